This is an optimization exercise on Yosys and OpenROAD, whose aim is small area and a short achievable clock period, not a production implementation.
Where RTL was checked, it was by simulation tests only, not by an equivalence proof against the original.
Runs are listed by start time; runs that overlapped did not see each other's results, and the first one shown may already differ from the original design.
Not every run is shown, and edits may drop behaviour that the tests do not exercise.
No functional check of the RTL was part of runs 2 to 5, 8 to 11, 19, 20, 25, 26, 28 and 29.
Power figures rest on the tool's default switching activity, not on a simulated workload.

==> flow/run.sh <==
#!/bin/bash
# synth_recipe.tcl (not shown) runs the flow's synth.tcl, then flattens the netlist and writes it again
# the make line also repeats each setting of config.mk as NAME=value (left out here)
make -C /OpenROAD-flow-scripts/flow DESIGN_CONFIG=/design/flow/config.mk WORK_HOME=/design/flow/orfs CLKGATE_MAP_FILE= SYNTH_SCRIPT=/design/flow/synth_recipe.tcl finish
==> flow/config.mk <==
export PLATFORM = sky130hd
export DESIGN_NAME = fpmul_pipe
export DESIGN_NICKNAME = fpmul_pipe
export VERILOG_FILES = /design/flow/design.v
export SDC_FILE = /design/flow/constraint.sdc
export NUM_CORES = 4
export LEC_CHECK = 0
export CAP_MARGIN = 20
export CORE_MARGIN = 2
export CORE_UTILIZATION = 40
export SLEW_MARGIN = 20
==> flow/constraint.sdc <==
create_clock -name core_clock -period 9.5 [get_ports {clk}]
set_input_delay 1.9000 -clock core_clock [delete_from_list [all_inputs] [get_ports {clk}]]
set_output_delay 1.9000 -clock core_clock [all_outputs]
set_load 0.01 [all_outputs]
==> flow/design.v <==
module fpmul (oprA, oprB, Result);
    input [31:0] oprA, oprB;
    output [31:0] Result;
    wire s_a, s_b;
    wire [7:0] exp_a, exp_b;
    wire [22:0] frac_a, frac_b;
    reg s_z; 
    reg [7:0] exp_z;
    reg [22:0] frac_z;
    assign {s_a, exp_a, frac_a} = oprA;
    assign {s_b, exp_b, frac_b} = oprB;
    assign Result = {s_z, exp_z, frac_z};
    always @(*)
        if(s_a == s_b) s_z = 1'b0;
        else s_z = 1'b1;
    reg [47:0] frac_z_i;
    reg inc_1;  
    always @(*)
    begin
        frac_z_i = {1'b1, frac_a} * {1'b1, frac_b};
        if(frac_z_i[47])
        begin
            inc_1 = 1'b1;
            frac_z = frac_z_i[46-:23];
        end
        else
        begin
            inc_1 = 1'b0;
            frac_z = frac_z_i[45-:23];
        end
    end
    reg [7:0] exp_z_2i;
    always @(*)
    begin
        exp_z_2i = (exp_a + exp_b) - 127;
        if(inc_1) exp_z = exp_z_2i + 1;
        else exp_z = exp_z_2i;
    end
endmodule
module fpmul_pipe (clk, oprA, oprB, Result);
    input clk;
    input [31:0] oprA, oprB;
    output [31:0] Result;
    reg [31:0] a_q, b_q;
    reg [31:0] r_q;
    wire [31:0] r_d;
    fpmul u_fpmul (.oprA(a_q), .oprB(b_q), .Result(r_d));
    always @(posedge clk)
    begin
        a_q <= oprA;
        b_q <= oprB;
        r_q <= r_d;
    end
    assign Result = r_q;
endmodule
==> results.json, run 1 <==
{
  "outcome": "timing/DRC/antenna clean",
  "yosysSeqAreaShare": 0.0919,
  "synth_edf_count": 0,
  "drtIter0Drc": 744,
  "numCtsBuffers": 9,
  "critPathCaptureType": "flip-flop",
  "gr-total-overflow": 0,
  "synth-seq-cells": 96,
  "hold_end": "r_q[31]",
  "design.core.area_um2": 51500,
  "synth-async-reset-ratio": 0,
  "rr_startpoint": "a_q[9]",
  "reg2regPathDepth": 25,
  "cpMostUsedCell": "fa_1",
  "final_util": 0.446,
  "num_rows": 83,
  "crit_required_ps": 9790,
  "synth.area.top_cells": "fa_1, ha_1, inv_1",
  "worst_slew_pin_slew_ps": 1110,
  "die_area_um2": 54100,
  "portBuffers": 96,
  "hold_buffers": 0,
  "drtPass1Iterations": 5,
  "dpl_worst_slack_ps": 1050,
  "syn_to_final_growth_pct": 9.83,
  "cp_top_family": "adder cells",
  "reg2reg_slack_ps": 930,
  "max_cap_violations": 0,
  "avgSynthCellArea_um2": 9.21,
  "dp_hpwl_um": 46600,
  "fin_setup_tns_ps": 0,
  "start_kind": "flip-flop",
  "post-route-period-util": 0.902,
  "yosysTopAreaCell": "fa_1",
  "antenna_found_initial": 0,
  "arrival_ps": 8860,
  "grt.total_usage": 0.225,
  "fin_skew_ps": 25.5,
  "ys_top_cells_by_count": "inv_1, fa_1, nand2_1",
  "root_buffer": "clkbuf_16",
  "grt_pass1_wl_um": 92100,
  "crit_buf_inv": 6,
  "synth_area_um2": 20900,
  "ys_types": 62,
  "die_width_um": 233,
  "avgRoutedWirePerCell_um": 18.8,
  "clockBufferDepth": 2,
  "period_needed_ps": 8570,
  "nFillCells": 5066,
  "drv_slew": 0,
  "critPathMaxStageDelay_ps": 1050,
  "htree_levels": 3,
  "synth_most_common_cell": "inv_1",
  "hold_start": "a_q[31]",
  "grt_setup_unrepaired": "false",
  "clk_pin_slew_worst_paths_ps": 100,
  "criticalPathCategory": "reg -> reg",
  "nets": 3050,
  "num_vias": 14800,
  "hold_viol_final": 0,
  "setup_ws_ps": 934,
  "cts_setup_buffers": 0,
  "syn_inst": 2269,
  "crit_slowest_cell": "dfxtp_1",
  "yosys.area.top_type_share": 0.462,
  "die_height_um": 233,
  "place_area_um2": 22700,
  "final_area_um2": 23000,
  "antenna_cells": 0,
  "gp_congestion": 0.949,
  "io_pins": 97,
  "vias_per_cell": 4.94,
  "crit_fanout": 24,
  "max_slew_margin": 0.259,
  "synth_top_flop_cell": "dfxtp_1",
  "ctsResizeCount": 0,
  "grt_pass1_vias": 16600,
  "grt_max_degree": 26,
  "fmax_mhz": 117,
  "hold_path.class": "reg -> reg",
  "yosys_warnings": 2,
  "drive_above_1_share": 0.0323,
  "ant_nets": 0,
  "setup_violations": 0,
  "cts_sinks": 96,
  "initial_core_util": 0.406,
  "wl_um": 56400,
  "r2r_end": "r_q[22]",
  "cts_tree": "built",
  "drc_errors": 0,
  "whs_path_depth": 1,
  "clock_latency_ps": 410
}
==> worst max path at each step <==
stage	to	slack, ps	from	cells past startpoint
global placement	r_q[22]	990	b_q[10]	25
detailed placement	r_q[0]	1050	a_q[10]	25
CTS	r_q[22]	1010	a_q[10]	25
global route	r_q[22]	410	a_q[10]	25
floorplan	r_q[27]	2240	a_q[13]	29
finish	r_q[22]	930	a_q[9]	25
==> per-layer routing <==
metal	vias to the layer above	part of all wire	GRT usage
li1	6641	-	-
met1	7671	0.43	0.301
met2	459	0.47	0.365
met3	67	0.071	0.0455
met4	0	0.029	0.0754
met5	-	0	0
==> layout by cell type (no fill, tap or decap), drive strengths merged, types with 13 or more instances in the layout <==
cell type	instances
nand2	298
a21oi	41
fa	482
ha	183
xor2	13
nor2	50
buf	43
a21o	15
dfxtp	96
and2	239
inv	608
clkdlybuf4s50	96
o21ai	25
xnor2	27
==> area by class of cell <==
class                           count  area (um2)  share of cell area
Multi-Input combinational cell   1468       16300               0.711
Tap cell                          680         851              0.0371
Timing Repair Buffer              139        1300              0.0565
Sequential cell                    96        1920              0.0838
Clock buffer                       10         229             0.00997
Clock inverter                      6        57.6             0.00251
Inverter                          606        2270              0.0991
==> worst reg2reg max path, cell delays in order (launching register included) <==
cell and delay (ps):
dfxtp_1 1050, nand2_1 210, fa_1 550, fa_1 550, inv_1 50, fa_1 490, inv_1 50, fa_1 530
inv_1 50, fa_1 380, fa_1 510, inv_1 50, fa_1 480, inv_1 50, ha_1 340, nand3_1 150
nor4_1 720, a22oi_1 310, a21oi_2 270, or3_1 260, a31o_4 220, a31oi_4 120, xor2_2 450, buf_4 280
nor3_1 60, a222oi_1 250
==> registers in the layout, summed over array words and instances (netlist names) <==
register,count
r_q,32
b_q,32
a_q,32
==> logic make-up after synthesis <==
group,Yosys count,synth area share
buffers and inverters,705,0.127
xor gates and xnor gates,40,0.0171
muxes,11,0.00551
adders and majority gates,665,0.571
AOI/OAI and AO/OA,119,0.0397
DFF,96,0.0919
and+or+nand+nor,633,0.147
==> through the flow <==
step | instances | hold slack [ps]
after floorplan | 2269 | 406
after global placement | 2989 | 415
after detailed placement | 2989 | 415
after CTS | 3005 | 429
after global routing | 3005 | 452
final | 3005 | 428
Power of run 1 is not shown: default switching activity piles up to over one toggle a cycle in this logic, so the estimate is an artifact.
==> run 2: too many edits to list; what changed since run 1 <==
flow/design.v: 55 -> 1958 lines; modules unchanged: 0
  fpmul_sa: new, 1380 lines, shown in part
  fpmul_sb: new, 542 lines, not shown
  fpmul_sc: new, 9 lines
  fpmul_pipe: edited, 16 -> 27 lines
  removed: fpmul
==> module fpmul_sa as of run 2, first 56 of 1380 lines <==
module fpmul_sa (oprA, oprB, r1, e1, s1);
    input [31:0] oprA, oprB;
    output [174:0] r1;
    output [7:0] e1;
    output s1;
    wire [23:0] ma = {1'b1, oprA[22:0]};
    wire [23:0] mb = {1'b1, oprB[22:0]};
    assign e1 = oprA[30:23] + oprB[30:23] + 8'd129;
    assign s1 = oprA[31] ^ oprB[31];
    wire a_0 = ma[0] & mb[0];
    wire a_1 = ma[0] & mb[1];
    wire a_2 = ma[0] & mb[2];
    wire a_3 = ma[0] & mb[3];
    wire a_4 = ma[0] & mb[4];
    wire a_5 = ma[0] & mb[5];
    wire a_6 = ma[0] & mb[6];
    wire a_7 = ma[0] & mb[7];
    wire a_8 = ma[0] & mb[8];
    wire a_9 = ma[0] & mb[9];
    wire a_10 = ma[0] & mb[10];
    wire a_11 = ma[0] & mb[11];
    wire a_12 = ma[0] & mb[12];
    wire a_13 = ma[0] & mb[13];
    wire a_14 = ma[0] & mb[14];
    wire a_15 = ma[0] & mb[15];
    wire a_16 = ma[0] & mb[16];
    wire a_17 = ma[0] & mb[17];
    wire a_18 = ma[0] & mb[18];
    wire a_19 = ma[0] & mb[19];
    wire a_20 = ma[0] & mb[20];
    wire a_21 = ma[0] & mb[21];
    wire a_22 = ma[0] & mb[22];
    wire a_23 = ma[1] & mb[0];
    wire a_24 = ma[1] & mb[1];
    wire a_25 = ma[1] & mb[2];
    wire a_26 = ma[1] & mb[3];
    wire a_27 = ma[1] & mb[4];
    wire a_28 = ma[1] & mb[5];
    wire a_29 = ma[1] & mb[6];
    wire a_30 = ma[1] & mb[7];
    wire a_31 = ma[1] & mb[8];
    wire a_32 = ma[1] & mb[9];
    wire a_33 = ma[1] & mb[10];
    wire a_34 = ma[1] & mb[11];
    wire a_35 = ma[1] & mb[12];
    wire a_36 = ma[1] & mb[13];
    wire a_37 = ma[1] & mb[14];
    wire a_38 = ma[1] & mb[15];
    wire a_39 = ma[1] & mb[16];
    wire a_40 = ma[1] & mb[17];
    wire a_41 = ma[1] & mb[18];
    wire a_42 = ma[1] & mb[19];
    wire a_43 = ma[1] & mb[20];
    wire a_44 = ma[1] & mb[21];
    wire a_45 = ma[1] & mb[22];
    wire a_46 = ma[2] & mb[0];
==> module fpmul_sc as of run 2 <==
module fpmul_sc (p2, e2, s2, Result);
    input [24:0] p2;
    input [7:0] e2;
    input s2;
    output [31:0] Result;
    wire [22:0] frac = p2[24] ? p2[23:1] : p2[22:0];
    wire [7:0] expo = e2 + {7'd0, p2[24]};
    assign Result = {s2, expo, frac};
endmodule
==> module fpmul_pipe as of run 2 <==
module fpmul_pipe (clk, oprA, oprB, Result);
    input clk;
    input [31:0] oprA, oprB;
    output [31:0] Result;
    wire [174:0] r1_d;
    wire [7:0] e1_d;
    wire s1_d;
    reg [174:0] r1_q;
    reg [7:0] e1_q;
    reg s1_q;
    wire [24:0] p2_d;
    reg [24:0] p2_q;
    reg [7:0] e2_q;
    reg s2_q;
    fpmul_sa u_sa (.oprA(oprA), .oprB(oprB), .r1(r1_d), .e1(e1_d), .s1(s1_d));
    fpmul_sb u_sb (.r1(r1_q), .p2(p2_d));
    fpmul_sc u_sc (.p2(p2_q), .e2(e2_q), .s2(s2_q), .Result(Result));
    always @(posedge clk)
    begin
        r1_q <= r1_d;
        e1_q <= e1_d;
        s1_q <= s1_d;
        p2_q <= p2_d;
        e2_q <= e1_q;
        s2_q <= s1_q;
    end
endmodule
==> run 2 against run 1 <==
Net effect:
- setup slack gained 3300 ps
- final area grew 8.3%
- first-iteration DRC count grew 14%
- largest cell class unchanged
- register-to-register slack gained 3700 ps
==> results.json, run 2 <==
{
  "outcome": "timing/DRC/antenna clean",
  "yosysTopAreaCell": "fa_1",
  "synth-compound-area-share": 0.0231,
  "powerDensity_nw_per_um2": 313,
  "start_kind": "input pin",
  "die_width_um": 239,
  "die_height_um": 239,
  "portBuffers": 96,
  "initial_core_util": 0.403,
  "drv_slew": 0,
  "final_util": 0.453,
  "ys_types": 54,
  "synth_top_family_by_area": "adder cells",
  "grt_pass1_wl_um": 94600,
  "setup_violations": 0,
  "vias_per_cell": 4.76,
  "synth.area.top_cells": "fa_1, dfxtp_1, inv_1",
  "io_pins": 97,
  "crit_required_ps": 9940,
  "layout_commonest_cell": "inv_1",
  "drtIter0Drc": 851,
  "htree_levels": 1,
  "antenna_found_initial": 4,
  "wl_um": 59200,
  "synth-async-reset-ratio": 0,
  "criticalPathCategory": "in -> reg",
  "synth_fa_ha_area_frac": 0.497,
  "hold_viol_final": 0,
  "critPathCaptureType": "flip-flop",
  "die_area_um2": 57200,
  "nets": 2939,
  "ctsResizeCount": 0,
  "gp_congestion": 0.939,
  "grt_pass1_vias": 16500,
  "hold_path.class": "reg -> reg",
  "fin_skew_ps": 14.2,
  "worst_slew_pin_slew_ps": 849,
  "grt.total_usage": 0.222,
  "top_register": "r1_q",
  "drtPass1Iterations": 5,
  "max_slew_margin": 0.432,
  "arrival_ps": 5730,
  "max_cap_violations": 0,
  "synth_most_common_cell": "inv_1",
  "leakagePower_uw": 0.0121,
  "clockBufferDepth": 3,
  "power_uw": 7790,
  "synthSimpleGateAreaFrac": 0.140,
  "avgSynthCellArea_um2": 10.0,
  "nFillCells": 5191,
  "root_buffer": "clkbuf_16",
  "ys_top_cells_by_count": "inv_1, fa_1, and2_1",
  "grt_setup_unrepaired": "false",
  "synth_top_flop_cell": "dfxtp_1",
  "hold_buffers": 0,
  "fin_setup_tns_ps": 0,
  "num_vias": 14400,
  "drc_errors": 0,
  "cts_tree": "built",
  "yosys.area.top_type_share": 0.439,
  "multiInputGateArea_um2": 15100,
  "num_rows": 86,
  "avgRoutedWirePerCell_um": 19.6,
  "yosys_warnings": 1,
  "numCtsBuffers": 27,
  "post-route-period-util": 0.557,
  "largest_reg_flops": 175,
  "syn_inst": 2210,
  "synth_edf_count": 0,
  "ir_drop_mv": 0.325,
  "final-instance-count-excl-fill": 3016,
  "gr-total-overflow": 0,
  "synthMuxAreaShare": 0.0122,
  "period_needed_ps": 5290,
  "syn_to_final_growth_pct": 12.4,
  "clk_pin_slew_worst_paths_ps": 60,
  "yosysSeqAreaShare": 0.197,
  "synth-seq-cells": 218,
  "design.core.area_um2": 54900,
  "crit_fanout": 20,
  "top_regs": "r1_q: 175 flops, p2_q: 25 flops",
  "regArea_um2": 4360,
  "dp_hpwl_um": 41900,
  "grt_max_degree": 25,
  "ant_nets": 0,
  "fmax_mhz": 189,
  "drive_above_1_share": 0.0529,
  "cts_sinks": 218,
  "cts_setup_buffers": 0,
  "clock_latency_ps": 570,
  "dp.cells": 2962,
  "layout_common_cells": "inv_1, fa_1, and2_1",
  "synth_xor_area_frac": 0.0119,
  "synth_area_um2": 22100
}
==> run 2: cell types whose count changed in the layout (fill, tap and decap cells not counted), moves of 5 or more <==
cell and delta:
mux2_2 +21, a21oi_1 -16, nor2_1 -7, o21ai_0 -15, a21o_1 -8, dfxtp_1 +123, clkbuf_16 +18, mux2i_1 -6
and2_1 +93, nand2_1 -133, ha_1 -81, clkinvlp_4 +6, xnor2_1 -6, diode_2 +5
==> run 2: cell type report <==
cell class              instances  share of cell area
multi-input cells            1296               0.609
clock inverters                16             0.00780
repair buffers                140              0.0517
inverters                     604              0.0912
well taps                     704              0.0354
diodes                          5            0.000503
flip-flops and latches        218               0.176
clock buffers                  33              0.0293
==> run 2: routing by layer <==
| layer | vias to the layer above | track usage | routed length [um] |
|---|---|---|---|
| met5 | - | 0 | 0 |
| met4 | 0 | 0.0824 | 2070 |
| met3 | 125 | 0.0566 | 4910 |
| met2 | 447 | 0.351 | 27100 |
| met1 | 7395 | 0.294 | 25100 |
| li1 | 6399 | - | - |
==> run 2: critical path: stages <==
cell and delay, ps:
clkdlybuf4s50_1 1020, inv_1 300, fa_1 610, inv_1 50, fa_1 370, inv_1 80, fa_1 430, fa_1 500
inv_1 50, fa_1 420
==> run 2: cell families after synthesis <==
logic type,after synthesis
compound gates,73
fa+ha+maj,587
flops,218
simple gates,582
xor+xnor,30
mux,24
buf+inv,696
==> run 2: path summary, 6_finish.rpt <==
path / startpoint / endpoint / slack, ps / cells past startpoint
worst min register to register: e1_q[6] / e2_q[6] / 320 / 0
worst max register to register: r1_q[77] / p2_q[17] / 4670 / 13
worst min-delay path: e1_q[6] / e2_q[6] / 320 / 0
worst max-delay path: oprA[3] / r1_q[104] / 4210 / 10
==> run 2: where the power goes <==
part	internal, uW	leakage, uW	total [uW]	switching [uW]
combinational	2270	0.00987	5260	3000
sequential	1330	0.00183	1450	125
clock	633	0.000434	1080	443
total	4230	0.0121	7790	3570
==> run 2: per-stage QoR <==
step / hold slack (ps) / setup slack, ps / cell area, um2
6_report: 323 / 4210 / 24900
5_1_grt: 330 / 4090 / 24900
4_1_cts: 324 / 4260 / 24900
3_5_place_dp: 312 / 3650 / 23900
3_3_place_gp: 311 / 3670 / 23900
2_1_floorplan: 310 / 4550 / 22100
==> run 3: too many edits to list; what changed since run 2 <==
flow/design.v: 1958 -> 1958 lines; modules unchanged: 1
  fpmul_sa: edited, 1380 -> 1552 lines, not shown
  fpmul_sb: edited, 542 -> 370 lines, shown in part
  fpmul_pipe: edited, 27 -> 27 lines
==> module fpmul_sb as of run 3, first 56 of 370 lines <==
module fpmul_sb (r1, p2);
    input [90:0] r1;
    output [24:0] p2;
    wire b_0 = r1[0] & r1[1];
    wire b_1 = r1[2] & r1[3];
    wire b_2 = r1[4] & r1[5];
    wire b_3 = r1[6] & r1[7];
    wire b_4 = r1[8] & r1[9];
    wire b_5 = r1[10] & r1[11];
    wire b_6 = r1[12] & r1[13];
    wire b_7 = r1[14] & r1[15];
    wire b_8 = r1[16] & r1[17];
    wire b_9 = r1[18] & r1[19];
    wire b_10 = r1[20] & r1[21];
    wire b_11 = r1[22] & r1[23];
    wire b_12 = r1[24] & r1[25];
    wire b_13 = r1[26] & r1[27];
    wire b_14 = r1[28] & r1[29];
    wire b_15 = r1[30] & r1[31];
    wire b_16 = r1[32] & r1[33];
    wire b_17 = r1[34] & r1[35];
    wire b_18 = r1[36] & r1[37];
    wire b_19 = r1[38] & r1[39];
    wire b_20 = r1[40] & r1[41];
    wire b_21 = r1[42] & r1[43];
    wire b_22 = r1[44] & r1[45];
    wire b_23 = r1[46] & r1[47];
    wire b_24 = r1[48] & r1[49];
    wire b_25 = r1[50] & r1[51];
    wire b_26 = r1[52] & r1[53];
    wire b_27 = r1[54] & r1[55];
    wire b_28 = r1[56] & r1[57];
    wire b_29 = r1[58] & r1[59];
    wire b_30 = r1[60] & r1[61];
    wire b_31 = r1[62] & r1[63];
    wire b_32 = r1[64] & r1[65];
    wire b_33 = r1[66] & r1[67];
    wire b_34 = r1[68] & r1[69];
    wire b_35 = r1[70] & r1[71];
    wire b_36 = r1[72] & r1[73];
    wire b_37 = r1[74] & r1[75];
    wire b_38 = r1[76] & r1[77];
    wire b_39 = r1[78] & r1[79];
    wire b_40 = r1[80] & r1[81];
    wire b_41 = r1[82] & r1[83];
    wire b_42 = r1[84] & r1[85];
    wire b_43 = r1[86] & r1[87];
    wire b_44 = r1[88] & r1[89];
    wire b_45 = r1[90] & 1'b1;
    wire b_46 = 1'b0 & 1'b0;
    wire b_47 = r1[0] ^ r1[1];
    wire b_48 = r1[2] ^ r1[3];
    wire b_49 = r1[4] ^ r1[5];
    wire b_50 = r1[6] ^ r1[7];
    wire b_51 = r1[8] ^ r1[9];
    wire b_52 = r1[10] ^ r1[11];
==> module fpmul_pipe, changes in run 3 <==
@@ -4,6 +4,6 @@
     output [31:0] Result;
-    wire [174:0] r1_d;
+    wire [90:0] r1_d;
     wire [7:0] e1_d;
     wire s1_d;
-    reg [174:0] r1_q;
+    reg [90:0] r1_q;
     reg [7:0] e1_q;
==> run 3 against run 2 <==
Net effect:
- power down 30%
- critical path depth grew 4
- utilization grew 0.24 points
- first-iteration DRC count is 3.6% higher
- register-to-register slack improved by 1500 ps
- cell count down 6.1%
- routed wire length is 2.8% lower
- clock power decreased by 39%
- count of clock-buffer cells in the layout down 16
- critical path type unchanged
- largest power group unchanged
==> results.json, run 3 <==
{
  "reg2reg_slack_ps": 6200,
  "initial_core_util": 0.407,
  "grt_setup_unrepaired": "false",
  "critPathCaptureType": "flip-flop",
  "final_area_um2": 22400,
  "dp_hpwl_um": 41800,
  "layout_common_cells": "inv_1, fa_1, nand2_1",
  "outcome": "timing/DRC/antenna clean",
  "antenna_cells": 0,
  "max_slew_margin": 0.322,
  "cts_sinks": 134,
  "cts_tree": "built",
  "synth_edf_count": 0,
  "dp.cells": 2800,
  "hold_ws_ps": 328,
  "rr_startpoint": "r1_q[18]",
  "clk_pin_slew_worst_paths_ps": 60,
  "nets": 2809,
  "clockBufferDepth": 2,
  "final-instance-count-excl-fill": 2832,
  "grt_pass1_vias": 16100,
  "cpMostUsedCell": "fa_1",
  "synth.area.top_cells": "fa_1, dfxtp_1, inv_1",
  "numCtsBuffers": 17,
  "r2r_end": "p2_q[10]",
  "synth_area_um2": 20000,
  "drtPass1Iterations": 5,
  "fmax_mhz": 152,
  "num_rows": 81,
  "synth_top_family_by_area": "adder cells",
  "antenna_found_initial": 2,
  "synth_xor_area_frac": 0.0149,
  "top_regs": "r1_q: 91 flops, p2_q: 25 flops",
  "leakagePower_uw": 0.0110,
  "synth-compound-area-share": 0.0243,
  "reg2regPathDepth": 10,
  "grt_max_degree": 25,
  "setup_violations": 0,
  "max_cap_violations": 0,
  "yosysSeqAreaShare": 0.134,
  "synth_fa_ha_area_frac": 0.550,
  "crit_slowest_cell": "clkdlybuf4s50_1",
  "yosys_warnings": 1,
  "layout_commonest_cell": "inv_1",
  "largest_reg_flops": 91,
  "met3_wirelength_um": 4950,
  "hold_viol_final": 0,
  "synth-seq-cells": 134,
  "gp_congestion": 0.869,
  "drv_slew": 0,
  "gr-total-overflow": 0,
  "fin_setup_tns_ps": 0,
  "avgSynthCellArea_um2": 9.63,
  "drc_errors": 0,
  "place_area_um2": 21800,
  "worst_slew_pin_slew_ps": 1010,
  "num_vias": 14000,
  "fin_skew_ps": 17.9,
  "grt.total_usage": 0.243,
  "setup.worst_path.end": "r1_q[47]",
  "portBuffers": 96,
  "clock_latency_ps": 480,
  "critPathMaxStageDelay_ps": 1140,
  "io_pins": 97,
  "synthSimpleGateAreaFrac": 0.139,
  "hold_buffers": 0,
  "ant_nets": 0,
  "path_cells": "clkdlybuf4s50_1 > inv_1 > nor2_1 > fa_1 > inv_1 > fa_1 > fa_1 > inv_1 > fa_1 > inv_1 > fa_1 > fa_1 > inv_1 > fa_1",
  "wl_met2_um": 27400,
  "top_layer_used": "met4",
  "power_uw": 5470,
  "synth-async-reset-ratio": 0,
  "root_buffer": "clkbuf_16",
  "syn_inst": 2078,
  "post-route-period-util": 0.691,
  "crit_fanout": 20,
  "drtIter0Drc": 882,
  "met1Wirelength_um": 22600,
  "synth_top_flop_cell": "dfxtp_1",
  "arrival_ps": 6910,
  "ir_drop_mv": 0.185,
  "start_kind": "input pin",
  "die_width_um": 228,
  "die_area_um2": 51800,
  "crit_start": "oprB[22]",
  "powerDensity_nw_per_um2": 244,
  "hold_path.class": "reg -> reg",
  "yosysTopAreaCell": "fa_1",
  "wl_um": 57500,
  "design.core.area_um2": 49200,
  "grt_pass1_wl_um": 90900,
  "yosys.area.top_type_share": 0.485,
  "htree_levels": 4,
  "ys_top_cells_by_count": "inv_1, fa_1, nand2_1",
  "top_register": "r1_q",
  "die_height_um": 228,
  "period_needed_ps": 6560,
  "crit_required_ps": 9850,
  "ctsResizeCount": 0,
  "drive_above_1_share": 0.0549,
  "vias_per_cell": 4.95,
  "syn_to_final_growth_pct": 11.9,
  "synthMuxAreaShare": 0.0146,
  "criticalPathCategory": "in -> reg",
  "synth_most_common_cell": "inv_1",
  "nFillCells": 4666,
  "avgRoutedWirePerCell_um": 20.3,
  "cts_setup_buffers": 0,
  "ys_types": 47
}
==> run 3: worst min-delay path by stage <==
stage                     startpoint      end  slack [ps]  depth (start not counted)
after floorplan              e1_q[0]  e2_q[0]         310                          0
after global placement       e1_q[7]  e2_q[7]         310                          0
after detailed placement     e1_q[4]  e2_q[4]         310                          0
after CTS                    e1_q[5]  e2_q[5]         330                          0
after global routing         e1_q[2]  e2_q[2]         330                          0
final                        e1_q[5]  e2_q[5]         330                          0
==> run 3: final cells by class <==
class	count	area, um2	share of cell area
multi-input combinational	1291	14900	0.664
sequential	134	2680	0.120
inverter	569	2140	0.0954
timing repair buffer	142	1310	0.0583
tap	664	831	0.0371
clock buffer	17	425	0.0190
clock inverter	15	139	0.00620
==> run 3: kinds of logic after synthesis <==
| kind of cell | count (synthesis) |
|---|---|
| buffers and inverters | 653 |
| adders and majority gates | 589 |
| and+or+nand+nor | 572 |
| DFF | 134 |
| AOI/OAI and AO/OA | 70 |
| xor gates and xnor gates | 34 |
| muxes | 26 |
==> run 3: metal layers <==
layer  global-route usage  up-vias
met5                    0        -
met4                0.109        0
met3               0.0626      172
met2                0.403      630
met1                0.298     7212
li1                     -     6014
==> run 3: worst max-delay path: cells and delay by family <==
family,cells,cell delay [ps]
fa+ha+maj,7,2980
buf+inv,6,1730
simple gates,1,300
==> run 3: report_power, final <==
| part | internal (uW) | switching (uW) | leakage [uW] |
|---|---|---|---|
| Clock | 345 | 309 | 0.000275 |
| Sequential | 903 | 104 | 0.00113 |
| Combinational | 1660 | 2160 | 0.00963 |
| Total | 2900 | 2570 | 0.0110 |
==> run 3: metrics by stage <==
stage | utilization | worst slack [ps]
5_1_grt | 0.456 | 2840
3_5_place_dp | 0.444 | 2550
3_3_place_gp | 0.444 | 2630
4_1_cts | 0.456 | 3080
6_report | 0.456 | 2940
2_1_floorplan | - | 3620
## Run 4: large edit since run 3, in outline
flow/design.v: 1958 -> 2011 lines; modules unchanged: 1
  fpmul_sa: edited, 1552 -> 1426 lines, shown in part
  fpmul_sb: edited, 370 -> 543 lines, not shown
  fpmul_fa: new, 6 lines
  fpmul_pipe: edited, 27 -> 27 lines
==> module fpmul_sa as of run 4, first 52 of 1426 lines <==
module fpmul_sa (oprA, oprB, r1, e1, s1);
    input [31:0] oprA, oprB;
    output [174:0] r1;
    output [7:0] e1;
    output s1;
    wire [23:0] ma = {1'b1, oprA[22:0]};
    wire [23:0] mb = {1'b1, oprB[22:0]};
    assign e1 = oprA[30:23] + oprB[30:23] + 8'd129;
    assign s1 = oprA[31] ^ oprB[31];
    wire a_0 = ~(ma[0] & mb[0]);
    wire a_1 = ~(ma[0] & mb[1]);
    wire a_2 = ~(ma[0] & mb[2]);
    wire a_3 = ~(ma[0] & mb[3]);
    wire a_4 = ~(ma[0] & mb[4]);
    wire a_5 = ~(ma[0] & mb[5]);
    wire a_6 = ~(ma[0] & mb[6]);
    wire a_7 = ~(ma[0] & mb[7]);
    wire a_8 = ~(ma[0] & mb[8]);
    wire a_9 = ~(ma[0] & mb[9]);
    wire a_10 = ~(ma[0] & mb[10]);
    wire a_11 = ~(ma[0] & mb[11]);
    wire a_12 = ~(ma[0] & mb[12]);
    wire a_13 = ~(ma[0] & mb[13]);
    wire a_14 = ~(ma[0] & mb[14]);
    wire a_15 = ~(ma[0] & mb[15]);
    wire a_16 = ~(ma[0] & mb[16]);
    wire a_17 = ~(ma[0] & mb[17]);
    wire a_18 = ~(ma[0] & mb[18]);
    wire a_19 = ~(ma[0] & mb[19]);
    wire a_20 = ~(ma[0] & mb[20]);
    wire a_21 = ~(ma[0] & mb[21]);
    wire a_22 = ~(ma[0] & mb[22]);
    wire a_23 = ~ma[0];
    wire a_24 = ~(ma[1] & mb[0]);
    wire a_25 = ~(ma[1] & mb[1]);
    wire a_26 = ~(ma[1] & mb[2]);
    wire a_27 = ~(ma[1] & mb[3]);
    wire a_28 = ~(ma[1] & mb[4]);
    wire a_29 = ~(ma[1] & mb[5]);
    wire a_30 = ~(ma[1] & mb[6]);
    wire a_31 = ~(ma[1] & mb[7]);
    wire a_32 = ~(ma[1] & mb[8]);
    wire a_33 = ~(ma[1] & mb[9]);
    wire a_34 = ~(ma[1] & mb[10]);
    wire a_35 = ~(ma[1] & mb[11]);
    wire a_36 = ~(ma[1] & mb[12]);
    wire a_37 = ~(ma[1] & mb[13]);
    wire a_38 = ~(ma[1] & mb[14]);
    wire a_39 = ~(ma[1] & mb[15]);
    wire a_40 = ~(ma[1] & mb[16]);
    wire a_41 = ~(ma[1] & mb[17]);
    wire a_42 = ~(ma[1] & mb[18]);
==> module fpmul_fa as of run 4 <==
module fpmul_fa (A, B, CIN, COUT, SUM);
    input A, B, CIN;
    output COUT, SUM;
    assign SUM = A ^ B ^ CIN;
    assign COUT = (A & B) | (A & CIN) | (B & CIN);
endmodule
==> module fpmul_pipe, changes in run 4 <==
@@ -4,6 +4,6 @@
     output [31:0] Result;
-    wire [90:0] r1_d;
+    wire [174:0] r1_d;
     wire [7:0] e1_d;
     wire s1_d;
-    reg [90:0] r1_q;
+    reg [174:0] r1_q;
     reg [7:0] e1_q;
--- a/flow/config.mk
+++ b/flow/config.mk
@@ -11 +11,3 @@
 export SLEW_MARGIN = 20
+export SYNTH_HIERARCHICAL = 1
+export SYNTH_MINIMUM_KEEP_SIZE = 0
==> run 4 against run 3 <==
Net effect:
- still clean on timing, DRC and antenna
- register-to-register slack worse by 1100 ps
- combinational power is 38% higher
- sequential cell count is 84 higher
- critical endpoint is now r1_q[96]
==> results.json, run 4 <==
{
  "outcome": "timing/DRC/antenna clean",
  "p_int_uw": 4390,
  "numCtsBuffers": 26,
  "clkPwrFrac": 0.139,
  "worst_slew_pin_slew_ps": 1150,
  "grt_pass1_wl_um": 90800,
  "crit_fanout": 19,
  "synth_most_common_cell": "nand2_1",
  "grt_max_degree": 25,
  "wl_um": 58700,
  "crit_buf_inv": 2,
  "r2r_end": "p2_q[24]",
  "io_pins": 97,
  "powerDensity_nw_per_um2": 358,
  "avgSynthCellArea_um2": 10.8,
  "die_width_um": 232,
  "fin_setup_tns_ps": 0,
  "ctsResizeCount": 0,
  "setup_violations": 0,
  "rr_startpoint": "r1_q[77]",
  "path_cells": "clkdlybuf4s50_1 > inv_2 > fa_1 > fa_1 > fa_1 > fa_1 > fa_1",
  "p_seq_frac": 0.193,
  "design.core.area_um2": 51400,
  "synth-seq-cells": 218,
  "fin_skew_ps": 29.2,
  "top_register": "r1_q",
  "drive_above_1_share": 0.0762,
  "synth_area_um2": 20900,
  "grt.total_usage": 0.226,
  "period_needed_ps": 5370,
  "comb_power_share": 0.667,
  "layout_commonest_cell": "nand2_1",
  "hold_end": "e2_q[6]",
  "final_area_um2": 22100,
  "top_regs": "r1_q: 175 flops, p2_q: 25 flops",
  "die_area_um2": 54000,
  "antenna_cells": 0,
  "syn_to_final_growth_pct": 5.77,
  "whs_path_depth": 0,
  "synth.area.top_cells": "fa_1, dfxtp_1, nand2_1",
  "grt_pass1_vias": 15400,
  "synth-async-reset-ratio": 0,
  "drtIter0Drc": 1064,
  "post-route-period-util": 0.566,
  "leakagePower_uw": 0.00841,
  "avgRoutedWirePerCell_um": 23.4,
  "largest_reg_flops": 175,
  "yosys.area.top_type_share": 0.465,
  "drv_slew": 0,
  "layout_common_cells": "nand2_1, fa_1, dfxtp_1",
  "reg2regPathDepth": 11,
  "gr-total-overflow": 0,
  "fmax_mhz": 186,
  "num_vias": 13300,
  "crit_slowest_cell": "clkdlybuf4s50_1",
  "clk_pin_slew_worst_paths_ps": 60,
  "criticalPathCategory": "in -> reg",
  "hold_path.class": "reg -> reg",
  "critPathMaxStageDelay_ps": 1230,
  "clockBufferDepth": 3,
  "reg2reg_slack_ps": 5110,
  "ant_nets": 0,
  "hold_buffers": 0,
  "synth_top_flop_cell": "dfxtp_1",
  "yosysTopAreaCell": "fa_1",
  "ir_drop_mv": 0.286,
  "cts_setup_buffers": 0,
  "place_area_um2": 21100,
  "cp_top_family": "adder cells",
  "hold_viol_final": 0,
  "hold_start": "e1_q[6]",
  "portBuffers": 96,
  "crit_required_ps": 9920,
  "arrival_ps": 5800,
  "htree_levels": 1,
  "critPathCaptureType": "flip-flop",
  "cts_sinks": 218,
  "syn_inst": 1933,
  "max_cap_violations": 0,
  "num_rows": 83,
  "gp_congestion": 0.939,
  "die_height_um": 232,
  "grt_setup_unrepaired": "false",
  "nets": 2439,
  "root_buffer": "clkbuf_16",
  "drtPass1Iterations": 5,
  "ys_top_cells_by_count": "nand2_1, fa_1, dfxtp_1",
  "drc_errors": 0,
  "start_kind": "input pin",
  "yosysSeqAreaShare": 0.209,
  "cpMostUsedCell": "fa_1",
  "power_switching_uw": 3510,
  "clock_latency_ps": 570,
  "p_sw_frac": 0.445,
  "ys_types": 55,
  "dp_hpwl_um": 41700,
  "cts_tree": "built",
  "nFillCells": 4771,
  "antenna_found_initial": 0,
  "yosys_warnings": 7,
  "vias_per_cell": 5.31,
  "synth_edf_count": 0,
  "max_slew_margin": 0.234,
  "final_util": 0.429,
  "initial_core_util": 0.406
}
[run 4: changes by cell type after synthesis, sizes merged, moves of 7 or more]
cell | before | now
a21oi | 34 | 27
and2 | 212 | 0
buf | 2 | 210
dfxtp | 134 | 218
ha | 104 | 82
inv | 564 | 113
nand2 | 258 | 509
nor2 | 66 | 58
[run 4: worst max-delay path by stage]
stage                 start       end  cells after the start
floorplan           oprA[3]  r1_q[96]                      9
global placement    oprA[0]  r1_q[92]                      7
detailed placement  oprA[0]  r1_q[92]                      7
CTS                 oprA[0]  r1_q[92]                      7
global route        oprA[1]  r1_q[96]                      7
finish              oprA[1]  r1_q[96]                      7
[run 4: per-stage QoR]
step	hold slack (ps)	setup slack (ps)	power [uW]	cells
floorplan	310	4480	6630	1933
global placement	311	3690	6650	2459
detailed placement	312	3640	6780	2459
CTS	326	4220	7940	2505
global route	334	4040	8670	2505
finish	326	4130	7900	2505
[run 4: area by class of cell]
| cell class | count | area (um2) | area share |
|---|---|---|---|
| inverters | 113 | 424 | 0.0192 |
| clock buffers | 36 | 749 | 0.0340 |
| clock inverters | 10 | 188 | 0.00850 |
| well taps | 680 | 851 | 0.0385 |
| repair buffers | 141 | 1300 | 0.0588 |
| multi-input cells | 1307 | 14200 | 0.643 |
| flip-flops and latches | 218 | 4360 | 0.198 |
[run 4: worst reg2reg max path, stage by stage, from the launching register on]
cell	delay, ps
dfxtp_1	370
fa_1	550
fa_1	750
ha_1	340
nand4_1	160
o21ai_1	280
o31ai_2	390
nand3_1	360
o211ai_1	440
a21oi_2	120
nor3_1	300
a2bb2oi_1	270
[run 4: routing by layer]
| metal | part of all wire | wire length [um] | vias up | global-route usage |
|---|---|---|---|---|
| li1 | - | - | 5420 | - |
| met1 | 0.41 | 23800 | 7049 | 0.299 |
| met4 | 0.033 | 1950 | 0 | 0.0745 |
| met2 | 0.47 | 27800 | 668 | 0.369 |
| met3 | 0.088 | 5190 | 153 | 0.0491 |
| met5 | 0 | 0 | - | 0 |
[run 4: power by group through the flow]
| stage | Combinational [uW] | Clock (uW) | Sequential, uW |
|---|---|---|---|
| after floorplan | 5130 | 0 | 1500 |
| after global placement | 5100 | 0 | 1550 |
| after detailed placement | 5220 | 0 | 1550 |
| after CTS | 5280 | 1120 | 1530 |
| after global routing | 5940 | 1160 | 1570 |
| final | 5270 | 1100 | 1530 |
[run 4: cells by family after synthesis]
kind of cell | share of synthesized area
buffers and inverters | 0.110
xor gates and xnor gates | 0.0122
and+or+nand+nor | 0.115
DFF | 0.209
AOI/OAI and AO/OA | 0.0260
adders and majority gates | 0.514
muxes | 0.0129
[run 4: Yosys stat by module (local to each module, per instance)]
module | copies in the design | area, um2 | cells inside
fpmul_sa | 1 | 4610 | 949
fpmul_pipe | 1 | 4360 | 218
fpmul_sb | 1 | 1810 | 241
fpmul_sc | 1 | 414 | 42
fpmul_fa | 483 | 20.0 | 1
==> inputs of run 5 (changes only) <==
--- a/flow/config.mk
+++ b/flow/config.mk
@@ -10,2 +10,3 @@
 export CORE_UTILIZATION = 40
+export SETUP_SLACK_MARGIN = 4.5
 export SLEW_MARGIN = 20
==> run 5 against run 4 <==
Net effect:
- maximum frequency up 8.9%
- power down 1.4%
- setup slack better by 440 ps
- final area down 0.60%
- global-route usage down 0.099 points
- area after synthesis unchanged
- first-iteration DRC count down 14%
==> results.json, run 5 <==
{
  "powerDensity_nw_per_um2": 355,
  "gp_congestion": 0.938,
  "arrival_ps": 5360,
  "nets": 2438,
  "die_width_um": 232,
  "yosysTopAreaCell": "fa_1",
  "fin_skew_ps": 22.4,
  "max_slew_margin": 0.467,
  "setup_violations": 0,
  "vias_per_cell": 5.19,
  "drtIter0Drc": 916,
  "synth.area.top_cells": "fa_1, dfxtp_1, nand2_1",
  "clockBufferDepth": 3,
  "crit_required_ps": 9930,
  "post-route-period-util": 0.520,
  "whs_path_depth": 0,
  "r2r_end": "p2_q[24]",
  "synth_area_um2": 20900,
  "worst_slew_pin_slew_ps": 798,
  "ys_types": 55,
  "cts_tree": "built",
  "hold_path.class": "reg -> reg",
  "clock_latency_ps": 560,
  "grt_max_degree": 25,
  "wl_um": 58200,
  "initial_core_util": 0.406,
  "root_buffer": "clkbuf_16",
  "avgRoutedWirePerCell_um": 23.3,
  "largest_reg_flops": 175,
  "layout_common_cells": "nand2_1, fa_1, dfxtp_1",
  "ys_top_cells_by_count": "nand2_1, fa_1, dfxtp_1",
  "drv_slew": 0,
  "max_cap_violations": 0,
  "yosys_warnings": 7,
  "dp.cells": 2459,
  "hold_viol_final": 0,
  "hold_end": "e2_q[7]",
  "drc_errors": 0,
  "place_area_um2": 21100,
  "die_area_um2": 54000,
  "ant_nets": 0,
  "portBuffers": 96,
  "synth-seq-cells": 218,
  "drive_above_1_share": 0.0753,
  "yosysSeqAreaShare": 0.209,
  "syn_to_final_growth_pct": 5.14,
  "fmax_mhz": 203,
  "criticalPathCategory": "in -> reg",
  "layout_commonest_cell": "nand2_1",
  "grt.total_usage": 0.225,
  "fin_setup_tns_ps": 0,
  "numCtsBuffers": 25,
  "syn_inst": 1933,
  "htree_levels": 1,
  "top_regs": "r1_q: 175 flops, p2_q: 25 flops",
  "reg2regPathDepth": 11,
  "dp_hpwl_um": 41200,
  "crit_fanout": 24,
  "hold_start": "e1_q[7]",
  "antenna_found_initial": 2,
  "synth_most_common_cell": "nand2_1",
  "synth_edf_count": 0,
  "avgSynthCellArea_um2": 10.8,
  "grt_pass1_wl_um": 89800,
  "cts_setup_buffers": 0,
  "ctsResizeCount": 2,
  "clk_pin_slew_worst_paths_ps": 60,
  "rr_startpoint": "r1_q[77]",
  "gr-total-overflow": 0,
  "grt_pass1_vias": 15100,
  "start_kind": "input pin",
  "num_vias": 13000,
  "reg2reg_slack_ps": 5100,
  "synth_top_flop_cell": "dfxtp_1",
  "num_rows": 83,
  "synth-async-reset-ratio": 0,
  "period_needed_ps": 4940,
  "grt_setup_unrepaired": "false",
  "critPathCaptureType": "flip-flop",
  "drtPass1Iterations": 5,
  "ir_drop_mv": 0.266,
  "final_area_um2": 21900,
  "yosys.area.top_type_share": 0.465,
  "final-instance-count-excl-fill": 2500,
  "hold_buffers": 0,
  "die_height_um": 232,
  "io_pins": 97,
  "top_register": "r1_q",
  "outcome": "timing/DRC/antenna clean",
  "design.core.area_um2": 51400,
  "leakagePower_uw": 0.00836,
  "cts_sinks": 218,
  "antenna_cells": 0
}
==> run 5: cell counts after synthesis <==
Identical to the previous run, type by type.
==> run 5: layer usage <==
layer | vias to the layer above | share of wire | global-route usage
met1 | 6798 | 0.40 | 0.289
li1 | 5416 | - | -
met5 | - | 0.00045 | 0
met2 | 629 | 0.47 | 0.362
met4 | 4 | 0.034 | 0.0749
met3 | 131 | 0.10 | 0.0697
==> run 5: cells by family (layout without fill, tap and decap cells) <==
logic type	after synthesis	in the layout	share of synthesized area
AOI/OAI and AO/OA	78	78	0.0260
xor gates and xnor gates	29	29	0.0122
adders and majority gates	567	567	0.514
buffers and inverters	408	295	0.110
DFF	218	218	0.209
muxes	24	24	0.0129
and+or+nand+nor	609	609	0.115
==> run 5: modules after synthesis, one instance, submodules excluded <==
module      cells  flops+latches  times used  cell area, um2
fpmul_sa      949              0           1            4610
fpmul_sb      241              0           1            1810
fpmul_sc       42              0           1             414
fpmul_fa        1              0         483            20.0
fpmul_pipe    218            218           1            4360
==> run 5: worst max-delay path by stage <==
stage,from,end,slack (ps),cells after the start
4_1_cts,oprA[1],r1_q[96],4530,7
3_3_place_gp,oprA[1],r1_q[96],3720,7
6_report,oprA[5],r1_q[108],4560,8
3_5_place_dp,oprA[1],r1_q[96],3650,7
2_1_floorplan,oprA[3],r1_q[96],4600,9
5_1_grt,oprB[11],r1_q[88],4500,10
==> run 5: critical path, cell delays in order <==
cell	delay, ps
clkdlybuf4s50_1	460
buf_4	420
nand2_1	160
fa_1	480
fa_1	460
fa_1	470
fa_1	560
fa_1	440
==> run 5: metrics by stage <==
step / setup slack (ps) / hold slack, ps / utilization / power [uW]
after floorplan: 4600 / 310 / - / 6630
after global placement: 3720 / 311 / 0.411 / 6660
after detailed placement: 3650 / 312 / 0.411 / 6780
after CTS: 4530 / 327 / 0.427 / 7820
after global routing: 4500 / 333 / 0.427 / 8610
final: 4560 / 325 / 0.427 / 7790
==> run 5: layout make-up <==
cell class              count  area, um2
clock inverters             6       87.6
well taps                 680        851
flip-flops and latches    218       4360
clock buffers              35        723
multi-input cells        1307      14200
fillers                  4794      29500
inverters                 113        424
repair buffers            141       1290
==> run 5: power breakdown <==
group          internal (uW)  switching, uW
Sequential              1340            198
Clock                    580            398
Combinational           2380           2900
Total                   4290           3500
==> run 6: too many edits to list; what changed since run 5 <==
flow/design.v: 2011 -> 2044 lines; modules unchanged: 3
  fpmul_sa: edited, 1426 -> 1447 lines, not shown
  fpmul_sb: edited, 543 -> 545 lines, shown in part
  fpmul_xnor: new, 5 lines
  fpmul_or: new, 5 lines
==> module fpmul_sb, changes in run 6, first 46 of 599 lines <==
@@ -3,4 +3,5 @@
     output [24:0] p2;
-    wire b_0 = ~(r1[5] ^ r1[6]);
-    wire b_1 = r1[5] | r1[6];
+    wire b_HS0, b_HC0;
+    fpmul_xnor b_hx0 (.A(r1[5]), .B(r1[6]), .Y(b_HS0));
+    fpmul_or b_ho0 (.A(r1[5]), .B(r1[6]), .Y(b_HC0));
     wire b_S0, b_C0;
@@ -87,8 +88,9 @@
     fpmul_fa b_fa40 (.A(r1[169]), .B(r1[170]), .CIN(r1[171]), .COUT(b_C40), .SUM(b_S40));
-    wire b_2 = ~(r1[2] ^ r1[3]);
-    wire b_3 = r1[2] | r1[3];
+    wire b_HS1, b_HC1;
+    fpmul_xnor b_hx1 (.A(r1[2]), .B(r1[3]), .Y(b_HS1));
+    fpmul_or b_ho1 (.A(r1[2]), .B(r1[3]), .Y(b_HC1));
     wire b_S41, b_C41;
-    fpmul_fa b_fa41 (.A(r1[7]), .B(r1[8]), .CIN(b_0), .COUT(b_C41), .SUM(b_S41));
+    fpmul_fa b_fa41 (.A(r1[7]), .B(r1[8]), .CIN(b_HS0), .COUT(b_C41), .SUM(b_S41));
     wire b_S42, b_C42;
-    fpmul_fa b_fa42 (.A(r1[12]), .B(b_1), .CIN(b_S0), .COUT(b_C42), .SUM(b_S42));
+    fpmul_fa b_fa42 (.A(r1[12]), .B(b_HC0), .CIN(b_S0), .COUT(b_C42), .SUM(b_S42));
     wire b_S43, b_C43;
@@ -175,98 +177,102 @@
     fpmul_fa b_fa83 (.A(r1[173]), .B(r1[174]), .CIN(b_C40), .COUT(b_C83), .SUM(b_S83));
-    wire b_4 = r1[0] & r1[1];
-    wire b_5 = b_2 & r1[4];
-    wire b_6 = b_3 & b_S41;
-    wire b_7 = b_C41 & b_S42;
-    wire b_8 = b_C42 & b_S43;
-    wire b_9 = b_C43 & b_S44;
-    wire b_10 = b_C44 & b_S45;
-    wire b_11 = b_C45 & b_S46;
-    wire b_12 = b_C46 & b_S47;
-    wire b_13 = b_C47 & b_S48;
-    wire b_14 = b_C48 & b_S49;
-    wire b_15 = b_C49 & b_S50;
-    wire b_16 = b_C50 & b_S51;
-    wire b_17 = b_C51 & b_S52;
-    wire b_18 = b_C52 & b_S53;
-    wire b_19 = b_C53 & b_S54;
-    wire b_20 = b_C54 & b_S55;
-    wire b_21 = b_C55 & b_S56;
-    wire b_22 = b_C56 & b_S57;
-    wire b_23 = b_C57 & b_S58;
-    wire b_24 = b_C58 & b_S59;
-    wire b_25 = b_C59 & b_S60;
==> module fpmul_xnor as of run 6 <==
module fpmul_xnor (A, B, Y);
    input A, B;
    output Y;
    assign Y = ~(A ^ B);
endmodule
==> module fpmul_or as of run 6 <==
module fpmul_or (A, B, Y);
    input A, B;
    output Y;
    assign Y = A | B;
endmodule
--- a/flow/config.mk
+++ b/flow/config.mk
@@ -10,3 +10,3 @@
 export CORE_UTILIZATION = 40
-export SETUP_SLACK_MARGIN = 4.5
+export SETUP_SLACK_MARGIN = 5
 export SLEW_MARGIN = 20
==> run 6 against run 5 <==
Net effect:
- clock power fell by 2%
- cell count barely moved
- maximum frequency up 10%
- setup slack better by 460 ps
- critical endpoint is now r1_q[76]
==> results.json, run 6 <==
{
  "arrival_ps": 4920,
  "wl_um": 58700,
  "post-route-period-util": 0.471,
  "root_buffer": "clkbuf_16",
  "yosys_warnings": 7,
  "yosys.area.top_type_share": 0.469,
  "outcome": "timing/DRC/antenna clean",
  "synth.area.top_cells": "fa_1, dfxtp_1, nand2_1",
  "hold_buffers": 0,
  "place_area_um2": 21100,
  "ant_nets": 0,
  "max_slew_margin": 0.467,
  "leakagePower_uw": 0.00894,
  "grt_pass1_vias": 14900,
  "synth_top_flop_cell": "dfxtp_1",
  "synth_area_um2": 20700,
  "synth-seq-cells": 218,
  "final-instance-count-excl-fill": 2499,
  "ys_types": 55,
  "synth_edf_count": 0,
  "hold_path.class": "reg -> reg",
  "vias_per_cell": 5.28,
  "period_needed_ps": 4480,
  "hold_end": "s2_q",
  "rr_startpoint": "r1_q[41]",
  "max_cap_violations": 0,
  "nets": 2411,
  "cts_sinks": 218,
  "final_area_um2": 23400,
  "hold_viol_final": 0,
  "grt_max_degree": 25,
  "gp_congestion": 0.849,
  "numCtsBuffers": 27,
  "grt_setup_unrepaired": "true",
  "drv_slew": 0,
  "die_area_um2": 53600,
  "dp.cells": 2422,
  "setup_violations": 0,
  "top_register": "r1_q",
  "die_height_um": 232,
  "reg2regPathDepth": 12,
  "drive_above_1_share": 0.109,
  "htree_levels": 1,
  "grt_pass1_wl_um": 89900,
  "drc_errors": 0,
  "clk_pin_slew_worst_paths_ps": 60,
  "layout_commonest_cell": "nand2_1",
  "multiInputGateArea_um2": 14400,
  "dp_hpwl_um": 36300,
  "io_pins": 97,
  "yosysTopAreaCell": "fa_1",
  "fmax_mhz": 223,
  "crit_required_ps": 9940,
  "ir_drop_mv": 0.329,
  "worst_slew_pin_slew_ps": 800,
  "layout_common_cells": "nand2_1, fa_1, dfxtp_1",
  "antenna_found_initial": 0,
  "powerDensity_nw_per_um2": 332,
  "hold_start": "s1_q",
  "portBuffers": 96,
  "design.core.area_um2": 51300,
  "fin_skew_ps": 11.2,
  "initial_core_util": 0.404,
  "yosysSeqAreaShare": 0.211,
  "critPathCaptureType": "flip-flop",
  "nFillCells": 4639,
  "fin_setup_tns_ps": 0,
  "antenna_cells": 0,
  "num_vias": 13200,
  "avgRoutedWirePerCell_um": 23.5,
  "syn_to_final_growth_pct": 12.7,
  "synth_most_common_cell": "nand2_1",
  "grt.total_usage": 0.225,
  "reg2reg_slack_ps": 5240,
  "synth-async-reset-ratio": 0,
  "criticalPathCategory": "in -> reg",
  "largest_reg_flops": 175,
  "cts_tree": "built",
  "regArea_um2": 4360,
  "avgSynthCellArea_um2": 10.9,
  "drtIter0Drc": 1063,
  "die_width_um": 232,
  "setup_ws_ps": 5020,
  "clock_latency_ps": 560,
  "crit_fanout": 24,
  "clockBufferDepth": 3,
  "start_kind": "input pin",
  "ys_top_cells_by_count": "nand2_1, fa_1, dfxtp_1",
  "r2r_end": "p2_q[11]",
  "dpl_worst_slack_ps": 4040,
  "syn_inst": 1895,
  "top_regs": "r1_q: 175 flops, p2_q: 25 flops",
  "gr-total-overflow": 0,
  "drtPass1Iterations": 5,
  "num_rows": 83,
  "whs_path_depth": 0
}
run 6: changes by cell type in the layout (fill, tap and decap cells not counted), moves of 29 or more:
cell,change
buf_12,+32
inv_1,-40
bufbuf_16,+29
clkdlybuf4s50_1,-30
nor2_1,-46
buf_4,-44
nand2_1,+30
fa_1,-29
fa_2,+29
run 6: how the worst max path moves through the flow:
stage              from       end  depth (start not counted)
2_1_floorplan   oprA[3]  r1_q[92]                          8
3_3_place_gp   oprB[22]  r1_q[92]                          8
3_5_place_dp   oprB[22]  r1_q[92]                          8
4_1_cts         oprA[8]  r1_q[92]                          8
5_1_grt         oprA[3]  r1_q[92]                          8
6_report        oprB[7]  r1_q[76]                          7
run 6: layout make-up:
| type | count | share of cell area |
|---|---|---|
| Timing Repair Buffer | 173 | 0.117 |
| Clock buffer | 38 | 0.0328 |
| Tap cell | 680 | 0.0364 |
| Sequential cell | 218 | 0.187 |
| Clock inverter | 8 | 0.00230 |
| Inverter | 63 | 0.0101 |
| Multi-Input combinational cell | 1319 | 0.615 |
run 6: logic make-up (layout without fill, tap and decap cells):
| family | count (synthesis) | in the layout | share of synthesized area |
|---|---|---|---|
| simple gates | 621 | 621 | 0.121 |
| flops | 218 | 218 | 0.211 |
| mux | 23 | 23 | 0.0125 |
| buf+inv | 358 | 282 | 0.102 |
| xor+xnor | 54 | 54 | 0.0228 |
| fa+ha+maj | 544 | 544 | 0.504 |
| compound gates | 77 | 77 | 0.0270 |
run 6: metrics by stage:
stage / total power, uW / utilization / hold slack (ps)
6_report: 7750 / 0.455 / 324
5_1_grt: 8460 / 0.455 / 328
4_1_cts: 7720 / 0.454 / 324
3_5_place_dp: 6640 / 0.411 / 312
3_3_place_gp: 6530 / 0.411 / 311
2_1_floorplan: 6590 / - / 310
run 6: critical path, cell delays in order:
cell,delay [ps]
clkdlybuf4s50_1,470
buf_6,290
nand2_1,130
fa_1,450
fa_1,580
fa_1,640
fa_1,440
run 6: per-module statistics from Yosys, one instance, submodules excluded:
module	times used	flip-flops and latches	cells inside	cell area, um2
fpmul_xnor	23	0	1	8.76
fpmul_fa	483	0	1	20.0
fpmul_sb	1	0	220	1730
fpmul_pipe	1	218	218	4360
fpmul_sa	1	0	886	4190
fpmul_or	23	0	1	6.26
fpmul_sc	1	0	42	414
run 6: repair_timing:
action	CTS	global route
setup endpoints to repair	26	19
gates resized for setup	134	44
gates cloned	29	2
setup buffers	0	0
run 6: power breakdown:
group	switching, uW	internal [uW]
registers	185	1340
clock network	401	558
logic	2850	2420
run 6: per-layer routing:
metal / GRT usage / vias to the layer above / wire length [um]
met5: 0 / - / 0
met2: 0.382 / 706 / 28700
met3: 0.0438 / 134 / 5080
met4: 0.0743 / 0 / 2110
li1: - / 5432 / -
met1: 0.289 / 6923 / 22800
==> inputs of run 7 (changes only) <==
==> flow/flow/run.sh (new file) <==
#!/bin/bash
# The standard layout, except that the port buffers are buf_4 cells rather than the
# clkdlybuf4s50_1 delay cells buffer_ports picks by default.
set -euo pipefail
export BUFFER_PORTS_ARGS="-buffer_cell sky130_fd_sc_hd__buf_4"
bash standard.sh finish > orfs_flow.log 2>&1
==> flow/standard.sh (new file) <==
#!/bin/bash
# synth_recipe.tcl (not shown) runs the flow's synth.tcl, then flattens the netlist and writes it again
# the make line also repeats each setting of config.mk as NAME=value (left out here)
make -C /OpenROAD-flow-scripts/flow DESIGN_CONFIG=/design/flow/config.mk WORK_HOME=/design/flow/orfs CLKGATE_MAP_FILE= SYNTH_SCRIPT=/design/flow/synth_recipe.tcl "${@:-finish}"
removed: flow/run.sh
==> run 7 against run 6 <==
Net effect:
- non-clock buffer count fell by 76
- synthesized cell count did not move
- maximum frequency rose by 2.3%
- die area did not move
- area after synthesis did not move
- setup slack improved by 100 ps
- combinational power fell by 3%
- still clean
- sequential cell count did not move
- cell count fell by 3.0%
==> results.json, run 7 <==
{
  "crit_start": "oprB[21]",
  "setup_violations": 0,
  "avgSynthCellArea_um2": 10.9,
  "crit_required_ps": 9940,
  "num_vias": 12600,
  "grt_pass1_vias": 14800,
  "grt.total_usage": 0.205,
  "nets": 2334,
  "vias_per_cell": 5.18,
  "io_pins": 97,
  "hold_start": "e1_q[7]",
  "start_kind": "input pin",
  "arrival_ps": 4820,
  "ys_top_cells_by_count": "nand2_1, fa_1, dfxtp_1",
  "synth_top_flop_cell": "dfxtp_1",
  "htree_levels": 1,
  "fmax_mhz": 228,
  "top_register": "r1_q",
  "initial_core_util": 0.404,
  "outcome": "timing/DRC/antenna clean",
  "layout_commonest_cell": "nand2_1",
  "criticalPathCategory": "in -> reg",
  "syn_to_final_growth_pct": 3.43,
  "synth_top_family_by_area": "adder cells",
  "drv_slew": 0,
  "drive_above_1_share": 0.123,
  "cts_tree": "built",
  "numCtsBuffers": 26,
  "ir_drop_mv": 0.311,
  "clock_latency_ps": 570,
  "syn_inst": 1895,
  "largest_reg_flops": 175,
  "die_width_um": 232,
  "top_regs": "r1_q: 175 flops, p2_q: 25 flops",
  "clockBufferDepth": 3,
  "hold_viol_final": 0,
  "drtIter0Drc": 995,
  "synth_most_common_cell": "nand2_1",
  "cts_sinks": 218,
  "die_height_um": 232,
  "antenna_cells": 0,
  "clk_pin_slew_worst_paths_ps": 60,
  "hold_buffers": 0,
  "drtPass1Iterations": 7,
  "gp_congestion": 0.811,
  "synth-seq-cells": 218,
  "final_util": 0.418,
  "synthSimpleGateAreaFrac": 0.121,
  "avgRoutedWirePerCell_um": 21.7,
  "root_buffer": "clkbuf_16",
  "yosys_warnings": 7,
  "grt_setup_unrepaired": "false",
  "design.core.area_um2": 51300,
  "die_area_um2": 53600,
  "worst_slew_pin_slew_ps": 471,
  "period_needed_ps": 4380,
  "ant_nets": 0,
  "max_slew_margin": 0.686,
  "crit_fanout": 24,
  "yosysSeqAreaShare": 0.211,
  "synth_fa_ha_area_frac": 0.504,
  "rr_startpoint": "r1_q[81]",
  "synth_edf_count": 0,
  "critPathCaptureType": "flip-flop",
  "post-route-period-util": 0.461,
  "dp_hpwl_um": 36700,
  "max_cap_violations": 0,
  "yosys.area.top_type_share": 0.469,
  "leakagePower_uw": 0.00802,
  "num_rows": 83,
  "cts_setup_buffers": 0,
  "ctsResizeCount": 0,
  "hold_ws_ps": 325,
  "hold_path.class": "reg -> reg",
  "wl_um": 52600,
  "layout_common_cells": "nand2_1, fa_1, dfxtp_1",
  "powerDensity_nw_per_um2": 359,
  "fin_skew_ps": 22.8,
  "synth-compound-area-share": 0.0270,
  "yosysTopAreaCell": "fa_1",
  "drc_errors": 0,
  "antenna_found_initial": 0,
  "ys_types": 55,
  "synth_xor_area_frac": 0.0228,
  "synth.area.top_cells": "fa_1, dfxtp_1, nand2_1",
  "synthMuxAreaShare": 0.0125,
  "synth-async-reset-ratio": 0,
  "gr-total-overflow": 0,
  "grt_max_degree": 25,
  "portBuffers": 96,
  "synth_area_um2": 20700,
  "grt_pass1_wl_um": 83400,
  "fin_setup_tns_ps": 0
}
run 7: area by class of cell:
class	instances	area, um2
Sequential cell	218	4360
Inverter	63	236
Timing Repair Buffer	97	728
Clock inverter	14	134
Tap cell	680	851
Fill cell	4858	29900
Clock buffer	34	762
Multi-Input combinational cell	1319	14300
run 7: routing by layer:
metal	share of wire	track usage	up-vias
met5	0	0	-
met4	0.033	0.0733	0
met3	0.074	0.0461	124
met2	0.50	0.353	546
met1	0.39	0.252	6627
li1	-	-	5263
run 7: cell families (layout without fill, tap and decap cells):
| kind of cell | Yosys count | count (layout) |
|---|---|---|
| flops | 218 | 218 |
| buf+inv | 358 | 208 |
| compound gates | 77 | 77 |
| fa+ha+maj | 544 | 544 |
| simple gates | 621 | 621 |
| mux | 23 | 23 |
| xor+xnor | 54 | 54 |
run 7: critical path: stages:
cell	delay, ps
buf_4	330
nand2_1	150
fa_2	420
fa_1	570
fa_1	440
fa_1	540
fa_2	430
run 7: worst paths after layout:
path                            slack [ps]  depth (start not counted)       end
worst max-delay path                  5120                          7  r1_q[92]
worst min-delay path                   330                          0   e2_q[7]
worst max register to register        5160                         12  p2_q[11]
worst min register to register         330                          0   e2_q[7]
run 7: report_power, final:
part | total [uW] | switching, uW | internal, uW
Sequential | 1520 | 182 | 1340
Combinational | 5130 | 2820 | 2310
Clock | 1040 | 419 | 618
run 7: metrics by stage:
stage	instances	setup slack, ps	total power, uW	cell area (um2)
6_report	2425	5120	7680	21400
5_1_grt	2425	5030	8460	21400
4_1_cts	2425	5120	7740	21400
3_5_place_dp	2377	4550	6670	20500
3_3_place_gp	2377	4550	6540	20500
2_1_floorplan	1895	4870	6590	21100
run 7: Yosys stat by module (local to each module, per instance), excerpt:
module | flops+latches | copies in the design | cells | area, um2
fpmul_or | 0 | 23 | 1 | 6.26
fpmul_pipe | 218 | 1 | 218 | 4360
fpmul_xnor | 0 | 23 | 1 | 8.76
fpmul_sa | 0 | 1 | 886 | 4190
fpmul_sc | 0 | 1 | 42 | 414
fpmul_sb | 0 | 1 | 220 | 1730
==> run 8: too many edits to list; what changed since run 7 <==
flow/design.v: 2044 -> 2099 lines; modules unchanged: 4
  fpmul_sa: edited, 1447 -> 1583 lines, not shown
  fpmul_sb: edited, 545 -> 464 lines, shown in part
  fpmul_pipe: edited, 27 -> 27 lines
==> module fpmul_sb, changes in run 8, first 41 of 969 lines <==
@@ -1,545 +1,464 @@
 module fpmul_sb (r1, p2);
-    input [174:0] r1;
+    input [116:0] r1;
     output [24:0] p2;
     wire b_HS0, b_HC0;
-    fpmul_xnor b_hx0 (.A(r1[5]), .B(r1[6]), .Y(b_HS0));
-    fpmul_or b_ho0 (.A(r1[5]), .B(r1[6]), .Y(b_HC0));
+    fpmul_xnor b_hx0 (.A(r1[33]), .B(r1[34]), .Y(b_HS0));
+    fpmul_or b_ho0 (.A(r1[33]), .B(r1[34]), .Y(b_HC0));
+    wire b_HS1, b_HC1;
+    fpmul_xnor b_hx1 (.A(r1[41]), .B(r1[42]), .Y(b_HS1));
+    fpmul_or b_ho1 (.A(r1[41]), .B(r1[42]), .Y(b_HC1));
+    wire b_HS2, b_HC2;
+    fpmul_xnor b_hx2 (.A(r1[49]), .B(r1[50]), .Y(b_HS2));
+    fpmul_or b_ho2 (.A(r1[49]), .B(r1[50]), .Y(b_HC2));
+    wire b_HS3, b_HC3;
+    fpmul_xnor b_hx3 (.A(r1[57]), .B(r1[58]), .Y(b_HS3));
+    fpmul_or b_ho3 (.A(r1[57]), .B(r1[58]), .Y(b_HC3));
+    wire b_HS4, b_HC4;
+    fpmul_xnor b_hx4 (.A(r1[65]), .B(r1[66]), .Y(b_HS4));
+    fpmul_or b_ho4 (.A(r1[65]), .B(r1[66]), .Y(b_HC4));
+    wire b_HS5, b_HC5;
+    fpmul_xnor b_hx5 (.A(r1[73]), .B(r1[74]), .Y(b_HS5));
+    fpmul_or b_ho5 (.A(r1[73]), .B(r1[74]), .Y(b_HC5));
+    wire b_HS6, b_HC6;
+    fpmul_xnor b_hx6 (.A(r1[14]), .B(r1[15]), .Y(b_HS6));
+    fpmul_or b_ho6 (.A(r1[14]), .B(r1[15]), .Y(b_HC6));
+    wire b_HS7, b_HC7;
+    fpmul_xnor b_hx7 (.A(r1[20]), .B(r1[21]), .Y(b_HS7));
+    fpmul_or b_ho7 (.A(r1[20]), .B(r1[21]), .Y(b_HC7));
+    wire b_HS8, b_HC8;
+    fpmul_xnor b_hx8 (.A(r1[24]), .B(r1[25]), .Y(b_HS8));
+    fpmul_or b_ho8 (.A(r1[24]), .B(r1[25]), .Y(b_HC8));
+    wire b_HS9, b_HC9;
+    fpmul_xnor b_hx9 (.A(r1[27]), .B(r1[28]), .Y(b_HS9));
+    fpmul_or b_ho9 (.A(r1[27]), .B(r1[28]), .Y(b_HC9));
+    wire b_HS10, b_HC10;
+    fpmul_xnor b_hx10 (.A(r1[30]), .B(r1[31]), .Y(b_HS10));
+    fpmul_or b_ho10 (.A(r1[30]), .B(r1[31]), .Y(b_HC10));
     wire b_S0, b_C0;
==> module fpmul_pipe, changes in run 8 <==
@@ -4,6 +4,6 @@
     output [31:0] Result;
-    wire [174:0] r1_d;
+    wire [116:0] r1_d;
     wire [7:0] e1_d;
     wire s1_d;
-    reg [174:0] r1_q;
+    reg [116:0] r1_q;
     reg [7:0] e1_q;
==> run 8 against run 7 <==
Net effect:
- utilization grew 0.50 points
- maximum frequency shrank 2.2%
- final area shrank 4.0%
- synthesized cell count shrank 2.3%
- die area shrank 5.2%
- clock power shrank 36%
- via count shrank 0.23%
- worst hold slack gained 2.4 ps
- global-route usage grew 1.3 points
- first-iteration DRC count shrank 16%
- area after synthesis shrank 5.2%
- critical path type unchanged
==> results.json, run 8 <==
{
  "period_needed_ps": 4480,
  "largest_reg_flops": 117,
  "grt_pass1_vias": 14400,
  "drtPass1Iterations": 7,
  "vias_per_cell": 5.30,
  "outcome": "timing/DRC/antenna clean",
  "setup_violations": 0,
  "syn_inst": 1851,
  "top_register": "r1_q",
  "regArea_um2": 3200,
  "avgRoutedWirePerCell_um": 22.0,
  "numCtsBuffers": 17,
  "yosysSeqAreaShare": 0.163,
  "hold_path.class": "reg -> reg",
  "worst_slew_pin_slew_ps": 725,
  "io_pins": 97,
  "arrival_ps": 4820,
  "ir_drop_mv": 0.328,
  "fin_setup_tns_ps": 0,
  "drv_slew": 0,
  "hold_ws_ps": 327,
  "yosys.area.top_type_share": 0.495,
  "die_height_um": 226,
  "synth.area.top_cells": "fa_1, dfxtp_1, nand2_1",
  "powerDensity_nw_per_um2": 339,
  "gp_congestion": 0.864,
  "antenna_cells": 0,
  "top_regs": "r1_q: 117 flops, p2_q: 25 flops",
  "clock_latency_ps": 460,
  "syn_to_final_growth_pct": 4.74,
  "yosys_warnings": 7,
  "portBuffers": 96,
  "max_slew_margin": 0.511,
  "nFillCells": 4599,
  "grt_max_degree": 26,
  "num_vias": 12500,
  "cts_sinks": 160,
  "avgSynthCellArea_um2": 10.6,
  "yosysTopAreaCell": "fa_1",
  "grt_setup_unrepaired": "false",
  "gr-total-overflow": 0,
  "htree_levels": 4,
  "initial_core_util": 0.403,
  "fmax_mhz": 223,
  "setup_ws_ps": 5020,
  "drc_errors": 0,
  "layout_common_cells": "nand2_1, fa_1, dfxtp_1",
  "dpl_worst_slack_ps": 4540,
  "clockBufferDepth": 2,
  "antenna_found_initial": 1,
  "grt_pass1_wl_um": 81800,
  "drive_above_1_share": 0.163,
  "ys_top_cells_by_count": "nand2_1, fa_1, dfxtp_1",
  "die_area_um2": 50900,
  "hold_viol_final": 0,
  "num_rows": 81,
  "synth-async-reset-ratio": 0,
  "cts_tree": "built",
  "hold_buffers": 0,
  "drtIter0Drc": 834,
  "grt.total_usage": 0.218,
  "multiInputGateArea_um2": 15000,
  "dp_hpwl_um": 36800,
  "wl_um": 52000,
  "nets": 2333,
  "layout_commonest_cell": "nand2_1",
  "synth_top_flop_cell": "dfxtp_1",
  "ant_nets": 0,
  "synth_edf_count": 0,
  "post-route-period-util": 0.471,
  "critPathCaptureType": "flip-flop",
  "criticalPathCategory": "in -> reg",
  "ys_types": 58,
  "fin_skew_ps": 13.3,
  "synth_most_common_cell": "nand2_1",
  "root_buffer": "clkbuf_16",
  "die_width_um": 226,
  "leakagePower_uw": 0.00739,
  "design.core.area_um2": 48600,
  "crit_required_ps": 9840,
  "start_kind": "input pin",
  "synth_area_um2": 19600,
  "max_cap_violations": 0,
  "synth-seq-cells": 160,
  "crit_fanout": 24,
  "clk_pin_slew_worst_paths_ps": 70
}
[run 8: critical path, stage by stage]
cell     delay, ps
buf_4          320
nand2_1        150
fa_2           420
fa_1           580
fa_1           450
fa_1           540
fa_2           430
[run 8: worst paths after layout]
| check | startpoint | end | slack, ps | depth (start not counted) |
|---|---|---|---|---|
| worst min-delay path | e1_q[0] | e2_q[0] | 330 | 0 |
| worst min register to register | e1_q[0] | e2_q[0] | 330 | 0 |
| worst max register to register | r1_q[38] | p2_q[13] | 5200 | 11 |
| worst max-delay path | oprB[21] | r1_q[53] | 5020 | 7 |
[run 8: layout make-up]
cell class | count | share of cell area
Clock buffer | 18 | 0.0209
Clock inverter | 14 | 0.00615
Sequential cell | 160 | 0.156
Tap cell | 622 | 0.0379
Timing Repair Buffer | 96 | 0.0362
Multi-Input combinational cell | 1392 | 0.732
Inverter | 62 | 0.0113
[run 8: logic make-up after synthesis]
kind of cell	Yosys count	synth area share
simple gates	662	0.140
fa+ha+maj	540	0.530
buf+inv	300	0.0857
flops	160	0.163
xor+xnor	91	0.0406
compound gates	74	0.0279
mux	23	0.0132
other cells	1	0.000191
[run 8: where the power goes]
part           leakage (uW)  internal [uW]  total (uW)  switching, uW
combinational       0.00577           2320        5020           2710
sequential          0.00135           1090        1290            196
clock              0.000273            344         667            323
total               0.00739           3750        6980           3230
[run 8: per-stage QoR]
stage / total power, uW / area (um2) / util / std cells
finish: 6980 / 20600 / 0.423 / 2364
CTS: 7040 / 20500 / 0.422 / 2364
detailed placement: 6330 / 20000 / 0.411 / 2332
floorplan: 6560 / 20400 / - / 1852
global route: 7720 / 20600 / 0.423 / 2364
global placement: 6200 / 20000 / 0.411 / 2332
[run 8: timing repair]
item                                    CTS  global route
endpoints found under the setup margin    0             6
gates resized for setup                   0             6
buffers inserted                          0             0
[run 8: modules after synthesis, one instance, submodules excluded, excerpt]
| module | times used | flops+latches | cells |
|---|---|---|---|
| fpmul_sc | 1 | 0 | 42 |
| fpmul_or | 58 | 0 | 1 |
| fpmul_pipe | 1 | 160 | 160 |
| fpmul_fa | 482 | 0 | 1 |
| fpmul_sa | 1 | 0 | 835 |
| fpmul_xnor | 58 | 0 | 1 |
[run 8: per-layer routing]
| metal | GRT usage | routed length (um) | vias up |
|---|---|---|---|
| li1 | - | - | 5278 |
| met1 | 0.281 | 21300 | 6558 |
| met2 | 0.349 | 24600 | 589 |
| met3 | 0.0572 | 4480 | 106 |
| met4 | 0.0884 | 1670 | 0 |
| met5 | 0 | 0 | - |
==> inputs of run 9 (changes only) <==
--- a/flow/config.mk
+++ b/flow/config.mk
@@ -10,2 +10,3 @@
 export CORE_UTILIZATION = 40
+export CTS_BUF_LIST = sky130_fd_sc_hd__clkbuf_4 sky130_fd_sc_hd__clkbuf_8
 export SETUP_SLACK_MARGIN = 5
==> run 9 against run 8 <==
Net effect:
- still clean on timing, DRC and antenna
- clock power is 26% lower
- utilization decreased by 0.43 points
- cell count hardly changed
- clock skew increased by 5.8 ps
==> results.json, run 9 <==
{
  "ant_nets": 0,
  "cts_tree": "built",
  "largest_reg_flops": 117,
  "clockBufferDepth": 2,
  "top_regs": "r1_q: 117 flops, p2_q: 25 flops",
  "hold_viol_final": 0,
  "htree_levels": 4,
  "synth-async-reset-ratio": 0,
  "drv_slew": 0,
  "die_width_um": 226,
  "synth_most_common_cell": "nand2_1",
  "nFillCells": 4638,
  "fin_setup_tns_ps": 0,
  "arrival_ps": 4840,
  "layout_commonest_cell": "nand2_1",
  "max_slew_margin": 0.474,
  "gr-total-overflow": 0,
  "clock_latency_ps": 530,
  "p_seq_frac": 0.189,
  "dp_hpwl_um": 36800,
  "die_area_um2": 50900,
  "die_height_um": 226,
  "io_pins": 97,
  "root_buffer": "clkbuf_8",
  "syn_inst": 1851,
  "avgRoutedWirePerCell_um": 22.0,
  "synth_area_um2": 19600,
  "yosysSeqAreaShare": 0.163,
  "hold_path.class": "reg -> reg",
  "period_needed_ps": 4430,
  "initial_core_util": 0.403,
  "path_cells": "buf_4 > nand2_1 > fa_2 > fa_2 > fa_1 > fa_2 > fa_1 > or2_1",
  "hold_buffers": 0,
  "crit_required_ps": 9910,
  "reg2regPathDepth": 11,
  "place_area_um2": 20000,
  "clk_pin_slew_worst_paths_ps": 90,
  "ir_drop_mv": 0.328,
  "worst_slew_pin_slew_ps": 781,
  "ys_top_cells_by_count": "nand2_1, fa_1, dfxtp_1",
  "power_switching_uw": 3200,
  "comb_power_share": 0.739,
  "vias_per_cell": 5.27,
  "avgSynthCellArea_um2": 10.6,
  "layout_common_cells": "nand2_1, fa_1, dfxtp_1",
  "cp.depth": 8,
  "nets": 2333,
  "numCtsBuffers": 17,
  "grt_pass1_vias": 14400,
  "outcome": "timing/DRC/antenna clean",
  "ys_types": 58,
  "synth_edf_count": 0,
  "synth_top_flop_cell": "dfxtp_1",
  "powerDensity_nw_per_um2": 334,
  "num_rows": 81,
  "yosys.area.top_type_share": 0.495,
  "top_register": "r1_q",
  "cp_top_family": "adder cells",
  "criticalPathCategory": "in -> reg",
  "portBuffers": 96,
  "clkPwrFrac": 0.073,
  "grt.total_usage": 0.217,
  "max_cap_violations": 0,
  "grt_max_degree": 26,
  "grt_setup_unrepaired": "false",
  "post-route-period-util": 0.467,
  "drtPass1Iterations": 5,
  "fmax_mhz": 225,
  "critPathMaxStageDelay_ps": 510,
  "wl_um": 51900,
  "whs_path_depth": 0,
  "design.core.area_um2": 48600,
  "crit_buf_inv": 1,
  "setup_violations": 0,
  "crit_slowest_cell": "fa_1",
  "synth.area.top_cells": "fa_1, dfxtp_1, nand2_1",
  "yosysTopAreaCell": "fa_1",
  "drive_above_1_share": 0.164,
  "fin_skew_ps": 19.1,
  "synth-seq-cells": 160,
  "crit_fanout": 25,
  "antenna_found_initial": 2,
  "critPathCaptureType": "flip-flop",
  "yosys_warnings": 7,
  "final_area_um2": 20400,
  "cts_sinks": 160,
  "start_kind": "input pin",
  "num_vias": 12500,
  "p_sw_frac": 0.471,
  "drtIter0Drc": 894,
  "p_int_uw": 3600,
  "drc_errors": 0,
  "leakagePower_uw": 0.00730,
  "grt_pass1_wl_um": 81700,
  "gp_congestion": 0.864,
  "cpMostUsedCell": "fa_2",
  "syn_to_final_growth_pct": 3.68
}
run 9: cells by family after synthesis:
family	synth area share
compound gates	0.0279
xor+xnor	0.0406
fa+ha+maj	0.530
buf+inv	0.0857
flops	0.163
mux	0.0132
other cells	0.000191
simple gates	0.140
run 9: timing repair:
item,in CTS,in global routing
resized for setup,1,0
endpoints found under the hold margin,0,0
setup buffers,0,0
endpoints found under the setup margin,3,0
run 9: layer usage:
layer  GRT usage  vias to the layer above  share of wire
met1       0.281                     6544           0.42
met5           0                        -              0
li1            -                     5272              -
met2       0.349                      551           0.47
met4      0.0814                        0          0.029
met3      0.0597                      102          0.083
run 9: per-module statistics from Yosys, one instance, submodules excluded:
module / cell area (um2) / cells inside / flip-flops and latches / times used
fpmul_sb: 1680 / 216 / 0 / 1
fpmul_or: 6.26 / 1 / 0 / 58
fpmul_pipe: 3200 / 160 / 160 / 1
fpmul_sc: 414 / 42 / 0 / 1
fpmul_fa: 20.0 / 1 / 0 / 482
fpmul_xnor: 8.76 / 1 / 0 / 58
fpmul_sa: 3810 / 835 / 0 / 1
run 9: path summary, 6_finish.rpt:
check                 from        to  slack, ps
setup / recovery   oprA[2]  r1_q[68]       5070
hold / removal     e1_q[0]   e2_q[0]        330
setup reg to reg  r1_q[38]  p2_q[13]       5150
hold reg to reg    e1_q[0]   e2_q[0]        330
run 9: cell type report:
type | instances | area, um2 | share of cell area
Multi-Input combinational cell | 1392 | 15000 | 0.739
Tap cell | 622 | 778 | 0.0382
Clock buffer | 18 | 241 | 0.0119
Inverter | 62 | 233 | 0.0114
Antenna cell | 1 | 2.50 | 0.000123
Timing Repair Buffer | 96 | 721 | 0.0354
Clock inverter | 14 | 126 | 0.00621
Sequential cell | 160 | 3200 | 0.157
run 9: power groups by stage:
| stage | Sequential (uW) | Clock, uW | Combinational [uW] |
|---|---|---|---|
| after floorplan | 1240 | 0 | 5320 |
| after global placement | 1300 | 0 | 4900 |
| after detailed placement | 1310 | 0 | 5020 |
| after CTS | 1290 | 518 | 5050 |
| after global routing | 1330 | 543 | 5670 |
| final | 1280 | 494 | 5020 |
run 9: per-stage QoR:
step | total power (uW) | hold WS, ps | util | cells | worst slack, ps
final | 6800 | 334 | 0.418 | 2365 | 5070
after detailed placement | 6330 | 312 | 0.411 | 2332 | 4540
after global placement | 6200 | 310 | 0.411 | 2332 | 4580
after CTS | 6860 | 336 | 0.418 | 2364 | 5120
after global routing | 7540 | 345 | 0.418 | 2365 | 5040
after floorplan | 6560 | 310 | - | 1852 | 4820
--- run 10: outline of the changes from run 9 ---
flow/design.v: 2099 -> 1538 lines; modules unchanged: 4
  fpmul_sa: edited, 1583 -> 956 lines, shown in part
  fpmul_sb: edited, 464 -> 530 lines, not shown
  fpmul_pipe: edited, 27 -> 27 lines
==> module fpmul_sa as of run 10, first 35 of 956 lines <==
module fpmul_sa (oprA, oprB, r1, e1, s1);
    input [31:0] oprA, oprB;
    output [139:0] r1;
    output [7:0] e1;
    output s1;
    wire [23:0] ma = {1'b1, oprA[22:0]};
    wire [23:0] mb = {1'b1, oprB[22:0]};
    assign e1 = oprA[30:23] + oprB[30:23] + 8'd129;
    assign s1 = oprA[31] ^ oprB[31];
    wire a_0 = mb[0] ^ 1'b0;
    wire a_1 = (mb[1] & ~mb[0] & ~1'b0) | (~mb[1] & mb[0] & 1'b0);
    wire a_2 = mb[1] & ~(mb[0] & 1'b0);
    wire a_3 = ~(((ma[0] & a_0) | (1'b0 & a_1)) ^ a_2);
    wire a_4 = ~(((ma[1] & a_0) | (ma[0] & a_1)) ^ a_2);
    wire a_5 = ~(((ma[2] & a_0) | (ma[1] & a_1)) ^ a_2);
    wire a_6 = ~(((ma[3] & a_0) | (ma[2] & a_1)) ^ a_2);
    wire a_7 = ~(((ma[4] & a_0) | (ma[3] & a_1)) ^ a_2);
    wire a_8 = ~(((ma[5] & a_0) | (ma[4] & a_1)) ^ a_2);
    wire a_9 = ~(((ma[6] & a_0) | (ma[5] & a_1)) ^ a_2);
    wire a_10 = ~(((ma[7] & a_0) | (ma[6] & a_1)) ^ a_2);
    wire a_11 = ~(((ma[8] & a_0) | (ma[7] & a_1)) ^ a_2);
    wire a_12 = ~(((ma[9] & a_0) | (ma[8] & a_1)) ^ a_2);
    wire a_13 = ~(((ma[10] & a_0) | (ma[9] & a_1)) ^ a_2);
    wire a_14 = ~(((ma[11] & a_0) | (ma[10] & a_1)) ^ a_2);
    wire a_15 = ~(((ma[12] & a_0) | (ma[11] & a_1)) ^ a_2);
    wire a_16 = ~(((ma[13] & a_0) | (ma[12] & a_1)) ^ a_2);
    wire a_17 = ~(((ma[14] & a_0) | (ma[13] & a_1)) ^ a_2);
    wire a_18 = ~(((ma[15] & a_0) | (ma[14] & a_1)) ^ a_2);
    wire a_19 = ~(((ma[16] & a_0) | (ma[15] & a_1)) ^ a_2);
    wire a_20 = ~(((ma[17] & a_0) | (ma[16] & a_1)) ^ a_2);
    wire a_21 = ~(((ma[18] & a_0) | (ma[17] & a_1)) ^ a_2);
    wire a_22 = ~(((ma[19] & a_0) | (ma[18] & a_1)) ^ a_2);
    wire a_23 = ~(((ma[20] & a_0) | (ma[19] & a_1)) ^ a_2);
    wire a_24 = ~(((ma[21] & a_0) | (ma[20] & a_1)) ^ a_2);
    wire a_25 = ~(((ma[22] & a_0) | (ma[21] & a_1)) ^ a_2);
==> module fpmul_pipe, changes in run 10 <==
@@ -4,6 +4,6 @@
     output [31:0] Result;
-    wire [116:0] r1_d;
+    wire [139:0] r1_d;
     wire [7:0] e1_d;
     wire s1_d;
-    reg [116:0] r1_q;
+    reg [139:0] r1_q;
     reg [7:0] e1_q;
==> run 10 against run 9 <==
Net effect:
- via count up 3.7%
- worst hold slack about the same
- cell count up 1.2%
- sequential cell count up 23
- maximum frequency down 1.2%
- register-to-register slack better by 400 ps
- critical path depth up 1
- routed wire length up 0.27%
- global-route usage down 0.64 points
- critical endpoint is now r1_q[97]
- largest cell class unchanged
- highest routed layer unchanged
==> results.json, run 10 <==
{
  "outcome": "timing/DRC/antenna clean",
  "crit_buf_inv": 2,
  "setup_violations": 0,
  "start_kind": "input pin",
  "grt_max_degree": 30,
  "ys_top_cells_by_count": "xnor2_1, fa_1, a22oi_1",
  "dp_hpwl_um": 36200,
  "critPathCaptureType": "flip-flop",
  "fin_skew_ps": 20.4,
  "clock_latency_ps": 580,
  "top_regs": "r1_q: 140 flops, p2_q: 25 flops",
  "synth_fa_ha_area_frac": 0.311,
  "drtIter0Drc": 1056,
  "grt_pass1_wl_um": 80500,
  "hold_ws_ps": 333,
  "yosysSeqAreaShare": 0.186,
  "post-route-period-util": 0.472,
  "fin_setup_tns_ps": 0,
  "cpMostUsedCell": "fa_1",
  "yosysTopAreaCell": "fa_1",
  "initial_core_util": 0.403,
  "dpl_worst_slack_ps": 4100,
  "yosys.area.top_type_share": 0.263,
  "path_cells": "buf_4 > ha_1 > nor2b_1 > inv_4 > xnor2_1 > fa_1 > fa_1 > fa_1 > or2_1",
  "vias_per_cell": 5.40,
  "synth_xor_area_frac": 0.180,
  "layout_commonest_cell": "xnor2_1",
  "synthSimpleGateAreaFrac": 0.0565,
  "reg2reg_slack_ps": 5550,
  "arrival_ps": 4970,
  "syn_to_final_growth_pct": 1.30,
  "synth.area.top_cells": "fa_1, dfxtp_1, xnor2_1",
  "synthMuxAreaShare": 0.0143,
  "synth_area_um2": 19700,
  "wl_um": 52100,
  "avgSynthCellArea_um2": 10.4,
  "antenna_cells": 0,
  "hold_path.class": "reg -> reg",
  "gp_congestion": 0.884,
  "top_register": "r1_q",
  "criticalPathCategory": "in -> reg",
  "crit_fanout": 25,
  "period_needed_ps": 4490,
  "die_height_um": 226,
  "grt_pass1_vias": 14000,
  "setup.worst_path.end": "r1_q[97]",
  "drtPass1Iterations": 6,
  "critPathMaxStageDelay_ps": 500,
  "antenna_found_initial": 1,
  "root_buffer": "clkbuf_8",
  "htree_levels": 4,
  "grt.total_usage": 0.211,
  "avgRoutedWirePerCell_um": 21.7,
  "reg2regPathDepth": 11,
  "drc_errors": 0,
  "ant_nets": 0,
  "clockBufferDepth": 2,
  "final-instance-count-excl-fill": 2394,
  "cts_tree": "built",
  "setup_ws_ps": 5010,
  "cp_top_family": "adder cells",
  "cp.depth": 9,
  "r2r_end": "p2_q[18]",
  "die_width_um": 226,
  "numCtsBuffers": 17,
  "layout_common_cells": "xnor2_1, fa_1, a22oi_1",
  "synth_top_flop_cell": "dfxtp_1",
  "synth-compound-area-share": 0.139,
  "drv_slew": 0,
  "nets": 2115,
  "num_rows": 81,
  "syn_inst": 1893,
  "synth_edf_count": 0,
  "ys_types": 66,
  "rr_startpoint": "r1_q[38]",
  "cts_sinks": 183,
  "num_vias": 12900,
  "gr-total-overflow": 0,
  "synth_top_family_by_area": "adder cells",
  "largest_reg_flops": 140,
  "synth-async-reset-ratio": 0,
  "die_area_um2": 50900,
  "max_slew_margin": 0.229,
  "crit_required_ps": 9980,
  "portBuffers": 96,
  "synth-seq-cells": 183,
  "dp.cells": 2358,
  "fmax_mhz": 223,
  "worst_slew_pin_slew_ps": 1160,
  "max_cap_violations": 0,
  "hold_viol_final": 0,
  "crit_start": "oprB[5]",
  "synth_most_common_cell": "xnor2_1",
  "crit_slowest_cell": "nor2b_1",
  "grt_setup_unrepaired": "false",
  "yosys_warnings": 7,
  "design.core.area_um2": 48700,
  "drive_above_1_share": 0.136,
  "clk_pin_slew_worst_paths_ps": 110,
  "io_pins": 97
}
run 10: cell type report:
| type | count | area (um2) |
|---|---|---|
| fill | 4702 | 28800 |
| multi-input combinational | 1345 | 13900 |
| sequential | 183 | 3660 |
| timing repair buffer | 116 | 883 |
| tap | 664 | 831 |
| clock buffer | 17 | 234 |
| inverter | 54 | 220 |
| clock inverter | 15 | 176 |
run 10: metrics by stage:
step	cell area (um2)	util
2_1_floorplan	19700	-
3_3_place_gp	19400	0.398
3_5_place_dp	19400	0.398
4_1_cts	19800	0.407
5_1_grt	19900	0.408
6_report	19900	0.408
run 10: per-layer routing:
metal / GRT usage / part of all wire
met1: 0.272 / 0.43
met2: 0.337 / 0.46
met3: 0.0493 / 0.082
met4: 0.0946 / 0.031
met5: 0 / 0
run 10: repair_timing:
| action | in CTS | in global routing |
|---|---|---|
| cloned | 1 | 0 |
| buffers inserted | 0 | 3 |
| endpoints found under the setup margin | 40 | 44 |
| resized for setup | 6 | 21 |
| pin swaps | 1 | 1 |
| endpoints found under the hold margin | 0 | 0 |
| hold buffers | 0 | 0 |
run 10: cell families after synthesis:
group	Yosys count
adders and majority gates	334
xor gates and xnor gates	404
other	1
buffers and inverters	377
AOI/OAI and AO/OA	365
muxes	25
and+or+nand+nor	204
DFF	183
run 10: Yosys stat by module (local to each module, per instance):
| module | flops+latches | times used | cells inside | area [um2] |
|---|---|---|---|---|
| fpmul_fa | 0 | 256 | 1 | 20.0 |
| fpmul_sc | 0 | 1 | 42 | 414 |
| fpmul_or | 0 | 72 | 1 | 6.26 |
| fpmul_pipe | 183 | 1 | 183 | 3660 |
| fpmul_xnor | 0 | 73 | 1 | 8.76 |
| fpmul_sa | 0 | 1 | 1042 | 7620 |
| fpmul_sb | 0 | 1 | 225 | 1740 |
run 10: worst min path at each step:
stage / to / startpoint / cells after the start / slack [ps]
floorplan: e2_q[0] / e1_q[0] / 0 / 310
finish: e2_q[7] / e1_q[7] / 0 / 330
CTS: e2_q[7] / e1_q[7] / 0 / 330
global placement: s2_q / s1_q / 0 / 310
global route: e2_q[4] / e1_q[4] / 0 / 340
detailed placement: e2_q[3] / e1_q[3] / 0 / 310
Power of run 10 is not shown: the default activity estimate is doubtful for this run.
==> run 11: too many edits to list; what changed since run 10 <==
flow/design.v: 1538 -> 1545 lines; modules unchanged: 4
  fpmul_sa: edited, 956 -> 936 lines, not shown
  fpmul_sb: edited, 530 -> 557 lines, shown in part
  fpmul_pipe: edited, 27 -> 27 lines
==> module fpmul_sb, changes in run 11, first 38 of 1005 lines <==
@@ -1,191 +1,210 @@
 module fpmul_sb (r1, p2);
-    input [139:0] r1;
+    input [146:0] r1;
     output [24:0] p2;
     wire b_HS0, b_HC0;
-    fpmul_xnor b_hx0 (.A(r1[33]), .B(r1[34]), .Y(b_HS0));
-    fpmul_or b_ho0 (.A(r1[33]), .B(r1[34]), .Y(b_HC0));
+    fpmul_xnor b_hx0 (.A(r1[30]), .B(r1[31]), .Y(b_HS0));
+    fpmul_or b_ho0 (.A(r1[30]), .B(r1[31]), .Y(b_HC0));
     wire b_HS1, b_HC1;
-    fpmul_xnor b_hx1 (.A(r1[41]), .B(r1[42]), .Y(b_HS1));
-    fpmul_or b_ho1 (.A(r1[41]), .B(r1[42]), .Y(b_HC1));
+    fpmul_xnor b_hx1 (.A(r1[38]), .B(r1[39]), .Y(b_HS1));
+    fpmul_or b_ho1 (.A(r1[38]), .B(r1[39]), .Y(b_HC1));
     wire b_HS2, b_HC2;
-    fpmul_xnor b_hx2 (.A(r1[49]), .B(r1[50]), .Y(b_HS2));
-    fpmul_or b_ho2 (.A(r1[49]), .B(r1[50]), .Y(b_HC2));
+    fpmul_xnor b_hx2 (.A(r1[46]), .B(r1[47]), .Y(b_HS2));
+    fpmul_or b_ho2 (.A(r1[46]), .B(r1[47]), .Y(b_HC2));
     wire b_HS3, b_HC3;
-    fpmul_xnor b_hx3 (.A(r1[57]), .B(r1[58]), .Y(b_HS3));
-    fpmul_or b_ho3 (.A(r1[57]), .B(r1[58]), .Y(b_HC3));
+    fpmul_xnor b_hx3 (.A(r1[51]), .B(r1[52]), .Y(b_HS3));
+    fpmul_or b_ho3 (.A(r1[51]), .B(r1[52]), .Y(b_HC3));
     wire b_HS4, b_HC4;
-    fpmul_xnor b_hx4 (.A(r1[62]), .B(r1[63]), .Y(b_HS4));
-    fpmul_or b_ho4 (.A(r1[62]), .B(r1[63]), .Y(b_HC4));
+    fpmul_xnor b_hx4 (.A(r1[55]), .B(r1[56]), .Y(b_HS4));
+    fpmul_or b_ho4 (.A(r1[55]), .B(r1[56]), .Y(b_HC4));
     wire b_HS5, b_HC5;
-    fpmul_xnor b_hx5 (.A(r1[66]), .B(r1[67]), .Y(b_HS5));
-    fpmul_or b_ho5 (.A(r1[66]), .B(r1[67]), .Y(b_HC5));
+    fpmul_xnor b_hx5 (.A(r1[59]), .B(r1[60]), .Y(b_HS5));
+    fpmul_or b_ho5 (.A(r1[59]), .B(r1[60]), .Y(b_HC5));
     wire b_HS6, b_HC6;
-    fpmul_xnor b_hx6 (.A(r1[70]), .B(r1[71]), .Y(b_HS6));
-    fpmul_or b_ho6 (.A(r1[70]), .B(r1[71]), .Y(b_HC6));
==> module fpmul_pipe, changes in run 11 <==
@@ -4,6 +4,6 @@
     output [31:0] Result;
-    wire [139:0] r1_d;
+    wire [146:0] r1_d;
     wire [7:0] e1_d;
     wire s1_d;
-    reg [139:0] r1_q;
+    reg [146:0] r1_q;
     reg [7:0] e1_q;
==> run 11 against run 10 <==
Net effect:
- still clean
- area after synthesis is 2.1% higher
- via count grew 0.56%
- count of clock-buffer cells in the layout did not move
- cell count rose by 0.58%
- highest routed layer unchanged
==> results.json, run 11 <==
{
  "die_area_um2": 52000,
  "hold_buffers": 0,
  "grt.total_usage": 0.209,
  "yosysSeqAreaShare": 0.190,
  "synth_area_um2": 20100,
  "critPathCaptureType": "flip-flop",
  "largest_reg_flops": 147,
  "num_vias": 13000,
  "numCtsBuffers": 17,
  "synth-async-reset-ratio": 0,
  "rr_startpoint": "r1_q[79]",
  "period_needed_ps": 4460,
  "portBuffers": 96,
  "top_register": "r1_q",
  "final-instance-count-excl-fill": 2408,
  "worst_slew_pin_slew_ps": 1080,
  "cpMostUsedCell": "fa_1",
  "post-route-period-util": 0.470,
  "nets": 2122,
  "crit_start": "oprB[17]",
  "ys_top_cells_by_count": "xnor2_1, fa_1, a22oi_1",
  "outcome": "timing/DRC/antenna clean",
  "crit_fanout": 24,
  "cp.depth": 8,
  "io_pins": 97,
  "critPathMaxStageDelay_ps": 530,
  "drc_errors": 0,
  "fin_setup_tns_ps": 0,
  "dpl_worst_slack_ps": 4060,
  "gr-total-overflow": 0,
  "dp.cells": 2376,
  "setup_violations": 0,
  "nFillCells": 4856,
  "cts_tree": "built",
  "crit_buf_inv": 2,
  "cts_sinks": 190,
  "reg2reg_slack_ps": 5370,
  "ys_types": 62,
  "grt_max_degree": 29,
  "drtIter0Drc": 1167,
  "r2r_end": "p2_q[17]",
  "setup_ws_ps": 5040,
  "max_slew_margin": 0.281,
  "yosys_warnings": 7,
  "final_area_um2": 20200,
  "crit_required_ps": 9910,
  "design.core.area_um2": 49900,
  "setup.worst_path.end": "r1_q[70]",
  "layout_commonest_cell": "xnor2_1",
  "antenna_cells": 0,
  "synth_most_common_cell": "xnor2_1",
  "wl_um": 53500,
  "clk_pin_slew_worst_paths_ps": 100,
  "grt_pass1_wl_um": 83200,
  "gp_congestion": 0.847,
  "layout_common_cells": "xnor2_1, fa_1, a22oi_1",
  "dp_hpwl_um": 36500,
  "top_regs": "r1_q: 147 flops, p2_q: 25 flops",
  "grt_pass1_vias": 13900,
  "grt_setup_unrepaired": "false",
  "synth_top_flop_cell": "dfxtp_1",
  "max_cap_violations": 0,
  "die_width_um": 228,
  "htree_levels": 4,
  "criticalPathCategory": "in -> reg",
  "crit_slowest_cell": "fa_1",
  "place_area_um2": 19700,
  "hold_path.class": "reg -> reg",
  "initial_core_util": 0.402,
  "antenna_found_initial": 0,
  "syn_to_final_growth_pct": 0.779,
  "fin_skew_ps": 14.2,
  "vias_per_cell": 5.40,
  "synth-seq-cells": 190,
  "synth_edf_count": 0,
  "path_cells": "buf_4 > ha_1 > nor2b_1 > inv_4 > xnor2_1 > fa_1 > fa_1 > fa_1",
  "num_rows": 82,
  "synth.area.top_cells": "fa_1, dfxtp_1, xnor2_1",
  "drv_slew": 0,
  "yosys.area.top_type_share": 0.257,
  "start_kind": "input pin",
  "hold_start": "e1_q[1]",
  "yosysTopAreaCell": "fa_1",
  "die_height_um": 228,
  "root_buffer": "clkbuf_8",
  "clock_latency_ps": 520,
  "hold_viol_final": 0,
  "ant_nets": 0,
  "clockBufferDepth": 2,
  "avgRoutedWirePerCell_um": 22.2,
  "fmax_mhz": 224,
  "cts_setup_buffers": 0,
  "avgSynthCellArea_um2": 10.5,
  "syn_inst": 1904,
  "cp_top_family": "adder cells",
  "arrival_ps": 4870,
  "drive_above_1_share": 0.151,
  "drtPass1Iterations": 5,
  "reg2regPathDepth": 12
}
## run 11: cell types whose count changed after synthesis, sizes merged, moves of 4 or more
cell,before,now
buf,242,268
clkbuf,81,61
dfxtp,183,190
nand2,32,26
nor2,39,43
o22ai,3,7
## run 11: worst min-delay path by stage
| stage | to | cells after the start |
|---|---|---|
| 6_report | e2_q[1] | 0 |
| 5_1_grt | e2_q[1] | 0 |
| 4_1_cts | e2_q[4] | 0 |
| 3_5_place_dp | e2_q[4] | 0 |
| 3_3_place_gp | e2_q[7] | 0 |
| 2_1_floorplan | e2_q[0] | 0 |
## run 11: per-layer routing
| layer | GRT usage | part of all wire | vias up |
|---|---|---|---|
| met5 | 0 | 0 | - |
| met4 | 0.0837 | 0.031 | 0 |
| met3 | 0.0465 | 0.080 | 106 |
| met2 | 0.334 | 0.46 | 580 |
| met1 | 0.276 | 0.43 | 6546 |
| li1 | - | - | 5768 |
## run 11: through the flow
stage                      util  hold slack, ps
after floorplan               -             310
after global placement    0.396             310
after detailed placement  0.396             312
after CTS                 0.405             338
after global routing      0.406             344
final                     0.406             335
## run 11: layout make-up
| type | instances | area (um2) | area share |
|---|---|---|---|
| Multi-Input combinational cell | 1340 | 14000 | 0.693 |
| Sequential cell | 190 | 3800 | 0.188 |
| Timing Repair Buffer | 118 | 897 | 0.0444 |
| Tap cell | 672 | 841 | 0.0416 |
| Clock buffer | 17 | 234 | 0.0116 |
| Inverter | 56 | 230 | 0.0114 |
| Clock inverter | 15 | 198 | 0.00978 |
## run 11: per-module statistics from Yosys, one instance, submodules excluded
module	cell area, um2	cells
fpmul_or	6.26	1
fpmul_sa	7910	1052
fpmul_sc	414	42
fpmul_xnor	8.76	1
fpmul_fa	20.0	1
fpmul_sb	1720	219
fpmul_pipe	3800	190
## run 11: logic make-up (layout without fill, tap and decap cells)
kind of cell	Yosys count	after routing	synth area share
AO/OA/AOI/OAI	353	353	0.138
XOR/XNOR	405	405	0.181
adder cells (fa/ha/maj)	336	336	0.306
buffers and inverters	385	206	0.115
flip-flops	190	190	0.190
multiplexers	24	24	0.0134
other	1	12	0.000187
AND/OR/NAND/NOR	210	210	0.0569
## run 11: what timing repair did
action,4_1_cts,5_1_grt
endpoints found under the setup margin,41,28
resized for setup,7,16
gates cloned,0,0
Power of run 11 is not shown: the default activity estimate is doubtful for this run.
--- run 12: outline of the changes from run 11 ---
flow/design.v: 1545 -> 1532 lines; modules unchanged: 4
  fpmul_sa: edited, 936 -> 988 lines, not shown
  fpmul_sb: edited, 557 -> 492 lines, shown in part
  fpmul_pipe: edited, 27 -> 27 lines
==> module fpmul_sb, changes in run 12, first 38 of 986 lines <==
@@ -1,210 +1,153 @@
 module fpmul_sb (r1, p2);
-    input [146:0] r1;
+    input [129:0] r1;
     output [24:0] p2;
     wire b_HS0, b_HC0;
-    fpmul_xnor b_hx0 (.A(r1[30]), .B(r1[31]), .Y(b_HS0));
-    fpmul_or b_ho0 (.A(r1[30]), .B(r1[31]), .Y(b_HC0));
+    fpmul_xnor b_hx0 (.A(r1[37]), .B(r1[38]), .Y(b_HS0));
+    fpmul_or b_ho0 (.A(r1[37]), .B(r1[38]), .Y(b_HC0));
     wire b_HS1, b_HC1;
-    fpmul_xnor b_hx1 (.A(r1[38]), .B(r1[39]), .Y(b_HS1));
-    fpmul_or b_ho1 (.A(r1[38]), .B(r1[39]), .Y(b_HC1));
+    fpmul_xnor b_hx1 (.A(r1[52]), .B(r1[53]), .Y(b_HS1));
+    fpmul_or b_ho1 (.A(r1[52]), .B(r1[53]), .Y(b_HC1));
     wire b_HS2, b_HC2;
-    fpmul_xnor b_hx2 (.A(r1[46]), .B(r1[47]), .Y(b_HS2));
-    fpmul_or b_ho2 (.A(r1[46]), .B(r1[47]), .Y(b_HC2));
+    fpmul_xnor b_hx2 (.A(r1[60]), .B(r1[61]), .Y(b_HS2));
+    fpmul_or b_ho2 (.A(r1[60]), .B(r1[61]), .Y(b_HC2));
     wire b_HS3, b_HC3;
-    fpmul_xnor b_hx3 (.A(r1[51]), .B(r1[52]), .Y(b_HS3));
-    fpmul_or b_ho3 (.A(r1[51]), .B(r1[52]), .Y(b_HC3));
+    fpmul_xnor b_hx3 (.A(r1[68]), .B(r1[69]), .Y(b_HS3));
+    fpmul_or b_ho3 (.A(r1[68]), .B(r1[69]), .Y(b_HC3));
     wire b_HS4, b_HC4;
-    fpmul_xnor b_hx4 (.A(r1[55]), .B(r1[56]), .Y(b_HS4));
-    fpmul_or b_ho4 (.A(r1[55]), .B(r1[56]), .Y(b_HC4));
+    fpmul_xnor b_hx4 (.A(r1[76]), .B(r1[77]), .Y(b_HS4));
+    fpmul_or b_ho4 (.A(r1[76]), .B(r1[77]), .Y(b_HC4));
     wire b_HS5, b_HC5;
-    fpmul_xnor b_hx5 (.A(r1[59]), .B(r1[60]), .Y(b_HS5));
-    fpmul_or b_ho5 (.A(r1[59]), .B(r1[60]), .Y(b_HC5));
+    fpmul_xnor b_hx5 (.A(r1[84]), .B(r1[85]), .Y(b_HS5));
+    fpmul_or b_ho5 (.A(r1[84]), .B(r1[85]), .Y(b_HC5));
     wire b_HS6, b_HC6;
-    fpmul_xnor b_hx6 (.A(r1[63]), .B(r1[64]), .Y(b_HS6));
-    fpmul_or b_ho6 (.A(r1[63]), .B(r1[64]), .Y(b_HC6));
==> module fpmul_pipe, changes in run 12 <==
@@ -4,6 +4,6 @@
     output [31:0] Result;
-    wire [146:0] r1_d;
+    wire [129:0] r1_d;
     wire [7:0] e1_d;
     wire s1_d;
-    reg [146:0] r1_q;
+    reg [129:0] r1_q;
     reg [7:0] e1_q;
==> flow/flow/run.sh (replaced) <==
#!/bin/bash
# The standard layout, except that the port buffers are buf_4 cells rather than the
# clkdlybuf4s50_1 delay cells buffer_ports picks by default, and that timing repair aims
# for a setup slack of 5.5 ns at the 9.5 ns clock.
set -euo pipefail
export BUFFER_PORTS_ARGS="-buffer_cell sky130_fd_sc_hd__buf_4"
export SETUP_SLACK_MARGIN=5.5
bash standard.sh finish > orfs_flow.log 2>&1
--- a/flow/config.mk
+++ b/flow/config.mk
@@ -10,4 +10,2 @@
 export CORE_UTILIZATION = 40
-export CTS_BUF_LIST = sky130_fd_sc_hd__clkbuf_4 sky130_fd_sc_hd__clkbuf_8
-export SETUP_SLACK_MARGIN = 5
 export SLEW_MARGIN = 20
==> run 12 against run 11 <==
Net effect:
- still clean on timing, DRC and antenna
- sequential cell count shrank 17
- maximum frequency grew 5.7%
- sequential share of layout area shrank 4.5 points
- first-iteration DRC count grew 40%
- critical path depth grew 3
- register-to-register slack gained 260 ps
- count of clock-buffer cells in the layout grew 1
- routed wire length grew 20%
- clock skew shrank 0.85 ps
- largest cell class unchanged
- highest routed layer unchanged
==> results.json, run 12 <==
{
  "hold_buffers": 0,
  "ys_top_cells_by_count": "xnor2_1, fa_1, a22oi_1",
  "nets": 2291,
  "nFillCells": 4005,
  "die_area_um2": 50100,
  "hold_path.class": "reg -> reg",
  "reg2regPathDepth": 11,
  "top_register": "r1_q",
  "final_area_um2": 24300,
  "clk_pin_slew_worst_paths_ps": 70,
  "design.core.area_um2": 47700,
  "clock_latency_ps": 490,
  "gr-total-overflow": 0,
  "wl_um": 64300,
  "ant_nets": 0,
  "synth_top_flop_cell": "dfxtp_1",
  "ir_drop_mv": 0.297,
  "drv_slew": 0,
  "setup_violations": 0,
  "crit_fanout": 6,
  "yosysSeqAreaShare": 0.179,
  "criticalPathCategory": "in -> reg",
  "critPathCaptureType": "flip-flop",
  "dpl_worst_slack_ps": 3960,
  "layout_common_cells": "xnor2_1, dfxtp_1, buf_4",
  "die_width_um": 224,
  "start_kind": "input pin",
  "clockBufferDepth": 2,
  "grt_pass1_wl_um": 95000,
  "ys_types": 66,
  "yosys_warnings": 7,
  "largest_reg_flops": 130,
  "io_pins": 97,
  "leakagePower_uw": 0.00905,
  "synth.area.top_cells": "fa_1, dfxtp_1, xnor2_1",
  "dp.cells": 2287,
  "max_cap_violations": 0,
  "grt_pass1_vias": 15200,
  "yosys.area.top_type_share": 0.267,
  "powerDensity_nw_per_um2": 352,
  "grt_max_degree": 28,
  "gp_congestion": 0.813,
  "fin_setup_tns_ps": 0,
  "cts_sinks": 173,
  "synth_edf_count": 0,
  "portBuffers": 96,
  "max_slew_margin": 0.570,
  "grt.total_usage": 0.257,
  "synth-async-reset-ratio": 0,
  "dp_hpwl_um": 36600,
  "yosysTopAreaCell": "fa_1",
  "grt_setup_unrepaired": "true",
  "hold_viol_final": 0,
  "arrival_ps": 4650,
  "worst_slew_pin_slew_ps": 638,
  "antenna_found_initial": 1,
  "num_vias": 14700,
  "top_regs": "r1_q: 130 flops, p2_q: 25 flops",
  "avgSynthCellArea_um2": 10.4,
  "setup_ws_ps": 5280,
  "drc_errors": 0,
  "crit_required_ps": 9930,
  "drive_above_1_share": 0.393,
  "synth-seq-cells": 173,
  "die_height_um": 224,
  "synth_most_common_cell": "xnor2_1",
  "fin_skew_ps": 13.4,
  "htree_levels": 4,
  "initial_core_util": 0.405,
  "hold_ws_ps": 327,
  "root_buffer": "clkbuf_16",
  "outcome": "timing/DRC/antenna clean",
  "post-route-period-util": 0.444,
  "whs_path_depth": 0,
  "cts_tree": "built",
  "syn_inst": 1869,
  "fmax_mhz": 237,
  "drtIter0Drc": 1636,
  "layout_commonest_cell": "xnor2_1",
  "synth_area_um2": 19300,
  "final-instance-count-excl-fill": 2521,
  "num_rows": 80,
  "drtPass1Iterations": 6,
  "reg2reg_slack_ps": 5630,
  "avgRoutedWirePerCell_um": 25.5,
  "syn_to_final_growth_pct": 25.5,
  "period_needed_ps": 4220,
  "numCtsBuffers": 17,
  "vias_per_cell": 5.83,
  "place_area_um2": 20000
}
==> run 12: cell types whose count changed after synthesis, sizes merged, moves of 4 or more <==
cell,change
dfxtp,-17
clkbuf,+20
nor2,-4
o22ai,-4
buf,-36
nand2,+6
==> run 12: critical path: stages <==
cell,delay (ps)
buf_12,120
nand3b_1,210
o21ai_4,130
buf_12,160
a22oi_1,80
xnor2_1,180
or2_1,260
fa_2,350
fa_1,480
or2_1,260
fa_2,520
==> run 12: cell families after synthesis <==
| logic type | count (synthesis) | synth area share |
|---|---|---|
| xor gates and xnor gates | 402 | 0.182 |
| and+or+nand+nor | 202 | 0.0568 |
| adders and majority gates | 334 | 0.316 |
| muxes | 25 | 0.0145 |
| DFF | 173 | 0.179 |
| other | 1 | 0.000194 |
| AOI/OAI and AO/OA | 365 | 0.142 |
| buffers and inverters | 367 | 0.110 |
==> run 12: worst paths after layout <==
path | startpoint | to
worst max register to register | r1_q[39] | p2_q[11]
worst max-delay path | oprB[5] | r1_q[45]
worst min-delay path | e1_q[7] | e2_q[7]
worst min register to register | e1_q[7] | e2_q[7]
==> run 12: cell type report <==
cell class | instances | area [um2] | area share
well taps | 615 | 769 | 0.0317
flip-flops and latches | 173 | 3460 | 0.143
clock inverters | 13 | 154 | 0.00634
multi-input cells | 1350 | 15700 | 0.648
clock buffers | 18 | 429 | 0.0177
repair inverters | 1 | 8.76 | 0.000361
inverters | 54 | 290 | 0.0120
diodes | 1 | 2.50 | 0.000103
repair buffers | 296 | 3430 | 0.141
==> run 12: metal layers <==
metal,part of all wire,track usage,up-vias
met5,0,0,-
met2,0.45,0.399,917
met1,0.38,0.316,7405
li1,-,-,6158
met4,0.050,0.134,0
met3,0.11,0.0908,221
==> run 12: through the flow <==
step	util	total power (uW)
final	0.508	8530
after global placement	0.420	7340
after detailed placement	0.420	7460
after CTS	0.486	8440
after global routing	0.508	9350
after floorplan	-	7840
==> run 12: what timing repair did <==
action | in CTS | in global routing
endpoints found under the setup margin | 113 | 77
resized for setup | 182 | 114
pin swaps | 171 | 111
setup buffers | 136 | 46
cloned | 19 | 1
==> run 12: modules after synthesis (local to each module, per instance) <==
| module | cells | times used |
|---|---|---|
| fpmul_xnor | 1 | 71 |
| fpmul_sc | 42 | 1 |
| fpmul_pipe | 173 | 1 |
| fpmul_fa | 1 | 256 |
| fpmul_sa | 1032 | 1 |
| fpmul_sb | 225 | 1 |
| fpmul_or | 1 | 70 |
==> run 12: report_power, final <==
group	leakage (uW)	internal, uW	switching (uW)	total (uW)
clock	0.000272	390	329	719
combinational	0.00732	3030	3400	6430
sequential	0.00146	1200	190	1390
total	0.00905	4620	3920	8530
==> inputs of run 13 (changes only) <==
==> flow/flow/run.sh (replaced) <==
#!/bin/bash
# The standard layout, except that the port buffers are buf_4 cells rather than the
# clkdlybuf4s50_1 delay cells buffer_ports picks by default, and that timing repair aims
# for a setup slack of 6.5 ns at the 9.5 ns clock.
set -euo pipefail
export BUFFER_PORTS_ARGS="-buffer_cell sky130_fd_sc_hd__buf_4"
export SETUP_SLACK_MARGIN=6.5
bash standard.sh finish > orfs_flow.log 2>&1
==> run 13 against run 12 <==
Net effect:
- cell count rose by 2.7%
- synthesized cell count did not move
- first-iteration DRC count rose by 1.3%
- critical path depth fell by 2
- worst hold slack improved by 2.2 ps
- setup slack got worse by 9.4 ps
- sequential cell count did not move
- die area did not move
- maximum frequency fell by 0.22%
- largest cell class unchanged
==> results.json, run 13 <==
{
  "io_pins": 97,
  "period_needed_ps": 4230,
  "hold_path.class": "reg -> reg",
  "num_vias": 15200,
  "synth_top_flop_cell": "dfxtp_1",
  "portBuffers": 96,
  "initial_core_util": 0.405,
  "vias_per_cell": 5.86,
  "largest_reg_flops": 130,
  "gp_congestion": 0.844,
  "synth_area_um2": 19300,
  "rr_startpoint": "r1_q[78]",
  "layout_commonest_cell": "xnor2_1",
  "critPathCaptureType": "flip-flop",
  "fmax_mhz": 236,
  "clock_latency_ps": 500,
  "die_height_um": 224,
  "start_kind": "input pin",
  "synth.area.top_cells": "fa_1, dfxtp_1, xnor2_1",
  "worst_slew_pin_slew_ps": 794,
  "reg2reg_slack_ps": 6040,
  "drc_errors": 0,
  "layout_common_cells": "xnor2_1, dfxtp_1, fa_2",
  "die_area_um2": 50100,
  "synth_edf_count": 0,
  "hold_start": "e1_q[3]",
  "clockBufferDepth": 2,
  "drive_above_1_share": 0.492,
  "avgSynthCellArea_um2": 10.4,
  "fin_setup_tns_ps": 0,
  "cts_sinks": 173,
  "crit_required_ps": 9870,
  "root_buffer": "clkbuf_16",
  "ys_types": 66,
  "cts_tree": "built",
  "gr-total-overflow": 0,
  "arrival_ps": 4600,
  "design.core.area_um2": 47700,
  "grt_pass1_wl_um": 102000,
  "drtIter0Drc": 1657,
  "post-route-period-util": 0.445,
  "hold_buffers": 0,
  "top_regs": "r1_q: 130 flops, p2_q: 25 flops",
  "max_cap_violations": 0,
  "syn_to_final_growth_pct": 36.7,
  "synth-async-reset-ratio": 0,
  "dp_hpwl_um": 37400,
  "grt_pass1_vias": 16200,
  "crit_fanout": 4,
  "hold_viol_final": 0,
  "yosys_warnings": 7,
  "drv_slew": 0,
  "drtPass1Iterations": 5,
  "yosysSeqAreaShare": 0.179,
  "syn_inst": 1869,
  "criticalPathCategory": "in -> reg",
  "crit_start": "oprB[6]",
  "nets": 2359,
  "antenna_found_initial": 0,
  "ys_top_cells_by_count": "xnor2_1, fa_1, a22oi_1",
  "yosys.area.top_type_share": 0.267,
  "grt.total_usage": 0.277,
  "fin_skew_ps": 12.9,
  "setup_violations": 0,
  "avgRoutedWirePerCell_um": 27.2,
  "numCtsBuffers": 17,
  "ant_nets": 0,
  "synth-seq-cells": 173,
  "clk_pin_slew_worst_paths_ps": 70,
  "yosysTopAreaCell": "fa_1",
  "die_width_um": 224,
  "wl_um": 70500,
  "htree_levels": 4,
  "grt_setup_unrepaired": "true",
  "num_rows": 80,
  "antenna_cells": 0,
  "grt_max_degree": 27,
  "synth_most_common_cell": "xnor2_1",
  "top_register": "r1_q",
  "outcome": "timing/DRC/antenna clean",
  "max_slew_margin": 0.469
}
## run 13: cell count changes in the layout (fill, tap and decap cells not counted), sizes merged
cell      previous run  this run
clkinvlp             4         0
bufinv               2         1
clkbuf              19        20
buf                294       357
bufbuf               1         4
clkinv               1         6
diode                1         0
inv                 61        63
## run 13: final timing paths
kind	endpoint	cells past startpoint
min	e2_q[3]	0
max reg2reg	p2_q[14]	12
max	r1_q[74]	9
min reg2reg	e2_q[3]	0
## run 13: final cells by class
cell class,count,area (um2)
timing repair inverter,1,20.0
fill,3800,21300
clock buffer,17,425
tap,615,769
multi-input combinational,1350,16900
clock inverter,15,153
sequential,173,3470
inverter,54,300
timing repair buffer,364,4400
## run 13: per-stage QoR
step	setup WS, ps	cell area (um2)	std cells	util	hold WS [ps]
after global placement	4010	20300	2283	0.426	310
after global routing	5260	26400	2589	0.554	336
after detailed placement	3980	20400	2284	0.427	312
after CTS	5350	25400	2551	0.533	330
final	5270	26400	2589	0.554	330
after floorplan	4930	21400	1880	-	310
## run 13: Yosys stat by module (local to each module, per instance)
module      cells  copies in the design  area (um2)  flip-flops and latches
fpmul_fa        1                   256        20.0                       0
fpmul_pipe    173                     1        3460                     173
fpmul_sa     1032                     1        7550                       0
fpmul_xnor      1                    71        8.76                       0
fpmul_sb      225                     1        1740                       0
fpmul_or        1                    70        6.26                       0
fpmul_sc       42                     1         414                       0
## run 13: cells by family (layout without fill, tap and decap cells)
kind of cell | count (synthesis) | count (layout) | share of synthesized area
xor+xnor | 402 | 402 | 0.182
buf+inv | 367 | 451 | 0.110
compound gates | 365 | 374 | 0.142
fa+ha+maj | 334 | 334 | 0.316
simple gates | 202 | 203 | 0.0568
flops | 173 | 173 | 0.179
mux | 25 | 25 | 0.0145
other cells | 1 | 12 | 0.000194
## run 13: critical path: stages
cell and delay (ps):
buf_8 130, ha_4 260, buf_6 140, buf_4 150, a22oi_2 230, xnor2_2 190, fa_2 560, fa_2 590
fa_2 450
## run 13: timing repair
action / 4_1_cts / 5_1_grt
gates resized for setup: 411 / 123
pin swaps: 253 / 153
endpoints found under the setup margin: 184 / 185
cloned: 23 / 3
setup buffers: 212 / 35
## run 13: routing by layer
layer | share of wire | vias to the layer above | global-route usage
met5 | 0 | - | 0
met3 | 0.10 | 300 | 0.0843
met4 | 0.074 | 0 | 0.191
met2 | 0.45 | 932 | 0.427
met1 | 0.37 | 7662 | 0.333
li1 | - | 6283 | -
Power of run 13 is not shown: the default activity estimate is doubtful for this run.
==> inputs of run 14 (changes only) <==
==> flow/flow/run.sh (replaced) <==
#!/bin/bash
# The standard layout, except that the port buffers are buf_4 cells rather than the
# clkdlybuf4s50_1 delay cells buffer_ports picks by default.
set -euo pipefail
export BUFFER_PORTS_ARGS="-buffer_cell sky130_fd_sc_hd__buf_4"
bash standard.sh finish > orfs_flow.log 2>&1
--- a/flow/config.mk
+++ b/flow/config.mk
@@ -10,2 +10,4 @@
 export CORE_UTILIZATION = 40
+export CTS_BUF_LIST = sky130_fd_sc_hd__clkbuf_4 sky130_fd_sc_hd__clkbuf_8
+export SETUP_SLACK_MARGIN = 5
 export SLEW_MARGIN = 20
==> run 14 against run 13 <==
Net effect:
- setup slack worse by 250 ps
- critical endpoint is now r1_q[97]
- worst hold slack worse by 4.5 ps
- cell count shrank 10%
- sequential share of layout area up 4.3 points
- sequential cell count unchanged
- largest cell class unchanged
- global-route usage shrank 5.8 points
- register-to-register slack lost 720 ps
- utilization fell by 14 points
- clock skew rose by 1.5 ps
==> results.json, run 14 <==
{
  "dp_hpwl_um": 36000,
  "drtIter0Drc": 980,
  "rr_startpoint": "r1_q[48]",
  "cts_tree": "built",
  "num_vias": 13100,
  "arrival_ps": 4890,
  "met1Wirelength_um": 22500,
  "yosysTopAreaCell": "fa_1",
  "numCtsBuffers": 17,
  "ys_top_cells_by_count": "xnor2_1, fa_1, a22oi_1",
  "hold_end": "e2_q[1]",
  "die_width_um": 224,
  "syn_inst": 1869,
  "yosys_warnings": 7,
  "reg2reg_slack_ps": 5320,
  "fin_skew_ps": 14.4,
  "final-instance-count-excl-fill": 2331,
  "cts_sinks": 173,
  "drtPass1Iterations": 6,
  "drc_errors": 0,
  "clock_latency_ps": 530,
  "fmax_mhz": 223,
  "top_regs": "r1_q: 130 flops, p2_q: 25 flops",
  "avgRoutedWirePerCell_um": 23.0,
  "grt.total_usage": 0.219,
  "r2r_end": "p2_q[18]",
  "fin_setup_tns_ps": 0,
  "max_cap_violations": 0,
  "grt_pass1_vias": 14100,
  "yosysSeqAreaShare": 0.179,
  "ant_nets": 0,
  "max_slew_margin": 0.265,
  "drv_slew": 0,
  "synth.area.top_cells": "fa_1, dfxtp_1, xnor2_1",
  "reg2regPathDepth": 10,
  "crit_fanout": 25,
  "avgSynthCellArea_um2": 10.4,
  "synth_area_um2": 19300,
  "gp_congestion": 0.810,
  "die_area_um2": 50100,
  "synth_most_common_cell": "xnor2_1",
  "post-route-period-util": 0.472,
  "clk_pin_slew_worst_paths_ps": 90,
  "worst_slew_pin_slew_ps": 1100,
  "grt_max_degree": 30,
  "outcome": "timing/DRC/antenna clean",
  "die_height_um": 224,
  "antenna_found_initial": 2,
  "synth-async-reset-ratio": 0,
  "num_rows": 80,
  "root_buffer": "clkbuf_8",
  "criticalPathCategory": "in -> reg",
  "yosys.area.top_type_share": 0.267,
  "synth-seq-cells": 173,
  "setup_ws_ps": 5020,
  "met3_wirelength_um": 3950,
  "critPathCaptureType": "flip-flop",
  "period_needed_ps": 4480,
  "dp.cells": 2294,
  "ys_types": 66,
  "start_kind": "input pin",
  "synth_top_flop_cell": "dfxtp_1",
  "setup_violations": 0,
  "grt_pass1_wl_um": 83300,
  "hold_path.class": "reg -> reg",
  "io_pins": 97,
  "htree_levels": 4,
  "largest_reg_flops": 130,
  "drive_above_1_share": 0.159,
  "final_util": 0.416,
  "initial_core_util": 0.405,
  "crit_required_ps": 9900,
  "nets": 2103,
  "layout_commonest_cell": "xnor2_1",
  "clockBufferDepth": 2,
  "synth_edf_count": 0,
  "hold_viol_final": 0,
  "syn_to_final_growth_pct": 2.65,
  "grt_setup_unrepaired": "true",
  "design.core.area_um2": 47700,
  "dpl_worst_slack_ps": 4020,
  "whs_path_depth": 0,
  "top_register": "r1_q",
  "top_layer_used": "met5",
  "vias_per_cell": 5.63,
  "wl_um": 53600,
  "hold_start": "e1_q[1]",
  "hold_buffers": 0,
  "wl_met2_um": 25600,
  "portBuffers": 96,
  "layout_common_cells": "xnor2_1, fa_1, a22oi_1",
  "gr-total-overflow": 0
}
-- run 14: what timing repair did --
| action | in CTS | in global routing |
|---|---|---|
| cloned | 1 | 0 |
| resized for setup | 17 | 6 |
| setup endpoints to repair | 81 | 11 |
| setup buffers | 4 | 2 |
| pin swaps | 2 | 1 |
-- run 14: cell type report --
cell class                      count  area (um2)
Clock buffer                       23         292
Multi-Input combinational cell   1341       14100
Timing Repair Buffer              118         935
Tap cell                          615         769
Sequential cell                   173        3460
Clock inverter                      6        88.8
Antenna cell                        1        2.50
Fill cell                        4520       27900
Inverter                           54         228
-- run 14: cells by family (layout without fill, tap and decap cells) --
logic type,count (synthesis),after routing,share of synthesized area
XOR/XNOR,402,402,0.182
adder cells (fa/ha/maj),334,334,0.316
AND/OR/NAND/NOR,202,202,0.0568
other,1,13,0.000194
multiplexers,25,25,0.0145
buffers and inverters,367,201,0.110
flip-flops,173,173,0.179
AO/OA/AOI/OAI,365,366,0.142
-- run 14: modules after synthesis, one instance, submodules excluded --
| module | times used | area, um2 | cells | flip-flops and latches |
|---|---|---|---|---|
| fpmul_fa | 256 | 20.0 | 1 | 0 |
| fpmul_or | 70 | 6.26 | 1 | 0 |
| fpmul_pipe | 1 | 3460 | 173 | 173 |
| fpmul_sa | 1 | 7550 | 1032 | 0 |
| fpmul_sb | 1 | 1740 | 225 | 0 |
| fpmul_sc | 1 | 414 | 42 | 0 |
| fpmul_xnor | 71 | 8.76 | 1 | 0 |
-- run 14: layer usage --
metal / track usage / vias up
met5: 0 / -
met4: 0.0871 / 2
met3: 0.0468 / 109
met2: 0.360 / 570
met1: 0.282 / 6702
li1: - / 5734
-- run 14: critical path, cell delays in order --
cell and delay, ps:
buf_4 140, ha_4 150, nor2b_2 340, inv_4 290, xnor2_1 280, fa_1 470, fa_1 510, fa_2 360
fa_1 430
-- run 14: stage by stage --
stage | hold slack, ps | area [um2]
after detailed placement | 312 | 19300
after global placement | 311 | 19300
after CTS | 326 | 19800
final | 325 | 19900
after global routing | 332 | 19900
after floorplan | 310 | 19800
-- run 14: worst max-delay path by stage --
stage / start / end / slack, ps / cells after the start
after global routing: oprB[11] / r1_q[103] / 4970 / 9
after detailed placement: oprB[1] / r1_q[64] / 4020 / 9
final: oprB[9] / r1_q[97] / 5020 / 9
after floorplan: oprB[3] / r1_q[45] / 4930 / 12
after global placement: oprB[1] / r1_q[64] / 4070 / 9
after CTS: oprB[1] / r1_q[36] / 5040 / 9
Power of run 14 is not shown: the default activity estimate is doubtful for this run.
==> inputs of run 15 (changes only) <==
==> flow/flow/run.sh (replaced) <==
#!/bin/bash
# The standard layout, except that the port buffers are buf_4 cells rather than the
# clkdlybuf4s50_1 delay cells buffer_ports picks by default, and that timing repair aims
# for a setup slack of 5.2 ns at the 9.5 ns clock.
set -euo pipefail
export BUFFER_PORTS_ARGS="-buffer_cell sky130_fd_sc_hd__buf_4"
export SETUP_SLACK_MARGIN=5.2
bash standard.sh finish > orfs_flow.log 2>&1
--- a/flow/config.mk
+++ b/flow/config.mk
@@ -11,3 +11,2 @@
 export CTS_BUF_LIST = sky130_fd_sc_hd__clkbuf_4 sky130_fd_sc_hd__clkbuf_8
-export SETUP_SLACK_MARGIN = 5
 export SLEW_MARGIN = 20
==> run 15 against run 14 <==
Net effect:
- still clean
- clock skew up 15 ps
- cell count up 0.82%
- count of clock-buffer cells in the layout down 3
- sequential cell count unchanged
- register-to-register slack better by 160 ps
- synthesized cell count unchanged
- final area up 4.2%
- routed wire length up 5.0%
- maximum frequency up 2.9%
- largest cell class unchanged
- highest routed layer is now met4
==> results.json, run 15 <==
{
  "initial_core_util": 0.405,
  "criticalPathCategory": "in -> reg",
  "grt-busiest-layer": "met2",
  "grt_max_degree": 30,
  "grt_util_met1": 0.319,
  "rr_startpoint": "r1_q[39]",
  "cts_sinks": 173,
  "clk_pin_slew_worst_paths_ps": 120,
  "period_needed_ps": 4350,
  "die_width_um": 224,
  "crit_fanout": 24,
  "gp_congestion": 0.859,
  "ys_top_cells_by_count": "xnor2_1, fa_1, a22oi_1",
  "dp.cells": 2286,
  "final_area_um2": 20700,
  "numCtsBuffers": 17,
  "outcome": "timing/DRC/antenna clean",
  "root_buffer": "clkbuf_8",
  "synth.area.top_cells": "fa_1, dfxtp_1, xnor2_1",
  "met2_usage": 0.341,
  "grt.total_usage": 0.226,
  "cts_tree": "built",
  "drv_slew": 0,
  "reg2regPathDepth": 11,
  "clock_latency_ps": 530,
  "synth-seq-cells": 173,
  "worst_slew_pin_slew_ps": 843,
  "drive_above_1_share": 0.223,
  "max_cap_violations": 0,
  "place_area_um2": 19700,
  "yosys.area.top_type_share": 0.267,
  "hold_path.class": "reg -> reg",
  "dp_hpwl_um": 37000,
  "avgRoutedWirePerCell_um": 24.0,
  "multiInputGateArea_um2": 14700,
  "use_met3": 0.0519,
  "synth_most_common_cell": "xnor2_1",
  "hold_ws_ps": 333,
  "post-route-period-util": 0.458,
  "hold_viol_final": 0,
  "synth_area_um2": 19300,
  "top_regs": "r1_q: 130 flops, p2_q: 25 flops",
  "final-instance-count-excl-fill": 2350,
  "avgSynthCellArea_um2": 10.4,
  "nets": 2119,
  "hold_start": "e1_q[6]",
  "start_kind": "input pin",
  "synth_top_flop_cell": "dfxtp_1",
  "design.core.area_um2": 47700,
  "yosys_warnings": 7,
  "antenna_found_initial": 1,
  "layout_common_cells": "xnor2_1, a22oi_1, fa_1",
  "arrival_ps": 4770,
  "syn_to_final_growth_pct": 6.91,
  "wl_um": 56300,
  "whs_path_depth": 0,
  "grt_pass1_vias": 13900,
  "regArea_um2": 3460,
  "critPathCaptureType": "flip-flop",
  "ant_nets": 0,
  "num_vias": 13300,
  "crit_required_ps": 9920,
  "max_slew_margin": 0.437,
  "reg2reg_slack_ps": 5480,
  "die_area_um2": 50100,
  "largest_reg_flops": 130,
  "setup_violations": 0,
  "io_pins": 97,
  "drc_errors": 0,
  "drtPass1Iterations": 5,
  "die_height_um": 224,
  "yosysTopAreaCell": "fa_1",
  "grt_pass1_wl_um": 85900,
  "hold_buffers": 0,
  "clockBufferDepth": 2,
  "grt_setup_unrepaired": "true",
  "syn_inst": 1869,
  "layout_commonest_cell": "xnor2_1",
  "nFillCells": 4479,
  "synth-async-reset-ratio": 0,
  "vias_per_cell": 5.68,
  "portBuffers": 96,
  "synth_edf_count": 0,
  "fin_skew_ps": 29.2,
  "fmax_mhz": 230,
  "yosysSeqAreaShare": 0.179,
  "drtIter0Drc": 1242,
  "htree_levels": 4,
  "gr-total-overflow": 0,
  "fin_setup_tns_ps": 0,
  "r2r_end": "p2_q[14]",
  "top_register": "r1_q",
  "num_rows": 80,
  "ys_types": 66,
  "hold_end": "e2_q[6]"
}
## run 15: cell counts after synthesis
Identical to the previous run, type by type.
## run 15: stage by stage
stage / setup slack [ps] / util
after floorplan: 4930 / -
after global placement: 4270 / 0.414
after detailed placement: 4160 / 0.414
after CTS: 5130 / 0.428
after global routing: 5110 / 0.433
final: 5150 / 0.433
## run 15: final cells by class
cell class,count,share of cell area
sequential,173,0.167
inverter,54,0.0117
timing repair buffer,125,0.0491
multi-input combinational,1350,0.712
tap,615,0.0372
clock inverter,12,0.00998
clock buffer,20,0.0130
antenna,1,0.000121
## run 15: cell families (layout without fill, tap and decap cells)
| logic type | after synthesis | after routing | synth area share |
|---|---|---|---|
| DFF | 173 | 173 | 0.179 |
| and+or+nand+nor | 202 | 202 | 0.0568 |
| adders and majority gates | 334 | 334 | 0.316 |
| xor gates and xnor gates | 402 | 402 | 0.182 |
| other | 1 | 13 | 0.000194 |
| AOI/OAI and AO/OA | 365 | 375 | 0.142 |
| muxes | 25 | 25 | 0.0145 |
| buffers and inverters | 367 | 211 | 0.110 |
## run 15: how the worst max path moves through the flow
stage	cells past startpoint	slack, ps	start	to
after floorplan	12	4930	oprB[3]	r1_q[45]
after detailed placement	10	4160	oprB[3]	r1_q[45]
after global routing	9	5110	oprB[3]	r1_q[45]
after global placement	10	4270	oprB[3]	r1_q[45]
final	9	5150	oprB[6]	r1_q[45]
after CTS	10	5130	oprB[6]	r1_q[45]
## run 15: worst max-delay path, cell delays in order
cell,delay [ps]
buf_4,160
ha_4,500
a22oi_1,170
xnor2_1,190
or2_1,290
fa_2,360
fa_1,500
or2_1,250
fa_1,430
## run 15: per-layer routing
metal	up-vias	wire length (um)
li1	5794	-
met1	6713	24800
met2	706	24600
met3	130	5040
met4	0	1850
met5	-	0
## run 15: per-module statistics from Yosys, one instance, submodules excluded
module / cell area, um2 / cells inside / times used / flip-flops and latches
fpmul_or: 6.26 / 1 / 70 / 0
fpmul_fa: 20.0 / 1 / 256 / 0
fpmul_sa: 7550 / 1032 / 1 / 0
fpmul_sb: 1740 / 225 / 1 / 0
fpmul_sc: 414 / 42 / 1 / 0
fpmul_xnor: 8.76 / 1 / 71 / 0
fpmul_pipe: 3460 / 173 / 1 / 173
## run 15: what timing repair did
item | in CTS | in global routing
buffers inserted | 8 | 13
gates cloned | 7 | 3
setup endpoints to repair | 80 | 46
pin swaps | 6 | 5
resized for setup | 24 | 15
Power of run 15 is not shown: the default activity estimate is doubtful for this run.
==> inputs of run 16 (changes only) <==
==> flow/flow/run.sh (replaced) <==
#!/bin/bash
# The standard layout, except that the port buffers are buf_4 cells rather than the
# clkdlybuf4s50_1 delay cells buffer_ports picks by default.
set -euo pipefail
export BUFFER_PORTS_ARGS="-buffer_cell sky130_fd_sc_hd__buf_4"
bash standard.sh finish > orfs_flow.log 2>&1
--- a/flow/config.mk
+++ b/flow/config.mk
@@ -9,4 +9,4 @@
 export CORE_MARGIN = 2
-export CORE_UTILIZATION = 40
-export CTS_BUF_LIST = sky130_fd_sc_hd__clkbuf_4 sky130_fd_sc_hd__clkbuf_8
+export CORE_UTILIZATION = 60
+export SETUP_SLACK_MARGIN = 5
 export SLEW_MARGIN = 20
==> run 16 against run 15 <==
Net effect:
- final area shrank 3.8%
- clock skew shrank 17 ps
- die area shrank 33%
- still clean
- largest cell class unchanged
- utilization grew 20 points
- sequential share of layout area grew 0.66 points
- critical path type unchanged
- sequential cell count is the same
- via count shrank 2.1%
==> results.json, run 16 <==
{
  "layout_common_cells": "xnor2_1, fa_1, a22oi_1",
  "synth_top_flop_cell": "dfxtp_1",
  "synth_edf_count": 0,
  "fmax_mhz": 225,
  "wl_um": 50900,
  "synth_top_family_by_area": "adder cells",
  "dp.cells": 2080,
  "max_slew_margin": 0.438,
  "cts_sinks": 173,
  "grt_pass1_vias": 13700,
  "cts_tree": "built",
  "clock_latency_ps": 460,
  "dp_hpwl_um": 34200,
  "grt_pass1_wl_um": 79500,
  "initial_core_util": 0.612,
  "top_regs": "r1_q: 130 flops, p2_q: 25 flops",
  "avgRoutedWirePerCell_um": 24.0,
  "portBuffers": 96,
  "drv_slew": 0,
  "arrival_ps": 4770,
  "final_area_um2": 19900,
  "max_cap_violations": 0,
  "hold_ws_ps": 325,
  "fin_skew_ps": 12.1,
  "die_width_um": 184,
  "hold_path.class": "reg -> reg",
  "avgSynthCellArea_um2": 10.4,
  "synth.area.top_cells": "fa_1, dfxtp_1, xnor2_1",
  "grt.total_usage": 0.315,
  "yosysTopAreaCell": "fa_1",
  "period_needed_ps": 4440,
  "criticalPathCategory": "in -> reg",
  "ys_types": 66,
  "hold_viol_final": 0,
  "grt_max_degree": 30,
  "layout_commonest_cell": "xnor2_1",
  "start_kind": "input pin",
  "syn_to_final_growth_pct": 2.86,
  "clk_pin_slew_worst_paths_ps": 60,
  "htree_levels": 4,
  "yosys.area.top_type_share": 0.267,
  "num_rows": 65,
  "drive_above_1_share": 0.160,
  "vias_per_cell": 6.16,
  "synth_fa_ha_area_frac": 0.316,
  "outcome": "timing/DRC/antenna clean",
  "yosys_warnings": 7,
  "numCtsBuffers": 17,
  "gp_congestion": 0.858,
  "die_area_um2": 33700,
  "final-instance-count-excl-fill": 2122,
  "setup_violations": 0,
  "drtPass1Iterations": 5,
  "whs_path_depth": 0,
  "synth-seq-cells": 173,
  "worst_slew_pin_slew_ps": 836,
  "synth-compound-area-share": 0.142,
  "nets": 2104,
  "synth-async-reset-ratio": 0,
  "synth_xor_area_frac": 0.182,
  "synthSimpleGateAreaFrac": 0.0568,
  "yosysSeqAreaShare": 0.179,
  "crit_fanout": 24,
  "crit_required_ps": 9830,
  "ys_top_cells_by_count": "xnor2_1, fa_1, a22oi_1",
  "num_vias": 13100,
  "fin_setup_tns_ps": 0,
  "grt_setup_unrepaired": "false",
  "synth_area_um2": 19300,
  "gr-total-overflow": 0,
  "antenna_found_initial": 0,
  "post-route-period-util": 0.467,
  "reg2regPathDepth": 10,
  "largest_reg_flops": 130,
  "critPathCaptureType": "flip-flop",
  "hold_buffers": 0,
  "io_pins": 97,
  "die_height_um": 184,
  "synth_most_common_cell": "xnor2_1",
  "drc_errors": 0,
  "synthMuxAreaShare": 0.0145,
  "drtIter0Drc": 1033,
  "design.core.area_um2": 31600,
  "root_buffer": "clkbuf_16",
  "place_area_um2": 19000,
  "syn_inst": 1869,
  "ant_nets": 0,
  "top_register": "r1_q",
  "clockBufferDepth": 2
}
[run 16: cell counts after synthesis]
Identical to the previous run, type by type.
[run 16: path summary, 6_finish.rpt]
check | start | endpoint | slack [ps]
worst max-delay path | oprB[7] | r1_q[93] | 5060
worst min-delay path | s1_q | s2_q | 320
worst max register to register | r1_q[73] | p2_q[14] | 5340
worst min register to register | s1_q | s2_q | 320
[run 16: repair_timing]
item,in CTS,in global routing
cloned,1,0
gates resized for setup,22,16
pin swaps,2,1
buffers inserted,5,3
setup endpoints to repair,89,27
[run 16: layout make-up]
type	count	area, um2
Sequential cell	173	3460
Timing Repair Buffer	119	941
Fill cell	2659	11700
Tap cell	402	503
Clock buffer	19	443
Inverter	54	233
Antenna cell	1	2.50
Clock inverter	13	186
Multi-Input combinational cell	1341	14100
[run 16: per-module statistics from Yosys, one instance, submodules excluded]
| module | cells inside | area (um2) | flops+latches | times used |
|---|---|---|---|---|
| fpmul_xnor | 1 | 8.76 | 0 | 71 |
| fpmul_or | 1 | 6.26 | 0 | 70 |
| fpmul_sc | 42 | 414 | 0 | 1 |
| fpmul_fa | 1 | 20.0 | 0 | 256 |
| fpmul_pipe | 173 | 3460 | 173 | 1 |
| fpmul_sa | 1032 | 7550 | 0 | 1 |
| fpmul_sb | 225 | 1740 | 0 | 1 |
[run 16: worst max-delay path, cell delays in order]
cell and delay, ps:
buf_4 140, ha_4 160, nor2b_2 340, inv_4 300
xnor2_1 230, fa_2 410, fa_1 470, fa_2 390
fa_1 420
[run 16: metrics by stage]
stage	utilization	setup slack (ps)
floorplan	-	4930
global placement	0.602	4060
detailed placement	0.602	3970
CTS	0.626	4990
global route	0.629	5000
finish	0.629	5060
[run 16: routing by layer]
layer	part of all wire	vias up	global-route usage	wire length (um)
met5	0	-	0	0
met2	0.47	548	0.501	23900
met3	0.076	94	0.0681	3880
met4	0.030	0	0.123	1540
li1	-	5744	-	-
met1	0.42	6675	0.423	21600
[run 16: kinds of logic after synthesis]
logic type,count (synthesis)
xor+xnor,402
mux,25
fa+ha+maj,334
flops,173
other cells,1
simple gates,202
buf+inv,367
compound gates,365
Power of run 16 is not shown: the default activity estimate is doubtful for this run.
==> inputs of run 17 (changes only) <==
--- a/flow/config.mk
+++ b/flow/config.mk
@@ -9,3 +9,3 @@
 export CORE_MARGIN = 2
-export CORE_UTILIZATION = 60
+export CORE_UTILIZATION = 40
 export SETUP_SLACK_MARGIN = 5
==> run 17 against run 16 <==
Net effect:
- clock skew hardly changed
- worst hold slack got worse by 1.4 ps
- setup slack got worse by 4.5 ps
- non-clock buffer count down 1
- via count up 0.26%
- critical path depth unchanged
- global-route usage is 9.6 points lower
- cell count increased by 9.8%
- sequential cell count did not move
- utilization down 21 points
- synthesized cell count unchanged
- register-to-register slack lost 50 ps
- critical path type unchanged
- critical endpoint is now r1_q[103]
==> results.json, run 17 <==
{
  "clk_pin_slew_worst_paths_ps": 70,
  "grt_pass1_vias": 14100,
  "cts_sinks": 173,
  "period_needed_ps": 4440,
  "nFillCells": 4490,
  "synth_edf_count": 0,
  "num_vias": 13100,
  "yosys.area.top_type_share": 0.267,
  "synth_top_flop_cell": "dfxtp_1",
  "reg2reg_slack_ps": 5290,
  "gr-total-overflow": 0,
  "crit_required_ps": 9870,
  "grt_max_degree": 30,
  "top_regs": "r1_q: 130 flops, p2_q: 25 flops",
  "crit_fanout": 25,
  "synth.area.top_cells": "fa_1, dfxtp_1, xnor2_1",
  "antenna_cells": 0,
  "ys_top_cells_by_count": "xnor2_1, fa_1, a22oi_1",
  "syn_inst": 1869,
  "grt_pass1_wl_um": 83200,
  "critPathMaxStageDelay_ps": 510,
  "synth-seq-cells": 173,
  "nets": 2103,
  "initial_core_util": 0.405,
  "setup_violations": 0,
  "outcome": "timing/DRC/antenna clean",
  "synth_most_common_cell": "xnor2_1",
  "cpMostUsedCell": "fa_1",
  "criticalPathCategory": "in -> reg",
  "top_register": "r1_q",
  "yosysSeqAreaShare": 0.179,
  "layout_common_cells": "xnor2_1, fa_1, a22oi_1",
  "yosysTopAreaCell": "fa_1",
  "clockBufferDepth": 2,
  "io_pins": 97,
  "gp_congestion": 0.810,
  "grt_setup_unrepaired": "true",
  "regArea_um2": 3460,
  "htree_levels": 4,
  "synth-async-reset-ratio": 0,
  "drtPass1Iterations": 6,
  "die_height_um": 224,
  "die_width_um": 224,
  "drtIter0Drc": 1048,
  "fin_setup_tns_ps": 0,
  "die_area_um2": 50100,
  "clock_latency_ps": 470,
  "critPathCaptureType": "flip-flop",
  "ys_types": 66,
  "path_cells": "buf_4 > ha_4 > nor2b_2 > inv_6 > xnor2_1 > fa_1 > fa_1 > fa_1 > or2_1",
  "crit_slowest_cell": "fa_1",
  "largest_reg_flops": 130,
  "max_cap_violations": 0,
  "layout_commonest_cell": "xnor2_1",
  "hold_buffers": 0,
  "post-route-period-util": 0.468,
  "numCtsBuffers": 17,
  "antenna_found_initial": 1,
  "crit_buf_inv": 2,
  "root_buffer": "clkbuf_16",
  "avgSynthCellArea_um2": 10.4,
  "cp_top_family": "adder cells",
  "worst_slew_pin_slew_ps": 1100,
  "max_slew_margin": 0.266,
  "hold_viol_final": 0,
  "multiInputGateArea_um2": 14100,
  "ant_nets": 0,
  "arrival_ps": 4810,
  "fin_skew_ps": 12.4,
  "drive_above_1_share": 0.156,
  "syn_to_final_growth_pct": 3.89,
  "dp_hpwl_um": 36000,
  "design.core.area_um2": 47700,
  "final_util": 0.421,
  "fmax_mhz": 225,
  "drv_slew": 0,
  "portBuffers": 96,
  "cts_tree": "built",
  "avgRoutedWirePerCell_um": 23.0,
  "synth_area_um2": 19300,
  "start_kind": "input pin",
  "hold_path.class": "reg -> reg",
  "yosys_warnings": 7,
  "drc_errors": 0,
  "num_rows": 80,
  "vias_per_cell": 5.62,
  "wl_um": 53600,
  "grt.total_usage": 0.219
}
-- run 17: logic make-up after synthesis --
| kind of cell | after synthesis | synth area share |
|---|---|---|
| compound gates | 365 | 0.142 |
| flops | 173 | 0.179 |
| simple gates | 202 | 0.0568 |
| buf+inv | 367 | 0.110 |
| mux | 25 | 0.0145 |
| xor+xnor | 402 | 0.182 |
| other cells | 1 | 0.000194 |
| fa+ha+maj | 334 | 0.316 |
-- run 17: worst reg2reg max path, stage by stage (launching register included) --
cell	delay [ps]
dfxtp_1	320
fa_1	570
fa_1	430
ha_1	310
a21o_1	110
a21oi_1	190
o2111a_1	380
o31ai_1	690
o2bb2ai_1	360
o21ai_1	200
and4b_1	250
a311oi_1	300
-- run 17: worst paths after layout --
| kind | start | to | depth (start not counted) |
|---|---|---|---|
| max reg2reg | r1_q[44] | p2_q[18] | 11 |
| min | e1_q[1] | e2_q[1] | 0 |
| min reg2reg | e1_q[1] | e2_q[1] | 0 |
| max | oprB[15] | r1_q[103] | 9 |
-- run 17: modules after synthesis, one instance, submodules excluded --
module,copies in the design,cells inside
fpmul_fa,256,1
fpmul_or,70,1
fpmul_pipe,1,173
fpmul_sa,1,1032
fpmul_sb,1,225
fpmul_sc,1,42
fpmul_xnor,71,1
-- run 17: timing repair --
item,CTS,global route
gates resized for setup,20,15
pin swaps,2,1
buffers inserted,4,2
cloned,1,0
endpoints found under the setup margin,90,12
-- run 17: area by class of cell --
cell class / instances / share of cell area
clock buffer: 23 / 0.0233
tap: 615 / 0.0383
multi-input combinational: 1341 / 0.702
clock inverter: 6 / 0.00442
timing repair buffer: 118 / 0.0478
inverter: 54 / 0.0118
sequential: 173 / 0.172
-- run 17: metrics by stage --
stage	instances	setup slack, ps	hold WS (ps)	cell area [um2]
global placement	2294	4070	311	19300
global route	2330	4990	327	20100
CTS	2328	5000	323	20000
detailed placement	2294	4020	312	19300
floorplan	1880	4930	310	19800
finish	2330	5060	324	20100
-- run 17: routing by layer --
layer,GRT usage,wire (um)
met5,0,13
met4,0.0832,1460
met3,0.0464,4190
met2,0.360,25600
met1,0.283,22300
Power of run 17 is not shown: the default activity estimate is doubtful for this run.
==> inputs of run 18 (changes only) <==
--- a/flow/config.mk
+++ b/flow/config.mk
@@ -14 +14,2 @@
 export SYNTH_MINIMUM_KEEP_SIZE = 0
+export TNS_END_PERCENT = 0
==> run 18 against run 17 <==
Net effect:
- final area fell by 0.87%
- critical path depth is the same
- largest cell class unchanged
- sequential share of layout area rose by 0.15 points
- via count rose by 0.38%
- critical path type unchanged
- first-iteration DRC count grew 8.0%
- highest routed layer is now met4
==> results.json, run 18 <==
{
  "outcome": "timing/DRC/antenna clean",
  "die_height_um": 224,
  "hold_viol_final": 0,
  "drc_errors": 0,
  "crit_buf_inv": 2,
  "max_cap_violations": 0,
  "yosysTopAreaCell": "fa_1",
  "crit_required_ps": 9870,
  "design.core.area_um2": 47700,
  "crit_slowest_cell": "fa_1",
  "nFillCells": 4582,
  "cts_tree": "built",
  "numCtsBuffers": 17,
  "top_regs": "r1_q: 130 flops, p2_q: 25 flops",
  "antenna_found_initial": 1,
  "cpMostUsedCell": "fa_1",
  "yosys.area.top_type_share": 0.267,
  "period_needed_ps": 4490,
  "gr-total-overflow": 0,
  "antenna_cells": 0,
  "die_area_um2": 50100,
  "num_vias": 13100,
  "wl_um": 52900,
  "drv_slew": 0,
  "synth-seq-cells": 173,
  "ant_nets": 0,
  "synth-async-reset-ratio": 0,
  "max_slew_margin": 0.385,
  "grt_setup_unrepaired": "true",
  "synth_edf_count": 0,
  "hold_buffers": 0,
  "clockBufferDepth": 2,
  "yosysSeqAreaShare": 0.179,
  "die_width_um": 224,
  "syn_inst": 1869,
  "syn_to_final_growth_pct": 2.99,
  "clk_pin_slew_worst_paths_ps": 70,
  "setup_violations": 0,
  "fmax_mhz": 223,
  "avgRoutedWirePerCell_um": 22.7,
  "nets": 2099,
  "cts_sinks": 173,
  "reg2reg_slack_ps": 5430,
  "drtPass1Iterations": 6,
  "fin_skew_ps": 15.5,
  "synth_most_common_cell": "xnor2_1",
  "arrival_ps": 4860,
  "vias_per_cell": 5.64,
  "initial_core_util": 0.405,
  "drtIter0Drc": 1132,
  "synth.area.top_cells": "fa_1, dfxtp_1, xnor2_1",
  "top_register": "r1_q",
  "cp_top_family": "adder cells",
  "worst_slew_pin_slew_ps": 915,
  "hold_path.class": "reg -> reg",
  "post-route-period-util": 0.472,
  "root_buffer": "clkbuf_16",
  "fin_setup_tns_ps": 0,
  "io_pins": 97,
  "num_rows": 80,
  "crit_fanout": 25,
  "grt_max_degree": 30,
  "drive_above_1_share": 0.148,
  "critPathCaptureType": "flip-flop",
  "layout_common_cells": "xnor2_1, fa_1, a22oi_1",
  "path_cells": "buf_4 > ha_4 > nor2b_2 > inv_4 > xnor2_1 > fa_1 > fa_1 > fa_1 > fa_1",
  "avgSynthCellArea_um2": 10.4,
  "dp_hpwl_um": 36500,
  "yosys_warnings": 7,
  "synth_top_flop_cell": "dfxtp_1",
  "largest_reg_flops": 130,
  "grt_pass1_vias": 14000,
  "cts_setup_buffers": 0,
  "htree_levels": 4,
  "gp_congestion": 0.837,
  "start_kind": "input pin",
  "grt.total_usage": 0.216,
  "critPathMaxStageDelay_ps": 470,
  "layout_commonest_cell": "xnor2_1",
  "synth_area_um2": 19300,
  "portBuffers": 96,
  "ys_top_cells_by_count": "xnor2_1, fa_1, a22oi_1",
  "criticalPathCategory": "in -> reg",
  "clock_latency_ps": 490,
  "grt_pass1_wl_um": 81800,
  "ys_types": 66
}
## run 18: cell counts after synthesis
Identical to the previous run, type by type.
## run 18: cell type report
type	count	area, um2	share of cell area
clock buffer	17	425	0.0213
clock inverter	15	149	0.00747
inverter	54	225	0.0113
multi-input combinational	1340	14000	0.703
sequential	173	3460	0.174
tap	615	769	0.0386
timing repair buffer	115	896	0.0450
## run 18: kinds of logic after synthesis
kind of cell | count (synthesis) | share of synthesized area
XOR/XNOR | 402 | 0.182
buffers and inverters | 367 | 0.110
AO/OA/AOI/OAI | 365 | 0.142
adder cells (fa/ha/maj) | 334 | 0.316
AND/OR/NAND/NOR | 202 | 0.0568
flip-flops | 173 | 0.179
multiplexers | 25 | 0.0145
other | 1 | 0.000194
## run 18: timing repair
item,4_1_cts,5_1_grt
gates cloned,0,0
endpoints found under the setup margin,65,36
gates resized for setup,16,15
## run 18: routing by layer
layer / wire (um) / global-route usage
met5: 0 / 0
met4: 1330 / 0.0692
met3: 4780 / 0.0518
met2: 23900 / 0.338
met1: 22900 / 0.296
## run 18: per-module statistics from Yosys, one instance, submodules excluded
module / cells inside / copies in the design / flip-flops and latches
fpmul_sa: 1032 / 1 / 0
fpmul_pipe: 173 / 1 / 173
fpmul_sb: 225 / 1 / 0
fpmul_sc: 42 / 1 / 0
fpmul_fa: 1 / 256 / 0
fpmul_xnor: 1 / 71 / 0
fpmul_or: 1 / 70 / 0
## run 18: final timing paths
check / start / to / depth (start not counted)
setup / recovery: oprB[9] / r1_q[97] / 9
hold / removal: s1_q / s2_q / 0
setup reg to reg: r1_q[62] / p2_q[14] / 10
hold reg to reg: s1_q / s2_q / 0
## run 18: metrics by stage
stage | hold slack, ps | instances | instance area [um2] | util | setup WS (ps)
after detailed placement | 313 | 2297 | 19300 | 0.403 | 4100
after CTS | 331 | 2329 | 19900 | 0.416 | 4880
after global routing | 343 | 2329 | 19900 | 0.417 | 4960
after global placement | 311 | 2297 | 19300 | 0.403 | 4140
final | 329 | 2329 | 19900 | 0.417 | 5010
after floorplan | 310 | 1880 | 19700 | - | 4900
Power of run 18 is not shown: the default activity estimate is doubtful for this run.
==> inputs of run 19 (changes only) <==
--- a/flow/design.v
+++ b/flow/design.v
@@ -2,3 +2,3 @@
     input [31:0] oprA, oprB;
-    output [129:0] r1;
+    output [116:0] r1;
     output [7:0] e1;
@@ -871,271 +871,268 @@
     fpmul_fa a_fa186 (.A(a_C123), .B(a_S125), .CIN(a_C124), .COUT(a_C186), .SUM(a_S186));
-    wire a_HS37, a_HC37;
-    fpmul_xnor a_hx37 (.A(a_C127), .B(a_S129), .Y(a_HS37));
-    fpmul_or a_ho37 (.A(a_C127), .B(a_S129), .Y(a_HC37));
-    wire a_HS38, a_HC38;
-    fpmul_xnor a_hx38 (.A(a_C131), .B(a_S133), .Y(a_HS38));
-    fpmul_or a_ho38 (.A(a_C131), .B(a_S133), .Y(a_HC38));
-    wire a_HS39, a_HC39;
-    fpmul_xnor a_hx39 (.A(a_C135), .B(a_S137), .Y(a_HS39));
-    fpmul_or a_ho39 (.A(a_C135), .B(a_S137), .Y(a_HC39));
-    wire a_HS40, a_HC40;
-    fpmul_xnor a_hx40 (.A(a_C139), .B(a_S141), .Y(a_HS40));
-    fpmul_or a_ho40 (.A(a_C139), .B(a_S141), .Y(a_HC40));
-    wire a_HS41, a_HC41;
-    fpmul_xnor a_hx41 (.A(a_C143), .B(a_S145), .Y(a_HS41));
-    fpmul_or a_ho41 (.A(a_C143), .B(a_S145), .Y(a_HC41));
-    wire a_HS42, a_HC42;
-    fpmul_xnor a_hx42 (.A(a_C147), .B(a_S149), .Y(a_HS42));
-    fpmul_or a_ho42 (.A(a_C147), .B(a_S149), .Y(a_HC42));
-    wire a_HS43, a_HC43;
-    fpmul_xnor a_hx43 (.A(a_S153), .B(a_C151), .Y(a_HS43));
-    fpmul_or a_ho43 (.A(a_S153), .B(a_C151), .Y(a_HC43));
     wire a_S187, a_C187;
-    fpmul_fa a_fa187 (.A(a_C153), .B(a_S155), .CIN(a_C154), .COUT(a_C187), .SUM(a_S187));
+    fpmul_fa a_fa187 (.A(a_C125), .B(a_S127), .CIN(a_C126), .COUT(a_C187), .SUM(a_S187));
     wire a_S188, a_C188;
-    fpmul_fa a_fa188 (.A(a_C155), .B(a_S157), .CIN(a_C156), .COUT(a_C188), .SUM(a_S188));
+    fpmul_fa a_fa188 (.A(a_C127), .B(a_S129), .CIN(a_C128), .COUT(a_C188), .SUM(a_S188));
     wire a_S189, a_C189;
-    fpmul_fa a_fa189 (.A(a_C157), .B(a_S159), .CIN(a_S160), .COUT(a_C189), .SUM(a_S189));
+    fpmul_fa a_fa189 (.A(a_C129), .B(a_S131), .CIN(a_C130), .COUT(a_C189), .SUM(a_S189));
     wire a_S190, a_C190;
-    fpmul_fa a_fa190 (.A(a_C159), .B(a_S161), .CIN(a_S162), .COUT(a_C190), .SUM(a_S190));
+    fpmul_fa a_fa190 (.A(a_C131), .B(a_S133), .CIN(a_C132), .COUT(a_C190), .SUM(a_S190));
     wire a_S191, a_C191;
-    fpmul_fa a_fa191 (.A(a_C161), .B(a_S163), .CIN(a_C162), .COUT(a_C191), .SUM(a_S191));
+    fpmul_fa a_fa191 (.A(a_C133), .B(a_S135), .CIN(a_C134), .COUT(a_C191), .SUM(a_S191));
     wire a_S192, a_C192;
-    fpmul_fa a_fa192 (.A(a_C163), .B(a_S165), .CIN(a_C164), .COUT(a_C192), .SUM(a_S192));
+    fpmul_fa a_fa192 (.A(a_C135), .B(a_S137), .CIN(a_C136), .COUT(a_C192), .SUM(a_S192));
     wire a_S193, a_C193;
-    fpmul_fa a_fa193 (.A(a_S167), .B(a_C165), .CIN(a_C166), .COUT(a_C193), .SUM(a_S193));
+    fpmul_fa a_fa193 (.A(a_C137), .B(a_C138), .CIN(a_S139), .COUT(a_C193), .SUM(a_S193));
     wire a_S194, a_C194;
-    fpmul_fa a_fa194 (.A(a_C167), .B(a_S169), .CIN(a_C168), .COUT(a_C194), .SUM(a_S194));
+    fpmul_fa a_fa194 (.A(a_C139), .B(a_S141), .CIN(a_C140), .COUT(a_C194), .SUM(a_S194));
     wire a_S195, a_C195;
-    fpmul_fa a_fa195 (.A(a_S171), .B(a_C169), .CIN(a_S172), .COUT(a_C195), .SUM(a_S195));
+    fpmul_fa a_fa195 (.A(a_C141), .B(a_S143), .CIN(a_C142), .COUT(a_C195), .SUM(a_S195));
     wire a_S196, a_C196;
-    fpmul_fa a_fa196 (.A(a_C171), .B(a_393), .CIN(a_HS33), .COUT(a_C196), .SUM(a_S196));
+    fpmul_fa a_fa196 (.A(a_C143), .B(a_S145), .CIN(a_C144), .COUT(a_C196), .SUM(a_S196));
     wire a_S197, a_C197;
-    fpmul_fa a_fa197 (.A(a_354), .B(a_394), .CIN(a_HC33), .COUT(a_C197), .SUM(a_S197));
+    fpmul_fa a_fa197 (.A(a_C145), .B(a_S147), .CIN(a_C146), .COUT(a_C197), .SUM(a_S197));
     wire a_S198, a_C198;
-    fpmul_fa a_fa198 (.A(a_HS34), .B(a_327), .CIN(a_355), .COUT(a_C198), .SUM(a_S198));
+    fpmul_fa a_fa198 (.A(a_C147), .B(a_S149), .CIN(a_C148), .COUT(a_C198), .SUM(a_S198));
     wire a_S199, a_C199;
-    fpmul_fa a_fa199 (.A(a_381), .B(a_HC34), .CIN(a_329), .COUT(a_C199), .SUM(a_S199));
-    wire a_HS44, a_HC44;
-    fpmul_xnor a_hx44 (.A(1'b0), .B(a_382), .Y(a_HS44));
-    fpmul_or a_ho44 (.A(1'b0), .B(a_382), .Y(a_HC44));
-    wire a_HS45, a_HC45;
-    fpmul_xnor a_hx45 (.A(a_58), .B(a_5), .Y(a_HS45));
-    fpmul_or a_ho45 (.A(a_58), .B(a_5), .Y(a_HC45));
-    wire a_HS46, a_HC46;
-    fpmul_xnor a_hx46 (.A(a_6), .B(a_34), .Y(a_HS46));
-    fpmul_or a_ho46 (.A(a_6), .B(a_34), .Y(a_HC46));
+    fpmul_fa a_fa199 (.A(a_C149), .B(a_S151), .CIN(a_C150), .COUT(a_C199), .SUM(a_S199));
     wire a_S200, a_C200;
-    fpmul_fa a_fa200 (.A(a_35), .B(a_63), .CIN(a_HS35), .COUT(a_C200), .SUM(a_S200));
+    fpmul_fa a_fa200 (.A(a_S153), .B(a_C151), .CIN(a_C152), .COUT(a_C200), .SUM(a_S200));
     wire a_S201, a_C201;
-    fpmul_fa a_fa201 (.A(a_64), .B(a_HC35), .CIN(a_HS36), .COUT(a_C201), .SUM(a_S201));
+    fpmul_fa a_fa201 (.A(a_C153), .B(a_S155), .CIN(a_C154), .COUT(a_C201), .SUM(a_S201));
     wire a_S202, a_C202;
-    fpmul_fa a_fa202 (.A(a_HC36), .B(a_HS28), .CIN(a_S174), .COUT(a_C202), .SUM(a_S202));
+    fpmul_fa a_fa202 (.A(a_C155), .B(a_S157), .CIN(a_C156), .COUT(a_C202), .SUM(a_S202));
     wire a_S203, a_C203;
-    fpmul_fa a_fa203 (.A(a_HS29), .B(a_C174), .CIN(a_S175), .COUT(a_C203), .SUM(a_S203));
+    fpmul_fa a_fa203 (.A(a_C157), .B(a_S159), .CIN(a_S160), .COUT(a_C203), .SUM(a_S203));
     wire a_S204, a_C204;
-    fpmul_fa a_fa204 (.A(a_S107), .B(a_C175), .CIN(a_S176), .COUT(a_C204), .SUM(a_S204));
+    fpmul_fa a_fa204 (.A(a_C159), .B(a_S161), .CIN(a_S162), .COUT(a_C204), .SUM(a_S204));
     wire a_S205, a_C205;
-    fpmul_fa a_fa205 (.A(a_S108), .B(a_C176), .CIN(a_S177), .COUT(a_C205), .SUM(a_S205));
+    fpmul_fa a_fa205 (.A(a_C161), .B(a_S163), .CIN(a_C162), .COUT(a_C205), .SUM(a_S205));
     wire a_S206, a_C206;
-    fpmul_fa a_fa206 (.A(a_C177), .B(a_S110), .CIN(a_S178), .COUT(a_C206), .SUM(a_S206));
+    fpmul_fa a_fa206 (.A(a_C163), .B(a_S165), .CIN(a_C164), .COUT(a_C206), .SUM(a_S206));
     wire a_S207, a_C207;
-    fpmul_fa a_fa207 (.A(a_S112), .B(a_C178), .CIN(a_S179), .COUT(a_C207), .SUM(a_S207));
+    fpmul_fa a_fa207 (.A(a_S167), .B(a_C165), .CIN(a_C166), .COUT(a_C207), .SUM(a_S207));
     wire a_S208, a_C208;
-    fpmul_fa a_fa208 (.A(a_S114), .B(a_C179), .CIN(a_S180), .COUT(a_C208), .SUM(a_S208));
-    wire a_HS47, a_HC47;
-    fpmul_xnor a_hx47 (.A(a_S118), .B(a_C181), .Y(a_HS47));
-    fpmul_or a_ho47 (.A(a_S118), .B(a_C181), .Y(a_HC47));
-    wire a_HS48, a_HC48;
-    fpmul_xnor a_hx48 (.A(a_S122), .B(a_C183), .Y(a_HS48));
-    fpmul_or a_ho48 (.A(a_S122), .B(a_C183), .Y(a_HC48));
-    wire a_HS49, a_HC49;
-    fpmul_xnor a_hx49 (.A(a_C128), .B(a_HS37), .Y(a_HS49));
-    fpmul_or a_ho49 (.A(a_C128), .B(a_HS37), .Y(a_HC49));
+    fpmul_fa a_fa208 (.A(a_C167), .B(a_S169), .CIN(a_C168), .COUT(a_C208), .SUM(a_S208));
     wire a_S209, a_C209;
-    fpmul_fa a_fa209 (.A(a_C129), .B(a_S131), .CIN(a_HC37), .COUT(a_C209), .SUM(a_S209));
-    wire a_HS50, a_HC50;
-    fpmul_xnor a_hx50 (.A(a_S156), .B(a_HC43), .Y(a_HS50));
-    fpmul_or a_ho50 (.A(a_S156), .B(a_HC43), .Y(a_HC50));
-    wire a_HS51, a_HC51;
-    fpmul_xnor a_hx51 (.A(a_C160), .B(a_S190), .Y(a_HS51));
-    fpmul_or a_ho51 (.A(a_C160), .B(a_S190), .Y(a_HC51));
-    wire a_HS52, a_HC52;
-    fpmul_xnor a_hx52 (.A(a_S166), .B(a_C191), .Y(a_HS52));
-    fpmul_or a_ho52 (.A(a_S166), .B(a_C191), .Y(a_HC52));
-    wire a_HS53, a_HC53;
-    fpmul_xnor a_hx53 (.A(a_S170), .B(a_C193), .Y(a_HS53));
-    fpmul_or a_ho53 (.A(a_S170), .B(a_C193), .Y(a_HC53));
+    fpmul_fa a_fa209 (.A(a_S171), .B(a_C169), .CIN(a_S172), .COUT(a_C209), .SUM(a_S209));
     wire a_S210, a_C210;
-    fpmul_fa a_fa210 (.A(a_C170), .B(a_S195), .CIN(a_C194), .COUT(a_C210), .SUM(a_S210));
+    fpmul_fa a_fa210 (.A(a_C171), .B(a_393), .CIN(a_HS33), .COUT(a_C210), .SUM(a_S210));
     wire a_S211, a_C211;
-    fpmul_fa a_fa211 (.A(a_C172), .B(a_S196), .CIN(a_C195), .COUT(a_C211), .SUM(a_S211));
+    fpmul_fa a_fa211 (.A(a_354), .B(a_394), .CIN(a_HC33), .COUT(a_C211), .SUM(a_S211));
     wire a_S212, a_C212;
-    fpmul_fa a_fa212 (.A(a_S173), .B(a_C196), .CIN(a_S197), .COUT(a_C212), .SUM(a_S212));
+    fpmul_fa a_fa212 (.A(a_HS34), .B(a_327), .CIN(a_355), .COUT(a_C212), .SUM(a_S212));
     wire a_S213, a_C213;
-    fpmul_fa a_fa213 (.A(a_C173), .B(a_S198), .CIN(a_C197), .COUT(a_C213), .SUM(a_S213));
+    fpmul_fa a_fa213 (.A(a_381), .B(a_HC34), .CIN(a_329), .COUT(a_C213), .SUM(a_S213));
+    wire a_HS37, a_HC37;
+    fpmul_xnor a_hx37 (.A(1'b0), .B(a_382), .Y(a_HS37));
+    fpmul_or a_ho37 (.A(1'b0), .B(a_382), .Y(a_HC37));
+    wire a_HS38, a_HC38;
+    fpmul_xnor a_hx38 (.A(a_58), .B(a_5), .Y(a_HS38));
+    fpmul_or a_ho38 (.A(a_58), .B(a_5), .Y(a_HC38));
+    wire a_HS39, a_HC39;
+    fpmul_xnor a_hx39 (.A(a_6), .B(a_34), .Y(a_HS39));
+    fpmul_or a_ho39 (.A(a_6), .B(a_34), .Y(a_HC39));
     wire a_S214, a_C214;
-    fpmul_fa a_fa214 (.A(a_356), .B(a_S199), .CIN(a_C198), .COUT(a_C214), .SUM(a_S214));
+    fpmul_fa a_fa214 (.A(a_35), .B(a_63), .CIN(a_HS35), .COUT(a_C214), .SUM(a_S214));
     wire a_S215, a_C215;
-    fpmul_fa a_fa215 (.A(a_HS44), .B(a_C199), .CIN(a_357), .COUT(a_C215), .SUM(a_S215));
-    wire a_395 = a_HC44 ^ a_359;
-    wire a_396 = a_HC44 & a_359;
+    fpmul_fa a_fa215 (.A(a_64), .B(a_HC35), .CIN(a_HS36), .COUT(a_C215), .SUM(a_S215));
+    wire a_S216, a_C216;
+    fpmul_fa a_fa216 (.A(a_HC36), .B(a_HS28), .CIN(a_S174), .COUT(a_C216), .SUM(a_S216));
+    wire a_S217, a_C217;
+    fpmul_fa a_fa217 (.A(a_HS29), .B(a_C174), .CIN(a_S175), .COUT(a_C217), .SUM(a_S217));
+    wire a_S218, a_C218;
+    fpmul_fa a_fa218 (.A(a_S107), .B(a_C175), .CIN(a_S176), .COUT(a_C218), .SUM(a_S218));
+    wire a_S219, a_C219;
+    fpmul_fa a_fa219 (.A(a_S108), .B(a_C176), .CIN(a_S177), .COUT(a_C219), .SUM(a_S219));
+    wire a_S220, a_C220;
+    fpmul_fa a_fa220 (.A(a_C177), .B(a_S110), .CIN(a_S178), .COUT(a_C220), .SUM(a_S220));
+    wire a_S221, a_C221;
+    fpmul_fa a_fa221 (.A(a_S112), .B(a_C178), .CIN(a_S179), .COUT(a_C221), .SUM(a_S221));
+    wire a_S222, a_C222;
+    fpmul_fa a_fa222 (.A(a_S114), .B(a_C179), .CIN(a_S180), .COUT(a_C222), .SUM(a_S222));
+    wire a_HS40, a_HC40;
+    fpmul_xnor a_hx40 (.A(a_S118), .B(a_C181), .Y(a_HS40));
+    fpmul_or a_ho40 (.A(a_S118), .B(a_C181), .Y(a_HC40));
+    wire a_HS41, a_HC41;
+    fpmul_xnor a_hx41 (.A(a_S122), .B(a_C183), .Y(a_HS41));
+    fpmul_or a_ho41 (.A(a_S122), .B(a_C183), .Y(a_HC41));
+    wire a_HS42, a_HC42;
+    fpmul_xnor a_hx42 (.A(a_C160), .B(a_S204), .Y(a_HS42));
+    fpmul_or a_ho42 (.A(a_C160), .B(a_S204), .Y(a_HC42));
+    wire a_HS43, a_HC43;
+    fpmul_xnor a_hx43 (.A(a_S166), .B(a_C205), .Y(a_HS43));
+    fpmul_or a_ho43 (.A(a_S166), .B(a_C205), .Y(a_HC43));
+    wire a_HS44, a_HC44;
+    fpmul_xnor a_hx44 (.A(a_S170), .B(a_C207), .Y(a_HS44));
+    fpmul_or a_ho44 (.A(a_S170), .B(a_C207), .Y(a_HC44));
+    wire a_S223, a_C223;
+    fpmul_fa a_fa223 (.A(a_C170), .B(a_S209), .CIN(a_C208), .COUT(a_C223), .SUM(a_S223));
+    wire a_S224, a_C224;
+    fpmul_fa a_fa224 (.A(a_C172), .B(a_S210), .CIN(a_C209), .COUT(a_C224), .SUM(a_S224));
+    wire a_S225, a_C225;
+    fpmul_fa a_fa225 (.A(a_S173), .B(a_C210), .CIN(a_S211), .COUT(a_C225), .SUM(a_S225));
+    wire a_S226, a_C226;
+    fpmul_fa a_fa226 (.A(a_C173), .B(a_S212), .CIN(a_C211), .COUT(a_C226), .SUM(a_S226));
+    wire a_S227, a_C227;
+    fpmul_fa a_fa227 (.A(a_356), .B(a_S213), .CIN(a_C212), .COUT(a_C227), .SUM(a_S227));
+    wire a_S228, a_C228;
+    fpmul_fa a_fa228 (.A(a_HS37), .B(a_C213), .CIN(a_357), .COUT(a_C228), .SUM(a_S228));
+    wire a_395 = a_HC37 ^ a_359;
+    wire a_396 = a_HC37 & a_359;
     wire a_397 = a_28 | a_3;
     wire a_398 = a_4 | a_397;
-    wire a_399 = (a_33 & a_HS45) | (a_33 & a_398) | (a_HS45 & a_398);
-    wire a_400 = (a_HC45 & a_HS46) | (a_HC45 & a_399) | (a_HS46 & a_399);
-    assign r1 = {a_400, a_395, a_C215, a_S215, a_C214, a_S214, a_C213, a_S213, a_C212, a_S212, a_C211, a_S211, a_C210, a_S210, a_HC53, a_S194, a_HS53, a_C192, a_S193, a_S168, a_HC52, a_S192, a_HS52, a_S191, a_C190, a_S164, a_HC51, a_C189, a_HS51, a_S189, a_C188, a_C158, a_S188, a_C187, a_S158, a_HC50, a_S187, a_HS50, a_HS43, a_S154, a_C152, a_HC42, a_S152, a_C150, a_S151, a_C149, a_HS42, a_S150, a_C148, a_HC41, a_S148, a_C146, a_S147, a_C145, a_HS41, a_S146, a_C144, a_HC40, a_S144, a_C142, a_S143, a_C141, a_HS40, a_S142, a_C140, a_HC39, a_S140, a_S139, a_C138, a_C137, a_HS39, a_S138, a_C136, a_S136, a_HC38, a_C134, a_S135, a_C133, a_HS38, a_S134, a_C132, a_C209, a_S132, a_C130, a_S209, a_HC49, a_S130, a_HS49, a_C186, a_S128, a_C126, a_S127, a_C125, a_S186, a_C185, a_S126, a_S185, a_C184, a_S124, a_HC48, a_S184, a_HS48, a_S183, a_C182, a_S120, a_HC47, a_S182, a_HS47, a_S181, a_C180, a_S116, a_C208, a_S208, a_C207, a_S207, a_C206, a_S206, a_C205, a_S205, a_C204, a_S204, a_C203, a_S203, a_C202, a_S202, a_C201, a_S201, a_C200, a_S200, a_HC46};
+    wire a_399 = (a_33 & a_HS38) | (a_33 & a_398) | (a_HS38 & a_398);
+    wire a_400 = (a_HC38 & a_HS39) | (a_HC38 & a_399) | (a_HS39 & a_399);
+    assign r1 = {a_400, a_395, a_C228, a_S228, a_C227, a_S227, a_C226, a_S226, a_C225, a_S225, a_C224, a_S224, a_C223, a_S223, a_HC44, a_S208, a_HS44, a_C206, a_S207, a_S168, a_HC43, a_S206, a_HS43, a_S205, a_C204, a_S164, a_HC42, a_C203, a_HS42, a_S203, a_C202, a_C158, a_S202, a_C201, a_S158, a_S201, a_C200, a_S156, a_S200, a_C199, a_S154, a_S199, a_C198, a_S152, a_S198, a_C197, a_S150, a_S197, a_C196, a_S148, a_S196, a_C195, a_S146, a_S195, a_C194, a_S144, a_S194, a_C193, a_S142, a_S193, a_C192, a_S140, a_S192, a_C191, a_S138, a_S191, a_C190, a_S136, a_S190, a_C189, a_S134, a_S189, a_C188, a_S132, a_S188, a_C187, a_S130, a_S187, a_C186, a_S128, a_S186, a_C185, a_S126, a_S185, a_C184, a_S124, a_HC41, a_S184, a_HS41, a_S183, a_C182, a_S120, a_HC40, a_S182, a_HS40, a_S181, a_C180, a_S116, a_C222, a_S222, a_C221, a_S221, a_C220, a_S220, a_C219, a_S219, a_C218, a_S218, a_C217, a_S217, a_C216, a_S216, a_C215, a_S215, a_C214, a_S214, a_HC39};
 endmodule
 module fpmul_sb (r1, p2);
-    input [129:0] r1;
+    input [116:0] r1;
     output [24:0] p2;
     wire b_HS0, b_HC0;
-    fpmul_xnor b_hx0 (.A(r1[37]), .B(r1[38]), .Y(b_HS0));
-    fpmul_or b_ho0 (.A(r1[37]), .B(r1[38]), .Y(b_HC0));
+    fpmul_xnor b_hx0 (.A(r1[18]), .B(r1[19]), .Y(b_HS0));
+    fpmul_or b_ho0 (.A(r1[18]), .B(r1[19]), .Y(b_HC0));
     wire b_HS1, b_HC1;
-    fpmul_xnor b_hx1 (.A(r1[52]), .B(r1[53]), .Y(b_HS1));
-    fpmul_or b_ho1 (.A(r1[52]), .B(r1[53]), .Y(b_HC1));
+    fpmul_xnor b_hx1 (.A(r1[24]), .B(r1[25]), .Y(b_HS1));
+    fpmul_or b_ho1 (.A(r1[24]), .B(r1[25]), .Y(b_HC1));
     wire b_HS2, b_HC2;
-    fpmul_xnor b_hx2 (.A(r1[60]), .B(r1[61]), .Y(b_HS2));
-    fpmul_or b_ho2 (.A(r1[60]), .B(r1[61]), .Y(b_HC2));
+    fpmul_xnor b_hx2 (.A(r1[30]), .B(r1[31]), .Y(b_HS2));
+    fpmul_or b_ho2 (.A(r1[30]), .B(r1[31]), .Y(b_HC2));
     wire b_HS3, b_HC3;
-    fpmul_xnor b_hx3 (.A(r1[68]), .B(r1[69]), .Y(b_HS3));
-    fpmul_or b_ho3 (.A(r1[68]), .B(r1[69]), .Y(b_HC3));
+    fpmul_xnor b_hx3 (.A(r1[34]), .B(r1[35]), .Y(b_HS3));
+    fpmul_or b_ho3 (.A(r1[34]), .B(r1[35]), .Y(b_HC3));
     wire b_HS4, b_HC4;
-    fpmul_xnor b_hx4 (.A(r1[76]), .B(r1[77]), .Y(b_HS4));
-    fpmul_or b_ho4 (.A(r1[76]), .B(r1[77]), .Y(b_HC4));
+    fpmul_xnor b_hx4 (.A(r1[37]), .B(r1[38]), .Y(b_HS4));
+    fpmul_or b_ho4 (.A(r1[37]), .B(r1[38]), .Y(b_HC4));
     wire b_HS5, b_HC5;
-    fpmul_xnor b_hx5 (.A(r1[84]), .B(r1[85]), .Y(b_HS5));
-    fpmul_or b_ho5 (.A(r1[84]), .B(r1[85]), .Y(b_HC5));
+    fpmul_xnor b_hx5 (.A(r1[40]), .B(r1[41]), .Y(b_HS5));
+    fpmul_or b_ho5 (.A(r1[40]), .B(r1[41]), .Y(b_HC5));
     wire b_HS6, b_HC6;
-    fpmul_xnor b_hx6 (.A(r1[18]), .B(r1[19]), .Y(b_HS6));
-    fpmul_or b_ho6 (.A(r1[18]), .B(r1[19]), .Y(b_HC6));
+    fpmul_xnor b_hx6 (.A(r1[43]), .B(r1[44]), .Y(b_HS6));
+    fpmul_or b_ho6 (.A(r1[43]), .B(r1[44]), .Y(b_HC6));
     wire b_HS7, b_HC7;
-    fpmul_xnor b_hx7 (.A(r1[24]), .B(r1[25]), .Y(b_HS7));
-    fpmul_or b_ho7 (.A(r1[24]), .B(r1[25]), .Y(b_HC7));
+    fpmul_xnor b_hx7 (.A(r1[46]), .B(r1[47]), .Y(b_HS7));
+    fpmul_or b_ho7 (.A(r1[46]), .B(r1[47]), .Y(b_HC7));
     wire b_HS8, b_HC8;
-    fpmul_xnor b_hx8 (.A(r1[30]), .B(r1[31]), .Y(b_HS8));
-    fpmul_or b_ho8 (.A(r1[30]), .B(r1[31]), .Y(b_HC8));
+    fpmul_xnor b_hx8 (.A(r1[49]), .B(r1[50]), .Y(b_HS8));
+    fpmul_or b_ho8 (.A(r1[49]), .B(r1[50]), .Y(b_HC8));
     wire b_HS9, b_HC9;
-    fpmul_xnor b_hx9 (.A(r1[34]), .B(r1[35]), .Y(b_HS9));
-    fpmul_or b_ho9 (.A(r1[34]), .B(r1[35]), .Y(b_HC9));
-    wire b_S0, b_C0;
-    fpmul_fa b_fa0 (.A(r1[39]), .B(r1[40]), .CIN(r1[41]), .COUT(b_C0), .SUM(b_S0));
+    fpmul_xnor b_hx9 (.A(r1[52]), .B(r1[53]), .Y(b_HS9));
+    fpmul_or b_ho9 (.A(r1[52]), .B(r1[53]), .Y(b_HC9));
     wire b_HS10, b_HC10;
-    fpmul_xnor b_hx10 (.A(r1[42]), .B(r1[43]), .Y(b_HS10));
-    fpmul_or b_ho10 (.A(r1[42]), .B(r1[43]), .Y(b_HC10));
+    fpmul_xnor b_hx10 (.A(r1[55]), .B(r1[56]), .Y(b_HS10));
+    fpmul_or b_ho10 (.A(r1[55]), .B(r1[56]), .Y(b_HC10));
+    wire b_HS11, b_HC11;
+    fpmul_xnor b_hx11 (.A(r1[58]), .B(r1[59]), .Y(b_HS11));
+    fpmul_or b_ho11 (.A(r1[58]), .B(r1[59]), .Y(b_HC11));
+    wire b_HS12, b_HC12;
+    fpmul_xnor b_hx12 (.A(r1[61]), .B(r1[62]), .Y(b_HS12));
+    fpmul_or b_ho12 (.A(r1[61]), .B(r1[62]), .Y(b_HC12));
+    wire b_HS13, b_HC13;
+    fpmul_xnor b_hx13 (.A(r1[64]), .B(r1[65]), .Y(b_HS13));
+    fpmul_or b_ho13 (.A(r1[64]), .B(r1[65]), .Y(b_HC13));
+    wire b_HS14, b_HC14;
+    fpmul_xnor b_hx14 (.A(r1[67]), .B(r1[68]), .Y(b_HS14));
+    fpmul_or b_ho14 (.A(r1[67]), .B(r1[68]), .Y(b_HC14));
+    wire b_HS15, b_HC15;
+    fpmul_xnor b_hx15 (.A(r1[70]), .B(r1[71]), .Y(b_HS15));
+    fpmul_or b_ho15 (.A(r1[70]), .B(r1[71]), .Y(b_HC15));
+    wire b_HS16, b_HC16;
+    fpmul_xnor b_hx16 (.A(r1[73]), .B(r1[74]), .Y(b_HS16));
+    fpmul_or b_ho16 (.A(r1[73]), .B(r1[74]), .Y(b_HC16));
+    wire b_HS17, b_HC17;
+    fpmul_xnor b_hx17 (.A(r1[76]), .B(r1[77]), .Y(b_HS17));
+    fpmul_or b_ho17 (.A(r1[76]), .B(r1[77]), .Y(b_HC17));
+    wire b_HS18, b_HC18;
+    fpmul_xnor b_hx18 (.A(r1[79]), .B(r1[80]), .Y(b_HS18));
+    fpmul_or b_ho18 (.A(r1[79]), .B(r1[80]), .Y(b_HC18));
+    wire b_HS19, b_HC19;
+    fpmul_xnor b_hx19 (.A(r1[82]), .B(r1[83]), .Y(b_HS19));
+    fpmul_or b_ho19 (.A(r1[82]), .B(r1[83]), .Y(b_HC19));
+    wire b_HS20, b_HC20;
+    fpmul_xnor b_hx20 (.A(r1[85]), .B(r1[86]), .Y(b_HS20));
+    fpmul_or b_ho20 (.A(r1[85]), .B(r1[86]), .Y(b_HC20));
+    wire b_HS21, b_HC21;
+    fpmul_xnor b_hx21 (.A(r1[90]), .B(r1[91]), .Y(b_HS21));
+    fpmul_or b_ho21 (.A(r1[90]), .B(r1[91]), .Y(b_HC21));
+    wire b_HS22, b_HC22;
+    fpmul_xnor b_hx22 (.A(r1[96]), .B(r1[97]), .Y(b_HS22));
+    fpmul_or b_ho22 (.A(r1[96]), .B(r1[97]), .Y(b_HC22));
+    wire b_HS23, b_HC23;
+    fpmul_xnor b_hx23 (.A(r1[20]), .B(r1[21]), .Y(b_HS23));
+    fpmul_or b_ho23 (.A(r1[20]), .B(r1[21]), .Y(b_HC23));
+    wire b_S0, b_C0;
+    fpmul_fa b_fa0 (.A(r1[22]), .B(r1[23]), .CIN(b_HC0), .COUT(b_C0), .SUM(b_S0));
     wire b_S1, b_C1;
-    fpmul_fa b_fa1 (.A(r1[44]), .B(r1[45]), .CIN(r1[46]), .COUT(b_C1), .SUM(b_S1));
+    fpmul_fa b_fa1 (.A(r1[26]), .B(r1[27]), .CIN(b_HS1), .COUT(b_C1), .SUM(b_S1));
     wire b_S2, b_C2;
-    fpmul_fa b_fa2 (.A(r1[48]), .B(r1[49]), .CIN(r1[50]), .COUT(b_C2), .SUM(b_S2));
+    fpmul_fa b_fa2 (.A(r1[28]), .B(r1[29]), .CIN(b_HC1), .COUT(b_C2), .SUM(b_S2));
     wire b_S3, b_C3;
-    fpmul_fa b_fa3 (.A(r1[54]), .B(r1[55]), .CIN(r1[56]), .COUT(b_C3), .SUM(b_S3));
+    fpmul_fa b_fa3 (.A(r1[32]), .B(r1[33]), .CIN(b_HS2), .COUT(b_C3), .SUM(b_S3));
     wire b_S4, b_C4;
-    fpmul_fa b_fa4 (.A(r1[57]), .B(r1[58]), .CIN(r1[59]), .COUT(b_C4), .SUM(b_S4));
+    fpmul_fa b_fa4 (.A(r1[36]), .B(b_HC2), .CIN(b_HS3), .COUT(b_C4), .SUM(b_S4));
     wire b_S5, b_C5;
-    fpmul_fa b_fa5 (.A(r1[62]), .B(r1[63]), .CIN(r1[64]), .COUT(b_C5), .SUM(b_S5));
+    fpmul_fa b_fa5 (.A(r1[39]), .B(b_HC3), .CIN(b_HS4), .COUT(b_C5), .SUM(b_S5));
     wire b_S6, b_C6;
-    fpmul_fa b_fa6 (.A(r1[65]), .B(r1[66]), .CIN(r1[67]), .COUT(b_C6), .SUM(b_S6));
+    fpmul_fa b_fa6 (.A(r1[42]), .B(b_HC4), .CIN(b_HS5), .COUT(b_C6), .SUM(b_S6));
     wire b_S7, b_C7;
-    fpmul_fa b_fa7 (.A(r1[70]), .B(r1[71]), .CIN(r1[72]), .COUT(b_C7), .SUM(b_S7));
+    fpmul_fa b_fa7 (.A(r1[45]), .B(b_HC5), .CIN(b_HS6), .COUT(b_C7), .SUM(b_S7));
     wire b_S8, b_C8;
-    fpmul_fa b_fa8 (.A(r1[73]), .B(r1[74]), .CIN(r1[75]), .COUT(b_C8), .SUM(b_S8));
+    fpmul_fa b_fa8 (.A(r1[48]), .B(b_HC6), .CIN(b_HS7), .COUT(b_C8), .SUM(b_S8));
     wire b_S9, b_C9;
-    fpmul_fa b_fa9 (.A(r1[78]), .B(r1[79]), .CIN(r1[80]), .COUT(b_C9), .SUM(b_S9));
+    fpmul_fa b_fa9 (.A(r1[51]), .B(b_HC7), .CIN(b_HS8), .COUT(b_C9), .SUM(b_S9));
     wire b_S10, b_C10;
-    fpmul_fa b_fa10 (.A(r1[81]), .B(r1[82]), .CIN(r1[83]), .COUT(b_C10), .SUM(b_S10));
+    fpmul_fa b_fa10 (.A(r1[54]), .B(b_HC8), .CIN(b_HS9), .COUT(b_C10), .SUM(b_S10));
     wire b_S11, b_C11;
-    fpmul_fa b_fa11 (.A(r1[86]), .B(r1[87]), .CIN(r1[88]), .COUT(b_C11), .SUM(b_S11));
+    fpmul_fa b_fa11 (.A(r1[57]), .B(b_HC9), .CIN(b_HS10), .COUT(b_C11), .SUM(b_S11));
     wire b_S12, b_C12;
-    fpmul_fa b_fa12 (.A(r1[89]), .B(r1[90]), .CIN(r1[91]), .COUT(b_C12), .SUM(b_S12));
-    wire b_HS11, b_HC11;
-    fpmul_xnor b_hx11 (.A(r1[94]), .B(r1[95]), .Y(b_HS11));
-    fpmul_or b_ho11 (.A(r1[94]), .B(r1[95]), .Y(b_HC11));
-    wire b_HS12, b_HC12;
-    fpmul_xnor b_hx12 (.A(r1[98]), .B(r1[99]), .Y(b_HS12));
-    fpmul_or b_ho12 (.A(r1[98]), .B(r1[99]), .Y(b_HC12));
-    wire b_HS13, b_HC13;
-    fpmul_xnor b_hx13 (.A(r1[103]), .B(r1[104]), .Y(b_HS13));
-    fpmul_or b_ho13 (.A(r1[103]), .B(r1[104]), .Y(b_HC13));
-    wire b_HS14, b_HC14;
-    fpmul_xnor b_hx14 (.A(r1[109]), .B(r1[110]), .Y(b_HS14));
-    fpmul_or b_ho14 (.A(r1[109]), .B(r1[110]), .Y(b_HC14));
-    wire b_HS15, b_HC15;
-    fpmul_xnor b_hx15 (.A(r1[20]), .B(r1[21]), .Y(b_HS15));
-    fpmul_or b_ho15 (.A(r1[20]), .B(r1[21]), .Y(b_HC15));
+    fpmul_fa b_fa12 (.A(r1[60]), .B(b_HC10), .CIN(b_HS11), .COUT(b_C12), .SUM(b_S12));
     wire b_S13, b_C13;
-    fpmul_fa b_fa13 (.A(r1[22]), .B(r1[23]), .CIN(b_HC6), .COUT(b_C13), .SUM(b_S13));
+    fpmul_fa b_fa13 (.A(r1[63]), .B(b_HC11), .CIN(b_HS12), .COUT(b_C13), .SUM(b_S13));
     wire b_S14, b_C14;
-    fpmul_fa b_fa14 (.A(r1[26]), .B(r1[27]), .CIN(b_HS7), .COUT(b_C14), .SUM(b_S14));
+    fpmul_fa b_fa14 (.A(r1[66]), .B(b_HC12), .CIN(b_HS13), .COUT(b_C14), .SUM(b_S14));
     wire b_S15, b_C15;
-    fpmul_fa b_fa15 (.A(r1[28]), .B(r1[29]), .CIN(b_HC7), .COUT(b_C15), .SUM(b_S15));
+    fpmul_fa b_fa15 (.A(r1[69]), .B(b_HC13), .CIN(b_HS14), .COUT(b_C15), .SUM(b_S15));
     wire b_S16, b_C16;
-    fpmul_fa b_fa16 (.A(r1[32]), .B(r1[33]), .CIN(b_HS8), .COUT(b_C16), .SUM(b_S16));
+    fpmul_fa b_fa16 (.A(r1[72]), .B(b_HC14), .CIN(b_HS15), .COUT(b_C16), .SUM(b_S16));
     wire b_S17, b_C17;
-    fpmul_fa b_fa17 (.A(r1[36]), .B(b_HC8), .CIN(b_HS9), .COUT(b_C17), .SUM(b_S17));
+    fpmul_fa b_fa17 (.A(r1[75]), .B(b_HC15), .CIN(b_HS16), .COUT(b_C17), .SUM(b_S17));
     wire b_S18, b_C18;
-    fpmul_fa b_fa18 (.A(b_HC9), .B(b_HS0), .CIN(b_S0), .COUT(b_C18), .SUM(b_S18));
+    fpmul_fa b_fa18 (.A(r1[78]), .B(b_HC16), .CIN(b_HS17), .COUT(b_C18), .SUM(b_S18));
     wire b_S19, b_C19;
-    fpmul_fa b_fa19 (.A(b_HC0), .B(b_HS10), .CIN(b_C0), .COUT(b_C19), .SUM(b_S19));
+    fpmul_fa b_fa19 (.A(r1[81]), .B(b_HC17), .CIN(b_HS18), .COUT(b_C19), .SUM(b_S19));
     wire b_S20, b_C20;
-    fpmul_fa b_fa20 (.A(r1[47]), .B(b_HC10), .CIN(b_S1), .COUT(b_C20), .SUM(b_S20));
+    fpmul_fa b_fa20 (.A(r1[84]), .B(b_HC18), .CIN(b_HS19), .COUT(b_C20), .SUM(b_S20));
     wire b_S21, b_C21;
-    fpmul_fa b_fa21 (.A(r1[51]), .B(b_C1), .CIN(b_S2), .COUT(b_C21), .SUM(b_S21));
+    fpmul_fa b_fa21 (.A(r1[87]), .B(b_HC19), .CIN(b_HS20), .COUT(b_C21), .SUM(b_S21));
     wire b_S22, b_C22;
-    fpmul_fa b_fa22 (.A(b_HS1), .B(b_C2), .CIN(b_S3), .COUT(b_C22), .SUM(b_S22));
+    fpmul_fa b_fa22 (.A(r1[88]), .B(r1[89]), .CIN(b_HC20), .COUT(b_C22), .SUM(b_S22));
     wire b_S23, b_C23;
-    fpmul_fa b_fa23 (.A(b_HC1), .B(b_C3), .CIN(b_S4), .COUT(b_C23), .SUM(b_S23));
+    fpmul_fa b_fa23 (.A(r1[92]), .B(r1[93]), .CIN(b_HS21), .COUT(b_C23), .SUM(b_S23));
     wire b_S24, b_C24;
-    fpmul_fa b_fa24 (.A(b_HS2), .B(b_C4), .CIN(b_S5), .COUT(b_C24), .SUM(b_S24));
+    fpmul_fa b_fa24 (.A(r1[94]), .B(r1[95]), .CIN(b_HC21), .COUT(b_C24), .SUM(b_S24));
     wire b_S25, b_C25;
-    fpmul_fa b_fa25 (.A(b_HC2), .B(b_C5), .CIN(b_S6), .COUT(b_C25), .SUM(b_S25));
+    fpmul_fa b_fa25 (.A(r1[98]), .B(r1[99]), .CIN(b_HS22), .COUT(b_C25), .SUM(b_S25));
     wire b_S26, b_C26;
-    fpmul_fa b_fa26 (.A(b_HS3), .B(b_C6), .CIN(b_S7), .COUT(b_C26), .SUM(b_S26));
-    wire b_S27, b_C27;
-    fpmul_fa b_fa27 (.A(b_HC3), .B(b_C7), .CIN(b_S8), .COUT(b_C27), .SUM(b_S27));
-    wire b_S28, b_C28;
-    fpmul_fa b_fa28 (.A(b_HS4), .B(b_C8), .CIN(b_S9), .COUT(b_C28), .SUM(b_S28));
-    wire b_S29, b_C29;
-    fpmul_fa b_fa29 (.A(b_HC4), .B(b_C9), .CIN(b_S10), .COUT(b_C29), .SUM(b_S29));
-    wire b_S30, b_C30;
-    fpmul_fa b_fa30 (.A(b_HS5), .B(b_C10), .CIN(b_S11), .COUT(b_C30), .SUM(b_S30));
-    wire b_S31, b_C31;
-    fpmul_fa b_fa31 (.A(b_HC5), .B(b_C11), .CIN(b_S12), .COUT(b_C31), .SUM(b_S31));
-    wire b_S32, b_C32;
-    fpmul_fa b_fa32 (.A(r1[92]), .B(r1[93]), .CIN(b_C12), .COUT(b_C32), .SUM(b_S32));
-    wire b_S33, b_C33;
-    fpmul_fa b_fa33 (.A(r1[96]), .B(r1[97]), .CIN(b_HS11), .COUT(b_C33), .SUM(b_S33));
-    wire b_S34, b_C34;
-    fpmul_fa b_fa34 (.A(r1[100]), .B(b_HC11), .CIN(b_HS12), .COUT(b_C34), .SUM(b_S34));
-    wire b_S35, b_C35;
-    fpmul_fa b_fa35 (.A(r1[101]), .B(r1[102]), .CIN(b_HC12), .COUT(b_C35), .SUM(b_S35));
-    wire b_S36, b_C36;
-    fpmul_fa b_fa36 (.A(r1[105]), .B(r1[106]), .CIN(b_HS13), .COUT(b_C36), .SUM(b_S36));
-    wire b_S37, b_C37;
-    fpmul_fa b_fa37 (.A(r1[107]), .B(r1[108]), .CIN(b_HC13), .COUT(b_C37), .SUM(b_S37));
-    wire b_S38, b_C38;
-    fpmul_fa b_fa38 (.A(r1[111]), .B(r1[112]), .CIN(b_HS14), .COUT(b_C38), .SUM(b_S38));
-    wire b_S39, b_C39;
-    fpmul_fa b_fa39 (.A(r1[113]), .B(r1[114]), .CIN(b_HC14), .COUT(b_C39), .SUM(b_S39));
-    wire b_HS16, b_HC16;
-    fpmul_xnor b_hx16 (.A(r1[115]), .B(r1[116]), .Y(b_HS16));
-    fpmul_or b_ho16 (.A(r1[115]), .B(r1[116]), .Y(b_HC16));
-    wire b_HS17, b_HC17;
-    fpmul_xnor b_hx17 (.A(r1[117]), .B(r1[118]), .Y(b_HS17));
-    fpmul_or b_ho17 (.A(r1[117]), .B(r1[118]), .Y(b_HC17));
-    wire b_HS18, b_HC18;
-    fpmul_xnor b_hx18 (.A(r1[119]), .B(r1[120]), .Y(b_HS18));
-    fpmul_or b_ho18 (.A(r1[119]), .B(r1[120]), .Y(b_HC18));
-    wire b_HS19, b_HC19;
-    fpmul_xnor b_hx19 (.A(r1[121]), .B(r1[122]), .Y(b_HS19));
-    fpmul_or b_ho19 (.A(r1[121]), .B(r1[122]), .Y(b_HC19));
-    wire b_HS20, b_HC20;
-    fpmul_xnor b_hx20 (.A(r1[123]), .B(r1[124]), .Y(b_HS20));
-    fpmul_or b_ho20 (.A(r1[123]), .B(r1[124]), .Y(b_HC20));
-    wire b_HS21, b_HC21;
-    fpmul_xnor b_hx21 (.A(r1[125]), .B(r1[126]), .Y(b_HS21));
-    fpmul_or b_ho21 (.A(r1[125]), .B(r1[126]), .Y(b_HC21));
-    wire b_HS22, b_HC22;
-    fpmul_xnor b_hx22 (.A(r1[127]), .B(r1[128]), .Y(b_HS22));
-    fpmul_or b_ho22 (.A(r1[127]), .B(r1[128]), .Y(b_HC22));
+    fpmul_fa b_fa26 (.A(r1[100]), .B(r1[101]), .CIN(b_HC22), .COUT(b_C26), .SUM(b_S26));
+    wire b_HS24, b_HC24;
+    fpmul_xnor b_hx24 (.A(r1[102]), .B(r1[103]), .Y(b_HS24));
+    fpmul_or b_ho24 (.A(r1[102]), .B(r1[103]), .Y(b_HC24));
+    wire b_HS25, b_HC25;
+    fpmul_xnor b_hx25 (.A(r1[104]), .B(r1[105]), .Y(b_HS25));
+    fpmul_or b_ho25 (.A(r1[104]), .B(r1[105]), .Y(b_HC25));
+    wire b_HS26, b_HC26;
+    fpmul_xnor b_hx26 (.A(r1[106]), .B(r1[107]), .Y(b_HS26));
+    fpmul_or b_ho26 (.A(r1[106]), .B(r1[107]), .Y(b_HC26));
+    wire b_HS27, b_HC27;
+    fpmul_xnor b_hx27 (.A(r1[108]), .B(r1[109]), .Y(b_HS27));
+    fpmul_or b_ho27 (.A(r1[108]), .B(r1[109]), .Y(b_HC27));
+    wire b_HS28, b_HC28;
+    fpmul_xnor b_hx28 (.A(r1[110]), .B(r1[111]), .Y(b_HS28));
+    fpmul_or b_ho28 (.A(r1[110]), .B(r1[111]), .Y(b_HC28));
+    wire b_HS29, b_HC29;
+    fpmul_xnor b_hx29 (.A(r1[112]), .B(r1[113]), .Y(b_HS29));
+    fpmul_or b_ho29 (.A(r1[112]), .B(r1[113]), .Y(b_HC29));
+    wire b_HS30, b_HC30;
+    fpmul_xnor b_hx30 (.A(r1[114]), .B(r1[115]), .Y(b_HS30));
+    fpmul_or b_ho30 (.A(r1[114]), .B(r1[115]), .Y(b_HC30));
     wire b_0 = r1[0] & r1[1];
@@ -1149,38 +1146,38 @@
     wire b_8 = r1[16] & r1[17];
-    wire b_9 = b_HS15 & b_HS6;
-    wire b_10 = b_HC15 & b_S13;
-    wire b_11 = b_C13 & b_S14;
-    wire b_12 = b_C14 & b_S15;
-    wire b_13 = b_C15 & b_S16;
-    wire b_14 = b_C16 & b_S17;
-    wire b_15 = b_C17 & b_S18;
-    wire b_16 = b_C18 & b_S19;
-    wire b_17 = b_C19 & b_S20;
-    wire b_18 = b_C20 & b_S21;
-    wire b_19 = b_C21 & b_S22;
-    wire b_20 = b_C22 & b_S23;
-    wire b_21 = b_C23 & b_S24;
-    wire b_22 = b_C24 & b_S25;
-    wire b_23 = b_C25 & b_S26;
-    wire b_24 = b_C26 & b_S27;
-    wire b_25 = b_C27 & b_S28;
-    wire b_26 = b_C28 & b_S29;
-    wire b_27 = b_C29 & b_S30;
-    wire b_28 = b_C30 & b_S31;
-    wire b_29 = b_C31 & b_S32;
-    wire b_30 = b_C32 & b_S33;
-    wire b_31 = b_C33 & b_S34;
-    wire b_32 = b_C34 & b_S35;
-    wire b_33 = b_C35 & b_S36;
-    wire b_34 = b_C36 & b_S37;
-    wire b_35 = b_C37 & b_S38;
-    wire b_36 = b_C38 & b_S39;
-    wire b_37 = b_C39 & b_HS16;
-    wire b_38 = b_HC16 & b_HS17;
-    wire b_39 = b_HC17 & b_HS18;
-    wire b_40 = b_HC18 & b_HS19;
-    wire b_41 = b_HC19 & b_HS20;
-    wire b_42 = b_HC20 & b_HS21;
-    wire b_43 = b_HC21 & b_HS22;
-    wire b_44 = (r1[0] & r1[1]) | (r1[0] & r1[129]) | (r1[1] & r1[129]);
+    wire b_9 = b_HS23 & b_HS0;
+    wire b_10 = b_HC23 & b_S0;
+    wire b_11 = b_C0 & b_S1;
+    wire b_12 = b_C1 & b_S2;
+    wire b_13 = b_C2 & b_S3;
+    wire b_14 = b_C3 & b_S4;
+    wire b_15 = b_C4 & b_S5;
+    wire b_16 = b_C5 & b_S6;
+    wire b_17 = b_C6 & b_S7;
+    wire b_18 = b_C7 & b_S8;
+    wire b_19 = b_C8 & b_S9;
+    wire b_20 = b_C9 & b_S10;
+    wire b_21 = b_C10 & b_S11;
+    wire b_22 = b_C11 & b_S12;
+    wire b_23 = b_C12 & b_S13;
+    wire b_24 = b_C13 & b_S14;
+    wire b_25 = b_C14 & b_S15;
+    wire b_26 = b_C15 & b_S16;
+    wire b_27 = b_C16 & b_S17;
+    wire b_28 = b_C17 & b_S18;
+    wire b_29 = b_C18 & b_S19;
+    wire b_30 = b_C19 & b_S20;
+    wire b_31 = b_C20 & b_S21;
+    wire b_32 = b_C21 & b_S22;
+    wire b_33 = b_C22 & b_S23;
+    wire b_34 = b_C23 & b_S24;
+    wire b_35 = b_C24 & b_S25;
+    wire b_36 = b_C25 & b_S26;
+    wire b_37 = b_C26 & b_HS24;
+    wire b_38 = b_HC24 & b_HS25;
+    wire b_39 = b_HC25 & b_HS26;
+    wire b_40 = b_HC26 & b_HS27;
+    wire b_41 = b_HC27 & b_HS28;
+    wire b_42 = b_HC28 & b_HS29;
+    wire b_43 = b_HC29 & b_HS30;
+    wire b_44 = (r1[0] & r1[1]) | (r1[0] & r1[116]) | (r1[1] & r1[116]);
     wire b_45 = r1[0] ^ r1[1];
@@ -1194,37 +1191,37 @@
     wire b_53 = r1[16] ^ r1[17];
-    wire b_54 = b_HS15 ^ b_HS6;
-    wire b_55 = b_HC15 ^ b_S13;
-    wire b_56 = b_C13 ^ b_S14;
-    wire b_57 = b_C14 ^ b_S15;
-    wire b_58 = b_C15 ^ b_S16;
-    wire b_59 = b_C16 ^ b_S17;
-    wire b_60 = b_C17 ^ b_S18;
-    wire b_61 = b_C18 ^ b_S19;
-    wire b_62 = b_C19 ^ b_S20;
-    wire b_63 = b_C20 ^ b_S21;
-    wire b_64 = b_C21 ^ b_S22;
-    wire b_65 = b_C22 ^ b_S23;
-    wire b_66 = b_C23 ^ b_S24;
-    wire b_67 = b_C24 ^ b_S25;
-    wire b_68 = b_C25 ^ b_S26;
-    wire b_69 = b_C26 ^ b_S27;
-    wire b_70 = b_C27 ^ b_S28;
-    wire b_71 = b_C28 ^ b_S29;
-    wire b_72 = b_C29 ^ b_S30;
-    wire b_73 = b_C30 ^ b_S31;
-    wire b_74 = b_C31 ^ b_S32;
-    wire b_75 = b_C32 ^ b_S33;
-    wire b_76 = b_C33 ^ b_S34;
-    wire b_77 = b_C34 ^ b_S35;
-    wire b_78 = b_C35 ^ b_S36;
-    wire b_79 = b_C36 ^ b_S37;
-    wire b_80 = b_C37 ^ b_S38;
-    wire b_81 = b_C38 ^ b_S39;
-    wire b_82 = b_C39 ^ b_HS16;
-    wire b_83 = b_HC16 ^ b_HS17;
-    wire b_84 = b_HC17 ^ b_HS18;
-    wire b_85 = b_HC18 ^ b_HS19;
-    wire b_86 = b_HC19 ^ b_HS20;
-    wire b_87 = b_HC20 ^ b_HS21;
-    wire b_88 = b_HC21 ^ b_HS22;
+    wire b_54 = b_HS23 ^ b_HS0;
+    wire b_55 = b_HC23 ^ b_S0;
+    wire b_56 = b_C0 ^ b_S1;
+    wire b_57 = b_C1 ^ b_S2;
+    wire b_58 = b_C2 ^ b_S3;
+    wire b_59 = b_C3 ^ b_S4;
+    wire b_60 = b_C4 ^ b_S5;
+    wire b_61 = b_C5 ^ b_S6;
+    wire b_62 = b_C6 ^ b_S7;
+    wire b_63 = b_C7 ^ b_S8;
+    wire b_64 = b_C8 ^ b_S9;
+    wire b_65 = b_C9 ^ b_S10;
+    wire b_66 = b_C10 ^ b_S11;
+    wire b_67 = b_C11 ^ b_S12;
+    wire b_68 = b_C12 ^ b_S13;
+    wire b_69 = b_C13 ^ b_S14;
+    wire b_70 = b_C14 ^ b_S15;
+    wire b_71 = b_C15 ^ b_S16;
+    wire b_72 = b_C16 ^ b_S17;
+    wire b_73 = b_C17 ^ b_S18;
+    wire b_74 = b_C18 ^ b_S19;
+    wire b_75 = b_C19 ^ b_S20;
+    wire b_76 = b_C20 ^ b_S21;
+    wire b_77 = b_C21 ^ b_S22;
+    wire b_78 = b_C22 ^ b_S23;
+    wire b_79 = b_C23 ^ b_S24;
+    wire b_80 = b_C24 ^ b_S25;
+    wire b_81 = b_C25 ^ b_S26;
+    wire b_82 = b_C26 ^ b_HS24;
+    wire b_83 = b_HC24 ^ b_HS25;
+    wire b_84 = b_HC25 ^ b_HS26;
+    wire b_85 = b_HC26 ^ b_HS27;
+    wire b_86 = b_HC27 ^ b_HS28;
+    wire b_87 = b_HC28 ^ b_HS29;
+    wire b_88 = b_HC29 ^ b_HS30;
     wire b_89 = b_1 | (b_46 & b_44);
@@ -1509,6 +1506,6 @@
     output [31:0] Result;
-    wire [129:0] r1_d;
+    wire [116:0] r1_d;
     wire [7:0] e1_d;
     wire s1_d;
-    reg [129:0] r1_q;
+    reg [116:0] r1_q;
     reg [7:0] e1_q;
--- a/flow/config.mk
+++ b/flow/config.mk
@@ -14,2 +14 @@
 export SYNTH_MINIMUM_KEEP_SIZE = 0
-export TNS_END_PERCENT = 0
==> run 19 against run 18 <==
Net effect:
- critical path depth grew 2
- first-iteration DRC count shrank 3.5%
- area after synthesis shrank 1.9%
- sequential cell count shrank 13
- utilization grew 2.4 points
- critical endpoint is now r1_q[66]
- still clean
- via count grew 0.72%
==> results.json, run 19 <==
{
  "ir_drop_mv": 0.200,
  "layout_common_cells": "xnor2_1, fa_1, a22oi_1",
  "drv_slew": 0,
  "avgSynthCellArea_um2": 10.3,
  "die_area_um2": 49200,
  "syn_to_final_growth_pct": 8.51,
  "post-route-period-util": 0.475,
  "antenna_cells": 0,
  "setup_ws_ps": 4980,
  "dpl_worst_slack_ps": 3790,
  "worst_slew_pin_slew_ps": 805,
  "fin_setup_tns_ps": 0,
  "drive_above_1_share": 0.204,
  "portBuffers": 96,
  "synth_edf_count": 0,
  "arrival_ps": 4860,
  "yosys.area.top_type_share": 0.272,
  "design.core.area_um2": 46700,
  "gr-total-overflow": 0,
  "yosys_warnings": 7,
  "criticalPathCategory": "in -> reg",
  "ys_types": 66,
  "synth.area.top_cells": "fa_1, dfxtp_1, xnor2_1",
  "period_needed_ps": 4520,
  "wl_um": 55700,
  "drc_errors": 0,
  "yosysTopAreaCell": "fa_1",
  "io_pins": 97,
  "top_register": "r1_q",
  "regArea_um2": 3200,
  "clockBufferDepth": 2,
  "vias_per_cell": 5.67,
  "setup_violations": 0,
  "max_slew_margin": 0.459,
  "grt_pass1_wl_um": 83000,
  "layout_commonest_cell": "xnor2_1",
  "grt_max_degree": 30,
  "antenna_found_initial": 0,
  "numCtsBuffers": 17,
  "crit_fanout": 6,
  "drtPass1Iterations": 17,
  "leakagePower_uw": 0.00753,
  "synth_most_common_cell": "xnor2_1",
  "outcome": "timing/DRC/antenna clean",
  "avgRoutedWirePerCell_um": 23.8,
  "final_util": 0.441,
  "num_rows": 79,
  "critPathCaptureType": "flip-flop",
  "fmax_mhz": 221,
  "max_cap_violations": 0,
  "htree_levels": 4,
  "ant_nets": 0,
  "fin_skew_ps": 8.63,
  "cts_sinks": 160,
  "top_regs": "r1_q: 117 flops, p2_q: 25 flops",
  "nets": 2114,
  "ys_top_cells_by_count": "xnor2_1, fa_1, a22oi_1",
  "cts_tree": "built",
  "grt_setup_unrepaired": "true",
  "synth_area_um2": 19000,
  "synth_top_flop_cell": "dfxtp_1",
  "die_height_um": 222,
  "die_width_um": 222,
  "initial_core_util": 0.407,
  "grt_pass1_vias": 13900,
  "synth-seq-cells": 160,
  "power_uw": 7600,
  "nFillCells": 4453,
  "dp_hpwl_um": 35600,
  "largest_reg_flops": 117,
  "hold_path.class": "reg -> reg",
  "root_buffer": "clkbuf_16",
  "syn_inst": 1841,
  "clk_pin_slew_worst_paths_ps": 70,
  "grt.total_usage": 0.223,
  "gp_congestion": 0.905,
  "yosysSeqAreaShare": 0.169,
  "hold_viol_final": 0,
  "crit_required_ps": 9840,
  "num_vias": 13200,
  "synth-async-reset-ratio": 0,
  "powerDensity_nw_per_um2": 369,
  "drtIter0Drc": 1092,
  "start_kind": "input pin",
  "multiInputGateArea_um2": 14400,
  "clock_latency_ps": 460
}
## run 19: worst paths after layout
path	from	endpoint	slack, ps	depth (start not counted)
max reg2reg	r1_q[35]	p2_q[18]	5630	11
min	e1_q[7]	e2_q[7]	330	0
min reg2reg	e1_q[7]	e2_q[7]	330	0
max	oprB[5]	r1_q[66]	4980	11
## run 19: per-stage QoR
stage          instance area, um2  std cells  hold WS, ps
4_1_cts                     20200       2312          327
5_1_grt                     20600       2336          332
3_5_place_dp                19200       2270          312
2_1_floorplan               19800       1852          310
3_3_place_gp                19200       2270          310
6_report                    20600       2336          326
## run 19: repair_timing
item / CTS / global route
hold buffers: 0 / 0
resized for setup: 43 / 32
pin swaps: 4 / 24
setup endpoints to repair: 76 / 27
buffers inserted: 8 / 21
cloned: 2 / 3
## run 19: per-module statistics from Yosys, one instance, submodules excluded
module      cell area, um2  flops+latches  cells inside
fpmul_sb              1740              0           225
fpmul_xnor            8.76              0             1
fpmul_fa              20.0              0             1
fpmul_or              6.26              0             1
fpmul_sa              7450              0          1019
fpmul_pipe            3200            160           160
fpmul_sc               414              0            42
## run 19: where the power goes
part	total, uW	switching (uW)	internal, uW
logic	5520	2960	2560
clock network	769	309	460
registers	1310	191	1120
## run 19: final cells by class
cell class | count | share of cell area
timing repair buffer | 143 | 0.0650
tap | 607 | 0.0369
clock buffer | 19 | 0.0220
inverter | 54 | 0.0120
sequential | 160 | 0.156
clock inverter | 13 | 0.00960
multi-input combinational | 1340 | 0.699
## run 19: cells by family (layout without fill, tap and decap cells)
group                    Yosys count  after routing  synth area share
adder cells (fa/ha/maj)          334            334             0.322
XOR/XNOR                         401            401             0.185
other                              1             12          0.000198
multiplexers                      25             25            0.0148
buffers and inverters            354            229             0.107
AND/OR/NAND/NOR                  201            201            0.0576
flip-flops                       160            160             0.169
AO/OA/AOI/OAI                    365            367             0.144
## run 19: metal layers
| layer | routed length [um] | up-vias | part of all wire | GRT usage |
|---|---|---|---|---|
| met5 | 0 | - | 0 | 0 |
| met4 | 1780 | 0 | 0.032 | 0.0902 |
| met3 | 5170 | 99 | 0.093 | 0.0470 |
| met2 | 25200 | 719 | 0.45 | 0.350 |
| met1 | 23500 | 6675 | 0.42 | 0.298 |
| li1 | - | 5747 | - | - |
## run 19: critical path, stage by stage
cell	delay (ps)
buf_4	140
nand2b_4	150
o22ai_4	200
buf_12	170
buf_4	110
a22oi_1	60
xnor2_1	180
fa_1	470
fa_1	480
fa_2	560
fa_1	420
## Run 20: large edit since run 19, in outline
flow/design.v: 1529 -> 1511 lines; modules unchanged: 4
  fpmul_sa: edited, 987 -> 998 lines, not shown
  fpmul_sb: edited, 490 -> 461 lines, shown in part
  fpmul_pipe: edited, 27 -> 27 lines
==> module fpmul_sb, changes in run 20, first 38 of 806 lines <==
@@ -1,7 +1,7 @@
 module fpmul_sb (r1, p2);
-    input [116:0] r1;
+    input [109:0] r1;
     output [24:0] p2;
     wire b_HS0, b_HC0;
-    fpmul_xnor b_hx0 (.A(r1[18]), .B(r1[19]), .Y(b_HS0));
-    fpmul_or b_ho0 (.A(r1[18]), .B(r1[19]), .Y(b_HC0));
+    fpmul_xnor b_hx0 (.A(r1[49]), .B(r1[50]), .Y(b_HS0));
+    fpmul_or b_ho0 (.A(r1[49]), .B(r1[50]), .Y(b_HC0));
     wire b_HS1, b_HC1;
@@ -27,54 +27,36 @@
     fpmul_or b_ho7 (.A(r1[46]), .B(r1[47]), .Y(b_HC7));
+    wire b_S0, b_C0;
+    fpmul_fa b_fa0 (.A(r1[51]), .B(r1[52]), .CIN(r1[53]), .COUT(b_C0), .SUM(b_S0));
     wire b_HS8, b_HC8;
-    fpmul_xnor b_hx8 (.A(r1[49]), .B(r1[50]), .Y(b_HS8));
-    fpmul_or b_ho8 (.A(r1[49]), .B(r1[50]), .Y(b_HC8));
+    fpmul_xnor b_hx8 (.A(r1[54]), .B(r1[55]), .Y(b_HS8));
+    fpmul_or b_ho8 (.A(r1[54]), .B(r1[55]), .Y(b_HC8));
+    wire b_S1, b_C1;
+    fpmul_fa b_fa1 (.A(r1[56]), .B(r1[57]), .CIN(r1[58]), .COUT(b_C1), .SUM(b_S1));
     wire b_HS9, b_HC9;
-    fpmul_xnor b_hx9 (.A(r1[52]), .B(r1[53]), .Y(b_HS9));
-    fpmul_or b_ho9 (.A(r1[52]), .B(r1[53]), .Y(b_HC9));
+    fpmul_xnor b_hx9 (.A(r1[60]), .B(r1[61]), .Y(b_HS9));
+    fpmul_or b_ho9 (.A(r1[60]), .B(r1[61]), .Y(b_HC9));
     wire b_HS10, b_HC10;
-    fpmul_xnor b_hx10 (.A(r1[55]), .B(r1[56]), .Y(b_HS10));
-    fpmul_or b_ho10 (.A(r1[55]), .B(r1[56]), .Y(b_HC10));
+    fpmul_xnor b_hx10 (.A(r1[63]), .B(r1[64]), .Y(b_HS10));
+    fpmul_or b_ho10 (.A(r1[63]), .B(r1[64]), .Y(b_HC10));
     wire b_HS11, b_HC11;
-    fpmul_xnor b_hx11 (.A(r1[58]), .B(r1[59]), .Y(b_HS11));
-    fpmul_or b_ho11 (.A(r1[58]), .B(r1[59]), .Y(b_HC11));
+    fpmul_xnor b_hx11 (.A(r1[66]), .B(r1[67]), .Y(b_HS11));
+    fpmul_or b_ho11 (.A(r1[66]), .B(r1[67]), .Y(b_HC11));
     wire b_HS12, b_HC12;
==> module fpmul_pipe, changes in run 20 <==
@@ -4,6 +4,6 @@
     output [31:0] Result;
-    wire [116:0] r1_d;
+    wire [109:0] r1_d;
     wire [7:0] e1_d;
     wire s1_d;
-    reg [116:0] r1_q;
+    reg [109:0] r1_q;
     reg [7:0] e1_q;
==> run 20 against run 19 <==
Net effect:
- maximum frequency grew 0.86%
- critical endpoint is now r1_q[45]
- highest routed layer unchanged
- largest cell class unchanged
- combinational power is 3% lower
- sequential cell count down 7
- routed wire length is 0.78% lower
- largest power group unchanged
==> results.json, run 20 <==
{
  "outcome": "timing/DRC/antenna clean",
  "grt_pass1_vias": 13300,
  "antenna_found_initial": 0,
  "top_regs": "r1_q: 110 flops, p2_q: 25 flops",
  "crit_start": "oprB[1]",
  "dp_hpwl_um": 35700,
  "cts_tree": "built",
  "leakagePower_uw": 0.00744,
  "grt_max_degree": 29,
  "die_height_um": 219,
  "vias_per_cell": 5.70,
  "layout_commonest_cell": "xnor2_1",
  "hold_buffers": 0,
  "yosys.area.top_type_share": 0.280,
  "gr-total-overflow": 0,
  "numCtsBuffers": 17,
  "drtIter0Drc": 1430,
  "die_area_um2": 47900,
  "drive_above_1_share": 0.238,
  "nets": 2091,
  "fmax_mhz": 223,
  "num_vias": 13100,
  "ys_top_cells_by_count": "xnor2_1, fa_1, a22oi_1",
  "yosys_warnings": 7,
  "max_slew_margin": 0.482,
  "rr_startpoint": "r1_q[56]",
  "yosysTopAreaCell": "fa_1",
  "syn_inst": 1802,
  "hold_start": "e1_q[6]",
  "cts_sinks": 153,
  "arrival_ps": 4880,
  "gp_congestion": 0.900,
  "die_width_um": 219,
  "initial_core_util": 0.406,
  "root_buffer": "clkbuf_16",
  "yosysSeqAreaShare": 0.166,
  "io_pins": 97,
  "portBuffers": 96,
  "syn_to_final_growth_pct": 11.0,
  "powerDensity_nw_per_um2": 355,
  "design.core.area_um2": 45500,
  "clk_pin_slew_worst_paths_ps": 60,
  "fin_skew_ps": 21.7,
  "grt.total_usage": 0.233,
  "antenna_cells": 0,
  "hold_path.class": "reg -> reg",
  "avgSynthCellArea_um2": 10.2,
  "max_cap_violations": 0,
  "synth_edf_count": 0,
  "post-route-period-util": 0.471,
  "grt_setup_unrepaired": "false",
  "ys_types": 59,
  "clock_latency_ps": 470,
  "setup_violations": 0,
  "criticalPathCategory": "in -> reg",
  "worst_slew_pin_slew_ps": 774,
  "fin_setup_tns_ps": 0,
  "synth_most_common_cell": "xnor2_1",
  "top_register": "r1_q",
  "htree_levels": 4,
  "clockBufferDepth": 2,
  "crit_required_ps": 9900,
  "avgRoutedWirePerCell_um": 23.9,
  "synth_top_flop_cell": "dfxtp_1",
  "synth-async-reset-ratio": 0,
  "largest_reg_flops": 110,
  "hold_ws_ps": 326,
  "drtPass1Iterations": 5,
  "wl_um": 55200,
  "drc_errors": 0,
  "ir_drop_mv": 0.208,
  "crit_fanout": 28,
  "period_needed_ps": 4480,
  "critPathCaptureType": "flip-flop",
  "synth.area.top_cells": "fa_1, xnor2_1, dfxtp_1",
  "grt_pass1_wl_um": 82600,
  "num_rows": 78,
  "ant_nets": 0,
  "layout_common_cells": "xnor2_1, a22oi_1, fa_1",
  "drv_slew": 0,
  "synth_area_um2": 18400,
  "hold_viol_final": 0,
  "synth-seq-cells": 153,
  "start_kind": "input pin"
}
[run 20: changes by cell type after synthesis, sizes merged, moves of 5 or more]
cell / change
or2: -5
inv: -6
xnor2: -9
clkbuf: +8
xor2: +7
dfxtp: -7
buf: -17
[run 20: logic make-up (layout without fill, tap and decap cells)]
logic type | count (synthesis) | count (layout) | share of synthesized area
flip-flops | 153 | 153 | 0.166
multiplexers | 24 | 24 | 0.0147
XOR/XNOR | 399 | 399 | 0.189
other | 1 | 12 | 0.000203
AO/OA/AOI/OAI | 359 | 363 | 0.138
adder cells (fa/ha/maj) | 333 | 333 | 0.331
AND/OR/NAND/NOR | 194 | 194 | 0.0579
buffers and inverters | 339 | 229 | 0.103
[run 20: modules after synthesis (local to each module, per instance)]
module      copies in the design  area, um2  flops+latches  cells
fpmul_sb                       1       1620              0    206
fpmul_xnor                    67       8.76              0      1
fpmul_sa                       1       7230              0   1012
fpmul_or                      66       6.26              0      1
fpmul_sc                       1        414              0     42
fpmul_fa                     256       20.0              0      1
fpmul_pipe                     1       3060            153    153
[run 20: per-stage QoR]
step | power (uW) | std cells | worst slack, ps | utilization | instance area, um2
2_1_floorplan | 6930 | 1813 | 4720 | - | 19800
3_3_place_gp | 6450 | 2231 | 3960 | 0.421 | 19200
3_5_place_dp | 6550 | 2231 | 3910 | 0.421 | 19200
4_1_cts | 7310 | 2285 | 5000 | 0.444 | 20200
5_1_grt | 8050 | 2307 | 5000 | 0.450 | 20500
6_report | 7280 | 2307 | 5020 | 0.450 | 20500
[run 20: where the power goes]
| group | total [uW] | internal, uW | switching [uW] |
|---|---|---|---|
| Clock | 704 | 411 | 293 |
| Combinational | 5330 | 2510 | 2820 |
| Sequential | 1240 | 1080 | 168 |
[run 20: worst paths after layout]
| path | to | slack, ps | cells past startpoint |
|---|---|---|---|
| setup reg to reg | p2_q[24] | 6000 | 11 |
| hold / removal | e2_q[6] | 330 | 0 |
| setup / recovery | r1_q[45] | 5020 | 8 |
| hold reg to reg | e2_q[6] | 330 | 0 |
[run 20: final cells by class]
type	count	area [um2]
repair buffers	149	1310
clock inverters	11	136
multi-input cells	1325	14500
fillers	4296	25000
flip-flops and latches	153	3060
inverters	48	235
clock buffers	21	470
well taps	600	751
[run 20: what timing repair did]
action	in CTS	in global routing
cloned	4	0
pin swaps	7	5
hold endpoints to repair	0	0
endpoints found under the setup margin	85	22
buffers inserted	18	22
gates resized for setup	38	23
[run 20: worst max-delay path, cell delays in order]
cell     delay, ps
buf_12         170
ha_4           510
a22oi_2        150
xnor2_1        190
fa_2           600
fa_2           450
fa_2           370
fa_2           520
[run 20: layer usage]
layer | routed length [um] | vias to the layer above | GRT usage
met3 | 5880 | 130 | 0.0661
li1 | - | 5678 | -
met4 | 2050 | 0 | 0.0860
met2 | 24300 | 777 | 0.358
met5 | 0 | - | 0
met1 | 23000 | 6560 | 0.312
==> inputs of run 21 (changes only) <==
==> flow/design.v: back to that of run 12 <==
==> flow/flow/run.sh (replaced) <==
#!/bin/bash
# The standard layout, except that the port buffers are buf_8 cells rather than the
# clkdlybuf4s50_1 delay cells buffer_ports picks by default.
set -euo pipefail
export BUFFER_PORTS_ARGS="-buffer_cell sky130_fd_sc_hd__buf_8"
bash standard.sh finish > orfs_flow.log 2>&1
==> run 21 against run 20 <==
Net effect:
- register-to-register slack worse by 560 ps
- worst hold slack worse by 2.3 ps
- synthesized cell count up 3.7%
- non-clock buffer count down 35
- routed wire length down 2.5%
- maximum frequency up 0.81%
- utilization down 1.6 points
- area after synthesis up 4.9%
- clock skew down 5.3 ps
- via count down 0.56%
- final area up 1.2%
- cell count up 0.95%
==> results.json, run 21 <==
{
  "outcome": "timing/DRC/antenna clean",
  "fin_skew_ps": 16.5,
  "synth.area.top_cells": "fa_1, dfxtp_1, xnor2_1",
  "clockBufferDepth": 2,
  "synth_xor_area_frac": 0.182,
  "grt.total_usage": 0.221,
  "synth_top_flop_cell": "dfxtp_1",
  "yosys.area.top_type_share": 0.267,
  "gr-total-overflow": 0,
  "drtIter0Drc": 1138,
  "avgSynthCellArea_um2": 10.4,
  "htree_levels": 4,
  "arrival_ps": 4800,
  "drtPass1Iterations": 5,
  "start_kind": "input pin",
  "hold_end": "e2_q[3]",
  "synth-seq-cells": 173,
  "critPathMaxStageDelay_ps": 580,
  "cts_tree": "built",
  "drive_above_1_share": 0.157,
  "yosys_warnings": 7,
  "top_regs": "r1_q: 130 flops, p2_q: 25 flops",
  "synth_most_common_cell": "xnor2_1",
  "fmax_mhz": 225,
  "rr_startpoint": "r1_q[48]",
  "synthMuxAreaShare": 0.0145,
  "grt_pass1_wl_um": 83800,
  "initial_core_util": 0.405,
  "syn_to_final_growth_pct": 7.07,
  "die_height_um": 224,
  "wl_um": 53900,
  "crit_slowest_cell": "fa_1",
  "synth_top_family_by_area": "adder cells",
  "critPathCaptureType": "flip-flop",
  "largest_reg_flops": 130,
  "synthSimpleGateAreaFrac": 0.0568,
  "layout_common_cells": "xnor2_1, fa_1, a22oi_1",
  "reg2reg_slack_ps": 5440,
  "die_width_um": 224,
  "num_vias": 13100,
  "nets": 2099,
  "numCtsBuffers": 17,
  "whs_path_depth": 0,
  "setup_violations": 0,
  "yosysSeqAreaShare": 0.179,
  "ys_top_cells_by_count": "xnor2_1, fa_1, a22oi_1",
  "cp_top_family": "adder cells",
  "design.core.area_um2": 47700,
  "cpMostUsedCell": "fa_1",
  "period_needed_ps": 4440,
  "cts_sinks": 173,
  "io_pins": 97,
  "drc_errors": 0,
  "hold_viol_final": 0,
  "yosysTopAreaCell": "fa_1",
  "ant_nets": 0,
  "grt_max_degree": 30,
  "crit_fanout": 24,
  "synth_fa_ha_area_frac": 0.316,
  "worst_slew_pin_slew_ps": 1110,
  "dpl_worst_slack_ps": 4020,
  "syn_inst": 1869,
  "vias_per_cell": 5.61,
  "clock_latency_ps": 480,
  "clk_pin_slew_worst_paths_ps": 70,
  "antenna_cells": 0,
  "crit_buf_inv": 2,
  "synth_edf_count": 0,
  "portBuffers": 96,
  "grt_setup_unrepaired": "false",
  "r2r_end": "p2_q[18]",
  "crit_required_ps": 9860,
  "final_util": 0.434,
  "root_buffer": "clkbuf_16",
  "die_area_um2": 50100,
  "synth_area_um2": 19300,
  "fin_setup_tns_ps": 0,
  "max_slew_margin": 0.259,
  "avgRoutedWirePerCell_um": 23.1,
  "reg2regPathDepth": 10,
  "hold_path.class": "reg -> reg",
  "criticalPathCategory": "in -> reg",
  "layout_commonest_cell": "xnor2_1",
  "dp_hpwl_um": 36200,
  "antenna_found_initial": 0,
  "grt_pass1_vias": 14100,
  "ys_types": 66,
  "hold_start": "e1_q[3]",
  "max_cap_violations": 0,
  "hold_buffers": 0,
  "gp_congestion": 0.826,
  "top_register": "r1_q",
  "path_cells": "buf_8 > ha_4 > nor2b_2 > inv_4 > xnor2_1 > fa_1 > fa_1 > fa_1 > or2_1",
  "post-route-period-util": 0.468,
  "synth-async-reset-ratio": 0,
  "setup_ws_ps": 5060,
  "num_rows": 80,
  "drv_slew": 0,
  "synth-compound-area-share": 0.142
}
run 21: cell count changes in the layout (fill, tap and decap cells not counted), moves of 10 or more:
| cell | change |
|---|---|
| a22oi_2 | -11 |
| xnor2_2 | -24 |
| buf_12 | -10 |
| buf_8 | +93 |
| buf_4 | -112 |
| fa_2 | -51 |
| dfxtp_1 | +19 |
| xnor2_1 | +35 |
| fa_1 | +51 |
| a22oi_1 | +12 |
run 21: layer usage:
layer  routed length (um)  global-route usage  vias up  part of all wire
li1                     -                   -     5734                 -
met1                22400               0.287     6616              0.41
met2                25700               0.361      610              0.48
met3                 4380              0.0472      112             0.081
met4                 1430              0.0834        0             0.027
met5                    0                   0        -                 0
run 21: worst max path at each step:
| stage | endpoint | slack, ps | cells past startpoint | from |
|---|---|---|---|---|
| 2_1_floorplan | r1_q[45] | 4930 | 12 | oprB[3] |
| 3_3_place_gp | r1_q[93] | 4130 | 9 | oprB[7] |
| 3_5_place_dp | r1_q[93] | 4020 | 9 | oprB[7] |
| 4_1_cts | r1_q[93] | 5030 | 9 | oprB[7] |
| 5_1_grt | r1_q[94] | 5020 | 11 | oprB[5] |
| 6_report | r1_q[103] | 5060 | 9 | oprB[11] |
run 21: metrics by stage:
stage	area [um2]	cells	hold slack, ps
global route	20700	2329	331
global placement	20000	2294	310
finish	20700	2329	324
detailed placement	20000	2294	312
CTS	20700	2329	325
floorplan	19800	1880	310
run 21: final cells by class:
type	instances	area (um2)
Multi-Input combinational cell	1341	14100
Inverter	54	225
Clock buffer	19	433
Clock inverter	13	139
Fill cell	4446	27000
Sequential cell	173	3460
Timing Repair Buffer	114	1600
Tap cell	615	769
run 21: modules after synthesis (local to each module, per instance):
| module | cell area [um2] | copies in the design |
|---|---|---|
| fpmul_xnor | 8.76 | 71 |
| fpmul_fa | 20.0 | 256 |
| fpmul_pipe | 3460 | 1 |
| fpmul_or | 6.26 | 70 |
| fpmul_sc | 414 | 1 |
| fpmul_sa | 7550 | 1 |
| fpmul_sb | 1740 | 1 |
run 21: repair_timing:
action / 4_1_cts / 5_1_grt
gates cloned: 1 / 0
buffers inserted: 2 / 0
setup endpoints to repair: 86 / 10
resized for setup: 17 / 5
pin swaps: 1 / 0
run 21: kinds of logic after synthesis:
group | count (synthesis)
adders and majority gates | 334
AOI/OAI and AO/OA | 365
DFF | 173
muxes | 25
xor gates and xnor gates | 402
other | 1
buffers and inverters | 367
and+or+nand+nor | 202
Power of run 21 is not shown: the default activity estimate is doubtful for this run.
==> inputs of run 22 (changes only) <==
==> flow/flow/run.sh (replaced) <==
#!/bin/bash
# The standard layout, except that the port buffers are buf_1 cells rather than the
# clkdlybuf4s50_1 delay cells buffer_ports picks by default.
set -euo pipefail
export BUFFER_PORTS_ARGS="-buffer_cell sky130_fd_sc_hd__buf_1"
bash standard.sh finish > orfs_flow.log 2>&1
==> run 22 against run 21 <==
Net effect:
- still clean on timing, DRC and antenna
- first-iteration DRC count is 10% lower
- synthesized cell count unchanged
- sequential cell count stayed put
- maximum frequency is 0.24% higher
- area after synthesis is the same
- register-to-register slack lost 110 ps
- via count is 0.99% higher
- cell count is 1.2% higher
- routed wire length fell by 1.7%
- non-clock buffer count is 29 higher
- die area did not move
- sequential share of layout area increased by 0.60 points
- critical path type unchanged
- largest cell class unchanged
==> results.json, run 22 <==
{
  "cts_tree": "built",
  "fin_setup_tns_ps": 0,
  "ys_types": 66,
  "period_needed_ps": 4430,
  "synth_edf_count": 0,
  "outcome": "timing/DRC/antenna clean",
  "hold_viol_final": 0,
  "final_area_um2": 20000,
  "die_width_um": 224,
  "clock_latency_ps": 480,
  "clockBufferDepth": 2,
  "avgRoutedWirePerCell_um": 22.5,
  "final-instance-count-excl-fill": 2358,
  "synth_top_family_by_area": "adder cells",
  "design.core.area_um2": 47700,
  "ant_nets": 0,
  "synth_xor_area_frac": 0.182,
  "layout_commonest_cell": "xnor2_1",
  "synth_area_um2": 19300,
  "gp_congestion": 0.834,
  "post-route-period-util": 0.467,
  "syn_inst": 1869,
  "num_vias": 13200,
  "cts_sinks": 173,
  "root_buffer": "clkbuf_16",
  "place_area_um2": 19100,
  "critPathCaptureType": "flip-flop",
  "synth-async-reset-ratio": 0,
  "drv_slew": 0,
  "drive_above_1_share": 0.124,
  "criticalPathCategory": "in -> reg",
  "synthMuxAreaShare": 0.0145,
  "portBuffers": 96,
  "top_regs": "r1_q: 130 flops, p2_q: 25 flops",
  "numCtsBuffers": 17,
  "dp_hpwl_um": 35700,
  "synth_fa_ha_area_frac": 0.316,
  "synth-compound-area-share": 0.142,
  "initial_core_util": 0.405,
  "htree_levels": 4,
  "max_cap_violations": 0,
  "grt_pass1_vias": 14200,
  "worst_slew_pin_slew_ps": 863,
  "syn_to_final_growth_pct": 3.38,
  "yosysSeqAreaShare": 0.179,
  "synth.area.top_cells": "fa_1, dfxtp_1, xnor2_1",
  "antenna_cells": 0,
  "drtIter0Drc": 1024,
  "nets": 2128,
  "drtPass1Iterations": 5,
  "synth-seq-cells": 173,
  "avgSynthCellArea_um2": 10.4,
  "max_slew_margin": 0.425,
  "ys_top_cells_by_count": "xnor2_1, fa_1, a22oi_1",
  "clk_pin_slew_worst_paths_ps": 70,
  "hold_path.class": "reg -> reg",
  "antenna_found_initial": 1,
  "drc_errors": 0,
  "grt.total_usage": 0.218,
  "yosys_warnings": 7,
  "vias_per_cell": 5.60,
  "die_height_um": 224,
  "yosys.area.top_type_share": 0.267,
  "layout_common_cells": "xnor2_1, fa_1, a22oi_1",
  "fmax_mhz": 226,
  "dp.cells": 2315,
  "wl_um": 53000,
  "synth_top_flop_cell": "dfxtp_1",
  "grt_setup_unrepaired": "true",
  "fin_skew_ps": 11.9,
  "grt_max_degree": 30,
  "gr-total-overflow": 0,
  "yosysTopAreaCell": "fa_1",
  "top_register": "r1_q",
  "synthSimpleGateAreaFrac": 0.0568,
  "largest_reg_flops": 130,
  "die_area_um2": 50100,
  "io_pins": 97,
  "grt_pass1_wl_um": 83200,
  "num_rows": 80,
  "arrival_ps": 4790,
  "start_kind": "input pin",
  "crit_required_ps": 9860,
  "crit_fanout": 25,
  "setup_violations": 0,
  "synth_most_common_cell": "xnor2_1"
}
run 22: timing repair:
| item | CTS | global route |
|---|---|---|
| hold buffers | 0 | 0 |
| hold endpoints to repair | 0 | 0 |
| pin swaps | 4 | 0 |
| gates cloned | 1 | 0 |
| gates resized for setup | 37 | 14 |
| setup endpoints to repair | 108 | 13 |
| buffers inserted | 10 | 0 |
run 22: layout make-up:
cell class	instances	area, um2
timing repair buffer	143	797
inverter	54	235
clock buffer	23	468
sequential	173	3460
multi-input combinational	1341	14100
fill	4546	27700
clock inverter	9	135
tap	615	769
run 22: cell families after synthesis:
logic type	after synthesis
multiplexers	25
flip-flops	173
XOR/XNOR	402
AO/OA/AOI/OAI	365
other	1
AND/OR/NAND/NOR	202
buffers and inverters	367
adder cells (fa/ha/maj)	334
run 22: path summary, 6_finish.rpt:
kind,from,end,slack (ps),cells after the start
max reg2reg,r1_q[48],p2_q[18],5330,10
min,e1_q[0],e2_q[0],320,0
min reg2reg,e1_q[0],e2_q[0],320,0
max,oprB[11],r1_q[97],5070,8
run 22: Yosys stat by module (local to each module, per instance):
module,area (um2),cells
fpmul_or,6.26,1
fpmul_pipe,3460,173
fpmul_sc,414,42
fpmul_fa,20.0,1
fpmul_sa,7550,1032
fpmul_sb,1740,225
fpmul_xnor,8.76,1
run 22: worst max-delay path: stages:
cell     delay, ps
buf_2          250
nor2b_4        350
inv_4          240
xnor2_1        280
fa_1           470
fa_1           500
fa_2           360
fa_1           440
run 22: metrics by stage:
step,hold slack [ps],util,worst slack (ps)
6_report,323,0.419,5070
5_1_grt,333,0.419,4980
4_1_cts,325,0.418,5000
3_5_place_dp,312,0.400,3620
3_3_place_gp,310,0.400,3700
2_1_floorplan,310,-,4930
run 22: routing by layer:
metal,GRT usage,vias up,share of wire
li1,-,5791,-
met1,0.285,6785,0.42
met3,0.0338,92,0.067
met4,0.0959,2,0.032
met2,0.358,532,0.48
met5,0,-,0.00021
Power of run 22 is not shown: the default activity estimate is doubtful for this run.
==> inputs of run 23 (changes only) <==
==> flow/flow/run.sh (replaced) <==
#!/bin/bash
# The standard layout, except that the port buffers are buf_2 cells rather than the
# clkdlybuf4s50_1 delay cells buffer_ports picks by default.
set -euo pipefail
export BUFFER_PORTS_ARGS="-buffer_cell sky130_fd_sc_hd__buf_2"
bash standard.sh finish > orfs_flow.log 2>&1
--- a/flow/config.mk
+++ b/flow/config.mk
@@ -14 +14,2 @@
 export SYNTH_MINIMUM_KEEP_SIZE = 0
+export TNS_END_PERCENT = 0
==> run 23 against run 22 <==
Net effect:
- register-to-register slack gained 230 ps
- area after synthesis is the same
- sequential cell count is the same
- still clean
- sequential share of layout area grew 0.13 points
- routed wire length shrank 1.1%
- utilization shrank 0.34 points
- count of clock-buffer cells in the layout shrank 4
==> results.json, run 23 <==
{
  "yosys_warnings": 7,
  "layout_common_cells": "xnor2_1, fa_1, a22oi_1",
  "hold_buffers": 0,
  "num_rows": 80,
  "io_pins": 97,
  "nets": 2106,
  "htree_levels": 4,
  "grt_pass1_vias": 13600,
  "met2_usage": 0.323,
  "hold_path.class": "reg -> reg",
  "yosys.area.top_type_share": 0.267,
  "largest_reg_flops": 130,
  "criticalPathCategory": "in -> reg",
  "reg2reg_slack_ps": 5560,
  "r2r_end": "p2_q[18]",
  "hold_viol_final": 0,
  "reg2regPathDepth": 10,
  "synth_top_flop_cell": "dfxtp_1",
  "antenna_cells": 0,
  "avgSynthCellArea_um2": 10.4,
  "gp_congestion": 0.879,
  "ys_top_cells_by_count": "xnor2_1, fa_1, a22oi_1",
  "use_met3": 0.0518,
  "critPathCaptureType": "flip-flop",
  "die_area_um2": 50100,
  "grt_setup_unrepaired": "true",
  "die_height_um": 224,
  "antenna_found_initial": 0,
  "ys_types": 66,
  "drtIter0Drc": 1308,
  "dp_hpwl_um": 36000,
  "grt_util_met1": 0.303,
  "synth_most_common_cell": "xnor2_1",
  "top_register": "r1_q",
  "fin_skew_ps": 12.8,
  "fmax_mhz": 220,
  "drc_errors": 0,
  "clock_latency_ps": 480,
  "layout_commonest_cell": "xnor2_1",
  "cts_sinks": 173,
  "numCtsBuffers": 17,
  "hold_start": "e1_q[5]",
  "die_width_um": 224,
  "crit_start": "oprB[0]",
  "max_cap_violations": 0,
  "worst_slew_pin_slew_ps": 796,
  "avgRoutedWirePerCell_um": 22.4,
  "synth-seq-cells": 173,
  "portBuffers": 96,
  "fin_setup_tns_ps": 0,
  "rr_startpoint": "r1_q[48]",
  "arrival_ps": 4920,
  "initial_core_util": 0.405,
  "start_kind": "input pin",
  "drive_above_1_share": 0.151,
  "outcome": "timing/DRC/antenna clean",
  "syn_to_final_growth_pct": 2.55,
  "max_slew_margin": 0.470,
  "clockBufferDepth": 2,
  "crit_fanout": 25,
  "synth_area_um2": 19300,
  "ant_nets": 0,
  "setup_violations": 0,
  "post-route-period-util": 0.479,
  "synth_edf_count": 0,
  "synth-async-reset-ratio": 0,
  "synth.area.top_cells": "fa_1, dfxtp_1, xnor2_1",
  "period_needed_ps": 4550,
  "drtPass1Iterations": 6,
  "vias_per_cell": 5.62,
  "drv_slew": 0,
  "top_regs": "r1_q: 130 flops, p2_q: 25 flops",
  "whs_path_depth": 0,
  "root_buffer": "clkbuf_16",
  "design.core.area_um2": 47700,
  "grt-busiest-layer": "met2",
  "grt_max_degree": 30,
  "crit_required_ps": 9870,
  "hold_end": "e2_q[5]",
  "wl_um": 52400,
  "grt_pass1_wl_um": 80800,
  "syn_inst": 1869,
  "clk_pin_slew_worst_paths_ps": 70,
  "grt.total_usage": 0.214,
  "yosysTopAreaCell": "fa_1",
  "yosysSeqAreaShare": 0.179,
  "gr-total-overflow": 0,
  "num_vias": 13100,
  "cts_tree": "built"
}
==> run 23: timing repair <==
item                       CTS  global route
pin swaps                    2             0
cloned                       1             0
resized for setup           19            16
setup endpoints to repair   90            33
setup buffers                6             0
==> run 23: cell type report <==
| class | count | area [um2] |
|---|---|---|
| flip-flops and latches | 173 | 3460 |
| multi-input cells | 1341 | 14000 |
| repair buffers | 121 | 727 |
| inverters | 54 | 228 |
| well taps | 615 | 769 |
| clock inverters | 13 | 201 |
| clock buffers | 19 | 443 |
| fillers | 4517 | 27900 |
==> run 23: modules after synthesis, one instance, submodules excluded <==
module      flops+latches  times used
fpmul_fa                0         256
fpmul_or                0          70
fpmul_pipe            173           1
fpmul_sa                0           1
fpmul_sb                0           1
fpmul_sc                0           1
fpmul_xnor              0          71
==> run 23: cells by family after synthesis <==
logic type | synth area share
multiplexers | 0.0145
AO/OA/AOI/OAI | 0.142
XOR/XNOR | 0.182
flip-flops | 0.179
buffers and inverters | 0.110
adder cells (fa/ha/maj) | 0.316
other | 0.000194
AND/OR/NAND/NOR | 0.0568
==> run 23: critical path: stages <==
cell	delay [ps]
buf_2	480
nand2b_2	620
nor2_1	80
a21oi_1	230
fa_1	480
fa_1	410
fa_1	450
or2_1	260
==> run 23: worst max-delay path by stage <==
stage	endpoint	slack [ps]	cells past startpoint
finish	r1_q[24]	4950	8
global route	r1_q[72]	4910	11
CTS	r1_q[45]	4960	9
detailed placement	r1_q[72]	3870	10
global placement	r1_q[72]	3890	10
floorplan	r1_q[97]	4900	10
==> run 23: per-layer routing <==
metal | vias to the layer above | wire length (um)
met5 | - | 0
met4 | 0 | 1010
met3 | 64 | 4970
met2 | 684 | 23000
met1 | 6633 | 23400
li1 | 5749 | -
==> run 23: per-stage QoR <==
step	util	worst slack (ps)	cell area, um2	instances	hold WS [ps]
finish	0.416	4950	19800	2336	327
floorplan	-	4900	19700	1880	310
detailed placement	0.398	3870	19000	2297	312
global placement	0.398	3890	19000	2297	310
global route	0.416	4910	19800	2336	333
CTS	0.415	4960	19800	2336	328
Power of run 23 is not shown: the default activity estimate is doubtful for this run.
==> inputs of run 24 (changes only) <==
--- a/flow/config.mk
+++ b/flow/config.mk
@@ -14,2 +14 @@
 export SYNTH_MINIMUM_KEEP_SIZE = 0
-export TNS_END_PERCENT = 0
==> run 24 against run 23 <==
Net effect:
- non-clock buffer count grew 7
- global-route usage grew 0.40 points
- area after synthesis is the same
- final area grew 0.59%
- register-to-register slack lost 260 ps
- utilization grew 0.25 points
- clock skew is essentially flat
- sequential share of layout area shrank 0.097 points
- die area is the same
- worst hold slack is essentially flat
- largest cell class unchanged
==> results.json, run 24 <==
{
  "cts_sinks": 173,
  "crit_fanout": 24,
  "criticalPathCategory": "in -> reg",
  "ys_top_cells_by_count": "xnor2_1, fa_1, a22oi_1",
  "final_area_um2": 20000,
  "yosys_warnings": 7,
  "cp.depth": 9,
  "grt_pass1_vias": 13900,
  "cpMostUsedCell": "fa_1",
  "syn_inst": 1869,
  "yosysSeqAreaShare": 0.179,
  "fin_setup_tns_ps": 0,
  "final_util": 0.418,
  "cp_top_family": "adder cells",
  "post-route-period-util": 0.468,
  "max_cap_violations": 0,
  "io_pins": 97,
  "layout_commonest_cell": "xnor2_1",
  "hold_buffers": 0,
  "num_vias": 13100,
  "period_needed_ps": 4450,
  "root_buffer": "clkbuf_16",
  "synth_top_flop_cell": "dfxtp_1",
  "clk_pin_slew_worst_paths_ps": 70,
  "ant_nets": 0,
  "layout_common_cells": "xnor2_1, fa_1, a22oi_1",
  "reg2reg_slack_ps": 5300,
  "numCtsBuffers": 17,
  "antenna_found_initial": 1,
  "largest_reg_flops": 130,
  "portBuffers": 96,
  "hold_viol_final": 0,
  "place_area_um2": 19100,
  "die_width_um": 224,
  "start_kind": "input pin",
  "initial_core_util": 0.405,
  "htree_levels": 4,
  "arrival_ps": 4830,
  "yosysTopAreaCell": "fa_1",
  "grt.total_usage": 0.218,
  "gp_congestion": 0.834,
  "die_height_um": 224,
  "clock_latency_ps": 500,
  "design.core.area_um2": 47700,
  "clockBufferDepth": 2,
  "outcome": "timing/DRC/antenna clean",
  "synth_edf_count": 0,
  "crit_start": "oprB[13]",
  "die_area_um2": 50100,
  "r2r_end": "p2_q[18]",
  "critPathMaxStageDelay_ps": 590,
  "dp_hpwl_um": 36000,
  "grt_pass1_wl_um": 82500,
  "drtIter0Drc": 989,
  "top_register": "r1_q",
  "grt_max_degree": 30,
  "drv_slew": 0,
  "gr-total-overflow": 0,
  "crit_slowest_cell": "fa_1",
  "path_cells": "buf_2 > ha_4 > nor2b_2 > inv_4 > xnor2_1 > fa_1 > fa_1 > fa_1 > or2_1",
  "fmax_mhz": 225,
  "num_rows": 80,
  "synth.area.top_cells": "fa_1, dfxtp_1, xnor2_1",
  "synth_area_um2": 19300,
  "vias_per_cell": 5.59,
  "worst_slew_pin_slew_ps": 870,
  "critPathCaptureType": "flip-flop",
  "drive_above_1_share": 0.162,
  "fin_skew_ps": 12.6,
  "synth-async-reset-ratio": 0,
  "setup_ws_ps": 5050,
  "setup.worst_path.end": "r1_q[103]",
  "hold_path.class": "reg -> reg",
  "rr_startpoint": "r1_q[44]",
  "nets": 2113,
  "syn_to_final_growth_pct": 3.16,
  "setup_violations": 0,
  "yosys.area.top_type_share": 0.267,
  "dpl_worst_slack_ps": 3740,
  "avgSynthCellArea_um2": 10.4,
  "grt_setup_unrepaired": "false",
  "drtPass1Iterations": 5,
  "ys_types": 66,
  "antenna_cells": 0,
  "avgRoutedWirePerCell_um": 22.5,
  "max_slew_margin": 0.420,
  "synth-seq-cells": 173,
  "reg2regPathDepth": 11,
  "cts_tree": "built",
  "top_regs": "r1_q: 130 flops, p2_q: 25 flops",
  "crit_required_ps": 9880,
  "wl_um": 52800,
  "synth_most_common_cell": "xnor2_1",
  "drc_errors": 0,
  "crit_buf_inv": 2
}
-- run 24: final cells by class --
cell class	count	area (um2)
Inverter	54	230
Multi-Input combinational cell	1341	14100
Timing Repair Buffer	128	783
Tap cell	615	769
Sequential cell	173	3460
Clock buffer	21	460
Fill cell	4491	27800
Clock inverter	10	139
-- run 24: how the worst min path moves through the flow --
stage               startpoint       to  cells past startpoint
global placement          s1_q     s2_q                      0
global route           e1_q[1]  e2_q[1]                      0
finish                 e1_q[6]  e2_q[6]                      0
CTS                    e1_q[2]  e2_q[2]                      0
detailed placement     e1_q[2]  e2_q[2]                      0
floorplan              e1_q[0]  e2_q[0]                      0
-- run 24: modules after synthesis (local to each module, per instance) --
module | area [um2] | flip-flops and latches | times used
fpmul_fa | 20.0 | 0 | 256
fpmul_or | 6.26 | 0 | 70
fpmul_pipe | 3460 | 173 | 1
fpmul_sa | 7550 | 0 | 1
fpmul_sb | 1740 | 0 | 1
fpmul_sc | 414 | 0 | 1
fpmul_xnor | 8.76 | 0 | 71
-- run 24: metrics by stage --
step,std cells,hold WS (ps)
CTS,2333,328
floorplan,1880,310
global placement,2297,310
global route,2342,328
detailed placement,2297,313
finish,2342,327
-- run 24: kinds of logic after synthesis --
group | synth area share
buf+inv | 0.110
simple gates | 0.0568
other cells | 0.000194
fa+ha+maj | 0.316
mux | 0.0145
compound gates | 0.142
xor+xnor | 0.182
flops | 0.179
-- run 24: routing by layer --
metal  GRT usage  up-vias  part of all wire
met4      0.0880        2             0.031
met1       0.281     6678              0.42
met5           0        -           0.00030
met3      0.0472      110             0.068
met2       0.358      546              0.48
li1            -     5761                 -
-- run 24: worst reg2reg max path: stages, from the launching register on --
cell and delay [ps]:
dfxtp_1 320, fa_1 550, fa_1 420, ha_1 310, a21o_1 120, a21oi_1 190
o2111a_1 370, o31ai_1 710, o2bb2ai_1 350, o21ai_1 190, and4b_1 240, a311oi_1 320
-- run 24: what timing repair did --
action | CTS | global route
setup endpoints to repair | 91 | 26
buffers inserted | 4 | 9
hold endpoints to repair | 0 | 0
pin swaps | 2 | 4
gates resized for setup | 23 | 9
gates cloned | 1 | 0
Power of run 24 is not shown: the default activity estimate is doubtful for this run.
==> inputs of run 25 (changes only) <==
--- a/flow/design.v
+++ b/flow/design.v
@@ -1273,208 +1273,142 @@
     wire b_132 = b_88 & b_87;
-    wire b_133 = b_2 | (b_47 & b_89);
-    wire b_134 = b_47 & b_90;
-    wire b_135 = b_91 | (b_92 & b_89);
-    wire b_136 = b_92 & b_90;
-    wire b_137 = b_6 | (b_51 & b_93);
-    wire b_138 = b_51 & b_94;
-    wire b_139 = b_95 | (b_96 & b_93);
-    wire b_140 = b_96 & b_94;
-    wire b_141 = b_10 | (b_55 & b_97);
-    wire b_142 = b_55 & b_98;
-    wire b_143 = b_99 | (b_100 & b_97);
-    wire b_144 = b_100 & b_98;
-    wire b_145 = b_14 | (b_59 & b_101);
-    wire b_146 = b_59 & b_102;
-    wire b_147 = b_103 | (b_104 & b_101);
-    wire b_148 = b_104 & b_102;
-    wire b_149 = b_18 | (b_63 & b_105);
-    wire b_150 = b_63 & b_106;
-    wire b_151 = b_107 | (b_108 & b_105);
-    wire b_152 = b_108 & b_106;
-    wire b_153 = b_22 | (b_67 & b_109);
-    wire b_154 = b_67 & b_110;
-    wire b_155 = b_111 | (b_112 & b_109);
-    wire b_156 = b_112 & b_110;
-    wire b_157 = b_26 | (b_71 & b_113);
-    wire b_158 = b_71 & b_114;
-    wire b_159 = b_115 | (b_116 & b_113);
-    wire b_160 = b_116 & b_114;
-    wire b_161 = b_30 | (b_75 & b_117);
-    wire b_162 = b_75 & b_118;
-    wire b_163 = b_119 | (b_120 & b_117);
-    wire b_164 = b_120 & b_118;
-    wire b_165 = b_34 | (b_79 & b_121);
-    wire b_166 = b_79 & b_122;
-    wire b_167 = b_123 | (b_124 & b_121);
-    wire b_168 = b_124 & b_122;
-    wire b_169 = b_38 | (b_83 & b_125);
-    wire b_170 = b_83 & b_126;
-    wire b_171 = b_127 | (b_128 & b_125);
-    wire b_172 = b_128 & b_126;
-    wire b_173 = b_42 | (b_87 & b_129);
-    wire b_174 = b_87 & b_130;
-    wire b_175 = b_131 | (b_132 & b_129);
-    wire b_176 = b_132 & b_130;
-    wire b_177 = b_4 | (b_49 & b_135);
-    wire b_178 = b_49 & b_136;
-    wire b_179 = b_93 | (b_94 & b_135);
-    wire b_180 = b_94 & b_136;
-    wire b_181 = b_137 | (b_138 & b_135);
-    wire b_182 = b_138 & b_136;
-    wire b_183 = b_139 | (b_140 & b_135);
-    wire b_184 = b_140 & b_136;
-    wire b_185 = b_12 | (b_57 & b_143);
-    wire b_186 = b_57 & b_144;
-    wire b_187 = b_101 | (b_102 & b_143);
-    wire b_188 = b_102 & b_144;
-    wire b_189 = b_145 | (b_146 & b_143);
-    wire b_190 = b_146 & b_144;
-    wire b_191 = b_147 | (b_148 & b_143);
-    wire b_192 = b_148 & b_144;
-    wire b_193 = b_20 | (b_65 & b_151);
-    wire b_194 = b_65 & b_152;
-    wire b_195 = b_109 | (b_110 & b_151);
-    wire b_196 = b_110 & b_152;
-    wire b_197 = b_153 | (b_154 & b_151);
-    wire b_198 = b_154 & b_152;
-    wire b_199 = b_155 | (b_156 & b_151);
-    wire b_200 = b_156 & b_152;
-    wire b_201 = b_28 | (b_73 & b_159);
-    wire b_202 = b_73 & b_160;
-    wire b_203 = b_117 | (b_118 & b_159);
-    wire b_204 = b_118 & b_160;
-    wire b_205 = b_161 | (b_162 & b_159);
-    wire b_206 = b_162 & b_160;
-    wire b_207 = b_163 | (b_164 & b_159);
-    wire b_208 = b_164 & b_160;
-    wire b_209 = b_36 | (b_81 & b_167);
-    wire b_210 = b_81 & b_168;
-    wire b_211 = b_125 | (b_126 & b_167);
-    wire b_212 = b_126 & b_168;
-    wire b_213 = b_169 | (b_170 & b_167);
-    wire b_214 = b_170 & b_168;
-    wire b_215 = b_171 | (b_172 & b_167);
-    wire b_216 = b_172 & b_168;
-    wire b_217 = b_8 | (b_53 & b_183);
-    wire b_218 = b_53 & b_184;
-    wire b_219 = b_97 | (b_98 & b_183);
-    wire b_220 = b_98 & b_184;
-    wire b_221 = b_141 | (b_142 & b_183);
-    wire b_222 = b_142 & b_184;
-    wire b_223 = b_143 | (b_144 & b_183);
-    wire b_224 = b_144 & b_184;
-    wire b_225 = b_185 | (b_186 & b_183);
-    wire b_226 = b_186 & b_184;
-    wire b_227 = b_187 | (b_188 & b_183);
-    wire b_228 = b_188 & b_184;
-    wire b_229 = b_189 | (b_190 & b_183);
-    wire b_230 = b_190 & b_184;
-    wire b_231 = b_191 | (b_192 & b_183);
-    wire b_232 = b_192 & b_184;
-    wire b_233 = b_24 | (b_69 & b_199);
-    wire b_234 = b_69 & b_200;
-    wire b_235 = b_113 | (b_114 & b_199);
-    wire b_236 = b_114 & b_200;
-    wire b_237 = b_157 | (b_158 & b_199);
-    wire b_238 = b_158 & b_200;
-    wire b_239 = b_159 | (b_160 & b_199);
-    wire b_240 = b_160 & b_200;
-    wire b_241 = b_201 | (b_202 & b_199);
-    wire b_242 = b_202 & b_200;
-    wire b_243 = b_203 | (b_204 & b_199);
-    wire b_244 = b_204 & b_200;
-    wire b_245 = b_205 | (b_206 & b_199);
-    wire b_246 = b_206 & b_200;
-    wire b_247 = b_207 | (b_208 & b_199);
-    wire b_248 = b_208 & b_200;
-    wire b_249 = b_40 | (b_85 & b_215);
-    wire b_250 = b_85 & b_216;
-    wire b_251 = b_129 | (b_130 & b_215);
-    wire b_252 = b_130 & b_216;
-    wire b_253 = b_173 | (b_174 & b_215);
-    wire b_254 = b_174 & b_216;
-    wire b_255 = b_175 | (b_176 & b_215);
-    wire b_256 = b_176 & b_216;
-    wire b_257 = b_16 | (b_61 & b_231);
-    wire b_258 = b_61 & b_232;
-    wire b_259 = b_105 | (b_106 & b_231);
-    wire b_260 = b_106 & b_232;
-    wire b_261 = b_149 | (b_150 & b_231);
-    wire b_262 = b_150 & b_232;
-    wire b_263 = b_151 | (b_152 & b_231);
-    wire b_264 = b_152 & b_232;
-    wire b_265 = b_193 | (b_194 & b_231);
-    wire b_266 = b_194 & b_232;
-    wire b_267 = b_195 | (b_196 & b_231);
-    wire b_268 = b_196 & b_232;
-    wire b_269 = b_197 | (b_198 & b_231);
-    wire b_270 = b_198 & b_232;
-    wire b_271 = b_199 | (b_200 & b_231);
-    wire b_272 = b_200 & b_232;
-    wire b_273 = b_233 | (b_234 & b_231);
-    wire b_274 = b_234 & b_232;
-    wire b_275 = b_235 | (b_236 & b_231);
-    wire b_276 = b_236 & b_232;
-    wire b_277 = b_237 | (b_238 & b_231);
-    wire b_278 = b_238 & b_232;
-    wire b_279 = b_239 | (b_240 & b_231);
-    wire b_280 = b_240 & b_232;
-    wire b_281 = b_241 | (b_242 & b_231);
-    wire b_282 = b_242 & b_232;
-    wire b_283 = b_243 | (b_244 & b_231);
-    wire b_284 = b_244 & b_232;
-    wire b_285 = b_245 | (b_246 & b_231);
-    wire b_286 = b_246 & b_232;
-    wire b_287 = b_247 | (b_248 & b_231);
-    wire b_288 = b_248 & b_232;
-    wire b_289 = b_32 | (b_77 & b_287);
-    wire b_290 = b_77 & b_288;
-    wire b_291 = b_121 | (b_122 & b_287);
-    wire b_292 = b_122 & b_288;
-    wire b_293 = b_165 | (b_166 & b_287);
-    wire b_294 = b_166 & b_288;
-    wire b_295 = b_167 | (b_168 & b_287);
-    wire b_296 = b_168 & b_288;
-    wire b_297 = b_209 | (b_210 & b_287);
-    wire b_298 = b_210 & b_288;
-    wire b_299 = b_211 | (b_212 & b_287);
-    wire b_300 = b_212 & b_288;
-    wire b_301 = b_213 | (b_214 & b_287);
-    wire b_302 = b_214 & b_288;
-    wire b_303 = b_215 | (b_216 & b_287);
-    wire b_304 = b_216 & b_288;
-    wire b_305 = b_249 | (b_250 & b_287);
-    wire b_306 = b_250 & b_288;
-    wire b_307 = b_251 | (b_252 & b_287);
-    wire b_308 = b_252 & b_288;
-    wire b_309 = b_253 | (b_254 & b_287);
-    wire b_310 = b_254 & b_288;
-    wire b_311 = b_255 | (b_256 & b_287);
-    wire b_312 = b_256 & b_288;
-    wire b_313 = ~(b_64 ^ b_261);
-    wire b_314 = ~(b_65 ^ b_263);
-    wire b_315 = ~(b_66 ^ b_265);
-    wire b_316 = ~(b_67 ^ b_267);
-    wire b_317 = ~(b_68 ^ b_269);
-    wire b_318 = ~(b_69 ^ b_271);
-    wire b_319 = ~(b_70 ^ b_273);
-    wire b_320 = ~(b_71 ^ b_275);
-    wire b_321 = ~(b_72 ^ b_277);
-    wire b_322 = ~(b_73 ^ b_279);
-    wire b_323 = ~(b_74 ^ b_281);
-    wire b_324 = ~(b_75 ^ b_283);
-    wire b_325 = ~(b_76 ^ b_285);
-    wire b_326 = ~(b_77 ^ b_287);
-    wire b_327 = ~(b_78 ^ b_289);
-    wire b_328 = ~(b_79 ^ b_291);
-    wire b_329 = ~(b_80 ^ b_293);
-    wire b_330 = ~(b_81 ^ b_295);
-    wire b_331 = ~(b_82 ^ b_297);
-    wire b_332 = ~(b_83 ^ b_299);
-    wire b_333 = ~(b_84 ^ b_301);
-    wire b_334 = ~(b_85 ^ b_303);
-    wire b_335 = ~(b_86 ^ b_305);
-    wire b_336 = ~(b_87 ^ b_307);
-    wire b_337 = ~(b_88 ^ b_309);
-    assign p2 = {b_337, b_336, b_335, b_334, b_333, b_332, b_331, b_330, b_329, b_328, b_327, b_326, b_325, b_324, b_323, b_322, b_321, b_320, b_319, b_318, b_317, b_316, b_315, b_314, b_313};
+    wire b_133 = b_91 | (b_92 & b_89);
+    wire b_134 = b_92 & b_90;
+    wire b_135 = b_95 | (b_96 & b_93);
+    wire b_136 = b_96 & b_94;
+    wire b_137 = b_99 | (b_100 & b_97);
+    wire b_138 = b_100 & b_98;
+    wire b_139 = b_103 | (b_104 & b_101);
+    wire b_140 = b_104 & b_102;
+    wire b_141 = b_107 | (b_108 & b_105);
+    wire b_142 = b_108 & b_106;
+    wire b_143 = b_111 | (b_112 & b_109);
+    wire b_144 = b_112 & b_110;
+    wire b_145 = b_115 | (b_116 & b_113);
+    wire b_146 = b_116 & b_114;
+    wire b_147 = b_119 | (b_120 & b_117);
+    wire b_148 = b_120 & b_118;
+    wire b_149 = b_123 | (b_124 & b_121);
+    wire b_150 = b_124 & b_122;
+    wire b_151 = b_127 | (b_128 & b_125);
+    wire b_152 = b_128 & b_126;
+    wire b_153 = b_131 | (b_132 & b_129);
+    wire b_154 = b_132 & b_130;
+    wire b_155 = b_135 | (b_136 & b_133);
+    wire b_156 = b_136 & b_134;
+    wire b_157 = b_139 | (b_140 & b_137);
+    wire b_158 = b_140 & b_138;
+    wire b_159 = b_143 | (b_144 & b_141);
+    wire b_160 = b_144 & b_142;
+    wire b_161 = b_147 | (b_148 & b_145);
+    wire b_162 = b_148 & b_146;
+    wire b_163 = b_151 | (b_152 & b_149);
+    wire b_164 = b_152 & b_150;
+    wire b_165 = b_157 | (b_158 & b_155);
+    wire b_166 = b_158 & b_156;
+    wire b_167 = b_161 | (b_162 & b_159);
+    wire b_168 = b_162 & b_160;
+    wire b_169 = b_167 | (b_168 & b_165);
+    wire b_170 = b_168 & b_166;
+    wire b_171 = b_159 | (b_160 & b_165);
+    wire b_172 = b_160 & b_166;
+    wire b_173 = b_163 | (b_164 & b_169);
+    wire b_174 = b_164 & b_170;
+    wire b_175 = b_137 | (b_138 & b_155);
+    wire b_176 = b_138 & b_156;
+    wire b_177 = b_141 | (b_142 & b_165);
+    wire b_178 = b_142 & b_166;
+    wire b_179 = b_145 | (b_146 & b_171);
+    wire b_180 = b_146 & b_172;
+    wire b_181 = b_149 | (b_150 & b_169);
+    wire b_182 = b_150 & b_170;
+    wire b_183 = b_153 | (b_154 & b_173);
+    wire b_184 = b_154 & b_174;
+    wire b_185 = b_93 | (b_94 & b_133);
+    wire b_186 = b_94 & b_134;
+    wire b_187 = b_97 | (b_98 & b_155);
+    wire b_188 = b_98 & b_156;
+    wire b_189 = b_101 | (b_102 & b_175);
+    wire b_190 = b_102 & b_176;
+    wire b_191 = b_105 | (b_106 & b_165);
+    wire b_192 = b_106 & b_166;
+    wire b_193 = b_109 | (b_110 & b_177);
+    wire b_194 = b_110 & b_178;
+    wire b_195 = b_113 | (b_114 & b_171);
+    wire b_196 = b_114 & b_172;
+    wire b_197 = b_117 | (b_118 & b_179);
+    wire b_198 = b_118 & b_180;
+    wire b_199 = b_121 | (b_122 & b_169);
+    wire b_200 = b_122 & b_170;
+    wire b_201 = b_125 | (b_126 & b_181);
+    wire b_202 = b_126 & b_182;
+    wire b_203 = b_129 | (b_130 & b_173);
+    wire b_204 = b_130 & b_174;
+    wire b_205 = b_2 | (b_47 & b_89);
+    wire b_206 = b_47 & b_90;
+    wire b_207 = b_4 | (b_49 & b_133);
+    wire b_208 = b_49 & b_134;
+    wire b_209 = b_6 | (b_51 & b_185);
+    wire b_210 = b_51 & b_186;
+    wire b_211 = b_8 | (b_53 & b_155);
+    wire b_212 = b_53 & b_156;
+    wire b_213 = b_10 | (b_55 & b_187);
+    wire b_214 = b_55 & b_188;
+    wire b_215 = b_12 | (b_57 & b_175);
+    wire b_216 = b_57 & b_176;
+    wire b_217 = b_14 | (b_59 & b_189);
+    wire b_218 = b_59 & b_190;
+    wire b_219 = b_16 | (b_61 & b_165);
+    wire b_220 = b_61 & b_166;
+    wire b_221 = b_18 | (b_63 & b_191);
+    wire b_222 = b_63 & b_192;
+    wire b_223 = b_20 | (b_65 & b_177);
+    wire b_224 = b_65 & b_178;
+    wire b_225 = b_22 | (b_67 & b_193);
+    wire b_226 = b_67 & b_194;
+    wire b_227 = b_24 | (b_69 & b_171);
+    wire b_228 = b_69 & b_172;
+    wire b_229 = b_26 | (b_71 & b_195);
+    wire b_230 = b_71 & b_196;
+    wire b_231 = b_28 | (b_73 & b_179);
+    wire b_232 = b_73 & b_180;
+    wire b_233 = b_30 | (b_75 & b_197);
+    wire b_234 = b_75 & b_198;
+    wire b_235 = b_32 | (b_77 & b_169);
+    wire b_236 = b_77 & b_170;
+    wire b_237 = b_34 | (b_79 & b_199);
+    wire b_238 = b_79 & b_200;
+    wire b_239 = b_36 | (b_81 & b_181);
+    wire b_240 = b_81 & b_182;
+    wire b_241 = b_38 | (b_83 & b_201);
+    wire b_242 = b_83 & b_202;
+    wire b_243 = b_40 | (b_85 & b_173);
+    wire b_244 = b_85 & b_174;
+    wire b_245 = b_42 | (b_87 & b_203);
+    wire b_246 = b_87 & b_204;
+    wire b_247 = ~(b_64 ^ b_221);
+    wire b_248 = ~(b_65 ^ b_177);
+    wire b_249 = ~(b_66 ^ b_223);
+    wire b_250 = ~(b_67 ^ b_193);
+    wire b_251 = ~(b_68 ^ b_225);
+    wire b_252 = ~(b_69 ^ b_171);
+    wire b_253 = ~(b_70 ^ b_227);
+    wire b_254 = ~(b_71 ^ b_195);
+    wire b_255 = ~(b_72 ^ b_229);
+    wire b_256 = ~(b_73 ^ b_179);
+    wire b_257 = ~(b_74 ^ b_231);
+    wire b_258 = ~(b_75 ^ b_197);
+    wire b_259 = ~(b_76 ^ b_233);
+    wire b_260 = ~(b_77 ^ b_169);
+    wire b_261 = ~(b_78 ^ b_235);
+    wire b_262 = ~(b_79 ^ b_199);
+    wire b_263 = ~(b_80 ^ b_237);
+    wire b_264 = ~(b_81 ^ b_181);
+    wire b_265 = ~(b_82 ^ b_239);
+    wire b_266 = ~(b_83 ^ b_201);
+    wire b_267 = ~(b_84 ^ b_241);
+    wire b_268 = ~(b_85 ^ b_173);
+    wire b_269 = ~(b_86 ^ b_243);
+    wire b_270 = ~(b_87 ^ b_203);
+    wire b_271 = ~(b_88 ^ b_245);
+    assign p2 = {b_271, b_270, b_269, b_268, b_267, b_266, b_265, b_264, b_263, b_262, b_261, b_260, b_259, b_258, b_257, b_256, b_255, b_254, b_253, b_252, b_251, b_250, b_249, b_248, b_247};
 endmodule
==> run 25 against run 24 <==
Net effect:
- global-route usage is 0.60 points lower
- sequential cell count stayed put
- via count is 2.5% lower
- sequential share of layout area is 0.21 points higher
- synthesized cell count is 1.4% lower
- register-to-register slack worse by 80 ps
- utilization is 0.42 points lower
- setup slack better by 15 ps
- die area is 0.24% lower
- first-iteration DRC count is 22% higher
- worst hold slack worse by 0.65 ps
- non-clock buffer count is 16 lower
- critical endpoint unchanged
==> results.json, run 25 <==
{
  "die_height_um": 224,
  "htree_levels": 4,
  "top_register": "r1_q",
  "num_vias": 12800,
  "root_buffer": "clkbuf_16",
  "start_kind": "input pin",
  "synth-async-reset-ratio": 0,
  "fmax_mhz": 226,
  "worst_slew_pin_slew_ps": 771,
  "top_regs": "r1_q: 130 flops, p2_q: 25 flops",
  "crit_slowest_cell": "ha_2",
  "ant_nets": 0,
  "critPathCaptureType": "flip-flop",
  "synth_most_common_cell": "xnor2_1",
  "yosysSeqAreaShare": 0.179,
  "io_pins": 97,
  "drtIter0Drc": 1208,
  "setup_violations": 0,
  "powerDensity_nw_per_um2": 382,
  "p_sw_frac": 0.456,
  "layout_common_cells": "xnor2_1, fa_1, a22oi_1",
  "p_int_uw": 4100,
  "drv_slew": 0,
  "largest_reg_flops": 130,
  "hold_path.class": "reg -> reg",
  "ys_top_cells_by_count": "xnor2_1, fa_1, a22oi_1",
  "crit_buf_inv": 1,
  "yosys.area.top_type_share": 0.279,
  "grt_max_degree": 30,
  "wl_um": 51900,
  "arrival_ps": 4800,
  "period_needed_ps": 4430,
  "synth_area_um2": 19300,
  "grt_pass1_wl_um": 80500,
  "gp_congestion": 0.930,
  "ir_drop_mv": 0.166,
  "cp_top_family": "adder cells",
  "vias_per_cell": 5.55,
  "p_seq_frac": 0.185,
  "yosysTopAreaCell": "fa_1",
  "path_cells": "buf_2 > ha_2 > a22oi_1 > xnor2_1 > fa_2 > fa_1 > fa_1 > or2_1",
  "antenna_found_initial": 2,
  "hold_buffers": 0,
  "comb_power_share": 0.725,
  "drtPass1Iterations": 5,
  "drive_above_1_share": 0.160,
  "power_switching_uw": 3430,
  "numCtsBuffers": 17,
  "hold_viol_final": 0,
  "hold_ws_ps": 326,
  "crit_required_ps": 9870,
  "grt.total_usage": 0.212,
  "grt_setup_unrepaired": "true",
  "gr-total-overflow": 0,
  "outcome": "timing/DRC/antenna clean",
  "syn_to_final_growth_pct": 2.15,
  "leakagePower_uw": 0.00721,
  "avgSynthCellArea_um2": 10.5,
  "setup_ws_ps": 5070,
  "final_util": 0.414,
  "synth_edf_count": 0,
  "layout_commonest_cell": "xnor2_1",
  "cpMostUsedCell": "fa_1",
  "max_cap_violations": 0,
  "post-route-period-util": 0.466,
  "clockBufferDepth": 2,
  "clkPwrFrac": 0.090,
  "design.core.area_um2": 47600,
  "fin_setup_tns_ps": 0,
  "cts_sinks": 173,
  "yosys_warnings": 7,
  "die_width_um": 224,
  "critPathMaxStageDelay_ps": 740,
  "nets": 2081,
  "synth_top_flop_cell": "dfxtp_1",
  "reg2reg_slack_ps": 5220,
  "dp_hpwl_um": 36000,
  "clk_pin_slew_worst_paths_ps": 60,
  "final_area_um2": 19700,
  "max_slew_margin": 0.486,
  "crit_fanout": 24,
  "initial_core_util": 0.405,
  "syn_inst": 1843,
  "fin_skew_ps": 12.7,
  "cts_tree": "built",
  "cts_setup_buffers": 0,
  "place_area_um2": 19000,
  "dpl_worst_slack_ps": 4000,
  "drc_errors": 0,
  "grt_pass1_vias": 13400,
  "criticalPathCategory": "in -> reg",
  "synth-seq-cells": 173,
  "ys_types": 58,
  "synth.area.top_cells": "fa_1, dfxtp_1, xnor2_1",
  "clock_latency_ps": 490,
  "num_rows": 80,
  "portBuffers": 96,
  "die_area_um2": 50000,
  "avgRoutedWirePerCell_um": 22.5
}
==> run 25: cell count changes in the layout (fill, tap and decap cells not counted), sizes merged, moves of 4 or more <==
cell / change
buf: -16
fa: +11
inv: +14
nand2: -6
nor2: -7
nor3: -4
o21ai: -6
xnor2: -5
==> run 25: logic make-up (layout without fill, tap and decap cells) <==
| kind of cell | count (synthesis) | count (layout) | synth area share |
|---|---|---|---|
| AO/OA/AOI/OAI | 345 | 345 | 0.134 |
| flip-flops | 173 | 173 | 0.179 |
| multiplexers | 24 | 24 | 0.0139 |
| adder cells (fa/ha/maj) | 344 | 344 | 0.328 |
| XOR/XNOR | 394 | 394 | 0.179 |
| buffers and inverters | 378 | 210 | 0.112 |
| other | 1 | 13 | 0.000194 |
| AND/OR/NAND/NOR | 184 | 184 | 0.0537 |
==> run 25: routing by layer <==
layer  GRT usage  vias up  share of wire
met2       0.326      614           0.45
met5           0        -              0
li1            -     5581              -
met1       0.285     6459           0.43
met4      0.0976        0          0.038
met3      0.0487      116          0.087
==> run 25: per-module statistics from Yosys, one instance, submodules excluded <==
module / flip-flops and latches / copies in the design / cell area (um2) / cells
fpmul_sa: 0 / 1 / 7550 / 1032
fpmul_xnor: 0 / 71 / 8.76 / 1
fpmul_or: 0 / 70 / 6.26 / 1
fpmul_fa: 0 / 256 / 20.0 / 1
fpmul_pipe: 173 / 1 / 3460 / 173
fpmul_sc: 0 / 1 / 414 / 42
fpmul_sb: 0 / 1 / 1690 / 199
==> run 25: layout make-up <==
cell class / instances / area, um2
Fill cell: 4589 / 27900
Multi-Input combinational cell: 1303 / 14000
Sequential cell: 173 / 3460
Tap cell: 615 / 769
Timing Repair Buffer: 112 / 633
Clock buffer: 22 / 474
Inverter: 66 / 278
Clock inverter: 10 / 80.1
Antenna cell: 1 / 2.50
==> run 25: stage by stage <==
stage | power, uW | std cells
3_3_place_gp | 6800 | 2269
5_1_grt | 8410 | 2302
2_1_floorplan | 7330 | 1854
6_report | 7530 | 2302
4_1_cts | 7620 | 2301
3_5_place_dp | 6900 | 2269
==> run 25: path summary, 6_finish.rpt <==
path | from | end | cells past startpoint
setup / recovery | oprB[19] | r1_q[103] | 8
hold / removal | e1_q[2] | e2_q[2] | 0
setup reg to reg | r1_q[48] | p2_q[24] | 14
hold reg to reg | e1_q[2] | e2_q[2] | 0
==> run 25: timing repair <==
action                     in CTS  in global routing
gates resized for setup        22                 19
pin swaps                       0                  1
setup endpoints to repair      94                 24
==> run 25: power by group through the flow <==
stage | logic, uW | registers (uW) | clock network (uW)
floorplan | 5960 | 1360 | 0
global placement | 5390 | 1410 | 0
CTS | 5520 | 1400 | 701
detailed placement | 5480 | 1420 | 0
global route | 6240 | 1440 | 727
finish | 5460 | 1400 | 675
==> inputs of run 26 (changes only) <==
--- a/flow/design.v
+++ b/flow/design.v
@@ -2,3 +2,3 @@
     input [31:0] oprA, oprB;
-    output [129:0] r1;
+    output [138:0] r1;
     output [7:0] e1;
@@ -867,2 +867,205 @@
     fpmul_fa a_fa184 (.A(a_C119), .B(a_C120), .CIN(a_S121), .COUT(a_C184), .SUM(a_S184));
+    wire a_S204, a_C204;
+    fpmul_fa a_fa204 (.A(a_C159), .B(a_S161), .CIN(a_S162), .COUT(a_C204), .SUM(a_S204));
+    wire a_S205, a_C205;
+    fpmul_fa a_fa205 (.A(a_C161), .B(a_S163), .CIN(a_C162), .COUT(a_C205), .SUM(a_S205));
+    wire a_S206, a_C206;
+    fpmul_fa a_fa206 (.A(a_C163), .B(a_S165), .CIN(a_C164), .COUT(a_C206), .SUM(a_S206));
+    wire a_S207, a_C207;
+    fpmul_fa a_fa207 (.A(a_S167), .B(a_C165), .CIN(a_C166), .COUT(a_C207), .SUM(a_S207));
+    wire a_S208, a_C208;
+    fpmul_fa a_fa208 (.A(a_C167), .B(a_S169), .CIN(a_C168), .COUT(a_C208), .SUM(a_S208));
+    wire a_S209, a_C209;
+    fpmul_fa a_fa209 (.A(a_S171), .B(a_C169), .CIN(a_S172), .COUT(a_C209), .SUM(a_S209));
+    wire a_S210, a_C210;
+    fpmul_fa a_fa210 (.A(a_C171), .B(a_393), .CIN(a_HS33), .COUT(a_C210), .SUM(a_S210));
+    wire a_S211, a_C211;
+    fpmul_fa a_fa211 (.A(a_354), .B(a_394), .CIN(a_HC33), .COUT(a_C211), .SUM(a_S211));
+    wire a_S212, a_C212;
+    fpmul_fa a_fa212 (.A(a_HS34), .B(a_327), .CIN(a_355), .COUT(a_C212), .SUM(a_S212));
+    wire a_S213, a_C213;
+    fpmul_fa a_fa213 (.A(a_381), .B(a_HC34), .CIN(a_329), .COUT(a_C213), .SUM(a_S213));
+    wire a_HS37, a_HC37;
+    fpmul_xnor a_hx37 (.A(1'b0), .B(a_382), .Y(a_HS37));
+    fpmul_or a_ho37 (.A(1'b0), .B(a_382), .Y(a_HC37));
+    wire a_HS38, a_HC38;
+    fpmul_xnor a_hx38 (.A(a_58), .B(a_5), .Y(a_HS38));
+    fpmul_or a_ho38 (.A(a_58), .B(a_5), .Y(a_HC38));
+    wire a_HS39, a_HC39;
+    fpmul_xnor a_hx39 (.A(a_6), .B(a_34), .Y(a_HS39));
+    fpmul_or a_ho39 (.A(a_6), .B(a_34), .Y(a_HC39));
+    wire a_S214, a_C214;
+    fpmul_fa a_fa214 (.A(a_35), .B(a_63), .CIN(a_HS35), .COUT(a_C214), .SUM(a_S214));
+    wire a_S215, a_C215;
+    fpmul_fa a_fa215 (.A(a_64), .B(a_HC35), .CIN(a_HS36), .COUT(a_C215), .SUM(a_S215));
+    wire a_S216, a_C216;
+    fpmul_fa a_fa216 (.A(a_HC36), .B(a_HS28), .CIN(a_S174), .COUT(a_C216), .SUM(a_S216));
+    wire a_S217, a_C217;
+    fpmul_fa a_fa217 (.A(a_HS29), .B(a_C174), .CIN(a_S175), .COUT(a_C217), .SUM(a_S217));
+    wire a_S218, a_C218;
+    fpmul_fa a_fa218 (.A(a_S107), .B(a_C175), .CIN(a_S176), .COUT(a_C218), .SUM(a_S218));
+    wire a_S219, a_C219;
+    fpmul_fa a_fa219 (.A(a_S108), .B(a_C176), .CIN(a_S177), .COUT(a_C219), .SUM(a_S219));
+    wire a_S220, a_C220;
+    fpmul_fa a_fa220 (.A(a_C177), .B(a_S110), .CIN(a_S178), .COUT(a_C220), .SUM(a_S220));
+    wire a_S252, a_C252;
+    fpmul_fa a_fa252 (.A(a_C172), .B(a_S210), .CIN(a_C209), .COUT(a_C252), .SUM(a_S252));
+    wire a_S253, a_C253;
+    fpmul_fa a_fa253 (.A(a_S173), .B(a_C210), .CIN(a_S211), .COUT(a_C253), .SUM(a_S253));
+    wire a_S254, a_C254;
+    fpmul_fa a_fa254 (.A(a_C173), .B(a_S212), .CIN(a_C211), .COUT(a_C254), .SUM(a_S254));
+    wire a_S255, a_C255;
+    fpmul_fa a_fa255 (.A(a_356), .B(a_S213), .CIN(a_C212), .COUT(a_C255), .SUM(a_S255));
+    wire a_S256, a_C256;
+    fpmul_fa a_fa256 (.A(a_HS37), .B(a_C213), .CIN(a_357), .COUT(a_C256), .SUM(a_S256));
+    wire a_395 = a_HC37 ^ a_359;
+    wire a_396 = a_HC37 & a_359;
+    wire a_397 = a_28 | a_3;
+    wire a_398 = a_4 | a_397;
+    wire a_399 = (a_33 & a_HS38) | (a_33 & a_398) | (a_HS38 & a_398);
+    wire a_400 = (a_HC38 & a_HS39) | (a_HC38 & a_399) | (a_HS39 & a_399);
+    assign r1 = {a_400, a_395, a_C256, a_S256, a_C255, a_S255, a_C254, a_S254, a_C253, a_S253, a_C252, a_S252, a_C220, a_S220, a_C219, a_S219, a_C218, a_S218, a_C217, a_S217, a_C216, a_S216, a_C215, a_S215, a_C214, a_S214, a_HC39, a_C208, a_S209, a_C170, a_S208, a_C207, a_S170, a_C206, a_S207, a_S168, a_S206, a_C205, a_S166, a_S205, a_C204, a_S164, a_S204, a_C160, a_C158, a_S158, a_S156, a_S154, a_S152, a_S150, a_S148, a_S146, a_S144, a_S142, a_S140, a_S138, a_S136, a_S134, a_S132, a_S130, a_S128, a_S126, a_C184, a_S124, a_S184, a_C183, a_S122, a_S183, a_C182, a_S120, a_S182, a_C181, a_S118, a_S181, a_C180, a_S116, a_S180, a_C179, a_S114, a_S179, a_C178, a_S112, a_S160, a_S159, a_C157, a_C156, a_S157, a_C155, a_C154, a_S155, a_C153, a_C152, a_C151, a_S153, a_C150, a_S151, a_C149, a_C148, a_S149, a_C147, a_C146, a_S147, a_C145, a_C144, a_S145, a_C143, a_C142, a_S143, a_C141, a_C140, a_S141, a_C139, a_S139, a_C138, a_C137, a_C136, a_S137, a_C135, a_C134, a_S135, a_C133, a_C132, a_S133, a_C131, a_C130, a_S131, a_C129, a_C128, a_S129, a_C127, a_C126, a_S127, a_C125, a_C124, a_S125, a_C123, a_C122, a_S123, a_C121};
+endmodule
+module fpmul_sb (r1, p2);
+    input [138:0] r1;
+    output [24:0] p2;
+    wire a_C121 = r1[0];
+    wire a_S123 = r1[1];
+    wire a_C122 = r1[2];
+    wire a_C123 = r1[3];
+    wire a_S125 = r1[4];
+    wire a_C124 = r1[5];
+    wire a_C125 = r1[6];
+    wire a_S127 = r1[7];
+    wire a_C126 = r1[8];
+    wire a_C127 = r1[9];
+    wire a_S129 = r1[10];
+    wire a_C128 = r1[11];
+    wire a_C129 = r1[12];
+    wire a_S131 = r1[13];
+    wire a_C130 = r1[14];
+    wire a_C131 = r1[15];
+    wire a_S133 = r1[16];
+    wire a_C132 = r1[17];
+    wire a_C133 = r1[18];
+    wire a_S135 = r1[19];
+    wire a_C134 = r1[20];
+    wire a_C135 = r1[21];
+    wire a_S137 = r1[22];
+    wire a_C136 = r1[23];
+    wire a_C137 = r1[24];
+    wire a_C138 = r1[25];
+    wire a_S139 = r1[26];
+    wire a_C139 = r1[27];
+    wire a_S141 = r1[28];
+    wire a_C140 = r1[29];
+    wire a_C141 = r1[30];
+    wire a_S143 = r1[31];
+    wire a_C142 = r1[32];
+    wire a_C143 = r1[33];
+    wire a_S145 = r1[34];
+    wire a_C144 = r1[35];
+    wire a_C145 = r1[36];
+    wire a_S147 = r1[37];
+    wire a_C146 = r1[38];
+    wire a_C147 = r1[39];
+    wire a_S149 = r1[40];
+    wire a_C148 = r1[41];
+    wire a_C149 = r1[42];
+    wire a_S151 = r1[43];
+    wire a_C150 = r1[44];
+    wire a_S153 = r1[45];
+    wire a_C151 = r1[46];
+    wire a_C152 = r1[47];
+    wire a_C153 = r1[48];
+    wire a_S155 = r1[49];
+    wire a_C154 = r1[50];
+    wire a_C155 = r1[51];
+    wire a_S157 = r1[52];
+    wire a_C156 = r1[53];
+    wire a_C157 = r1[54];
+    wire a_S159 = r1[55];
+    wire a_S160 = r1[56];
+    wire a_S112 = r1[57];
+    wire a_C178 = r1[58];
+    wire a_S179 = r1[59];
+    wire a_S114 = r1[60];
+    wire a_C179 = r1[61];
+    wire a_S180 = r1[62];
+    wire a_S116 = r1[63];
+    wire a_C180 = r1[64];
+    wire a_S181 = r1[65];
+    wire a_S118 = r1[66];
+    wire a_C181 = r1[67];
+    wire a_S182 = r1[68];
+    wire a_S120 = r1[69];
+    wire a_C182 = r1[70];
+    wire a_S183 = r1[71];
+    wire a_S122 = r1[72];
+    wire a_C183 = r1[73];
+    wire a_S184 = r1[74];
+    wire a_S124 = r1[75];
+    wire a_C184 = r1[76];
+    wire a_S126 = r1[77];
+    wire a_S128 = r1[78];
+    wire a_S130 = r1[79];
+    wire a_S132 = r1[80];
+    wire a_S134 = r1[81];
+    wire a_S136 = r1[82];
+    wire a_S138 = r1[83];
+    wire a_S140 = r1[84];
+    wire a_S142 = r1[85];
+    wire a_S144 = r1[86];
+    wire a_S146 = r1[87];
+    wire a_S148 = r1[88];
+    wire a_S150 = r1[89];
+    wire a_S152 = r1[90];
+    wire a_S154 = r1[91];
+    wire a_S156 = r1[92];
+    wire a_S158 = r1[93];
+    wire a_C158 = r1[94];
+    wire a_C160 = r1[95];
+    wire a_S204 = r1[96];
+    wire a_S164 = r1[97];
+    wire a_C204 = r1[98];
+    wire a_S205 = r1[99];
+    wire a_S166 = r1[100];
+    wire a_C205 = r1[101];
+    wire a_S206 = r1[102];
+    wire a_S168 = r1[103];
+    wire a_S207 = r1[104];
+    wire a_C206 = r1[105];
+    wire a_S170 = r1[106];
+    wire a_C207 = r1[107];
+    wire a_S208 = r1[108];
+    wire a_C170 = r1[109];
+    wire a_S209 = r1[110];
+    wire a_C208 = r1[111];
+    wire a_HC39 = r1[112];
+    wire a_S214 = r1[113];
+    wire a_C214 = r1[114];
+    wire a_S215 = r1[115];
+    wire a_C215 = r1[116];
+    wire a_S216 = r1[117];
+    wire a_C216 = r1[118];
+    wire a_S217 = r1[119];
+    wire a_C217 = r1[120];
+    wire a_S218 = r1[121];
+    wire a_C218 = r1[122];
+    wire a_S219 = r1[123];
+    wire a_C219 = r1[124];
+    wire a_S220 = r1[125];
+    wire a_C220 = r1[126];
+    wire a_S252 = r1[127];
+    wire a_C252 = r1[128];
+    wire a_S253 = r1[129];
+    wire a_C253 = r1[130];
+    wire a_S254 = r1[131];
+    wire a_C254 = r1[132];
+    wire a_S255 = r1[133];
+    wire a_C255 = r1[134];
+    wire a_S256 = r1[135];
+    wire a_C256 = r1[136];
+    wire a_395 = r1[137];
+    wire a_400 = r1[138];
     wire a_S185, a_C185;
@@ -871,360 +1074,187 @@
     fpmul_fa a_fa186 (.A(a_C123), .B(a_S125), .CIN(a_C124), .COUT(a_C186), .SUM(a_S186));
-    wire a_HS37, a_HC37;
-    fpmul_xnor a_hx37 (.A(a_C127), .B(a_S129), .Y(a_HS37));
-    fpmul_or a_ho37 (.A(a_C127), .B(a_S129), .Y(a_HC37));
-    wire a_HS38, a_HC38;
-    fpmul_xnor a_hx38 (.A(a_C131), .B(a_S133), .Y(a_HS38));
-    fpmul_or a_ho38 (.A(a_C131), .B(a_S133), .Y(a_HC38));
-    wire a_HS39, a_HC39;
-    fpmul_xnor a_hx39 (.A(a_C135), .B(a_S137), .Y(a_HS39));
-    fpmul_or a_ho39 (.A(a_C135), .B(a_S137), .Y(a_HC39));
-    wire a_HS40, a_HC40;
-    fpmul_xnor a_hx40 (.A(a_C139), .B(a_S141), .Y(a_HS40));
-    fpmul_or a_ho40 (.A(a_C139), .B(a_S141), .Y(a_HC40));
-    wire a_HS41, a_HC41;
-    fpmul_xnor a_hx41 (.A(a_C143), .B(a_S145), .Y(a_HS41));
-    fpmul_or a_ho41 (.A(a_C143), .B(a_S145), .Y(a_HC41));
-    wire a_HS42, a_HC42;
-    fpmul_xnor a_hx42 (.A(a_C147), .B(a_S149), .Y(a_HS42));
-    fpmul_or a_ho42 (.A(a_C147), .B(a_S149), .Y(a_HC42));
-    wire a_HS43, a_HC43;
-    fpmul_xnor a_hx43 (.A(a_S153), .B(a_C151), .Y(a_HS43));
-    fpmul_or a_ho43 (.A(a_S153), .B(a_C151), .Y(a_HC43));
     wire a_S187, a_C187;
-    fpmul_fa a_fa187 (.A(a_C153), .B(a_S155), .CIN(a_C154), .COUT(a_C187), .SUM(a_S187));
+    fpmul_fa a_fa187 (.A(a_C125), .B(a_S127), .CIN(a_C126), .COUT(a_C187), .SUM(a_S187));
     wire a_S188, a_C188;
-    fpmul_fa a_fa188 (.A(a_C155), .B(a_S157), .CIN(a_C156), .COUT(a_C188), .SUM(a_S188));
+    fpmul_fa a_fa188 (.A(a_C127), .B(a_S129), .CIN(a_C128), .COUT(a_C188), .SUM(a_S188));
     wire a_S189, a_C189;
-    fpmul_fa a_fa189 (.A(a_C157), .B(a_S159), .CIN(a_S160), .COUT(a_C189), .SUM(a_S189));
+    fpmul_fa a_fa189 (.A(a_C129), .B(a_S131), .CIN(a_C130), .COUT(a_C189), .SUM(a_S189));
     wire a_S190, a_C190;
-    fpmul_fa a_fa190 (.A(a_C159), .B(a_S161), .CIN(a_S162), .COUT(a_C190), .SUM(a_S190));
+    fpmul_fa a_fa190 (.A(a_C131), .B(a_S133), .CIN(a_C132), .COUT(a_C190), .SUM(a_S190));
     wire a_S191, a_C191;
-    fpmul_fa a_fa191 (.A(a_C161), .B(a_S163), .CIN(a_C162), .COUT(a_C191), .SUM(a_S191));
+    fpmul_fa a_fa191 (.A(a_C133), .B(a_S135), .CIN(a_C134), .COUT(a_C191), .SUM(a_S191));
     wire a_S192, a_C192;
-    fpmul_fa a_fa192 (.A(a_C163), .B(a_S165), .CIN(a_C164), .COUT(a_C192), .SUM(a_S192));
+    fpmul_fa a_fa192 (.A(a_C135), .B(a_S137), .CIN(a_C136), .COUT(a_C192), .SUM(a_S192));
     wire a_S193, a_C193;
-    fpmul_fa a_fa193 (.A(a_S167), .B(a_C165), .CIN(a_C166), .COUT(a_C193), .SUM(a_S193));
+    fpmul_fa a_fa193 (.A(a_C137), .B(a_C138), .CIN(a_S139), .COUT(a_C193), .SUM(a_S193));
     wire a_S194, a_C194;
-    fpmul_fa a_fa194 (.A(a_C167), .B(a_S169), .CIN(a_C168), .COUT(a_C194), .SUM(a_S194));
+    fpmul_fa a_fa194 (.A(a_C139), .B(a_S141), .CIN(a_C140), .COUT(a_C194), .SUM(a_S194));
     wire a_S195, a_C195;
-    fpmul_fa a_fa195 (.A(a_S171), .B(a_C169), .CIN(a_S172), .COUT(a_C195), .SUM(a_S195));
+    fpmul_fa a_fa195 (.A(a_C141), .B(a_S143), .CIN(a_C142), .COUT(a_C195), .SUM(a_S195));
     wire a_S196, a_C196;
-    fpmul_fa a_fa196 (.A(a_C171), .B(a_393), .CIN(a_HS33), .COUT(a_C196), .SUM(a_S196));
+    fpmul_fa a_fa196 (.A(a_C143), .B(a_S145), .CIN(a_C144), .COUT(a_C196), .SUM(a_S196));
     wire a_S197, a_C197;
-    fpmul_fa a_fa197 (.A(a_354), .B(a_394), .CIN(a_HC33), .COUT(a_C197), .SUM(a_S197));
+    fpmul_fa a_fa197 (.A(a_C145), .B(a_S147), .CIN(a_C146), .COUT(a_C197), .SUM(a_S197));
     wire a_S198, a_C198;
-    fpmul_fa a_fa198 (.A(a_HS34), .B(a_327), .CIN(a_355), .COUT(a_C198), .SUM(a_S198));
+    fpmul_fa a_fa198 (.A(a_C147), .B(a_S149), .CIN(a_C148), .COUT(a_C198), .SUM(a_S198));
     wire a_S199, a_C199;
-    fpmul_fa a_fa199 (.A(a_381), .B(a_HC34), .CIN(a_329), .COUT(a_C199), .SUM(a_S199));
-    wire a_HS44, a_HC44;
-    fpmul_xnor a_hx44 (.A(1'b0), .B(a_382), .Y(a_HS44));
-    fpmul_or a_ho44 (.A(1'b0), .B(a_382), .Y(a_HC44));
-    wire a_HS45, a_HC45;
-    fpmul_xnor a_hx45 (.A(a_58), .B(a_5), .Y(a_HS45));
-    fpmul_or a_ho45 (.A(a_58), .B(a_5), .Y(a_HC45));
-    wire a_HS46, a_HC46;
-    fpmul_xnor a_hx46 (.A(a_6), .B(a_34), .Y(a_HS46));
-    fpmul_or a_ho46 (.A(a_6), .B(a_34), .Y(a_HC46));
+    fpmul_fa a_fa199 (.A(a_C149), .B(a_S151), .CIN(a_C150), .COUT(a_C199), .SUM(a_S199));
     wire a_S200, a_C200;
-    fpmul_fa a_fa200 (.A(a_35), .B(a_63), .CIN(a_HS35), .COUT(a_C200), .SUM(a_S200));
+    fpmul_fa a_fa200 (.A(a_S153), .B(a_C151), .CIN(a_C152), .COUT(a_C200), .SUM(a_S200));
     wire a_S201, a_C201;
-    fpmul_fa a_fa201 (.A(a_64), .B(a_HC35), .CIN(a_HS36), .COUT(a_C201), .SUM(a_S201));
+    fpmul_fa a_fa201 (.A(a_C153), .B(a_S155), .CIN(a_C154), .COUT(a_C201), .SUM(a_S201));
     wire a_S202, a_C202;
-    fpmul_fa a_fa202 (.A(a_HC36), .B(a_HS28), .CIN(a_S174), .COUT(a_C202), .SUM(a_S202));
+    fpmul_fa a_fa202 (.A(a_C155), .B(a_S157), .CIN(a_C156), .COUT(a_C202), .SUM(a_S202));
     wire a_S203, a_C203;
-    fpmul_fa a_fa203 (.A(a_HS29), .B(a_C174), .CIN(a_S175), .COUT(a_C203), .SUM(a_S203));
-    wire a_S204, a_C204;
-    fpmul_fa a_fa204 (.A(a_S107), .B(a_C175), .CIN(a_S176), .COUT(a_C204), .SUM(a_S204));
-    wire a_S205, a_C205;
-    fpmul_fa a_fa205 (.A(a_S108), .B(a_C176), .CIN(a_S177), .COUT(a_C205), .SUM(a_S205));
-    wire a_S206, a_C206;
-    fpmul_fa a_fa206 (.A(a_C177), .B(a_S110), .CIN(a_S178), .COUT(a_C206), .SUM(a_S206));
-    wire a_S207, a_C207;
-    fpmul_fa a_fa207 (.A(a_S112), .B(a_C178), .CIN(a_S179), .COUT(a_C207), .SUM(a_S207));
-    wire a_S208, a_C208;
-    fpmul_fa a_fa208 (.A(a_S114), .B(a_C179), .CIN(a_S180), .COUT(a_C208), .SUM(a_S208));
-    wire a_HS47, a_HC47;
-    fpmul_xnor a_hx47 (.A(a_S118), .B(a_C181), .Y(a_HS47));
-    fpmul_or a_ho47 (.A(a_S118), .B(a_C181), .Y(a_HC47));
-    wire a_HS48, a_HC48;
-    fpmul_xnor a_hx48 (.A(a_S122), .B(a_C183), .Y(a_HS48));
-    fpmul_or a_ho48 (.A(a_S122), .B(a_C183), .Y(a_HC48));
-    wire a_HS49, a_HC49;
-    fpmul_xnor a_hx49 (.A(a_C128), .B(a_HS37), .Y(a_HS49));
-    fpmul_or a_ho49 (.A(a_C128), .B(a_HS37), .Y(a_HC49));
-    wire a_S209, a_C209;
-    fpmul_fa a_fa209 (.A(a_C129), .B(a_S131), .CIN(a_HC37), .COUT(a_C209), .SUM(a_S209));
-    wire a_HS50, a_HC50;
-    fpmul_xnor a_hx50 (.A(a_S156), .B(a_HC43), .Y(a_HS50));
-    fpmul_or a_ho50 (.A(a_S156), .B(a_HC43), .Y(a_HC50));
-    wire a_HS51, a_HC51;
-    fpmul_xnor a_hx51 (.A(a_C160), .B(a_S190), .Y(a_HS51));
-    fpmul_or a_ho51 (.A(a_C160), .B(a_S190), .Y(a_HC51));
-    wire a_HS52, a_HC52;
-    fpmul_xnor a_hx52 (.A(a_S166), .B(a_C191), .Y(a_HS52));
-    fpmul_or a_ho52 (.A(a_S166), .B(a_C191), .Y(a_HC52));
-    wire a_HS53, a_HC53;
-    fpmul_xnor a_hx53 (.A(a_S170), .B(a_C193), .Y(a_HS53));
-    fpmul_or a_ho53 (.A(a_S170), .B(a_C193), .Y(a_HC53));
-    wire a_S210, a_C210;
-    fpmul_fa a_fa210 (.A(a_C170), .B(a_S195), .CIN(a_C194), .COUT(a_C210), .SUM(a_S210));
-    wire a_S211, a_C211;
-    fpmul_fa a_fa211 (.A(a_C172), .B(a_S196), .CIN(a_C195), .COUT(a_C211), .SUM(a_S211));
-    wire a_S212, a_C212;
-    fpmul_fa a_fa212 (.A(a_S173), .B(a_C196), .CIN(a_S197), .COUT(a_C212), .SUM(a_S212));
-    wire a_S213, a_C213;
-    fpmul_fa a_fa213 (.A(a_C173), .B(a_S198), .CIN(a_C197), .COUT(a_C213), .SUM(a_S213));
-    wire a_S214, a_C214;
-    fpmul_fa a_fa214 (.A(a_356), .B(a_S199), .CIN(a_C198), .COUT(a_C214), .SUM(a_S214));
-    wire a_S215, a_C215;
-    fpmul_fa a_fa215 (.A(a_HS44), .B(a_C199), .CIN(a_357), .COUT(a_C215), .SUM(a_S215));
-    wire a_395 = a_HC44 ^ a_359;
-    wire a_396 = a_HC44 & a_359;
-    wire a_397 = a_28 | a_3;
-    wire a_398 = a_4 | a_397;
-    wire a_399 = (a_33 & a_HS45) | (a_33 & a_398) | (a_HS45 & a_398);
-    wire a_400 = (a_HC45 & a_HS46) | (a_HC45 & a_399) | (a_HS46 & a_399);
-    assign r1 = {a_400, a_395, a_C215, a_S215, a_C214, a_S214, a_C213, a_S213, a_C212, a_S212, a_C211, a_S211, a_C210, a_S210, a_HC53, a_S194, a_HS53, a_C192, a_S193, a_S168, a_HC52, a_S192, a_HS52, a_S191, a_C190, a_S164, a_HC51, a_C189, a_HS51, a_S189, a_C188, a_C158, a_S188, a_C187, a_S158, a_HC50, a_S187, a_HS50, a_HS43, a_S154, a_C152, a_HC42, a_S152, a_C150, a_S151, a_C149, a_HS42, a_S150, a_C148, a_HC41, a_S148, a_C146, a_S147, a_C145, a_HS41, a_S146, a_C144, a_HC40, a_S144, a_C142, a_S143, a_C141, a_HS40, a_S142, a_C140, a_HC39, a_S140, a_S139, a_C138, a_C137, a_HS39, a_S138, a_C136, a_S136, a_HC38, a_C134, a_S135, a_C133, a_HS38, a_S134, a_C132, a_C209, a_S132, a_C130, a_S209, a_HC49, a_S130, a_HS49, a_C186, a_S128, a_C126, a_S127, a_C125, a_S186, a_C185, a_S126, a_S185, a_C184, a_S124, a_HC48, a_S184, a_HS48, a_S183, a_C182, a_S120, a_HC47, a_S182, a_HS47, a_S181, a_C180, a_S116, a_C208, a_S208, a_C207, a_S207, a_C206, a_S206, a_C205, a_S205, a_C204, a_S204, a_C203, a_S203, a_C202, a_S202, a_C201, a_S201, a_C200, a_S200, a_HC46};
-endmodule
-module fpmul_sb (r1, p2);
-    input [129:0] r1;
-    output [24:0] p2;
-    wire b_HS0, b_HC0;
-    fpmul_xnor b_hx0 (.A(r1[37]), .B(r1[38]), .Y(b_HS0));
-    fpmul_or b_ho0 (.A(r1[37]), .B(r1[38]), .Y(b_HC0));
-    wire b_HS1, b_HC1;
-    fpmul_xnor b_hx1 (.A(r1[52]), .B(r1[53]), .Y(b_HS1));
-    fpmul_or b_ho1 (.A(r1[52]), .B(r1[53]), .Y(b_HC1));
-    wire b_HS2, b_HC2;
-    fpmul_xnor b_hx2 (.A(r1[60]), .B(r1[61]), .Y(b_HS2));
-    fpmul_or b_ho2 (.A(r1[60]), .B(r1[61]), .Y(b_HC2));
-    wire b_HS3, b_HC3;
-    fpmul_xnor b_hx3 (.A(r1[68]), .B(r1[69]), .Y(b_HS3));
-    fpmul_or b_ho3 (.A(r1[68]), .B(r1[69]), .Y(b_HC3));
-    wire b_HS4, b_HC4;
-    fpmul_xnor b_hx4 (.A(r1[76]), .B(r1[77]), .Y(b_HS4));
-    fpmul_or b_ho4 (.A(r1[76]), .B(r1[77]), .Y(b_HC4));
-    wire b_HS5, b_HC5;
-    fpmul_xnor b_hx5 (.A(r1[84]), .B(r1[85]), .Y(b_HS5));
-    fpmul_or b_ho5 (.A(r1[84]), .B(r1[85]), .Y(b_HC5));
-    wire b_HS6, b_HC6;
-    fpmul_xnor b_hx6 (.A(r1[18]), .B(r1[19]), .Y(b_HS6));
-    fpmul_or b_ho6 (.A(r1[18]), .B(r1[19]), .Y(b_HC6));
-    wire b_HS7, b_HC7;
-    fpmul_xnor b_hx7 (.A(r1[24]), .B(r1[25]), .Y(b_HS7));
-    fpmul_or b_ho7 (.A(r1[24]), .B(r1[25]), .Y(b_HC7));
-    wire b_HS8, b_HC8;
-    fpmul_xnor b_hx8 (.A(r1[30]), .B(r1[31]), .Y(b_HS8));
-    fpmul_or b_ho8 (.A(r1[30]), .B(r1[31]), .Y(b_HC8));
-    wire b_HS9, b_HC9;
-    fpmul_xnor b_hx9 (.A(r1[34]), .B(r1[35]), .Y(b_HS9));
-    fpmul_or b_ho9 (.A(r1[34]), .B(r1[35]), .Y(b_HC9));
-    wire b_S0, b_C0;
-    fpmul_fa b_fa0 (.A(r1[39]), .B(r1[40]), .CIN(r1[41]), .COUT(b_C0), .SUM(b_S0));
-    wire b_HS10, b_HC10;
-    fpmul_xnor b_hx10 (.A(r1[42]), .B(r1[43]), .Y(b_HS10));
-    fpmul_or b_ho10 (.A(r1[42]), .B(r1[43]), .Y(b_HC10));
-    wire b_S1, b_C1;
-    fpmul_fa b_fa1 (.A(r1[44]), .B(r1[45]), .CIN(r1[46]), .COUT(b_C1), .SUM(b_S1));
-    wire b_S2, b_C2;
-    fpmul_fa b_fa2 (.A(r1[48]), .B(r1[49]), .CIN(r1[50]), .COUT(b_C2), .SUM(b_S2));
-    wire b_S3, b_C3;
-    fpmul_fa b_fa3 (.A(r1[54]), .B(r1[55]), .CIN(r1[56]), .COUT(b_C3), .SUM(b_S3));
-    wire b_S4, b_C4;
-    fpmul_fa b_fa4 (.A(r1[57]), .B(r1[58]), .CIN(r1[59]), .COUT(b_C4), .SUM(b_S4));
-    wire b_S5, b_C5;
-    fpmul_fa b_fa5 (.A(r1[62]), .B(r1[63]), .CIN(r1[64]), .COUT(b_C5), .SUM(b_S5));
-    wire b_S6, b_C6;
-    fpmul_fa b_fa6 (.A(r1[65]), .B(r1[66]), .CIN(r1[67]), .COUT(b_C6), .SUM(b_S6));
-    wire b_S7, b_C7;
-    fpmul_fa b_fa7 (.A(r1[70]), .B(r1[71]), .CIN(r1[72]), .COUT(b_C7), .SUM(b_S7));
-    wire b_S8, b_C8;
-    fpmul_fa b_fa8 (.A(r1[73]), .B(r1[74]), .CIN(r1[75]), .COUT(b_C8), .SUM(b_S8));
-    wire b_S9, b_C9;
-    fpmul_fa b_fa9 (.A(r1[78]), .B(r1[79]), .CIN(r1[80]), .COUT(b_C9), .SUM(b_S9));
-    wire b_S10, b_C10;
-    fpmul_fa b_fa10 (.A(r1[81]), .B(r1[82]), .CIN(r1[83]), .COUT(b_C10), .SUM(b_S10));
-    wire b_S11, b_C11;
-    fpmul_fa b_fa11 (.A(r1[86]), .B(r1[87]), .CIN(r1[88]), .COUT(b_C11), .SUM(b_S11));
-    wire b_S12, b_C12;
-    fpmul_fa b_fa12 (.A(r1[89]), .B(r1[90]), .CIN(r1[91]), .COUT(b_C12), .SUM(b_S12));
-    wire b_HS11, b_HC11;
-    fpmul_xnor b_hx11 (.A(r1[94]), .B(r1[95]), .Y(b_HS11));
-    fpmul_or b_ho11 (.A(r1[94]), .B(r1[95]), .Y(b_HC11));
-    wire b_HS12, b_HC12;
-    fpmul_xnor b_hx12 (.A(r1[98]), .B(r1[99]), .Y(b_HS12));
-    fpmul_or b_ho12 (.A(r1[98]), .B(r1[99]), .Y(b_HC12));
-    wire b_HS13, b_HC13;
-    fpmul_xnor b_hx13 (.A(r1[103]), .B(r1[104]), .Y(b_HS13));
-    fpmul_or b_ho13 (.A(r1[103]), .B(r1[104]), .Y(b_HC13));
-    wire b_HS14, b_HC14;
-    fpmul_xnor b_hx14 (.A(r1[109]), .B(r1[110]), .Y(b_HS14));
-    fpmul_or b_ho14 (.A(r1[109]), .B(r1[110]), .Y(b_HC14));
-    wire b_HS15, b_HC15;
-    fpmul_xnor b_hx15 (.A(r1[20]), .B(r1[21]), .Y(b_HS15));
-    fpmul_or b_ho15 (.A(r1[20]), .B(r1[21]), .Y(b_HC15));
-    wire b_S13, b_C13;
-    fpmul_fa b_fa13 (.A(r1[22]), .B(r1[23]), .CIN(b_HC6), .COUT(b_C13), .SUM(b_S13));
-    wire b_S14, b_C14;
-    fpmul_fa b_fa14 (.A(r1[26]), .B(r1[27]), .CIN(b_HS7), .COUT(b_C14), .SUM(b_S14));
-    wire b_S15, b_C15;
-    fpmul_fa b_fa15 (.A(r1[28]), .B(r1[29]), .CIN(b_HC7), .COUT(b_C15), .SUM(b_S15));
-    wire b_S16, b_C16;
-    fpmul_fa b_fa16 (.A(r1[32]), .B(r1[33]), .CIN(b_HS8), .COUT(b_C16), .SUM(b_S16));
-    wire b_S17, b_C17;
-    fpmul_fa b_fa17 (.A(r1[36]), .B(b_HC8), .CIN(b_HS9), .COUT(b_C17), .SUM(b_S17));
-    wire b_S18, b_C18;
-    fpmul_fa b_fa18 (.A(b_HC9), .B(b_HS0), .CIN(b_S0), .COUT(b_C18), .SUM(b_S18));
-    wire b_S19, b_C19;
-    fpmul_fa b_fa19 (.A(b_HC0), .B(b_HS10), .CIN(b_C0), .COUT(b_C19), .SUM(b_S19));
-    wire b_S20, b_C20;
-    fpmul_fa b_fa20 (.A(r1[47]), .B(b_HC10), .CIN(b_S1), .COUT(b_C20), .SUM(b_S20));
-    wire b_S21, b_C21;
-    fpmul_fa b_fa21 (.A(r1[51]), .B(b_C1), .CIN(b_S2), .COUT(b_C21), .SUM(b_S21));
-    wire b_S22, b_C22;
-    fpmul_fa b_fa22 (.A(b_HS1), .B(b_C2), .CIN(b_S3), .COUT(b_C22), .SUM(b_S22));
-    wire b_S23, b_C23;
-    fpmul_fa b_fa23 (.A(b_HC1), .B(b_C3), .CIN(b_S4), .COUT(b_C23), .SUM(b_S23));
-    wire b_S24, b_C24;
-    fpmul_fa b_fa24 (.A(b_HS2), .B(b_C4), .CIN(b_S5), .COUT(b_C24), .SUM(b_S24));
-    wire b_S25, b_C25;
-    fpmul_fa b_fa25 (.A(b_HC2), .B(b_C5), .CIN(b_S6), .COUT(b_C25), .SUM(b_S25));
-    wire b_S26, b_C26;
-    fpmul_fa b_fa26 (.A(b_HS3), .B(b_C6), .CIN(b_S7), .COUT(b_C26), .SUM(b_S26));
-    wire b_S27, b_C27;
-    fpmul_fa b_fa27 (.A(b_HC3), .B(b_C7), .CIN(b_S8), .COUT(b_C27), .SUM(b_S27));
-    wire b_S28, b_C28;
-    fpmul_fa b_fa28 (.A(b_HS4), .B(b_C8), .CIN(b_S9), .COUT(b_C28), .SUM(b_S28));
-    wire b_S29, b_C29;
-    fpmul_fa b_fa29 (.A(b_HC4), .B(b_C9), .CIN(b_S10), .COUT(b_C29), .SUM(b_S29));
-    wire b_S30, b_C30;
-    fpmul_fa b_fa30 (.A(b_HS5), .B(b_C10), .CIN(b_S11), .COUT(b_C30), .SUM(b_S30));
-    wire b_S31, b_C31;
-    fpmul_fa b_fa31 (.A(b_HC5), .B(b_C11), .CIN(b_S12), .COUT(b_C31), .SUM(b_S31));
-    wire b_S32, b_C32;
-    fpmul_fa b_fa32 (.A(r1[92]), .B(r1[93]), .CIN(b_C12), .COUT(b_C32), .SUM(b_S32));
-    wire b_S33, b_C33;
-    fpmul_fa b_fa33 (.A(r1[96]), .B(r1[97]), .CIN(b_HS11), .COUT(b_C33), .SUM(b_S33));
-    wire b_S34, b_C34;
-    fpmul_fa b_fa34 (.A(r1[100]), .B(b_HC11), .CIN(b_HS12), .COUT(b_C34), .SUM(b_S34));
-    wire b_S35, b_C35;
-    fpmul_fa b_fa35 (.A(r1[101]), .B(r1[102]), .CIN(b_HC12), .COUT(b_C35), .SUM(b_S35));
-    wire b_S36, b_C36;
-    fpmul_fa b_fa36 (.A(r1[105]), .B(r1[106]), .CIN(b_HS13), .COUT(b_C36), .SUM(b_S36));
-    wire b_S37, b_C37;
-    fpmul_fa b_fa37 (.A(r1[107]), .B(r1[108]), .CIN(b_HC13), .COUT(b_C37), .SUM(b_S37));
-    wire b_S38, b_C38;
-    fpmul_fa b_fa38 (.A(r1[111]), .B(r1[112]), .CIN(b_HS14), .COUT(b_C38), .SUM(b_S38));
-    wire b_S39, b_C39;
-    fpmul_fa b_fa39 (.A(r1[113]), .B(r1[114]), .CIN(b_HC14), .COUT(b_C39), .SUM(b_S39));
-    wire b_HS16, b_HC16;
-    fpmul_xnor b_hx16 (.A(r1[115]), .B(r1[116]), .Y(b_HS16));
-    fpmul_or b_ho16 (.A(r1[115]), .B(r1[116]), .Y(b_HC16));
-    wire b_HS17, b_HC17;
-    fpmul_xnor b_hx17 (.A(r1[117]), .B(r1[118]), .Y(b_HS17));
-    fpmul_or b_ho17 (.A(r1[117]), .B(r1[118]), .Y(b_HC17));
-    wire b_HS18, b_HC18;
-    fpmul_xnor b_hx18 (.A(r1[119]), .B(r1[120]), .Y(b_HS18));
-    fpmul_or b_ho18 (.A(r1[119]), .B(r1[120]), .Y(b_HC18));
-    wire b_HS19, b_HC19;
-    fpmul_xnor b_hx19 (.A(r1[121]), .B(r1[122]), .Y(b_HS19));
-    fpmul_or b_ho19 (.A(r1[121]), .B(r1[122]), .Y(b_HC19));
-    wire b_HS20, b_HC20;
-    fpmul_xnor b_hx20 (.A(r1[123]), .B(r1[124]), .Y(b_HS20));
-    fpmul_or b_ho20 (.A(r1[123]), .B(r1[124]), .Y(b_HC20));
-    wire b_HS21, b_HC21;
-    fpmul_xnor b_hx21 (.A(r1[125]), .B(r1[126]), .Y(b_HS21));
-    fpmul_or b_ho21 (.A(r1[125]), .B(r1[126]), .Y(b_HC21));
-    wire b_HS22, b_HC22;
-    fpmul_xnor b_hx22 (.A(r1[127]), .B(r1[128]), .Y(b_HS22));
-    fpmul_or b_ho22 (.A(r1[127]), .B(r1[128]), .Y(b_HC22));
-    wire b_0 = r1[0] & r1[1];
-    wire b_1 = r1[2] & r1[3];
-    wire b_2 = r1[4] & r1[5];
-    wire b_3 = r1[6] & r1[7];
-    wire b_4 = r1[8] & r1[9];
-    wire b_5 = r1[10] & r1[11];
-    wire b_6 = r1[12] & r1[13];
-    wire b_7 = r1[14] & r1[15];
-    wire b_8 = r1[16] & r1[17];
-    wire b_9 = b_HS15 & b_HS6;
-    wire b_10 = b_HC15 & b_S13;
-    wire b_11 = b_C13 & b_S14;
-    wire b_12 = b_C14 & b_S15;
-    wire b_13 = b_C15 & b_S16;
-    wire b_14 = b_C16 & b_S17;
-    wire b_15 = b_C17 & b_S18;
-    wire b_16 = b_C18 & b_S19;
-    wire b_17 = b_C19 & b_S20;
-    wire b_18 = b_C20 & b_S21;
-    wire b_19 = b_C21 & b_S22;
-    wire b_20 = b_C22 & b_S23;
-    wire b_21 = b_C23 & b_S24;
-    wire b_22 = b_C24 & b_S25;
-    wire b_23 = b_C25 & b_S26;
-    wire b_24 = b_C26 & b_S27;
-    wire b_25 = b_C27 & b_S28;
-    wire b_26 = b_C28 & b_S29;
-    wire b_27 = b_C29 & b_S30;
-    wire b_28 = b_C30 & b_S31;
-    wire b_29 = b_C31 & b_S32;
-    wire b_30 = b_C32 & b_S33;
-    wire b_31 = b_C33 & b_S34;
-    wire b_32 = b_C34 & b_S35;
-    wire b_33 = b_C35 & b_S36;
-    wire b_34 = b_C36 & b_S37;
-    wire b_35 = b_C37 & b_S38;
-    wire b_36 = b_C38 & b_S39;
-    wire b_37 = b_C39 & b_HS16;
-    wire b_38 = b_HC16 & b_HS17;
-    wire b_39 = b_HC17 & b_HS18;
-    wire b_40 = b_HC18 & b_HS19;
-    wire b_41 = b_HC19 & b_HS20;
-    wire b_42 = b_HC20 & b_HS21;
-    wire b_43 = b_HC21 & b_HS22;
-    wire b_44 = (r1[0] & r1[1]) | (r1[0] & r1[129]) | (r1[1] & r1[129]);
-    wire b_45 = r1[0] ^ r1[1];
-    wire b_46 = r1[2] ^ r1[3];
-    wire b_47 = r1[4] ^ r1[5];
-    wire b_48 = r1[6] ^ r1[7];
-    wire b_49 = r1[8] ^ r1[9];
-    wire b_50 = r1[10] ^ r1[11];
-    wire b_51 = r1[12] ^ r1[13];
-    wire b_52 = r1[14] ^ r1[15];
-    wire b_53 = r1[16] ^ r1[17];
-    wire b_54 = b_HS15 ^ b_HS6;
-    wire b_55 = b_HC15 ^ b_S13;
-    wire b_56 = b_C13 ^ b_S14;
-    wire b_57 = b_C14 ^ b_S15;
-    wire b_58 = b_C15 ^ b_S16;
-    wire b_59 = b_C16 ^ b_S17;
-    wire b_60 = b_C17 ^ b_S18;
-    wire b_61 = b_C18 ^ b_S19;
-    wire b_62 = b_C19 ^ b_S20;
-    wire b_63 = b_C20 ^ b_S21;
-    wire b_64 = b_C21 ^ b_S22;
-    wire b_65 = b_C22 ^ b_S23;
-    wire b_66 = b_C23 ^ b_S24;
-    wire b_67 = b_C24 ^ b_S25;
-    wire b_68 = b_C25 ^ b_S26;
-    wire b_69 = b_C26 ^ b_S27;
-    wire b_70 = b_C27 ^ b_S28;
-    wire b_71 = b_C28 ^ b_S29;
-    wire b_72 = b_C29 ^ b_S30;
-    wire b_73 = b_C30 ^ b_S31;
-    wire b_74 = b_C31 ^ b_S32;
-    wire b_75 = b_C32 ^ b_S33;
-    wire b_76 = b_C33 ^ b_S34;
-    wire b_77 = b_C34 ^ b_S35;
-    wire b_78 = b_C35 ^ b_S36;
-    wire b_79 = b_C36 ^ b_S37;
-    wire b_80 = b_C37 ^ b_S38;
-    wire b_81 = b_C38 ^ b_S39;
-    wire b_82 = b_C39 ^ b_HS16;
-    wire b_83 = b_HC16 ^ b_HS17;
-    wire b_84 = b_HC17 ^ b_HS18;
-    wire b_85 = b_HC18 ^ b_HS19;
-    wire b_86 = b_HC19 ^ b_HS20;
-    wire b_87 = b_HC20 ^ b_HS21;
-    wire b_88 = b_HC21 ^ b_HS22;
+    fpmul_fa a_fa203 (.A(a_C157), .B(a_S159), .CIN(a_S160), .COUT(a_C203), .SUM(a_S203));
+    wire a_S221, a_C221;
+    fpmul_fa a_fa221 (.A(a_S112), .B(a_C178), .CIN(a_S179), .COUT(a_C221), .SUM(a_S221));
+    wire a_S222, a_C222;
+    fpmul_fa a_fa222 (.A(a_S114), .B(a_C179), .CIN(a_S180), .COUT(a_C222), .SUM(a_S222));
+    wire a_S223, a_C223;
+    fpmul_fa a_fa223 (.A(a_S116), .B(a_C180), .CIN(a_S181), .COUT(a_C223), .SUM(a_S223));
+    wire a_S224, a_C224;
+    fpmul_fa a_fa224 (.A(a_S118), .B(a_C181), .CIN(a_S182), .COUT(a_C224), .SUM(a_S224));
+    wire a_S225, a_C225;
+    fpmul_fa a_fa225 (.A(a_S120), .B(a_C182), .CIN(a_S183), .COUT(a_C225), .SUM(a_S225));
+    wire a_S226, a_C226;
+    fpmul_fa a_fa226 (.A(a_S122), .B(a_C183), .CIN(a_S184), .COUT(a_C226), .SUM(a_S226));
+    wire a_S227, a_C227;
+    fpmul_fa a_fa227 (.A(a_S124), .B(a_C184), .CIN(a_S185), .COUT(a_C227), .SUM(a_S227));
+    wire a_S228, a_C228;
+    fpmul_fa a_fa228 (.A(a_S126), .B(a_C185), .CIN(a_S186), .COUT(a_C228), .SUM(a_S228));
+    wire a_S229, a_C229;
+    fpmul_fa a_fa229 (.A(a_S128), .B(a_C186), .CIN(a_S187), .COUT(a_C229), .SUM(a_S229));
+    wire a_S230, a_C230;
+    fpmul_fa a_fa230 (.A(a_S130), .B(a_C187), .CIN(a_S188), .COUT(a_C230), .SUM(a_S230));
+    wire a_S231, a_C231;
+    fpmul_fa a_fa231 (.A(a_S132), .B(a_C188), .CIN(a_S189), .COUT(a_C231), .SUM(a_S231));
+    wire a_S232, a_C232;
+    fpmul_fa a_fa232 (.A(a_S134), .B(a_C189), .CIN(a_S190), .COUT(a_C232), .SUM(a_S232));
+    wire a_S233, a_C233;
+    fpmul_fa a_fa233 (.A(a_S136), .B(a_C190), .CIN(a_S191), .COUT(a_C233), .SUM(a_S233));
+    wire a_S234, a_C234;
+    fpmul_fa a_fa234 (.A(a_S138), .B(a_C191), .CIN(a_S192), .COUT(a_C234), .SUM(a_S234));
+    wire a_S235, a_C235;
+    fpmul_fa a_fa235 (.A(a_S140), .B(a_C192), .CIN(a_S193), .COUT(a_C235), .SUM(a_S235));
+    wire a_S236, a_C236;
+    fpmul_fa a_fa236 (.A(a_S142), .B(a_C193), .CIN(a_S194), .COUT(a_C236), .SUM(a_S236));
+    wire a_S237, a_C237;
+    fpmul_fa a_fa237 (.A(a_S144), .B(a_C194), .CIN(a_S195), .COUT(a_C237), .SUM(a_S237));
+    wire a_S238, a_C238;
+    fpmul_fa a_fa238 (.A(a_S146), .B(a_C195), .CIN(a_S196), .COUT(a_C238), .SUM(a_S238));
+    wire a_S239, a_C239;
+    fpmul_fa a_fa239 (.A(a_S148), .B(a_C196), .CIN(a_S197), .COUT(a_C239), .SUM(a_S239));
+    wire a_S240, a_C240;
+    fpmul_fa a_fa240 (.A(a_S150), .B(a_C197), .CIN(a_S198), .COUT(a_C240), .SUM(a_S240));
+    wire a_S241, a_C241;
+    fpmul_fa a_fa241 (.A(a_S152), .B(a_C198), .CIN(a_S199), .COUT(a_C241), .SUM(a_S241));
+    wire a_S242, a_C242;
+    fpmul_fa a_fa242 (.A(a_S154), .B(a_C199), .CIN(a_S200), .COUT(a_C242), .SUM(a_S242));
+    wire a_S243, a_C243;
+    fpmul_fa a_fa243 (.A(a_S156), .B(a_C200), .CIN(a_S201), .COUT(a_C243), .SUM(a_S243));
+    wire a_S244, a_C244;
+    fpmul_fa a_fa244 (.A(a_S158), .B(a_C201), .CIN(a_S202), .COUT(a_C244), .SUM(a_S244));
+    wire a_S245, a_C245;
+    fpmul_fa a_fa245 (.A(a_C158), .B(a_C202), .CIN(a_S203), .COUT(a_C245), .SUM(a_S245));
+    wire a_S246, a_C246;
+    fpmul_fa a_fa246 (.A(a_C160), .B(a_S204), .CIN(a_C203), .COUT(a_C246), .SUM(a_S246));
+    wire a_S247, a_C247;
+    fpmul_fa a_fa247 (.A(a_S164), .B(a_C204), .CIN(a_S205), .COUT(a_C247), .SUM(a_S247));
+    wire a_S248, a_C248;
+    fpmul_fa a_fa248 (.A(a_S166), .B(a_C205), .CIN(a_S206), .COUT(a_C248), .SUM(a_S248));
+    wire a_S249, a_C249;
+    fpmul_fa a_fa249 (.A(a_S168), .B(a_S207), .CIN(a_C206), .COUT(a_C249), .SUM(a_S249));
+    wire a_S250, a_C250;
+    fpmul_fa a_fa250 (.A(a_S170), .B(a_C207), .CIN(a_S208), .COUT(a_C250), .SUM(a_S250));
+    wire a_S251, a_C251;
+    fpmul_fa a_fa251 (.A(a_C170), .B(a_S209), .CIN(a_C208), .COUT(a_C251), .SUM(a_S251));
+    wire b_0 = a_HC39 & a_S214;
+    wire b_1 = a_C214 & a_S215;
+    wire b_2 = a_C215 & a_S216;
+    wire b_3 = a_C216 & a_S217;
+    wire b_4 = a_C217 & a_S218;
+    wire b_5 = a_C218 & a_S219;
+    wire b_6 = a_C219 & a_S220;
+    wire b_7 = a_C220 & a_S221;
+    wire b_8 = a_C221 & a_S222;
+    wire b_9 = a_C222 & a_S223;
+    wire b_10 = a_C223 & a_S224;
+    wire b_11 = a_C224 & a_S225;
+    wire b_12 = a_C225 & a_S226;
+    wire b_13 = a_C226 & a_S227;
+    wire b_14 = a_C227 & a_S228;
+    wire b_15 = a_C228 & a_S229;
+    wire b_16 = a_C229 & a_S230;
+    wire b_17 = a_C230 & a_S231;
+    wire b_18 = a_C231 & a_S232;
+    wire b_19 = a_C232 & a_S233;
+    wire b_20 = a_C233 & a_S234;
+    wire b_21 = a_C234 & a_S235;
+    wire b_22 = a_C235 & a_S236;
+    wire b_23 = a_C236 & a_S237;
+    wire b_24 = a_C237 & a_S238;
+    wire b_25 = a_C238 & a_S239;
+    wire b_26 = a_C239 & a_S240;
+    wire b_27 = a_C240 & a_S241;
+    wire b_28 = a_C241 & a_S242;
+    wire b_29 = a_C242 & a_S243;
+    wire b_30 = a_C243 & a_S244;
+    wire b_31 = a_C244 & a_S245;
+    wire b_32 = a_C245 & a_S246;
+    wire b_33 = a_C246 & a_S247;
+    wire b_34 = a_C247 & a_S248;
+    wire b_35 = a_C248 & a_S249;
+    wire b_36 = a_C249 & a_S250;
+    wire b_37 = a_C250 & a_S251;
+    wire b_38 = a_C251 & a_S252;
+    wire b_39 = a_C252 & a_S253;
+    wire b_40 = a_C253 & a_S254;
+    wire b_41 = a_C254 & a_S255;
+    wire b_42 = a_C255 & a_S256;
+    wire b_43 = a_C256 & a_395;
+    wire b_44 = (a_HC39 & a_S214) | (a_HC39 & a_400) | (a_S214 & a_400);
+    wire b_45 = a_HC39 ^ a_S214;
+    wire b_46 = a_C214 ^ a_S215;
+    wire b_47 = a_C215 ^ a_S216;
+    wire b_48 = a_C216 ^ a_S217;
+    wire b_49 = a_C217 ^ a_S218;
+    wire b_50 = a_C218 ^ a_S219;
+    wire b_51 = a_C219 ^ a_S220;
+    wire b_52 = a_C220 ^ a_S221;
+    wire b_53 = a_C221 ^ a_S222;
+    wire b_54 = a_C222 ^ a_S223;
+    wire b_55 = a_C223 ^ a_S224;
+    wire b_56 = a_C224 ^ a_S225;
+    wire b_57 = a_C225 ^ a_S226;
+    wire b_58 = a_C226 ^ a_S227;
+    wire b_59 = a_C227 ^ a_S228;
+    wire b_60 = a_C228 ^ a_S229;
+    wire b_61 = a_C229 ^ a_S230;
+    wire b_62 = a_C230 ^ a_S231;
+    wire b_63 = a_C231 ^ a_S232;
+    wire b_64 = a_C232 ^ a_S233;
+    wire b_65 = a_C233 ^ a_S234;
+    wire b_66 = a_C234 ^ a_S235;
+    wire b_67 = a_C235 ^ a_S236;
+    wire b_68 = a_C236 ^ a_S237;
+    wire b_69 = a_C237 ^ a_S238;
+    wire b_70 = a_C238 ^ a_S239;
+    wire b_71 = a_C239 ^ a_S240;
+    wire b_72 = a_C240 ^ a_S241;
+    wire b_73 = a_C241 ^ a_S242;
+    wire b_74 = a_C242 ^ a_S243;
+    wire b_75 = a_C243 ^ a_S244;
+    wire b_76 = a_C244 ^ a_S245;
+    wire b_77 = a_C245 ^ a_S246;
+    wire b_78 = a_C246 ^ a_S247;
+    wire b_79 = a_C247 ^ a_S248;
+    wire b_80 = a_C248 ^ a_S249;
+    wire b_81 = a_C249 ^ a_S250;
+    wire b_82 = a_C250 ^ a_S251;
+    wire b_83 = a_C251 ^ a_S252;
+    wire b_84 = a_C252 ^ a_S253;
+    wire b_85 = a_C253 ^ a_S254;
+    wire b_86 = a_C254 ^ a_S255;
+    wire b_87 = a_C255 ^ a_S256;
+    wire b_88 = a_C256 ^ a_395;
     wire b_89 = b_1 | (b_46 & b_44);
@@ -1443,6 +1473,6 @@
     output [31:0] Result;
-    wire [129:0] r1_d;
+    wire [138:0] r1_d;
     wire [7:0] e1_d;
     wire s1_d;
-    reg [129:0] r1_q;
+    reg [138:0] r1_q;
     reg [7:0] e1_q;
==> run 26 against run 25 <==
Net effect:
- critical endpoint is now r1_q[83]
- clock power up 3.6%
- utilization down 0.19 points
- sequential power up 4%
- power down 2.9%
- register-to-register slack better by 140 ps
- area after synthesis down 1.4%
- final area down 2.3%
- sequential share of layout area up 1.4 points
- largest cell class unchanged
- synthesized cell count down 3.0%
- combinational power down 5.7%
- global-route usage up 0.31 points
==> results.json, run 26 <==
{
  "fin_skew_ps": 13.3,
  "drtPass1Iterations": 7,
  "post-route-period-util": 0.468,
  "crit_fanout": 24,
  "synth_fa_ha_area_frac": 0.333,
  "cts_tree": "built",
  "synth.area.top_cells": "fa_1, dfxtp_1, xnor2_1",
  "largest_reg_flops": 139,
  "drc_errors": 0,
  "setup_violations": 0,
  "final_area_um2": 19300,
  "avgSynthCellArea_um2": 10.6,
  "synth_area_um2": 19000,
  "fin_setup_tns_ps": 0,
  "grt.total_usage": 0.215,
  "grt_pass1_wl_um": 80100,
  "criticalPathCategory": "in -> reg",
  "ir_drop_mv": 0.199,
  "synth-seq-cells": 182,
  "gr-total-overflow": 0,
  "clock_latency_ps": 500,
  "antenna_found_initial": 2,
  "hold_viol_final": 0,
  "gp_congestion": 0.891,
  "synth-async-reset-ratio": 0,
  "cpMostUsedCell": "fa_1",
  "synthSimpleGateAreaFrac": 0.0420,
  "critPathCaptureType": "flip-flop",
  "leakagePower_uw": 0.00721,
  "synth_top_family_by_area": "adder cells",
  "dpl_worst_slack_ps": 4080,
  "synthMuxAreaShare": 0.0141,
  "design.core.area_um2": 46800,
  "syn_inst": 1787,
  "fmax_mhz": 225,
  "num_rows": 79,
  "crit_buf_inv": 3,
  "worst_slew_pin_slew_ps": 854,
  "clk_pin_slew_worst_paths_ps": 70,
  "avgRoutedWirePerCell_um": 23.3,
  "crit_slowest_cell": "fa_1",
  "layout_commonest_cell": "xnor2_1",
  "cp_top_family": "adder cells",
  "start_kind": "input pin",
  "cts_sinks": 182,
  "layout_common_cells": "xnor2_1, fa_1, a22oi_1",
  "path_cells": "buf_2 > ha_1 > nor2b_1 > buf_4 > inv_2 > xnor2_1 > fa_1 > fa_1 > fa_1",
  "dp_hpwl_um": 35600,
  "crit_required_ps": 9880,
  "yosysTopAreaCell": "fa_1",
  "syn_to_final_growth_pct": 1.23,
  "numCtsBuffers": 17,
  "critPathMaxStageDelay_ps": 640,
  "arrival_ps": 4820,
  "initial_core_util": 0.407,
  "portBuffers": 96,
  "grt_pass1_vias": 13400,
  "die_area_um2": 49300,
  "yosysSeqAreaShare": 0.192,
  "place_area_um2": 18500,
  "root_buffer": "clkbuf_16",
  "drive_above_1_share": 0.149,
  "hold_path.class": "reg -> reg",
  "period_needed_ps": 4440,
  "die_width_um": 222,
  "yosys_warnings": 7,
  "ys_top_cells_by_count": "xnor2_1, fa_1, a22oi_1",
  "setup_ws_ps": 5060,
  "wl_um": 52200,
  "htree_levels": 4,
  "synth_top_flop_cell": "dfxtp_1",
  "clockBufferDepth": 2,
  "hold_ws_ps": 329,
  "ant_nets": 0,
  "grt_max_degree": 30,
  "top_register": "r1_q",
  "powerDensity_nw_per_um2": 380,
  "num_vias": 12600,
  "synth_edf_count": 0,
  "yosys.area.top_type_share": 0.284,
  "synth-compound-area-share": 0.137,
  "nets": 2026,
  "ys_types": 59,
  "synth_most_common_cell": "xnor2_1",
  "drv_slew": 0,
  "die_height_um": 222,
  "synth_xor_area_frac": 0.164,
  "drtIter0Drc": 1268,
  "hold_buffers": 0,
  "power_uw": 7310,
  "max_cap_violations": 0,
  "outcome": "timing/DRC/antenna clean",
  "top_regs": "r1_q: 139 flops, p2_q: 25 flops",
  "io_pins": 97,
  "max_slew_margin": 0.430,
  "grt_setup_unrepaired": "false",
  "vias_per_cell": 5.61
}
[run 26: per-layer routing]
metal / vias up / global-route usage / share of wire / wire length, um
met3: 105 / 0.0578 / 0.098 / 5120
met5: - / 0 / 0.00025 / 13
li1: 5413 / - / - / -
met1: 6392 / 0.297 / 0.43 / 22500
met2: 654 / 0.322 / 0.44 / 23200
met4: 2 / 0.0837 / 0.026 / 1370
[run 26: path summary, 6_finish.rpt]
| kind | start | endpoint | slack (ps) | cells past startpoint |
|---|---|---|---|---|
| worst max-delay path | oprB[17] | r1_q[83] | 5060 | 9 |
| worst max register to register | r1_q[15] | p2_q[24] | 5360 | 14 |
| worst min register to register | e1_q[4] | e2_q[4] | 330 | 0 |
| worst min-delay path | e1_q[4] | e2_q[4] | 330 | 0 |
[run 26: what timing repair did]
item,in CTS,in global routing
setup endpoints to repair,56,20
endpoints found under the hold margin,0,0
resized for setup,26,16
cloned,0,1
pin swaps,0,3
setup buffers,0,1
[run 26: logic make-up after synthesis]
kind of cell | Yosys count
flops | 182
buf+inv | 386
other cells | 1
simple gates | 146
mux | 24
xor+xnor | 357
fa+ha+maj | 345
compound gates | 346
[run 26: where the power goes]
group	internal [uW]	total, uW	switching, uW
sequential	1250	1460	208
clock	373	699	326
combinational	2350	5150	2800
[run 26: modules after synthesis (local to each module, per instance)]
module      cell area, um2  flops+latches  times used
fpmul_sc               414              0           1
fpmul_sa              7620              0           1
fpmul_xnor            8.76              0          34
fpmul_sb              1700              0           1
fpmul_fa              20.0              0         257
fpmul_or              6.26              0          34
fpmul_pipe            3640            182           1
[run 26: worst register-to-register path: cells and delay by family, from the launching register on]
family	cells	cell delay (ps)
compound gates	4	990
fa+ha+maj	4	1680
simple gates	4	750
flops	1	320
xor+xnor	2	340
[run 26: area by class of cell]
| cell class | instances | area (um2) |
|---|---|---|
| sequential | 182 | 3640 |
| tap | 607 | 759 |
| multi-input combinational | 1230 | 13300 |
| timing repair buffer | 121 | 731 |
| clock inverter | 11 | 98.8 |
| fill | 4473 | 27500 |
| inverter | 65 | 264 |
| antenna | 1 | 2.50 |
| clock buffer | 21 | 460 |
[run 26: metrics by stage]
| stage | util | std cells |
|---|---|---|
| finish | 0.412 | 2238 |
| global route | 0.412 | 2237 |
| CTS | 0.410 | 2235 |
| detailed placement | 0.396 | 2203 |
| global placement | 0.396 | 2203 |
| floorplan | - | 1798 |
==> inputs of run 27 (changes only) <==
--- a/flow/design.v
+++ b/flow/design.v
@@ -2,3 +2,3 @@
     input [31:0] oprA, oprB;
-    output [138:0] r1;
+    output [127:0] r1;
     output [7:0] e1;
@@ -867,2 +867,12 @@
     fpmul_fa a_fa184 (.A(a_C119), .B(a_C120), .CIN(a_S121), .COUT(a_C184), .SUM(a_S184));
+    wire a_S185, a_C185;
+    fpmul_fa a_fa185 (.A(a_C121), .B(a_S123), .CIN(a_C122), .COUT(a_C185), .SUM(a_S185));
+    wire a_S186, a_C186;
+    fpmul_fa a_fa186 (.A(a_C123), .B(a_S125), .CIN(a_C124), .COUT(a_C186), .SUM(a_S186));
+    wire a_S201, a_C201;
+    fpmul_fa a_fa201 (.A(a_C153), .B(a_S155), .CIN(a_C154), .COUT(a_C201), .SUM(a_S201));
+    wire a_S202, a_C202;
+    fpmul_fa a_fa202 (.A(a_C155), .B(a_S157), .CIN(a_C156), .COUT(a_C202), .SUM(a_S202));
+    wire a_S203, a_C203;
+    fpmul_fa a_fa203 (.A(a_C157), .B(a_S159), .CIN(a_S160), .COUT(a_C203), .SUM(a_S203));
     wire a_S204, a_C204;
@@ -910,2 +920,10 @@
     fpmul_fa a_fa220 (.A(a_C177), .B(a_S110), .CIN(a_S178), .COUT(a_C220), .SUM(a_S220));
+    wire a_S221, a_C221;
+    fpmul_fa a_fa221 (.A(a_S112), .B(a_C178), .CIN(a_S179), .COUT(a_C221), .SUM(a_S221));
+    wire a_S222, a_C222;
+    fpmul_fa a_fa222 (.A(a_S114), .B(a_C179), .CIN(a_S180), .COUT(a_C222), .SUM(a_S222));
+    wire a_S250, a_C250;
+    fpmul_fa a_fa250 (.A(a_S170), .B(a_C207), .CIN(a_S208), .COUT(a_C250), .SUM(a_S250));
+    wire a_S251, a_C251;
+    fpmul_fa a_fa251 (.A(a_C170), .B(a_S209), .CIN(a_C208), .COUT(a_C251), .SUM(a_S251));
     wire a_S252, a_C252;
@@ -926,150 +944,136 @@
     wire a_400 = (a_HC38 & a_HS39) | (a_HC38 & a_399) | (a_HS39 & a_399);
-    assign r1 = {a_400, a_395, a_C256, a_S256, a_C255, a_S255, a_C254, a_S254, a_C253, a_S253, a_C252, a_S252, a_C220, a_S220, a_C219, a_S219, a_C218, a_S218, a_C217, a_S217, a_C216, a_S216, a_C215, a_S215, a_C214, a_S214, a_HC39, a_C208, a_S209, a_C170, a_S208, a_C207, a_S170, a_C206, a_S207, a_S168, a_S206, a_C205, a_S166, a_S205, a_C204, a_S164, a_S204, a_C160, a_C158, a_S158, a_S156, a_S154, a_S152, a_S150, a_S148, a_S146, a_S144, a_S142, a_S140, a_S138, a_S136, a_S134, a_S132, a_S130, a_S128, a_S126, a_C184, a_S124, a_S184, a_C183, a_S122, a_S183, a_C182, a_S120, a_S182, a_C181, a_S118, a_S181, a_C180, a_S116, a_S180, a_C179, a_S114, a_S179, a_C178, a_S112, a_S160, a_S159, a_C157, a_C156, a_S157, a_C155, a_C154, a_S155, a_C153, a_C152, a_C151, a_S153, a_C150, a_S151, a_C149, a_C148, a_S149, a_C147, a_C146, a_S147, a_C145, a_C144, a_S145, a_C143, a_C142, a_S143, a_C141, a_C140, a_S141, a_C139, a_S139, a_C138, a_C137, a_C136, a_S137, a_C135, a_C134, a_S135, a_C133, a_C132, a_S133, a_C131, a_C130, a_S131, a_C129, a_C128, a_S129, a_C127, a_C126, a_S127, a_C125, a_C124, a_S125, a_C123, a_C122, a_S123, a_C121};
+    wire a_401 = (a_HC39 & a_S214) | (a_HC39 & a_400) | (a_S214 & a_400);
+    assign r1 = {a_401, a_395, a_C256, a_S256, a_C255, a_S255, a_C254, a_S254, a_C253, a_S253, a_C252, a_S252, a_C251, a_S251, a_C250, a_S250, a_C222, a_S222, a_C221, a_S221, a_C220, a_S220, a_C219, a_S219, a_C218, a_S218, a_C217, a_S217, a_C216, a_S216, a_C215, a_S215, a_C214, a_C206, a_S207, a_S168, a_S206, a_C205, a_S166, a_S205, a_C204, a_S164, a_C203, a_S204, a_C160, a_S203, a_C202, a_C158, a_S202, a_C201, a_S158, a_S201, a_S156, a_S154, a_S152, a_S150, a_S148, a_S146, a_S144, a_S142, a_S140, a_S138, a_S136, a_S134, a_S132, a_S130, a_C186, a_S128, a_S186, a_C185, a_S126, a_S185, a_C184, a_S124, a_S184, a_C183, a_S122, a_S183, a_C182, a_S120, a_S182, a_C181, a_S118, a_S181, a_C180, a_S116, a_C152, a_C151, a_S153, a_C150, a_S151, a_C149, a_C148, a_S149, a_C147, a_C146, a_S147, a_C145, a_C144, a_S145, a_C143, a_C142, a_S143, a_C141, a_C140, a_S141, a_C139, a_S139, a_C138, a_C137, a_C136, a_S137, a_C135, a_C134, a_S135, a_C133, a_C132, a_S133, a_C131, a_C130, a_S131, a_C129, a_C128, a_S129, a_C127, a_C126, a_S127, a_C125};
 endmodule
 module fpmul_sb (r1, p2);
-    input [138:0] r1;
+    input [127:0] r1;
     output [24:0] p2;
-    wire a_C121 = r1[0];
-    wire a_S123 = r1[1];
-    wire a_C122 = r1[2];
-    wire a_C123 = r1[3];
-    wire a_S125 = r1[4];
-    wire a_C124 = r1[5];
-    wire a_C125 = r1[6];
-    wire a_S127 = r1[7];
-    wire a_C126 = r1[8];
-    wire a_C127 = r1[9];
-    wire a_S129 = r1[10];
-    wire a_C128 = r1[11];
-    wire a_C129 = r1[12];
-    wire a_S131 = r1[13];
-    wire a_C130 = r1[14];
-    wire a_C131 = r1[15];
-    wire a_S133 = r1[16];
-    wire a_C132 = r1[17];
-    wire a_C133 = r1[18];
-    wire a_S135 = r1[19];
-    wire a_C134 = r1[20];
-    wire a_C135 = r1[21];
-    wire a_S137 = r1[22];
-    wire a_C136 = r1[23];
-    wire a_C137 = r1[24];
-    wire a_C138 = r1[25];
-    wire a_S139 = r1[26];
-    wire a_C139 = r1[27];
-    wire a_S141 = r1[28];
-    wire a_C140 = r1[29];
-    wire a_C141 = r1[30];
-    wire a_S143 = r1[31];
-    wire a_C142 = r1[32];
-    wire a_C143 = r1[33];
-    wire a_S145 = r1[34];
-    wire a_C144 = r1[35];
-    wire a_C145 = r1[36];
-    wire a_S147 = r1[37];
-    wire a_C146 = r1[38];
-    wire a_C147 = r1[39];
-    wire a_S149 = r1[40];
-    wire a_C148 = r1[41];
-    wire a_C149 = r1[42];
-    wire a_S151 = r1[43];
-    wire a_C150 = r1[44];
-    wire a_S153 = r1[45];
-    wire a_C151 = r1[46];
-    wire a_C152 = r1[47];
-    wire a_C153 = r1[48];
-    wire a_S155 = r1[49];
-    wire a_C154 = r1[50];
-    wire a_C155 = r1[51];
-    wire a_S157 = r1[52];
-    wire a_C156 = r1[53];
-    wire a_C157 = r1[54];
-    wire a_S159 = r1[55];
-    wire a_S160 = r1[56];
-    wire a_S112 = r1[57];
-    wire a_C178 = r1[58];
-    wire a_S179 = r1[59];
-    wire a_S114 = r1[60];
-    wire a_C179 = r1[61];
-    wire a_S180 = r1[62];
-    wire a_S116 = r1[63];
-    wire a_C180 = r1[64];
-    wire a_S181 = r1[65];
-    wire a_S118 = r1[66];
-    wire a_C181 = r1[67];
-    wire a_S182 = r1[68];
-    wire a_S120 = r1[69];
-    wire a_C182 = r1[70];
-    wire a_S183 = r1[71];
-    wire a_S122 = r1[72];
-    wire a_C183 = r1[73];
-    wire a_S184 = r1[74];
-    wire a_S124 = r1[75];
-    wire a_C184 = r1[76];
-    wire a_S126 = r1[77];
-    wire a_S128 = r1[78];
-    wire a_S130 = r1[79];
-    wire a_S132 = r1[80];
-    wire a_S134 = r1[81];
-    wire a_S136 = r1[82];
-    wire a_S138 = r1[83];
-    wire a_S140 = r1[84];
-    wire a_S142 = r1[85];
-    wire a_S144 = r1[86];
-    wire a_S146 = r1[87];
-    wire a_S148 = r1[88];
-    wire a_S150 = r1[89];
-    wire a_S152 = r1[90];
-    wire a_S154 = r1[91];
-    wire a_S156 = r1[92];
-    wire a_S158 = r1[93];
-    wire a_C158 = r1[94];
-    wire a_C160 = r1[95];
-    wire a_S204 = r1[96];
-    wire a_S164 = r1[97];
-    wire a_C204 = r1[98];
-    wire a_S205 = r1[99];
-    wire a_S166 = r1[100];
-    wire a_C205 = r1[101];
-    wire a_S206 = r1[102];
-    wire a_S168 = r1[103];
-    wire a_S207 = r1[104];
-    wire a_C206 = r1[105];
-    wire a_S170 = r1[106];
-    wire a_C207 = r1[107];
-    wire a_S208 = r1[108];
-    wire a_C170 = r1[109];
-    wire a_S209 = r1[110];
-    wire a_C208 = r1[111];
-    wire a_HC39 = r1[112];
-    wire a_S214 = r1[113];
-    wire a_C214 = r1[114];
-    wire a_S215 = r1[115];
-    wire a_C215 = r1[116];
-    wire a_S216 = r1[117];
-    wire a_C216 = r1[118];
-    wire a_S217 = r1[119];
-    wire a_C217 = r1[120];
-    wire a_S218 = r1[121];
-    wire a_C218 = r1[122];
-    wire a_S219 = r1[123];
-    wire a_C219 = r1[124];
-    wire a_S220 = r1[125];
-    wire a_C220 = r1[126];
-    wire a_S252 = r1[127];
-    wire a_C252 = r1[128];
-    wire a_S253 = r1[129];
-    wire a_C253 = r1[130];
-    wire a_S254 = r1[131];
-    wire a_C254 = r1[132];
-    wire a_S255 = r1[133];
-    wire a_C255 = r1[134];
-    wire a_S256 = r1[135];
-    wire a_C256 = r1[136];
-    wire a_395 = r1[137];
-    wire a_400 = r1[138];
-    wire a_S185, a_C185;
-    fpmul_fa a_fa185 (.A(a_C121), .B(a_S123), .CIN(a_C122), .COUT(a_C185), .SUM(a_S185));
-    wire a_S186, a_C186;
-    fpmul_fa a_fa186 (.A(a_C123), .B(a_S125), .CIN(a_C124), .COUT(a_C186), .SUM(a_S186));
+    wire a_C125 = r1[0];
+    wire a_S127 = r1[1];
+    wire a_C126 = r1[2];
+    wire a_C127 = r1[3];
+    wire a_S129 = r1[4];
+    wire a_C128 = r1[5];
+    wire a_C129 = r1[6];
+    wire a_S131 = r1[7];
+    wire a_C130 = r1[8];
+    wire a_C131 = r1[9];
+    wire a_S133 = r1[10];
+    wire a_C132 = r1[11];
+    wire a_C133 = r1[12];
+    wire a_S135 = r1[13];
+    wire a_C134 = r1[14];
+    wire a_C135 = r1[15];
+    wire a_S137 = r1[16];
+    wire a_C136 = r1[17];
+    wire a_C137 = r1[18];
+    wire a_C138 = r1[19];
+    wire a_S139 = r1[20];
+    wire a_C139 = r1[21];
+    wire a_S141 = r1[22];
+    wire a_C140 = r1[23];
+    wire a_C141 = r1[24];
+    wire a_S143 = r1[25];
+    wire a_C142 = r1[26];
+    wire a_C143 = r1[27];
+    wire a_S145 = r1[28];
+    wire a_C144 = r1[29];
+    wire a_C145 = r1[30];
+    wire a_S147 = r1[31];
+    wire a_C146 = r1[32];
+    wire a_C147 = r1[33];
+    wire a_S149 = r1[34];
+    wire a_C148 = r1[35];
+    wire a_C149 = r1[36];
+    wire a_S151 = r1[37];
+    wire a_C150 = r1[38];
+    wire a_S153 = r1[39];
+    wire a_C151 = r1[40];
+    wire a_C152 = r1[41];
+    wire a_S116 = r1[42];
+    wire a_C180 = r1[43];
+    wire a_S181 = r1[44];
+    wire a_S118 = r1[45];
+    wire a_C181 = r1[46];
+    wire a_S182 = r1[47];
+    wire a_S120 = r1[48];
+    wire a_C182 = r1[49];
+    wire a_S183 = r1[50];
+    wire a_S122 = r1[51];
+    wire a_C183 = r1[52];
+    wire a_S184 = r1[53];
+    wire a_S124 = r1[54];
+    wire a_C184 = r1[55];
+    wire a_S185 = r1[56];
+    wire a_S126 = r1[57];
+    wire a_C185 = r1[58];
+    wire a_S186 = r1[59];
+    wire a_S128 = r1[60];
+    wire a_C186 = r1[61];
+    wire a_S130 = r1[62];
+    wire a_S132 = r1[63];
+    wire a_S134 = r1[64];
+    wire a_S136 = r1[65];
+    wire a_S138 = r1[66];
+    wire a_S140 = r1[67];
+    wire a_S142 = r1[68];
+    wire a_S144 = r1[69];
+    wire a_S146 = r1[70];
+    wire a_S148 = r1[71];
+    wire a_S150 = r1[72];
+    wire a_S152 = r1[73];
+    wire a_S154 = r1[74];
+    wire a_S156 = r1[75];
+    wire a_S201 = r1[76];
+    wire a_S158 = r1[77];
+    wire a_C201 = r1[78];
+    wire a_S202 = r1[79];
+    wire a_C158 = r1[80];
+    wire a_C202 = r1[81];
+    wire a_S203 = r1[82];
+    wire a_C160 = r1[83];
+    wire a_S204 = r1[84];
+    wire a_C203 = r1[85];
+    wire a_S164 = r1[86];
+    wire a_C204 = r1[87];
+    wire a_S205 = r1[88];
+    wire a_S166 = r1[89];
+    wire a_C205 = r1[90];
+    wire a_S206 = r1[91];
+    wire a_S168 = r1[92];
+    wire a_S207 = r1[93];
+    wire a_C206 = r1[94];
+    wire a_C214 = r1[95];
+    wire a_S215 = r1[96];
+    wire a_C215 = r1[97];
+    wire a_S216 = r1[98];
+    wire a_C216 = r1[99];
+    wire a_S217 = r1[100];
+    wire a_C217 = r1[101];
+    wire a_S218 = r1[102];
+    wire a_C218 = r1[103];
+    wire a_S219 = r1[104];
+    wire a_C219 = r1[105];
+    wire a_S220 = r1[106];
+    wire a_C220 = r1[107];
+    wire a_S221 = r1[108];
+    wire a_C221 = r1[109];
+    wire a_S222 = r1[110];
+    wire a_C222 = r1[111];
+    wire a_S250 = r1[112];
+    wire a_C250 = r1[113];
+    wire a_S251 = r1[114];
+    wire a_C251 = r1[115];
+    wire a_S252 = r1[116];
+    wire a_C252 = r1[117];
+    wire a_S253 = r1[118];
+    wire a_C253 = r1[119];
+    wire a_S254 = r1[120];
+    wire a_C254 = r1[121];
+    wire a_S255 = r1[122];
+    wire a_C255 = r1[123];
+    wire a_S256 = r1[124];
+    wire a_C256 = r1[125];
+    wire a_395 = r1[126];
+    wire a_401 = r1[127];
     wire a_S187, a_C187;
@@ -1102,12 +1106,2 @@
     fpmul_fa a_fa200 (.A(a_S153), .B(a_C151), .CIN(a_C152), .COUT(a_C200), .SUM(a_S200));
-    wire a_S201, a_C201;
-    fpmul_fa a_fa201 (.A(a_C153), .B(a_S155), .CIN(a_C154), .COUT(a_C201), .SUM(a_S201));
-    wire a_S202, a_C202;
-    fpmul_fa a_fa202 (.A(a_C155), .B(a_S157), .CIN(a_C156), .COUT(a_C202), .SUM(a_S202));
-    wire a_S203, a_C203;
-    fpmul_fa a_fa203 (.A(a_C157), .B(a_S159), .CIN(a_S160), .COUT(a_C203), .SUM(a_S203));
-    wire a_S221, a_C221;
-    fpmul_fa a_fa221 (.A(a_S112), .B(a_C178), .CIN(a_S179), .COUT(a_C221), .SUM(a_S221));
-    wire a_S222, a_C222;
-    fpmul_fa a_fa222 (.A(a_S114), .B(a_C179), .CIN(a_S180), .COUT(a_C222), .SUM(a_S222));
     wire a_S223, a_C223;
@@ -1166,279 +1160,267 @@
     fpmul_fa a_fa249 (.A(a_S168), .B(a_S207), .CIN(a_C206), .COUT(a_C249), .SUM(a_S249));
-    wire a_S250, a_C250;
-    fpmul_fa a_fa250 (.A(a_S170), .B(a_C207), .CIN(a_S208), .COUT(a_C250), .SUM(a_S250));
-    wire a_S251, a_C251;
-    fpmul_fa a_fa251 (.A(a_C170), .B(a_S209), .CIN(a_C208), .COUT(a_C251), .SUM(a_S251));
-    wire b_0 = a_HC39 & a_S214;
-    wire b_1 = a_C214 & a_S215;
-    wire b_2 = a_C215 & a_S216;
-    wire b_3 = a_C216 & a_S217;
-    wire b_4 = a_C217 & a_S218;
-    wire b_5 = a_C218 & a_S219;
-    wire b_6 = a_C219 & a_S220;
-    wire b_7 = a_C220 & a_S221;
-    wire b_8 = a_C221 & a_S222;
-    wire b_9 = a_C222 & a_S223;
-    wire b_10 = a_C223 & a_S224;
-    wire b_11 = a_C224 & a_S225;
-    wire b_12 = a_C225 & a_S226;
-    wire b_13 = a_C226 & a_S227;
-    wire b_14 = a_C227 & a_S228;
-    wire b_15 = a_C228 & a_S229;
-    wire b_16 = a_C229 & a_S230;
-    wire b_17 = a_C230 & a_S231;
-    wire b_18 = a_C231 & a_S232;
-    wire b_19 = a_C232 & a_S233;
-    wire b_20 = a_C233 & a_S234;
-    wire b_21 = a_C234 & a_S235;
-    wire b_22 = a_C235 & a_S236;
-    wire b_23 = a_C236 & a_S237;
-    wire b_24 = a_C237 & a_S238;
-    wire b_25 = a_C238 & a_S239;
-    wire b_26 = a_C239 & a_S240;
-    wire b_27 = a_C240 & a_S241;
-    wire b_28 = a_C241 & a_S242;
-    wire b_29 = a_C242 & a_S243;
-    wire b_30 = a_C243 & a_S244;
-    wire b_31 = a_C244 & a_S245;
-    wire b_32 = a_C245 & a_S246;
-    wire b_33 = a_C246 & a_S247;
-    wire b_34 = a_C247 & a_S248;
-    wire b_35 = a_C248 & a_S249;
-    wire b_36 = a_C249 & a_S250;
-    wire b_37 = a_C250 & a_S251;
-    wire b_38 = a_C251 & a_S252;
-    wire b_39 = a_C252 & a_S253;
-    wire b_40 = a_C253 & a_S254;
-    wire b_41 = a_C254 & a_S255;
-    wire b_42 = a_C255 & a_S256;
-    wire b_43 = a_C256 & a_395;
-    wire b_44 = (a_HC39 & a_S214) | (a_HC39 & a_400) | (a_S214 & a_400);
-    wire b_45 = a_HC39 ^ a_S214;
-    wire b_46 = a_C214 ^ a_S215;
-    wire b_47 = a_C215 ^ a_S216;
-    wire b_48 = a_C216 ^ a_S217;
-    wire b_49 = a_C217 ^ a_S218;
-    wire b_50 = a_C218 ^ a_S219;
-    wire b_51 = a_C219 ^ a_S220;
-    wire b_52 = a_C220 ^ a_S221;
-    wire b_53 = a_C221 ^ a_S222;
-    wire b_54 = a_C222 ^ a_S223;
-    wire b_55 = a_C223 ^ a_S224;
-    wire b_56 = a_C224 ^ a_S225;
-    wire b_57 = a_C225 ^ a_S226;
-    wire b_58 = a_C226 ^ a_S227;
-    wire b_59 = a_C227 ^ a_S228;
-    wire b_60 = a_C228 ^ a_S229;
-    wire b_61 = a_C229 ^ a_S230;
-    wire b_62 = a_C230 ^ a_S231;
-    wire b_63 = a_C231 ^ a_S232;
-    wire b_64 = a_C232 ^ a_S233;
-    wire b_65 = a_C233 ^ a_S234;
-    wire b_66 = a_C234 ^ a_S235;
-    wire b_67 = a_C235 ^ a_S236;
-    wire b_68 = a_C236 ^ a_S237;
-    wire b_69 = a_C237 ^ a_S238;
-    wire b_70 = a_C238 ^ a_S239;
-    wire b_71 = a_C239 ^ a_S240;
-    wire b_72 = a_C240 ^ a_S241;
-    wire b_73 = a_C241 ^ a_S242;
-    wire b_74 = a_C242 ^ a_S243;
-    wire b_75 = a_C243 ^ a_S244;
-    wire b_76 = a_C244 ^ a_S245;
-    wire b_77 = a_C245 ^ a_S246;
-    wire b_78 = a_C246 ^ a_S247;
-    wire b_79 = a_C247 ^ a_S248;
-    wire b_80 = a_C248 ^ a_S249;
-    wire b_81 = a_C249 ^ a_S250;
-    wire b_82 = a_C250 ^ a_S251;
-    wire b_83 = a_C251 ^ a_S252;
-    wire b_84 = a_C252 ^ a_S253;
-    wire b_85 = a_C253 ^ a_S254;
-    wire b_86 = a_C254 ^ a_S255;
-    wire b_87 = a_C255 ^ a_S256;
-    wire b_88 = a_C256 ^ a_395;
-    wire b_89 = b_1 | (b_46 & b_44);
-    wire b_90 = b_46 & b_45;
-    wire b_91 = b_3 | (b_48 & b_2);
-    wire b_92 = b_48 & b_47;
-    wire b_93 = b_5 | (b_50 & b_4);
-    wire b_94 = b_50 & b_49;
-    wire b_95 = b_7 | (b_52 & b_6);
-    wire b_96 = b_52 & b_51;
-    wire b_97 = b_9 | (b_54 & b_8);
-    wire b_98 = b_54 & b_53;
-    wire b_99 = b_11 | (b_56 & b_10);
-    wire b_100 = b_56 & b_55;
-    wire b_101 = b_13 | (b_58 & b_12);
-    wire b_102 = b_58 & b_57;
-    wire b_103 = b_15 | (b_60 & b_14);
-    wire b_104 = b_60 & b_59;
-    wire b_105 = b_17 | (b_62 & b_16);
-    wire b_106 = b_62 & b_61;
-    wire b_107 = b_19 | (b_64 & b_18);
-    wire b_108 = b_64 & b_63;
-    wire b_109 = b_21 | (b_66 & b_20);
-    wire b_110 = b_66 & b_65;
-    wire b_111 = b_23 | (b_68 & b_22);
-    wire b_112 = b_68 & b_67;
-    wire b_113 = b_25 | (b_70 & b_24);
-    wire b_114 = b_70 & b_69;
-    wire b_115 = b_27 | (b_72 & b_26);
-    wire b_116 = b_72 & b_71;
-    wire b_117 = b_29 | (b_74 & b_28);
-    wire b_118 = b_74 & b_73;
-    wire b_119 = b_31 | (b_76 & b_30);
-    wire b_120 = b_76 & b_75;
-    wire b_121 = b_33 | (b_78 & b_32);
-    wire b_122 = b_78 & b_77;
-    wire b_123 = b_35 | (b_80 & b_34);
-    wire b_124 = b_80 & b_79;
-    wire b_125 = b_37 | (b_82 & b_36);
-    wire b_126 = b_82 & b_81;
-    wire b_127 = b_39 | (b_84 & b_38);
-    wire b_128 = b_84 & b_83;
-    wire b_129 = b_41 | (b_86 & b_40);
-    wire b_130 = b_86 & b_85;
-    wire b_131 = b_43 | (b_88 & b_42);
-    wire b_132 = b_88 & b_87;
-    wire b_133 = b_91 | (b_92 & b_89);
-    wire b_134 = b_92 & b_90;
-    wire b_135 = b_95 | (b_96 & b_93);
-    wire b_136 = b_96 & b_94;
-    wire b_137 = b_99 | (b_100 & b_97);
-    wire b_138 = b_100 & b_98;
-    wire b_139 = b_103 | (b_104 & b_101);
-    wire b_140 = b_104 & b_102;
-    wire b_141 = b_107 | (b_108 & b_105);
-    wire b_142 = b_108 & b_106;
-    wire b_143 = b_111 | (b_112 & b_109);
-    wire b_144 = b_112 & b_110;
-    wire b_145 = b_115 | (b_116 & b_113);
-    wire b_146 = b_116 & b_114;
-    wire b_147 = b_119 | (b_120 & b_117);
-    wire b_148 = b_120 & b_118;
-    wire b_149 = b_123 | (b_124 & b_121);
-    wire b_150 = b_124 & b_122;
-    wire b_151 = b_127 | (b_128 & b_125);
-    wire b_152 = b_128 & b_126;
-    wire b_153 = b_131 | (b_132 & b_129);
-    wire b_154 = b_132 & b_130;
-    wire b_155 = b_135 | (b_136 & b_133);
-    wire b_156 = b_136 & b_134;
-    wire b_157 = b_139 | (b_140 & b_137);
-    wire b_158 = b_140 & b_138;
-    wire b_159 = b_143 | (b_144 & b_141);
-    wire b_160 = b_144 & b_142;
-    wire b_161 = b_147 | (b_148 & b_145);
-    wire b_162 = b_148 & b_146;
-    wire b_163 = b_151 | (b_152 & b_149);
-    wire b_164 = b_152 & b_150;
-    wire b_165 = b_157 | (b_158 & b_155);
-    wire b_166 = b_158 & b_156;
-    wire b_167 = b_161 | (b_162 & b_159);
-    wire b_168 = b_162 & b_160;
-    wire b_169 = b_167 | (b_168 & b_165);
-    wire b_170 = b_168 & b_166;
-    wire b_171 = b_159 | (b_160 & b_165);
-    wire b_172 = b_160 & b_166;
-    wire b_173 = b_163 | (b_164 & b_169);
-    wire b_174 = b_164 & b_170;
-    wire b_175 = b_137 | (b_138 & b_155);
-    wire b_176 = b_138 & b_156;
-    wire b_177 = b_141 | (b_142 & b_165);
-    wire b_178 = b_142 & b_166;
-    wire b_179 = b_145 | (b_146 & b_171);
-    wire b_180 = b_146 & b_172;
-    wire b_181 = b_149 | (b_150 & b_169);
-    wire b_182 = b_150 & b_170;
-    wire b_183 = b_153 | (b_154 & b_173);
-    wire b_184 = b_154 & b_174;
-    wire b_185 = b_93 | (b_94 & b_133);
-    wire b_186 = b_94 & b_134;
-    wire b_187 = b_97 | (b_98 & b_155);
-    wire b_188 = b_98 & b_156;
-    wire b_189 = b_101 | (b_102 & b_175);
-    wire b_190 = b_102 & b_176;
-    wire b_191 = b_105 | (b_106 & b_165);
-    wire b_192 = b_106 & b_166;
-    wire b_193 = b_109 | (b_110 & b_177);
-    wire b_194 = b_110 & b_178;
-    wire b_195 = b_113 | (b_114 & b_171);
-    wire b_196 = b_114 & b_172;
-    wire b_197 = b_117 | (b_118 & b_179);
-    wire b_198 = b_118 & b_180;
-    wire b_199 = b_121 | (b_122 & b_169);
-    wire b_200 = b_122 & b_170;
-    wire b_201 = b_125 | (b_126 & b_181);
-    wire b_202 = b_126 & b_182;
-    wire b_203 = b_129 | (b_130 & b_173);
-    wire b_204 = b_130 & b_174;
-    wire b_205 = b_2 | (b_47 & b_89);
-    wire b_206 = b_47 & b_90;
-    wire b_207 = b_4 | (b_49 & b_133);
-    wire b_208 = b_49 & b_134;
-    wire b_209 = b_6 | (b_51 & b_185);
-    wire b_210 = b_51 & b_186;
-    wire b_211 = b_8 | (b_53 & b_155);
-    wire b_212 = b_53 & b_156;
-    wire b_213 = b_10 | (b_55 & b_187);
-    wire b_214 = b_55 & b_188;
-    wire b_215 = b_12 | (b_57 & b_175);
-    wire b_216 = b_57 & b_176;
-    wire b_217 = b_14 | (b_59 & b_189);
-    wire b_218 = b_59 & b_190;
-    wire b_219 = b_16 | (b_61 & b_165);
-    wire b_220 = b_61 & b_166;
-    wire b_221 = b_18 | (b_63 & b_191);
-    wire b_222 = b_63 & b_192;
-    wire b_223 = b_20 | (b_65 & b_177);
-    wire b_224 = b_65 & b_178;
-    wire b_225 = b_22 | (b_67 & b_193);
-    wire b_226 = b_67 & b_194;
-    wire b_227 = b_24 | (b_69 & b_171);
-    wire b_228 = b_69 & b_172;
-    wire b_229 = b_26 | (b_71 & b_195);
-    wire b_230 = b_71 & b_196;
-    wire b_231 = b_28 | (b_73 & b_179);
-    wire b_232 = b_73 & b_180;
-    wire b_233 = b_30 | (b_75 & b_197);
-    wire b_234 = b_75 & b_198;
-    wire b_235 = b_32 | (b_77 & b_169);
-    wire b_236 = b_77 & b_170;
-    wire b_237 = b_34 | (b_79 & b_199);
-    wire b_238 = b_79 & b_200;
-    wire b_239 = b_36 | (b_81 & b_181);
-    wire b_240 = b_81 & b_182;
-    wire b_241 = b_38 | (b_83 & b_201);
-    wire b_242 = b_83 & b_202;
-    wire b_243 = b_40 | (b_85 & b_173);
-    wire b_244 = b_85 & b_174;
-    wire b_245 = b_42 | (b_87 & b_203);
-    wire b_246 = b_87 & b_204;
-    wire b_247 = ~(b_64 ^ b_221);
-    wire b_248 = ~(b_65 ^ b_177);
-    wire b_249 = ~(b_66 ^ b_223);
-    wire b_250 = ~(b_67 ^ b_193);
-    wire b_251 = ~(b_68 ^ b_225);
-    wire b_252 = ~(b_69 ^ b_171);
-    wire b_253 = ~(b_70 ^ b_227);
-    wire b_254 = ~(b_71 ^ b_195);
-    wire b_255 = ~(b_72 ^ b_229);
-    wire b_256 = ~(b_73 ^ b_179);
-    wire b_257 = ~(b_74 ^ b_231);
-    wire b_258 = ~(b_75 ^ b_197);
-    wire b_259 = ~(b_76 ^ b_233);
-    wire b_260 = ~(b_77 ^ b_169);
-    wire b_261 = ~(b_78 ^ b_235);
-    wire b_262 = ~(b_79 ^ b_199);
-    wire b_263 = ~(b_80 ^ b_237);
-    wire b_264 = ~(b_81 ^ b_181);
-    wire b_265 = ~(b_82 ^ b_239);
-    wire b_266 = ~(b_83 ^ b_201);
-    wire b_267 = ~(b_84 ^ b_241);
-    wire b_268 = ~(b_85 ^ b_173);
-    wire b_269 = ~(b_86 ^ b_243);
-    wire b_270 = ~(b_87 ^ b_203);
-    wire b_271 = ~(b_88 ^ b_245);
-    assign p2 = {b_271, b_270, b_269, b_268, b_267, b_266, b_265, b_264, b_263, b_262, b_261, b_260, b_259, b_258, b_257, b_256, b_255, b_254, b_253, b_252, b_251, b_250, b_249, b_248, b_247};
+    wire b_0 = a_C214 & a_S215;
+    wire b_1 = a_C215 & a_S216;
+    wire b_2 = a_C216 & a_S217;
+    wire b_3 = a_C217 & a_S218;
+    wire b_4 = a_C218 & a_S219;
+    wire b_5 = a_C219 & a_S220;
+    wire b_6 = a_C220 & a_S221;
+    wire b_7 = a_C221 & a_S222;
+    wire b_8 = a_C222 & a_S223;
+    wire b_9 = a_C223 & a_S224;
+    wire b_10 = a_C224 & a_S225;
+    wire b_11 = a_C225 & a_S226;
+    wire b_12 = a_C226 & a_S227;
+    wire b_13 = a_C227 & a_S228;
+    wire b_14 = a_C228 & a_S229;
+    wire b_15 = a_C229 & a_S230;
+    wire b_16 = a_C230 & a_S231;
+    wire b_17 = a_C231 & a_S232;
+    wire b_18 = a_C232 & a_S233;
+    wire b_19 = a_C233 & a_S234;
+    wire b_20 = a_C234 & a_S235;
+    wire b_21 = a_C235 & a_S236;
+    wire b_22 = a_C236 & a_S237;
+    wire b_23 = a_C237 & a_S238;
+    wire b_24 = a_C238 & a_S239;
+    wire b_25 = a_C239 & a_S240;
+    wire b_26 = a_C240 & a_S241;
+    wire b_27 = a_C241 & a_S242;
+    wire b_28 = a_C242 & a_S243;
+    wire b_29 = a_C243 & a_S244;
+    wire b_30 = a_C244 & a_S245;
+    wire b_31 = a_C245 & a_S246;
+    wire b_32 = a_C246 & a_S247;
+    wire b_33 = a_C247 & a_S248;
+    wire b_34 = a_C248 & a_S249;
+    wire b_35 = a_C249 & a_S250;
+    wire b_36 = a_C250 & a_S251;
+    wire b_37 = a_C251 & a_S252;
+    wire b_38 = a_C252 & a_S253;
+    wire b_39 = a_C253 & a_S254;
+    wire b_40 = a_C254 & a_S255;
+    wire b_41 = a_C255 & a_S256;
+    wire b_42 = a_C256 & a_395;
+    wire b_43 = (a_C214 & a_S215) | (a_C214 & a_401) | (a_S215 & a_401);
+    wire b_44 = a_C214 ^ a_S215;
+    wire b_45 = a_C215 ^ a_S216;
+    wire b_46 = a_C216 ^ a_S217;
+    wire b_47 = a_C217 ^ a_S218;
+    wire b_48 = a_C218 ^ a_S219;
+    wire b_49 = a_C219 ^ a_S220;
+    wire b_50 = a_C220 ^ a_S221;
+    wire b_51 = a_C221 ^ a_S222;
+    wire b_52 = a_C222 ^ a_S223;
+    wire b_53 = a_C223 ^ a_S224;
+    wire b_54 = a_C224 ^ a_S225;
+    wire b_55 = a_C225 ^ a_S226;
+    wire b_56 = a_C226 ^ a_S227;
+    wire b_57 = a_C227 ^ a_S228;
+    wire b_58 = a_C228 ^ a_S229;
+    wire b_59 = a_C229 ^ a_S230;
+    wire b_60 = a_C230 ^ a_S231;
+    wire b_61 = a_C231 ^ a_S232;
+    wire b_62 = a_C232 ^ a_S233;
+    wire b_63 = a_C233 ^ a_S234;
+    wire b_64 = a_C234 ^ a_S235;
+    wire b_65 = a_C235 ^ a_S236;
+    wire b_66 = a_C236 ^ a_S237;
+    wire b_67 = a_C237 ^ a_S238;
+    wire b_68 = a_C238 ^ a_S239;
+    wire b_69 = a_C239 ^ a_S240;
+    wire b_70 = a_C240 ^ a_S241;
+    wire b_71 = a_C241 ^ a_S242;
+    wire b_72 = a_C242 ^ a_S243;
+    wire b_73 = a_C243 ^ a_S244;
+    wire b_74 = a_C244 ^ a_S245;
+    wire b_75 = a_C245 ^ a_S246;
+    wire b_76 = a_C246 ^ a_S247;
+    wire b_77 = a_C247 ^ a_S248;
+    wire b_78 = a_C248 ^ a_S249;
+    wire b_79 = a_C249 ^ a_S250;
+    wire b_80 = a_C250 ^ a_S251;
+    wire b_81 = a_C251 ^ a_S252;
+    wire b_82 = a_C252 ^ a_S253;
+    wire b_83 = a_C253 ^ a_S254;
+    wire b_84 = a_C254 ^ a_S255;
+    wire b_85 = a_C255 ^ a_S256;
+    wire b_86 = a_C256 ^ a_395;
+    wire b_87 = b_1 | (b_45 & b_43);
+    wire b_88 = b_45 & b_44;
+    wire b_89 = b_3 | (b_47 & b_2);
+    wire b_90 = b_47 & b_46;
+    wire b_91 = b_5 | (b_49 & b_4);
+    wire b_92 = b_49 & b_48;
+    wire b_93 = b_7 | (b_51 & b_6);
+    wire b_94 = b_51 & b_50;
+    wire b_95 = b_9 | (b_53 & b_8);
+    wire b_96 = b_53 & b_52;
+    wire b_97 = b_11 | (b_55 & b_10);
+    wire b_98 = b_55 & b_54;
+    wire b_99 = b_13 | (b_57 & b_12);
+    wire b_100 = b_57 & b_56;
+    wire b_101 = b_15 | (b_59 & b_14);
+    wire b_102 = b_59 & b_58;
+    wire b_103 = b_17 | (b_61 & b_16);
+    wire b_104 = b_61 & b_60;
+    wire b_105 = b_19 | (b_63 & b_18);
+    wire b_106 = b_63 & b_62;
+    wire b_107 = b_21 | (b_65 & b_20);
+    wire b_108 = b_65 & b_64;
+    wire b_109 = b_23 | (b_67 & b_22);
+    wire b_110 = b_67 & b_66;
+    wire b_111 = b_25 | (b_69 & b_24);
+    wire b_112 = b_69 & b_68;
+    wire b_113 = b_27 | (b_71 & b_26);
+    wire b_114 = b_71 & b_70;
+    wire b_115 = b_29 | (b_73 & b_28);
+    wire b_116 = b_73 & b_72;
+    wire b_117 = b_31 | (b_75 & b_30);
+    wire b_118 = b_75 & b_74;
+    wire b_119 = b_33 | (b_77 & b_32);
+    wire b_120 = b_77 & b_76;
+    wire b_121 = b_35 | (b_79 & b_34);
+    wire b_122 = b_79 & b_78;
+    wire b_123 = b_37 | (b_81 & b_36);
+    wire b_124 = b_81 & b_80;
+    wire b_125 = b_39 | (b_83 & b_38);
+    wire b_126 = b_83 & b_82;
+    wire b_127 = b_41 | (b_85 & b_40);
+    wire b_128 = b_85 & b_84;
+    wire b_129 = b_89 | (b_90 & b_87);
+    wire b_130 = b_90 & b_88;
+    wire b_131 = b_93 | (b_94 & b_91);
+    wire b_132 = b_94 & b_92;
+    wire b_133 = b_97 | (b_98 & b_95);
+    wire b_134 = b_98 & b_96;
+    wire b_135 = b_101 | (b_102 & b_99);
+    wire b_136 = b_102 & b_100;
+    wire b_137 = b_105 | (b_106 & b_103);
+    wire b_138 = b_106 & b_104;
+    wire b_139 = b_109 | (b_110 & b_107);
+    wire b_140 = b_110 & b_108;
+    wire b_141 = b_113 | (b_114 & b_111);
+    wire b_142 = b_114 & b_112;
+    wire b_143 = b_117 | (b_118 & b_115);
+    wire b_144 = b_118 & b_116;
+    wire b_145 = b_121 | (b_122 & b_119);
+    wire b_146 = b_122 & b_120;
+    wire b_147 = b_125 | (b_126 & b_123);
+    wire b_148 = b_126 & b_124;
+    wire b_149 = b_131 | (b_132 & b_129);
+    wire b_150 = b_132 & b_130;
+    wire b_151 = b_135 | (b_136 & b_133);
+    wire b_152 = b_136 & b_134;
+    wire b_153 = b_139 | (b_140 & b_137);
+    wire b_154 = b_140 & b_138;
+    wire b_155 = b_143 | (b_144 & b_141);
+    wire b_156 = b_144 & b_142;
+    wire b_157 = b_147 | (b_148 & b_145);
+    wire b_158 = b_148 & b_146;
+    wire b_159 = b_151 | (b_152 & b_149);
+    wire b_160 = b_152 & b_150;
+    wire b_161 = b_155 | (b_156 & b_153);
+    wire b_162 = b_156 & b_154;
+    wire b_163 = b_161 | (b_162 & b_159);
+    wire b_164 = b_162 & b_160;
+    wire b_165 = b_153 | (b_154 & b_159);
+    wire b_166 = b_154 & b_160;
+    wire b_167 = b_157 | (b_158 & b_163);
+    wire b_168 = b_158 & b_164;
+    wire b_169 = b_133 | (b_134 & b_149);
+    wire b_170 = b_134 & b_150;
+    wire b_171 = b_137 | (b_138 & b_159);
+    wire b_172 = b_138 & b_160;
+    wire b_173 = b_141 | (b_142 & b_165);
+    wire b_174 = b_142 & b_166;
+    wire b_175 = b_145 | (b_146 & b_163);
+    wire b_176 = b_146 & b_164;
+    wire b_177 = b_91 | (b_92 & b_129);
+    wire b_178 = b_92 & b_130;
+    wire b_179 = b_95 | (b_96 & b_149);
+    wire b_180 = b_96 & b_150;
+    wire b_181 = b_99 | (b_100 & b_169);
+    wire b_182 = b_100 & b_170;
+    wire b_183 = b_103 | (b_104 & b_159);
+    wire b_184 = b_104 & b_160;
+    wire b_185 = b_107 | (b_108 & b_171);
+    wire b_186 = b_108 & b_172;
+    wire b_187 = b_111 | (b_112 & b_165);
+    wire b_188 = b_112 & b_166;
+    wire b_189 = b_115 | (b_116 & b_173);
+    wire b_190 = b_116 & b_174;
+    wire b_191 = b_119 | (b_120 & b_163);
+    wire b_192 = b_120 & b_164;
+    wire b_193 = b_123 | (b_124 & b_175);
+    wire b_194 = b_124 & b_176;
+    wire b_195 = b_127 | (b_128 & b_167);
+    wire b_196 = b_128 & b_168;
+    wire b_197 = b_2 | (b_46 & b_87);
+    wire b_198 = b_46 & b_88;
+    wire b_199 = b_4 | (b_48 & b_129);
+    wire b_200 = b_48 & b_130;
+    wire b_201 = b_6 | (b_50 & b_177);
+    wire b_202 = b_50 & b_178;
+    wire b_203 = b_8 | (b_52 & b_149);
+    wire b_204 = b_52 & b_150;
+    wire b_205 = b_10 | (b_54 & b_179);
+    wire b_206 = b_54 & b_180;
+    wire b_207 = b_12 | (b_56 & b_169);
+    wire b_208 = b_56 & b_170;
+    wire b_209 = b_14 | (b_58 & b_181);
+    wire b_210 = b_58 & b_182;
+    wire b_211 = b_16 | (b_60 & b_159);
+    wire b_212 = b_60 & b_160;
+    wire b_213 = b_18 | (b_62 & b_183);
+    wire b_214 = b_62 & b_184;
+    wire b_215 = b_20 | (b_64 & b_171);
+    wire b_216 = b_64 & b_172;
+    wire b_217 = b_22 | (b_66 & b_185);
+    wire b_218 = b_66 & b_186;
+    wire b_219 = b_24 | (b_68 & b_165);
+    wire b_220 = b_68 & b_166;
+    wire b_221 = b_26 | (b_70 & b_187);
+    wire b_222 = b_70 & b_188;
+    wire b_223 = b_28 | (b_72 & b_173);
+    wire b_224 = b_72 & b_174;
+    wire b_225 = b_30 | (b_74 & b_189);
+    wire b_226 = b_74 & b_190;
+    wire b_227 = b_32 | (b_76 & b_163);
+    wire b_228 = b_76 & b_164;
+    wire b_229 = b_34 | (b_78 & b_191);
+    wire b_230 = b_78 & b_192;
+    wire b_231 = b_36 | (b_80 & b_175);
+    wire b_232 = b_80 & b_176;
+    wire b_233 = b_38 | (b_82 & b_193);
+    wire b_234 = b_82 & b_194;
+    wire b_235 = b_40 | (b_84 & b_167);
+    wire b_236 = b_84 & b_168;
+    wire b_237 = b_42 | (b_86 & b_195);
+    wire b_238 = b_86 & b_196;
+    wire b_239 = ~(b_62 ^ b_183);
+    wire b_240 = ~(b_63 ^ b_213);
+    wire b_241 = ~(b_64 ^ b_171);
+    wire b_242 = ~(b_65 ^ b_215);
+    wire b_243 = ~(b_66 ^ b_185);
+    wire b_244 = ~(b_67 ^ b_217);
+    wire b_245 = ~(b_68 ^ b_165);
+    wire b_246 = ~(b_69 ^ b_219);
+    wire b_247 = ~(b_70 ^ b_187);
+    wire b_248 = ~(b_71 ^ b_221);
+    wire b_249 = ~(b_72 ^ b_173);
+    wire b_250 = ~(b_73 ^ b_223);
+    wire b_251 = ~(b_74 ^ b_189);
+    wire b_252 = ~(b_75 ^ b_225);
+    wire b_253 = ~(b_76 ^ b_163);
+    wire b_254 = ~(b_77 ^ b_227);
+    wire b_255 = ~(b_78 ^ b_191);
+    wire b_256 = ~(b_79 ^ b_229);
+    wire b_257 = ~(b_80 ^ b_175);
+    wire b_258 = ~(b_81 ^ b_231);
+    wire b_259 = ~(b_82 ^ b_193);
+    wire b_260 = ~(b_83 ^ b_233);
+    wire b_261 = ~(b_84 ^ b_167);
+    wire b_262 = ~(b_85 ^ b_235);
+    wire b_263 = ~(b_86 ^ b_195);
+    assign p2 = {b_263, b_262, b_261, b_260, b_259, b_258, b_257, b_256, b_255, b_254, b_253, b_252, b_251, b_250, b_249, b_248, b_247, b_246, b_245, b_244, b_243, b_242, b_241, b_240, b_239};
 endmodule
@@ -1473,6 +1455,6 @@
     output [31:0] Result;
-    wire [138:0] r1_d;
+    wire [127:0] r1_d;
     wire [7:0] e1_d;
     wire s1_d;
-    reg [138:0] r1_q;
+    reg [127:0] r1_q;
     reg [7:0] e1_q;
==> run 27 against run 26 <==
Net effect:
- first-iteration DRC count is 4.9% lower
- maximum frequency fell by 1.1%
- non-clock buffer count shrank 8
- sequential share of layout area fell by 0.97 points
- critical path type unchanged
- largest power group unchanged
==> results.json, run 27 <==
{
  "ir_drop_mv": 0.240,
  "ys_top_cells_by_count": "xnor2_1, fa_1, a22oi_1",
  "num_vias": 12600,
  "yosysSeqAreaShare": 0.184,
  "max_cap_violations": 0,
  "design.core.area_um2": 45600,
  "grt_setup_unrepaired": "false",
  "worst_slew_pin_slew_ps": 848,
  "htree_levels": 4,
  "grt.total_usage": 0.229,
  "synthMuxAreaShare": 0.0139,
  "synth_fa_ha_area_frac": 0.342,
  "setup_violations": 0,
  "clk_pin_slew_worst_paths_ps": 60,
  "synth-compound-area-share": 0.135,
  "leakagePower_uw": 0.00712,
  "synth_most_common_cell": "xnor2_1",
  "crit_required_ps": 9850,
  "vias_per_cell": 5.71,
  "final_area_um2": 19100,
  "gr-total-overflow": 0,
  "cpMostUsedCell": "fa_1",
  "hold_start": "e1_q[3]",
  "cts_sinks": 171,
  "numCtsBuffers": 17,
  "synth.area.top_cells": "fa_1, dfxtp_1, xnor2_1",
  "fin_setup_tns_ps": 0,
  "fin_skew_ps": 17.9,
  "dpl_worst_slack_ps": 3750,
  "synth_top_flop_cell": "dfxtp_1",
  "drc_errors": 0,
  "hold_path.class": "reg -> reg",
  "rr_startpoint": "r1_q[0]",
  "drv_slew": 0,
  "grt_pass1_wl_um": 81500,
  "yosys.area.top_type_share": 0.291,
  "critPathCaptureType": "flip-flop",
  "portBuffers": 96,
  "final_util": 0.418,
  "avgRoutedWirePerCell_um": 23.9,
  "synthSimpleGateAreaFrac": 0.0414,
  "setup_ws_ps": 5010,
  "gp_congestion": 0.880,
  "clock_latency_ps": 490,
  "num_rows": 78,
  "start_kind": "input pin",
  "synth-seq-cells": 171,
  "hold_viol_final": 0,
  "nets": 2011,
  "layout_common_cells": "xnor2_1, fa_1, a22oi_1",
  "drtIter0Drc": 1206,
  "path_cells": "buf_6 > nand2_1 > o22ai_4 > buf_12 > a22oi_2 > xnor2_1 > fa_1 > fa_1 > fa_1",
  "fmax_mhz": 223,
  "drtPass1Iterations": 6,
  "crit_start": "oprB[1]",
  "initial_core_util": 0.408,
  "synth-async-reset-ratio": 0,
  "die_width_um": 219,
  "top_register": "r1_q",
  "synth_edf_count": 0,
  "powerDensity_nw_per_um2": 372,
  "syn_inst": 1767,
  "layout_commonest_cell": "xnor2_1",
  "cts_tree": "built",
  "top_regs": "r1_q: 128 flops, p2_q: 25 flops",
  "yosysTopAreaCell": "fa_1",
  "crit_fanout": 28,
  "dp_hpwl_um": 35800,
  "ant_nets": 0,
  "syn_to_final_growth_pct": 2.66,
  "hold_buffers": 0,
  "criticalPathCategory": "in -> reg",
  "wl_um": 53000,
  "largest_reg_flops": 128,
  "outcome": "timing/DRC/antenna clean",
  "synth_top_family_by_area": "adder cells",
  "clockBufferDepth": 2,
  "io_pins": 97,
  "drive_above_1_share": 0.146,
  "power_uw": 7100,
  "die_height_um": 219,
  "root_buffer": "clkbuf_16",
  "critPathMaxStageDelay_ps": 590,
  "antenna_found_initial": 1,
  "synth_xor_area_frac": 0.169,
  "cp_top_family": "adder cells",
  "crit_buf_inv": 2,
  "yosys_warnings": 7,
  "grt_pass1_vias": 13400,
  "grt_max_degree": 29,
  "ys_types": 55,
  "arrival_ps": 4850,
  "crit_slowest_cell": "fa_1",
  "synth_area_um2": 18600,
  "place_area_um2": 18200,
  "die_area_um2": 48200,
  "avgSynthCellArea_um2": 10.5,
  "post-route-period-util": 0.473,
  "max_slew_margin": 0.435,
  "period_needed_ps": 4490
}
==> run 27: cell types whose count changed after synthesis, moves of 5 or more <==
cell / delta
a22oi_1: +19
a22oi_2: -19
buf_4: -16
clkbuf_1: +5
dfxtp_1: -11
o21ai_2: -6
==> run 27: path summary, 6_finish.rpt <==
path | endpoint | slack, ps | cells after the start
max | r1_q[110] | 5010 | 9
min | e2_q[3] | 330 | 0
max reg2reg | p2_q[15] | 5260 | 12
min reg2reg | e2_q[3] | 330 | 0
==> run 27: metal layers <==
layer,part of all wire,global-route usage,up-vias
li1,-,-,5384
met1,0.40,0.294,6409
met2,0.47,0.361,723
met3,0.098,0.0622,112
met4,0.034,0.105,0
met5,0,0,-
==> run 27: cell families (layout without fill, tap and decap cells) <==
family | count (synthesis) | in the layout
buf+inv | 372 | 204
xor+xnor | 358 | 358
compound gates | 351 | 352
fa+ha+maj | 346 | 346
flops | 171 | 171
simple gates | 145 | 145
mux | 23 | 23
other cells | 1 | 13
==> run 27: timing repair <==
action	CTS	global route
pin swaps	2	0
endpoints found under the setup margin	99	39
cloned	1	0
endpoints found under the hold margin	0	0
buffers inserted	3	0
resized for setup	30	14
==> run 27: layout make-up <==
cell class | count | area (um2)
multi-input combinational | 1236 | 13400
tap | 600 | 751
clock buffer | 20 | 447
fill | 4333 | 26500
timing repair buffer | 113 | 652
antenna | 1 | 2.50
inverter | 63 | 264
sequential | 171 | 3420
clock inverter | 8 | 146
==> run 27: metrics by stage <==
| stage | hold slack (ps) | cells |
|---|---|---|
| 4_1_cts | 328 | 2211 |
| 2_1_floorplan | 310 | 1778 |
| 3_5_place_dp | 312 | 2179 |
| 6_report | 327 | 2212 |
| 5_1_grt | 329 | 2211 |
| 3_3_place_gp | 310 | 2179 |
==> run 27: modules after synthesis (local to each module, per instance) <==
module,area [um2],copies in the design,cells inside
fpmul_fa,20.0,257,1
fpmul_or,6.26,34,1
fpmul_pipe,3420,1,171
fpmul_sa,7390,1,1030
fpmul_sb,1690,1,199
fpmul_sc,414,1,42
fpmul_xnor,8.76,34,1
==> run 27: worst register-to-register path, delay by kind of cell (launching register included) <==
family          cells  cell delay, ps
simple gates        2             440
xor+xnor            1             170
fa+ha+maj           4            1940
compound gates      5            1250
flops               1             320
==> run 27: power by group <==
| group | switching, uW | internal, uW | leakage (uW) |
|---|---|---|---|
| registers | 194 | 1180 | 0.00144 |
| logic | 2740 | 2240 | 0.00539 |
| clock network | 303 | 439 | 0.000288 |
| total | 3230 | 3860 | 0.00712 |
==> inputs of run 28 (changes only) <==
--- a/flow/design.v
+++ b/flow/design.v
@@ -2,3 +2,3 @@
     input [31:0] oprA, oprB;
-    output [127:0] r1;
+    output [107:0] r1;
     output [7:0] e1;
@@ -871,2 +871,28 @@
     fpmul_fa a_fa186 (.A(a_C123), .B(a_S125), .CIN(a_C124), .COUT(a_C186), .SUM(a_S186));
+    wire a_S187, a_C187;
+    fpmul_fa a_fa187 (.A(a_C125), .B(a_S127), .CIN(a_C126), .COUT(a_C187), .SUM(a_S187));
+    wire a_S188, a_C188;
+    fpmul_fa a_fa188 (.A(a_C127), .B(a_S129), .CIN(a_C128), .COUT(a_C188), .SUM(a_S188));
+    wire a_S189, a_C189;
+    fpmul_fa a_fa189 (.A(a_C129), .B(a_S131), .CIN(a_C130), .COUT(a_C189), .SUM(a_S189));
+    wire a_S190, a_C190;
+    fpmul_fa a_fa190 (.A(a_C131), .B(a_S133), .CIN(a_C132), .COUT(a_C190), .SUM(a_S190));
+    wire a_S191, a_C191;
+    fpmul_fa a_fa191 (.A(a_C133), .B(a_S135), .CIN(a_C134), .COUT(a_C191), .SUM(a_S191));
+    wire a_S192, a_C192;
+    fpmul_fa a_fa192 (.A(a_C135), .B(a_S137), .CIN(a_C136), .COUT(a_C192), .SUM(a_S192));
+    wire a_S194, a_C194;
+    fpmul_fa a_fa194 (.A(a_C139), .B(a_S141), .CIN(a_C140), .COUT(a_C194), .SUM(a_S194));
+    wire a_S195, a_C195;
+    fpmul_fa a_fa195 (.A(a_C141), .B(a_S143), .CIN(a_C142), .COUT(a_C195), .SUM(a_S195));
+    wire a_S196, a_C196;
+    fpmul_fa a_fa196 (.A(a_C143), .B(a_S145), .CIN(a_C144), .COUT(a_C196), .SUM(a_S196));
+    wire a_S197, a_C197;
+    fpmul_fa a_fa197 (.A(a_C145), .B(a_S147), .CIN(a_C146), .COUT(a_C197), .SUM(a_S197));
+    wire a_S198, a_C198;
+    fpmul_fa a_fa198 (.A(a_C147), .B(a_S149), .CIN(a_C148), .COUT(a_C198), .SUM(a_S198));
+    wire a_S199, a_C199;
+    fpmul_fa a_fa199 (.A(a_C149), .B(a_S151), .CIN(a_C150), .COUT(a_C199), .SUM(a_S199));
+    wire a_S200, a_C200;
+    fpmul_fa a_fa200 (.A(a_S153), .B(a_C151), .CIN(a_C152), .COUT(a_C200), .SUM(a_S200));
     wire a_S201, a_C201;
@@ -924,2 +950,16 @@
     fpmul_fa a_fa222 (.A(a_S114), .B(a_C179), .CIN(a_S180), .COUT(a_C222), .SUM(a_S222));
+    wire a_S223, a_C223;
+    fpmul_fa a_fa223 (.A(a_S116), .B(a_C180), .CIN(a_S181), .COUT(a_C223), .SUM(a_S223));
+    wire a_S224, a_C224;
+    fpmul_fa a_fa224 (.A(a_S118), .B(a_C181), .CIN(a_S182), .COUT(a_C224), .SUM(a_S224));
+    wire a_S225, a_C225;
+    fpmul_fa a_fa225 (.A(a_S120), .B(a_C182), .CIN(a_S183), .COUT(a_C225), .SUM(a_S225));
+    wire a_S226, a_C226;
+    fpmul_fa a_fa226 (.A(a_S122), .B(a_C183), .CIN(a_S184), .COUT(a_C226), .SUM(a_S226));
+    wire a_S247, a_C247;
+    fpmul_fa a_fa247 (.A(a_S164), .B(a_C204), .CIN(a_S205), .COUT(a_C247), .SUM(a_S247));
+    wire a_S248, a_C248;
+    fpmul_fa a_fa248 (.A(a_S166), .B(a_C205), .CIN(a_S206), .COUT(a_C248), .SUM(a_S248));
+    wire a_S249, a_C249;
+    fpmul_fa a_fa249 (.A(a_S168), .B(a_S207), .CIN(a_C206), .COUT(a_C249), .SUM(a_S249));
     wire a_S250, a_C250;
@@ -945,171 +985,117 @@
     wire a_401 = (a_HC39 & a_S214) | (a_HC39 & a_400) | (a_S214 & a_400);
-    assign r1 = {a_401, a_395, a_C256, a_S256, a_C255, a_S255, a_C254, a_S254, a_C253, a_S253, a_C252, a_S252, a_C251, a_S251, a_C250, a_S250, a_C222, a_S222, a_C221, a_S221, a_C220, a_S220, a_C219, a_S219, a_C218, a_S218, a_C217, a_S217, a_C216, a_S216, a_C215, a_S215, a_C214, a_C206, a_S207, a_S168, a_S206, a_C205, a_S166, a_S205, a_C204, a_S164, a_C203, a_S204, a_C160, a_S203, a_C202, a_C158, a_S202, a_C201, a_S158, a_S201, a_S156, a_S154, a_S152, a_S150, a_S148, a_S146, a_S144, a_S142, a_S140, a_S138, a_S136, a_S134, a_S132, a_S130, a_C186, a_S128, a_S186, a_C185, a_S126, a_S185, a_C184, a_S124, a_S184, a_C183, a_S122, a_S183, a_C182, a_S120, a_S182, a_C181, a_S118, a_S181, a_C180, a_S116, a_C152, a_C151, a_S153, a_C150, a_S151, a_C149, a_C148, a_S149, a_C147, a_C146, a_S147, a_C145, a_C144, a_S145, a_C143, a_C142, a_S143, a_C141, a_C140, a_S141, a_C139, a_S139, a_C138, a_C137, a_C136, a_S137, a_C135, a_C134, a_S135, a_C133, a_C132, a_S133, a_C131, a_C130, a_S131, a_C129, a_C128, a_S129, a_C127, a_C126, a_S127, a_C125};
+    assign r1 = {a_401, a_395, a_C256, a_S256, a_C255, a_S255, a_C254, a_S254, a_C253, a_S253, a_C252, a_S252, a_C251, a_S251, a_C250, a_S250, a_C249, a_S249, a_C248, a_S248, a_C247, a_S247, a_C226, a_S226, a_C225, a_S225, a_C224, a_S224, a_C223, a_S223, a_C222, a_S222, a_C221, a_S221, a_C220, a_S220, a_C219, a_S219, a_C218, a_S218, a_C217, a_S217, a_C216, a_S216, a_C215, a_S215, a_C214, a_C203, a_S204, a_C160, a_S203, a_C202, a_C158, a_S202, a_C201, a_S158, a_S201, a_C200, a_S156, a_S200, a_C199, a_S154, a_S199, a_C198, a_S152, a_S198, a_C197, a_S150, a_S197, a_C196, a_S148, a_S196, a_C195, a_S146, a_S195, a_C194, a_S144, a_S194, a_S142, a_C192, a_S140, a_S192, a_C191, a_S138, a_S191, a_C190, a_S136, a_S190, a_C189, a_S134, a_S189, a_C188, a_S132, a_S188, a_C187, a_S130, a_S187, a_C186, a_S128, a_S186, a_C185, a_S126, a_S185, a_C184, a_S124, a_S139, a_C138, a_C137};
 endmodule
 module fpmul_sb (r1, p2);
-    input [127:0] r1;
+    input [107:0] r1;
     output [24:0] p2;
-    wire a_C125 = r1[0];
-    wire a_S127 = r1[1];
-    wire a_C126 = r1[2];
-    wire a_C127 = r1[3];
-    wire a_S129 = r1[4];
-    wire a_C128 = r1[5];
-    wire a_C129 = r1[6];
-    wire a_S131 = r1[7];
-    wire a_C130 = r1[8];
-    wire a_C131 = r1[9];
-    wire a_S133 = r1[10];
-    wire a_C132 = r1[11];
-    wire a_C133 = r1[12];
-    wire a_S135 = r1[13];
-    wire a_C134 = r1[14];
-    wire a_C135 = r1[15];
-    wire a_S137 = r1[16];
-    wire a_C136 = r1[17];
-    wire a_C137 = r1[18];
-    wire a_C138 = r1[19];
-    wire a_S139 = r1[20];
-    wire a_C139 = r1[21];
-    wire a_S141 = r1[22];
-    wire a_C140 = r1[23];
-    wire a_C141 = r1[24];
-    wire a_S143 = r1[25];
-    wire a_C142 = r1[26];
-    wire a_C143 = r1[27];
-    wire a_S145 = r1[28];
-    wire a_C144 = r1[29];
-    wire a_C145 = r1[30];
-    wire a_S147 = r1[31];
-    wire a_C146 = r1[32];
-    wire a_C147 = r1[33];
-    wire a_S149 = r1[34];
-    wire a_C148 = r1[35];
-    wire a_C149 = r1[36];
-    wire a_S151 = r1[37];
-    wire a_C150 = r1[38];
-    wire a_S153 = r1[39];
-    wire a_C151 = r1[40];
-    wire a_C152 = r1[41];
-    wire a_S116 = r1[42];
-    wire a_C180 = r1[43];
-    wire a_S181 = r1[44];
-    wire a_S118 = r1[45];
-    wire a_C181 = r1[46];
-    wire a_S182 = r1[47];
-    wire a_S120 = r1[48];
-    wire a_C182 = r1[49];
-    wire a_S183 = r1[50];
-    wire a_S122 = r1[51];
-    wire a_C183 = r1[52];
-    wire a_S184 = r1[53];
-    wire a_S124 = r1[54];
-    wire a_C184 = r1[55];
-    wire a_S185 = r1[56];
-    wire a_S126 = r1[57];
-    wire a_C185 = r1[58];
-    wire a_S186 = r1[59];
-    wire a_S128 = r1[60];
-    wire a_C186 = r1[61];
-    wire a_S130 = r1[62];
-    wire a_S132 = r1[63];
-    wire a_S134 = r1[64];
-    wire a_S136 = r1[65];
-    wire a_S138 = r1[66];
-    wire a_S140 = r1[67];
-    wire a_S142 = r1[68];
-    wire a_S144 = r1[69];
-    wire a_S146 = r1[70];
-    wire a_S148 = r1[71];
-    wire a_S150 = r1[72];
-    wire a_S152 = r1[73];
-    wire a_S154 = r1[74];
-    wire a_S156 = r1[75];
-    wire a_S201 = r1[76];
-    wire a_S158 = r1[77];
-    wire a_C201 = r1[78];
-    wire a_S202 = r1[79];
-    wire a_C158 = r1[80];
-    wire a_C202 = r1[81];
-    wire a_S203 = r1[82];
-    wire a_C160 = r1[83];
-    wire a_S204 = r1[84];
-    wire a_C203 = r1[85];
-    wire a_S164 = r1[86];
-    wire a_C204 = r1[87];
-    wire a_S205 = r1[88];
-    wire a_S166 = r1[89];
-    wire a_C205 = r1[90];
-    wire a_S206 = r1[91];
-    wire a_S168 = r1[92];
-    wire a_S207 = r1[93];
-    wire a_C206 = r1[94];
-    wire a_C214 = r1[95];
-    wire a_S215 = r1[96];
-    wire a_C215 = r1[97];
-    wire a_S216 = r1[98];
-    wire a_C216 = r1[99];
-    wire a_S217 = r1[100];
-    wire a_C217 = r1[101];
-    wire a_S218 = r1[102];
-    wire a_C218 = r1[103];
-    wire a_S219 = r1[104];
-    wire a_C219 = r1[105];
-    wire a_S220 = r1[106];
-    wire a_C220 = r1[107];
-    wire a_S221 = r1[108];
-    wire a_C221 = r1[109];
-    wire a_S222 = r1[110];
-    wire a_C222 = r1[111];
-    wire a_S250 = r1[112];
-    wire a_C250 = r1[113];
-    wire a_S251 = r1[114];
-    wire a_C251 = r1[115];
-    wire a_S252 = r1[116];
-    wire a_C252 = r1[117];
-    wire a_S253 = r1[118];
-    wire a_C253 = r1[119];
-    wire a_S254 = r1[120];
-    wire a_C254 = r1[121];
-    wire a_S255 = r1[122];
-    wire a_C255 = r1[123];
-    wire a_S256 = r1[124];
-    wire a_C256 = r1[125];
-    wire a_395 = r1[126];
-    wire a_401 = r1[127];
-    wire a_S187, a_C187;
-    fpmul_fa a_fa187 (.A(a_C125), .B(a_S127), .CIN(a_C126), .COUT(a_C187), .SUM(a_S187));
-    wire a_S188, a_C188;
-    fpmul_fa a_fa188 (.A(a_C127), .B(a_S129), .CIN(a_C128), .COUT(a_C188), .SUM(a_S188));
-    wire a_S189, a_C189;
-    fpmul_fa a_fa189 (.A(a_C129), .B(a_S131), .CIN(a_C130), .COUT(a_C189), .SUM(a_S189));
-    wire a_S190, a_C190;
-    fpmul_fa a_fa190 (.A(a_C131), .B(a_S133), .CIN(a_C132), .COUT(a_C190), .SUM(a_S190));
-    wire a_S191, a_C191;
-    fpmul_fa a_fa191 (.A(a_C133), .B(a_S135), .CIN(a_C134), .COUT(a_C191), .SUM(a_S191));
-    wire a_S192, a_C192;
-    fpmul_fa a_fa192 (.A(a_C135), .B(a_S137), .CIN(a_C136), .COUT(a_C192), .SUM(a_S192));
+    wire a_C137 = r1[0];
+    wire a_C138 = r1[1];
+    wire a_S139 = r1[2];
+    wire a_S124 = r1[3];
+    wire a_C184 = r1[4];
+    wire a_S185 = r1[5];
+    wire a_S126 = r1[6];
+    wire a_C185 = r1[7];
+    wire a_S186 = r1[8];
+    wire a_S128 = r1[9];
+    wire a_C186 = r1[10];
+    wire a_S187 = r1[11];
+    wire a_S130 = r1[12];
+    wire a_C187 = r1[13];
+    wire a_S188 = r1[14];
+    wire a_S132 = r1[15];
+    wire a_C188 = r1[16];
+    wire a_S189 = r1[17];
+    wire a_S134 = r1[18];
+    wire a_C189 = r1[19];
+    wire a_S190 = r1[20];
+    wire a_S136 = r1[21];
+    wire a_C190 = r1[22];
+    wire a_S191 = r1[23];
+    wire a_S138 = r1[24];
+    wire a_C191 = r1[25];
+    wire a_S192 = r1[26];
+    wire a_S140 = r1[27];
+    wire a_C192 = r1[28];
+    wire a_S142 = r1[29];
+    wire a_S194 = r1[30];
+    wire a_S144 = r1[31];
+    wire a_C194 = r1[32];
+    wire a_S195 = r1[33];
+    wire a_S146 = r1[34];
+    wire a_C195 = r1[35];
+    wire a_S196 = r1[36];
+    wire a_S148 = r1[37];
+    wire a_C196 = r1[38];
+    wire a_S197 = r1[39];
+    wire a_S150 = r1[40];
+    wire a_C197 = r1[41];
+    wire a_S198 = r1[42];
+    wire a_S152 = r1[43];
+    wire a_C198 = r1[44];
+    wire a_S199 = r1[45];
+    wire a_S154 = r1[46];
+    wire a_C199 = r1[47];
+    wire a_S200 = r1[48];
+    wire a_S156 = r1[49];
+    wire a_C200 = r1[50];
+    wire a_S201 = r1[51];
+    wire a_S158 = r1[52];
+    wire a_C201 = r1[53];
+    wire a_S202 = r1[54];
+    wire a_C158 = r1[55];
+    wire a_C202 = r1[56];
+    wire a_S203 = r1[57];
+    wire a_C160 = r1[58];
+    wire a_S204 = r1[59];
+    wire a_C203 = r1[60];
+    wire a_C214 = r1[61];
+    wire a_S215 = r1[62];
+    wire a_C215 = r1[63];
+    wire a_S216 = r1[64];
+    wire a_C216 = r1[65];
+    wire a_S217 = r1[66];
+    wire a_C217 = r1[67];
+    wire a_S218 = r1[68];
+    wire a_C218 = r1[69];
+    wire a_S219 = r1[70];
+    wire a_C219 = r1[71];
+    wire a_S220 = r1[72];
+    wire a_C220 = r1[73];
+    wire a_S221 = r1[74];
+    wire a_C221 = r1[75];
+    wire a_S222 = r1[76];
+    wire a_C222 = r1[77];
+    wire a_S223 = r1[78];
+    wire a_C223 = r1[79];
+    wire a_S224 = r1[80];
+    wire a_C224 = r1[81];
+    wire a_S225 = r1[82];
+    wire a_C225 = r1[83];
+    wire a_S226 = r1[84];
+    wire a_C226 = r1[85];
+    wire a_S247 = r1[86];
+    wire a_C247 = r1[87];
+    wire a_S248 = r1[88];
+    wire a_C248 = r1[89];
+    wire a_S249 = r1[90];
+    wire a_C249 = r1[91];
+    wire a_S250 = r1[92];
+    wire a_C250 = r1[93];
+    wire a_S251 = r1[94];
+    wire a_C251 = r1[95];
+    wire a_S252 = r1[96];
+    wire a_C252 = r1[97];
+    wire a_S253 = r1[98];
+    wire a_C253 = r1[99];
+    wire a_S254 = r1[100];
+    wire a_C254 = r1[101];
+    wire a_S255 = r1[102];
+    wire a_C255 = r1[103];
+    wire a_S256 = r1[104];
+    wire a_C256 = r1[105];
+    wire a_395 = r1[106];
+    wire a_401 = r1[107];
     wire a_S193, a_C193;
     fpmul_fa a_fa193 (.A(a_C137), .B(a_C138), .CIN(a_S139), .COUT(a_C193), .SUM(a_S193));
-    wire a_S194, a_C194;
-    fpmul_fa a_fa194 (.A(a_C139), .B(a_S141), .CIN(a_C140), .COUT(a_C194), .SUM(a_S194));
-    wire a_S195, a_C195;
-    fpmul_fa a_fa195 (.A(a_C141), .B(a_S143), .CIN(a_C142), .COUT(a_C195), .SUM(a_S195));
-    wire a_S196, a_C196;
-    fpmul_fa a_fa196 (.A(a_C143), .B(a_S145), .CIN(a_C144), .COUT(a_C196), .SUM(a_S196));
-    wire a_S197, a_C197;
-    fpmul_fa a_fa197 (.A(a_C145), .B(a_S147), .CIN(a_C146), .COUT(a_C197), .SUM(a_S197));
-    wire a_S198, a_C198;
-    fpmul_fa a_fa198 (.A(a_C147), .B(a_S149), .CIN(a_C148), .COUT(a_C198), .SUM(a_S198));
-    wire a_S199, a_C199;
-    fpmul_fa a_fa199 (.A(a_C149), .B(a_S151), .CIN(a_C150), .COUT(a_C199), .SUM(a_S199));
-    wire a_S200, a_C200;
-    fpmul_fa a_fa200 (.A(a_S153), .B(a_C151), .CIN(a_C152), .COUT(a_C200), .SUM(a_S200));
-    wire a_S223, a_C223;
-    fpmul_fa a_fa223 (.A(a_S116), .B(a_C180), .CIN(a_S181), .COUT(a_C223), .SUM(a_S223));
-    wire a_S224, a_C224;
-    fpmul_fa a_fa224 (.A(a_S118), .B(a_C181), .CIN(a_S182), .COUT(a_C224), .SUM(a_S224));
-    wire a_S225, a_C225;
-    fpmul_fa a_fa225 (.A(a_S120), .B(a_C182), .CIN(a_S183), .COUT(a_C225), .SUM(a_S225));
-    wire a_S226, a_C226;
-    fpmul_fa a_fa226 (.A(a_S122), .B(a_C183), .CIN(a_S184), .COUT(a_C226), .SUM(a_S226));
     wire a_S227, a_C227;
@@ -1154,8 +1140,2 @@
     fpmul_fa a_fa246 (.A(a_C160), .B(a_S204), .CIN(a_C203), .COUT(a_C246), .SUM(a_S246));
-    wire a_S247, a_C247;
-    fpmul_fa a_fa247 (.A(a_S164), .B(a_C204), .CIN(a_S205), .COUT(a_C247), .SUM(a_S247));
-    wire a_S248, a_C248;
-    fpmul_fa a_fa248 (.A(a_S166), .B(a_C205), .CIN(a_S206), .COUT(a_C248), .SUM(a_S248));
-    wire a_S249, a_C249;
-    fpmul_fa a_fa249 (.A(a_S168), .B(a_S207), .CIN(a_C206), .COUT(a_C249), .SUM(a_S249));
     wire b_0 = a_C214 & a_S215;
@@ -1455,6 +1435,6 @@
     output [31:0] Result;
-    wire [127:0] r1_d;
+    wire [107:0] r1_d;
     wire [7:0] e1_d;
     wire s1_d;
-    reg [127:0] r1_q;
+    reg [107:0] r1_q;
     reg [7:0] e1_q;
==> run 28 against run 27 <==
Net effect:
- die area down 2.3%
- worst hold slack got worse by 1.3 ps
- largest power group unchanged
- routed wire length grew 9.8%
- setup slack lost 27 ps
- still clean on timing, DRC and antenna
==> results.json, run 28 <==
{
  "nets": 2098,
  "root_buffer": "clkbuf_16",
  "dp.cells": 2168,
  "yosys_warnings": 7,
  "final_area_um2": 20900,
  "clockBufferDepth": 2,
  "hold_path.class": "reg -> reg",
  "antenna_found_initial": 1,
  "crit_required_ps": 9890,
  "p_int_uw": 3600,
  "largest_reg_flops": 108,
  "arrival_ps": 4910,
  "synth_edf_count": 0,
  "cts_tree": "built",
  "ys_types": 56,
  "dp_hpwl_um": 35400,
  "ir_drop_mv": 0.145,
  "fmax_mhz": 221,
  "period_needed_ps": 4520,
  "avgSynthCellArea_um2": 10.4,
  "htree_levels": 4,
  "top_register": "r1_q",
  "wl_um": 58100,
  "clock_latency_ps": 450,
  "drc_errors": 0,
  "clk_pin_slew_worst_paths_ps": 60,
  "multiInputGateArea_um2": 14400,
  "num_vias": 13300,
  "vias_per_cell": 5.78,
  "numCtsBuffers": 17,
  "synth_most_common_cell": "xnor2_1",
  "crit_slowest_cell": "buf_2",
  "layout_commonest_cell": "xnor2_1",
  "num_rows": 78,
  "synth-async-reset-ratio": 0,
  "layout_common_cells": "xnor2_1, a22oi_1, fa_1",
  "design.core.area_um2": 45100,
  "die_height_um": 217,
  "syn_inst": 1742,
  "path_cells": "buf_2 > a22oi_1 > xnor2_1 > fa_1 > fa_2 > fa_2 > fa_2",
  "yosys.area.top_type_share": 0.298,
  "p_seq_frac": 0.184,
  "criticalPathCategory": "in -> reg",
  "hold_start": "e1_q[4]",
  "die_area_um2": 47100,
  "yosysTopAreaCell": "fa_1",
  "whs_path_depth": 0,
  "grt_pass1_wl_um": 84400,
  "place_area_um2": 18600,
  "max_cap_violations": 0,
  "grt_setup_unrepaired": "true",
  "setup_violations": 0,
  "reg2reg_slack_ps": 6050,
  "drtPass1Iterations": 7,
  "r2r_end": "p2_q[21]",
  "regArea_um2": 3020,
  "cpMostUsedCell": "fa_2",
  "start_kind": "input pin",
  "top_regs": "r1_q: 108 flops, p2_q: 25 flops",
  "initial_core_util": 0.402,
  "critPathCaptureType": "flip-flop",
  "portBuffers": 96,
  "powerDensity_nw_per_um2": 315,
  "outcome": "timing/DRC/antenna clean",
  "p_sw_frac": 0.452,
  "critPathMaxStageDelay_ps": 580,
  "gp_congestion": 0.867,
  "grt.total_usage": 0.241,
  "hold_end": "e2_q[4]",
  "hold_buffers": 0,
  "crit_buf_inv": 1,
  "cp_top_family": "adder cells",
  "io_pins": 97,
  "yosysSeqAreaShare": 0.167,
  "fin_setup_tns_ps": 0,
  "setup_ws_ps": 4980,
  "drtIter0Drc": 1424,
  "power_uw": 6570,
  "grt_pass1_vias": 13500,
  "power_switching_uw": 2970,
  "reg2regPathDepth": 10,
  "synth_area_um2": 18100,
  "nFillCells": 4124,
  "rr_startpoint": "r1_q[0]",
  "clkPwrFrac": 0.107,
  "comb_power_share": 0.709,
  "drv_slew": 0,
  "leakagePower_uw": 0.00784,
  "fin_skew_ps": 10.6,
  "synth.area.top_cells": "fa_1, dfxtp_1, xnor2_1",
  "cts_sinks": 151,
  "dpl_worst_slack_ps": 3420,
  "final-instance-count-excl-fill": 2302,
  "post-route-period-util": 0.476,
  "antenna_cells": 0,
  "die_width_um": 217,
  "crit_start": "oprA[7]",
  "ant_nets": 0,
  "crit_fanout": 25,
  "max_slew_margin": 0.476,
  "grt_max_degree": 29,
  "synth_top_flop_cell": "dfxtp_1",
  "worst_slew_pin_slew_ps": 786,
  "hold_viol_final": 0,
  "drive_above_1_share": 0.287,
  "avgRoutedWirePerCell_um": 25.3,
  "ys_top_cells_by_count": "xnor2_1, fa_1, a22oi_1",
  "synth-seq-cells": 151,
  "syn_to_final_growth_pct": 15.2,
  "gr-total-overflow": 0
}
[run 28: cell types whose count changed after synthesis, moves of 3 or more]
cell	previous run	this run
o21ai_0	9	5
o31ai_1	0	4
nand2_1	29	35
a31o_1	3	0
o21ai_1	8	12
buf_4	165	145
a21oi_1	50	46
a31oi_1	1	7
dfxtp_1	171	151
[run 28: through the flow]
| step | util | hold WS [ps] |
|---|---|---|
| 2_1_floorplan | - | 310 |
| 3_3_place_gp | 0.413 | 311 |
| 6_report | 0.463 | 325 |
| 4_1_cts | 0.442 | 327 |
| 5_1_grt | 0.463 | 330 |
| 3_5_place_dp | 0.413 | 313 |
[run 28: routing by layer]
| layer | GRT usage | wire (um) | vias to the layer above |
|---|---|---|---|
| met5 | 0 | 11 | - |
| met4 | 0.0977 | 2120 | 2 |
| met3 | 0.0471 | 5440 | 147 |
| met2 | 0.394 | 27100 | 767 |
| met1 | 0.313 | 23500 | 6791 |
| li1 | - | - | 5595 |
[run 28: worst max path at each step]
stage,end,cells after the start
3_3_place_gp,r1_q[82],9
6_report,r1_q[36],7
3_5_place_dp,r1_q[82],9
4_1_cts,r1_q[82],8
5_1_grt,r1_q[36],11
2_1_floorplan,r1_q[30],11
[run 28: power groups by stage]
stage | Combinational (uW) | Clock [uW] | Sequential (uW)
finish | 4660 | 702 | 1210
global route | 5210 | 746 | 1250
CTS | 4570 | 719 | 1210
detailed placement | 4490 | 0 | 1230
global placement | 4370 | 0 | 1220
floorplan | 4920 | 0 | 1180
[run 28: area by class of cell]
class,instances,share of cell area
multi-input combinational,1256,0.690
sequential,151,0.145
timing repair buffer,199,0.0861
tap,600,0.0359
clock buffer,21,0.0216
inverter,64,0.0143
clock inverter,11,0.00719
[run 28: logic make-up after synthesis]
| logic type | share of synthesized area |
|---|---|
| AO/OA/AOI/OAI | 0.140 |
| XOR/XNOR | 0.173 |
| adder cells (fa/ha/maj) | 0.350 |
| buffers and inverters | 0.109 |
| flip-flops | 0.167 |
| multiplexers | 0.0143 |
| other | 0.000207 |
| AND/OR/NAND/NOR | 0.0473 |
[run 28: timing repair]
action | in CTS | in global routing
cloned | 6 | 6
pin swaps | 20 | 69
setup endpoints to repair | 93 | 26
buffers inserted | 42 | 48
gates resized for setup | 53 | 88
[run 28: per-module statistics from Yosys, one instance, submodules excluded]
module	cells inside	cell area [um2]
fpmul_xnor	1	8.76
fpmul_sa	1010	7240
fpmul_or	1	6.26
fpmul_sb	214	1800
fpmul_pipe	151	3020
fpmul_fa	1	20.0
fpmul_sc	42	414
[run 28: worst register-to-register path, delay by kind of cell (launching register included)]
family          cells  cell delay, ps
xor+xnor            1             140
compound gates      5            1180
flops               1             330
fa+ha+maj           4            1690
==> run 29: too many edits to list; what changed since run 28 <==
flow/design.v: 1458 -> 2053 lines; modules unchanged: 4
  fpmul_sa: edited, 987 -> 1557 lines, shown in part
  fpmul_sb: edited, 419 -> 444 lines, not shown
  fpmul_pipe: edited, 27 -> 27 lines
==> module fpmul_sa as of run 29, first 52 of 1557 lines <==
module fpmul_sa (oprA, oprB, r1, e1, s1);
    input [31:0] oprA, oprB;
    output [114:0] r1;
    output [7:0] e1;
    output s1;
    wire [23:0] ma = {1'b1, oprA[22:0]};
    wire [23:0] mb = {1'b1, oprB[22:0]};
    assign e1 = oprA[30:23] + oprB[30:23] + 8'd129;
    assign s1 = oprA[31] ^ oprB[31];
    wire a_0 = ~(ma[0] & mb[0]);
    wire a_1 = ~(ma[0] & mb[1]);
    wire a_2 = ~(ma[0] & mb[2]);
    wire a_3 = ~(ma[0] & mb[3]);
    wire a_4 = ~(ma[0] & mb[4]);
    wire a_5 = ~(ma[0] & mb[5]);
    wire a_6 = ~(ma[0] & mb[6]);
    wire a_7 = ~(ma[0] & mb[7]);
    wire a_8 = ~(ma[0] & mb[8]);
    wire a_9 = ~(ma[0] & mb[9]);
    wire a_10 = ~(ma[0] & mb[10]);
    wire a_11 = ~(ma[0] & mb[11]);
    wire a_12 = ~(ma[0] & mb[12]);
    wire a_13 = ~(ma[0] & mb[13]);
    wire a_14 = ~(ma[0] & mb[14]);
    wire a_15 = ~(ma[0] & mb[15]);
    wire a_16 = ~(ma[0] & mb[16]);
    wire a_17 = ~(ma[0] & mb[17]);
    wire a_18 = ~(ma[0] & mb[18]);
    wire a_19 = ~(ma[0] & mb[19]);
    wire a_20 = ~(ma[0] & mb[20]);
    wire a_21 = ~(ma[0] & mb[21]);
    wire a_22 = ~(ma[0] & mb[22]);
    wire a_23 = ~ma[0];
    wire a_24 = ~(ma[1] & mb[0]);
    wire a_25 = ~(ma[1] & mb[1]);
    wire a_26 = ~(ma[1] & mb[2]);
    wire a_27 = ~(ma[1] & mb[3]);
    wire a_28 = ~(ma[1] & mb[4]);
    wire a_29 = ~(ma[1] & mb[5]);
    wire a_30 = ~(ma[1] & mb[6]);
    wire a_31 = ~(ma[1] & mb[7]);
    wire a_32 = ~(ma[1] & mb[8]);
    wire a_33 = ~(ma[1] & mb[9]);
    wire a_34 = ~(ma[1] & mb[10]);
    wire a_35 = ~(ma[1] & mb[11]);
    wire a_36 = ~(ma[1] & mb[12]);
    wire a_37 = ~(ma[1] & mb[13]);
    wire a_38 = ~(ma[1] & mb[14]);
    wire a_39 = ~(ma[1] & mb[15]);
    wire a_40 = ~(ma[1] & mb[16]);
    wire a_41 = ~(ma[1] & mb[17]);
    wire a_42 = ~(ma[1] & mb[18]);
==> module fpmul_pipe, changes in run 29 <==
@@ -4,6 +4,6 @@
     output [31:0] Result;
-    wire [107:0] r1_d;
+    wire [114:0] r1_d;
     wire [7:0] e1_d;
     wire s1_d;
-    reg [107:0] r1_q;
+    reg [114:0] r1_q;
     reg [7:0] e1_q;
==> run 29 against run 28 <==
Net effect:
- die area up 4.7%
- largest cell class unchanged
- still clean on timing, DRC and antenna
- power down 4.6%
- sequential share of layout area up 1.5 points
- final area down 4.9%
- count of clock-buffer cells in the layout down 3
- routed wire length down 11%
- via count down 8.7%
- utilization down 3.8 points
- area after synthesis up 4.8%
- global-route usage down 1.9 points
- synthesized cell count up 0.57%
- clock power up 0.9%
==> results.json, run 29 <==
{
  "grt.total_usage": 0.222,
  "whs_path_depth": 0,
  "largest_reg_flops": 115,
  "layout_commonest_cell": "nand2_1",
  "nFillCells": 4345,
  "gr-total-overflow": 0,
  "max_slew_margin": 0.567,
  "die_width_um": 222,
  "criticalPathCategory": "in -> reg",
  "nets": 2246,
  "leakagePower_uw": 0.00733,
  "avgRoutedWirePerCell_um": 23.0,
  "yosys_warnings": 7,
  "drv_slew": 0,
  "ys_top_cells_by_count": "nand2_1, fa_1, dfxtp_1",
  "synth_xor_area_frac": 0.0217,
  "drive_above_1_share": 0.176,
  "io_pins": 97,
  "worst_slew_pin_slew_ps": 648,
  "syn_to_final_growth_pct": 4.60,
  "yosysSeqAreaShare": 0.166,
  "die_area_um2": 49300,
  "initial_core_util": 0.407,
  "max_cap_violations": 0,
  "gp_congestion": 0.812,
  "synth.area.top_cells": "fa_1, dfxtp_1, nand2_1",
  "fin_skew_ps": 11.8,
  "synthMuxAreaShare": 0.0136,
  "synth_area_um2": 19000,
  "dp_hpwl_um": 35600,
  "reg2reg_slack_ps": 5400,
  "grt_pass1_wl_um": 81400,
  "crit_buf_inv": 1,
  "ctsResizeCount": 46,
  "num_rows": 79,
  "final_util": 0.425,
  "cts_sinks": 158,
  "top_register": "r1_q",
  "clk_pin_slew_worst_paths_ps": 60,
  "arrival_ps": 4810,
  "grt_max_degree": 26,
  "top_regs": "r1_q: 115 flops, p2_q: 25 flops",
  "synth_fa_ha_area_frac": 0.558,
  "drc_errors": 0,
  "grt_pass1_vias": 14200,
  "grt_setup_unrepaired": "false",
  "clock_latency_ps": 460,
  "fmax_mhz": 224,
  "powerDensity_nw_per_um2": 316,
  "cpMostUsedCell": "fa_1",
  "outcome": "timing/DRC/antenna clean",
  "hold_path.class": "reg -> reg",
  "synth_top_family_by_area": "adder cells",
  "synthSimpleGateAreaFrac": 0.126,
  "synth_most_common_cell": "nand2_1",
  "antenna_cells": 0,
  "crit_fanout": 24,
  "antenna_found_initial": 0,
  "syn_inst": 1752,
  "cts_tree": "built",
  "numCtsBuffers": 17,
  "clockBufferDepth": 2,
  "reg2regPathDepth": 12,
  "hold_start": "s1_q",
  "start_kind": "input pin",
  "vias_per_cell": 5.39,
  "avgSynthCellArea_um2": 10.8,
  "synth_top_flop_cell": "dfxtp_1",
  "cts_setup_buffers": 0,
  "period_needed_ps": 4470,
  "die_height_um": 222,
  "wl_um": 51700,
  "drtPass1Iterations": 5,
  "yosysTopAreaCell": "fa_1",
  "design.core.area_um2": 46800,
  "root_buffer": "clkbuf_16",
  "r2r_end": "p2_q[14]",
  "ys_types": 49,
  "yosys.area.top_type_share": 0.522,
  "path_cells": "buf_4 > nand2_1 > fa_2 > fa_1 > fa_1 > fa_1 > fa_2",
  "synth-seq-cells": 158,
  "cp_top_family": "adder cells",
  "ant_nets": 0,
  "synth-async-reset-ratio": 0,
  "hold_buffers": 0,
  "num_vias": 12100,
  "hold_ws_ps": 326,
  "setup_violations": 0,
  "layout_common_cells": "nand2_1, fa_1, dfxtp_1",
  "hold_viol_final": 0,
  "hold_end": "s2_q",
  "fin_setup_tns_ps": 0,
  "htree_levels": 4,
  "portBuffers": 96,
  "crit_slowest_cell": "fa_1",
  "synth_edf_count": 0,
  "crit_required_ps": 9840,
  "rr_startpoint": "r1_q[6]",
  "drtIter0Drc": 874,
  "post-route-period-util": 0.471,
  "ir_drop_mv": 0.233,
  "synth-compound-area-share": 0.0243,
  "critPathMaxStageDelay_ps": 580,
  "critPathCaptureType": "flip-flop"
}
==> run 29: worst reg2reg max path, stage by stage (launching register included) <==
cell	delay [ps]
dfxtp_1	360
fa_1	560
fa_1	480
ha_1	330
nand3_1	120
nor2_1	80
a211oi_2	480
o21ai_2	230
a21boi_2	400
o21ai_1	170
a31o_1	270
fa_1	480
inv_1	40
==> run 29: cells by family (layout without fill, tap and decap cells) <==
kind of cell,after synthesis,in the layout
xor+xnor,47,47
buf+inv,310,203
fa+ha+maj,550,550
simple gates,601,601
mux,23,23
flops,158,158
compound gates,63,63
==> run 29: per-module statistics from Yosys, one instance, submodules excluded <==
module | flops+latches | times used | area [um2]
fpmul_sc | 0 | 1 | 414
fpmul_sb | 0 | 1 | 1610
fpmul_sa | 0 | 1 | 3800
fpmul_or | 0 | 23 | 6.26
fpmul_xnor | 0 | 23 | 8.76
fpmul_pipe | 158 | 1 | 3160
fpmul_fa | 0 | 483 | 20.0
==> run 29: worst max path at each step <==
stage,startpoint,to,slack [ps],cells past startpoint
detailed placement,oprB[0],r1_q[57],4250,7
CTS,oprB[0],r1_q[56],5000,7
global route,oprB[20],r1_q[54],5000,7
global placement,oprB[0],r1_q[56],4300,7
floorplan,oprA[2],r1_q[54],4830,9
finish,oprB[21],r1_q[55],5030,7
==> run 29: routing by layer <==
layer  up-vias  wire length, um  part of all wire  global-route usage
met3       119             4330             0.084              0.0539
met2       613            25300              0.49               0.375
met1      6465            20100              0.39               0.271
met5         -                0                 0                   0
li1       4945                -                 -                   -
met4         0             1960             0.038              0.0976
==> run 29: cell type report <==
cell class | count | area (um2) | share of cell area
inverters | 74 | 282 | 0.0142
multi-input cells | 1284 | 14500 | 0.727
clock buffers | 18 | 429 | 0.0216
repair buffers | 97 | 641 | 0.0322
clock inverters | 14 | 153 | 0.00768
flip-flops and latches | 158 | 3160 | 0.159
well taps | 607 | 759 | 0.0382
==> run 29: report_power, final <==
| part | leakage (uW) | total, uW | internal, uW | switching (uW) |
|---|---|---|---|---|
| Sequential | 0.00133 | 1260 | 1070 | 190 |
| Combinational | 0.00571 | 4310 | 1930 | 2370 |
| Clock | 0.000287 | 708 | 391 | 317 |
==> run 29: metrics by stage <==
stage	setup slack [ps]	instance area, um2	total power [uW]	std cells
after floorplan	4830	19800	5710	1752
after global placement	4300	19100	5460	2220
after detailed placement	4250	19100	5580	2220
after CTS	5000	19800	6350	2252
after global routing	5000	19900	6940	2252
final	5030	19900	6270	2252
==> run 30: too many edits to list; what changed since run 29 <==
flow/design.v: 2053 -> 1481 lines; modules unchanged: 4
  fpmul_sa: edited, 1557 -> 941 lines, shown in part
  fpmul_sb: edited, 444 -> 488 lines, not shown
  fpmul_pipe: edited, 27 -> 27 lines
==> module fpmul_sa as of run 30, first 35 of 941 lines <==
module fpmul_sa (oprA, oprB, r1, e1, s1);
    input [31:0] oprA, oprB;
    output [130:0] r1;
    output [7:0] e1;
    output s1;
    wire [23:0] ma = {1'b1, oprA[22:0]};
    wire [23:0] mb = {1'b1, oprB[22:0]};
    assign e1 = oprA[30:23] + oprB[30:23] + 8'd129;
    assign s1 = oprA[31] ^ oprB[31];
    wire a_0 = mb[0] ^ 1'b0;
    wire a_1 = (mb[1] & ~mb[0] & ~1'b0) | (~mb[1] & mb[0] & 1'b0);
    wire a_2 = mb[1] & ~(mb[0] & 1'b0);
    wire a_3 = ~(((ma[0] & a_0) | (1'b0 & a_1)) ^ a_2);
    wire a_4 = ~(((ma[1] & a_0) | (ma[0] & a_1)) ^ a_2);
    wire a_5 = ~(((ma[2] & a_0) | (ma[1] & a_1)) ^ a_2);
    wire a_6 = ~(((ma[3] & a_0) | (ma[2] & a_1)) ^ a_2);
    wire a_7 = ~(((ma[4] & a_0) | (ma[3] & a_1)) ^ a_2);
    wire a_8 = ~(((ma[5] & a_0) | (ma[4] & a_1)) ^ a_2);
    wire a_9 = ~(((ma[6] & a_0) | (ma[5] & a_1)) ^ a_2);
    wire a_10 = ~(((ma[7] & a_0) | (ma[6] & a_1)) ^ a_2);
    wire a_11 = ~(((ma[8] & a_0) | (ma[7] & a_1)) ^ a_2);
    wire a_12 = ~(((ma[9] & a_0) | (ma[8] & a_1)) ^ a_2);
    wire a_13 = ~(((ma[10] & a_0) | (ma[9] & a_1)) ^ a_2);
    wire a_14 = ~(((ma[11] & a_0) | (ma[10] & a_1)) ^ a_2);
    wire a_15 = ~(((ma[12] & a_0) | (ma[11] & a_1)) ^ a_2);
    wire a_16 = ~(((ma[13] & a_0) | (ma[12] & a_1)) ^ a_2);
    wire a_17 = ~(((ma[14] & a_0) | (ma[13] & a_1)) ^ a_2);
    wire a_18 = ~(((ma[15] & a_0) | (ma[14] & a_1)) ^ a_2);
    wire a_19 = ~(((ma[16] & a_0) | (ma[15] & a_1)) ^ a_2);
    wire a_20 = ~(((ma[17] & a_0) | (ma[16] & a_1)) ^ a_2);
    wire a_21 = ~(((ma[18] & a_0) | (ma[17] & a_1)) ^ a_2);
    wire a_22 = ~(((ma[19] & a_0) | (ma[18] & a_1)) ^ a_2);
    wire a_23 = ~(((ma[20] & a_0) | (ma[19] & a_1)) ^ a_2);
    wire a_24 = ~(((ma[21] & a_0) | (ma[20] & a_1)) ^ a_2);
    wire a_25 = ~(((ma[22] & a_0) | (ma[21] & a_1)) ^ a_2);
==> module fpmul_pipe, changes in run 30 <==
@@ -4,6 +4,6 @@
     output [31:0] Result;
-    wire [114:0] r1_d;
+    wire [130:0] r1_d;
     wire [7:0] e1_d;
     wire s1_d;
-    reg [114:0] r1_q;
+    reg [130:0] r1_q;
     reg [7:0] e1_q;
==> run 30 against run 29 <==
Net effect:
- largest power group unchanged
- critical endpoint is now r1_q[84]
- critical path depth grew 3
- still clean
- highest routed layer unchanged
- register-to-register slack got worse by 70 ps
- utilization down 1.6 points
- synthesized cell count up 1.3%
==> results.json, run 30 <==
{
  "outcome": "timing/DRC/antenna clean",
  "yosys_warnings": 7,
  "num_vias": 12600,
  "met2_usage": 0.349,
  "fin_setup_tns_ps": 0,
  "worst_slew_pin_slew_ps": 812,
  "max_cap_violations": 0,
  "clock_latency_ps": 490,
  "root_buffer": "clkbuf_16",
  "nets": 2016,
  "path_cells": "buf_2 > nand3b_1 > o21ai_2 > buf_4 > a21oi_1 > xnor2_1 > fa_1 > fa_1 > fa_1 > fa_1",
  "final-instance-count-excl-fill": 2226,
  "design.core.area_um2": 46400,
  "drtPass1Iterations": 5,
  "grt_pass1_vias": 13300,
  "crit_fanout": 24,
  "antenna_cells": 0,
  "syn_inst": 1775,
  "dp.cells": 2193,
  "layout_commonest_cell": "xnor2_1",
  "post-route-period-util": 0.469,
  "numCtsBuffers": 17,
  "avgRoutedWirePerCell_um": 23.1,
  "period_needed_ps": 4450,
  "htree_levels": 4,
  "grt.total_usage": 0.221,
  "ant_nets": 0,
  "cpMostUsedCell": "fa_1",
  "yosys.area.top_type_share": 0.289,
  "io_pins": 97,
  "ys_types": 56,
  "hold_path.class": "reg -> reg",
  "start_kind": "input pin",
  "clockBufferDepth": 2,
  "top_regs": "r1_q: 131 flops, p2_q: 25 flops",
  "cts_sinks": 174,
  "criticalPathCategory": "in -> reg",
  "syn_to_final_growth_pct": 1.68,
  "layout_common_cells": "xnor2_1, fa_1, a22oi_1",
  "final_area_um2": 19000,
  "yosysSeqAreaShare": 0.187,
  "grt-busiest-layer": "met2",
  "grt_util_met1": 0.282,
  "setup_violations": 0,
  "hold_viol_final": 0,
  "die_height_um": 220,
  "dp_hpwl_um": 34800,
  "arrival_ps": 4820,
  "critPathCaptureType": "flip-flop",
  "synth_area_um2": 18700,
  "synth_edf_count": 0,
  "synth-seq-cells": 174,
  "drive_above_1_share": 0.132,
  "largest_reg_flops": 131,
  "die_area_um2": 48400,
  "place_area_um2": 18200,
  "grt_pass1_wl_um": 79100,
  "gr-total-overflow": 0,
  "antenna_found_initial": 0,
  "clk_pin_slew_worst_paths_ps": 70,
  "synth_top_flop_cell": "dfxtp_1",
  "grt_setup_unrepaired": "false",
  "avgSynthCellArea_um2": 10.5,
  "die_width_um": 220,
  "top_register": "r1_q",
  "wl_um": 51500,
  "num_rows": 79,
  "synth.area.top_cells": "fa_1, dfxtp_1, xnor2_1",
  "critPathMaxStageDelay_ps": 500,
  "ir_drop_mv": 0.215,
  "power_uw": 7060,
  "initial_core_util": 0.403,
  "gp_congestion": 0.883,
  "cts_tree": "built",
  "use_met3": 0.0671,
  "max_slew_margin": 0.453,
  "synth-async-reset-ratio": 0,
  "portBuffers": 96,
  "nFillCells": 4415,
  "crit_required_ps": 9860,
  "fin_skew_ps": 6.70,
  "hold_buffers": 0,
  "vias_per_cell": 5.64,
  "yosysTopAreaCell": "fa_1",
  "crit_buf_inv": 2,
  "drc_errors": 0,
  "grt_max_degree": 29,
  "drv_slew": 0,
  "cp_top_family": "adder cells",
  "drtIter0Drc": 1200,
  "ys_top_cells_by_count": "xnor2_1, fa_1, a22oi_1",
  "synth_most_common_cell": "xnor2_1",
  "crit_slowest_cell": "fa_1",
  "fmax_mhz": 225,
  "powerDensity_nw_per_um2": 372,
  "leakagePower_uw": 0.00711
}
-- run 30: changes by cell type after synthesis, moves of 21 or more --
cell / change
nand2_1: -504
ha_1: +21
buf_4: +26
xnor2_1: +281
fa_1: -226
a22oi_1: +242
xor2_1: +30
buf_2: +54
a21oi_1: +38
-- run 30: stage by stage --
step | hold slack [ps] | util | setup WS, ps
after CTS | 327 | 0.408 | 4960
after global routing | 331 | 0.410 | 5010
after detailed placement | 313 | 0.393 | 4000
after global placement | 310 | 0.393 | 3970
final | 327 | 0.410 | 5050
after floorplan | 310 | - | 4990
-- run 30: power by group --
group / total (uW) / internal (uW) / switching (uW)
clock network: 749 / 441 / 309
registers: 1410 / 1210 / 202
logic: 4910 / 2230 / 2680
-- run 30: worst paths after layout --
kind	startpoint	endpoint	slack, ps	cells after the start
setup / recovery	oprB[11]	r1_q[84]	5050	10
setup reg to reg	r1_q[21]	p2_q[20]	5330	12
hold / removal	s1_q	s2_q	330	0
hold reg to reg	s1_q	s2_q	330	0
-- run 30: modules after synthesis (local to each module, per instance) --
module,cells,copies in the design,flops+latches,cell area [um2]
fpmul_sb,201,1,0,1710
fpmul_fa,1,257,0,20.0
fpmul_xnor,1,34,0,8.76
fpmul_pipe,174,1,174,3480
fpmul_sc,42,1,0,414
fpmul_or,1,34,0,6.26
fpmul_sa,1033,1,0,7410
-- run 30: cell type report --
class                           instances  area (um2)  share of cell area
Multi-Input combinational cell       1237       13200               0.697
Tap cell                              607         759              0.0400
Sequential cell                       174        3480               0.183
Timing Repair Buffer                  113         627              0.0330
Inverter                               64         265              0.0140
Clock buffer                           23         488              0.0257
Clock inverter                          8         129             0.00679
-- run 30: what timing repair did --
item / in CTS / in global routing
resized for setup: 25 / 10
pin swaps: 1 / 1
setup buffers: 0 / 1
cloned: 1 / 0
endpoints found under the setup margin: 89 / 47
-- run 30: kinds of logic (layout without fill, tap and decap cells) --
family,Yosys count,count (layout),share of synthesized area
fa+ha+maj,346,346,0.340
compound gates,350,351,0.134
other cells,1,12,0.000201
flops,174,174,0.187
simple gates,147,147,0.0419
mux,23,23,0.0139
xor+xnor,358,358,0.168
buf+inv,376,208,0.115
-- run 30: per-layer routing --
layer / wire [um] / up-vias
li1: - / 5392
met1: 20800 / 6415
met2: 24000 / 649
met3: 5180 / 109
met4: 1510 / 0
met5: 0 / -
==> inputs of run 31 (changes only) <==
==> flow/flow/run.sh (replaced) <==
#!/bin/bash
# The standard layout, except that the port buffers are buf_2 cells rather than the
# clkdlybuf4s50_1 delay cells buffer_ports picks by default, and that timing repair aims
# for a setup slack of 4.8 ns at the 9.5 ns clock.
set -euo pipefail
export BUFFER_PORTS_ARGS="-buffer_cell sky130_fd_sc_hd__buf_2"
export SETUP_SLACK_MARGIN=4.8
bash standard.sh finish > orfs_flow.log 2>&1
--- a/flow/config.mk
+++ b/flow/config.mk
@@ -10,3 +10,3 @@
 export CORE_UTILIZATION = 40
-export SETUP_SLACK_MARGIN = 5
+export CTS_BUF_LIST = sky130_fd_sc_hd__clkbuf_4 sky130_fd_sc_hd__clkbuf_8
 export SLEW_MARGIN = 20
==> run 31 against run 30 <==
Net effect:
- final area shrank 1.6%
- utilization down 0.67 points
- non-clock buffer count is the same
- maximum frequency is 5.1% lower
- highest routed layer unchanged
- critical path depth down 1
- synthesized cell count stayed put
- first-iteration DRC count is 8.0% higher
- clock skew increased by 12 ps
==> results.json, run 31 <==
{
  "wl_um": 51800,
  "crit_fanout": 28,
  "start_kind": "input pin",
  "hold_end": "e2_q[4]",
  "power_uw": 6960,
  "powerDensity_nw_per_um2": 373,
  "synth_top_flop_cell": "dfxtp_1",
  "whs_path_depth": 0,
  "cts_setup_buffers": 0,
  "grt_pass1_wl_um": 79400,
  "multiInputGateArea_um2": 13100,
  "synth_edf_count": 0,
  "drtIter0Drc": 1296,
  "gr-total-overflow": 0,
  "crit_required_ps": 9920,
  "ys_types": 56,
  "p_seq_frac": 0.200,
  "max_cap_violations": 0,
  "portBuffers": 96,
  "antenna_found_initial": 0,
  "vias_per_cell": 5.71,
  "yosysTopAreaCell": "fa_1",
  "ys_top_cells_by_count": "xnor2_1, fa_1, a22oi_1",
  "fmax_mhz": 213,
  "io_pins": 97,
  "drc_errors": 0,
  "hold_path.class": "reg -> reg",
  "top_register": "r1_q",
  "initial_core_util": 0.403,
  "leakagePower_uw": 0.00700,
  "criticalPathCategory": "in -> reg",
  "die_width_um": 220,
  "die_area_um2": 48400,
  "arrival_ps": 5110,
  "p_int_uw": 3690,
  "rr_startpoint": "r1_q[0]",
  "setup_violations": 0,
  "num_rows": 79,
  "clock_latency_ps": 540,
  "clkPwrFrac": 0.081,
  "clockBufferDepth": 2,
  "drv_slew": 0,
  "nFillCells": 4458,
  "htree_levels": 4,
  "design.core.area_um2": 46400,
  "cts_tree": "built",
  "post-route-period-util": 0.494,
  "drtPass1Iterations": 6,
  "regArea_um2": 3480,
  "layout_common_cells": "xnor2_1, fa_1, a22oi_1",
  "yosys_warnings": 7,
  "p_sw_frac": 0.470,
  "grt.total_usage": 0.220,
  "reg2regPathDepth": 12,
  "layout_commonest_cell": "xnor2_1",
  "syn_to_final_growth_pct": 0.0136,
  "max_slew_margin": 0.280,
  "power_switching_uw": 3270,
  "place_area_um2": 18200,
  "critPathCaptureType": "flip-flop",
  "avgRoutedWirePerCell_um": 23.3,
  "synth-async-reset-ratio": 0,
  "yosys.area.top_type_share": 0.289,
  "hold_viol_final": 0,
  "top_regs": "r1_q: 131 flops, p2_q: 25 flops",
  "ant_nets": 0,
  "die_height_um": 220,
  "period_needed_ps": 4690,
  "grt_pass1_vias": 13300,
  "dp_hpwl_um": 35500,
  "synth_area_um2": 18700,
  "fin_skew_ps": 18.4,
  "num_vias": 12700,
  "synth-seq-cells": 174,
  "cts_sinks": 174,
  "fin_setup_tns_ps": 0,
  "largest_reg_flops": 131,
  "hold_start": "e1_q[4]",
  "nets": 2015,
  "syn_inst": 1775,
  "grt_setup_unrepaired": "false",
  "gp_congestion": 0.875,
  "clk_pin_slew_worst_paths_ps": 110,
  "outcome": "timing/DRC/antenna clean",
  "ir_drop_mv": 0.308,
  "synth.area.top_cells": "fa_1, dfxtp_1, xnor2_1",
  "root_buffer": "clkbuf_8",
  "drive_above_1_share": 0.128,
  "yosysSeqAreaShare": 0.187,
  "numCtsBuffers": 17,
  "comb_power_share": 0.718,
  "worst_slew_pin_slew_ps": 1080,
  "reg2reg_slack_ps": 5060,
  "r2r_end": "p2_q[21]",
  "grt_max_degree": 29,
  "synth_most_common_cell": "xnor2_1",
  "final_area_um2": 18700,
  "avgSynthCellArea_um2": 10.5
}
run 31: cell counts after synthesis:
No cell type changed its count.
run 31: worst max-delay path, cell delays in order:
cell and delay [ps]:
buf_6 190, ha_2 250, nor2b_2 500, inv_4 370
xnor2_1 250, xnor2_1 290, fa_1 490, fa_1 390
fa_1 430
run 31: cell type report:
| cell class | instances | area share |
|---|---|---|
| Clock buffer | 17 | 0.0125 |
| Tap cell | 607 | 0.0407 |
| Sequential cell | 174 | 0.187 |
| Multi-Input combinational cell | 1236 | 0.703 |
| Inverter | 64 | 0.0137 |
| Clock inverter | 15 | 0.0104 |
| Antenna cell | 1 | 0.000134 |
| Timing Repair Buffer | 113 | 0.0329 |
run 31: power by group through the flow:
| stage | clock [uW] | sequential (uW) | combinational, uW |
|---|---|---|---|
| floorplan | 0 | 1370 | 5430 |
| global placement | 0 | 1420 | 4870 |
| detailed placement | 0 | 1420 | 5040 |
| CTS | 587 | 1400 | 5070 |
| global route | 613 | 1440 | 5730 |
| finish | 566 | 1400 | 5000 |
run 31: cells by family (layout without fill, tap and decap cells):
family	count (synthesis)	after routing	share of synthesized area
mux	23	23	0.0139
compound gates	350	350	0.134
flops	174	174	0.187
simple gates	147	147	0.0419
xor+xnor	358	358	0.168
fa+ha+maj	346	346	0.340
other cells	1	13	0.000201
buf+inv	376	209	0.115
run 31: per-stage QoR:
stage | instances | hold WS, ps | setup WS, ps | utilization
finish | 2227 | 335 | 4810 | 0.403
global route | 2226 | 347 | 4810 | 0.403
CTS | 2226 | 339 | 4810 | 0.402
detailed placement | 2194 | 312 | 3540 | 0.392
global placement | 2194 | 310 | 3540 | 0.392
floorplan | 1786 | 310 | 4860 | -
run 31: worst max-delay path by stage:
stage | start | endpoint | slack [ps]
floorplan | oprB[10] | r1_q[84] | 4860
global placement | oprB[1] | r1_q[65] | 3540
detailed placement | oprB[1] | r1_q[65] | 3540
CTS | oprB[5] | r1_q[77] | 4810
global route | oprB[15] | r1_q[117] | 4810
finish | oprB[1] | r1_q[65] | 4810
run 31: metal layers:
| metal | share of wire | wire length (um) | vias up | global-route usage |
|---|---|---|---|---|
| met4 | 0.032 | 1640 | 0 | 0.0848 |
| met1 | 0.41 | 21000 | 6466 | 0.285 |
| met5 | 0 | 0 | - | 0 |
| met2 | 0.46 | 24100 | 751 | 0.353 |
| met3 | 0.098 | 5060 | 117 | 0.0553 |
| li1 | - | - | 5388 | - |
run 31: modules after synthesis, one instance, submodules excluded:
module,times used,cells inside
fpmul_sb,1,201
fpmul_pipe,1,174
fpmul_sc,1,42
fpmul_or,34,1
fpmul_xnor,34,1
fpmul_fa,257,1
fpmul_sa,1,1033
run 31: timing repair:
item                                    4_1_cts  5_1_grt
endpoints found under the setup margin       76       33
hold buffers                                  0        0
resized for setup                            13        9
==> inputs of run 32 (changes only) <==
==> flow/flow/run.sh (replaced) <==
#!/bin/bash
# The standard layout, except that the port buffers are buf_2 cells rather than the
# clkdlybuf4s50_1 delay cells buffer_ports picks by default.
set -euo pipefail
export BUFFER_PORTS_ARGS="-buffer_cell sky130_fd_sc_hd__buf_2"
bash standard.sh finish > orfs_flow.log 2>&1
--- a/flow/config.mk
+++ b/flow/config.mk
@@ -11,2 +11,3 @@
 export CTS_BUF_LIST = sky130_fd_sc_hd__clkbuf_4 sky130_fd_sc_hd__clkbuf_8
+export SETUP_SLACK_MARGIN = 5
 export SLEW_MARGIN = 20
==> run 32 against run 31 <==
Net effect:
- non-clock buffer count did not move
- critical path depth fell by 2
- power decreased by 1.1%
- setup slack better by 230 ps
- still clean on timing, DRC and antenna
- largest cell class unchanged
- routed wire length down 0.97%
- synthesized cell count is the same
- cell count is the same
==> results.json, run 32 <==
{
  "synth_top_flop_cell": "dfxtp_1",
  "grt_pass1_wl_um": 79100,
  "clockBufferDepth": 2,
  "fin_skew_ps": 13.6,
  "drv_slew": 0,
  "drtIter0Drc": 1104,
  "reg2reg_slack_ps": 5330,
  "initial_core_util": 0.403,
  "yosys_warnings": 7,
  "reg2regPathDepth": 12,
  "p_sw_frac": 0.460,
  "arrival_ps": 4890,
  "yosysSeqAreaShare": 0.187,
  "drive_above_1_share": 0.133,
  "criticalPathCategory": "in -> reg",
  "crit_start": "oprB[11]",
  "crit_required_ps": 9930,
  "largest_reg_flops": 131,
  "clkPwrFrac": 0.084,
  "power_switching_uw": 3170,
  "leakagePower_uw": 0.00703,
  "syn_to_final_growth_pct": 0.583,
  "portBuffers": 96,
  "comb_power_share": 0.712,
  "yosys.area.top_type_share": 0.289,
  "drc_errors": 0,
  "antenna_found_initial": 0,
  "worst_slew_pin_slew_ps": 825,
  "synth-seq-cells": 174,
  "wl_um": 51300,
  "critPathCaptureType": "flip-flop",
  "start_kind": "input pin",
  "dp_hpwl_um": 34800,
  "numCtsBuffers": 17,
  "hold_path.class": "reg -> reg",
  "grt_setup_unrepaired": "false",
  "avgRoutedWirePerCell_um": 23.0,
  "grt.total_usage": 0.221,
  "grt_pass1_vias": 13300,
  "syn_inst": 1775,
  "ys_types": 56,
  "max_slew_margin": 0.444,
  "synth_area_um2": 18700,
  "synth_edf_count": 0,
  "max_cap_violations": 0,
  "nets": 2016,
  "ir_drop_mv": 0.216,
  "r2r_end": "p2_q[15]",
  "outcome": "timing/DRC/antenna clean",
  "hold_buffers": 0,
  "top_regs": "r1_q: 131 flops, p2_q: 25 flops",
  "clk_pin_slew_worst_paths_ps": 80,
  "setup_violations": 0,
  "path_cells": "buf_2 > ha_2 > nand2_1 > xor2_1 > fa_1 > fa_1 > fa_1",
  "crit_slowest_cell": "ha_2",
  "fmax_mhz": 224,
  "num_rows": 79,
  "avgSynthCellArea_um2": 10.5,
  "rr_startpoint": "r1_q[3]",
  "fin_setup_tns_ps": 0,
  "htree_levels": 4,
  "nFillCells": 4436,
  "die_width_um": 220,
  "synth.area.top_cells": "fa_1, dfxtp_1, xnor2_1",
  "period_needed_ps": 4470,
  "cpMostUsedCell": "fa_1",
  "critPathMaxStageDelay_ps": 800,
  "layout_common_cells": "xnor2_1, fa_1, a22oi_1",
  "synth-async-reset-ratio": 0,
  "hold_ws_ps": 332,
  "cts_sinks": 174,
  "crit_fanout": 24,
  "final_util": 0.405,
  "top_register": "r1_q",
  "power_uw": 6890,
  "ys_top_cells_by_count": "xnor2_1, fa_1, a22oi_1",
  "die_area_um2": 48400,
  "p_int_uw": 3720,
  "cts_tree": "built",
  "vias_per_cell": 5.63,
  "drtPass1Iterations": 6,
  "setup.worst_path.end": "r1_q[115]",
  "num_vias": 12500,
  "post-route-period-util": 0.470,
  "root_buffer": "clkbuf_8",
  "grt_max_degree": 29,
  "hold_viol_final": 0,
  "layout_commonest_cell": "xnor2_1",
  "gr-total-overflow": 0,
  "yosysTopAreaCell": "fa_1",
  "final-instance-count-excl-fill": 2227,
  "ant_nets": 0,
  "gp_congestion": 0.883,
  "io_pins": 97,
  "clock_latency_ps": 560,
  "synth_most_common_cell": "xnor2_1",
  "die_height_um": 220,
  "powerDensity_nw_per_um2": 367,
  "p_seq_frac": 0.204,
  "dp.cells": 2193,
  "design.core.area_um2": 46400
}
run 32: area by class of cell:
type | instances | area (um2) | share of cell area
Multi-Input combinational cell | 1237 | 13200 | 0.704
Sequential cell | 174 | 3480 | 0.185
Tap cell | 607 | 759 | 0.0404
Timing Repair Buffer | 113 | 623 | 0.0332
Clock buffer | 23 | 304 | 0.0162
Inverter | 64 | 265 | 0.0141
Clock inverter | 8 | 129 | 0.00686
Antenna cell | 1 | 2.50 | 0.000133
run 32: worst min path at each step:
stage | startpoint | to | slack, ps | depth (start not counted)
final | s1_q | s2_q | 330 | 0
after global placement | s1_q | s2_q | 310 | 0
after floorplan | e1_q[0] | e2_q[0] | 310 | 0
after global routing | e1_q[7] | e2_q[7] | 340 | 0
after CTS | e1_q[7] | e2_q[7] | 330 | 0
after detailed placement | e1_q[4] | e2_q[4] | 310 | 0
run 32: worst max-delay path: cells and delay by family:
| kind | cells | cell delay [ps] |
|---|---|---|
| buffers and inverters | 1 | 150 |
| xor gates and xnor gates | 1 | 420 |
| and+or+nand+nor | 1 | 140 |
| adders and majority gates | 4 | 2280 |
run 32: cell families (layout without fill, tap and decap cells):
logic type	count (synthesis)	in the layout	share of synthesized area
AND/OR/NAND/NOR	147	147	0.0419
AO/OA/AOI/OAI	350	351	0.134
flip-flops	174	174	0.187
multiplexers	23	23	0.0139
other	1	13	0.000201
adder cells (fa/ha/maj)	346	346	0.340
XOR/XNOR	358	358	0.168
buffers and inverters	376	208	0.115
run 32: through the flow:
| stage | cell area, um2 | setup WS, ps |
|---|---|---|
| global placement | 18200 | 3970 |
| global route | 18800 | 5030 |
| detailed placement | 18200 | 4000 |
| floorplan | 18800 | 4990 |
| finish | 18800 | 5030 |
| CTS | 18700 | 5010 |
run 32: per-module statistics from Yosys (local to each module, per instance):
module / flip-flops and latches / area [um2] / copies in the design
fpmul_pipe: 174 / 3480 / 1
fpmul_fa: 0 / 20.0 / 257
fpmul_xnor: 0 / 8.76 / 34
fpmul_sb: 0 / 1710 / 1
fpmul_or: 0 / 6.26 / 34
fpmul_sa: 0 / 7410 / 1
fpmul_sc: 0 / 414 / 1
run 32: timing repair:
action                     4_1_cts  5_1_grt
setup buffers                    0        1
gates resized for setup         19       14
setup endpoints to repair       76       47
gates cloned                     1        0
pin swaps                        1        1
run 32: routing by layer:
layer | track usage | up-vias | wire length (um)
met5 | 0.00208 | - | 0
li1 | - | 5387 | -
met1 | 0.282 | 6386 | 21000
met4 | 0.0908 | 0 | 1680
met3 | 0.0660 | 126 | 4920
met2 | 0.347 | 635 | 23700
run 32: power groups by stage:
stage | clock network [uW] | registers (uW) | logic (uW)
floorplan | 0 | 1370 | 5440
finish | 580 | 1410 | 4900
detailed placement | 0 | 1430 | 4930
global placement | 0 | 1420 | 4840
global route | 632 | 1450 | 5640
CTS | 603 | 1410 | 4970

==> re-timing with driven ports <==
How much do the figures lean on ideal ports? The routed layouts below were timed once more, with nothing changed but the port constraints.
Step 1 sets driving cells, clkbuf_16 on the clock port and buf_2 on the other inputs (assumed; they add their load-dependent delay and slew).
Step 2 moves the port delays by t, midway between the first and last clock arrival at a register: inputs arrive t later, outputs are due t later. That takes back most of the time a late clock gives input paths.
Three values: ideal ports, drivers, drivers and shift; two values: the first two.
run	shift t [ns]	setup WS [ns]	latest minus earliest clock arrival (ns)	worst data-port slew with drivers (ns)	cell pins on the clock port's net
run 1	0.463	0.934 / 0.934 / 0.934	0.026 / 0.026	0.06	1
run 2	0.618	4.209 / 4.245 / 3.627	0.015 / 0.014	0.10	1
run 3	0.532	2.940 / 2.975 / 2.443	0.020 / 0.020	0.05	1
run 4	0.604	4.126 / 4.129 / 3.525	0.030 / 0.030	0.05	1
run 5	0.601	4.564 / 4.589 / 3.989	0.023 / 0.023	0.05	1
run 6	0.607	5.022 / 5.047 / 4.440	0.013 / 0.013	0.03	1
run 7	0.605	5.121 / 5.149 / 4.545	0.027 / 0.027	0.06	1
run 8	0.508	5.024 / 5.040 / 4.532	0.015 / 0.015	0.06	1
run 9	0.571	5.065 / 5.076 / 4.505	0.022 / 0.022	0.05	1
run 10	0.625	5.012 / 5.046 / 4.421	0.024 / 0.024	0.05	1
run 11	0.575	5.038 / 5.072 / 4.497	0.016 / 0.016	0.04	1
run 12	0.540	5.279 / 5.185 / 4.645	0.016 / 0.016	0.16	1
run 13	0.552	5.270 / 5.285 / 4.733	0.018 / 0.018	0.16	1
run 14	0.568	5.020 / 5.046 / 4.479	0.025 / 0.025	0.09	1
run 15	0.566	5.148 / 5.174 / 4.609	0.029 / 0.029	0.10	1
run 16	0.506	5.062 / 5.095 / 4.589	0.013 / 0.013	0.06	1
run 17	0.521	5.058 / 5.094 / 4.573	0.018 / 0.018	0.08	1
run 18	0.537	5.013 / 5.033 / 4.496	0.016 / 0.016	0.09	1
run 19	0.514	4.983 / 5.018 / 4.504	0.012 / 0.011	0.08	1
run 20	0.516	5.021 / 5.034 / 4.519	0.022 / 0.021	0.06	1
run 21	0.523	5.057 / 5.074 / 4.551	0.022 / 0.022	0.09	1
run 22	0.522	5.068 / 5.098 / 4.577	0.017 / 0.017	0.08	1
run 23	0.526	4.953 / 4.968 / 4.443	0.016 / 0.017	0.06	1
run 24	0.546	5.053 / 5.051 / 4.506	0.018 / 0.019	0.08	1
run 25	0.540	5.068 / 5.107 / 4.567	0.014 / 0.014	0.08	1
run 26	0.548	5.058 / 5.091 / 4.543	0.013 / 0.013	0.07	1
run 27	0.538	5.007 / 4.965 / 4.427	0.019 / 0.019	0.09	1
run 28	0.508	4.980 / 4.969 / 4.461	0.014 / 0.014	0.19	1
run 29	0.516	5.029 / 5.048 / 4.532	0.019 / 0.019	0.09	1
run 30	0.534	5.047 / 5.082 / 4.548	0.012 / 0.012	0.04	1
run 31	0.578	4.808 / 4.820 / 4.242	0.026 / 0.026	0.05	1
run 32	0.597	5.034 / 5.067 / 4.469	0.019 / 0.019	0.04	1
After both steps every run listed still meets setup and hold. For run 12, which loses most, drivers alone change the setup slack by -0.094 ns; drivers and shift together by -0.634 ns.
